Context: an optimization exercise on an open-source flow, tuned for small area, a short achievable clock period and few clock cycles per item. The choices shown serve that exercise and are no tape-out recipe. RTL that was checked went through simulation tests only; none was proved equivalent to the original. Order is by start time. A run may have started before the one above it ended, and the first run may already hold edits. The series may have gaps, and a smaller design here may also do less where the tests do not look. Function not checked in runs 2, 3, 10, 21, 22, 32, 33, 36, 40 and 41: the RTL went through the layout flow alone. In runs 16 to 41 the design's own scripts or RTL, not TritonCTS, make the clock network. The clock port is modelled as an ideal driver, which makes a skipped or thinned clock tree look cheaper than it is; a real chip needs a root buffer or a tree. Power is estimated from default activity; no workload was simulated.

--- flow/design.v ---
`timescale 1ns / 1ps
module Encoder(clk, reset, start, p_text, m_key, done, c_text);
    input clk, reset, start;
    input wire [block_length-1 : 0] p_text;
    input wire [key_length-1: 0] m_key;
    output reg done;
    output reg [block_length-1 : 0]  c_text;
    reg[4:0] counter ;
    reg [key_length-1:0] key;
    reg [63:0] s_in; 
    wire [key_length-1:0] key_reg;
    wire [63:0] s_out;
    parameter block_length = 64;
    parameter key_length = 80;
    Round_Enc u2(key,s_in,s_out);
    Key_Generator u1(key,counter,key_reg);
    parameter IDLE = 2'b00;
    parameter LOAD = 2'b01;
    parameter ROUND = 2'b10;
    parameter ROUND25 = 2'b11;
    reg [1:0] state;
      always @(posedge clk) begin
        if(reset) begin
            state <= IDLE;
            counter <= 5'd0; 
            done <= 1'b0;
        end 
        else begin
            case (state) 
              IDLE: begin 
                  done <= 0;
                  if (start == 1) begin
                      counter <= 5'd0;
                      state <= LOAD;
                  end
              end 
              LOAD: begin
                  if (counter == 0) begin
                      key <= m_key; 
                      s_in <= p_text;
                      counter <= counter +1;
                  end
                  else begin
                  counter <= counter -1;
                  state <= ROUND;
                  end
              end
              ROUND: begin      
                  if (counter < 5'd24) begin
                      counter <= counter +1;
                      key <= key_reg; 
                      s_in <= s_out;
                  end 
                  else if (counter == 5'd24) begin
                      state <= ROUND25;
                  end
               end
               ROUND25: begin
                  done <= 1;
                  c_text <= s_out[63:0] ^ key_reg[63:0] ;
                  state <= IDLE;
               end   
            endcase
         end
      end
endmodule
module Key_Generator(Key, RC, Key_Register);
    input [79:0] Key;
    input [4:0] RC; 
    output [79:0] Key_Register;
    wire [79:0] keywire; 
    wire [3:0] key1; 
    wire [4:0] key2;
    assign keywire = {Key[66:0],Key[79:67]};
    S_Box lsb(keywire[3:0],key1);        
    assign key2 = (RC ^ keywire[63:59]);
    assign Key_Register = {keywire[79:64],key2,keywire[58:4],key1};
endmodule
module Round_Enc(round_key, state_in, state_out);
    input [79:0] round_key;
    input [63:0] state_in;
    output [63:0] state_out;
    wire [63:0] S1,S2;
    Add_round_key     f1(state_in, round_key[63:0], S1);  
    S_Box_Layer       f2(S1,S2);
    Permutation_Layer f3(S2,state_out);
endmodule    
module Add_round_key(S_in, R_key, S_out);
    input [63:0] S_in;
    input [63:0] R_key;
    output [63:0] S_out;
    assign S_out = R_key ^ S_in;
endmodule
module S_Box_Layer(a, S_a);
    input [63:0] a;
    output [63:0] S_a;
    genvar i;
    generate for(i=0; i<16; i=i+1) begin  
        S_Box f(a[(4*i+3) : (4*i)], S_a[(4*i+3) : (4*i)]); 
        end 
    endgenerate
endmodule
module S_Box(k, S_k);
    input [3:0] k;
    output reg [3:0] S_k; 
    always @* begin
        case(k)
            4'h0: S_k= 4'hE; 
            4'h1: S_k= 4'h4;    
            4'h2: S_k= 4'hB; 
            4'h3: S_k= 4'h1;
            4'h4: S_k= 4'h7; 
            4'h5: S_k= 4'h9;
            4'h6: S_k= 4'hC; 
            4'h7: S_k= 4'hA;    
            4'h8: S_k= 4'hD; 
            4'h9: S_k= 4'h2;
            4'hA: S_k= 4'h0; 
            4'hB: S_k= 4'hF;
            4'hC: S_k= 4'h8; 
            4'hD: S_k= 4'h5;
            4'hE: S_k= 4'h3; 
            4'hF: S_k= 4'h6;
        endcase
    end
endmodule
module Permutation_Layer(s_in, s_out);
    input [63:0] s_in;
    output [63:0] s_out;
    wire [63:0] S1, S2;
    Block_Shuffle     bs(s_in,S1);
    Round_Permutation rp(S1,S2);
    XOR_Operation     xr(S2,s_out);
endmodule
module Block_Shuffle(j, B_j);
    input [63:0] j;
    output [63:0] B_j;
    genvar i;
    generate for(i=0; i<4; i=i+1)  
    Block_S f(j[(16*i+15) : (16*i)], B_j[(16*i+15) : (16*i)]);  
    endgenerate
endmodule
module Block_S(j, B_j);
    input [15:0] j;
    output reg [15:0] B_j;
    always @* begin
        B_j[3:0]  = j[11:8];
        B_j[7:4]  = j[15:12];
        B_j[11:8] = j[3:0];
        B_j[15:12]= j[7:4];
    end
endmodule
module XOR_Operation(X, W_x);
    input [63:0] X;
    output reg [63:0] W_x;
    always @* begin
        W_x[63:48] = (X[63:48]^X[47:32]^X[15:0]);
        W_x[47:32] = (X[47:32]^X[15:0]);
        W_x[31:16] = (X[63:48]^X[31:16]);
        W_x[15:0]  = (X[63:48]^X[31:16]^X[15:0]);
    end
endmodule
module Round_Permutation(j, r_j);
    input [63:0] j;
    output reg [63:0] r_j ;
    always @* begin
        r_j[15:0]  = {j[14:0],j[15]};
        r_j[31:16] = {j[27:16],j[31:28]};
        r_j[47:32] = {j[40:32],j[47:41]};
        r_j[63:48] = {j[54:48],j[63:55]};
    end
endmodule
--- flow/run.sh ---
#!/bin/bash
# synth_recipe.tcl (not shown) runs the flow's synth.tcl, then flattens the netlist and writes it again
# the make line also repeats each setting of config.mk as NAME=value (left out here)
make -C /OpenROAD-flow-scripts/flow DESIGN_CONFIG=/design/flow/config.mk WORK_HOME=/design/flow/orfs CLKGATE_MAP_FILE= SYNTH_SCRIPT=/design/flow/synth_recipe.tcl finish
--- flow/config.mk ---
export PLATFORM = sky130hd
export DESIGN_NAME = Encoder
export DESIGN_NICKNAME = Encoder
export VERILOG_FILES = /design/flow/design.v
export SDC_FILE = /design/flow/constraint.sdc
export NUM_CORES = 4
export LEC_CHECK = 0
export CAP_MARGIN = 20
export CORE_MARGIN = 2
export CORE_UTILIZATION = 40
export SLEW_MARGIN = 20
--- flow/constraint.sdc ---
create_clock -name core_clock -period 3.5 [get_ports {clk}]
set_input_delay 0.7000 -clock core_clock [delete_from_list [all_inputs] [get_ports {clk}]]
set_output_delay 0.7000 -clock core_clock [all_outputs]
set_load 0.01 [all_outputs]
==> summary.txt, run 1 <==
outcome=complete, no violations; Final setup viols=0; Yosys reg bits=220; row count=66; area leader, netlist=edfxtp_1; Core Area=0.0324 mm²; Max H-tree Level=1; Max FO, Critical Path=4; first-pass GRT wire length=50500 µm; final antenna-violating net count=0; Startpoint Class=flip-flop; total wire length=34300 µm; Sw Share=43.2%; 1st-iter DRT viols=502; Post-DP Area=0.0159 mm²; Layout area overhead=27.7%; Root Driver=clkbuf_16; drt first pass iters=5; Post-CTS Resized=0; area share of and/or/nand/nor cells after synthesis=3.76%; synth warn=5; # diodes=0; number of flops mapped to enable cells by yosys=208; CP max stage delay=510 ps; Mapped Nets=1165; Tcrit/Tclk final=90.2%; Boundary Pins=212; Final WS setup=345 ps; Sink Count=220; largest family of logic cells by synthesized area=multiplexers; top_reg_cell synth=edfxtp_1; P per Cell Area=1110 mW/mm²; Hold Path Class=reg -> reg; Seq/Total Area, Yosys=49.5%; Post-Synth XOR/XNOR Area=17.8%; Reg2Reg Setup Slack=340 ps; clock network fraction of total power=13.8%; Fillers=2894; critical path startpoint=key[48]; Synth Area in Compound Gates=3.61%; layout net count=1398; CP bufs+invs=0; largest net degree at the start of global routing=78; Max-slew headroom=50.5%; WS Path Type=reg -> reg; GRT Overall Usage=19.8%; Worst path top cell family by delay=XOR/XNOR gates; RSZ-0062 raised after global routing=no; Max-Cap Viols=0; DR vias/cell=5.01; max reg flops=80; Final Max Slew Viols=0; Post-Syn Area=0.0131 mm²; largest cells by area after synthesis=edfxtp_1, mux2_2, xnor2_1, mux2i_1, xor2_1; Die Y=185 µm; cell internal pwr=10.5 mW; DRC=0; total power=18.5 mW; clock buffer depth=3; Worst R2R Start=key[48]; antenna violations before repair=0; minimum clock period=3160 ps; Crit path arrival time=3430 ps; count leader, synth=edfxtp_1; min-delay src=done; Post-Layout Inst Area=0.0167 mm²; TritonCTS clock tree=built; P_sw=8.01 mW; Post-Synth Adder-Cell Area=3.82%; share of cells above drive strength 1=19.1%; combinational share of power=60.3%; Final Skew=22.2 ps; vias in the first global route=8194; drt wl/cell=20.5 µm; fraction of registers with async set/reset=0%; I/O Buffers=211; maximum clock rate=317 MHz; CTS Buf Count=26; hpwl dp=25700 µm; Routability Congestion=0.795; Pleak=6.07 nW; fraction of synthesized area in multiplexers=19.4%; Worst-Margin Slew=737 ps; CP dominant cell by count=xnor2_1; Flop pwr share=25.9%; worst slack, placed=365 ps; setup TNS=0 ps; clock transition at the registers of the reported paths=60 ps; Worst-Skew Late Latency=530 ps; Cell Chain, Critical Path=xnor2_1 > ha_1 > mux2i_1 > xnor2_1 > xor2_1 > xnor2_1 > mux2_2; CP endpoint kind=flip-flop; Max VDD drop=0.546 mV; Mapped Cells=978; Die W=185 µm; CP required=3770 ps; library cells used by synthesis=51; Setup Fix Bufs, Post-CTS=0; routed vias=8360; Yosys top cell area share=47.7%; Starting Density=40.4%; cts hold-fix bufs=0; die area=0.0342 mm²; global route overflow=0; critical path's slowest cell=xor2_1; Avg Cell Area, Syn=13.4 µm²; Post-synth top cells=edfxtp_1, xnor2_1, mux2_2, mux2i_1, xor2_1; final hold vios=0
-- layout make-up --
type	count	area (µm²)	share of cell area, %
clock buffer	33	698	4.18
clock inverter	12	86.3	0.516
inverter	48	185	1.11
multi-input combinational	684	6390	38.2
sequential	220	6490	38.8
tap	442	553	3.31
timing repair buffer	231	2310	13.8
-- cells in the final DEF, fill, tap and decap left out, types with 5 or more instances in the layout --
master,n
clkdlybuf4s50_1,211
edfxtp_1,208
xnor2_1,121
mux2_2,112
mux2i_1,81
xor2_1,80
nor2_1,68
a21oi_1,48
inv_1,45
ha_1,38
xnor2_2,29
clkbuf_16,27
buf_4,16
nand2_1,14
o21ai_0,13
mux4_2,12
dfxtp_1,10
clkinv_2,8
nand3_1,7
clkbuf_1,6
nor2b_1,5
-- routing by layer --
| layer | vias up | share of wire, % | track usage [%] |
|---|---|---|---|
| li1 | 3980 | - | - |
| met1 | 4114 | 47 | 28.9 |
| met2 | 235 | 46 | 31.6 |
| met3 | 31 | 5.7 | 2.97 |
| met4 | 0 | 1.4 | 3.87 |
| met5 | - | 0 | 0 |
-- tightest hold or removal path, cell delays in order (launching register included) --
cell and delay [ps]:
dfxtp_1 330, mux2i_1 70, nor2_1 70
-- cells by family (layout without fill, tap and decap cells) --
family                   Yosys count  count (layout)
flip-flops                       220             220
buffers and inverters             74             324
multiplexers                     215             215
AO/OA/AOI/OAI                     82              82
adder cells (fa/ha/maj)           40              40
AND/OR/NAND/NOR                  112             112
XOR/XNOR                         235             235
-- path summary, 6_finish.rpt --
check / end / cells after the start
min reg2reg: done / 2
max reg2reg: s_in[1] / 7
max: s_in[1] / 7
min: done / 2
-- per-stage QoR --
step	utilization (%)	hold slack [ps]	cells
after CTS	51.7	515	1670
after global routing	51.7	568	1670
after floorplan	-	500	978
final	51.7	500	1670
after detailed placement	49.2	502	1625
after global placement	49.2	495	1625
-- power by group through the flow --
stage	registers [mW]	clock network, mW	logic [mW]
2_1_floorplan	4.80	0	7.81
3_3_place_gp	4.84	0	11.2
3_5_place_dp	4.85	0	11.3
4_1_cts	4.80	2.61	11.4
5_1_grt	4.85	2.70	12.2
6_report	4.80	2.56	11.2
Testbench counts, summed over its fixed seeds: cycles 14,848, items 512.
==> run 2, diff against run 1 <==
==> flow/design.v (replaced) <==
`timescale 1ns / 1ps
module Encoder(clk, reset, start, p_text, m_key, done, c_text);
    input clk, reset, start;
    input wire [63:0] p_text;
    input wire [79:0] m_key;
    output reg done;
    output wire [63:0] c_text;
    reg [63:0] t;
    reg [79:0] k;
    reg [4:0]  cnt;
    reg        busy;
    function [3:0] sbox(input [3:0] x);
        begin
            sbox[0] = x[1] ^ x[2] ^ x[3] ^ (x[0] & x[3]);
            sbox[1] = ~(x[0] ^ x[3] ^ (x[1] & x[2]) ^ (x[0] & x[2] & x[3]));
            sbox[2] = ~(x[1] ^ (x[0] & x[2]) ^ (x[1] & x[2]) ^ (x[0] & x[3]) ^ (x[2] & x[3])
                        ^ (x[0] & x[2] & x[3]));
            sbox[3] = ~(x[0] ^ x[2] ^ (x[1] & x[2]) ^ (x[0] & x[1] & x[2]) ^ (x[1] & x[3])
                        ^ (x[2] & x[3]) ^ (x[1] & x[2] & x[3]));
        end
    endfunction
    wire [79:0] w = {k[66:0], k[79:67]};
    wire [79:0] g = {w[79:64], cnt ^ w[63:59], w[58:4], sbox(w[3:0])};
    wire [79:0] kd = busy ? g : m_key;
    wire [63:0] b;
    genvar i;
    generate for (i = 0; i < 16; i = i + 1) begin : sb
        assign b[4*i+3:4*i] = sbox(t[4*i+3:4*i]) & {4{busy}};
    end endgenerate
    wire [63:0] c, d, s;
    generate for (i = 0; i < 4; i = i + 1) begin : sh
        assign c[16*i+15:16*i] = {b[16*i+7:16*i+4], b[16*i+3:16*i],
                                  b[16*i+15:16*i+12], b[16*i+11:16*i+8]};
    end endgenerate
    assign d[15:0]  = {c[14:0],  c[15]};
    assign d[31:16] = {c[27:16], c[31:28]};
    assign d[47:32] = {c[40:32], c[47:41]};
    assign d[63:48] = {c[54:48], c[63:55]};
    assign s[63:48] = d[63:48] ^ d[47:32] ^ d[15:0];
    assign s[47:32] = d[47:32] ^ d[15:0];
    assign s[31:16] = d[63:48] ^ d[31:16];
    assign s[15:0]  = d[63:48] ^ d[31:16] ^ d[15:0];
    wire [63:0] y = busy ? g[63:0] : (p_text ^ m_key[63:0]);
    assign c_text = t;
    always @(posedge clk) begin
        t <= s ^ y;
        k <= kd;
        cnt <= busy ? cnt + 5'd1 : 5'd0;
        if (reset) begin
            busy <= 1'b0;
            done <= 1'b0;
        end else if (!busy) begin
            done <= 1'b0;
            busy <= start;
        end else if (cnt == 5'd24) begin
            busy <= 1'b0;
            done <= 1'b1;
        end
    end
endmodule
--- a/flow/config.mk
+++ b/flow/config.mk
@@ -5,6 +5,7 @@
 export SDC_FILE = /design/flow/constraint.sdc
 export NUM_CORES = 4
 export LEC_CHECK = 0
+export ABC_AREA = 1
 export CAP_MARGIN = 20
 export CORE_MARGIN = 2
 export CORE_UTILIZATION = 40
==> summary.txt, run 2 <==
outcome=complete, no violations; Mapped Nets=1936 (+66%); Final Skew=14.2 ps (-7.92 ps); Final setup viols=0 (unchanged); row count=61 (-7.6%); Fillers=2814 (-2.8%); library cells used by synthesis=37 (-27%); Max-slew headroom=56.1% (+5.6 points); cts hold-fix bufs=0 (unchanged); hpwl dp=27100 µm (+5.4%); total wire length=33700 µm (-1.5%); Yosys top cell area share=27.1% (-21 points); Max-Cap Viols=0 (unchanged); placed cells=2286 (+41%); CP bufs+invs=1 (+1); Layout area overhead=26.0%; routed vias=11.0k (+32%); Final Max Slew Viols=0 (unchanged); biggest regs=k (80), t (64), cnt (5); synth warn=1 (-4); count leader, synth=nand2_1; Worst-Margin Slew=653 ps (-83.9 ps); I/O Buffers=211 (unchanged); Crit path arrival time=1700 ps (-1730 ps); Sw Share=50.1% (+6.9 points); combinational share of power=66.5% (+6.2 points); area leader, netlist=dfxtp_1; TritonCTS clock tree=built; cell internal pwr=7.30 mW (-31%); GRT Overall Usage=23.2% (+3.4 points); Root Driver=clkbuf_16; Seq/Total Area, Yosys=27.1% (-22 points); commonest non-fill, non-tap cell in the layout=nand2_1; RSZ-0062 raised after global routing=no; antenna violations before repair=0 (unchanged); final hold vios=0 (unchanged); maximum clock rate=417 MHz (+32%); number of flops mapped to enable cells by yosys=0 (-100%); fraction of registers with async set/reset=0% (unchanged); largest net degree at the start of global routing=128 (+64%); layout net count=2127 (+52%); first-pass GRT wire length=52100 µm (+3.2%); clock transition at the registers of the reported paths=70 ps (about the same); # diodes=0 (unchanged); Max VDD drop=0.326 mV (-40%); Mapped Cells=1736 (+78%); Non-Filler Instances=2318 (+39%); setup TNS=0 ps (unchanged); Starting Density=40.4% (-0.041 points); minimum clock period=2400 ps (-760 ps); drt wl/cell=14.6 µm (-29%); Worst path top cell family by delay=flip-flops; CP max stage delay=630 ps (+120 ps); Die Y=171 µm (-7.5%); Post-CTS Resized=0 (unchanged); max reg flops=80 (unchanged); CP required=2800 ps (-970 ps); Post-Syn Area=0.0112 mm² (-15%); top_reg_cell synth=dfxtp_1; Boundary Pins=212 (unchanged); Cell Chain, Critical Path=clkdlybuf4s50_1; share of cells above drive strength 1=4.18% (-15 points); CTS Buf Count=17 (-35%); die area=0.0293 mm² (-14%); Yosys reg bits=151 (-31%); Tcrit/Tclk final=68.4% (-22 points); DR vias/cell=4.76 (-5.0%); Setup Fix Bufs, Post-CTS=0 (unchanged); P_sw=7.32 mW (-8.6%); Avg Cell Area, Syn=6.43 µm² (-52%); most frequent cells in the layout=nand2_1, clkdlybuf4s50_1, inv_1; global route overflow=0 (unchanged); 1st-iter DRT viols=652 (+30%); Hold Path Class=reg -> reg; Core Area=0.0276 mm² (-15%); Sink Count=151 (-31%); clock buffer depth=2 (-1); DRC=0 (unchanged); Routability Congestion=0.888 (+12%); clock network fraction of total power=12.1% (-1.7 points); CP endpoint kind=output port; Max FO, Critical Path=9 (+5); P per Cell Area=1040 mW/mm² (-6.3%); Worst-Skew Late Latency=430 ps (-100 ps); Flop pwr share=21.4% (-4.5 points); Post-synth top cells=nand2_1, inv_1, dfxtp_1, nand3_1, xor2_1; critical path's slowest cell=dfxtp_1; Reg with most FFs=k; Pleak=7.25 nW (+19%); Max H-tree Level=4 (+3); drt first pass iters=6 (+1); Startpoint Class=flip-flop; vias in the first global route=10.0k (+22%); final antenna-violating net count=0 (unchanged); WS Path Type=reg -> out; largest cells by area after synthesis=dfxtp_1, nand2_1, xor2_1, inv_1, ha_1; Die W=171 µm (-7.5%)
[run 2: cell types whose count changed in the layout (fill, tap and decap cells not counted), moves of 21 or more]
cell / delta
inv_1: +149
mux2_2: -112
o21ai_0: +27
mux2i_1: -81
xnor2_1: -58
nand4_1: +23
nand2_1: +738
nand3_1: +102
edfxtp_1: -208
dfxtp_1: +140
xor2_1: +21
xnor2_2: -29
[run 2: through the flow]
| stage | hold slack [ps] | util, % | worst slack [ps] | cell area (µm²) | total power [mW] |
|---|---|---|---|---|---|
| detailed placement | 413 | 48.9 | 1120 | 13500 | 12.9 |
| global placement | 411 | 48.9 | 1160 | 13500 | 12.6 |
| CTS | 429 | 50.9 | 1100 | 14100 | 14.7 |
| finish | 429 | 50.9 | 1100 | 14100 | 14.6 |
| floorplan | 403 | - | 1800 | 11200 | 10.0 |
| global route | 450 | 50.9 | 954 | 14100 | 16.1 |
[run 2: power groups by stage]
stage          registers [mW]  clock network [mW]  logic, mW
2_1_floorplan            2.99                   0       7.05
3_3_place_gp             3.17                   0       9.45
3_5_place_dp             3.16                   0       9.69
4_1_cts                  3.13                1.79       9.75
5_1_grt                  3.22                1.87       11.0
6_report                 3.13                1.76       9.72
[run 2: kinds of logic (layout without fill, tap and decap cells)]
| family | count (synthesis) | after routing | synth area share (%) |
|---|---|---|---|
| compound gates | 124 | 124 | 6.12 |
| xor+xnor | 170 | 170 | 14.0 |
| fa+ha+maj | 53 | 53 | 5.94 |
| buf+inv | 242 | 446 | 9.39 |
| flops | 151 | 151 | 27.1 |
| simple gates | 996 | 996 | 37.5 |
[run 2: area by class of cell]
cell class	instances	area (µm²)	area share, %
multi-input cells	1343	7090	50.4
flip-flops and latches	151	3030	21.5
repair buffers	216	2170	15.5
inverters	198	748	5.32
clock buffers	23	488	3.47
well taps	378	473	3.36
clock inverters	9	66.3	0.471
[run 2: routing by layer]
| metal | global-route usage, % | wire length (µm) | part of all wire (%) |
|---|---|---|---|
| met1 | 31.1 | 15700 | 46 |
| met4 | 5.86 | 531 | 1.6 |
| met5 | 0 | 0 | 0 |
| met2 | 38.7 | 15600 | 46 |
| met3 | 4.02 | 1910 | 5.7 |
[run 2: path summary, 6_finish.rpt]
check,from,endpoint,slack (ps),cells after the start
worst max-delay path,t[59],c_text[59],1100,1
worst min-delay path,k[60],k[73],430,2
worst max register to register,busy,t[14],1130,6
worst min register to register,k[60],k[73],430,2
==> run 3, diff against run 2 <==
--- a/flow/config.mk
+++ b/flow/config.mk
@@ -9,4 +9,5 @@
 export CAP_MARGIN = 20
 export CORE_MARGIN = 2
 export CORE_UTILIZATION = 40
+export SETUP_SLACK_MARGIN = 2.0
 export SLEW_MARGIN = 20
==> summary.txt, run 3 <==
first-pass GRT wire length=63200 µm (+21%); max reg flops=80 (unchanged); Post-Syn Area=0.0112 mm² (unchanged); vias in the first global route=11.3k (+13%); Final setup viols=0 (unchanged); DRC=0 (unchanged); Root Driver=clkbuf_16; critical path depth in cells=9 (+8); Max-slew headroom=64.3% (+8.1 points); Die Y=171 µm (unchanged); clock transition at the registers of the reported paths=80 ps (about the same); outcome=complete, no violations; Hold Path Class=reg -> reg; drt first pass iters=7 (+1); Die W=171 µm (unchanged); Max FO, Critical Path=3 (-6); RSZ-0062 raised after global routing=yes; Final Skew=13.7 ps (-0.515 ps); GRT met1 Usage=35.7% (+4.6 points); Post-synth top cells=nand2_1, inv_1, dfxtp_1, nand3_1, xor2_1; # diodes=0 (unchanged); drt wl/cell=18.5 µm (+27%); P per Cell Area=1150 mW/mm² (+11%); setup TNS=0 ps (unchanged); CP bufs+invs=2 (+1); Boundary Pins=212 (unchanged); TritonCTS clock tree=built; Routability Congestion=0.849 (-4.4%); hold-critical path depth=2 (unchanged); Avg Cell Area, Syn=6.43 µm² (unchanged); Yosys top cell area share=27.1% (unchanged); layout net count=2289 (+7.6%); Core Area=0.0276 mm² (unchanged); most used routing layer=met2; I/O Buffers=211 (unchanged); commonest non-fill, non-tap cell in the layout=nand2_1; Max-Cap Viols=0 (unchanged); area share of and/or/nand/nor cells after synthesis=37.5% (unchanged); count leader, synth=nand2_1; largest cells by area after synthesis=dfxtp_1, nand2_1, xor2_1, inv_1, ha_1; Max H-tree Level=4 (unchanged); Startpoint Class=flip-flop; final hold vios=0 (unchanged); CP required=3840 ps (+1040 ps); Seq/Total Area, Yosys=27.1% (unchanged); Non-Filler Instances=2480 (+7.0%); Pleak=8.98 nW (+24%); share of cells above drive strength 1=35.5% (+31 points); 1st-iter DRT viols=824 (+26%); Final Max Slew Viols=0 (unchanged); synth warn=1 (unchanged); routed vias=12.5k (+14%); worst r2r path cells=9 (+3); Mapped Cells=1736 (unchanged); Layout area overhead=66.7%; most frequent cells in the layout=nand2_1, inv_1, clkdlybuf4s50_1; Worst path top cell family by delay=simple AND/OR/NAND/NOR gates; maximum clock rate=537 MHz (+29%); CP max stage delay=380 ps (-250 ps); CTS Buf Count=17 (unchanged); critical path's slowest cell=dfxtp_4; antenna violations before repair=1 (+1); Worst-Skew Late Latency=450 ps (+20 ps); WS Path Type=reg -> reg; final antenna-violating net count=0 (unchanged); global route overflow=0 (unchanged); Reg2Reg Setup Slack=1640 ps (+510 ps); hpwl dp=28900 µm (+6.8%); area leader, netlist=dfxtp_1; M3 GR Usage=5.51% (+1.5 points); clock buffer depth=2 (unchanged); largest net degree at the start of global routing=57 (-55%); fraction of registers with async set/reset=0% (unchanged); Max VDD drop=0.583 mV (+79%); fraction of synthesized area in multiplexers=0% (unchanged); Post-Synth XOR/XNOR Area=14.0% (unchanged); Worst-Margin Slew=530 ps (-123 ps); CP endpoint kind=flip-flop; row count=61 (unchanged); minimum clock period=1860 ps (-532 ps); Post-Synth Adder-Cell Area=5.94% (unchanged); DR vias/cell=5.06 (+6.3%); Starting Density=40.4% (unchanged); Cell Chain, Critical Path=buf_4 > ha_4 > xnor2_4 > xor2_2 > inv_2 > nand2_4 > nand4_1 > nand3_2 > nand2_1; top_reg_cell synth=dfxtp_1; Yosys reg bits=151 (unchanged); number of flops mapped to enable cells by yosys=0 (unchanged); biggest regs=k (80), t (64), cnt (5); library cells used by synthesis=37 (unchanged); Synth Area in Compound Gates=6.12% (unchanged); total power=21.5 mW (+47%); largest family of logic cells by synthesized area=simple AND/OR/NAND/NOR gates; Tcrit/Tclk final=53.3% (-15 points); Mapped Nets=1936 (unchanged); placed cells=2286 (unchanged); Crit path arrival time=2200 ps (+500 ps); die area=0.0293 mm² (unchanged); GR Layer Usage met2=49.7% (+11 points); Reg with most FFs=k; total wire length=45800 µm (+36%); GRT Overall Usage=28.8% (+5.5 points); Sink Count=151 (unchanged)
==> run 3: cell counts after synthesis <==
No cell type changed its count.
==> run 3: what timing repair did <==
| action | CTS | global route |
|---|---|---|
| gates cloned | 10 | 2 |
| buffers inserted | 90 | 60 |
| pin swaps | 79 | 169 |
| gates resized for setup | 583 | 358 |
| setup endpoints to repair | 156 | 147 |
| hold buffers | 0 | 0 |
==> run 3: layer usage <==
| layer | wire length (µm) | vias to the layer above |
|---|---|---|
| met5 | 0 | - |
| met4 | 1830 | 0 |
| met3 | 3020 | 106 |
| met2 | 22300 | 436 |
| met1 | 18600 | 5882 |
| li1 | - | 6117 |
==> run 3: area by class of cell <==
| class | instances | area (µm²) |
|---|---|---|
| Tap cell | 378 | 473 |
| Clock buffer | 17 | 425 |
| Fill cell | 2271 | 9020 |
| Inverter | 198 | 764 |
| Timing Repair inverter | 3 | 55.1 |
| Clock inverter | 15 | 179 |
| Multi-Input combinational cell | 1343 | 9460 |
| Timing Repair Buffer | 375 | 3990 |
| Sequential cell | 151 | 3270 |
==> run 3: stage by stage <==
| stage | utilization [%] | hold WS [ps] | area (µm²) | setup slack (ps) |
|---|---|---|---|---|
| 2_1_floorplan | - | 403 | 11600 | 1960 |
| 3_3_place_gp | 50.3 | 409 | 13900 | 1160 |
| 3_5_place_dp | 50.3 | 410 | 13900 | 1150 |
| 4_1_cts | 59.9 | 426 | 16500 | 1720 |
| 5_1_grt | 67.3 | 436 | 18600 | 1520 |
| 6_report | 67.3 | 429 | 18600 | 1640 |
==> run 3: worst min-delay path: cells and delay by family, from the launching register on <==
kind	cells	cell delay (ps)
AND/OR/NAND/NOR	2	90
flip-flops	1	310
==> run 3: logic make-up after synthesis <==
kind of cell | Yosys count
flip-flops | 151
AO/OA/AOI/OAI | 124
XOR/XNOR | 170
adder cells (fa/ha/maj) | 53
AND/OR/NAND/NOR | 996
buffers and inverters | 242
==> run 3: path summary, 6_finish.rpt <==
check,from,endpoint
setup reg to reg,t[12],t[54]
setup / recovery,t[12],t[54]
hold / removal,k[65],k[78]
hold reg to reg,k[65],k[78]
==> run 3: power breakdown <==
group / total, mW / switching (mW) / leakage (nW) / internal, mW
logic: 16.2 / 8.63 / 7.38 / 7.55
registers: 3.38 / 0.848 / 1.30 / 2.53
clock network: 1.90 / 0.935 / 0.295 / 0.967
total: 21.5 / 10.4 / 8.98 / 11.0
==> run 4, diff against run 3 <==
==> flow/design.v (replaced) <==
`timescale 1ns / 1ps
module Encoder(clk, reset, start, p_text, m_key, done, c_text);
    input clk, reset, start;
    input wire [63:0] p_text;
    input wire [79:0] m_key;
    output reg done;
    output wire [63:0] c_text;
    reg [63:0] t;
    reg [79:0] k;
    reg [4:0]  cnt;
    reg        busy;
    wire idle;
    C_inv ui (.A(busy), .Y(idle));
    genvar i;
    wire [79:0] w = {k[66:0], k[79:67]};
    wire [3:0] ks;
    SBox uk (.x(w[3:0]), .y(ks));
    wire [4:0] rcx;
    generate for (i = 0; i < 5; i = i + 1) begin : rc
        C_xor2 u (.A(cnt[i]), .B(w[59+i]), .X(rcx[i]));
    end endgenerate
    wire [79:0] g = {w[79:64], rcx, w[58:4], ks};
    wire [79:0] kd;
    generate for (i = 0; i < 80; i = i + 1) begin : km
        wire n0, n1;
        C_nand2 u0 (.A(g[i]), .B(busy), .Y(n0));
        C_nand2 u1 (.A(m_key[i]), .B(idle), .Y(n1));
        C_nand2 u2 (.A(n0), .B(n1), .Y(kd[i]));
    end endgenerate
    wire [63:0] pn, y;
    generate for (i = 0; i < 64; i = i + 1) begin : yk
        C_nand2 u0 (.A(p_text[i]), .B(idle), .Y(pn[i]));
        C_xnor2 u1 (.A(kd[i]), .B(pn[i]), .Y(y[i]));
    end endgenerate
    wire [63:0] b;
    generate for (i = 0; i < 16; i = i + 1) begin : sb
        SBoxG u (.x(t[4*i+3:4*i]), .en(busy), .enn(idle), .y(b[4*i+3:4*i]));
    end endgenerate
    wire [63:0] c, d;
    generate for (i = 0; i < 4; i = i + 1) begin : sh
        assign c[16*i+15:16*i] = {b[16*i+7:16*i+4], b[16*i+3:16*i],
                                  b[16*i+15:16*i+12], b[16*i+11:16*i+8]};
    end endgenerate
    assign d[15:0]  = {c[14:0],  c[15]};
    assign d[31:16] = {c[27:16], c[31:28]};
    assign d[47:32] = {c[40:32], c[47:41]};
    assign d[63:48] = {c[54:48], c[63:55]};
    wire [63:0] tn;
    wire [15:0] e2, e1, a3, a0;
    generate for (i = 0; i < 16; i = i + 1) begin : mx
        C_xor2 x0 (.A(d[32+i]), .B(d[i]),    .X(e2[i]));
        C_xor2 x1 (.A(d[48+i]), .B(d[16+i]), .X(e1[i]));
        C_xor2 x2 (.A(d[48+i]), .B(y[48+i]), .X(a3[i]));
        C_xor2 x3 (.A(d[i]),    .B(y[i]),    .X(a0[i]));
        C_xor2 x4 (.A(a3[i]),   .B(e2[i]),   .X(tn[48+i]));
        C_xor2 x5 (.A(e2[i]),   .B(y[32+i]), .X(tn[32+i]));
        C_xor2 x6 (.A(e1[i]),   .B(y[16+i]), .X(tn[16+i]));
        C_xor2 x7 (.A(a0[i]),   .B(e1[i]),   .X(tn[i]));
    end endgenerate
    assign c_text = t;
    always @(posedge clk) begin
        t <= tn;
        k <= kd;
        cnt <= busy ? cnt + 5'd1 : 5'd0;
        if (reset) begin
            busy <= 1'b0;
            done <= 1'b0;
        end else if (!busy) begin
            done <= 1'b0;
            busy <= start;
        end else if (cnt == 5'd24) begin
            busy <= 1'b0;
            done <= 1'b1;
        end
    end
endmodule
module SBoxG(x, en, enn, y);
    input [3:0] x;
    input en, enn;
    output [3:0] y;
    wire _00_;
    wire _01_;
    wire _02_;
    wire _03_;
    wire _04_;
    wire _05_;
    wire _06_;
    wire _07_;
    wire _08_;
    wire _09_;
    wire _10_;
    wire _11_;
    wire _12_;
    wire _13_;
    wire _14_;
    wire _15_;
    wire _16_;
    wire _17_;
    wire _18_;
    C_inv g0 (.A(x[0]), .Y(_00_));
    C_inv g1 (.A(x[2]), .Y(_01_));
    C_inv g2 (.A(x[3]), .Y(_02_));
    C_nand2 g3 (.A(_00_), .B(_02_), .Y(_03_));
    C_nor2 g4 (.A(_01_), .B(_03_), .Y(_04_));
    C_nor2 g5 (.A(_00_), .B(_02_), .Y(_05_));
    C_nor2 g6 (.A(x[1]), .B(x[2]), .Y(_06_));
    C_nand2 g7 (.A(_05_), .B(_06_), .Y(_07_));
    C_o311a g8 (.A1(_05_), .A2(_06_), .A3(_04_), .B1(en), .C1(_07_), .X(y[2]));
    C_nand2 g9 (.A(_01_), .B(_05_), .Y(_08_));
    C_nand2 g10 (.A(x[1]), .B(x[2]), .Y(_09_));
    C_inv g11 (.A(_09_), .Y(_10_));
    C_o21ai g12 (.A1(_03_), .A2(_09_), .B1(en), .Y(_11_));
    C_a31oi g13 (.A1(_08_), .A2(_09_), .A3(_03_), .B1(_11_), .Y(y[1]));
    C_nor2 g14 (.A(_06_), .B(_10_), .Y(_12_));
    C_nor2 g15 (.A(x[0]), .B(_02_), .Y(_13_));
    C_o21ai g16 (.A1(_12_), .A2(_13_), .B1(en), .Y(_14_));
    C_a31oi g17 (.A1(_00_), .A2(x[3]), .A3(_12_), .B1(_14_), .Y(y[0]));
    C_o22ai g18 (.A1(x[2]), .A2(x[3]), .B1(x[1]), .B2(_02_), .Y(_15_));
    C_nand2 g19 (.A(_00_), .B(_15_), .Y(_16_));
    C_or2 g20 (.A(_00_), .B(_15_), .X(_17_));
    C_o21ai g21 (.A1(_02_), .A2(_09_), .B1(en), .Y(_18_));
    C_a31oi g22 (.A1(_09_), .A2(_17_), .A3(_16_), .B1(_18_), .Y(y[3]));
endmodule
module SBox(x, y);
    input [3:0] x;
    output [3:0] y;
    wire _00_;
    wire _01_;
    wire _02_;
    wire _03_;
    wire _04_;
    wire _05_;
    wire _06_;
    wire _07_;
    wire _08_;
    wire _09_;
    wire _10_;
    wire _11_;
    wire _12_;
    wire _13_;
    wire _14_;
    wire _15_;
    C_inv g0 (.A(x[0]), .Y(_15_));
    C_inv g1 (.A(x[2]), .Y(_00_));
    C_inv g2 (.A(x[1]), .Y(_01_));
    C_inv g3 (.A(x[3]), .Y(_02_));
    C_o22ai g4 (.A1(_01_), .A2(_02_), .B1(_00_), .B2(x[3]), .Y(_03_));
    C_nor2 g5 (.A(_00_), .B(_01_), .Y(_04_));
    C_inv g6 (.A(_04_), .Y(_05_));
    C_o22ai g7 (.A1(_02_), .A2(_05_), .B1(_15_), .B2(_03_), .Y(_06_));
    C_a31oi g8 (.A1(_15_), .A2(_05_), .A3(_03_), .B1(_06_), .Y(y[3]));
    C_nor2 g9 (.A(_15_), .B(_02_), .Y(_07_));
    C_nor2 g10 (.A(x[2]), .B(x[1]), .Y(_08_));
    C_nor2 g11 (.A(x[0]), .B(x[3]), .Y(_09_));
    C_nand2 g12 (.A(x[2]), .B(_09_), .Y(_10_));
    C_nor2 g13 (.A(_07_), .B(_08_), .Y(_11_));
    C_a32oi g14 (.A1(x[0]), .A2(x[3]), .A3(_08_), .B1(_10_), .B2(_11_), .Y(y[2]));
    C_a311oi g15 (.A1(x[0]), .A2(x[3]), .A3(_00_), .B1(_04_), .C1(_09_), .Y(_12_));
    C_a31oi g16 (.A1(_15_), .A2(_02_), .A3(_04_), .B1(_12_), .Y(y[1]));
    C_nor2 g17 (.A(_04_), .B(_08_), .Y(_13_));
    C_nor2 g18 (.A(x[0]), .B(_02_), .Y(_14_));
    C_xor2 g19 (.A(_13_), .B(_14_), .X(y[0]));
endmodule
module C_a311oi(A1, A2, A3, B1, C1, Y);
    input A1, A2, A3, B1, C1;
    output Y;
    assign Y = (~A1&~B1&~C1) | (~A2&~B1&~C1) | (~A3&~B1&~C1);
endmodule
module C_a31oi(A1, A2, A3, B1, Y);
    input A1, A2, A3, B1;
    output Y;
    assign Y = (~A1&~B1) | (~A2&~B1) | (~A3&~B1);
endmodule
module C_a32oi(A1, A2, A3, B1, B2, Y);
    input A1, A2, A3, B1, B2;
    output Y;
    assign Y = (~A1&~B1) | (~A1&~B2) | (~A2&~B1) | (~A3&~B1) | (~A2&~B2) | (~A3&~B2);
endmodule
module C_inv(A, Y);
    input A;
    output Y;
    assign Y = (~A);
endmodule
module C_nand2(A, B, Y);
    input A, B;
    output Y;
    assign Y = (~A) | (~B);
endmodule
module C_nor2(A, B, Y);
    input A, B;
    output Y;
    assign Y = (~A&~B);
endmodule
module C_o21ai(A1, A2, B1, Y);
    input A1, A2, B1;
    output Y;
    assign Y = (~A1&~A2) | (~B1);
endmodule
module C_o22ai(A1, A2, B1, B2, Y);
    input A1, A2, B1, B2;
    output Y;
    assign Y = (~B1&~B2) | (~A1&~A2);
endmodule
module C_o311a(A1, A2, A3, B1, C1, X);
    input A1, A2, A3, B1, C1;
    output X;
    assign X = (A1&B1&C1) | (A2&B1&C1) | (A3&B1&C1);
endmodule
module C_or2(A, B, X);
    input A, B;
    output X;
    assign X = (A) | (B);
endmodule
module C_xnor2(A, B, Y);
    input A, B;
    output Y;
    assign Y = (~A&~B) | (A&B);
endmodule
module C_xor2(A, B, X);
    input A, B;
    output X;
    assign X = (A&~B) | (~A&B);
endmodule
--- a/flow/config.mk
+++ b/flow/config.mk
@@ -5,9 +5,8 @@
 export SDC_FILE = /design/flow/constraint.sdc
 export NUM_CORES = 4
 export LEC_CHECK = 0
-export ABC_AREA = 1
 export CAP_MARGIN = 20
 export CORE_MARGIN = 2
 export CORE_UTILIZATION = 40
-export SETUP_SLACK_MARGIN = 2.0
 export SLEW_MARGIN = 20
+export SYNTH_HIERARCHICAL = 1
==> summary.txt, run 4 <==
antenna violations before repair=0 (-1); fraction of registers with async set/reset=0% (unchanged); Post-CTS Resized=0 (-100%); CP required=3850 ps (about the same); commonest non-fill, non-tap cell in the layout=nand2_1; Mapped Cells=1063 (-39%); share of cells above drive strength 1=2.98% (-33 points); Sink Count=151 (unchanged); hpwl dp=18600 µm (-36%); biggest regs=k (80), t (64), cnt (5); setup TNS=0 ps (unchanged); layout net count=1446 (-37%); synth warn=7 (+6); max reg flops=80 (unchanged); Yosys top cell area share=38.3% (+11 points); Final Max Slew Viols=0 (unchanged); Root Driver=clkbuf_16; Routability Congestion=0.848 (-0.12%); critical path depth in cells=5 (-4); Sw Share=41.2% (-7.3 points); WS Path Type=reg -> reg; row count=51 (-16%); Hold Path Class=reg -> reg; Yosys reg bits=151 (unchanged); final antenna-violating net count=0 (unchanged); Max VDD drop=0.419 mV (-28%); Max-Cap Viols=0 (unchanged); Setup Fix Bufs, Post-CTS=0 (-100%); critical path startpoint=busy; combinational share of power=48.1% (-27 points); largest net degree at the start of global routing=89 (+56%); Avg Cell Area, Syn=7.42 µm² (+15%); clock buffer depth=2 (unchanged); Seq/Total Area, Yosys=38.3% (+11 points); CP endpoint kind=flip-flop; Final WS setup=1110 ps (-522 ps); CP bufs+invs=1 (-1); Reg with most FFs=k; Boundary Pins=212 (unchanged); Max-slew headroom=44.0% (-20 points); number of flops mapped to enable cells by yosys=0 (unchanged); 1st-iter DRT viols=598 (-27%); Worst R2R Start=busy; TritonCTS clock tree=built; Die Y=144 µm (-16%); reg2reg end=t[12]; Layout area overhead=39.5%; Final Skew=10.1 ps (-3.62 ps); worst slack, placed=1140 ps (-14.2 ps); Max H-tree Level=4 (unchanged); Starting Density=40.7% (+0.26 points); Worst-Skew Late Latency=430 ps (-20 ps); clock network fraction of total power=21.6% (+13 points); Final setup viols=0 (unchanged); global route overflow=0 (unchanged); cell internal pwr=5.41 mW (-51%); P_sw=3.79 mW (-64%); Tcrit/Tclk final=68.2% (+15 points); Reg2Reg Setup Slack=1110 ps (-520 ps); DR vias/cell=4.74 (-6.3%); end of the critical path=t[12]; I/O Buffers=211 (unchanged); most frequent cells in the layout=nand2_1, clkdlybuf4s50_1, dfxtp_1; area leader, netlist=dfxtp_1; Post-synth top cells=nand2_1, dfxtp_1, xor2_1, nor2_1, inv_1; outcome=complete, no violations; largest cells by area after synthesis=dfxtp_1, nand2_1, xor2_1, xnor2_1, nor2_1; count leader, synth=nand2_1; drt first pass iters=7 (unchanged); drt wl/cell=15.0 µm (-19%); Mapped Nets=1212 (-37%); maximum clock rate=419 MHz (-22%); Die W=144 µm (-16%); total power=9.20 mW (-57%); CTS Buf Count=17 (unchanged); Fillers=1891 (-17%); cts hold-fix bufs=0 (unchanged); min-delay src=k[53]; fin util=56.8% (-11 points); Flop pwr share=30.3% (+15 points); GRT Overall Usage=22.4% (-6.4 points); Post-Syn Area=0.00789 mm² (-29%); Max FO, Critical Path=60 (+57); Worst-Margin Slew=840 ps (+310 ps); Worst path top cell family by delay=compound AO/OA/AOI/OAI gates; Cell Chain, Critical Path=buf_4 > o21ai_1 > a31oi_1 > xor2_1 > xor2_1; P per Cell Area=835 mW/mm² (-28%); die area=0.0209 mm² (-29%); worst r2r path cells=5 (-4); vias in the first global route=6644 (-41%); Startpoint Class=flip-flop; # diodes=0 (unchanged); first-pass GRT wire length=34900 µm (-45%); Core Area=0.0194 mm² (-30%); total wire length=23600 µm (-48%); CP max stage delay=560 ps (+180 ps); RSZ-0062 raised after global routing=no; CP dominant cell by count=xor2_1; Crit path arrival time=2730 ps (+530 ps); library cells used by synthesis=23 (-38%); clock transition at the registers of the reported paths=60 ps (-20 ps); DRC=0 (unchanged); Pleak=5.26 nW (-41%); critical path's slowest cell=buf_4; final hold vios=0 (unchanged); top_reg_cell synth=dfxtp_1; routed vias=7464 (-40%); Hold Slack=424 ps (-4.62 ps); minimum clock period=2390 ps (+522 ps)
run 4: how the worst min path moves through the flow:
| stage | to | slack, ps | depth (start not counted) |
|---|---|---|---|
| after global routing | k[64] | 460 | 2 |
| after CTS | k[66] | 430 | 2 |
| final | k[66] | 420 | 2 |
| after floorplan | k[64] | 400 | 2 |
| after detailed placement | k[65] | 410 | 2 |
| after global placement | k[66] | 410 | 2 |
run 4: cells by family (layout without fill, tap and decap cells):
family          count (synthesis)  after routing  share of synthesized area, %
xor+xnor                      199            199                          22.1
buf+inv                        74            321                          3.54
fa+ha+maj                       2              2                         0.317
compound gates                136            136                          11.0
mux                             2              2                         0.254
simple gates                  499            499                          24.5
flops                         151            151                          38.3
run 4: Yosys stat by module (local to each module, per instance), a selection:
module | cells | flip-flops and latches | times used
C_o22ai | 1 | 0 | 18
C_or2 | 1 | 0 | 16
C_xnor2 | 1 | 0 | 64
C_xor2 | 1 | 0 | 134
C_a311oi | 1 | 0 | 1
C_o311a | 1 | 0 | 16
C_a31oi | 1 | 0 | 50
C_o21ai | 1 | 0 | 48
run 4: power by group through the flow:
stage          combinational, mW  sequential [mW]  clock, mW
3_5_place_dp                4.40             2.81          0
4_1_cts                     4.43             2.78       2.02
6_report                    4.43             2.78       1.99
2_1_floorplan               2.54             2.87          0
3_3_place_gp                4.33             2.83          0
5_1_grt                     4.86             2.85       2.08
run 4: layout make-up:
class	instances	area, µm²	area share, %
sequential	151	3030	27.5
multi-input combinational	838	4590	41.7
inverter	73	278	2.52
clock buffer	19	443	4.02
timing repair buffer	216	2150	19.5
clock inverter	13	193	1.75
tap	265	332	3.01
run 4: layer usage:
metal | track usage [%] | part of all wire, % | vias to the layer above
li1 | - | - | 3886
met1 | 29.7 | 46 | 3332
met2 | 36.8 | 46 | 228
met3 | 5.46 | 6.5 | 18
met4 | 5.37 | 1.4 | 0
met5 | 0 | 0 | -
run 4: through the flow:
stage,cells,area (µm²)
after floorplan,1063,7900
after global placement,1543,10400
after detailed placement,1543,10400
after CTS,1575,11000
after global routing,1575,11000
final,1575,11000
run 4: worst min-delay path: cells and delay by family, from the launching register on:
family | cells | cell delay (ps)
simple gates | 2 | 90
flops | 1 | 310
Testbench counts for the RTL of run 4, summed over its fixed seeds: cycles 13,312, items 512.
==> run 5, diff against run 4 <==
--- a/flow/config.mk
+++ b/flow/config.mk
@@ -8,5 +8,6 @@
 export CAP_MARGIN = 20
 export CORE_MARGIN = 2
 export CORE_UTILIZATION = 40
+export SETUP_SLACK_MARGIN = 2.2
 export SLEW_MARGIN = 20
 export SYNTH_HIERARCHICAL = 1
==> summary.txt, run 5 <==
Max-slew headroom=73.0% (+29 points); library cells used by synthesis=23 (unchanged); Hold Path Class=reg -> reg; Crit path arrival time=2160 ps (-570 ps); number of flops mapped to enable cells by yosys=0 (unchanged); Worst-Skew Late Latency=430 ps (about the same); total power=12.5 mW (+36%); Max FO, Critical Path=5 (-92%); first-pass GRT wire length=42900 µm (+23%); fin util=75.1% (+18 points); fraction of registers with async set/reset=0% (unchanged); min-delay src=k[53]; GRT Overall Usage=27.7% (+5.3 points); P_sw=5.52 mW (+46%); Final Max Slew Viols=0 (unchanged); max reg flops=80 (unchanged); commonest non-fill, non-tap cell in the layout=nand2_1; Root Driver=clkbuf_16; die area=0.0209 mm² (unchanged); Hold Slack=425 ps (+0.976 ps); clock transition at the registers of the reported paths=60 ps (about the same); WS Path Type=reg -> reg; Worst path top cell family by delay=simple AND/OR/NAND/NOR gates; share of cells above drive strength 1=38.8% (+36 points); combinational share of power=59.9% (+12 points); Layout area overhead=84.7%; Worst-Margin Slew=403 ps (-437 ps); routed vias=8685 (+16%); clock buffer depth=2 (unchanged); Seq/Total Area, Yosys=38.3% (unchanged); Core Area=0.0194 mm² (unchanged); CP max stage delay=410 ps (-150 ps); largest net degree at the start of global routing=35 (-61%); area leader, netlist=dfxtp_1; minimum clock period=1810 ps (-579 ps); Sink Count=151 (unchanged); critical path depth in cells=6 (+1); hold endpoint=k[66]; vias in the first global route=7873 (+18%); Worst R2R Start=t[12]; top_reg_cell synth=dfxtp_1; DRC=0 (unchanged); CP bufs+invs=1 (unchanged); count leader, synth=nand2_1; P per Cell Area=859 mW/mm² (+2.8%); largest cells by area after synthesis=dfxtp_1, nand2_1, xor2_1, xnor2_1, nor2_1; clock network fraction of total power=15.0% (-6.6 points); CP required=3850 ps (about the same); outcome=complete, no violations; Sw Share=44.1% (+2.9 points); most frequent cells in the layout=nand2_1, clkdlybuf4s50_1, xor2_1; cell internal pwr=7.00 mW (+30%); final hold vios=0 (unchanged); Max VDD drop=0.514 mV (+23%); Tcrit/Tclk final=51.6% (-17 points); Reg with most FFs=k; Boundary Pins=212 (unchanged); Startpoint Class=flip-flop; hpwl dp=19100 µm (+2.5%); Mapped Nets=1212 (unchanged); maximum clock rate=553 MHz (+32%); Yosys reg bits=151 (unchanged); DR vias/cell=5.12 (+8.0%); reg2reg end=t[38]; Pleak=6.58 nW (+25%); synth warn=7 (unchanged); row count=51 (unchanged); CP endpoint kind=flip-flop; Die Y=144 µm (unchanged); RSZ-0062 raised after global routing=yes; total wire length=32100 µm (+36%); Mapped Cells=1063 (unchanged); 1st-iter DRT viols=584 (-2.3%); Routability Congestion=0.844 (-0.48%); antenna violations before repair=2 (+2); final antenna-violating net count=0 (unchanged); global route overflow=0 (unchanged); Avg Cell Area, Syn=7.42 µm² (unchanged); Final Skew=14.5 ps (+4.41 ps); setup TNS=0 ps (unchanged); Cell Chain, Critical Path=clkinvlp_4 > nor2_1 > nand2_1 > a31oi_4 > xor2_4 > xor2_1; Max-Cap Viols=0 (unchanged); Post-synth top cells=nand2_1, dfxtp_1, xor2_1, nor2_1, inv_1; Reg2Reg Setup Slack=1690 ps (+580 ps); Die W=144 µm (unchanged); CTS Buf Count=17 (unchanged); Post-Syn Area=0.00789 mm² (unchanged); Yosys top cell area share=38.3% (unchanged); critical path's slowest cell=dfxtp_4; Max H-tree Level=4 (unchanged); I/O Buffers=211 (unchanged); placed cells=1548 (+0.32%); biggest regs=k (80), t (64), cnt (5); TritonCTS clock tree=built; Flop pwr share=25.1% (-5.2 points); Non-Filler Instances=1697 (+7.7%); Final setup viols=0 (unchanged); worst r2r path cells=6 (+1); hold-critical path depth=2 (unchanged); Starting Density=40.7% (unchanged); layout net count=1566 (+8.3%); drt first pass iters=7 (unchanged); drt wl/cell=18.9 µm (+26%)
run 5: cell counts after synthesis:
Identical to the previous run, type by type.
run 5: modules after synthesis (local to each module, per instance), a selection:
module | copies in the design | cell area [µm²] | flip-flops and latches | cells
Encoder | 1 | 3180 | 151 | 173
C_o311a | 16 | 10.0 | 0 | 1
C_xor2 | 134 | 8.76 | 0 | 1
C_o22ai | 18 | 6.26 | 0 | 1
C_a31oi | 50 | 6.26 | 0 | 1
C_or2 | 16 | 6.26 | 0 | 1
C_o21ai | 48 | 5.00 | 0 | 1
C_inv | 70 | 3.75 | 0 | 1
C_nand2 | 385 | 3.75 | 0 | 1
run 5: worst max-delay path by stage:
stage / startpoint / to / slack (ps)
2_1_floorplan: busy / t[13] / 20
3_3_place_gp: busy / t[12] / 1070
3_5_place_dp: busy / t[12] / 1030
4_1_cts: t[15] / c_text[15] / 1830
5_1_grt: t[12] / t[38] / 1710
6_report: t[12] / t[38] / 1690
run 5: repair_timing:
action                     4_1_cts  5_1_grt
buffers inserted                85       17
setup endpoints to repair      214      133
cloned                          10        3
gates resized for setup        693      171
pin swaps                       88       78
hold buffers                     0        0
run 5: metrics by stage:
stage	setup WS, ps	cell area [µm²]
after floorplan	18.9	7900
after global placement	1070	10400
final	1690	14600
after CTS	1830	13500
after detailed placement	1030	10400
after global routing	1710	14600
run 5: area by class of cell:
class / count / area, µm²
Multi-Input combinational cell: 838 / 6480
Fill cell: 1406 / 4830
Timing Repair Buffer: 335 / 3620
Sequential cell: 151 / 3220
Clock buffer: 20 / 437
Tap cell: 265 / 332
Inverter: 73 / 327
Clock inverter: 12 / 153
Timing Repair inverter: 1 / 7.51
Antenna cell: 2 / 5.00
run 5: cell families after synthesis:
family          share of synthesized area, %
fa+ha+maj                              0.317
flops                                   38.3
mux                                    0.254
compound gates                          11.0
simple gates                            24.5
xor+xnor                                22.1
buf+inv                                 3.54
run 5: power by group through the flow:
stage | combinational (mW) | clock (mW) | sequential [mW]
CTS | 6.33 | 1.88 | 2.99
floorplan | 2.55 | 0 | 2.87
global placement | 4.38 | 0 | 2.82
finish | 7.49 | 1.88 | 3.14
detailed placement | 4.44 | 0 | 2.82
global route | 7.90 | 1.97 | 3.19
run 5: worst register-to-register path, stage by stage (launching register included):
cell,delay [ps]
dfxtp_4,410
clkinvlp_4,190
nor2_1,290
nand2_1,160
a31oi_4,270
xor2_4,250
xor2_1,170
run 5: routing by layer:
| metal | track usage, % | vias up | wire [µm] |
|---|---|---|---|
| li1 | - | 4101 | - |
| met1 | 35.2 | 4148 | 12900 |
| met2 | 46.6 | 368 | 15900 |
| met3 | 6.46 | 68 | 2260 |
| met4 | 8.84 | 0 | 1020 |
| met5 | 0 | - | 0 |
==> run 6, diff against run 5 <==
==> flow/flow/run.sh (new file) <==
#!/bin/bash
# The standard layout, with plain buf_1 cells as the port buffers.
set -uo pipefail
export BUFFER_PORTS_ARGS="-buffer_cell sky130_fd_sc_hd__buf_1"
bash standard.sh > standard_flow.log 2>&1
==> flow/standard.sh (new file) <==
#!/bin/bash
# synth_recipe.tcl (not shown) runs the flow's synth.tcl, then flattens the netlist and writes it again
# the make line also repeats each setting of config.mk as NAME=value (left out here)
make -C /OpenROAD-flow-scripts/flow DESIGN_CONFIG=/design/flow/config.mk WORK_HOME=/design/flow/orfs CLKGATE_MAP_FILE= SYNTH_SCRIPT=/design/flow/synth_recipe.tcl "${@:-finish}"
--- a/flow/config.mk
+++ b/flow/config.mk
@@ -8,6 +8,5 @@
 export CAP_MARGIN = 20
 export CORE_MARGIN = 2
 export CORE_UTILIZATION = 40
-export SETUP_SLACK_MARGIN = 2.2
 export SLEW_MARGIN = 20
 export SYNTH_HIERARCHICAL = 1
removed: flow/run.sh
==> summary.txt, run 6 <==
outcome=complete, no violations; Tcrit/Tclk final=65.3% (+14 points); synth warn=7 (unchanged); Mapped Cells=1063 (unchanged); Yosys reg bits=151 (unchanged); cell internal pwr=4.72 mW (-33%); commonest non-fill, non-tap cell in the layout=nand2_1; Reg with most FFs=k; Max-Cap Viols=0 (unchanged); Final Skew=7.52 ps (-7.01 ps); antenna violations before repair=0 (-2); layout net count=1444 (-7.8%); Avg Cell Area, Syn=7.42 µm² (unchanged); Hold Slack=426 ps (+0.904 ps); Sink Count=151 (unchanged); top_reg_cell synth=dfxtp_1; Final setup viols=0 (unchanged); Post-Synth XOR/XNOR Area=22.1% (unchanged); Max-slew headroom=49.8% (-23 points); # diodes=0 (-2); clock transition at the registers of the reported paths=60 ps (about the same); count leader, synth=nand2_1; P per Cell Area=879 mW/mm² (+2.3%); Post-Synth Adder-Cell Area=0.317% (unchanged); final antenna-violating net count=0 (unchanged); CP required=3860 ps (about the same); row count=51 (unchanged); largest net degree at the start of global routing=155 (+340%); Startpoint Class=flip-flop; Seq/Total Area, Yosys=38.3% (unchanged); Setup Fix Bufs, Post-CTS=0 (-100%); Yosys top cell area share=38.3% (unchanged); DR vias/cell=4.83 (-5.7%); Max VDD drop=0.328 mV (-36%); Worst-Margin Slew=753 ps (+350 ps); minimum clock period=2290 ps (+478 ps); maximum clock rate=438 MHz (-21%); Crit path arrival time=2640 ps (+480 ps); Root Driver=clkbuf_16; GR Layer Usage met2=36.3% (-10 points); Mapped Nets=1212 (unchanged); setup TNS=0 ps (unchanged); share of cells above drive strength 1=2.52% (-36 points); TritonCTS clock tree=built; most frequent cells in the layout=nand2_1, buf_1, dfxtp_1; Post-Syn Area=0.00789 mm² (unchanged); drt first pass iters=5 (-2); clock network fraction of total power=21.4% (+6.4 points); fraction of synthesized area in multiplexers=0.254% (unchanged); die area=0.0209 mm² (unchanged); largest cells by area after synthesis=dfxtp_1, nand2_1, xor2_1, xnor2_1, nor2_1; drt wl/cell=15.0 µm (-21%); WS Path Type=reg -> reg; Post-synth top cells=nand2_1, dfxtp_1, xor2_1, nor2_1, inv_1; Max H-tree Level=4 (unchanged); vias in the first global route=6727 (-15%); Sw Share=44.4% (+0.38 points); fraction of registers with async set/reset=0% (unchanged); max reg flops=80 (unchanged); library cells used by synthesis=23 (unchanged); GRT met1 Usage=30.2% (-4.9 points); Starting Density=40.7% (unchanged); biggest regs=k (80), t (64), cnt (5); most used routing layer=met2; largest family of logic cells by synthesized area=simple AND/OR/NAND/NOR gates; placed cells=1541 (-0.45%); Die W=144 µm (unchanged); Max FO, Critical Path=154 (+149); Non-Filler Instances=1572 (-7.4%); Pleak=4.66 nW (-29%); final hold vios=0 (unchanged); I/O Buffers=211 (unchanged); Hold Path Class=reg -> reg; DRC=0 (unchanged); Boundary Pins=212 (unchanged); Synth Area in Compound Gates=11.0% (unchanged); number of flops mapped to enable cells by yosys=0 (unchanged); Routability Congestion=0.856 (+1.4%); hpwl dp=18300 µm (-3.9%); P_sw=3.77 mW (-32%); Layout area overhead=22.3%; clock buffer depth=2 (unchanged); area leader, netlist=dfxtp_1; Die Y=144 µm (unchanged); global route overflow=0 (unchanged); routed vias=7585 (-13%); RSZ-0062 raised after global routing=no; cts hold-fix bufs=0 (unchanged); combinational share of power=45.4% (-15 points); Core Area=0.0194 mm² (unchanged); 1st-iter DRT viols=434 (-26%); Flop pwr share=33.2% (+8.1 points); CTS Buf Count=17 (unchanged); Final Max Slew Viols=0 (unchanged); total wire length=23600 µm (-26%); GRT Overall Usage=22.6% (-5.1 points); CP endpoint kind=flip-flop; Post-CTS Resized=0 (-100%); M3 GR Usage=4.57% (-1.9 points); Worst-Skew Late Latency=430 ps (about the same); first-pass GRT wire length=35400 µm (-17%); area share of and/or/nand/nor cells after synthesis=24.5% (unchanged)
-- run 6: power by group through the flow --
stage                     Clock (mW)  Combinational (mW)  Sequential, mW
after floorplan                    0                2.54            2.87
after global placement             0                3.78            2.84
after detailed placement           0                3.84            2.83
after CTS                       1.85                3.86            2.80
after global routing            1.92                4.33            2.87
final                           1.82                3.86            2.81
-- run 6: cells by family (layout without fill, tap and decap cells) --
family | Yosys count | after routing
and+or+nand+nor | 499 | 499
xor gates and xnor gates | 199 | 199
DFF | 151 | 151
AOI/OAI and AO/OA | 136 | 136
buffers and inverters | 74 | 318
adders and majority gates | 2 | 2
muxes | 2 | 2
-- run 6: area by class of cell --
| cell class | count | area [µm²] |
|---|---|---|
| tap | 265 | 332 |
| sequential | 151 | 3030 |
| timing repair buffer | 214 | 852 |
| multi-input combinational | 838 | 4590 |
| clock inverter | 7 | 93.8 |
| inverter | 73 | 278 |
| fill | 2032 | 9750 |
| clock buffer | 24 | 482 |
-- run 6: per-layer routing --
layer  wire, µm  vias to the layer above
li1           -                     3880
met3       1530                       40
met2      10700                      262
met4        649                        0
met5          0                        -
met1      10700                     3403
-- run 6: final timing paths --
path	startpoint	end	slack, ps	cells past startpoint
setup / recovery	busy	t[33]	1210	5
hold reg to reg	k[57]	k[70]	430	2
setup reg to reg	busy	t[33]	1210	5
hold / removal	k[57]	k[70]	430	2
-- run 6: per-module statistics from Yosys, one instance, submodules excluded, a selection --
module    flops+latches  cells  area [µm²]  copies in the design
C_o21ai               0      1        5.00                    48
C_nor2                0      1        3.75                    87
C_a31oi               0      1        6.26                    50
C_o311a               0      1        10.0                    16
C_a311oi              0      1        8.76                     1
C_nand2               0      1        3.75                   385
C_a32oi               0      1        8.76                     1
C_or2                 0      1        6.26                    16
Encoder             151    173        3180                     1
C_inv                 0      1        3.75                    70
C_xor2                0      1        8.76                   134
-- run 6: worst max-delay path, cell delays in order, from the launching register on --
cell and delay, ps:
dfxtp_4 370, buf_12 420, o21ai_1 150, a31oi_1 540, xor2_1 360, xor2_1 170
-- run 6: stage by stage --
| stage | total power, mW | util (%) | area (µm²) | setup slack (ps) |
|---|---|---|---|---|
| floorplan | 5.41 | - | 7900 | 12.2 |
| global placement | 6.61 | 46.8 | 9080 | 1350 |
| detailed placement | 6.67 | 46.8 | 9080 | 1310 |
| CTS | 8.51 | 49.8 | 9650 | 1290 |
| global route | 9.12 | 49.8 | 9650 | 1110 |
| finish | 8.49 | 49.8 | 9650 | 1210 |
==> run 7, diff against run 6 <==
==> flow/run.sh (new file) <==
#!/bin/bash
# synth_recipe.tcl (not shown) runs the flow's synth.tcl, then flattens the netlist and writes it again
# the make line also repeats each setting of config.mk as NAME=value (left out here)
make -C /OpenROAD-flow-scripts/flow DESIGN_CONFIG=/design/flow/config.mk WORK_HOME=/design/flow/orfs CLKGATE_MAP_FILE= SYNTH_SCRIPT=/design/flow/synth_recipe.tcl finish
--- a/flow/config.mk
+++ b/flow/config.mk
@@ -8,5 +8,6 @@
 export CAP_MARGIN = 20
 export CORE_MARGIN = 2
 export CORE_UTILIZATION = 40
+export SETUP_SLACK_MARGIN = 1.5
 export SLEW_MARGIN = 20
 export SYNTH_HIERARCHICAL = 1
removed: flow/flow/run.sh
removed: flow/standard.sh
==> summary.txt, run 7 <==
reg2reg end=t[33]; P per Cell Area=802 mW/mm² (-8.8%); Die W=144 µm (unchanged); row count=51 (unchanged); Yosys reg bits=151 (unchanged); DR vias/cell=4.77 (-1.2%); global route overflow=0 (unchanged); CP required=2800 ps (-1060 ps); Sw Share=43.0% (-1.4 points); area leader, netlist=dfxtp_1; critical path's slowest cell=dfxtp_1; Max VDD drop=0.391 mV (+19%); clock transition at the registers of the reported paths=60 ps (about the same); drt wl/cell=15.4 µm (+2.3%); Final Max Slew Viols=0 (unchanged); hpwl dp=18700 µm (+1.9%); Startpoint Class=flip-flop; Mapped Nets=1212 (unchanged); Max-Cap Viols=0 (unchanged); Yosys top cell area share=38.3% (unchanged); Cell Chain, Critical Path=dlygate4sd2_1; Boundary Pins=212 (unchanged); fraction of registers with async set/reset=0% (unchanged); maximum clock rate=526 MHz (+20%); WS Path Type=reg -> out; Reg with most FFs=k; CP endpoint kind=output port; clock network fraction of total power=21.0% (-0.4 points); Sink Count=151 (unchanged); hold-critical path depth=2 (unchanged); total wire length=24300 µm (+3.0%); Reg2Reg Setup Slack=1610 ps (+400 ps); CP max stage delay=420 ps (-120 ps); critical path startpoint=t[7]; die area=0.0209 mm² (unchanged); largest cells by area after synthesis=dfxtp_1, nand2_1, xor2_1, xnor2_1, nor2_1; Mapped Cells=1063 (unchanged); max reg flops=80 (unchanged); outcome=complete, no violations; Post-Syn Area=0.00789 mm² (unchanged); Seq/Total Area, Yosys=38.3% (unchanged); min-delay src=k[53]; share of cells above drive strength 1=4.93% (+2.4 points); Post-synth top cells=nand2_1, dfxtp_1, xor2_1, nor2_1, inv_1; # diodes=0 (unchanged); combinational share of power=47.1% (+1.7 points); I/O Buffers=211 (unchanged); Final Skew=11.7 ps (+4.14 ps); largest net degree at the start of global routing=57 (-63%); Max H-tree Level=4 (unchanged); P_sw=3.81 mW (+0.97%); clock buffer depth=2 (unchanged); top_reg_cell synth=dfxtp_1; Routability Congestion=0.875 (+2.2%); Crit path arrival time=1200 ps (-1440 ps); Core Area=0.0194 mm² (unchanged); layout net count=1454 (+0.69%); Die Y=144 µm (unchanged); TritonCTS clock tree=built; DRC=0 (unchanged); hold endpoint=k[66]; CP bufs+invs=1 (unchanged); Flop pwr share=31.8% (-1.4 points); Worst-Margin Slew=502 ps (-252 ps); synth warn=7 (unchanged); setup TNS=0 ps (unchanged); Fillers=1940 (-4.5%); Worst-Skew Late Latency=430 ps (about the same); count leader, synth=nand2_1; Max FO, Critical Path=4 (-97%); drt first pass iters=5 (unchanged); Starting Density=40.7% (unchanged); routed vias=7543 (-0.55%); final hold vios=0 (unchanged); Root Driver=clkbuf_16; minimum clock period=1900 ps (-383 ps); antenna violations before repair=0 (unchanged); biggest regs=k (80), t (64), cnt (5); worst r2r path cells=6 (+1); vias in the first global route=6841 (+1.7%); RSZ-0062 raised after global routing=no; cell internal pwr=5.04 mW (+6.9%); number of flops mapped to enable cells by yosys=0 (unchanged); GRT Overall Usage=23.1% (+0.49 points); Final setup viols=0 (unchanged); Worst path top cell family by delay=flip-flops; final antenna-violating net count=0 (unchanged); Hold Path Class=reg -> reg; first-pass GRT wire length=36000 µm (+1.7%); commonest non-fill, non-tap cell in the layout=nand2_1; 1st-iter DRT viols=420 (-3.2%); CTS Buf Count=17 (unchanged); Worst R2R Start=busy; Pleak=5.40 nW (+16%); Layout area overhead=39.8%; Avg Cell Area, Syn=7.42 µm² (unchanged); library cells used by synthesis=23 (unchanged); most frequent cells in the layout=nand2_1, clkdlybuf4s50_1, dfxtp_1; fin util=56.9% (+7.1 points); Max-slew headroom=66.4% (+17 points); Tcrit/Tclk final=54.4% (-11 points)
run 7: changes by cell type in the layout (fill, tap and decap cells not counted), moves of 3 or more:
cell	previous run	this run
clkinvlp_4	3	6
inv_6	1	4
buf_4	0	9
buf_1	211	0
clkbuf_1	4	1
dlygate4sd2_1	0	65
xnor2_1	64	61
dfxtp_1	150	139
clkdlybuf4s50_1	0	146
dfxtp_2	0	11
xnor2_2	0	3
run 7: power by group through the flow:
stage | Sequential, mW | Clock, mW | Combinational (mW)
after floorplan | 2.87 | 0 | 2.55
after global placement | 2.86 | 0 | 4.31
after detailed placement | 2.84 | 0 | 4.37
after CTS | 2.81 | 1.89 | 4.14
after global routing | 2.88 | 1.97 | 4.60
final | 2.82 | 1.86 | 4.17
run 7: layout make-up:
type	instances	area, µm²	share of cell area (%)
Timing Repair Buffer	224	2160	19.5
Multi-Input combinational cell	838	4640	42.0
Inverter	73	278	2.52
Clock inverter	13	146	1.33
Clock buffer	19	443	4.01
Sequential cell	151	3040	27.6
Tap cell	265	332	3.01
run 7: cell families (layout without fill, tap and decap cells):
logic type | count (synthesis) | after routing | share of synthesized area (%)
AND/OR/NAND/NOR | 499 | 499 | 24.5
AO/OA/AOI/OAI | 136 | 136 | 11.0
multiplexers | 2 | 2 | 0.254
adder cells (fa/ha/maj) | 2 | 2 | 0.317
flip-flops | 151 | 151 | 38.3
buffers and inverters | 74 | 329 | 3.54
XOR/XNOR | 199 | 199 | 22.1
run 7: worst max path at each step:
stage	endpoint	slack [ps]	cells after the start
final	c_text[7]	1600	1
after global routing	t[12]	1490	7
after detailed placement	t[12]	1230	7
after global placement	t[12]	1260	7
after floorplan	t[13]	20	6
after CTS	t[12]	1480	7
run 7: Yosys stat by module, one instance, submodules excluded, excerpt:
| module | cells inside | flops+latches |
|---|---|---|
| C_xnor2 | 1 | 0 |
| C_a32oi | 1 | 0 |
| C_a311oi | 1 | 0 |
| C_o22ai | 1 | 0 |
| C_a31oi | 1 | 0 |
| C_o21ai | 1 | 0 |
| C_nand2 | 1 | 0 |
run 7: metal layers:
metal / global-route usage [%] / vias up / part of all wire [%]
met5: 0 / - / 0
met4: 7.10 / 0 / 2.1
met3: 6.19 / 26 / 5.8
met2: 37.6 / 200 / 46
met1: 29.9 / 3418 / 46
li1: - / 3899 / -
run 7: timing repair:
action	4_1_cts	5_1_grt
hold endpoints to repair	0	0
buffers inserted	2	4
setup endpoints to repair	107	12
pin swaps	0	1
hold buffers	0	0
gates resized for setup	80	5
run 7: metrics by stage:
step                      power [mW]  setup slack (ps)  std cells  instance area [µm²]  hold WS, ps
after CTS                       8.85              1480       1579                11000          428
after detailed placement        7.21              1230       1545                10400          413
final                           8.85              1600       1583                11000          426
after floorplan                 5.42              18.9       1063                 7900          403
after global placement          7.16              1260       1545                10400          407
after global routing            9.45              1490       1583                11000          444
==> run 8, diff against run 7 <==
==> flow/flow/run.sh (new file) <==
#!/bin/bash
# The standard layout, with plain buf_1 cells as the port buffers.
set -uo pipefail
export BUFFER_PORTS_ARGS="-buffer_cell sky130_fd_sc_hd__buf_1"
bash standard.sh > standard_flow.log 2>&1
==> flow/standard.sh (new file) <==
#!/bin/bash
# synth_recipe.tcl (not shown) runs the flow's synth.tcl, then flattens the netlist and writes it again
# the make line also repeats each setting of config.mk as NAME=value (left out here)
make -C /OpenROAD-flow-scripts/flow DESIGN_CONFIG=/design/flow/config.mk WORK_HOME=/design/flow/orfs CLKGATE_MAP_FILE= SYNTH_SCRIPT=/design/flow/synth_recipe.tcl "${@:-finish}"
--- a/flow/config.mk
+++ b/flow/config.mk
@@ -8,6 +8,6 @@
 export CAP_MARGIN = 20
 export CORE_MARGIN = 2
 export CORE_UTILIZATION = 40
-export SETUP_SLACK_MARGIN = 1.5
+export SETUP_SLACK_MARGIN = 1.8
 export SLEW_MARGIN = 20
 export SYNTH_HIERARCHICAL = 1
removed: flow/run.sh
==> summary.txt, run 8 <==
outcome=complete, no violations; routed vias=7861 (+4.2%); largest net degree at the start of global routing=78 (+37%); Post-Synth Adder-Cell Area=0.317% (unchanged); Non-Filler Instances=1594 (+0.69%); final hold vios=0 (unchanged); fraction of synthesized area in multiplexers=0.254% (unchanged); synth warn=7 (unchanged); Seq/Total Area, Yosys=38.3% (unchanged); Max H-tree Level=4 (unchanged); Hold Slack=424 ps (-1.72 ps); layout net count=1465 (+0.76%); CP max stage delay=350 ps (-70 ps); Sink Count=151 (unchanged); die area=0.0209 mm² (unchanged); drt first pass iters=6 (+1); Max VDD drop=0.427 mV (+9.2%); Post-Layout Inst Area=0.0108 mm² (-1.9%); hpwl dp=17700 µm (-5.5%); Max-slew headroom=70.3% (+4.0 points); Starting Density=40.7% (unchanged); Max FO, Critical Path=5 (+1); setup TNS=0 ps (unchanged); Cell Chain, Critical Path=inv_1 > o22ai_1 > or2_1 > a31oi_2 > xor2_1 > buf_4 > xor2_1; Post-Syn Area=0.00789 mm² (unchanged); area share of and/or/nand/nor cells after synthesis=24.5% (unchanged); Reg with most FFs=k; Tcrit/Tclk final=48.4% (-5.9 points); commonest non-fill, non-tap cell in the layout=nand2_1; first-pass GRT wire length=36600 µm (+1.5%); placed cells=1540 (-0.32%); fraction of registers with async set/reset=0% (unchanged); Yosys top cell area share=38.3% (unchanged); area leader, netlist=dfxtp_1; cts hold-fix bufs=0 (unchanged); Post-synth top cells=nand2_1, dfxtp_1, xor2_1, nor2_1, inv_1; Worst path top cell family by delay=compound AO/OA/AOI/OAI gates; Worst-Skew Late Latency=440 ps (about the same); Pleak=5.20 nW (-3.7%); Core Area=0.0194 mm² (unchanged); Yosys reg bits=151 (unchanged); Worst-Margin Slew=443 ps (-59.1 ps); critical path's slowest cell=dfxtp_2; Max-Cap Viols=0 (unchanged); Routability Congestion=0.852 (-2.6%); # diodes=0 (unchanged); CP bufs+invs=2 (+1); Die Y=144 µm (unchanged); CP dominant cell by count=xor2_1; library cells used by synthesis=23 (unchanged); CTS Buf Count=17 (unchanged); clock buffer depth=2 (unchanged); biggest regs=k (80), t (64), cnt (5); 1st-iter DRT viols=581 (+38%); most frequent cells in the layout=nand2_1, buf_1, xor2_1; minimum clock period=1700 ps (-207 ps); row count=51 (unchanged); Avg Cell Area, Syn=7.42 µm² (unchanged); Worst R2R Start=t[15]; top_reg_cell synth=dfxtp_1; drt wl/cell=17.0 µm (+11%); antenna violations before repair=0 (unchanged); CP endpoint kind=flip-flop; global route overflow=0 (unchanged); max reg flops=80 (unchanged); vias in the first global route=6872 (+0.45%); CP required=3810 ps (+1010 ps); TritonCTS clock tree=built; RSZ-0062 raised after global routing=yes; count leader, synth=nand2_1; maximum clock rate=590 MHz (+12%); Mapped Nets=1212 (unchanged); Post-DP Area=0.00906 mm² (-13%); GRT Overall Usage=23.9% (+0.78 points); largest cells by area after synthesis=dfxtp_1, nand2_1, xor2_1, xnor2_1, nor2_1; Die W=144 µm (unchanged); number of flops mapped to enable cells by yosys=0 (unchanged); total wire length=27200 µm (+12%); Final Max Slew Viols=0 (unchanged); Synth Area in Compound Gates=11.0% (unchanged); DR vias/cell=4.93 (+3.5%); P per Cell Area=872 mW/mm² (+8.7%); critical path startpoint=t[15]; min-delay src=k[53]; Layout area overhead=37.2%; total power=9.44 mW (+6.7%); Boundary Pins=212 (unchanged); final antenna-violating net count=0 (unchanged); Final Skew=14.2 ps (+2.55 ps); share of cells above drive strength 1=20.3% (+15 points); Crit path arrival time=2010 ps (+810 ps); Final setup viols=0 (unchanged); largest family of logic cells by synthesized area=simple AND/OR/NAND/NOR gates; Startpoint Class=flip-flop; Hold Path Class=reg -> reg; Root Driver=clkbuf_16; Post-Synth XOR/XNOR Area=22.1% (unchanged); clock transition at the registers of the reported paths=60 ps (about the same); Mapped Cells=1063 (unchanged); DRC=0 (unchanged); I/O Buffers=211 (unchanged); WS Path Type=reg -> reg
run 8: kinds of logic (layout without fill, tap and decap cells):
| group | count (synthesis) | after routing |
|---|---|---|
| xor+xnor | 199 | 199 |
| mux | 2 | 2 |
| flops | 151 | 151 |
| compound gates | 136 | 136 |
| buf+inv | 74 | 340 |
| fa+ha+maj | 2 | 2 |
| simple gates | 499 | 499 |
run 8: worst min-delay path: stages (launching register included):
cell	delay (ps)
dfxtp_1	300
nand2_1	40
nand2_1	50
run 8: path summary, 6_finish.rpt:
path / to / slack [ps] / cells past startpoint
setup / recovery: t[40] / 1800 / 7
hold / removal: k[66] / 420 / 2
setup reg to reg: t[40] / 1800 / 7
hold reg to reg: k[66] / 420 / 2
run 8: final cells by class:
cell class / count / area [µm²]
clock buffer: 19 / 443
clock inverter: 13 / 156
fill: 1907 / 8570
inverter: 73 / 278
multi-input combinational: 838 / 5250
sequential: 151 / 3100
tap: 265 / 332
timing repair buffer: 235 / 1260
run 8: per-module statistics from Yosys (local to each module, per instance), excerpt:
| module | flip-flops and latches | cell area [µm²] | times used |
|---|---|---|---|
| C_nor2 | 0 | 3.75 | 87 |
| C_xnor2 | 0 | 8.76 | 64 |
| C_a31oi | 0 | 6.26 | 50 |
| C_o311a | 0 | 10.0 | 16 |
| C_a32oi | 0 | 8.76 | 1 |
| C_o22ai | 0 | 6.26 | 18 |
| C_xor2 | 0 | 8.76 | 134 |
| C_inv | 0 | 3.75 | 70 |
| Encoder | 151 | 3180 | 1 |
| C_nand2 | 0 | 3.75 | 385 |
| C_a311oi | 0 | 8.76 | 1 |
| C_or2 | 0 | 6.26 | 16 |
run 8: per-layer routing:
layer  vias up  routed length, µm  part of all wire [%]  global-route usage, %
met5         -                  0                     0                      0
met4         0                730                   2.7                   8.07
met3        37               2030                   7.5                   5.20
met2       305              12700                    47                   39.5
met1      3619              11700                    43                   30.9
li1       3900                  -                     -                      -
run 8: where the power goes:
| part | switching (mW) | internal [mW] |
|---|---|---|
| Combinational | 2.87 | 1.78 |
| Clock | 0.739 | 1.14 |
| Sequential | 0.552 | 2.36 |
| Total | 4.16 | 5.28 |
run 8: timing repair:
item,4_1_cts,5_1_grt
pin swaps,6,19
setup buffers,9,5
cloned,4,4
hold endpoints to repair,0,0
resized for setup,119,114
endpoints found under the setup margin,115,99
run 8: metrics by stage:
stage | worst slack (ps) | util, %
final | 1800 | 55.8
after global routing | 1710 | 55.8
after CTS | 1770 | 53.0
after detailed placement | 1300 | 46.7
after global placement | 1310 | 46.7
after floorplan | 18.9 | -
==> run 9, diff against run 8 <==
--- a/flow/config.mk
+++ b/flow/config.mk
@@ -7,7 +7,9 @@
 export LEC_CHECK = 0
 export CAP_MARGIN = 20
 export CORE_MARGIN = 2
-export CORE_UTILIZATION = 40
+export CORE_UTILIZATION = 60
+export CTS_BUF_LIST = sky130_fd_sc_hd__clkbuf_4 sky130_fd_sc_hd__clkbuf_8
+export PLACE_DENSITY = 0.7
 export SETUP_SLACK_MARGIN = 1.8
 export SLEW_MARGIN = 20
 export SYNTH_HIERARCHICAL = 1
==> summary.txt, run 9 <==
outcome=complete, no violations; # diodes=0 (unchanged); register area=0.00318 mm² (+2.6%); largest cells by area after synthesis=dfxtp_1, nand2_1, xor2_1, xnor2_1, nor2_1; row count=41 (-20%); Mapped Nets=1212 (unchanged); Post-Syn Area=0.00789 mm² (unchanged); Worst-Margin Slew=407 ps (-36.0 ps); vias in the first global route=7342 (+6.8%); Root Driver=clkbuf_8; CP required=3870 ps (+60 ps); RSZ-0062 raised after global routing=yes; commonest non-fill, non-tap cell in the layout=nand2_1; Max FO, Critical Path=18 (+13); top_reg_cell synth=dfxtp_1; CP endpoint kind=flip-flop; Final setup viols=0 (unchanged); clock buffer depth=2 (unchanged); hpwl dp=15900 µm (-9.8%); TritonCTS clock tree=built; Die W=119 µm (-18%); Hold Slack=418 ps (-5.80 ps); Seq/Total Area, Yosys=38.3% (unchanged); Pleak=5.33 nW (+2.5%); drt wl/cell=20.3 µm (+19%); layout net count=1473 (+0.55%); Sw Share=46.0% (+2.0 points); I/O Buffers=211 (unchanged); count leader, synth=nand2_1; routed vias=8760 (+11%); Max-Cap Viols=0 (unchanged); combinational share of power=53.5% (+4.2 points); Starting Density=62.0% (+21 points); P per Cell Area=892 mW/mm² (+2.3%); Max H-tree Level=4 (unchanged); clock network fraction of total power=15.6% (-4.2 points); Yosys top cell area share=38.3% (unchanged); Max VDD drop=0.520 mV (+22%); Post-Layout Inst Area=0.0111 mm² (+2.7%); Core Area=0.0127 mm² (-34%); max reg flops=80 (unchanged); global route overflow=0 (unchanged); Final WS setup=1590 ps (-210 ps); total wire length=30700 µm (+13%); maximum clock rate=525 MHz (-11%); minimum clock period=1910 ps (+210 ps); die area=0.0141 mm² (-32%); Max-slew headroom=72.9% (+2.5 points); Startpoint Class=flip-flop; library cells used by synthesis=23 (unchanged); Multi-input gate area=0.00548 mm² (+4.4%); final antenna-violating net count=0 (unchanged); Die Y=119 µm (-18%); P_sw=4.56 mW (+9.7%); Yosys reg bits=151 (unchanged); CTS Buf Count=17 (unchanged); biggest regs=k (80), t (64), cnt (5); Crit path arrival time=2280 ps (+270 ps); Mapped Cells=1063 (unchanged); Final Skew=21.8 ps (+7.60 ps); number of flops mapped to enable cells by yosys=0 (unchanged); Routability Congestion=0.881 (+3.4%); largest net degree at the start of global routing=78 (unchanged); area leader, netlist=dfxtp_1; Tcrit/Tclk final=54.4% (+6.0 points); Sink Count=151 (unchanged); DR vias/cell=5.81 (+18%); drt first pass iters=9 (+3); Post-DP Area=0.00894 mm² (-1.3%); Worst-Skew Late Latency=470 ps (+30 ps); Post-synth top cells=nand2_1, dfxtp_1, xor2_1, nor2_1, inv_1; Final Max Slew Viols=0 (unchanged); Reg with most FFs=k; cell internal pwr=5.35 mW (+1.3%); synth warn=7 (unchanged); Boundary Pins=212 (unchanged); fraction of registers with async set/reset=0% (unchanged); Layout area overhead=40.9%; worst slack, placed=1390 ps (+95.7 ps); GRT Overall Usage=34.4% (+10 points); Hold Path Class=in -> reg; 1st-iter DRT viols=1004 (+73%); WS Path Type=reg -> reg; share of cells above drive strength 1=25.4% (+5.1 points); first-pass GRT wire length=37400 µm (+2.1%); DRC=0 (unchanged); Flop pwr share=30.9% (about the same); setup TNS=0 ps (unchanged); most frequent cells in the layout=nand2_1, buf_1, xor2_1; antenna violations before repair=1 (+1); Fillers=682 (-64%); Avg Cell Area, Syn=7.42 µm² (unchanged); clock transition at the registers of the reported paths=100 ps (+40 ps); final hold vios=0 (unchanged)
[run 9: cell counts after synthesis]
Identical to the previous run, type by type.
[run 9: worst paths after layout]
path	to	depth (start not counted)	slack, ps	startpoint
max	t[3]	8	1590	busy
min	k[65]	3	420	m_key[65]
max reg2reg	t[3]	8	1590	busy
min reg2reg	k[79]	2	430	k[66]
[run 9: routing by layer]
metal	track usage, %	vias to the layer above	wire, µm
li1	-	3911	-
met3	9.12	185	3780
met5	0	-	0
met1	44.0	3973	11000
met2	54.8	691	13900
met4	14.2	0	2030
[run 9: worst max-delay path, stage by stage (launching register included)]
cell	delay (ps)
dfxtp_4	410
clkinvlp_4	110
buf_12	150
buf_16	170
nand2_1	100
nand2_2	100
xnor2_4	270
xor2_2	230
xor2_1	270
[run 9: final cells by class]
| cell class | instances | share of cell area (%) |
|---|---|---|
| Multi-Input combinational cell | 838 | 49.3 |
| Inverter | 73 | 2.50 |
| Tap cell | 172 | 1.94 |
| Clock buffer | 21 | 2.49 |
| Sequential cell | 151 | 28.6 |
| Timing Repair Buffer | 243 | 13.5 |
| Clock inverter | 10 | 1.58 |
[run 9: per-module statistics from Yosys, one instance, submodules excluded, a selection]
module / cell area [µm²] / copies in the design / cells
Encoder: 3180 / 1 / 173
C_o311a: 10.0 / 16 / 1
C_a311oi: 8.76 / 1 / 1
C_a32oi: 8.76 / 1 / 1
C_xnor2: 8.76 / 64 / 1
C_xor2: 8.76 / 134 / 1
C_a31oi: 6.26 / 50 / 1
C_o22ai: 6.26 / 18 / 1
C_or2: 6.26 / 16 / 1
C_o21ai: 5.00 / 48 / 1
C_inv: 3.75 / 70 / 1
C_nand2: 3.75 / 385 / 1
C_nor2: 3.75 / 87 / 1
[run 9: timing repair]
| item | 4_1_cts | 5_1_grt |
|---|---|---|
| setup buffers | 9 | 11 |
| gates cloned | 4 | 6 |
| hold buffers | 0 | 0 |
| setup endpoints to repair | 125 | 109 |
| pin swaps | 7 | 40 |
| gates resized for setup | 165 | 198 |
[run 9: stage by stage]
step / cells / utilization [%] / total power [mW]
after detailed placement: 1447 / 70.3 / 6.54
after global routing: 1508 / 87.4 / 10.3
after floorplan: 1063 / - / 5.42
after global placement: 1447 / 70.3 / 6.45
after CTS: 1491 / 79.3 / 8.62
final: 1508 / 87.4 / 9.91
[run 9: cell families (layout without fill, tap and decap cells)]
family / Yosys count / after routing / synth area share [%]
simple gates: 499 / 499 / 24.5
flops: 151 / 151 / 38.3
mux: 2 / 2 / 0.254
compound gates: 136 / 136 / 11.0
xor+xnor: 199 / 199 / 22.1
fa+ha+maj: 2 / 2 / 0.317
buf+inv: 74 / 347 / 3.54
[run 9: power by group through the flow]
stage | combinational [mW] | clock [mW] | sequential, mW
4_1_cts | 4.23 | 1.54 | 2.85
6_report | 5.31 | 1.55 | 3.06
5_1_grt | 5.58 | 1.63 | 3.09
2_1_floorplan | 2.55 | 0 | 2.87
3_3_place_gp | 3.66 | 0 | 2.80
3_5_place_dp | 3.75 | 0 | 2.80
==> run 10, diff against run 9 <==
==> flow/design.v (replaced) <==
`timescale 1ns / 1ps
module Encoder(clk, reset, start, p_text, m_key, done, c_text);
    input clk, reset, start;
    input wire [63:0] p_text;
    input wire [79:0] m_key;
    output reg done;
    output wire [63:0] c_text;
    reg [63:0] t;
    reg [79:0] k;
    reg [4:0]  cnt;
    reg        busy;
    wire idle;
    C_inv ui (.A(busy), .Y(idle));
    genvar i;
    wire [79:0] w = {k[66:0], k[79:67]};
    wire [3:0] ks;
    SBox uk (.x(w[3:0]), .y(ks));
    wire [4:0] rcx;
    generate for (i = 0; i < 5; i = i + 1) begin : rc
        C_xor2 u (.A(cnt[i]), .B(w[59+i]), .X(rcx[i]));
    end endgenerate
    wire [79:0] g = {w[79:64], rcx, w[58:4], ks};
    wire [79:0] kd;
    generate for (i = 0; i < 80; i = i + 1) begin : km
        wire n0, n1;
        C_nand2 u0 (.A(g[i]), .B(busy), .Y(n0));
        C_nand2 u1 (.A(m_key[i]), .B(idle), .Y(n1));
        C_nand2 u2 (.A(n0), .B(n1), .Y(kd[i]));
    end endgenerate
    wire [63:0] pn, y;
    generate for (i = 0; i < 64; i = i + 1) begin : yk
        C_nand2 u0 (.A(p_text[i]), .B(idle), .Y(pn[i]));
        C_xnor2 u1 (.A(kd[i]), .B(pn[i]), .Y(y[i]));
    end endgenerate
    wire [63:0] b;
    generate for (i = 0; i < 16; i = i + 1) begin : sb
        SBoxG u (.x(t[4*i+3:4*i]), .enn(idle), .y(b[4*i+3:4*i]));
    end endgenerate
    wire [63:0] c, d;
    generate for (i = 0; i < 4; i = i + 1) begin : sh
        assign c[16*i+15:16*i] = {b[16*i+7:16*i+4], b[16*i+3:16*i],
                                  b[16*i+15:16*i+12], b[16*i+11:16*i+8]};
    end endgenerate
    assign d[15:0]  = {c[14:0],  c[15]};
    assign d[31:16] = {c[27:16], c[31:28]};
    assign d[47:32] = {c[40:32], c[47:41]};
    assign d[63:48] = {c[54:48], c[63:55]};
    wire [63:0] tn;
    wire [15:0] e2, e1, a3, a0;
    generate for (i = 0; i < 16; i = i + 1) begin : mx
        C_xor2 x0 (.A(d[32+i]), .B(d[i]),    .X(e2[i]));
        C_xor2 x1 (.A(d[48+i]), .B(d[16+i]), .X(e1[i]));
        C_xor2 x2 (.A(d[48+i]), .B(y[48+i]), .X(a3[i]));
        C_xor2 x3 (.A(d[i]),    .B(y[i]),    .X(a0[i]));
        C_xor2 x4 (.A(a3[i]),   .B(e2[i]),   .X(tn[48+i]));
        C_xor2 x5 (.A(e2[i]),   .B(y[32+i]), .X(tn[32+i]));
        C_xor2 x6 (.A(e1[i]),   .B(y[16+i]), .X(tn[16+i]));
        C_xor2 x7 (.A(a0[i]),   .B(e1[i]),   .X(tn[i]));
    end endgenerate
    assign c_text = t;
    always @(posedge clk) begin
        t <= tn;
        k <= kd;
        cnt <= busy ? cnt + 5'd1 : 5'd0;
        if (reset) begin
            busy <= 1'b0;
            done <= 1'b0;
        end else if (!busy) begin
            done <= 1'b0;
            busy <= start;
        end else if (cnt == 5'd24) begin
            busy <= 1'b0;
            done <= 1'b1;
        end
    end
endmodule
module SBoxN(x, yn);
    input [3:0] x;
    output [3:0] yn;
    wire n03, a03, n01, a13, e03, x12, qn, f11, f20, f31, f30;
    C_nor2   g0 (.A(x[0]), .B(x[3]), .Y(n03));
    C_nand2  g1 (.A(x[0]), .B(x[3]), .Y(a03));
    C_nor2   g2 (.A(x[0]), .B(x[1]), .Y(n01));
    C_nand2  g3 (.A(x[1]), .B(x[3]), .Y(a13));
    C_xnor2  g4 (.A(x[0]), .B(x[3]), .Y(e03));
    C_xor2   g5 (.A(x[1]), .B(x[2]), .X(x12));
    C_nand2b g6 (.A_N(x[0]), .B(x[3]), .Y(qn));
    C_xor2   g7 (.A(x[1]), .B(n03), .X(f11));
    C_xor2   g8 (.A(x[1]), .B(a03), .X(f20));
    C_xnor2  g9 (.A(x[3]), .B(n01), .Y(f31));
    C_xor2   g10 (.A(x[0]), .B(a13), .X(f30));
    C_xor2   g11 (.A(x12), .B(qn), .X(yn[0]));
    C_mux2i  g12 (.A0(e03), .A1(f11), .S(x[2]), .Y(yn[1]));
    C_mux2i  g13 (.A0(f20), .A1(e03), .S(x[2]), .Y(yn[2]));
    C_mux2i  g14 (.A0(f30), .A1(f31), .S(x[2]), .Y(yn[3]));
endmodule
module SBoxG(x, enn, y);
    input [3:0] x;
    input enn;
    output [3:0] y;
    wire [3:0] yn;
    SBoxN s (.x(x), .yn(yn));
    C_nor2 g0 (.A(yn[0]), .B(enn), .Y(y[0]));
    C_nor2 g1 (.A(yn[1]), .B(enn), .Y(y[1]));
    C_nor2 g2 (.A(yn[2]), .B(enn), .Y(y[2]));
    C_nor2 g3 (.A(yn[3]), .B(enn), .Y(y[3]));
endmodule
module SBox(x, y);
    input [3:0] x;
    output [3:0] y;
    wire [3:0] yn;
    SBoxN s (.x(x), .yn(yn));
    C_inv g0 (.A(yn[0]), .Y(y[0]));
    C_inv g1 (.A(yn[1]), .Y(y[1]));
    C_inv g2 (.A(yn[2]), .Y(y[2]));
    C_inv g3 (.A(yn[3]), .Y(y[3]));
endmodule
module C_inv(A, Y);
    input A;
    output Y;
    assign Y = (~A);
endmodule
module C_mux2i(A0, A1, S, Y);
    input A0, A1, S;
    output Y;
    assign Y = (~A0&~S) | (~A1&S);
endmodule
module C_nand2(A, B, Y);
    input A, B;
    output Y;
    assign Y = (~A) | (~B);
endmodule
module C_nand2b(A_N, B, Y);
    input A_N, B;
    output Y;
    assign Y = (A_N) | (~B);
endmodule
module C_nor2(A, B, Y);
    input A, B;
    output Y;
    assign Y = (~A&~B);
endmodule
module C_xnor2(A, B, Y);
    input A, B;
    output Y;
    assign Y = (~A&~B) | (A&B);
endmodule
module C_xor2(A, B, X);
    input A, B;
    output X;
    assign X = (A&~B) | (~A&B);
endmodule
--- a/flow/config.mk
+++ b/flow/config.mk
@@ -7,9 +7,7 @@
 export LEC_CHECK = 0
 export CAP_MARGIN = 20
 export CORE_MARGIN = 2
-export CORE_UTILIZATION = 60
-export CTS_BUF_LIST = sky130_fd_sc_hd__clkbuf_4 sky130_fd_sc_hd__clkbuf_8
-export PLACE_DENSITY = 0.7
+export CORE_UTILIZATION = 40
 export SETUP_SLACK_MARGIN = 1.8
 export SLEW_MARGIN = 20
 export SYNTH_HIERARCHICAL = 1
==> summary.txt, run 10 <==
outcome=complete, no violations; DRC=0 (unchanged); TritonCTS clock tree=built; Cell Chain, Critical Path=clkinvlp_4 > buf_12 > buf_16 > nand2_2 > nand2_2 > xnor2_2 > xor2_1 > xor2_1; Final Max Slew Viols=0 (unchanged); minimum clock period=1710 ps (-190 ps); count leader, synth=nand2_1; commonest non-fill, non-tap cell in the layout=nand2_1; Max FO, Critical Path=20 (+2); Post-synth top cells=nand2_1, xor2_1, dfxtp_1, nor2_1, xnor2_1; number of flops mapped to enable cells by yosys=0 (unchanged); total wire length=26200 µm (-15%); library cells used by synthesis=16 (-30%); WS Path Type=reg -> reg; I/O Buffers=211 (unchanged); Worst-Skew Late Latency=420 ps (-50 ps); Routability Congestion=0.806 (-8.5%); Yosys reg bits=151 (unchanged); final antenna-violating net count=0 (unchanged); share of cells above drive strength 1=26.2% (+0.80 points); reg2reg end=t[54]; # diodes=0 (unchanged); Boundary Pins=212 (unchanged); Layout area overhead=43.3%; DR vias/cell=4.61 (-21%); CP endpoint kind=flip-flop; Hold Path Class=reg -> reg; Final setup viols=0 (unchanged); vias in the first global route=6723 (-8.4%); Crit path arrival time=2060 ps (-220 ps); Starting Density=40.7% (-21 points); Sink Count=151 (unchanged); Mapped Nets=1147 (-5.4%); hold endpoint=k[77]; clock buffer depth=2 (unchanged); Final Skew=10.4 ps (-11.5 ps); biggest regs=k (80), t (64), cnt (5); maximum clock rate=583 MHz (+11%); first-pass GRT wire length=37200 µm (-0.46%); Multi-input gate area=0.00592 mm² (+8.0%); 1st-iter DRT viols=313 (-69%); Max VDD drop=0.476 mV (-8.6%); Reg with most FFs=k; most frequent cells in the layout=nand2_1, xor2_1, buf_1; global route overflow=0 (unchanged); RSZ-0062 raised after global routing=yes; Fillers=1841 (+170%); Root Driver=clkbuf_16; Max H-tree Level=4 (unchanged); Die W=147 µm (+24%); area leader, netlist=dfxtp_1; CTS Buf Count=17 (unchanged); largest net degree at the start of global routing=91 (+17%); max reg flops=80 (unchanged); Worst R2R Start=busy; synth warn=7 (unchanged); total power=11.0 mW (+11%); Startpoint Class=flip-flop; Pleak=5.54 nW (+3.9%); hold-critical path depth=2 (-1); top_reg_cell synth=dfxtp_1; worst r2r path cells=8 (unchanged); CP required=3840 ps (-30 ps); Reg2Reg Setup Slack=1790 ps (+190 ps); Worst path top cell family by delay=XOR/XNOR gates; min-delay src=k[64]; Hold Slack=421 ps (+2.98 ps); drt first pass iters=5 (-4); Yosys top cell area share=36.8% (-1.5 points); P per Cell Area=938 mW/mm² (+5.2%); clock transition at the registers of the reported paths=70 ps (-30 ps); CP bufs+invs=3 (unchanged); hpwl dp=17600 µm (+10%); Avg Cell Area, Syn=8.23 µm² (+11%); drt wl/cell=16.7 µm (-18%); die area=0.0217 mm² (+54%); fraction of registers with async set/reset=0% (unchanged); final hold vios=0 (unchanged); GRT Overall Usage=22.7% (-12 points); largest cells by area after synthesis=dfxtp_1, xor2_1, nand2_1, xnor2_1, mux2i_1; Die Y=147 µm (+24%); Post-DP Area=0.00942 mm² (+5.4%); CP max stage delay=380 ps (-30 ps); routed vias=7213 (-18%); layout net count=1431 (-2.9%); Mapped Cells=998 (-6.1%); Seq/Total Area, Yosys=36.8% (-1.5 points); register area=0.00327 mm² (+2.8%); Core Area=0.0202 mm² (+59%); Worst-Margin Slew=404 ps (-3.09 ps); cts hold-fix bufs=0 (unchanged); Post-Layout Inst Area=0.0118 mm² (+6.0%); Max-slew headroom=73.0% (+0.16 points); critical path's slowest cell=dfxtp_4; row count=52 (+27%); Max-Cap Viols=0 (unchanged); Post-Syn Area=0.00822 mm² (+4.2%); Tcrit/Tclk final=49.0% (-5.4 points); antenna violations before repair=1 (unchanged)
-- run 10: through the flow --
stage | utilization (%) | setup WS [ps] | TNS, ps | instances
after detailed placement | 46.7 | 1280 | 0 | 1484
after CTS | 53.8 | 1760 | 0 | 1535
after global placement | 46.7 | 1290 | 0 | 1484
after floorplan | - | -240 | -15170 | 998
after global routing | 58.4 | 1670 | 0 | 1565
final | 58.4 | 1790 | 0 | 1565
-- run 10: worst max-delay path by stage --
stage | depth (start not counted) | endpoint | slack, ps | startpoint
final | 8 | t[54] | 1790 | busy
after global routing | 8 | t[54] | 1670 | busy
after CTS | 9 | t[3] | 1760 | k[70]
after detailed placement | 7 | t[3] | 1280 | busy
after global placement | 7 | t[7] | 1290 | busy
after floorplan | 4 | t[32] | -240 | busy
-- run 10: final cells by class --
type	instances	area share, %
Multi-Input combinational cell	838	50.3
Inverter	8	0.287
Timing Repair inverter	1	0.0637
Timing Repair Buffer	265	13.7
Clock inverter	11	1.04
Clock buffer	21	4.01
Sequential cell	151	27.8
Tap cell	270	2.87
-- run 10: cell families after synthesis --
logic type,synth area share (%)
buf+inv,0.426
simple gates,22.0
fa+ha+maj,0.304
xor+xnor,33.8
mux,6.46
flops,36.8
compound gates,0.274
-- run 10: repair_timing --
item / 4_1_cts / 5_1_grt
gates cloned: 6 / 4
buffers inserted: 13 / 26
pin swaps: 13 / 49
gates resized for setup: 220 / 150
setup endpoints to repair: 129 / 112
-- run 10: per-module statistics from Yosys (local to each module, per instance), excerpt --
module / flip-flops and latches / copies in the design
C_xnor2: 0 / 98
C_mux2i: 0 / 51
Encoder: 151 / 1
C_nand2b: 0 / 17
C_inv: 0 / 5
C_xor2: 0 / 218
C_nor2: 0 / 98
C_nand2: 0 / 338
-- run 10: report_power, final --
part	leakage, nW	internal [mW]	switching (mW)	total [mW]
clock	0.280	1.11	0.746	1.86
combinational	3.96	2.67	3.10	5.76
sequential	1.29	2.55	0.880	3.43
-- run 10: worst min-delay path: cells and delay by family, from the launching register on --
kind / cells / cell delay, ps
and+or+nand+nor: 2 / 90
DFF: 1 / 300
-- run 10: layer usage --
| layer | track usage, % | part of all wire [%] | vias up | wire length [µm] |
|---|---|---|---|---|
| met5 | 0 | 0 | - | 0 |
| met4 | 6.78 | 1.7 | 0 | 444 |
| met3 | 5.06 | 6.5 | 22 | 1700 |
| met2 | 37.5 | 47 | 201 | 12400 |
| met1 | 29.7 | 44 | 3344 | 11600 |
| li1 | - | - | 3646 | - |
==> run 11, diff against run 10 <==
--- a/flow/design.v
+++ b/flow/design.v
@@ -9,8 +9,8 @@
     reg [79:0] k;
     reg [4:0]  cnt;
     reg        busy;
-    wire idle;
-    C_inv ui (.A(busy), .Y(idle));
+    reg [1:0]  busy_k;
+    reg [5:0]  idle_r;
     genvar i;
     wire [79:0] w = {k[66:0], k[79:67]};
     wire [3:0] ks;
@@ -23,18 +23,18 @@
     wire [79:0] kd;
     generate for (i = 0; i < 80; i = i + 1) begin : km
         wire n0, n1;
-        C_nand2 u0 (.A(g[i]), .B(busy), .Y(n0));
-        C_nand2 u1 (.A(m_key[i]), .B(idle), .Y(n1));
+        C_nand2 u0 (.A(g[i]), .B(busy_k[i%2]), .Y(n0));
+        C_nand2 u1 (.A(m_key[i]), .B(idle_r[i%2]), .Y(n1));
         C_nand2 u2 (.A(n0), .B(n1), .Y(kd[i]));
     end endgenerate
     wire [63:0] pn, y;
     generate for (i = 0; i < 64; i = i + 1) begin : yk
-        C_nand2 u0 (.A(p_text[i]), .B(idle), .Y(pn[i]));
+        C_nand2 u0 (.A(p_text[i]), .B(idle_r[2+i%2]), .Y(pn[i]));
         C_xnor2 u1 (.A(kd[i]), .B(pn[i]), .Y(y[i]));
     end endgenerate
     wire [63:0] b;
     generate for (i = 0; i < 16; i = i + 1) begin : sb
-        SBoxG u (.x(t[4*i+3:4*i]), .enn(idle), .y(b[4*i+3:4*i]));
+        SBoxG u (.x(t[4*i+3:4*i]), .enn(idle_r[4+i%2]), .y(b[4*i+3:4*i]));
     end endgenerate
     wire [63:0] c, d;
     generate for (i = 0; i < 4; i = i + 1) begin : sh
@@ -58,10 +58,15 @@
         C_xor2 x7 (.A(a0[i]),   .B(e1[i]),   .X(tn[i]));
     end endgenerate
     assign c_text = t;
+    integer j;
     always @(posedge clk) begin
         t <= tn;
         k <= kd;
         cnt <= busy ? cnt + 5'd1 : 5'd0;
+        for (j = 0; j < 2; j = j + 1)
+            busy_k[j] <= !reset && (busy_k[j] ? cnt != 5'd24 : start);
+        for (j = 0; j < 6; j = j + 1)
+            idle_r[j] <= reset || (idle_r[j] ? !start : cnt == 5'd24);
         if (reset) begin
             busy <= 1'b0;
             done <= 1'b0;
==> summary.txt, run 11 <==
hpwl dp=19700 µm (+12%); minimum clock period=1700 ps (-19.6 ps); routed vias=7261 (+0.67%); total power=10.7 mW (-3.5%); Die Y=150 µm (+1.6%); count leader, synth=nand2_1; CP endpoint kind=output port; library cells used by synthesis=18 (+2); die area=0.0224 mm² (+3.2%); synth warn=7 (unchanged); cell internal pwr=6.21 mW (-1.9%); layout net count=1412 (-1.3%); row count=53 (+1.9%); vias in the first global route=7109 (+5.7%); Mapped Cells=1022 (+2.4%); Root Driver=clkbuf_16; Max H-tree Level=4 (unchanged); combinational share of power=47.9% (-4.2 points); final hold vios=0 (unchanged); Seq/Total Area, Yosys=37.5% (+0.71 points); critical path depth in cells=1 (-7); Layout area overhead=28.1%; 1st-iter DRT viols=365 (+17%); commonest non-fill, non-tap cell in the layout=nand2_1; number of flops mapped to enable cells by yosys=0 (unchanged); final antenna-violating net count=0 (unchanged); Die W=150 µm (+1.6%); Max-Cap Viols=0 (unchanged); CP max stage delay=400 ps (+20 ps); largest cells by area after synthesis=dfxtp_1, xor2_1, nand2_1, xnor2_1, mux2i_1; area leader, netlist=dfxtp_1; maximum clock rate=590 MHz (+1.2%); worst r2r path cells=9 (+1); clock transition at the registers of the reported paths=60 ps (about the same); fin util=51.9% (-6.5 points); Hold Path Class=reg -> reg; biggest regs=k (80), t (64), idle_r (6); most frequent cells in the layout=nand2_1, xor2_1, buf_1; Starting Density=40.5% (-0.23 points); Max VDD drop=0.361 mV (-24%); CP bufs+invs=1 (-2); hold-critical path depth=2 (unchanged); GRT Overall Usage=23.0% (+0.33 points); WS Path Type=reg -> out; Flop pwr share=33.5% (+2.5 points); Sink Count=159 (+5.3%); Mapped Nets=1171 (+2.1%); Core Area=0.0210 mm² (+3.9%); Final Skew=12.5 ps (+2.13 ps); Worst-Margin Slew=437 ps (+33.2 ps); P_sw=4.46 mW (-5.6%); P per Cell Area=981 mW/mm² (+4.6%); Worst-Skew Late Latency=430 ps (about the same); Post-synth top cells=nand2_1, xor2_1, dfxtp_1, nor2_1, xnor2_1; Boundary Pins=212 (unchanged); Final Max Slew Viols=0 (unchanged); clock buffer depth=2 (unchanged); Yosys reg bits=159 (+5.3%); RSZ-0062 raised after global routing=yes; critical path's slowest cell=dfxtp_2; DRC=0 (unchanged); Routability Congestion=0.825 (+2.4%); Avg Cell Area, Syn=8.31 µm² (+0.88%); I/O Buffers=211 (unchanged); outcome=complete, no violations; Tcrit/Tclk final=48.4% (-0.56 points); Worst path top cell family by delay=flip-flops; Cell Chain, Critical Path=buf_2; Crit path arrival time=1000 ps (-1060 ps); setup TNS=0 ps (unchanged); first-pass GRT wire length=38600 µm (+3.9%); Max FO, Critical Path=7 (-65%); Final setup viols=0 (unchanged); Max-slew headroom=70.8% (-2.3 points); Post-Syn Area=0.00849 mm² (+3.3%); share of cells above drive strength 1=15.8% (-10 points); Yosys top cell area share=37.5% (+0.71 points); DR vias/cell=4.68 (+1.6%); antenna violations before repair=0 (-1); Startpoint Class=flip-flop; CP required=2800 ps (-1040 ps); # diodes=0 (unchanged); fraction of registers with async set/reset=0% (unchanged); clock network fraction of total power=18.7% (+1.9 points); TritonCTS clock tree=built; Reg with most FFs=k; total wire length=25900 µm (-1.1%); largest net degree at the start of global routing=43 (-53%); drt first pass iters=6 (+1); Pleak=5.08 nW (-8.3%); CTS Buf Count=17 (unchanged); drt wl/cell=16.7 µm (-0.24%); max reg flops=80 (unchanged); Sw Share=41.8% (-0.93 points); global route overflow=0 (unchanged); top_reg_cell synth=dfxtp_1
run 11: path summary, 6_finish.rpt:
path / startpoint / endpoint / slack [ps]
worst max-delay path: t[48] / c_text[48] / 1800
worst min-delay path: k[64] / k[77] / 420
worst max register to register: k[68] / t[3] / 1800
worst min register to register: k[64] / k[77] / 420
run 11: cell type report:
class                   count  area (µm²)
clock inverters             9         156
clock buffers              23         478
multi-input cells         855        5420
inverters                   7        26.3
fillers                  2044       10100
flip-flops and latches    159        3440
repair buffers            223        1010
well taps                 275         344
run 11: Yosys stat by module (local to each module, per instance), a selection:
module,area [µm²],flip-flops and latches,cells
C_nand2b,6.26,0,1
C_nor2,3.75,0,1
C_mux2i,10.0,0,1
Encoder,3450,159,198
C_inv,3.75,0,1
C_xnor2,8.76,0,1
C_xor2,8.76,0,1
C_nand2,3.75,0,1
run 11: per-stage QoR:
step	worst slack, ps	hold WS, ps	std cells	area [µm²]
floorplan	1860	403	1022	8490
global placement	1430	413	1518	9710
detailed placement	1380	410	1518	9710
CTS	1800	422	1550	10700
global route	1690	438	1551	10900
finish	1800	424	1551	10900
run 11: logic make-up (layout without fill, tap and decap cells):
kind of cell             Yosys count  after routing  share of synthesized area, %
AO/OA/AOI/OAI                     10             10                         0.914
adder cells (fa/ha/maj)            2              2                         0.295
AND/OR/NAND/NOR                  473            473                          21.9
flip-flops                       159            159                          37.5
XOR/XNOR                         317            317                          32.7
multiplexers                      53             53                          6.25
buffers and inverters              8            262                         0.398
run 11: power by group through the flow:
stage | Combinational (mW) | Clock, mW | Sequential (mW)
2_1_floorplan | 3.34 | 0 | 3.36
3_3_place_gp | 4.67 | 0 | 3.35
3_5_place_dp | 4.76 | 0 | 3.35
4_1_cts | 4.96 | 2.01 | 3.50
5_1_grt | 5.60 | 2.09 | 3.67
6_report | 5.10 | 1.99 | 3.57
run 11: timing repair:
| item | CTS | global route |
|---|---|---|
| gates resized for setup | 175 | 63 |
| buffers inserted | 0 | 1 |
| hold buffers | 0 | 0 |
| setup endpoints to repair | 122 | 71 |
| pin swaps | 0 | 1 |
run 11: tightest hold or removal path: stages (launching register included):
cell     delay (ps)
dfxtp_1         310
nand2_1          40
nand2_1          50
run 11: layer usage:
| layer | wire [µm] | part of all wire, % | global-route usage, % | vias to the layer above |
|---|---|---|---|---|
| li1 | - | - | - | 3648 |
| met1 | 11400 | 44 | 29.9 | 3385 |
| met2 | 12400 | 48 | 38.6 | 198 |
| met3 | 1490 | 5.7 | 4.33 | 30 |
| met4 | 548 | 2.1 | 7.36 | 0 |
| met5 | 0 | 0 | 0 | - |
Testbench counts for the RTL of run 11, summed over its fixed seeds: cycles 13,312, items 512.
==> run 12, diff against run 11 <==
--- a/flow/design.v
+++ b/flow/design.v
@@ -9,7 +9,7 @@
     reg [79:0] k;
     reg [4:0]  cnt;
     reg        busy;
-    reg [1:0]  busy_k;
+    reg [3:0]  busy_k;
     reg [5:0]  idle_r;
     genvar i;
     wire [79:0] w = {k[66:0], k[79:67]};
@@ -34,7 +34,7 @@
     end endgenerate
     wire [63:0] b;
     generate for (i = 0; i < 16; i = i + 1) begin : sb
-        SBoxG u (.x(t[4*i+3:4*i]), .enn(idle_r[4+i%2]), .y(b[4*i+3:4*i]));
+        SBoxG u (.x(t[4*i+3:4*i]), .en(busy_k[2+i%2]), .enn(idle_r[4+i%2]), .y(b[4*i+3:4*i]));
     end endgenerate
     wire [63:0] c, d;
     generate for (i = 0; i < 4; i = i + 1) begin : sh
@@ -63,7 +63,7 @@
         t <= tn;
         k <= kd;
         cnt <= busy ? cnt + 5'd1 : 5'd0;
-        for (j = 0; j < 2; j = j + 1)
+        for (j = 0; j < 4; j = j + 1)
             busy_k[j] <= !reset && (busy_k[j] ? cnt != 5'd24 : start);
         for (j = 0; j < 6; j = j + 1)
             idle_r[j] <= reset || (idle_r[j] ? !start : cnt == 5'd24);
@@ -79,71 +79,142 @@
         end
     end
 endmodule
-module SBoxN(x, yn);
+module SBoxG(x, en, enn, y);
     input [3:0] x;
-    output [3:0] yn;
-    wire n03, a03, n01, a13, e03, x12, qn, f11, f20, f31, f30;
-    C_nor2   g0 (.A(x[0]), .B(x[3]), .Y(n03));
-    C_nand2  g1 (.A(x[0]), .B(x[3]), .Y(a03));
-    C_nor2   g2 (.A(x[0]), .B(x[1]), .Y(n01));
-    C_nand2  g3 (.A(x[1]), .B(x[3]), .Y(a13));
-    C_xnor2  g4 (.A(x[0]), .B(x[3]), .Y(e03));
-    C_xor2   g5 (.A(x[1]), .B(x[2]), .X(x12));
-    C_nand2b g6 (.A_N(x[0]), .B(x[3]), .Y(qn));
-    C_xor2   g7 (.A(x[1]), .B(n03), .X(f11));
-    C_xor2   g8 (.A(x[1]), .B(a03), .X(f20));
-    C_xnor2  g9 (.A(x[3]), .B(n01), .Y(f31));
-    C_xor2   g10 (.A(x[0]), .B(a13), .X(f30));
-    C_xor2   g11 (.A(x12), .B(qn), .X(yn[0]));
-    C_mux2i  g12 (.A0(e03), .A1(f11), .S(x[2]), .Y(yn[1]));
-    C_mux2i  g13 (.A0(f20), .A1(e03), .S(x[2]), .Y(yn[2]));
-    C_mux2i  g14 (.A0(f30), .A1(f31), .S(x[2]), .Y(yn[3]));
-endmodule
-module SBoxG(x, enn, y);
-    input [3:0] x;
-    input enn;
+    input en, enn;
     output [3:0] y;
-    wire [3:0] yn;
-    SBoxN s (.x(x), .yn(yn));
-    C_nor2 g0 (.A(yn[0]), .B(enn), .Y(y[0]));
-    C_nor2 g1 (.A(yn[1]), .B(enn), .Y(y[1]));
-    C_nor2 g2 (.A(yn[2]), .B(enn), .Y(y[2]));
-    C_nor2 g3 (.A(yn[3]), .B(enn), .Y(y[3]));
+    wire _00_;
+    wire _01_;
+    wire _02_;
+    wire _03_;
+    wire _04_;
+    wire _05_;
+    wire _06_;
+    wire _07_;
+    wire _08_;
+    wire _09_;
+    wire _10_;
+    wire _11_;
+    wire _12_;
+    wire _13_;
+    wire _14_;
+    wire _15_;
+    wire _16_;
+    wire _17_;
+    wire _18_;
+    C_inv g0 (.A(x[0]), .Y(_00_));
+    C_inv g1 (.A(x[2]), .Y(_01_));
+    C_inv g2 (.A(x[3]), .Y(_02_));
+    C_nand2 g3 (.A(_00_), .B(_02_), .Y(_03_));
+    C_nor2 g4 (.A(_01_), .B(_03_), .Y(_04_));
+    C_nor2 g5 (.A(_00_), .B(_02_), .Y(_05_));
+    C_nor2 g6 (.A(x[1]), .B(x[2]), .Y(_06_));
+    C_nand2 g7 (.A(_05_), .B(_06_), .Y(_07_));
+    C_o311a g8 (.A1(_05_), .A2(_06_), .A3(_04_), .B1(en), .C1(_07_), .X(y[2]));
+    C_nand2 g9 (.A(_01_), .B(_05_), .Y(_08_));
+    C_nand2 g10 (.A(x[1]), .B(x[2]), .Y(_09_));
+    C_inv g11 (.A(_09_), .Y(_10_));
+    C_o21ai g12 (.A1(_03_), .A2(_09_), .B1(en), .Y(_11_));
+    C_a31oi g13 (.A1(_08_), .A2(_09_), .A3(_03_), .B1(_11_), .Y(y[1]));
+    C_nor2 g14 (.A(_06_), .B(_10_), .Y(_12_));
+    C_nor2 g15 (.A(x[0]), .B(_02_), .Y(_13_));
+    C_o21ai g16 (.A1(_12_), .A2(_13_), .B1(en), .Y(_14_));
+    C_a31oi g17 (.A1(_00_), .A2(x[3]), .A3(_12_), .B1(_14_), .Y(y[0]));
+    C_o22ai g18 (.A1(x[2]), .A2(x[3]), .B1(x[1]), .B2(_02_), .Y(_15_));
+    C_nand2 g19 (.A(_00_), .B(_15_), .Y(_16_));
+    C_or2 g20 (.A(_00_), .B(_15_), .X(_17_));
+    C_o21ai g21 (.A1(_02_), .A2(_09_), .B1(en), .Y(_18_));
+    C_a31oi g22 (.A1(_09_), .A2(_17_), .A3(_16_), .B1(_18_), .Y(y[3]));
 endmodule
 module SBox(x, y);
     input [3:0] x;
     output [3:0] y;
-    wire [3:0] yn;
-    SBoxN s (.x(x), .yn(yn));
-    C_inv g0 (.A(yn[0]), .Y(y[0]));
-    C_inv g1 (.A(yn[1]), .Y(y[1]));
-    C_inv g2 (.A(yn[2]), .Y(y[2]));
-    C_inv g3 (.A(yn[3]), .Y(y[3]));
+    wire _00_;
+    wire _01_;
+    wire _02_;
+    wire _03_;
+    wire _04_;
+    wire _05_;
+    wire _06_;
+    wire _07_;
+    wire _08_;
+    wire _09_;
+    wire _10_;
+    wire _11_;
+    wire _12_;
+    wire _13_;
+    wire _14_;
+    wire _15_;
+    C_inv g0 (.A(x[0]), .Y(_15_));
+    C_inv g1 (.A(x[2]), .Y(_00_));
+    C_inv g2 (.A(x[1]), .Y(_01_));
+    C_inv g3 (.A(x[3]), .Y(_02_));
+    C_o22ai g4 (.A1(_01_), .A2(_02_), .B1(_00_), .B2(x[3]), .Y(_03_));
+    C_nor2 g5 (.A(_00_), .B(_01_), .Y(_04_));
+    C_inv g6 (.A(_04_), .Y(_05_));
+    C_o22ai g7 (.A1(_02_), .A2(_05_), .B1(_15_), .B2(_03_), .Y(_06_));
+    C_a31oi g8 (.A1(_15_), .A2(_05_), .A3(_03_), .B1(_06_), .Y(y[3]));
+    C_nor2 g9 (.A(_15_), .B(_02_), .Y(_07_));
+    C_nor2 g10 (.A(x[2]), .B(x[1]), .Y(_08_));
+    C_nor2 g11 (.A(x[0]), .B(x[3]), .Y(_09_));
+    C_nand2 g12 (.A(x[2]), .B(_09_), .Y(_10_));
+    C_nor2 g13 (.A(_07_), .B(_08_), .Y(_11_));
+    C_a32oi g14 (.A1(x[0]), .A2(x[3]), .A3(_08_), .B1(_10_), .B2(_11_), .Y(y[2]));
+    C_a311oi g15 (.A1(x[0]), .A2(x[3]), .A3(_00_), .B1(_04_), .C1(_09_), .Y(_12_));
+    C_a31oi g16 (.A1(_15_), .A2(_02_), .A3(_04_), .B1(_12_), .Y(y[1]));
+    C_nor2 g17 (.A(_04_), .B(_08_), .Y(_13_));
+    C_nor2 g18 (.A(x[0]), .B(_02_), .Y(_14_));
+    C_xor2 g19 (.A(_13_), .B(_14_), .X(y[0]));
+endmodule
+module C_a311oi(A1, A2, A3, B1, C1, Y);
+    input A1, A2, A3, B1, C1;
+    output Y;
+    assign Y = (~A1&~B1&~C1) | (~A2&~B1&~C1) | (~A3&~B1&~C1);
+endmodule
+module C_a31oi(A1, A2, A3, B1, Y);
+    input A1, A2, A3, B1;
+    output Y;
+    assign Y = (~A1&~B1) | (~A2&~B1) | (~A3&~B1);
+endmodule
+module C_a32oi(A1, A2, A3, B1, B2, Y);
+    input A1, A2, A3, B1, B2;
+    output Y;
+    assign Y = (~A1&~B1) | (~A1&~B2) | (~A2&~B1) | (~A3&~B1) | (~A2&~B2) | (~A3&~B2);
 endmodule
 module C_inv(A, Y);
     input A;
     output Y;
     assign Y = (~A);
 endmodule
-module C_mux2i(A0, A1, S, Y);
-    input A0, A1, S;
-    output Y;
-    assign Y = (~A0&~S) | (~A1&S);
-endmodule
 module C_nand2(A, B, Y);
     input A, B;
     output Y;
     assign Y = (~A) | (~B);
 endmodule
-module C_nand2b(A_N, B, Y);
-    input A_N, B;
-    output Y;
-    assign Y = (A_N) | (~B);
-endmodule
 module C_nor2(A, B, Y);
     input A, B;
     output Y;
     assign Y = (~A&~B);
+endmodule
+module C_o21ai(A1, A2, B1, Y);
+    input A1, A2, B1;
+    output Y;
+    assign Y = (~A1&~A2) | (~B1);
+endmodule
+module C_o22ai(A1, A2, B1, B2, Y);
+    input A1, A2, B1, B2;
+    output Y;
+    assign Y = (~B1&~B2) | (~A1&~A2);
+endmodule
+module C_o311a(A1, A2, A3, B1, C1, X);
+    input A1, A2, A3, B1, C1;
+    output X;
+    assign X = (A1&B1&C1) | (A2&B1&C1) | (A3&B1&C1);
+endmodule
+module C_or2(A, B, X);
+    input A, B;
+    output X;
+    assign X = (A) | (B);
 endmodule
 module C_xnor2(A, B, Y);
     input A, B;
==> summary.txt, run 12 <==
CP bufs+invs=1 (unchanged); CP endpoint kind=output port; max reg flops=80 (unchanged); Cell Chain, Critical Path=buf_2; total wire length=27000 µm (+4.2%); Root Driver=clkbuf_16; Tcrit/Tclk final=48.6% (+0.12 points); Starting Density=40.6% (+0.11 points); register area=0.00327 mm² (-4.8%); drt wl/cell=16.7 µm (about the same); Max H-tree Level=4 (unchanged); WS Path Type=reg -> out; Mapped Cells=1089 (+6.6%); Worst path top cell family by delay=flip-flops; outcome=complete, no violations; Startpoint Class=flip-flop; DR vias/cell=4.95 (+5.8%); Routability Congestion=0.899 (+8.9%); Mapped Nets=1238 (+5.7%); maximum clock rate=588 MHz (-0.25%); Die Y=147 µm (-1.7%); TritonCTS clock tree=built; share of cells above drive strength 1=17.4% (+1.7 points); worst r2r path cells=7 (-2); Max-Cap Viols=0 (unchanged); antenna violations before repair=0 (unchanged); Final Skew=8.95 ps (-3.54 ps); hold-critical path depth=2 (unchanged); Pleak=5.05 nW (-0.59%); hpwl dp=20700 µm (+5.1%); Boundary Pins=212 (unchanged); Max VDD drop=0.434 mV (+20%); die area=0.0216 mm² (-3.4%); Worst-Margin Slew=486 ps (+49.3 ps); RSZ-0062 raised after global routing=yes; drt first pass iters=6 (unchanged); min-delay src=k[62]; placed cells=1579 (+4.0%); vias in the first global route=7198 (+1.3%); Sink Count=159 (unchanged); Post-Layout Inst Area=0.0107 mm² (-1.6%); cts hold-fix bufs=0 (unchanged); Reg2Reg Setup Slack=1860 ps (+60 ps); synth warn=7 (unchanged); fin util=53.0% (+1.1 points); Final Max Slew Viols=0 (unchanged); total power=9.31 mW (-13%); GRT Overall Usage=24.2% (+1.2 points); Hold Path Class=reg -> reg; reg2reg end=t[49]; Max FO, Critical Path=4 (-3); Max-slew headroom=67.4% (-3.4 points); final antenna-violating net count=0 (unchanged); routed vias=8007 (+10%); global route overflow=0 (unchanged); Post-DP Area=0.00939 mm² (-3.3%); minimum clock period=1700 ps (+4.30 ps); commonest non-fill, non-tap cell in the layout=nand2_1; clock transition at the registers of the reported paths=60 ps (about the same); Fillers=2023 (-1.0%); first-pass GRT wire length=39900 µm (+3.2%); P per Cell Area=871 mW/mm² (-11%); CP max stage delay=410 ps (about the same); most frequent cells in the layout=nand2_1, buf_1, xor2_1; Reg with most FFs=k; Avg Cell Area, Syn=7.52 µm² (-9.4%); Post-Syn Area=0.00819 mm² (-3.5%); Core Area=0.0202 mm² (-3.7%); Layout area overhead=30.5%; setup TNS=0 ps (unchanged); final hold vios=0 (unchanged); clock buffer depth=2 (unchanged); layout net count=1484 (+5.1%); Final setup viols=0 (unchanged); # diodes=0 (unchanged); critical path's slowest cell=dfxtp_2; row count=52 (-1.9%); Non-Filler Instances=1617 (+4.3%); critical path depth in cells=1 (unchanged); CP required=2800 ps (about the same); biggest regs=k (80), t (64), cnt (5); hold endpoint=k[75]; I/O Buffers=211 (unchanged); Die W=147 µm (-1.7%); 1st-iter DRT viols=460 (+26%); DRC=0 (unchanged); Worst R2R Start=t[10]; largest net degree at the start of global routing=43 (unchanged); Multi-input gate area=0.00520 mm² (-3.9%); Worst-Skew Late Latency=430 ps (about the same); Crit path arrival time=1000 ps (about the same); CTS Buf Count=17 (unchanged)
==> run 12: cell types whose count changed in the layout (fill, tap and decap cells not counted), moves of 16 or more <==
cell / change
o21ai_1: +48
inv_1: +61
o311a_1: +16
nand2b_1: -19
mux2i_1: -51
dfxtp_4: -60
o22ai_1: +17
xor2_1: -91
or2_1: +16
a31oi_1: +27
dfxtp_2: +49
nand2_1: +40
xnor2_1: -37
==> run 12: power breakdown <==
part	total (mW)	internal, mW	leakage (nW)	switching [mW]
Sequential	3.08	2.46	1.34	0.613
Clock	1.84	1.08	0.277	0.761
Combinational	4.39	1.64	3.43	2.75
Total	9.31	5.18	5.05	4.13
==> run 12: cell type report <==
| class | instances | share of cell area, % |
|---|---|---|
| Multi-Input combinational cell | 855 | 48.7 |
| Sequential cell | 159 | 30.6 |
| Timing Repair Buffer | 230 | 9.63 |
| Clock buffer | 20 | 4.27 |
| Tap cell | 270 | 3.16 |
| Inverter | 72 | 2.57 |
| Clock inverter | 11 | 1.09 |
==> run 12: worst max-delay path by stage <==
| stage | from | to | slack, ps |
|---|---|---|---|
| CTS | k[70] | t[3] | 1800 |
| floorplan | busy_k[0] | t[0] | 1850 |
| detailed placement | busy_k[2] | t[26] | 1480 |
| finish | t[27] | c_text[27] | 1800 |
| global route | k[69] | t[3] | 1730 |
| global placement | busy_k[2] | t[44] | 1540 |
==> run 12: timing repair <==
action | 4_1_cts | 5_1_grt
cloned | 0 | 0
pin swaps | 2 | 16
setup buffers | 1 | 6
setup endpoints to repair | 123 | 66
gates resized for setup | 127 | 84
==> run 12: per-stage QoR <==
stage               hold WS [ps]  worst slack, ps
floorplan                    403             1850
global placement             408             1540
detailed placement           411             1480
CTS                          422             1800
global route                 447             1730
finish                       426             1800
==> run 12: per-layer routing <==
metal	vias up	wire, µm	track usage, %
met5	-	0	0
met4	0	469	6.59
met3	31	1840	4.19
met2	325	12500	40.1
met1	3670	12100	32.7
li1	3981	-	-
Testbench counts for the RTL of run 12, summed over its fixed seeds: cycles 13,312, items 512.
==> run 13, diff against run 12 <==
--- a/flow/config.mk
+++ b/flow/config.mk
@@ -8,6 +8,6 @@
 export CAP_MARGIN = 20
 export CORE_MARGIN = 2
 export CORE_UTILIZATION = 40
-export SETUP_SLACK_MARGIN = 1.8
+export SETUP_SLACK_MARGIN = 1.95
 export SLEW_MARGIN = 20
 export SYNTH_HIERARCHICAL = 1
==> summary.txt, run 13 <==
outcome=complete, no violations; Max H-tree Level=4 (unchanged); routed vias=9120 (+14%); minimum clock period=1730 ps (+29.9 ps); Hold Path Class=reg -> reg; Max-Cap Viols=0 (unchanged); biggest regs=k (80), t (64), cnt (5); Routability Congestion=0.870 (-3.2%); CP dominant cell by count=buf_6; Worst-Margin Slew=452 ps (-33.6 ps); largest net degree at the start of global routing=23 (-47%); clock network fraction of total power=14.4% (-5.4 points); CTS Buf Count=17 (unchanged); Flop pwr share=27.6% (-5.4 points); Max FO, Critical Path=4 (unchanged); DRC=0 (unchanged); Mapped Cells=1089 (unchanged); Post-Syn Area=0.00819 mm² (unchanged); Max VDD drop=0.518 mV (+19%); setup TNS=0 ps (unchanged); share of cells above drive strength 1=37.3% (+20 points); 1st-iter DRT viols=716 (+56%); Startpoint Class=flip-flop; final hold vios=0 (unchanged); clock transition at the registers of the reported paths=60 ps (about the same); CP bufs+invs=2 (+1); I/O Buffers=211 (unchanged); Die Y=147 µm (unchanged); final antenna-violating net count=0 (unchanged); Max-slew headroom=69.8% (+2.5 points); Final Skew=10.4 ps (+1.42 ps); cell internal pwr=7.01 mW (+35%); Core Area=0.0202 mm² (unchanged); Tcrit/Tclk final=49.4% (+0.85 points); antenna violations before repair=0 (unchanged); Avg Cell Area, Syn=7.52 µm² (unchanged); critical path's slowest cell=dfxtp_4; max reg flops=80 (unchanged); Crit path arrival time=1030 ps (+30 ps); drt first pass iters=7 (+1); Starting Density=40.6% (unchanged); global route overflow=0 (unchanged); GRT Overall Usage=27.4% (+3.2 points); CP endpoint kind=output port; fin util=66.5% (+13 points); # diodes=0 (unchanged); maximum clock rate=578 MHz (-1.7%); layout net count=1604 (+8.1%); commonest non-fill, non-tap cell in the layout=nand2_1; P per Cell Area=932 mW/mm² (+7.0%); most frequent cells in the layout=nand2_1, buf_1, xor2_1; CP max stage delay=370 ps (-40 ps); Sw Share=43.9% (-0.42 points); hpwl dp=20200 µm (-2.6%); Reg with most FFs=k; DR vias/cell=5.25 (+6.0%); Pleak=6.08 nW (+20%); first-pass GRT wire length=45300 µm (+14%); vias in the first global route=8267 (+15%); RSZ-0062 raised after global routing=yes; Die W=147 µm (unchanged); WS Path Type=reg -> out; clock buffer depth=2 (unchanged); die area=0.0216 mm² (unchanged); row count=52 (unchanged); Worst-Skew Late Latency=430 ps (about the same); P_sw=5.49 mW (+33%); total wire length=34700 µm (+28%); Cell Chain, Critical Path=buf_6 > buf_6; Root Driver=clkbuf_16; cts hold-fix bufs=0 (unchanged); Final setup viols=0 (unchanged); Final Max Slew Viols=0 (unchanged); drt wl/cell=20.0 µm (+20%); Layout area overhead=63.7%; synth warn=7 (unchanged); CP required=2800 ps (about the same); Sink Count=159 (unchanged); TritonCTS clock tree=built; combinational share of power=58.0% (+11 points); Mapped Nets=1238 (unchanged); Worst path top cell family by delay=flip-flops; Boundary Pins=212 (unchanged)
[run 13: power by group through the flow]
stage / logic, mW / clock network, mW / registers, mW
after CTS: 5.15 / 1.80 / 3.18
after detailed placement: 3.71 / 0 / 3.02
after global placement: 3.67 / 0 / 3.03
after floorplan: 2.52 / 0 / 2.99
final: 7.25 / 1.80 / 3.45
after global routing: 7.66 / 1.89 / 3.48
[run 13: what timing repair did]
| action | 4_1_cts | 5_1_grt |
|---|---|---|
| setup endpoints to repair | 129 | 129 |
| gates cloned | 0 | 0 |
| gates resized for setup | 332 | 302 |
| buffers inserted | 56 | 78 |
| pin swaps | 29 | 117 |
[run 13: final cells by class]
cell class              instances  area [µm²]
clock buffers                  22         474
inverters                      72         329
flip-flops and latches        159        3440
repair buffers                350        2650
fillers                      1614        6750
clock inverters                 9        85.1
well taps                     270         338
multi-input cells             855        6100
[run 13: path summary, 6_finish.rpt]
| check | cells past startpoint | to | slack (ps) | start |
|---|---|---|---|---|
| setup / recovery | 2 | c_text[62] | 1770 | t[62] |
| hold / removal | 2 | k[70] | 420 | k[57] |
| setup reg to reg | 7 | t[0] | 1810 | t[62] |
| hold reg to reg | 2 | k[70] | 420 | k[57] |
[run 13: worst register-to-register path, delay by kind of cell, from the launching register on]
| kind | cells | cell delay [ps] |
|---|---|---|
| buffers and inverters | 2 | 200 |
| AND/OR/NAND/NOR | 1 | 240 |
| AO/OA/AOI/OAI | 2 | 350 |
| flip-flops | 1 | 380 |
| XOR/XNOR | 2 | 440 |
[run 13: through the flow]
step           cells  power, mW  hold slack (ps)  instance area, µm²  setup slack, ps
6_report        1737       12.5              425               13400             1770
5_1_grt         1737       13.0              438               13400             1700
4_1_cts         1659       10.1              423               11500             1850
3_5_place_dp    1572       6.73              408                9350             1410
3_3_place_gp    1572       6.69              408                9350             1420
2_1_floorplan   1089       5.52              403                8200             1970
[run 13: routing by layer]
| metal | track usage (%) | share of wire, % |
|---|---|---|
| met1 | 35.9 | 40 |
| met2 | 46.0 | 48 |
| met4 | 8.46 | 3.8 |
| met5 | 0 | 0 |
| met3 | 5.12 | 7.8 |
==> run 14, diff against run 13 <==
--- a/flow/config.mk
+++ b/flow/config.mk
@@ -7,7 +7,7 @@
 export LEC_CHECK = 0
 export CAP_MARGIN = 20
 export CORE_MARGIN = 2
-export CORE_UTILIZATION = 40
-export SETUP_SLACK_MARGIN = 1.95
+export CORE_UTILIZATION = 55
+export SETUP_SLACK_MARGIN = 1.8
 export SLEW_MARGIN = 20
 export SYNTH_HIERARCHICAL = 1
==> summary.txt, run 14 <==
Startpoint Class=flip-flop; Mapped Cells=1089 (unchanged); most frequent cells in the layout=nand2_1, buf_1, xor2_1, dfxtp_1, nor2_1; maximum clock rate=579 MHz (+0.17%); clock buffer depth=2 (unchanged); vias in the first global route=7524 (-9.0%); CP required=3840 ps (+1040 ps); biggest regs=k (80), t (64), cnt (5); Starting Density=56.4% (+16 points); Tcrit/Tclk final=49.3% (-0.081 points); Worst-Skew Late Latency=420 ps (about the same); Reg with most FFs=k; Boundary Pins=212 (unchanged); DRC=0 (unchanged); 1st-iter DRT viols=716 (unchanged); Mapped Nets=1238 (unchanged); Die Y=126 µm (-14%); Max-Cap Viols=0 (unchanged); Die W=126 µm (-14%); Avg Cell Area, Syn=7.52 µm² (unchanged); setup TNS=0 ps (unchanged); Layout area overhead=30.7%; DR vias/cell=5.28 (+0.51%); GRT met1 Usage=41.0% (+5.1 points); Final setup viols=0 (unchanged); Worst-Margin Slew=468 ps (+15.4 ps); TritonCTS clock tree=built; CTS Buf Count=17 (unchanged); Sink Count=159 (unchanged); Crit path arrival time=2070 ps (+1040 ps); Post-Syn Area=0.00819 mm² (unchanged); Max H-tree Level=4 (unchanged); outcome=complete, no violations; Root Driver=clkbuf_16; placed cells=1491 (-5.2%); Hold Path Class=reg -> reg; Max VDD drop=0.482 mV (-7.0%); Max-slew headroom=68.8% (-1.0 points); final antenna-violating net count=0 (unchanged); WS Path Type=reg -> reg; max reg flops=80 (unchanged); commonest non-fill, non-tap cell in the layout=nand2_1; total wire length=25500 µm (-26%); GR Layer Usage met2=50.9% (+5.0 points); # diodes=0 (unchanged); drt wl/cell=16.7 µm (-16%); M3 GR Usage=7.22% (+2.1 points); minimum clock period=1730 ps (-2.85 ps); Final Skew=8.19 ps (-2.18 ps); row count=44 (-15%); share of cells above drive strength 1=17.4% (-20 points); synth warn=7 (unchanged); antenna violations before repair=0 (unchanged); global route overflow=0 (unchanged); Core Area=0.0145 mm² (-28%); RSZ-0062 raised after global routing=yes; clock transition at the registers of the reported paths=60 ps (about the same); Routability Congestion=0.868 (-0.21%); first-pass GRT wire length=38400 µm (-15%); final hold vios=0 (unchanged); Pleak=5.04 nW (-17%); I/O Buffers=211 (unchanged); P per Cell Area=886 mW/mm² (-4.9%); GRT Overall Usage=30.9% (+3.5 points); Max FO, Critical Path=5 (+1); die area=0.0159 mm² (-27%); drt first pass iters=6 (-1); hpwl dp=18300 µm (-9.1%); routed vias=8085 (-11%); largest net degree at the start of global routing=43 (+87%); Non-Filler Instances=1532 (-12%); CP endpoint kind=flip-flop; layout net count=1484 (-7.5%); Final Max Slew Viols=0 (unchanged); Hold Slack=426 ps (+0.757 ps); most used routing layer=met2
==> run 14: path summary, 6_finish.rpt <==
check           to  slack, ps  start  cells past startpoint
max           t[5]       1770  t[13]                      7
min          k[78]        430  k[65]                      2
max reg2reg   t[5]       1770  t[13]                      7
min reg2reg  k[78]        430  k[65]                      2
==> run 14: metrics by stage <==
stage	setup WS (ps)	utilization [%]	total power, mW	cell area [µm²]
2_1_floorplan	1850	-	5.52	8190
3_3_place_gp	1590	63.8	6.61	9270
3_5_place_dp	1580	63.8	6.68	9270
4_1_cts	1760	69.8	8.85	10100
5_1_grt	1690	73.7	10.1	10700
6_report	1770	73.7	9.49	10700
==> run 14: layout make-up <==
type,instances,area [µm²]
Inverter,72,275
Fill cell,1184,3820
Clock inverter,12,160
Multi-Input combinational cell,855,5300
Sequential cell,159,3260
Timing Repair Buffer,230,1030
Tap cell,184,230
Clock buffer,20,457
==> run 14: power by group <==
group	internal (mW)	total, mW	switching, mW
clock	1.17	1.93	0.763
combinational	1.69	4.56	2.86
sequential	2.45	3.01	0.559
total	5.30	9.49	4.19
==> run 14: critical path, cell delays in order (launching register included) <==
cell and delay, ps:
dfxtp_2 350, nand2_1 180, inv_1 70, nor2_1 200, o21ai_1 120, a31oi_2 330
xor2_1 230, xor2_1 160
==> run 14: repair_timing <==
action	4_1_cts	5_1_grt
pin swaps	5	28
gates resized for setup	79	135
setup buffers	3	6
endpoints found under the setup margin	70	99
hold buffers	0	0
==> run 14: metal layers <==
layer  wire (µm)  vias to the layer above
met5           0                        -
met4         399                        0
met3        2070                       39
met2       12000                      342
met1       11100                     3736
li1            -                     3968
==> run 15, diff against run 14 <==
--- a/flow/config.mk
+++ b/flow/config.mk
@@ -7,7 +7,9 @@
 export LEC_CHECK = 0
 export CAP_MARGIN = 20
 export CORE_MARGIN = 2
-export CORE_UTILIZATION = 55
+export CORE_UTILIZATION = 40
+export CTS_CLUSTER_DIAMETER = 80
+export CTS_CLUSTER_SIZE = 25
 export SETUP_SLACK_MARGIN = 1.8
 export SLEW_MARGIN = 20
 export SYNTH_HIERARCHICAL = 1
==> summary.txt, run 15 <==
WS Path Type=reg -> out; Max H-tree Level=4 (unchanged); drt first pass iters=6 (unchanged); CP max stage delay=410 ps (+60 ps); routed vias=8007 (-0.96%); final hold vios=0 (unchanged); global route overflow=0 (unchanged); max reg flops=80 (unchanged); maximum clock rate=588 MHz (+1.6%); Crit path arrival time=1000 ps (-1070 ps); Hold Slack=426 ps (+0.115 ps); share of cells above drive strength 1=17.4% (+0.087 points); minimum clock period=1700 ps (-27.0 ps); Final Max Slew Viols=0 (unchanged); critical path's slowest cell=dfxtp_2; Worst path top cell family by delay=flip-flops; Routability Congestion=0.899 (+3.5%); Die Y=147 µm (+17%); total wire length=27000 µm (+5.7%); Worst R2R Start=t[10]; Boundary Pins=212 (unchanged); critical path startpoint=t[27]; cell internal pwr=5.18 mW (-2.3%); CTS Buf Count=17 (unchanged); CP required=2800 ps (-1040 ps); Post-Layout Inst Area=0.0107 mm² (-0.15%); DR vias/cell=4.95 (-6.2%); Startpoint Class=flip-flop; TritonCTS clock tree=built; Core Area=0.0202 mm² (+39%); most frequent cells in the layout=nand2_1, buf_1, xor2_1; CP bufs+invs=1 (unchanged); final antenna-violating net count=0 (unchanged); Layout area overhead=30.5%; RSZ-0062 raised after global routing=yes; hpwl dp=20700 µm (+13%); Avg Cell Area, Syn=7.52 µm² (unchanged); Pleak=5.05 nW (+0.17%); Post-DP Area=0.00939 mm² (+1.3%); 1st-iter DRT viols=460 (-36%); Reg with most FFs=k; die area=0.0216 mm² (+36%); Die W=147 µm (+17%); Mapped Nets=1238 (unchanged); P_sw=4.13 mW (-1.4%); clock transition at the registers of the reported paths=60 ps (about the same); biggest regs=k (80), t (64), cnt (5); Starting Density=40.6% (-16 points); row count=52 (+18%); Root Driver=clkbuf_16; Flop pwr share=33.0% (+1.3 points); Worst-Margin Slew=486 ps (+18.2 ps); Worst-Skew Late Latency=430 ps (about the same); I/O Buffers=211 (unchanged); largest net degree at the start of global routing=43 (unchanged); Sink Count=159 (unchanged); outcome=complete, no violations; Final Skew=8.95 ps (+0.758 ps); Hold Path Class=reg -> reg; combinational share of power=47.2% (-0.8 points); synth warn=7 (unchanged); Max VDD drop=0.434 mV (-9.9%); Sw Share=44.3% (+0.22 points); Max-Cap Viols=0 (unchanged); min-delay src=k[62]; setup TNS=0 ps (unchanged); Post-Syn Area=0.00819 mm² (unchanged); DRC=0 (unchanged); layout net count=1484 (unchanged); Final setup viols=0 (unchanged); clock network fraction of total power=19.8% (-0.5 points); Mapped Cells=1089 (unchanged); first-pass GRT wire length=39900 µm (+3.9%); Cell Chain, Critical Path=buf_2; Max-slew headroom=67.4% (-1.4 points); Max FO, Critical Path=4 (-1); # diodes=0 (unchanged); CP endpoint kind=output port; GRT Overall Usage=24.2% (-6.7 points); clock buffer depth=2 (unchanged); cts hold-fix bufs=0 (unchanged); vias in the first global route=7198 (-4.3%); antenna violations before repair=0 (unchanged); commonest non-fill, non-tap cell in the layout=nand2_1; P per Cell Area=871 mW/mm² (-1.7%); drt wl/cell=16.7 µm (+0.12%); Tcrit/Tclk final=48.6% (-0.77 points)
==> run 15: changes by cell type in the layout (fill, tap and decap cells not counted), moves of 5 or more <==
cell / previous run / this run
buf_1: 167 / 158
dfxtp_1: 110 / 98
inv_1: 62 / 68
clkbuf_2: 15 / 4
buf_2: 27 / 48
a31oi_1: 22 / 27
xor2_1: 110 / 117
inv_2: 8 / 2
xor2_2: 23 / 16
dfxtp_2: 44 / 55
==> run 15: routing by layer <==
layer / up-vias / routed length [µm] / GRT usage, %
met5: - / 0 / 0
met4: 0 / 469 / 6.59
met3: 31 / 1840 / 4.19
met2: 325 / 12500 / 40.1
met1: 3670 / 12100 / 32.7
li1: 3981 / - / -
==> run 15: power groups by stage <==
stage | Combinational (mW) | Clock, mW | Sequential [mW]
6_report | 4.39 | 1.84 | 3.08
5_1_grt | 4.80 | 1.95 | 3.12
4_1_cts | 4.00 | 1.87 | 3.01
3_5_place_dp | 3.79 | 0 | 2.97
3_3_place_gp | 3.73 | 0 | 2.98
2_1_floorplan | 2.52 | 0 | 2.99
==> run 15: repair_timing <==
action                                 in CTS  in global routing
endpoints found under the hold margin       0                  0
setup endpoints to repair                 123                 66
setup buffers                               1                  6
pin swaps                                   2                 16
resized for setup                         127                 84
==> run 15: path summary, 6_finish.rpt <==
| check | slack [ps] | cells past startpoint | to |
|---|---|---|---|
| worst max-delay path | 1800 | 1 | c_text[27] |
| worst min-delay path | 430 | 2 | k[75] |
| worst max register to register | 1860 | 7 | t[49] |
| worst min register to register | 430 | 2 | k[75] |
==> run 15: layout make-up <==
cell class                      count  area, µm²
Clock inverter                     11        116
Timing Repair Buffer              230       1030
Tap cell                          270        338
Fill cell                        2023       9480
Sequential cell                   159       3270
Inverter                           72        275
Clock buffer                       20        457
Multi-Input combinational cell    855       5200
==> run 15: per-stage QoR <==
stage / setup slack [ps] / total power, mW / cells / util (%)
finish: 1800 / 9.31 / 1617 / 53.0
global route: 1730 / 9.88 / 1617 / 53.0
CTS: 1800 / 8.88 / 1611 / 50.9
detailed placement: 1480 / 6.76 / 1579 / 46.6
global placement: 1540 / 6.71 / 1579 / 46.6
floorplan: 1850 / 5.52 / 1089 / -
==> run 16, diff against run 15 <==
==> flow/flow/run.sh (replaced) <==
#!/bin/bash
# The standard layout, with plain buf_1 cells as the port buffers and a
# hand-built two-level clock tree (flow/clock_tree.tcl) in place of TritonCTS.
set -uo pipefail
export BUFFER_PORTS_ARGS="-buffer_cell sky130_fd_sc_hd__buf_1"
export PRE_CTS_TCL="$PWD/flow/clock_tree.tcl"
bash standard.sh > standard_flow.log 2>&1
==> flow/flow/clock_tree.tcl (new file) <==
# Sourced by ORFS's cts.tcl (PRE_CTS_TCL) after the placed design is loaded:
# builds a two-level clock tree (clock port -> 2 clkbuf_16 -> 8 clkbuf_16 ->
# flip-flops, each last-level buffer serving the flip-flops of one region),
# and replaces TritonCTS for this run.
source [file join [file dirname [info script]] clock_tree_lib.tcl]
manual_clock_tree2 1 2 2 4 sky130_fd_sc_hd__clkbuf_16 sky130_fd_sc_hd__clkbuf_16
set_propagated_clock [all_clocks]
rename clock_tree_synthesis tritoncts_not_used
proc clock_tree_synthesis { args } {
  puts "clock_tree_synthesis skipped: the clock tree was built by flow/clock_tree.tcl"
}
==> flow/flow/clock_tree_lib.tcl (new file) <==
# Two-level clock tree: the clock port drives n1 buffers; each drives
# buffers that each drive the flip-flops of one region.
proc mt_split { items nx ny } {
  # items: list of {obj x y}; returns nx*ny groups split by x then by y
  set sx [lsort -integer -index 1 $items]
  set n [llength $sx]
  set groups {}
  for {set i 0} {$i < $nx} {incr i} {
    set col [lrange $sx [expr {$i * $n / $nx}] [expr {($i + 1) * $n / $nx - 1}]]
    set col [lsort -integer -index 2 $col]
    set m [llength $col]
    for {set j 0} {$j < $ny} {incr j} {
      lappend groups [lrange $col [expr {$j * $m / $ny}] [expr {($j + 1) * $m / $ny - 1}]]
    }
  }
  return $groups
}
proc mt_centroid { g } {
  set sx 0; set sy 0
  foreach s $g { set sx [expr {$sx + [lindex $s 1]}]; set sy [expr {$sy + [lindex $s 2]}] }
  return [list [expr {$sx / [llength $g]}] [expr {$sy / [llength $g]}]]
}
proc mt_buffer { name master x y innet outname } {
  set block [ord::get_db_block]
  set inst [odb::dbInst_create $block $master $name]
  $inst setLocation $x $y
  $inst setPlacementStatus PLACED
  set net [odb::dbNet_create $block $outname]
  $net setSigType CLOCK
  [$inst findITerm A] connect $innet
  [$inst findITerm X] connect $net
  return [list $inst $net]
}
proc manual_clock_tree2 { n1x n1y n2x n2y cell1 cell2 } {
  set block [ord::get_db_block]
  set db [ord::get_db]
  set clkNet [$block findNet clk]
  set m1 [$db findMaster $cell1]
  set m2 [$db findMaster $cell2]
  set sinks {}
  foreach it [$clkNet getITerms] {
    set loc [[$it getInst] getLocation]
    lappend sinks [list $it [lindex $loc 0] [lindex $loc 1]]
  }
  # level 2 groups
  set l2 {}
  set k 0
  foreach g [mt_split $sinks $n2x $n2y] {
    lassign [mt_centroid $g] cx cy
    lappend l2 [list $g $cx $cy $k]
    incr k
  }
  # level 1 groups of level 2 buffers
  set k1 0
  foreach g1 [mt_split $l2 $n1x $n1y] {
    lassign [mt_centroid $g1] cx cy
    lassign [mt_buffer "clkbuf_l1_$k1" $m1 $cx $cy $clkNet "clknet_l1_$k1"] i1 n1
    foreach e $g1 {
      lassign $e g x y k2
      lassign [mt_buffer "clkbuf_l2_$k2" $m2 $x $y $n1 "clknet_l2_$k2"] i2 n2
      foreach s $g {
        set it [lindex $s 0]
        $it disconnect
        $it connect $n2
      }
    }
    incr k1
  }
}
--- a/flow/config.mk
+++ b/flow/config.mk
@@ -8,8 +8,6 @@
 export CAP_MARGIN = 20
 export CORE_MARGIN = 2
 export CORE_UTILIZATION = 40
-export CTS_CLUSTER_DIAMETER = 80
-export CTS_CLUSTER_SIZE = 25
 export SETUP_SLACK_MARGIN = 1.8
 export SLEW_MARGIN = 20
 export SYNTH_HIERARCHICAL = 1
==> summary.txt, run 16 <==
share of cells above drive strength 1=9.88% (-7.6 points); hpwl dp=20700 µm (unchanged); Worst path top cell family by delay=flip-flops; Core Area=0.0202 mm² (unchanged); # diodes=0 (unchanged); Mapped Cells=1089 (unchanged); synth warn=7 (unchanged); CP required=2800 ps (about the same); drt wl/cell=16.9 µm (+1.0%); Die Y=147 µm (unchanged); critical path's slowest cell=dfxtp_1; Crit path arrival time=980 ps (-20 ps); global route overflow=0 (unchanged); DRC=0 (unchanged); antenna violations before repair=0 (unchanged); largest net degree at the start of global routing=43 (unchanged); Tcrit/Tclk final=48.0% (-0.52 points); Max-Cap Viols=0 (unchanged); most frequent cells in the layout=nand2_1, buf_1, dfxtp_1; die area=0.0216 mm² (unchanged); Max VDD drop=0.284 mV (-35%); Final WS setup=1820 ps (+18.1 ps); CP endpoint kind=output port; Boundary Pins=212 (unchanged); row count=52 (unchanged); Routability Congestion=0.899 (unchanged); layout net count=1477 (-0.47%); vias in the first global route=7135 (-0.88%); Worst-Margin Slew=459 ps (-27.5 ps); Hold Path Class=reg -> reg; Final Skew=14.0 ps (+5.06 ps); total power=8.49 mW (-8.8%); Max-slew headroom=69.2% (+1.8 points); outcome=complete, no violations; P per Cell Area=825 mW/mm² (-5.2%); maximum clock rate=595 MHz (+1.1%); minimum clock period=1680 ps (-18.1 ps); 1st-iter DRT viols=549 (+19%); Final setup viols=0 (unchanged); RSZ-0062 raised after global routing=yes; setup TNS=0 ps (unchanged); Layout area overhead=25.6%; I/O Buffers=211 (unchanged); Starting Density=40.6% (unchanged); final antenna-violating net count=0 (unchanged); Avg Cell Area, Syn=7.52 µm² (unchanged); CP max stage delay=440 ps (+30 ps); final hold vios=0 (unchanged); biggest regs=k (80), t (64), cnt (5); Die W=147 µm (unchanged); DR vias/cell=4.97 (+0.42%); GRT Overall Usage=23.2% (-1.1 points); Cell Chain, Critical Path=buf_1; total wire length=26900 µm (-0.29%); Reg with most FFs=k; first-pass GRT wire length=39500 µm (-1.0%); max reg flops=80 (unchanged); Worst-Skew Late Latency=320 ps (-110 ps); Max FO, Critical Path=4 (unchanged); worst slack, placed=1480 ps (unchanged); cts hold-fix bufs=0 (unchanged); CP bufs+invs=1 (unchanged); drt first pass iters=6 (unchanged); Post-Syn Area=0.00819 mm² (unchanged); Startpoint Class=flip-flop; clock transition at the registers of the reported paths=90 ps (+30 ps); commonest non-fill, non-tap cell in the layout=nand2_1; WS Path Type=reg -> out; fin util=51.0% (-2.0 points); Mapped Nets=1238 (unchanged); routed vias=7936 (-0.89%); Pleak=4.75 nW (-5.9%); Final Max Slew Viols=0 (unchanged)
run 16: cell count changes in the layout (fill, tap and decap cells not counted), moves of 4 or more:
cell	delta
dfxtp_1	+42
xor2_2	+4
clkinv_2	-5
dfxtp_2	-39
buf_1	+50
buf_2	-47
clkbuf_16	-7
xor2_1	-4
run 16: through the flow:
| stage | hold WS, ps | cell area [µm²] | instances |
|---|---|---|---|
| after detailed placement | 411 | 9390 | 1579 |
| after CTS | 425 | 9860 | 1590 |
| after global routing | 451 | 10300 | 1596 |
| after global placement | 408 | 9390 | 1579 |
| final | 427 | 10300 | 1596 |
| after floorplan | 403 | 8190 | 1089 |
run 16: per-layer routing:
layer	GRT usage, %	share of wire (%)	vias up
met2	39.7	46	302
li1	-	-	3950
met4	3.27	1.9	0
met1	32.3	45	3648
met5	0	0	-
met3	2.45	7.0	36
run 16: power breakdown:
group	internal [mW]	total, mW	switching (mW)	leakage [nW]
clock network	0.514	1.10	0.589	0.123
registers	2.39	3.02	0.625	1.34
logic	1.59	4.37	2.79	3.29
total	4.49	8.49	4.00	4.75
run 16: worst reg2reg max path, stage by stage, from the launching register on:
cell and delay [ps]:
dfxtp_4 390, inv_2 70, o22ai_2 160, o22ai_1 110, a31oi_1 160, nand2_1 90
nand2_2 110, xnor2_2 140, xor2_1 200, xor2_1 170
run 16: path summary, 6_finish.rpt:
kind	endpoint	startpoint	cells after the start	slack [ps]
max reg2reg	t[3]	k[70]	9	1820
max	c_text[13]	t[13]	1	1820
min reg2reg	k[75]	k[62]	2	430
min	k[75]	k[62]	2	430
run 16: final cells by class:
| type | instances | area, µm² |
|---|---|---|
| flip-flops and latches | 159 | 3210 |
| fillers | 2065 | 9880 |
| repair buffers | 230 | 960 |
| plain buffers | 10 | 250 |
| multi-input cells | 855 | 5260 |
| well taps | 270 | 338 |
| inverters | 72 | 270 |
run 16: what timing repair did:
item | 4_1_cts | 5_1_grt
pin swaps | 2 | 21
setup buffers | 1 | 6
setup endpoints to repair | 65 | 64
gates resized for setup | 37 | 86
==> run 17, diff against run 16 <==
==> flow/design.v: back to that of run 11 <==
--- a/flow/config.mk
+++ b/flow/config.mk
@@ -8,6 +8,6 @@
 export CAP_MARGIN = 20
 export CORE_MARGIN = 2
 export CORE_UTILIZATION = 40
-export SETUP_SLACK_MARGIN = 1.8
+export SETUP_SLACK_MARGIN = 1.95
 export SLEW_MARGIN = 20
 export SYNTH_HIERARCHICAL = 1
==> summary.txt, run 17 <==
drt first pass iters=5 (-1); minimum clock period=1600 ps (-79.3 ps); number of flops mapped to enable cells by yosys=0; vias in the first global route=7278 (+2.0%); Die W=150 µm (+1.7%); Worst-Skew Late Latency=310 ps (about the same); Fillers=1926 (-6.7%); Max VDD drop=0.312 mV (+9.9%); Post-synth top cells=nand2_1, xor2_1, dfxtp_1, nor2_1, xnor2_1; top routing layer used=met4; I/O Buffers=211 (unchanged); final antenna-violating net count=0 (unchanged); P per Cell Area=952 mW/mm² (+15%); Startpoint Class=flip-flop; synth warn=7 (unchanged); die area=0.0224 mm² (+3.5%); Max FO, Critical Path=4 (unchanged); worst slack, placed=1510 ps (+30.5 ps); library cells used by synthesis=18; Post-Syn Area=0.00849 mm² (+3.6%); fraction of registers with async set/reset=0%; Crit path arrival time=1840 ps (+860 ps); Yosys reg bits=159; Starting Density=40.5% (-0.11 points); layout net count=1483 (+0.41%); Yosys top cell area share=37.5%; Hold Slack=424 ps (-2.61 ps); first-pass GRT wire length=40500 µm (+2.7%); count leader, synth=nand2_1; share of cells above drive strength 1=26.0% (+16 points); Mapped Nets=1171 (-5.4%); M1 WL=12200 µm (+0.46%); most frequent cells in the layout=nand2_1, xor2_1, buf_1; Seq/Total Area, Yosys=37.5%; antenna violations before repair=0 (unchanged); hpwl dp=19500 µm (-5.8%); CP endpoint kind=flip-flop; setup TNS=0 ps (unchanged); Mapped Cells=1022 (-6.2%); DR vias/cell=4.71 (-5.2%); Hold Path Class=reg -> reg; drt wl/cell=17.7 µm (+4.7%); Final Skew=12.1 ps (-1.91 ps); final hold vios=0 (unchanged); Max-Cap Viols=0 (unchanged); Cell Chain, Critical Path=nor2_2 > xnor2_1 > mux2i_1 > inv_1 > nand2_1 > nand2_2 > xnor2_4 > xor2_1 > xor2_1; worst r2r path cells=9 (unchanged); largest net degree at the start of global routing=35 (-19%); CP bufs+invs=1 (unchanged); RSZ-0062 raised after global routing=yes; global route overflow=0 (unchanged); Tcrit/Tclk final=45.8% (-2.3 points); Avg Cell Area, Syn=8.31 µm² (+10%); max reg flops=80 (unchanged); Layout area overhead=40.5%; Reg with most FFs=k; Core Area=0.0210 mm² (+3.9%); cts hold-fix bufs=0 (unchanged); reg2reg end=t[3]; met2 wire length=13800 µm (+12%); Worst R2R Start=k[68]; fin util=56.9% (+5.9 points); Final WS setup=1900 ps (+79.3 ps); Routability Congestion=0.837 (-6.9%); critical path startpoint=k[68]; Worst path top cell family by delay=XOR/XNOR gates; end of the critical path=t[3]; Worst-Margin Slew=390 ps (-68.8 ps); critical path depth in cells=9 (+8); biggest regs=k (80), t (64), idle_r (6); CP max stage delay=370 ps (-70 ps); 1st-iter DRT viols=339 (-38%); Boundary Pins=212 (unchanged); clock transition at the registers of the reported paths=80 ps (about the same); Pleak=5.49 nW (+15%); DRC=0 (unchanged); Max-slew headroom=74.0% (+4.8 points); top_reg_cell synth=dfxtp_1; Final Max Slew Viols=0 (unchanged); Reg2Reg Setup Slack=1900 ps (+80 ps); maximum clock rate=624 MHz (+5.0%); routed wl met3=1610 µm (-14%); commonest non-fill, non-tap cell in the layout=nand2_1; largest cells by area after synthesis=dfxtp_1, xor2_1, nand2_1, xnor2_1, mux2i_1; Die Y=150 µm (+1.7%); total wire length=28400 µm (+5.4%); row count=53 (+1.9%); GRT Overall Usage=23.7% (+0.54 points); routed vias=7573 (-4.6%); critical path's slowest cell=dfxtp_4; WS Path Type=reg -> reg; # diodes=0 (unchanged); Final setup viols=0 (unchanged); area leader, netlist=dfxtp_1; outcome=complete, no violations; CP required=3730 ps (+930 ps); CP dominant cell by count=xor2_1
-- run 17: logic make-up after synthesis --
logic type,Yosys count,share of synthesized area [%]
and+or+nand+nor,473,21.9
xor gates and xnor gates,317,32.7
DFF,159,37.5
muxes,53,6.25
AOI/OAI and AO/OA,10,0.914
buffers and inverters,8,0.398
adders and majority gates,2,0.295
-- run 17: metrics by stage --
step	cells	instance area, µm²	total power, mW
after CTS	1574	11100	10.3
after floorplan	1022	8490	6.70
after detailed placement	1516	9690	8.07
final	1607	11900	11.4
after global placement	1516	9690	7.99
after global routing	1607	11900	12.1
-- run 17: modules after synthesis (local to each module, per instance), excerpt --
module | times used | area, µm² | flip-flops and latches | cells
C_mux2i | 51 | 10.0 | 0 | 1
C_nand2b | 17 | 6.26 | 0 | 1
C_xnor2 | 98 | 8.76 | 0 | 1
C_nor2 | 98 | 3.75 | 0 | 1
Encoder | 1 | 3450 | 159 | 198
C_inv | 4 | 3.75 | 0 | 1
C_nand2 | 338 | 3.75 | 0 | 1
C_xor2 | 218 | 8.76 | 0 | 1
-- run 17: worst reg2reg max path: cells and delay by family, from the launching register on --
kind | cells | cell delay (ps)
xor gates and xnor gates | 4 | 620
buffers and inverters | 1 | 60
and+or+nand+nor | 3 | 310
DFF | 1 | 370
muxes | 1 | 170
-- run 17: layer usage --
metal / global-route usage (%) / vias to the layer above
li1: - / 3772
met3: 2.90 / 47
met2: 42.2 / 219
met5: 0 / -
met4: 5.85 / 0
met1: 30.5 / 3535
-- run 17: cell type report --
class	count	area, µm²	area share (%)
Buffer	10	250	2.10
Inverter	7	26.3	0.220
Multi-Input combinational cell	855	5860	49.1
Sequential cell	159	3450	29.0
Tap cell	275	344	2.88
Timing Repair Buffer	301	2000	16.7
-- run 17: timing repair --
item / 4_1_cts / 5_1_grt
pin swaps: 22 / 81
endpoints found under the setup margin: 128 / 113
setup buffers: 48 / 33
gates resized for setup: 288 / 130
-- run 17: worst min-delay path by stage --
stage / from / endpoint / slack, ps / cells after the start
after global placement: k[51] / k[64] / 410 / 2
after global routing: k[61] / k[74] / 450 / 2
final: k[63] / k[76] / 420 / 2
after CTS: k[63] / k[76] / 430 / 2
after detailed placement: k[63] / k[76] / 410 / 2
after floorplan: k[51] / k[64] / 400 / 2
-- run 17: power by group --
group	total, mW	switching, mW	internal [mW]
Sequential	3.54	0.894	2.65
Combinational	6.73	3.34	3.39
Clock	1.09	0.575	0.514
Total	11.4	4.81	6.55
Testbench counts for the RTL of run 17, summed over its fixed seeds: cycles 13,312, items 512.
==> run 18, diff against run 17 <==
--- a/flow/config.mk
+++ b/flow/config.mk
@@ -8,6 +8,6 @@
 export CAP_MARGIN = 20
 export CORE_MARGIN = 2
 export CORE_UTILIZATION = 40
-export SETUP_SLACK_MARGIN = 1.95
+export SETUP_SLACK_MARGIN = 2.05
 export SLEW_MARGIN = 20
 export SYNTH_HIERARCHICAL = 1
==> summary.txt, run 18 <==
commonest non-fill, non-tap cell in the layout=nand2_1; maximum clock rate=606 MHz (-2.9%); Worst-Margin Slew=553 ps (+163 ps); number of flops mapped to enable cells by yosys=0 (unchanged); die area=0.0224 mm² (unchanged); biggest regs=k (80), t (64), idle_r (6); Post-Syn Area=0.00849 mm² (unchanged); I/O Buffers=211 (unchanged); Mapped Nets=1171 (unchanged); Worst-Skew Late Latency=320 ps (about the same); Crit path arrival time=1900 ps (+60 ps); clock transition at the registers of the reported paths=90 ps (about the same); Post-synth top cells=nand2_1, xor2_1, dfxtp_1, nor2_1, xnor2_1; Max-Cap Viols=0 (unchanged); P per Cell Area=982 mW/mm² (+3.1%); layout net count=1525 (+2.8%); top_reg_cell synth=dfxtp_1; Die W=150 µm (unchanged); register area=0.00347 mm² (+0.40%); Worst path top cell family by delay=XOR/XNOR gates; antenna violations before repair=0 (unchanged); Max-slew headroom=63.1% (-11 points); Startpoint Class=flip-flop; critical path startpoint=t[11]; Non-Filler Instances=1649 (+2.6%); outcome=complete, no violations; CP bufs+invs=2 (+1); Avg Cell Area, Syn=8.31 µm² (unchanged); Pleak=5.96 nW (+8.7%); critical path's slowest cell=dfxtp_4; most frequent cells in the layout=nand2_1, xor2_1, buf_1; Tcrit/Tclk final=47.1% (+1.4 points); Starting Density=40.5% (unchanged); placed cells=1510 (-0.40%); Reg with most FFs=k; Final Skew=8.92 ps (-3.18 ps); Max FO, Critical Path=4 (unchanged); total wire length=32000 µm (+13%); first-pass GRT wire length=45500 µm (+12%); Seq/Total Area, Yosys=37.5% (unchanged); setup TNS=0 ps (unchanged); routed vias=8053 (+6.3%); max reg flops=80 (unchanged); vias in the first global route=7963 (+9.4%); hpwl dp=19600 µm (+0.18%); synth warn=7 (unchanged); minimum clock period=1650 ps (+47.9 ps); Final setup viols=0 (unchanged); largest net degree at the start of global routing=35 (unchanged); CP required=3750 ps (+20 ps); WS Path Type=reg -> reg; CP max stage delay=370 ps (about the same); fin util=62.3% (+5.4 points); GRT Overall Usage=26.8% (+3.1 points); Yosys top cell area share=37.5% (unchanged); Hold Path Class=reg -> reg; row count=53 (unchanged); area leader, netlist=dfxtp_1; Yosys reg bits=159 (unchanged); Cell Chain, Critical Path=buf_6 > nand2_4 > xor2_1 > mux2i_1 > nor2_2 > buf_4 > xor2_2 > xor2_1; Boundary Pins=212 (unchanged); Multi-input gate area=0.00626 mm² (+6.9%); largest cells by area after synthesis=dfxtp_1, xor2_1, nand2_1, xnor2_1, mux2i_1; Mapped Cells=1022 (unchanged); Fillers=1722 (-11%); Core Area=0.0210 mm² (unchanged); library cells used by synthesis=18 (unchanged); # diodes=0 (unchanged); cts hold-fix bufs=0 (unchanged); CP dominant cell by count=xor2_1; CP endpoint kind=flip-flop; 1st-iter DRT viols=529 (+56%); Die Y=150 µm (unchanged); drt first pass iters=5 (unchanged); RSZ-0062 raised after global routing=yes; final antenna-violating net count=0 (unchanged); final hold vios=0 (unchanged); Routability Congestion=0.821 (-1.9%); Max VDD drop=0.379 mV (+21%); fraction of registers with async set/reset=0% (unchanged); Worst R2R Start=t[11]; min-delay src=k[53]; drt wl/cell=19.4 µm (+10%); DRC=0 (unchanged); Final Max Slew Viols=0 (unchanged); count leader, synth=nand2_1; global route overflow=0 (unchanged); DR vias/cell=4.88 (+3.6%); share of cells above drive strength 1=33.3% (+7.4 points); Layout area overhead=53.8%
[run 18: where the power goes]
part           total [mW]  switching [mW]  internal (mW)
clock                1.11           0.598          0.514
sequential           3.59           0.940           2.65
combinational        8.12            3.96           4.16
[run 18: worst reg2reg max path, cell delays in order (launching register included)]
cell and delay [ps]:
dfxtp_4 370, buf_6 140, nand2_4 60, xor2_1 170, mux2i_1 110, nor2_2 230
buf_4 170, xor2_2 160, xor2_1 160
[run 18: Yosys stat by module, one instance, submodules excluded, excerpt]
module / cells / flip-flops and latches
C_xor2: 1 / 0
C_inv: 1 / 0
C_mux2i: 1 / 0
C_nand2b: 1 / 0
C_nor2: 1 / 0
C_nand2: 1 / 0
Encoder: 198 / 159
C_xnor2: 1 / 0
[run 18: area by class of cell]
class,count,area share (%)
Inverter,7,0.201
Multi-Input combinational cell,855,48.0
Buffer,10,1.92
Sequential cell,159,26.6
Tap cell,275,2.64
Timing Repair Buffer,343,20.7
[run 18: stage by stage]
stage | setup WS [ps] | area, µm² | hold WS (ps) | power, mW
CTS | 1910 | 12400 | 429 | 11.7
finish | 1850 | 13100 | 430 | 12.8
detailed placement | 1570 | 9650 | 409 | 8.10
global route | 1820 | 13100 | 454 | 13.5
global placement | 1470 | 9650 | 408 | 8.03
floorplan | 2050 | 8500 | 403 | 6.70
[run 18: metal layers]
layer	global-route usage (%)	wire, µm	up-vias
li1	-	-	3831
met1	34.2	12900	3841
met2	47.4	15900	317
met3	4.24	2290	64
met4	6.37	979	0
met5	0	0	-
[run 18: repair_timing]
item,CTS,global route
gates cloned,1,0
gates resized for setup,436,115
buffers inserted,109,19
setup endpoints to repair,137,130
pin swaps,94,126
[run 18: logic make-up after synthesis]
logic type	count (synthesis)	synth area share [%]
fa+ha+maj	2	0.295
flops	159	37.5
simple gates	473	21.9
xor+xnor	317	32.7
compound gates	10	0.914
mux	53	6.25
buf+inv	8	0.398
[run 18: path summary, 6_finish.rpt]
check	to	slack (ps)	cells past startpoint
min reg2reg	k[66]	430	2
min	k[66]	430	2
max reg2reg	t[3]	1850	8
max	t[3]	1850	8
==> run 19, diff against run 18 <==
--- a/flow/config.mk
+++ b/flow/config.mk
@@ -8,6 +8,6 @@
 export CAP_MARGIN = 20
 export CORE_MARGIN = 2
 export CORE_UTILIZATION = 40
-export SETUP_SLACK_MARGIN = 2.05
+export SETUP_SLACK_MARGIN = 1.8
 export SLEW_MARGIN = 20
 export SYNTH_HIERARCHICAL = 1
==> summary.txt, run 19 <==
global route overflow=0 (unchanged); Routability Congestion=0.825 (+0.46%); Final Skew=9.88 ps (+0.961 ps); biggest regs=k (80), t (64), idle_r (6); layout net count=1408 (-7.7%); maximum clock rate=600 MHz (-0.95%); clock transition at the registers of the reported paths=80 ps (about the same); die area=0.0224 mm² (unchanged); Yosys top cell area share=37.5% (unchanged); I/O Buffers=211 (unchanged); share of cells above drive strength 1=10.7% (-23 points); # diodes=0 (unchanged); CP max stage delay=460 ps (+90 ps); Pleak=4.73 nW (-21%); fraction of registers with async set/reset=0% (unchanged); Boundary Pins=212 (unchanged); Reg with most FFs=k; Flop pwr share=36.0% (+8.0 points); CP required=3740 ps (about the same); Final Max Slew Viols=0 (unchanged); max reg flops=80 (unchanged); cell internal pwr=5.21 mW (-29%); register area=0.00329 mm² (-5.3%); area leader, netlist=dfxtp_1; critical path's slowest cell=dfxtp_1; Multi-input gate area=0.00548 mm² (-12%); DRC=0 (unchanged); routed vias=7152 (-11%); setup TNS=0 ps (unchanged); Starting Density=40.5% (unchanged); Sw Share=45.2% (+2.3 points); Max FO, Critical Path=7 (+3); Cell Chain, Critical Path=nand2_1 > xor2_1 > mux2i_1 > nor2_2 > xor2_2 > xor2_1; final antenna-violating net count=0 (unchanged); Hold Slack=431 ps (+0.519 ps); total power=9.51 mW (-26%); synth warn=7 (unchanged); P_sw=4.30 mW (-22%); Core Area=0.0210 mm² (unchanged); final hold vios=0 (unchanged); fin util=49.3% (-13 points); Startpoint Class=flip-flop; Mapped Nets=1171 (unchanged); drt first pass iters=5 (unchanged); combinational share of power=52.7% (-11 points); most frequent cells in the layout=nand2_1, buf_1, xor2_1; outcome=complete, no violations; RSZ-0062 raised after global routing=yes; CP dominant cell by count=xor2_1; CP bufs+invs=0 (-2); Fillers=2129 (+24%); clock network fraction of total power=11.4% (+2.7 points); Avg Cell Area, Syn=8.31 µm² (unchanged); Crit path arrival time=1900 ps (about the same); WS Path Type=reg -> reg; drt wl/cell=16.6 µm (-15%); top_reg_cell synth=dfxtp_1; Layout area overhead=21.7%; Post-synth top cells=nand2_1, xor2_1, dfxtp_1, nor2_1, xnor2_1; first-pass GRT wire length=37800 µm (-17%); Worst path top cell family by delay=XOR/XNOR gates; vias in the first global route=6866 (-14%); minimum clock period=1670 ps (+15.7 ps); total wire length=25400 µm (-21%); P per Cell Area=920 mW/mm² (-6.2%); Worst-Margin Slew=452 ps (-101 ps); CP endpoint kind=flip-flop; 1st-iter DRT viols=358 (-32%); Seq/Total Area, Yosys=37.5% (unchanged); Worst-Skew Late Latency=310 ps (about the same); Die Y=150 µm (unchanged); library cells used by synthesis=18 (unchanged); count leader, synth=nand2_1; Max-slew headroom=69.9% (+6.7 points); commonest non-fill, non-tap cell in the layout=nand2_1; number of flops mapped to enable cells by yosys=0 (unchanged); Max-Cap Viols=0 (unchanged); Post-Syn Area=0.00849 mm² (unchanged); antenna violations before repair=0 (unchanged); hpwl dp=19700 µm (+0.74%); Max VDD drop=0.289 mV (-24%); Yosys reg bits=159 (unchanged); GRT Overall Usage=21.8% (-4.9 points); largest cells by area after synthesis=dfxtp_1, xor2_1, nand2_1, xnor2_1, mux2i_1; DR vias/cell=4.67 (-4.4%); Hold Path Class=reg -> reg; Final setup viols=0 (unchanged); Mapped Cells=1022 (unchanged); Die W=150 µm (unchanged); row count=53 (unchanged); cts hold-fix bufs=0 (unchanged); largest net degree at the start of global routing=43 (+23%); Tcrit/Tclk final=47.6% (+0.45 points)
run 19: cell types whose count changed in the layout (fill, tap and decap cells not counted), moves of 15 or more:
cell     delta
buf_6     -113
xnor2_2    -15
nand2_2    -19
nor2_4     -16
nor2_1     +60
xor2_1     +34
nor2_2     -44
buf_4      -54
nand2_1    +21
dfxtp_2    +61
xor2_2     -27
dfxtp_4    -69
buf_1      +63
xnor2_1    +15
run 19: cell type report:
type	instances	share of cell area, %
tap	275	3.33
multi-input combinational	855	53.0
timing repair buffer	226	9.13
sequential	159	31.8
inverter	7	0.254
buffer	10	2.42
run 19: modules after synthesis, one instance, submodules excluded, excerpt:
module	flops+latches	cells inside
C_mux2i	0	1
C_nor2	0	1
C_nand2	0	1
C_inv	0	1
Encoder	159	198
C_nand2b	0	1
C_xor2	0	1
C_xnor2	0	1
run 19: worst paths after layout:
| kind | startpoint | end | slack, ps | cells past startpoint |
|---|---|---|---|---|
| setup / recovery | t[59] | t[12] | 1830 | 6 |
| hold / removal | k[53] | k[66] | 430 | 2 |
| setup reg to reg | t[59] | t[12] | 1830 | 6 |
| hold reg to reg | k[53] | k[66] | 430 | 2 |
run 19: repair_timing:
action                     CTS  global route
setup endpoints to repair   95            68
gates resized for setup     58            61
pin swaps                    3             6
buffers inserted             1             3
run 19: power by group through the flow:
stage / combinational, mW / clock (mW) / sequential [mW]
floorplan: 3.34 / 0 / 3.36
global placement: 4.67 / 0 / 3.35
detailed placement: 4.76 / 0 / 3.35
CTS: 4.88 / 1.11 / 3.37
global route: 5.53 / 1.18 / 3.52
finish: 5.01 / 1.08 / 3.42
run 19: kinds of logic (layout without fill, tap and decap cells):
kind of cell	after synthesis	after routing	synth area share [%]
buffers and inverters	8	243	0.398
DFF	159	159	37.5
adders and majority gates	2	2	0.295
xor gates and xnor gates	317	317	32.7
AOI/OAI and AO/OA	10	10	0.914
muxes	53	53	6.25
and+or+nand+nor	473	473	21.9
run 19: worst min-delay path, delay by kind of cell, from the launching register on:
family | cells | cell delay, ps
DFF | 1 | 310
and+or+nand+nor | 2 | 100
run 19: through the flow:
step,instances,area (µm²),worst slack (ps)
finish,1532,10300,1830
global route,1532,10300,1740
global placement,1518,9710,1430
detailed placement,1518,9710,1380
CTS,1529,10100,1800
floorplan,1022,8490,1860
run 19: routing by layer:
metal  GRT usage, %  share of wire (%)
met3           2.68                6.3
met2           37.1                 47
met5              0                  0
met4           4.29                2.3
met1           30.0                 44
==> run 20, diff against run 19 <==
--- a/flow/config.mk
+++ b/flow/config.mk
@@ -8,6 +8,6 @@
 export CAP_MARGIN = 20
 export CORE_MARGIN = 2
 export CORE_UTILIZATION = 40
-export SETUP_SLACK_MARGIN = 1.8
+export SETUP_SLACK_MARGIN = 1.75
 export SLEW_MARGIN = 20
 export SYNTH_HIERARCHICAL = 1
==> summary.txt, run 20 <==
Reg with most FFs=k; Boundary Pins=212 (unchanged); GRT Overall Usage=21.8% (-0.056 points); Max VDD drop=0.295 mV (+1.9%); Final WS setup=1750 ps (-82.4 ps); CP bufs+invs=1 (+1); Starting Density=40.5% (unchanged); top_reg_cell synth=dfxtp_1; Routability Congestion=0.825 (unchanged); minimum clock period=1750 ps (+82.4 ps); vias in the first global route=6849 (-0.25%); CP max stage delay=500 ps (+40 ps); P per Cell Area=922 mW/mm² (+0.22%); Worst path top cell family by delay=flip-flops; commonest non-fill, non-tap cell in the layout=nand2_1; maximum clock rate=572 MHz (-4.7%); number of flops mapped to enable cells by yosys=0 (unchanged); worst slack, placed=1380 ps (unchanged); area leader, netlist=dfxtp_1; DR vias/cell=4.67 (about the same); first-pass GRT wire length=37700 µm (-0.22%); Final Skew=9.30 ps (-0.578 ps); Cell Chain, Critical Path=buf_1; Hold Slack=429 ps (-1.45 ps); final antenna-violating net count=0 (unchanged); Layout area overhead=20.6%; biggest regs=k (80), t (64), idle_r (6); register area=0.00325 mm² (-1.1%); Post-synth top cells=nand2_1, xor2_1, dfxtp_1, nor2_1, xnor2_1; Crit path arrival time=1050 ps (-850 ps); fin util=48.9% (-0.41 points); Yosys top cell area share=37.5% (unchanged); Final Max Slew Viols=0 (unchanged); Tcrit/Tclk final=49.9% (+2.4 points); fraction of registers with async set/reset=0% (unchanged); hpwl dp=19700 µm (unchanged); Final setup viols=0 (unchanged); antenna violations before repair=0 (unchanged); CP required=2800 ps (-940 ps); die area=0.0224 mm² (unchanged); Mapped Cells=1022 (unchanged); outcome=complete, no violations; total wire length=25300 µm (-0.39%); drt wl/cell=16.5 µm (-0.19%); DRC=0 (unchanged); Max FO, Critical Path=5 (-2); Worst-Skew Late Latency=310 ps (about the same); Pleak=4.69 nW (-0.87%); Yosys reg bits=159 (unchanged); count leader, synth=nand2_1; largest cells by area after synthesis=dfxtp_1, xor2_1, nand2_1, xnor2_1, mux2i_1; synth warn=7 (unchanged); Die Y=150 µm (unchanged); Core Area=0.0210 mm² (unchanged); Fillers=2127 (-0.094%); CP endpoint kind=output port; 1st-iter DRT viols=401 (+12%); Avg Cell Area, Syn=8.31 µm² (unchanged); final hold vios=0 (unchanged); Mapped Nets=1171 (unchanged); share of cells above drive strength 1=7.89% (-2.8 points); drt first pass iters=5 (unchanged); Multi-input gate area=0.00548 mm² (about the same); layout net count=1405 (-0.21%); Die W=150 µm (unchanged); Post-Syn Area=0.00849 mm² (unchanged); # diodes=0 (unchanged); critical path's slowest cell=dfxtp_1; RSZ-0062 raised after global routing=yes; cts hold-fix bufs=0 (unchanged); Max-slew headroom=66.6% (-3.2 points); Hold Path Class=reg -> reg; largest net degree at the start of global routing=43 (unchanged); most frequent cells in the layout=nand2_1, buf_1, xor2_1; Startpoint Class=flip-flop; I/O Buffers=211 (unchanged); WS Path Type=reg -> out; Max-Cap Viols=0 (unchanged); Worst-Margin Slew=501 ps (+48.4 ps); row count=53 (unchanged); library cells used by synthesis=18 (unchanged); setup TNS=0 ps (unchanged); Seq/Total Area, Yosys=37.5% (unchanged); clock transition at the registers of the reported paths=90 ps (about the same); total power=9.45 mW (-0.62%); max reg flops=80 (unchanged); routed vias=7141 (-0.15%); global route overflow=0 (unchanged)
## run 20: final timing paths
| kind | startpoint | to | slack, ps | depth (start not counted) |
|---|---|---|---|---|
| min | k[53] | k[66] | 430 | 2 |
| min reg2reg | k[53] | k[66] | 430 | 2 |
| max reg2reg | idle_r[3] | t[3] | 1800 | 5 |
| max | t[6] | c_text[6] | 1750 | 1 |
## run 20: area by class of cell
cell class | count | area share [%]
timing repair buffer | 223 | 8.77
tap | 275 | 3.36
inverter | 7 | 0.257
buffer | 10 | 2.44
multi-input combinational | 855 | 53.5
sequential | 159 | 31.7
## run 20: where the power goes
part           internal, mW  total, mW  switching (mW)
registers              2.44       3.37           0.933
logic                  2.19       4.99            2.79
clock network         0.514       1.09           0.575
## run 20: cell families (layout without fill, tap and decap cells)
kind of cell / count (synthesis) / after routing / synth area share [%]
flops: 159 / 159 / 37.5
simple gates: 473 / 473 / 21.9
mux: 53 / 53 / 6.25
xor+xnor: 317 / 317 / 32.7
compound gates: 10 / 10 / 0.914
fa+ha+maj: 2 / 2 / 0.295
buf+inv: 8 / 240 / 0.398
## run 20: what timing repair did
| action | 4_1_cts | 5_1_grt |
|---|---|---|
| resized for setup | 14 | 71 |
| gates cloned | 0 | 0 |
| pin swaps | 1 | 5 |
| endpoints found under the setup margin | 57 | 81 |
| buffers inserted | 0 | 1 |
## run 20: per-stage QoR
step | cell area [µm²] | cells
2_1_floorplan | 8490 | 1022
3_3_place_gp | 9710 | 1518
3_5_place_dp | 9710 | 1518
4_1_cts | 10000 | 1528
5_1_grt | 10200 | 1529
6_report | 10200 | 1529
## run 20: metal layers
metal / vias to the layer above / track usage (%) / routed length, µm
li1: 3614 / - / -
met1: 3286 / 30.0 / 11400
met2: 204 / 37.0 / 11800
met3: 37 / 2.44 / 1510
met4: 0 / 4.25 / 602
met5: - / 0 / 0
## run 20: Yosys stat by module (local to each module, per instance), a selection
module / cells / area, µm² / times used
C_inv: 1 / 3.75 / 4
C_nand2b: 1 / 6.26 / 17
C_nor2: 1 / 3.75 / 98
C_xnor2: 1 / 8.76 / 98
C_xor2: 1 / 8.76 / 218
Encoder: 198 / 3450 / 1
==> run 21, diff against run 20 <==
--- a/flow/design.v
+++ b/flow/design.v
@@ -9,7 +9,7 @@
     reg [79:0] k;
     reg [4:0]  cnt;
     reg        busy;
-    reg [1:0]  busy_k;
+    reg [3:0]  busy_k;
     reg [5:0]  idle_r;
     genvar i;
     wire [79:0] w = {k[66:0], k[79:67]};
@@ -34,7 +34,7 @@
     end endgenerate
     wire [63:0] b;
     generate for (i = 0; i < 16; i = i + 1) begin : sb
-        SBoxG u (.x(t[4*i+3:4*i]), .enn(idle_r[4+i%2]), .y(b[4*i+3:4*i]));
+        SBoxG u (.x(t[4*i+3:4*i]), .en(busy_k[2+i%2]), .enn(idle_r[4+i%2]), .y(b[4*i+3:4*i]));
     end endgenerate
     wire [63:0] c, d;
     generate for (i = 0; i < 4; i = i + 1) begin : sh
@@ -63,7 +63,7 @@
         t <= tn;
         k <= kd;
         cnt <= busy ? cnt + 5'd1 : 5'd0;
-        for (j = 0; j < 2; j = j + 1)
+        for (j = 0; j < 4; j = j + 1)
             busy_k[j] <= !reset && (busy_k[j] ? cnt != 5'd24 : start);
         for (j = 0; j < 6; j = j + 1)
             idle_r[j] <= reset || (idle_r[j] ? !start : cnt == 5'd24);
@@ -99,16 +99,35 @@
     C_mux2i  g13 (.A0(f20), .A1(e03), .S(x[2]), .Y(yn[2]));
     C_mux2i  g14 (.A0(f30), .A1(f31), .S(x[2]), .Y(yn[3]));
 endmodule
-module SBoxG(x, enn, y);
+module SBoxG(x, en, enn, y);
     input [3:0] x;
-    input enn;
+    input en, enn;
     output [3:0] y;
-    wire [3:0] yn;
-    SBoxN s (.x(x), .yn(yn));
-    C_nor2 g0 (.A(yn[0]), .B(enn), .Y(y[0]));
-    C_nor2 g1 (.A(yn[1]), .B(enn), .Y(y[1]));
-    C_nor2 g2 (.A(yn[2]), .B(enn), .Y(y[2]));
-    C_nor2 g3 (.A(yn[3]), .B(enn), .Y(y[3]));
+    wire n03, a03, n01, a13, e03, x12, qn, f11, f20, f31, f30, s0n, sel0;
+    wire h1, l1, h2, l2, h3, l3;
+    C_nor2   g0 (.A(x[0]), .B(x[3]), .Y(n03));
+    C_nand2  g1 (.A(x[0]), .B(x[3]), .Y(a03));
+    C_nor2   g2 (.A(x[0]), .B(x[1]), .Y(n01));
+    C_nand2  g3 (.A(x[1]), .B(x[3]), .Y(a13));
+    C_xnor2  g4 (.A(x[0]), .B(x[3]), .Y(e03));
+    C_xor2   g5 (.A(x[1]), .B(x[2]), .X(x12));
+    C_nand2b g6 (.A_N(x[0]), .B(x[3]), .Y(qn));
+    C_nor2   g7 (.A(x[2]), .B(enn), .Y(sel0));
+    C_xor2   g8 (.A(x[1]), .B(n03), .X(f11));
+    C_xor2   g9 (.A(x[1]), .B(a03), .X(f20));
+    C_xnor2  g10 (.A(x[3]), .B(n01), .Y(f31));
+    C_xor2   g11 (.A(x[0]), .B(a13), .X(f30));
+    C_xor2   g12 (.A(x12), .B(qn), .X(s0n));
+    C_nor2   g13 (.A(s0n), .B(enn), .Y(y[0]));
+    C_nand3  g14 (.A(x[2]), .B(en), .C(f11), .Y(h1));
+    C_nand2  g15 (.A(sel0), .B(e03), .Y(l1));
+    C_nand2  g16 (.A(h1), .B(l1), .Y(y[1]));
+    C_nand3  g17 (.A(x[2]), .B(en), .C(e03), .Y(h2));
+    C_nand2  g18 (.A(sel0), .B(f20), .Y(l2));
+    C_nand2  g19 (.A(h2), .B(l2), .Y(y[2]));
+    C_nand3  g20 (.A(x[2]), .B(en), .C(f31), .Y(h3));
+    C_nand2  g21 (.A(sel0), .B(f30), .Y(l3));
+    C_nand2  g22 (.A(h3), .B(l3), .Y(y[3]));
 endmodule
 module SBox(x, y);
     input [3:0] x;
@@ -140,6 +159,11 @@
     output Y;
     assign Y = (A_N) | (~B);
 endmodule
+module C_nand3(A, B, C, Y);
+    input A, B, C;
+    output Y;
+    assign Y = (~A) | (~B) | (~C);
+endmodule
 module C_nor2(A, B, Y);
     input A, B;
     output Y;
--- a/flow/config.mk
+++ b/flow/config.mk
@@ -8,6 +8,6 @@
 export CAP_MARGIN = 20
 export CORE_MARGIN = 2
 export CORE_UTILIZATION = 40
-export SETUP_SLACK_MARGIN = 1.75
+export SETUP_SLACK_MARGIN = 1.8
 export SLEW_MARGIN = 20
 export SYNTH_HIERARCHICAL = 1
==> summary.txt, run 21 <==
outcome=complete, no violations; Reg with most FFs=k; final antenna-violating net count=0 (unchanged); Core Area=0.0210 mm² (+0.32%); Layout area overhead=20.5%; routed vias=7598 (+6.4%); row count=53 (unchanged); number of flops mapped to enable cells by yosys=0 (unchanged); largest family of logic cells by synthesized area=XOR/XNOR gates; WS Path Type=reg -> out; P per Cell Area=882 mW/mm² (-4.4%); final hold vios=0 (unchanged); drt wl/cell=16.9 µm (+2.1%); Fillers=2174 (+2.2%); Reg2Reg Setup Slack=1850 ps (+50 ps); vias in the first global route=7258 (+6.0%); Seq/Total Area, Yosys=37.5% (about the same); maximum clock rate=584 MHz (+2.1%); worst slack, placed=1340 ps (-41.8 ps); Die Y=151 µm (+0.57%); library cells used by synthesis=20 (+2); I/O Buffers=211 (unchanged); biggest regs=k (80), t (64), idle_r (6); Hold Slack=429 ps (+0.0530 ps); Pleak=4.85 nW (+3.5%); Worst-Skew Late Latency=320 ps (about the same); 1st-iter DRT viols=502 (+25%); largest cells by area after synthesis=dfxtp_1, xor2_1, nand2_1, xnor2_1, nor2_1; Post-Synth Adder-Cell Area=0.291% (-0.0034 points); Starting Density=40.9% (+0.35 points); DRC=0 (unchanged); Avg Cell Area, Syn=7.85 µm² (-5.5%); total wire length=27100 µm (+7.2%); Crit path arrival time=1010 ps (-40 ps); Max-Cap Viols=0 (unchanged); global route overflow=0 (unchanged); Post-Syn Area=0.00859 mm² (+1.2%); hpwl dp=20900 µm (+6.0%); CP endpoint kind=output port; layout net count=1481 (+5.4%); most frequent cells in the layout=nand2_1, xor2_1, buf_1; clock transition at the registers of the reported paths=90 ps (about the same); largest net degree at the start of global routing=28 (-35%); CP bufs+invs=1 (unchanged); setup TNS=0 ps (unchanged); Post-Synth XOR/XNOR Area=32.3% (-0.38 points); hold endpoint=k[75]; reg2reg end=t[3]; Mapped Nets=1243 (+6.1%); area share of and/or/nand/nor cells after synthesis=27.3% (+5.4 points); share of cells above drive strength 1=8.95% (+1.1 points); Die W=151 µm (+0.57%); Final setup viols=0 (unchanged); Tcrit/Tclk final=48.9% (-1.0 points); Startpoint Class=flip-flop; die area=0.0227 mm² (+1.2%); antenna violations before repair=0 (unchanged); first-pass GRT wire length=40500 µm (+7.6%); Final Skew=11.7 ps (+2.37 ps); top_reg_cell synth=dfxtp_1; critical path's slowest cell=dfxtp_2; hold-critical path depth=2 (unchanged); GRT Overall Usage=23.3% (+1.6 points); Mapped Cells=1094 (+7.0%); synth warn=7 (unchanged); # diodes=0 (unchanged); Worst-Margin Slew=459 ps (-41.6 ps); cts hold-fix bufs=0 (unchanged); CP required=2800 ps (about the same); RSZ-0062 raised after global routing=yes; Max FO, Critical Path=7 (+2); worst r2r path cells=9 (+4); Final Max Slew Viols=0 (unchanged); Hold Path Class=reg -> reg; Synth Area in Compound Gates=1.37% (+0.46 points); Yosys reg bits=161 (+1.3%); Worst path top cell family by delay=flip-flops; DR vias/cell=4.73 (+1.4%); minimum clock period=1710 ps (-36.1 ps); min-delay src=k[62]; Max-slew headroom=69.2% (+2.6 points); fraction of registers with async set/reset=0% (unchanged); Worst R2R Start=k[70]; CP max stage delay=480 ps (-20 ps); Max VDD drop=0.326 mV (+11%); max reg flops=80 (unchanged); fraction of synthesized area in multiplexers=0.583% (-5.7 points); Boundary Pins=212 (unchanged); Yosys top cell area share=37.5% (about the same); area leader, netlist=dfxtp_1; count leader, synth=nand2_1; Cell Chain, Critical Path=buf_1; Routability Congestion=0.852 (+3.2%); Final WS setup=1790 ps (+36.1 ps); commonest non-fill, non-tap cell in the layout=nand2_1; Post-synth top cells=nand2_1, xor2_1, dfxtp_1, xnor2_1, nor2_1; drt first pass iters=5 (unchanged)
-- run 21: cell types whose count changed in the layout (fill, tap and decap cells not counted), moves of 12 or more --
cell and change:
dfxtp_1 -27, nor2_2 -12, mux2i_1 -48, xor2_1 +15, nand2_1 +94, nand3_1 +48
dfxtp_2 +23, nor2_1 -17, xor2_2 -14
-- run 21: worst max-delay path by stage --
| stage | start | to | slack (ps) | depth (start not counted) |
|---|---|---|---|---|
| final | t[19] | c_text[19] | 1790 | 1 |
| after global routing | k[70] | t[3] | 1720 | 9 |
| after CTS | busy_k[1] | t[7] | 1800 | 6 |
| after detailed placement | idle_r[1] | t[51] | 1340 | 6 |
| after global placement | idle_r[1] | t[49] | 1350 | 6 |
| after floorplan | busy_k[1] | t[13] | 1850 | 5 |
-- run 21: per-stage QoR --
stage	utilization [%]	total power, mW	instances	area, µm²
after floorplan	-	6.47	1094	8590
after global placement	46.8	7.81	1589	9830
after detailed placement	46.8	7.84	1589	9830
after CTS	48.7	9.08	1600	10200
after global routing	49.2	9.82	1605	10400
final	49.2	9.13	1605	10400
-- run 21: Yosys stat by module (local to each module, per instance), excerpt --
module	area, µm²	cells inside
C_xnor2	8.76	1
C_nand3	5.00	1
C_xor2	8.76	1
Encoder	3550	206
C_nand2b	6.26	1
C_nand2	3.75	1
C_mux2i	10.0	1
C_inv	3.75	1
C_nor2	3.75	1
-- run 21: timing repair --
item / 4_1_cts / 5_1_grt
setup endpoints to repair: 109 / 46
setup buffers: 1 / 5
pin swaps: 4 / 12
resized for setup: 76 / 28
-- run 21: metal layers --
metal / routed length [µm] / vias to the layer above / GRT usage, % / share of wire [%]
met5: 0 / - / 0 / 0
met4: 552 / 0 / 4.15 / 2.0
met3: 1940 / 33 / 1.97 / 7.2
met2: 12300 / 246 / 38.4 / 45
met1: 12300 / 3462 / 33.7 / 45
li1: - / 3857 / - / -
-- run 21: kinds of logic after synthesis --
group / count (synthesis)
buffers and inverters: 10
adder cells (fa/ha/maj): 2
AO/OA/AOI/OAI: 12
XOR/XNOR: 317
flip-flops: 161
multiplexers: 5
AND/OR/NAND/NOR: 587
-- run 21: layout make-up --
type,count,area (µm²),area share [%]
Buffer,10,250,2.42
Tap cell,275,344,3.32
Inverter,7,26.3,0.254
Timing Repair Buffer,229,985,9.51
Multi-Input combinational cell,923,5410,52.2
Sequential cell,161,3340,32.3
-- run 21: power by group --
| group | internal [mW] | switching [mW] | total [mW] |
|---|---|---|---|
| Clock | 0.515 | 0.597 | 1.11 |
| Sequential | 2.51 | 1.01 | 3.52 |
| Combinational | 1.93 | 2.57 | 4.50 |
| Total | 4.96 | 4.17 | 9.13 |
==> run 22, diff against run 21 <==
--- a/flow/config.mk
+++ b/flow/config.mk
@@ -8,6 +8,6 @@
 export CAP_MARGIN = 20
 export CORE_MARGIN = 2
 export CORE_UTILIZATION = 40
-export SETUP_SLACK_MARGIN = 1.8
+export SETUP_SLACK_MARGIN = 1.9
 export SLEW_MARGIN = 20
 export SYNTH_HIERARCHICAL = 1
==> summary.txt, run 22 <==
outcome=complete, no violations; largest net degree at the start of global routing=29 (+3.6%); Cell Chain, Critical Path=nand2_2 > xor2_1 > mux2i_1 > inv_1 > nand2_2 > nand2_2 > xnor2_4 > xor2_2 > xor2_1; Max FO, Critical Path=6 (-1); biggest regs=k (80), t (64), idle_r (6); Layout area overhead=28.9%; P per Cell Area=882 mW/mm² (about the same); area leader, netlist=dfxtp_1; total wire length=29800 µm (+10%); Die W=151 µm (unchanged); number of flops mapped to enable cells by yosys=0 (unchanged); CP max stage delay=400 ps (-80 ps); layout net count=1511 (+2.0%); Flop pwr share=36.5% (-2.1 points); synth warn=7 (unchanged); cell internal pwr=5.46 mW (+10%); vias in the first global route=7417 (+2.2%); DR vias/cell=4.85 (+2.5%); library cells used by synthesis=20 (unchanged); CP bufs+invs=1 (unchanged); Hold Slack=430 ps (+1.21 ps); clock transition at the registers of the reported paths=90 ps (about the same); Worst R2R Start=k[70]; setup TNS=0 ps (unchanged); end of the critical path=t[3]; routed vias=7930 (+4.4%); Final setup viols=0 (unchanged); max reg flops=80 (unchanged); global route overflow=0 (unchanged); drt wl/cell=18.3 µm (+8.2%); Max-slew headroom=67.7% (-1.5 points); Routability Congestion=0.868 (+1.9%); critical path depth in cells=9 (+8); Starting Density=40.9% (unchanged); Pleak=5.27 nW (+8.6%); Reg with most FFs=k; Yosys reg bits=161 (unchanged); Boundary Pins=212 (unchanged); CP endpoint kind=flip-flop; DRC=0 (unchanged); Crit path arrival time=1920 ps (+910 ps); Max-Cap Viols=0 (unchanged); WS Path Type=reg -> reg; critical path's slowest cell=dfxtp_4; Yosys top cell area share=37.5% (unchanged); Final Skew=15.4 ps (+3.77 ps); Post-Syn Area=0.00859 mm² (unchanged); 1st-iter DRT viols=593 (+18%); register area=0.00350 mm² (+4.8%); Reg2Reg Setup Slack=1830 ps (-20 ps); fraction of registers with async set/reset=0% (unchanged); final hold vios=0 (unchanged); share of cells above drive strength 1=17.4% (+8.5 points); clock network fraction of total power=11.4% (-0.8 points); first-pass GRT wire length=42300 µm (+4.3%); RSZ-0062 raised after global routing=yes; Seq/Total Area, Yosys=37.5% (unchanged); row count=53 (unchanged); Mapped Cells=1094 (unchanged); top_reg_cell synth=dfxtp_1; Worst-Skew Late Latency=330 ps (about the same); I/O Buffers=211 (unchanged); Startpoint Class=flip-flop; largest cells by area after synthesis=dfxtp_1, xor2_1, nand2_1, xnor2_1, nor2_1; Mapped Nets=1243 (unchanged); maximum clock rate=600 MHz (+2.8%); Hold Path Class=reg -> reg; Worst-Margin Slew=484 ps (+25.5 ps); combinational share of power=52.1% (+2.8 points); final antenna-violating net count=0 (unchanged); die area=0.0227 mm² (unchanged); P_sw=4.31 mW (+3.2%); antenna violations before repair=0 (unchanged); Worst path top cell family by delay=XOR/XNOR gates; # diodes=0 (unchanged); Die Y=151 µm (unchanged); Max VDD drop=0.313 mV (-4.1%); CP dominant cell by count=nand2_2; most frequent cells in the layout=nand2_1, xor2_1, buf_1; Core Area=0.0210 mm² (unchanged); hpwl dp=20600 µm (-1.3%); drt first pass iters=5 (unchanged); reg2reg end=t[3]; count leader, synth=nand2_1; critical path startpoint=k[70]; commonest non-fill, non-tap cell in the layout=nand2_1; CP required=3760 ps (+960 ps); Post-synth top cells=nand2_1, xor2_1, dfxtp_1, xnor2_1, nor2_1; worst r2r path cells=9 (unchanged); minimum clock period=1670 ps (-45.9 ps); Fillers=2020 (-7.1%); Tcrit/Tclk final=47.6% (-1.3 points); GRT Overall Usage=24.6% (+1.3 points); Multi-input gate area=0.00554 mm² (+2.4%); Avg Cell Area, Syn=7.85 µm² (unchanged); Final Max Slew Viols=0 (unchanged); Sw Share=44.1% (-1.6 points)
-- run 22: cell types whose count changed in the layout (fill, tap and decap cells not counted), moves of 11 or more --
cell	before	now
xor2_1	217	206
buf_1	207	148
buf_4	11	38
buf_2	2	46
dfxtp_4	11	72
xor2_2	2	13
dfxtp_2	60	6
-- run 22: what timing repair did --
item | in CTS | in global routing
hold buffers | 0 | 0
buffers inserted | 9 | 31
pin swaps | 7 | 14
gates cloned | 0 | 1
setup endpoints to repair | 128 | 105
gates resized for setup | 190 | 69
-- run 22: kinds of logic (layout without fill, tap and decap cells) --
group,after synthesis,count (layout),synth area share (%)
simple gates,587,587,27.3
xor+xnor,317,317,32.3
flops,161,161,37.5
compound gates,12,12,1.37
buf+inv,10,276,0.583
mux,5,5,0.583
fa+ha+maj,2,2,0.291
-- run 22: cell type report --
type	instances	area share, %
Inverter	7	0.237
Buffer	10	2.26
Sequential cell	161	31.6
Tap cell	275	3.11
Timing Repair Buffer	259	12.8
Multi-Input combinational cell	923	50.0
-- run 22: power by group through the flow --
stage               clock, mW  combinational, mW  sequential, mW
finish                   1.11               5.09            3.56
global route             1.21               5.61            3.65
CTS                      1.13               4.67            3.53
detailed placement          0               4.42            3.42
global placement            0               4.38            3.42
floorplan                   0               3.11            3.36
-- run 22: worst reg2reg max path, cell delays in order (launching register included) --
cell and delay [ps]:
dfxtp_4 400, nand2_2 60, xor2_1 160, mux2i_1 180, inv_1 80, nand2_2 70, nand2_2 90, xnor2_4 230
xor2_2 190, xor2_1 150
-- run 22: Yosys stat by module, one instance, submodules excluded, excerpt --
module,cell area (µm²),times used,flops+latches,cells inside
Encoder,3550,1,161,206
C_nor2,3.75,66,0,1
C_mux2i,10.0,3,0,1
C_nand3,5.00,48,0,1
C_inv,3.75,4,0,1
C_nand2b,6.26,17,0,1
C_xor2,8.76,218,0,1
C_xnor2,8.76,98,0,1
C_nand2,3.75,434,0,1
-- run 22: how the worst min path moves through the flow --
| stage | start | end | slack [ps] | depth (start not counted) |
|---|---|---|---|---|
| 4_1_cts | k[62] | k[75] | 420 | 2 |
| 3_5_place_dp | k[62] | k[75] | 410 | 2 |
| 5_1_grt | k[57] | k[70] | 450 | 2 |
| 6_report | k[62] | k[75] | 430 | 2 |
| 2_1_floorplan | k[51] | k[64] | 400 | 2 |
| 3_3_place_gp | k[57] | k[70] | 410 | 2 |
-- run 22: routing by layer --
metal / share of wire [%] / track usage [%] / vias up
met1: 45 / 35.0 / 3718
met4: 2.1 / 4.81 / 0
met2: 46 / 40.4 / 278
met5: 0 / 0 / -
met3: 7.2 / 2.88 / 35
li1: - / - / 3899
-- run 22: metrics by stage --
step / cell area (µm²) / worst slack (ps) / cells / util, % / power (mW)
2_1_floorplan: 8590 / 1980 / 1094 / - / 6.47
3_3_place_gp: 9760 / 1460 / 1584 / 46.4 / 7.80
3_5_place_dp: 9760 / 1440 / 1584 / 46.4 / 7.84
4_1_cts: 10500 / 1840 / 1603 / 50.0 / 9.33
5_1_grt: 11100 / 1770 / 1635 / 52.7 / 10.5
6_report: 11100 / 1830 / 1635 / 52.7 / 9.76
==> run 23, diff against run 22 <==
==> flow/design.v: back to that of run 11 <==
==> flow/flow/clock_tree.tcl (replaced) <==
# Sourced by ORFS's cts.tcl (PRE_CTS_TCL) after the placed design is loaded:
# builds a two-level clock tree (clock port -> 4 clkbuf_16 -> 8 clkbuf_16 ->
# flip-flops, each last-level buffer serving the flip-flops of one region),
# and replaces TritonCTS for this run.
source [file join [file dirname [info script]] clock_tree_lib.tcl]
manual_clock_tree2 2 2 2 4 sky130_fd_sc_hd__clkbuf_16 sky130_fd_sc_hd__clkbuf_16
set_propagated_clock [all_clocks]
rename clock_tree_synthesis tritoncts_not_used
proc clock_tree_synthesis { args } {
  puts "clock_tree_synthesis skipped: the clock tree was built by flow/clock_tree.tcl"
}
--- a/flow/config.mk
+++ b/flow/config.mk
@@ -8,6 +8,6 @@
 export CAP_MARGIN = 20
 export CORE_MARGIN = 2
 export CORE_UTILIZATION = 40
-export SETUP_SLACK_MARGIN = 1.9
+export SETUP_SLACK_MARGIN = 1.8
 export SLEW_MARGIN = 20
 export SYNTH_HIERARCHICAL = 1
==> summary.txt, run 23 <==
outcome=complete, no violations; Mapped Nets=1171 (-5.8%); Yosys top cell area share=37.5% (about the same); layout net count=1411 (-6.6%); Final WS setup=1840 ps (+4.15 ps); share of cells above drive strength 1=10.3% (-7.1 points); drt wl/cell=16.6 µm (-9.3%); count leader, synth=nand2_1; P per Cell Area=927 mW/mm² (+5.1%); Non-Filler Instances=1535 (-6.1%); GRT met1 Usage=29.9% (-5.1 points); Avg Cell Area, Syn=8.31 µm² (+5.8%); clock network fraction of total power=12.2% (+0.8 points); global route overflow=0 (unchanged); Startpoint Class=flip-flop; Worst-Skew Late Latency=280 ps (-50 ps); max reg flops=80 (unchanged); Tcrit/Tclk final=47.5% (-0.12 points); first-pass GRT wire length=37700 µm (-11%); Max-slew headroom=69.2% (+1.5 points); vias in the first global route=6864 (-7.5%); library cells used by synthesis=18 (-10%); most frequent cells in the layout=nand2_1, buf_1, xor2_1; Flop pwr share=35.3% (-1.2 points); Final Skew=15.2 ps (-0.240 ps); critical path depth in cells=1 (-8); Reg with most FFs=k; CP endpoint kind=output port; Post-DP Area=0.00971 mm² (-0.47%); critical path's slowest cell=dfxtp_1; fraction of registers with async set/reset=0% (unchanged); number of flops mapped to enable cells by yosys=0 (unchanged); Seq/Total Area, Yosys=37.5% (about the same); total wire length=25400 µm (-15%); largest net degree at the start of global routing=43 (+48%); final hold vios=0 (unchanged); most used routing layer=met2; minimum clock period=1660 ps (-4.15 ps); combinational share of power=52.6% (+0.5 points); RSZ-0062 raised after global routing=yes; CP required=2800 ps (-960 ps); antenna violations before repair=0 (unchanged); Sw Share=44.9% (+0.83 points); I/O Buffers=211 (unchanged); area leader, netlist=dfxtp_1; 1st-iter DRT viols=368 (-38%); Core Area=0.0210 mm² (-0.32%); Pleak=4.75 nW (-9.9%); Layout area overhead=22.7%; Max-Cap Viols=0 (unchanged); Post-Syn Area=0.00849 mm² (-1.2%); GR Layer Usage met2=37.3% (-3.1 points); M3 GR Usage=2.38% (-0.50 points); Mapped Cells=1022 (-6.6%); biggest regs=k (80), t (64), idle_r (6); Crit path arrival time=960 ps (-960 ps); GRT Overall Usage=21.8% (-2.8 points); hold-critical path depth=2 (unchanged); top_reg_cell synth=dfxtp_1; Boundary Pins=212 (unchanged); hpwl dp=19700 µm (-4.4%); Starting Density=40.5% (-0.35 points); Final setup viols=0 (unchanged); Worst-Margin Slew=462 ps (-22.8 ps); P_sw=4.34 mW (+0.71%); min-delay src=k[53]; total power=9.65 mW (-1.1%); cell internal pwr=5.32 mW (-2.6%); cts hold-fix bufs=0 (unchanged); worst slack, placed=1380 ps (-61.4 ps); routed vias=7158 (-9.7%); CP max stage delay=470 ps (+70 ps); fin util=49.7% (-3.0 points); CP bufs+invs=1 (unchanged); Worst path top cell family by delay=flip-flops; Max VDD drop=0.293 mV (-6.4%); Cell Chain, Critical Path=buf_1; die area=0.0224 mm² (-1.1%); Die Y=150 µm (-0.57%); drt first pass iters=5 (unchanged); Final Max Slew Viols=0 (unchanged); Routability Congestion=0.825 (-4.9%); commonest non-fill, non-tap cell in the layout=nand2_1; final antenna-violating net count=0 (unchanged); setup TNS=0 ps (unchanged); Hold Slack=429 ps (-1.47 ps); DR vias/cell=4.66 (-3.9%); synth warn=7 (unchanged); # diodes=0 (unchanged); Max FO, Critical Path=6 (unchanged); Reg2Reg Setup Slack=1850 ps (+20 ps); critical path startpoint=t[33]; clock transition at the registers of the reported paths=80 ps (about the same); Post-synth top cells=nand2_1, xor2_1, dfxtp_1, nor2_1, xnor2_1; placed cells=1518 (-4.2%); DRC=0 (unchanged); WS Path Type=reg -> out; worst r2r path cells=9 (unchanged); Worst R2R Start=k[70]; row count=53 (unchanged); Post-Layout Inst Area=0.0104 mm² (-5.9%); maximum clock rate=602 MHz (+0.25%); Yosys reg bits=159 (-1.2%); Hold Path Class=reg -> reg; largest cells by area after synthesis=dfxtp_1, xor2_1, nand2_1, xnor2_1, mux2i_1; Die W=150 µm (-0.57%)
## run 23: changes by cell type after synthesis, sizes merged, moves of 30 or more
cell and delta:
nand2 -96, nor2 +30, nand3 -48, mux2i +48
## run 23: layout make-up
class	count	area, µm²
fill	2119	10500
timing repair buffer	227	936
inverter	7	26.3
multi-input combinational	855	5540
sequential	159	3270
buffer	12	300
tap	275	344
## run 23: metal layers
metal,part of all wire (%),vias up
met5,0,-
met4,2.2,0
met3,5.3,35
met1,45,3298
li1,-,3625
met2,47,200
## run 23: cells by family after synthesis
kind of cell	Yosys count	share of synthesized area, %
and+or+nand+nor	473	21.9
AOI/OAI and AO/OA	10	0.914
xor gates and xnor gates	317	32.7
adders and majority gates	2	0.295
DFF	159	37.5
muxes	53	6.25
buffers and inverters	8	0.398
## run 23: per-module statistics from Yosys (local to each module, per instance), a selection
module	copies in the design	cell area, µm²
C_nor2	98	3.75
C_xnor2	98	8.76
C_nand2b	17	6.26
Encoder	1	3450
C_nand2	338	3.75
C_inv	4	3.75
C_mux2i	51	10.0
C_xor2	218	8.76
## run 23: final timing paths
check	endpoint
max	c_text[33]
min	k[66]
max reg2reg	t[3]
min reg2reg	k[66]
## run 23: what timing repair did
action | 4_1_cts | 5_1_grt
setup endpoints to repair | 70 | 81
setup buffers | 1 | 4
resized for setup | 33 | 81
pin swaps | 3 | 6
cloned | 0 | 0
## run 23: power by group through the flow
| stage | clock, mW | sequential [mW] | combinational [mW] |
|---|---|---|---|
| 6_report | 1.17 | 3.40 | 5.08 |
| 5_1_grt | 1.26 | 3.50 | 5.59 |
| 4_1_cts | 1.19 | 3.33 | 4.88 |
| 3_5_place_dp | 0 | 3.35 | 4.76 |
| 3_3_place_gp | 0 | 3.35 | 4.67 |
| 2_1_floorplan | 0 | 3.36 | 3.34 |
Testbench counts for the RTL of run 23, summed over its fixed seeds: cycles 13,312, items 512.
==> run 24, diff against run 23 <==
==> flow/design.v: back to that of run 12 <==
==> summary.txt, run 24 <==
Reg2Reg Setup Slack=1830 ps (-20 ps); commonest non-fill, non-tap cell in the layout=nand2_1; Mapped Nets=1238 (+5.7%); minimum clock period=1670 ps (+7.16 ps); hpwl dp=20700 µm (+5.1%); Post-DP Area=0.00939 mm² (-3.3%); # diodes=0 (unchanged); Routability Congestion=0.899 (+8.9%); drt wl/cell=16.9 µm (+1.8%); Die W=147 µm (-1.7%); vias in the first global route=7185 (+4.7%); routed vias=7935 (+11%); Worst-Margin Slew=514 ps (+52.0 ps); reg2reg end=t[51]; DRC=0 (unchanged); worst slack, placed=1480 ps (+98.6 ps); row count=52 (-1.9%); DR vias/cell=4.97 (+6.5%); fin util=51.3% (+1.6 points); GRT Overall Usage=23.2% (+1.4 points); P per Cell Area=828 mW/mm² (-11%); Fillers=2064 (-2.6%); Max VDD drop=0.292 mV (-0.30%); register area=0.00321 mm² (-1.6%); drt first pass iters=5 (unchanged); Hold Slack=422 ps (-7.49 ps); share of cells above drive strength 1=10.3% (about the same); layout net count=1479 (+4.8%); Starting Density=40.6% (+0.11 points); 1st-iter DRT viols=498 (+35%); worst r2r path cells=6 (-3); Core Area=0.0202 mm² (-3.7%); Startpoint Class=flip-flop; max reg flops=80 (unchanged); total wire length=27000 µm (+6.0%); Avg Cell Area, Syn=7.52 µm² (-9.4%); Max-slew headroom=65.5% (-3.7 points); Layout area overhead=26.4%; Boundary Pins=212 (unchanged); antenna violations before repair=0 (unchanged); die area=0.0216 mm² (-3.4%); Multi-input gate area=0.00527 mm² (-4.9%); clock transition at the registers of the reported paths=90 ps (about the same); final antenna-violating net count=0 (unchanged); maximum clock rate=599 MHz (-0.43%); Post-Syn Area=0.00819 mm² (-3.5%); RSZ-0062 raised after global routing=yes; CP endpoint kind=flip-flop; Non-Filler Instances=1598 (+4.1%); Max FO, Critical Path=5 (-1); placed cells=1579 (+4.0%); final hold vios=0 (unchanged); Post-Layout Inst Area=0.0104 mm² (-0.56%); WS Path Type=reg -> reg; Crit path arrival time=1840 ps (+880 ps); Final setup viols=0 (unchanged); Final Skew=16.9 ps (+1.73 ps); total power=8.57 mW (-11%); Max-Cap Viols=0 (unchanged); first-pass GRT wire length=39600 µm (+5.2%); Hold Path Class=reg -> reg; Tcrit/Tclk final=47.7% (+0.20 points); Final WS setup=1830 ps (-7.16 ps); most frequent cells in the layout=nand2_1, buf_1, dfxtp_1; Mapped Cells=1089 (+6.6%); hold endpoint=k[75]; global route overflow=0 (unchanged); hold-critical path depth=2 (unchanged); Pleak=4.77 nW (+0.48%); CP max stage delay=400 ps (-70 ps); min-delay src=k[62]; outcome=complete, no violations; critical path's slowest cell=dfxtp_1; Final Max Slew Viols=0 (unchanged); setup TNS=0 ps (unchanged); I/O Buffers=211 (unchanged); Worst R2R Start=t[8]; Die Y=147 µm (-1.7%); biggest regs=k (80), t (64), cnt (5); Cell Chain, Critical Path=inv_1 > nand2_1 > nor2_1 > o311a_1 > xor2_2 > xor2_1; synth warn=7 (unchanged); Worst-Skew Late Latency=280 ps (about the same); CP required=3670 ps (+870 ps); largest net degree at the start of global routing=43 (unchanged); Reg with most FFs=k
[run 24: final cells by class]
cell class                 count  area share (%)
multi-input combinational    855            50.9
sequential                   159            31.0
timing repair buffer         230            9.28
tap                          270            3.26
buffer                        12            2.90
inverter                      72            2.66
[run 24: layer usage]
layer	GRT usage, %	share of wire [%]	vias up
met3	2.55	6.4	35
met2	39.4	46	281
met1	32.2	46	3673
li1	-	-	3946
met4	4.52	2.4	0
met5	0	0	-
[run 24: power breakdown]
group | total [mW] | switching [mW] | internal [mW] | leakage [nW]
registers | 3.03 | 0.639 | 2.39 | 1.34
clock network | 1.19 | 0.572 | 0.613 | 0.148
logic | 4.35 | 2.78 | 1.57 | 3.28
[run 24: worst max-delay path: cells and delay by family, from the launching register on]
family | cells | cell delay [ps]
XOR/XNOR | 2 | 420
flip-flops | 1 | 400
AO/OA/AOI/OAI | 1 | 380
AND/OR/NAND/NOR | 2 | 210
buffers and inverters | 1 | 140
[run 24: worst max-delay path by stage]
stage / cells after the start / from / to / slack (ps)
5_1_grt: 10 / k[69] / t[3] / 1740
6_report: 6 / t[8] / t[51] / 1830
3_3_place_gp: 5 / busy_k[2] / t[44] / 1540
3_5_place_dp: 5 / busy_k[2] / t[26] / 1480
2_1_floorplan: 5 / busy_k[0] / t[0] / 1850
4_1_cts: 6 / t[63] / t[16] / 1730
[run 24: what timing repair did]
action | in CTS | in global routing
hold buffers | 0 | 0
setup endpoints to repair | 63 | 64
resized for setup | 34 | 95
buffers inserted | 1 | 6
cloned | 0 | 0
pin swaps | 3 | 26
Testbench counts for the RTL of run 24, summed over its fixed seeds: cycles 13,312, items 512.
==> run 25, diff against run 24 <==
==> flow/design.v: back to that of run 11 <==
--- a/flow/config.mk
+++ b/flow/config.mk
@@ -8,6 +8,7 @@
 export CAP_MARGIN = 20
 export CORE_MARGIN = 2
 export CORE_UTILIZATION = 40
+export PLACE_DENSITY = 0.75
 export SETUP_SLACK_MARGIN = 1.8
 export SLEW_MARGIN = 20
 export SYNTH_HIERARCHICAL = 1
==> summary.txt, run 25 <==
vias in the first global route=7530 (+4.8%); Worst path top cell family by delay=XOR/XNOR gates; Post-Synth Adder-Cell Area=0.295%; critical path's slowest cell=dfxtp_4; setup TNS=0 ps (unchanged); # diodes=0 (unchanged); Routability Congestion=0.875 (-2.6%); Core Area=0.0210 mm² (+3.9%); CP bufs+invs=1 (unchanged); final antenna-violating net count=0 (unchanged); Boundary Pins=212 (unchanged); Post-synth top cells=nand2_1, xor2_1, dfxtp_1, nor2_1, xnor2_1; I/O Buffers=211 (unchanged); drt wl/cell=17.3 µm (+2.7%); layout net count=1417 (-4.2%); final hold vios=0 (unchanged); Avg Cell Area, Syn=8.31 µm² (+10%); Die Y=150 µm (+1.7%); global route overflow=0 (unchanged); Post-Layout Inst Area=0.0104 mm² (+0.82%); CP dominant cell by count=xor2_1; Cell Chain, Critical Path=buf_4 > nand2_1 > xnor2_1 > xor2_1 > xor2_1; CP required=3710 ps (+40 ps); number of flops mapped to enable cells by yosys=0; RSZ-0062 raised after global routing=yes; Flop pwr share=35.2% (-0.2 points); Final Skew=12.0 ps (-4.96 ps); worst slack, placed=1420 ps (-56.7 ps); Final setup viols=0 (unchanged); row count=53 (+1.9%); combinational share of power=52.6% (+1.8 points); synth warn=7 (unchanged); Sw Share=45.4% (-1.1 points); Post-DP Area=0.00973 mm² (+3.6%); Startpoint Class=flip-flop; WS Path Type=reg -> reg; Max-slew headroom=73.4% (+7.9 points); clock transition at the registers of the reported paths=90 ps (about the same); Max VDD drop=0.352 mV (+21%); fraction of synthesized area in multiplexers=6.25%; hpwl dp=20700 µm (about the same); Pleak=4.78 nW (about the same); most frequent cells in the layout=nand2_1, buf_1, xor2_1; Seq/Total Area, Yosys=37.5%; Starting Density=40.5% (-0.11 points); Yosys reg bits=159; Max FO, Critical Path=19 (+14); area leader, netlist=dfxtp_1; Max-Cap Viols=0 (unchanged); routed vias=7453 (-6.1%); Post-Syn Area=0.00849 mm² (+3.6%); total power=9.75 mW (+14%); cell internal pwr=5.32 mW (+16%); GRT Overall Usage=23.1% (-0.11 points); share of cells above drive strength 1=11.6% (+1.3 points); Layout area overhead=23.0%; top_reg_cell synth=dfxtp_1; max reg flops=80 (unchanged); outcome=complete, no violations; CP max stage delay=490 ps (+90 ps); drt first pass iters=5 (unchanged); Non-Filler Instances=1541 (-3.6%); Mapped Nets=1171 (-5.4%); DR vias/cell=4.84 (-2.6%); Final WS setup=1800 ps (-29.3 ps); Crit path arrival time=1910 ps (+70 ps); DRC=0 (unchanged); largest family of logic cells by synthesized area=XOR/XNOR gates; fin util=49.8% (-1.5 points); commonest non-fill, non-tap cell in the layout=nand2_1; largest net degree at the start of global routing=28 (-35%); Mapped Cells=1022 (-6.2%); clock network fraction of total power=12.3% (-1.5 points); biggest regs=k (80), t (64), idle_r (6); count leader, synth=nand2_1; library cells used by synthesis=18; 1st-iter DRT viols=558 (+12%); Post-Synth XOR/XNOR Area=32.7%; Hold Slack=428 ps (+6.73 ps); Synth Area in Compound Gates=0.914%; antenna violations before repair=1 (+1); total wire length=26700 µm (-0.93%); Die W=150 µm (+1.7%); Yosys top cell area share=37.5%; Tcrit/Tclk final=48.5% (+0.84 points); CP endpoint kind=flip-flop; die area=0.0224 mm² (+3.5%); maximum clock rate=589 MHz (-1.7%); minimum clock period=1700 ps (+29.3 ps); fraction of registers with async set/reset=0%; placed cells=1522 (-3.6%); largest cells by area after synthesis=dfxtp_1, xor2_1, nand2_1, xnor2_1, mux2i_1; Reg with most FFs=k; area share of and/or/nand/nor cells after synthesis=21.9%; Worst-Skew Late Latency=290 ps (about the same); Final Max Slew Viols=0 (unchanged); P per Cell Area=934 mW/mm² (+13%); Hold Path Class=reg -> reg; Worst-Margin Slew=397 ps (-117 ps); first-pass GRT wire length=40400 µm (+1.8%); P_sw=4.43 mW (+11%)
## run 25: cell types whose count changed in the layout (fill, tap and decap cells not counted), sizes merged, moves of 5 or more
cell    before  now
xnor2       64   98
mux2i        2   53
or2         16    0
nand2      387  340
inv         72    7
buf        228  233
a31oi       50    0
o21ai       48    0
xor2       135  219
nor2        92  101
nand2b       6   25
o22ai       18    0
o311a       16    0
## run 25: final timing paths
| kind | startpoint | end | slack, ps | cells after the start |
|---|---|---|---|---|
| max | idle_r[3] | t[15] | 1800 | 5 |
| min | k[63] | k[76] | 430 | 2 |
| max reg2reg | idle_r[3] | t[15] | 1800 | 5 |
| min reg2reg | k[63] | k[76] | 430 | 2 |
## run 25: power by group through the flow
stage | clock network, mW | logic (mW) | registers (mW)
after global routing | 1.27 | 5.61 | 3.52
final | 1.20 | 5.13 | 3.43
after CTS | 1.20 | 4.90 | 3.34
after detailed placement | 0 | 4.75 | 3.36
after global placement | 0 | 4.62 | 3.32
after floorplan | 0 | 3.34 | 3.36
## run 25: per-layer routing
| metal | share of wire [%] | vias up | GRT usage [%] |
|---|---|---|---|
| li1 | - | 3641 | - |
| met1 | 42 | 3527 | 29.8 |
| met2 | 48 | 242 | 40.6 |
| met3 | 6.9 | 41 | 3.23 |
| met4 | 2.6 | 2 | 6.13 |
| met5 | 0.049 | - | 0 |
## run 25: cell type report
| cell class | instances | area, µm² |
|---|---|---|
| Buffer | 12 | 300 |
| Fill cell | 2003 | 10500 |
| Tap cell | 275 | 344 |
| Timing Repair Buffer | 233 | 966 |
| Sequential cell | 159 | 3290 |
| Inverter | 7 | 26.3 |
| Multi-Input combinational cell | 855 | 5510 |
## run 25: logic make-up after synthesis
group / Yosys count
compound gates: 10
xor+xnor: 317
fa+ha+maj: 2
buf+inv: 8
flops: 159
mux: 53
simple gates: 473
## run 25: modules after synthesis (local to each module, per instance), a selection
module    area, µm²  flops+latches  copies in the design  cells
Encoder        3450            159                     1    198
C_xor2         8.76              0                   218      1
C_nand2b       6.26              0                    17      1
C_xnor2        8.76              0                    98      1
C_inv          3.75              0                     4      1
C_nor2         3.75              0                    98      1
C_nand2        3.75              0                   338      1
C_mux2i        10.0              0                    51      1
## run 25: timing repair
item,in CTS,in global routing
pin swaps,3,10
hold buffers,0,0
setup endpoints to repair,74,103
buffers inserted,2,5
gates resized for setup,45,80
## run 25: worst reg2reg max path, delay by kind of cell, from the launching register on
family	cells	cell delay (ps)
DFF	1	490
and+or+nand+nor	1	110
buffers and inverters	1	310
xor gates and xnor gates	3	710
Testbench counts for the RTL of run 25, summed over its fixed seeds: cycles 13,312, items 512.
==> run 26, diff against run 25 <==
--- a/flow/config.mk
+++ b/flow/config.mk
@@ -7,8 +7,7 @@
 export LEC_CHECK = 0
 export CAP_MARGIN = 20
 export CORE_MARGIN = 2
-export CORE_UTILIZATION = 40
-export PLACE_DENSITY = 0.75
+export CORE_UTILIZATION = 50
 export SETUP_SLACK_MARGIN = 1.8
 export SLEW_MARGIN = 20
 export SYNTH_HIERARCHICAL = 1
==> summary.txt, run 26 <==
count leader, synth=nand2_1; Reg2Reg Setup Slack=1730 ps (-80 ps); vias in the first global route=6891 (-8.5%); reg2reg end=t[3]; minimum clock period=1770 ps (+76.3 ps); synth warn=7 (unchanged); drt wl/cell=16.7 µm (-3.9%); most frequent cells in the layout=nand2_1, buf_1, xor2_1; max reg flops=80 (unchanged); Startpoint Class=flip-flop; die area=0.0180 mm² (-19%); top_reg_cell synth=dfxtp_1; Hold Path Class=reg -> reg; fraction of synthesized area in multiplexers=6.25% (unchanged); layout net count=1411 (-0.42%); hpwl dp=18800 µm (-9.1%); Final Skew=11.6 ps (-0.374 ps); Core Area=0.0166 mm² (-21%); share of cells above drive strength 1=9.68% (-1.9 points); Max VDD drop=0.389 mV (+10%); Mapped Cells=1022 (unchanged); Pleak=4.76 nW (-0.23%); DRC=0 (unchanged); hold endpoint=k[65]; Worst-Skew Late Latency=280 ps (about the same); Final Max Slew Viols=0 (unchanged); CP max stage delay=400 ps (-90 ps); Post-synth top cells=nand2_1, xor2_1, dfxtp_1, nor2_1, xnor2_1; Synth Area in Compound Gates=0.914% (unchanged); WS Path Type=reg -> reg; Layout area overhead=21.3%; Max-Cap Viols=0 (unchanged); Die Y=134 µm (-10%); Yosys reg bits=159 (unchanged); worst r2r path cells=9 (+4); drt first pass iters=5 (unchanged); P per Cell Area=922 mW/mm² (-1.3%); routed vias=7120 (-4.5%); Max-slew headroom=62.0% (-11 points); placed cells=1465 (-3.7%); CP required=3700 ps (about the same); Final setup viols=0 (unchanged); largest family of logic cells by synthesized area=XOR/XNOR gates; Post-Synth Adder-Cell Area=0.295% (unchanged); global route overflow=0 (unchanged); area leader, netlist=dfxtp_1; cts hold-fix bufs=0 (unchanged); setup TNS=0 ps (unchanged); commonest non-fill, non-tap cell in the layout=nand2_1; outcome=complete, no violations; min-delay src=k[52]; Post-Synth XOR/XNOR Area=32.7% (unchanged); Avg Cell Area, Syn=8.31 µm² (unchanged); Post-Syn Area=0.00849 mm² (unchanged); Non-Filler Instances=1480 (-4.0%); Max FO, Critical Path=4 (-15); Cell Chain, Critical Path=nand2_2 > xor2_1 > mux2i_1 > inv_1 > nand2_2 > nand2_2 > xnor2_2 > xor2_1 > xor2_1; biggest regs=k (80), t (64), idle_r (6); first-pass GRT wire length=36900 µm (-8.4%); DR vias/cell=4.81 (-0.53%); Crit path arrival time=1970 ps (+60 ps); Reg with most FFs=k; Fillers=1567 (-22%); row count=47 (-11%); Boundary Pins=212 (unchanged); critical path's slowest cell=dfxtp_4; final hold vios=0 (unchanged); GRT Overall Usage=26.1% (+3.0 points); clock transition at the registers of the reported paths=80 ps (about the same); 1st-iter DRT viols=423 (-24%); total wire length=24700 µm (-7.7%); CP endpoint kind=flip-flop; I/O Buffers=211 (unchanged); CP bufs+invs=1 (unchanged); # diodes=0 (unchanged); largest cells by area after synthesis=dfxtp_1, xor2_1, nand2_1, xnor2_1, mux2i_1; antenna violations before repair=0 (-1); Worst R2R Start=k[68]; final antenna-violating net count=0 (unchanged); number of flops mapped to enable cells by yosys=0 (unchanged); RSZ-0062 raised after global routing=yes; fraction of registers with async set/reset=0% (unchanged); Tcrit/Tclk final=50.7% (+2.2 points); Die W=134 µm (-10%); Routability Congestion=0.842 (-3.7%); area share of and/or/nand/nor cells after synthesis=21.9% (unchanged); Worst-Margin Slew=570 ps (+173 ps); Starting Density=51.2% (+11 points); maximum clock rate=564 MHz (-4.3%); largest net degree at the start of global routing=40 (+43%); hold-critical path depth=2 (unchanged); Yosys top cell area share=37.5% (unchanged); Seq/Total Area, Yosys=37.5% (unchanged); Mapped Nets=1171 (unchanged); library cells used by synthesis=18 (unchanged); Worst path top cell family by delay=XOR/XNOR gates
## run 26: cell counts after synthesis
No cell type changed its count.
## run 26: what timing repair did
item | CTS | global route
resized for setup | 25 | 81
gates cloned | 0 | 1
endpoints found under the setup margin | 68 | 86
endpoints found under the hold margin | 0 | 0
setup buffers | 0 | 2
pin swaps | 2 | 13
## run 26: Yosys stat by module, one instance, submodules excluded, a selection
module / flip-flops and latches / cells
Encoder: 159 / 198
C_xor2: 0 / 1
C_mux2i: 0 / 1
C_xnor2: 0 / 1
C_nand2: 0 / 1
C_nor2: 0 / 1
C_inv: 0 / 1
C_nand2b: 0 / 1
## run 26: cell type report
| cell class | instances | area (µm²) | area share (%) |
|---|---|---|---|
| Inverter | 7 | 26.3 | 0.255 |
| Buffer | 12 | 300 | 2.92 |
| Tap cell | 220 | 275 | 2.67 |
| Multi-Input combinational cell | 855 | 5460 | 53.1 |
| Sequential cell | 159 | 3270 | 31.7 |
| Timing Repair Buffer | 227 | 962 | 9.35 |
## run 26: logic make-up after synthesis
logic type                 count (synthesis)
muxes                                     53
DFF                                      159
adders and majority gates                  2
buffers and inverters                      8
xor gates and xnor gates                 317
AOI/OAI and AO/OA                         10
and+or+nand+nor                          473
## run 26: worst reg2reg max path: stages, from the launching register on
cell and delay, ps:
dfxtp_4 400, nand2_2 60, xor2_1 150, mux2i_1 260, inv_1 100, nand2_2 80
nand2_2 70, xnor2_2 210, xor2_1 180, xor2_1 180
## run 26: worst max-delay path by stage
stage,start,end,slack (ps),cells after the start
global placement,idle_r[3],t[1],1390,5
floorplan,busy_k[0],t[0],1860,5
finish,k[68],t[3],1730,9
detailed placement,idle_r[3],t[1],1370,5
CTS,t[1],c_text[1],1790,1
global route,k[68],t[3],1670,9
## run 26: metal layers
metal / share of wire, % / track usage (%) / vias up
met5: 0 / 0 / -
met4: 1.5 / 3.86 / 0
met3: 4.8 / 1.70 / 22
met2: 46 / 43.7 / 214
met1: 47 / 37.9 / 3259
li1: - / - / 3625
## run 26: metrics by stage
step | hold WS (ps) | cell area, µm² | utilization, % | setup slack [ps] | power [mW]
2_1_floorplan | 403 | 8490 | - | 1860 | 6.70
3_3_place_gp | 408 | 9660 | 58.2 | 1390 | 8.04
3_5_place_dp | 414 | 9660 | 58.2 | 1370 | 8.08
4_1_cts | 433 | 10000 | 60.5 | 1790 | 9.29
5_1_grt | 458 | 10300 | 62.1 | 1670 | 10.2
6_report | 430 | 10300 | 62.1 | 1730 | 9.49
## run 26: report_power, final
group	leakage (nW)	internal [mW]	switching, mW
registers	1.34	2.46	0.974
logic	3.28	2.18	2.70
clock network	0.148	0.612	0.554
==> run 27, diff against run 26 <==
--- a/flow/design.v
+++ b/flow/design.v
@@ -13,14 +13,15 @@
     reg [5:0]  idle_r;
     genvar i;
     wire [79:0] w = {k[66:0], k[79:67]};
-    wire [3:0] ks;
-    SBox uk (.x(w[3:0]), .y(ks));
+    reg  [3:0] ks;
+    wire [3:0] ksd;
     wire [4:0] rcx;
     generate for (i = 0; i < 5; i = i + 1) begin : rc
         C_xor2 u (.A(cnt[i]), .B(w[59+i]), .X(rcx[i]));
     end endgenerate
     wire [79:0] g = {w[79:64], rcx, w[58:4], ks};
     wire [79:0] kd;
+    SBox uk (.x(kd[70:67]), .y(ksd));
     generate for (i = 0; i < 80; i = i + 1) begin : km
         wire n0, n1;
         C_nand2 u0 (.A(g[i]), .B(busy_k[i%2]), .Y(n0));
@@ -62,6 +63,7 @@
     always @(posedge clk) begin
         t <= tn;
         k <= kd;
+        ks <= ksd;
         cnt <= busy ? cnt + 5'd1 : 5'd0;
         for (j = 0; j < 2; j = j + 1)
             busy_k[j] <= !reset && (busy_k[j] ? cnt != 5'd24 : start);
--- a/flow/config.mk
+++ b/flow/config.mk
@@ -7,7 +7,7 @@
 export LEC_CHECK = 0
 export CAP_MARGIN = 20
 export CORE_MARGIN = 2
-export CORE_UTILIZATION = 50
+export CORE_UTILIZATION = 40
 export SETUP_SLACK_MARGIN = 1.8
 export SLEW_MARGIN = 20
 export SYNTH_HIERARCHICAL = 1
==> summary.txt, run 27 <==
most frequent cells in the layout=nand2_1, buf_1, xor2_1; Routability Congestion=0.892 (+5.9%); Pleak=4.74 nW (-0.59%); Worst-Margin Slew=422 ps (-148 ps); Post-synth top cells=nand2_1, xor2_1, dfxtp_1, nor2_1, xnor2_1; antenna violations before repair=0 (unchanged); Non-Filler Instances=1534 (+3.6%); Tcrit/Tclk final=48.1% (-2.6 points); Yosys reg bits=159 (unchanged); row count=53 (+13%); fraction of registers with async set/reset=0% (unchanged); die area=0.0224 mm² (+24%); worst r2r path cells=6 (-3); DRC=0 (unchanged); vias in the first global route=6894 (+0.044%); first-pass GRT wire length=37900 µm (+2.6%); Final Skew=9.35 ps (-2.25 ps); Fillers=2104 (+34%); setup TNS=0 ps (unchanged); hpwl dp=19900 µm (+5.7%); GRT Overall Usage=22.1% (-4.1 points); CP max stage delay=480 ps (+80 ps); placed cells=1515 (+3.4%); routed vias=7149 (+0.41%); largest net degree at the start of global routing=43 (+7.5%); largest cells by area after synthesis=dfxtp_1, xor2_1, nand2_1, xnor2_1, mux2i_1; Yosys top cell area share=37.5% (unchanged); synth warn=7 (unchanged); Startpoint Class=flip-flop; share of cells above drive strength 1=9.21% (-0.47 points); Starting Density=40.5% (-11 points); CP bufs+invs=1 (unchanged); max reg flops=76 (-5.0%); maximum clock rate=594 MHz (+5.4%); Die Y=150 µm (+11%); Final setup viols=0 (unchanged); Boundary Pins=212 (unchanged); CP required=2800 ps (-900 ps); Avg Cell Area, Syn=8.31 µm² (unchanged); biggest regs=k (76), t (64), idle_r (6); Layout area overhead=21.8%; 1st-iter DRT viols=371 (-12%); # diodes=0 (unchanged); I/O Buffers=211 (unchanged); clock transition at the registers of the reported paths=80 ps (about the same); Worst R2R Start=t[4]; Max VDD drop=0.298 mV (-23%); global route overflow=0 (unchanged); Max-slew headroom=71.1% (+9.1 points); critical path's slowest cell=dfxtp_1; library cells used by synthesis=18 (unchanged); Post-Syn Area=0.00849 mm² (unchanged); hold-critical path depth=2 (unchanged); final hold vios=0 (unchanged); Mapped Cells=1022 (unchanged); Die W=150 µm (+11%); drt wl/cell=17.2 µm (+3.3%); number of flops mapped to enable cells by yosys=0 (unchanged); Max FO, Critical Path=5 (+1); minimum clock period=1680 ps (-91.7 ps); P per Cell Area=927 mW/mm² (+0.55%); drt first pass iters=5 (unchanged); DR vias/cell=4.66 (-3.1%); hold endpoint=k[75]; reg2reg end=t[62]; Worst path top cell family by delay=flip-flops; RSZ-0062 raised after global routing=yes; top_reg_cell synth=dfxtp_1; Reg with most FFs=k; final antenna-violating net count=0 (unchanged); Max-Cap Viols=0 (unchanged); Hold Path Class=reg -> reg; total wire length=26400 µm (+7.0%); outcome=complete, no violations; count leader, synth=nand2_1; Crit path arrival time=980 ps (-990 ps); area leader, netlist=dfxtp_1; commonest non-fill, non-tap cell in the layout=nand2_1; min-delay src=k[62]; Cell Chain, Critical Path=buf_1; Core Area=0.0210 mm² (+26%); Worst-Skew Late Latency=280 ps (about the same); WS Path Type=reg -> out; Reg2Reg Setup Slack=1850 ps (+120 ps); Final Max Slew Viols=0 (unchanged); Mapped Nets=1171 (unchanged); Seq/Total Area, Yosys=37.5% (unchanged); layout net count=1410 (-0.071%); CP endpoint kind=output port
run 27: cell counts after synthesis:
Identical to the previous run, type by type.
run 27: report_power, final:
part           leakage, nW  internal (mW)  total (mW)  switching [mW]
sequential            1.34           2.47        3.40           0.936
combinational         3.25           2.21        5.01            2.80
clock                0.148          0.613        1.18           0.562
run 27: stage by stage:
step	utilization (%)	hold slack [ps]	area (µm²)	total power, mW	setup slack, ps
after global routing	49.4	457	10300	10.3	1770
after CTS	48.1	430	10100	9.36	1800
after detailed placement	46.2	409	9680	8.09	1600
after floorplan	-	403	8490	6.71	1980
final	49.4	424	10300	9.59	1820
after global placement	46.2	408	9680	7.99	1640
run 27: cells by family after synthesis:
family | synth area share, %
flip-flops | 37.5
AND/OR/NAND/NOR | 21.9
adder cells (fa/ha/maj) | 0.295
multiplexers | 6.25
XOR/XNOR | 32.7
AO/OA/AOI/OAI | 0.914
buffers and inverters | 0.398
run 27: final cells by class:
cell class / instances / area (µm²) / share of cell area, %
plain buffers: 12 / 300 / 2.90
inverters: 7 / 26.3 / 0.254
multi-input cells: 855 / 5440 / 52.6
flip-flops and latches: 159 / 3260 / 31.5
well taps: 275 / 344 / 3.33
repair buffers: 226 / 971 / 9.39
run 27: worst max-delay path by stage:
stage	startpoint	to	slack, ps	cells past startpoint
2_1_floorplan	idle_r[2]	t[0]	1980	4
3_3_place_gp	busy_k[0]	t[62]	1640	5
3_5_place_dp	busy_k[0]	ks[2]	1600	6
4_1_cts	t[60]	t[31]	1800	6
5_1_grt	t[4]	t[62]	1770	6
6_report	t[62]	c_text[62]	1820	1
run 27: timing repair:
item,in CTS,in global routing
setup endpoints to repair,66,89
hold buffers,0,0
resized for setup,31,61
buffers inserted,0,7
pin swaps,1,6
run 27: modules after synthesis (local to each module, per instance), a selection:
module / area (µm²) / cells
C_xnor2: 8.76 / 1
C_nand2b: 6.26 / 1
C_mux2i: 10.0 / 1
C_inv: 3.75 / 1
C_nand2: 3.75 / 1
C_xor2: 8.76 / 1
Encoder: 3450 / 198
C_nor2: 3.75 / 1
run 27: metal layers:
| metal | track usage (%) | vias to the layer above | share of wire (%) |
|---|---|---|---|
| met5 | 0 | - | 0 |
| li1 | - | 3623 | - |
| met3 | 2.96 | 40 | 6.4 |
| met2 | 35.6 | 226 | 45 |
| met1 | 30.9 | 3260 | 46 |
| met4 | 6.13 | 0 | 3.0 |
run 27: tightest hold or removal path: stages, from the launching register on:
cell and delay, ps:
dfxtp_1 310, nand2_1 40, nand2_1 50
Testbench counts for the RTL of run 27, summed over its fixed seeds: cycles 13,312, items 512.
==> run 28, diff against run 27 <==
--- a/flow/config.mk
+++ b/flow/config.mk
@@ -8,6 +8,6 @@
 export CAP_MARGIN = 20
 export CORE_MARGIN = 2
 export CORE_UTILIZATION = 40
-export SETUP_SLACK_MARGIN = 1.8
+export SETUP_SLACK_MARGIN = 1.85
 export SLEW_MARGIN = 20
 export SYNTH_HIERARCHICAL = 1
==> summary.txt, run 28 <==
outcome=complete, no violations; synth warn=7 (unchanged); final antenna-violating net count=0 (unchanged); cell internal pwr=5.36 mW (+1.3%); Avg Cell Area, Syn=8.31 µm² (unchanged); Die W=150 µm (unchanged); Max VDD drop=0.293 mV (-1.7%); Boundary Pins=212 (unchanged); fraction of registers with async set/reset=0% (unchanged); commonest non-fill, non-tap cell in the layout=nand2_1; 1st-iter DRT viols=352 (-5.1%); routed vias=7155 (+0.084%); Final WS setup=1870 ps (+51.3 ps); total wire length=26500 µm (+0.33%); WS Path Type=reg -> out; Yosys top cell area share=37.5% (unchanged); Cell Chain, Critical Path=buf_1; Multi-input gate area=0.00550 mm² (+1.1%); antenna violations before repair=0 (unchanged); maximum clock rate=613 MHz (+3.1%); register area=0.00328 mm² (+0.69%); minimum clock period=1630 ps (-51.3 ps); max reg flops=76 (unchanged); fraction of synthesized area in multiplexers=6.25% (unchanged); Worst path top cell family by delay=flip-flops; Worst-Skew Late Latency=280 ps (about the same); I/O Buffers=211 (unchanged); largest cells by area after synthesis=dfxtp_1, xor2_1, nand2_1, xnor2_1, mux2i_1; Final setup viols=0 (unchanged); Post-Syn Area=0.00849 mm² (unchanged); # diodes=0 (unchanged); area leader, netlist=dfxtp_1; hpwl dp=19900 µm (unchanged); Startpoint Class=flip-flop; Yosys reg bits=159 (unchanged); clock network fraction of total power=12.2% (about the same); P per Cell Area=929 mW/mm² (+0.24%); biggest regs=k (76), t (64), idle_r (6); Max FO, Critical Path=5 (unchanged); Worst-Margin Slew=468 ps (+46.0 ps); CP endpoint kind=output port; Post-Synth Adder-Cell Area=0.295% (unchanged); most used routing layer=met2; Layout area overhead=22.9%; Final Skew=11.1 ps (+1.79 ps); GRT met1 Usage=30.8% (-0.064 points); fin util=49.8% (+0.44 points); Crit path arrival time=930 ps (-50 ps); Reg with most FFs=k; Mapped Nets=1171 (unchanged); drt wl/cell=17.3 µm (+0.33%); Sw Share=44.7% (-0.085 points); CP max stage delay=450 ps (-30 ps); cts hold-fix bufs=0 (unchanged); P_sw=4.34 mW (+0.95%); most frequent cells in the layout=nand2_1, buf_1, xor2_1; critical path's slowest cell=dfxtp_2; final hold vios=0 (unchanged); RSZ-0062 raised after global routing=yes; Tcrit/Tclk final=46.6% (-1.5 points); Starting Density=40.5% (unchanged); Synth Area in Compound Gates=0.914% (unchanged); Seq/Total Area, Yosys=37.5% (unchanged); Die Y=150 µm (unchanged); M3 GR Usage=3.29% (+0.34 points); die area=0.0224 mm² (unchanged); Max-Cap Viols=0 (unchanged); GR Layer Usage met2=36.0% (+0.34 points); top_reg_cell synth=dfxtp_1; Core Area=0.0210 mm² (unchanged); largest net degree at the start of global routing=43 (unchanged); setup TNS=0 ps (unchanged); global route overflow=0 (unchanged); largest family of logic cells by synthesized area=XOR/XNOR gates; CP required=2800 ps (about the same); share of cells above drive strength 1=11.8% (+2.6 points); GRT Overall Usage=22.1% (+0.093 points); Hold Path Class=reg -> reg; combinational share of power=52.4% (+0.2 points); area share of and/or/nand/nor cells after synthesis=21.9% (unchanged); drt first pass iters=5 (unchanged); Max-slew headroom=68.8% (-2.3 points); number of flops mapped to enable cells by yosys=0 (unchanged); DR vias/cell=4.66 (about the same); Flop pwr share=35.4% (about the same); layout net count=1410 (unchanged); Mapped Cells=1022 (unchanged); clock transition at the registers of the reported paths=90 ps (about the same); Pleak=4.76 nW (+0.40%); Routability Congestion=0.892 (unchanged); CP bufs+invs=1 (unchanged); Fillers=2088 (-0.76%); library cells used by synthesis=18 (unchanged); DRC=0 (unchanged); Post-synth top cells=nand2_1, xor2_1, dfxtp_1, nor2_1, xnor2_1; worst slack, placed=1600 ps (unchanged); vias in the first global route=6901 (+0.10%); Final Max Slew Viols=0 (unchanged); Post-Synth XOR/XNOR Area=32.7% (unchanged); first-pass GRT wire length=38100 µm (+0.46%); row count=53 (unchanged); count leader, synth=nand2_1
[run 28: tightest hold or removal path, stage by stage (launching register included)]
cell and delay (ps):
dfxtp_1 320, nand2_1 40, nand2_1 50
[run 28: Yosys stat by module, one instance, submodules excluded, a selection]
module	copies in the design	area [µm²]
C_nand2	338	3.75
C_mux2i	51	10.0
Encoder	1	3450
C_inv	4	3.75
C_xor2	218	8.76
C_nor2	98	3.75
C_nand2b	17	6.26
C_xnor2	98	8.76
[run 28: worst paths after layout]
path,end,cells past startpoint,slack (ps),startpoint
setup reg to reg,t[21],4,1920,idle_r[5]
hold reg to reg,k[75],2,420,k[62]
setup / recovery,c_text[2],1,1870,t[2]
hold / removal,k[75],2,420,k[62]
[run 28: kinds of logic after synthesis]
kind of cell               count (synthesis)
DFF                                      159
buffers and inverters                      8
and+or+nand+nor                          473
xor gates and xnor gates                 317
adders and majority gates                  2
muxes                                     53
AOI/OAI and AO/OA                         10
[run 28: metrics by stage]
step	cell area [µm²]	power (mW)	hold WS (ps)	std cells
finish	10400	9.69	425	1534
global placement	9680	7.99	408	1515
floorplan	8490	6.71	403	1022
global route	10400	10.4	457	1534
detailed placement	9680	8.09	409	1515
CTS	10200	9.47	430	1529
[run 28: power groups by stage]
stage	clock network [mW]	registers (mW)	logic [mW]
4_1_cts	1.20	3.41	4.87
3_3_place_gp	0	3.36	4.63
5_1_grt	1.27	3.54	5.61
2_1_floorplan	0	3.36	3.35
6_report	1.18	3.43	5.08
3_5_place_dp	0	3.38	4.72
[run 28: cell type report]
| class | count | area share [%] |
|---|---|---|
| Buffer | 12 | 2.88 |
| Inverter | 7 | 0.252 |
| Multi-Input combinational cell | 855 | 52.7 |
| Sequential cell | 159 | 31.5 |
| Tap cell | 275 | 3.30 |
| Timing Repair Buffer | 226 | 9.41 |
[run 28: per-layer routing]
metal / routed length [µm] / share of wire, %
met5: 0 / 0
met4: 745 / 2.8
met3: 1950 / 7.4
met2: 11800 / 44
met1: 12000 / 45
[run 28: timing repair]
item,in CTS,in global routing
setup endpoints to repair,115,72
setup buffers,2,5
pin swaps,3,4
gates resized for setup,75,52
==> run 29, diff against run 28 <==
--- a/flow/config.mk
+++ b/flow/config.mk
@@ -8,6 +8,6 @@
 export CAP_MARGIN = 20
 export CORE_MARGIN = 2
 export CORE_UTILIZATION = 40
-export SETUP_SLACK_MARGIN = 1.85
+export SETUP_SLACK_MARGIN = 2.0
 export SLEW_MARGIN = 20
 export SYNTH_HIERARCHICAL = 1
==> summary.txt, run 29 <==
library cells used by synthesis=18 (unchanged); Pleak=5.64 nW (+19%); Die W=150 µm (unchanged); total wire length=30200 µm (+14%); Fillers=1911 (-8.5%); Yosys reg bits=159 (unchanged); cts hold-fix bufs=0 (unchanged); Mapped Nets=1171 (unchanged); maximum clock rate=626 MHz (+2.1%); setup TNS=0 ps (unchanged); GRT Overall Usage=25.1% (+2.9 points); critical path depth in cells=8 (+7); Worst-Margin Slew=431 ps (-36.5 ps); Mapped Cells=1022 (unchanged); DR vias/cell=4.78 (+2.4%); vias in the first global route=7672 (+11%); Boundary Pins=212 (unchanged); critical path's slowest cell=dfxtp_4; # diodes=0 (unchanged); Routability Congestion=0.869 (-2.6%); Hold Slack=431 ps (+5.87 ps); count leader, synth=nand2_1; Max VDD drop=0.343 mV (+17%); Yosys top cell area share=37.5% (unchanged); worst r2r path cells=8 (+4); 1st-iter DRT viols=308 (-13%); Core Area=0.0210 mm² (unchanged); Final Skew=9.97 ps (-1.17 ps); DRC=0 (unchanged); biggest regs=k (76), t (64), idle_r (6); Reg with most FFs=k; Final setup viols=0 (unchanged); first-pass GRT wire length=42700 µm (+12%); CP max stage delay=440 ps (about the same); routed vias=7722 (+7.9%); Seq/Total Area, Yosys=37.5% (unchanged); minimum clock period=1600 ps (-34.1 ps); outcome=complete, no violations; Max-slew headroom=71.0% (+2.2 points); final hold vios=0 (unchanged); reg2reg end=t[6]; I/O Buffers=211 (unchanged); drt first pass iters=5 (unchanged); Starting Density=40.5% (unchanged); largest cells by area after synthesis=dfxtp_1, xor2_1, nand2_1, xnor2_1, mux2i_1; commonest non-fill, non-tap cell in the layout=nand2_1; Final Max Slew Viols=0 (unchanged); critical path startpoint=t[27]; die area=0.0224 mm² (unchanged); CP required=3680 ps (+880 ps); area leader, netlist=dfxtp_1; Layout area overhead=45.2%; number of flops mapped to enable cells by yosys=0 (unchanged); synth warn=7 (unchanged); WS Path Type=reg -> reg; Crit path arrival time=1770 ps (+840 ps); Post-Syn Area=0.00849 mm² (unchanged); Post-synth top cells=nand2_1, xor2_1, dfxtp_1, nor2_1, xnor2_1; Max FO, Critical Path=7 (+2); global route overflow=0 (unchanged); clock transition at the registers of the reported paths=90 ps (about the same); Non-Filler Instances=1616 (+5.3%); Worst-Skew Late Latency=280 ps (about the same); max reg flops=76 (unchanged); CP bufs+invs=2 (+1); Die Y=150 µm (unchanged); fraction of registers with async set/reset=0% (unchanged); Tcrit/Tclk final=45.6% (-0.97 points); layout net count=1492 (+5.8%); Startpoint Class=flip-flop; RSZ-0062 raised after global routing=yes; Max-Cap Viols=0 (unchanged); Worst path top cell family by delay=XOR/XNOR gates; Worst R2R Start=t[27]; placed cells=1517 (+0.13%); share of cells above drive strength 1=28.7% (+17 points); drt wl/cell=18.7 µm (+8.3%); Cell Chain, Critical Path=nand2_2 > xor2_1 > mux2i_1 > nor2_2 > xor2_2 > buf_6 > buf_6 > xor2_1; Reg2Reg Setup Slack=1900 ps (-20 ps); fin util=58.8% (+9.0 points); total power=12.1 mW (+24%); hold-critical path depth=2 (unchanged); most frequent cells in the layout=nand2_1, xor2_1, buf_1; Hold Path Class=reg -> reg; hpwl dp=20800 µm (+4.7%); row count=53 (unchanged); antenna violations before repair=0 (unchanged); final antenna-violating net count=0 (unchanged); CP endpoint kind=flip-flop; Avg Cell Area, Syn=8.31 µm² (unchanged); P per Cell Area=978 mW/mm² (+5.3%); top_reg_cell synth=dfxtp_1; largest net degree at the start of global routing=33 (-23%); end of the critical path=t[6]
[run 29: cell types whose count changed in the layout (fill, tap and decap cells not counted), moves of 9 or more]
cell     before  now
nor2_2       20   52
xnor2_1      98   89
buf_1       204  146
nand2_2       0   16
xor2_1      197  178
buf_4        10   58
nand2_1     340  321
xor2_2       22   40
dfxtp_4       5   71
nor2_4        1   14
dfxtp_2      65    2
nor2_1       80   35
buf_6         1   86
[run 29: final cells by class]
type / count / area [µm²] / share of cell area (%)
buffer: 12 / 300 / 2.44
multi-input combinational: 855 / 5980 / 48.5
tap: 275 / 344 / 2.79
inverter: 7 / 26.3 / 0.213
sequential: 159 / 3450 / 28.0
timing repair buffer: 308 / 2220 / 18.0
[run 29: power breakdown]
group,switching [mW],total (mW),internal [mW]
registers,1.02,3.68,2.66
logic,3.52,7.19,3.67
clock network,0.579,1.19,0.614
[run 29: worst min-delay path by stage]
stage / slack, ps / start / end
after floorplan: 400 / k[51] / k[64]
final: 430 / k[66] / k[79]
after CTS: 430 / k[53] / k[66]
after global routing: 450 / k[59] / k[72]
after global placement: 410 / k[65] / k[78]
after detailed placement: 410 / k[53] / k[66]
[run 29: Yosys stat by module, one instance, submodules excluded, excerpt]
module / times used / flip-flops and latches
C_nor2: 98 / 0
C_nand2b: 17 / 0
Encoder: 1 / 159
C_mux2i: 51 / 0
C_nand2: 338 / 0
C_xor2: 218 / 0
[run 29: cells by family after synthesis]
| group | Yosys count | synth area share [%] |
|---|---|---|
| AND/OR/NAND/NOR | 473 | 21.9 |
| multiplexers | 53 | 6.25 |
| buffers and inverters | 8 | 0.398 |
| XOR/XNOR | 317 | 32.7 |
| flip-flops | 159 | 37.5 |
| AO/OA/AOI/OAI | 10 | 0.914 |
| adder cells (fa/ha/maj) | 2 | 0.295 |
[run 29: per-stage QoR]
stage | worst slack [ps] | area, µm²
detailed placement | 1590 | 9700
global placement | 1570 | 9700
finish | 1900 | 12300
floorplan | 2000 | 8500
global route | 1850 | 12300
CTS | 1930 | 11500
[run 29: repair_timing]
action / CTS / global route
setup endpoints to repair: 132 / 121
pin swaps: 31 / 98
cloned: 0 / 1
setup buffers: 66 / 20
hold endpoints to repair: 0 / 0
resized for setup: 317 / 150
[run 29: worst register-to-register path: cells and delay by family, from the launching register on]
kind                   cells  cell delay [ps]
XOR/XNOR                   3              480
buffers and inverters      2              250
flip-flops                 1              440
multiplexers               1              160
AND/OR/NAND/NOR            2              160
[run 29: metal layers]
metal / track usage (%) / vias up / wire [µm]
li1: - / 3782 / -
met2: 43.4 / 267 / 14500
met4: 7.59 / 0 / 1070
met5: 0 / - / 0
met3: 3.29 / 60 / 1830
met1: 32.6 / 3613 / 12800
==> run 30, diff against run 29 <==
--- a/flow/config.mk
+++ b/flow/config.mk
@@ -8,6 +8,6 @@
 export CAP_MARGIN = 20
 export CORE_MARGIN = 2
 export CORE_UTILIZATION = 40
-export SETUP_SLACK_MARGIN = 2.0
+export SETUP_SLACK_MARGIN = 1.95
 export SLEW_MARGIN = 20
 export SYNTH_HIERARCHICAL = 1
==> summary.txt, run 30 <==
CP endpoint kind=output port; Worst-Skew Late Latency=290 ps (about the same); final antenna-violating net count=0 (unchanged); Tcrit/Tclk final=44.4% (-1.2 points); # diodes=0 (unchanged); Die Y=150 µm (unchanged); Worst path top cell family by delay=flip-flops; Multi-input gate area=0.00569 mm² (-4.9%); Reg2Reg Setup Slack=1960 ps (+60 ps); most used routing layer=met2; die area=0.0224 mm² (unchanged); Final Skew=9.27 ps (-0.693 ps); largest net degree at the start of global routing=35 (+6.1%); max reg flops=76 (unchanged); M3 GR Usage=2.77% (-0.52 points); GR Layer Usage met2=38.8% (-4.6 points); critical path's slowest cell=dfxtp_4; Max-Cap Viols=0 (unchanged); Max FO, Critical Path=7 (unchanged); fraction of registers with async set/reset=0% (unchanged); count leader, synth=nand2_1; Reg with most FFs=k; total wire length=27900 µm (-7.5%); Starting Density=40.5% (unchanged); Hold Path Class=reg -> reg; layout net count=1443 (-3.3%); Hold Slack=428 ps (-2.79 ps); maximum clock rate=643 MHz (+2.8%); minimum clock period=1550 ps (-43.4 ps); CP bufs+invs=1 (-1); global route overflow=0 (unchanged); most frequent cells in the layout=nand2_1, xor2_1, buf_1; area leader, netlist=dfxtp_1; Cell Chain, Critical Path=buf_2; number of flops mapped to enable cells by yosys=0 (unchanged); Routability Congestion=0.892 (+2.6%); fin util=53.9% (-4.9 points); Crit path arrival time=850 ps (-920 ps); CP max stage delay=410 ps (-30 ps); Boundary Pins=212 (unchanged); Final setup viols=0 (unchanged); largest cells by area after synthesis=dfxtp_1, xor2_1, nand2_1, xnor2_1, mux2i_1; Die W=150 µm (unchanged); Max-slew headroom=74.2% (+3.2 points); Final Max Slew Viols=0 (unchanged); DR vias/cell=4.71 (-1.4%); drt first pass iters=4 (-1); outcome=complete, no violations; routed vias=7384 (-4.4%); I/O Buffers=211 (unchanged); commonest non-fill, non-tap cell in the layout=nand2_1; vias in the first global route=7034 (-8.3%); library cells used by synthesis=18 (unchanged); Fillers=1985 (+3.9%); GRT met1 Usage=32.3% (-0.36 points); WS Path Type=reg -> out; P per Cell Area=939 mW/mm² (-4.0%); antenna violations before repair=0 (unchanged); Worst-Margin Slew=379 ps (-52.0 ps); share of cells above drive strength 1=21.1% (-7.7 points); setup TNS=0 ps (unchanged); DRC=0 (unchanged); first-pass GRT wire length=39600 µm (-7.1%); Post-Syn Area=0.00849 mm² (unchanged); RSZ-0062 raised after global routing=yes; GRT Overall Usage=23.3% (-1.8 points); Pleak=5.19 nW (-7.9%); biggest regs=k (76), t (64), idle_r (6); hpwl dp=19900 µm (-4.5%); 1st-iter DRT viols=411 (+33%); Mapped Cells=1022 (unchanged); Post-synth top cells=nand2_1, xor2_1, dfxtp_1, nor2_1, xnor2_1; Startpoint Class=flip-flop; Mapped Nets=1171 (unchanged); Max VDD drop=0.328 mV (-4.3%); row count=53 (unchanged); Yosys reg bits=159 (unchanged); Yosys top cell area share=37.5% (unchanged); CP required=2800 ps (-880 ps); top_reg_cell synth=dfxtp_1; final hold vios=0 (unchanged); synth warn=7 (unchanged); Avg Cell Area, Syn=8.31 µm² (unchanged); Core Area=0.0210 mm² (unchanged); Layout area overhead=33.1%; drt wl/cell=17.8 µm (-4.6%); clock transition at the registers of the reported paths=90 ps (about the same); register area=0.00344 mm² (-0.25%); Seq/Total Area, Yosys=37.5% (unchanged)
-- run 30: worst min-delay path: cells and delay by family (launching register included) --
family / cells / cell delay, ps
AND/OR/NAND/NOR: 2 / 100
flip-flops: 1 / 310
-- run 30: area by class of cell --
class	instances	share of cell area [%]
Tap cell	275	3.05
Buffer	12	2.66
Multi-Input combinational cell	855	50.4
Timing Repair Buffer	259	13.2
Sequential cell	159	30.5
Inverter	7	0.233
-- run 30: cell families (layout without fill, tap and decap cells) --
logic type / count (synthesis) / in the layout / share of synthesized area (%)
AO/OA/AOI/OAI: 10 / 10 / 0.914
XOR/XNOR: 317 / 317 / 32.7
adder cells (fa/ha/maj): 2 / 2 / 0.295
buffers and inverters: 8 / 278 / 0.398
flip-flops: 159 / 159 / 37.5
multiplexers: 53 / 53 / 6.25
AND/OR/NAND/NOR: 473 / 473 / 21.9
-- run 30: timing repair --
item                                   CTS  global route
setup endpoints to repair              132           111
setup buffers                           10            30
hold buffers                             0             0
gates resized for setup                204           129
pin swaps                               12            35
endpoints found under the hold margin    0             0
-- run 30: per-layer routing --
layer	wire, µm	up-vias
li1	-	3678
met1	12400	3418
met2	12900	251
met3	1860	37
met4	777	0
met5	0	-
-- run 30: worst paths after layout --
| check | to | startpoint | cells after the start |
|---|---|---|---|
| setup reg to reg | t[21] | t[52] | 5 |
| hold reg to reg | k[75] | k[62] | 2 |
| setup / recovery | c_text[27] | t[27] | 1 |
| hold / removal | k[75] | k[62] | 2 |
-- run 30: power breakdown --
part / internal (mW) / switching, mW / leakage [nW] / total (mW)
combinational: 2.75 / 3.04 / 3.68 / 5.79
sequential: 2.65 / 0.975 / 1.36 / 3.63
clock: 0.614 / 0.575 / 0.148 / 1.19
total: 6.02 / 4.59 / 5.19 / 10.6
-- run 30: through the flow --
stage	cell area, µm²	cells	power, mW	setup WS [ps]
detailed placement	9680	1515	8.09	1600
global placement	9680	1515	7.99	1640
CTS	10600	1537	9.81	1950
global route	11300	1567	11.3	1870
floorplan	8490	1022	6.71	1980
finish	11300	1567	10.6	1950
-- run 30: per-module statistics from Yosys (local to each module, per instance), excerpt --
module | flip-flops and latches | cells
C_nor2 | 0 | 1
C_mux2i | 0 | 1
C_xnor2 | 0 | 1
C_nand2b | 0 | 1
C_xor2 | 0 | 1
C_nand2 | 0 | 1
C_inv | 0 | 1
Encoder | 159 | 198
==> run 31, diff against run 30 <==
--- a/flow/config.mk
+++ b/flow/config.mk
@@ -8,6 +8,6 @@
 export CAP_MARGIN = 20
 export CORE_MARGIN = 2
 export CORE_UTILIZATION = 40
-export SETUP_SLACK_MARGIN = 1.95
+export SETUP_SLACK_MARGIN = 1.9
 export SLEW_MARGIN = 20
 export SYNTH_HIERARCHICAL = 1
==> summary.txt, run 31 <==
fraction of synthesized area in multiplexers=6.25% (unchanged); Mapped Nets=1171 (unchanged); largest net degree at the start of global routing=43 (+23%); vias in the first global route=6916 (-1.7%); hold-critical path depth=2 (unchanged); Final setup viols=0 (unchanged); Max FO, Critical Path=5 (-2); antenna violations before repair=0 (unchanged); RSZ-0062 raised after global routing=yes; Worst R2R Start=t[7]; total power=9.98 mW (-5.9%); Cell Chain, Critical Path=buf_2; WS Path Type=reg -> out; fraction of registers with async set/reset=0% (unchanged); CP required=2800 ps (about the same); # diodes=0 (unchanged); global route overflow=0 (unchanged); DR vias/cell=4.67 (-0.95%); largest family of logic cells by synthesized area=XOR/XNOR gates; Core Area=0.0210 mm² (unchanged); placed cells=1515 (unchanged); Die Y=150 µm (unchanged); area share of and/or/nand/nor cells after synthesis=21.9% (unchanged); most frequent cells in the layout=nand2_1, xor2_1, buf_1; Max VDD drop=0.297 mV (-9.4%); commonest non-fill, non-tap cell in the layout=nand2_1; synth warn=7 (unchanged); max reg flops=76 (unchanged); library cells used by synthesis=18 (unchanged); Final Skew=10.2 ps (+0.903 ps); 1st-iter DRT viols=346 (-16%); Tcrit/Tclk final=45.2% (+0.81 points); CP bufs+invs=1 (unchanged); Worst-Skew Late Latency=280 ps (about the same); Max-slew headroom=73.7% (-0.47 points); Starting Density=40.5% (unchanged); Boundary Pins=212 (unchanged); first-pass GRT wire length=38500 µm (-2.8%); Post-Synth Adder-Cell Area=0.295% (unchanged); min-delay src=k[62]; Worst-Margin Slew=394 ps (+14.5 ps); I/O Buffers=211 (unchanged); Post-Syn Area=0.00849 mm² (unchanged); largest cells by area after synthesis=dfxtp_1, xor2_1, nand2_1, xnor2_1, mux2i_1; Non-Filler Instances=1536 (-2.0%); critical path's slowest cell=dfxtp_2; reg2reg end=t[62]; number of flops mapped to enable cells by yosys=0 (unchanged); GRT Overall Usage=22.5% (-0.80 points); outcome=complete, no violations; Seq/Total Area, Yosys=37.5% (unchanged); CP endpoint kind=output port; Final Max Slew Viols=0 (unchanged); Final WS setup=1920 ps (-28.3 ps); Crit path arrival time=880 ps (+30 ps); clock transition at the registers of the reported paths=80 ps (about the same); minimum clock period=1580 ps (+28.3 ps); Avg Cell Area, Syn=8.31 µm² (unchanged); Worst path top cell family by delay=flip-flops; Mapped Cells=1022 (unchanged); Reg with most FFs=k; hold endpoint=k[75]; CP max stage delay=420 ps (about the same); hpwl dp=19900 µm (unchanged); critical path startpoint=t[14]; drt first pass iters=5 (+1); drt wl/cell=17.4 µm (-2.3%); fin util=50.9% (-3.0 points); Layout area overhead=25.6%; Max-Cap Viols=0 (unchanged); Yosys top cell area share=37.5% (unchanged); total wire length=26800 µm (-4.2%); Pleak=4.85 nW (-6.5%); worst r2r path cells=6 (+1); share of cells above drive strength 1=15.6% (-5.4 points); final antenna-violating net count=0 (unchanged); Reg2Reg Setup Slack=1950 ps (about the same); routed vias=7169 (-2.9%); Routability Congestion=0.892 (unchanged); cts hold-fix bufs=0 (unchanged); layout net count=1412 (-2.1%); Synth Area in Compound Gates=0.914% (unchanged); final hold vios=0 (unchanged); Post-Synth XOR/XNOR Area=32.7% (unchanged); Startpoint Class=flip-flop; setup TNS=0 ps (unchanged); worst slack, placed=1600 ps (unchanged); Post-synth top cells=nand2_1, xor2_1, dfxtp_1, nor2_1, xnor2_1; maximum clock rate=632 MHz (-1.8%); DRC=0 (unchanged); count leader, synth=nand2_1; Die W=150 µm (unchanged); top_reg_cell synth=dfxtp_1; die area=0.0224 mm² (unchanged); biggest regs=k (76), t (64), idle_r (6); Hold Path Class=reg -> reg; Fillers=2075 (+4.5%); P per Cell Area=935 mW/mm² (-0.33%); area leader, netlist=dfxtp_1; Yosys reg bits=159 (unchanged); row count=53 (unchanged)
[run 31: cell counts after synthesis]
Identical to the previous run, type by type.
[run 31: worst max path at each step]
stage,to,slack [ps],cells past startpoint
3_5_place_dp,ks[2],1600,6
2_1_floorplan,t[0],1980,4
3_3_place_gp,t[62],1640,5
4_1_cts,t[62],1900,6
5_1_grt,t[46],1850,6
6_report,c_text[14],1920,1
[run 31: worst reg2reg max path, cell delays in order, from the launching register on]
cell and delay, ps:
dfxtp_4 380, nor2_1 170, xor2_1 210, mux2i_2 160, nor2_4 200, xor2_2 210, xor2_1 160
[run 31: stage by stage]
stage	cell area (µm²)	hold slack, ps
finish	10700	424
global route	10700	457
CTS	10300	430
detailed placement	9680	409
global placement	9680	408
floorplan	8490	403
[run 31: cell type report]
class	instances	area, µm²	share of cell area [%]
Inverter	7	26.3	0.246
Multi-Input combinational cell	855	5600	52.5
Tap cell	275	344	3.23
Timing Repair Buffer	228	1030	9.66
Sequential cell	159	3360	31.5
Buffer	12	300	2.82
[run 31: timing repair]
action	in CTS	in global routing
gates resized for setup	121	88
setup endpoints to repair	132	86
pin swaps	4	27
setup buffers	3	6
[run 31: Yosys stat by module (local to each module, per instance), excerpt]
module	flops+latches	cells	cell area, µm²
C_inv	0	1	3.75
C_nand2b	0	1	6.26
Encoder	159	198	3450
C_xnor2	0	1	8.76
C_nor2	0	1	3.75
C_xor2	0	1	8.76
C_mux2i	0	1	10.0
C_nand2	0	1	3.75
[run 31: where the power goes]
group	internal (mW)	switching (mW)	leakage (nW)
sequential	2.57	0.950	1.35
combinational	2.35	2.92	3.35
clock	0.613	0.567	0.148
[run 31: kinds of logic (layout without fill, tap and decap cells)]
family / after synthesis / count (layout)
adder cells (fa/ha/maj): 2 / 2
XOR/XNOR: 317 / 317
multiplexers: 53 / 53
flip-flops: 159 / 159
buffers and inverters: 8 / 247
AND/OR/NAND/NOR: 473 / 473
AO/OA/AOI/OAI: 10 / 10
[run 31: per-layer routing]
| layer | wire [µm] | GRT usage [%] |
|---|---|---|
| met1 | 12200 | 30.9 |
| met5 | 0 | 0 |
| met2 | 12300 | 37.2 |
| met3 | 1660 | 3.60 |
| met4 | 640 | 5.57 |
==> run 32, diff against run 31 <==
--- a/flow/design.v
+++ b/flow/design.v
@@ -9,7 +9,7 @@
     reg [79:0] k;
     reg [4:0]  cnt;
     reg        busy;
-    reg [1:0]  busy_k;
+    reg [3:0]  busy_k;
     reg [5:0]  idle_r;
     genvar i;
     wire [79:0] w = {k[66:0], k[79:67]};
@@ -35,7 +35,7 @@
     end endgenerate
     wire [63:0] b;
     generate for (i = 0; i < 16; i = i + 1) begin : sb
-        SBoxG u (.x(t[4*i+3:4*i]), .enn(idle_r[4+i%2]), .y(b[4*i+3:4*i]));
+        SBoxG u (.x(t[4*i+3:4*i]), .en(busy_k[2+i%2]), .enn(idle_r[4+i%2]), .y(b[4*i+3:4*i]));
     end endgenerate
     wire [63:0] c, d;
     generate for (i = 0; i < 4; i = i + 1) begin : sh
@@ -65,7 +65,7 @@
         k <= kd;
         ks <= ksd;
         cnt <= busy ? cnt + 5'd1 : 5'd0;
-        for (j = 0; j < 2; j = j + 1)
+        for (j = 0; j < 4; j = j + 1)
             busy_k[j] <= !reset && (busy_k[j] ? cnt != 5'd24 : start);
         for (j = 0; j < 6; j = j + 1)
             idle_r[j] <= reset || (idle_r[j] ? !start : cnt == 5'd24);
@@ -81,71 +81,142 @@
         end
     end
 endmodule
-module SBoxN(x, yn);
+module SBoxG(x, en, enn, y);
     input [3:0] x;
-    output [3:0] yn;
-    wire n03, a03, n01, a13, e03, x12, qn, f11, f20, f31, f30;
-    C_nor2   g0 (.A(x[0]), .B(x[3]), .Y(n03));
-    C_nand2  g1 (.A(x[0]), .B(x[3]), .Y(a03));
-    C_nor2   g2 (.A(x[0]), .B(x[1]), .Y(n01));
-    C_nand2  g3 (.A(x[1]), .B(x[3]), .Y(a13));
-    C_xnor2  g4 (.A(x[0]), .B(x[3]), .Y(e03));
-    C_xor2   g5 (.A(x[1]), .B(x[2]), .X(x12));
-    C_nand2b g6 (.A_N(x[0]), .B(x[3]), .Y(qn));
-    C_xor2   g7 (.A(x[1]), .B(n03), .X(f11));
-    C_xor2   g8 (.A(x[1]), .B(a03), .X(f20));
-    C_xnor2  g9 (.A(x[3]), .B(n01), .Y(f31));
-    C_xor2   g10 (.A(x[0]), .B(a13), .X(f30));
-    C_xor2   g11 (.A(x12), .B(qn), .X(yn[0]));
-    C_mux2i  g12 (.A0(e03), .A1(f11), .S(x[2]), .Y(yn[1]));
-    C_mux2i  g13 (.A0(f20), .A1(e03), .S(x[2]), .Y(yn[2]));
-    C_mux2i  g14 (.A0(f30), .A1(f31), .S(x[2]), .Y(yn[3]));
-endmodule
-module SBoxG(x, enn, y);
-    input [3:0] x;
-    input enn;
+    input en, enn;
     output [3:0] y;
-    wire [3:0] yn;
-    SBoxN s (.x(x), .yn(yn));
-    C_nor2 g0 (.A(yn[0]), .B(enn), .Y(y[0]));
-    C_nor2 g1 (.A(yn[1]), .B(enn), .Y(y[1]));
-    C_nor2 g2 (.A(yn[2]), .B(enn), .Y(y[2]));
-    C_nor2 g3 (.A(yn[3]), .B(enn), .Y(y[3]));
+    wire _00_;
+    wire _01_;
+    wire _02_;
+    wire _03_;
+    wire _04_;
+    wire _05_;
+    wire _06_;
+    wire _07_;
+    wire _08_;
+    wire _09_;
+    wire _10_;
+    wire _11_;
+    wire _12_;
+    wire _13_;
+    wire _14_;
+    wire _15_;
+    wire _16_;
+    wire _17_;
+    wire _18_;
+    C_inv g0 (.A(x[0]), .Y(_00_));
+    C_inv g1 (.A(x[2]), .Y(_01_));
+    C_inv g2 (.A(x[3]), .Y(_02_));
+    C_nand2 g3 (.A(_00_), .B(_02_), .Y(_03_));
+    C_nor2 g4 (.A(_01_), .B(_03_), .Y(_04_));
+    C_nor2 g5 (.A(_00_), .B(_02_), .Y(_05_));
+    C_nor2 g6 (.A(x[1]), .B(x[2]), .Y(_06_));
+    C_nand2 g7 (.A(_05_), .B(_06_), .Y(_07_));
+    C_o311a g8 (.A1(_05_), .A2(_06_), .A3(_04_), .B1(en), .C1(_07_), .X(y[2]));
+    C_nand2 g9 (.A(_01_), .B(_05_), .Y(_08_));
+    C_nand2 g10 (.A(x[1]), .B(x[2]), .Y(_09_));
+    C_inv g11 (.A(_09_), .Y(_10_));
+    C_o21ai g12 (.A1(_03_), .A2(_09_), .B1(en), .Y(_11_));
+    C_a31oi g13 (.A1(_08_), .A2(_09_), .A3(_03_), .B1(_11_), .Y(y[1]));
+    C_nor2 g14 (.A(_06_), .B(_10_), .Y(_12_));
+    C_nor2 g15 (.A(x[0]), .B(_02_), .Y(_13_));
+    C_o21ai g16 (.A1(_12_), .A2(_13_), .B1(en), .Y(_14_));
+    C_a31oi g17 (.A1(_00_), .A2(x[3]), .A3(_12_), .B1(_14_), .Y(y[0]));
+    C_o22ai g18 (.A1(x[2]), .A2(x[3]), .B1(x[1]), .B2(_02_), .Y(_15_));
+    C_nand2 g19 (.A(_00_), .B(_15_), .Y(_16_));
+    C_or2 g20 (.A(_00_), .B(_15_), .X(_17_));
+    C_o21ai g21 (.A1(_02_), .A2(_09_), .B1(en), .Y(_18_));
+    C_a31oi g22 (.A1(_09_), .A2(_17_), .A3(_16_), .B1(_18_), .Y(y[3]));
 endmodule
 module SBox(x, y);
     input [3:0] x;
     output [3:0] y;
-    wire [3:0] yn;
-    SBoxN s (.x(x), .yn(yn));
-    C_inv g0 (.A(yn[0]), .Y(y[0]));
-    C_inv g1 (.A(yn[1]), .Y(y[1]));
-    C_inv g2 (.A(yn[2]), .Y(y[2]));
-    C_inv g3 (.A(yn[3]), .Y(y[3]));
+    wire _00_;
+    wire _01_;
+    wire _02_;
+    wire _03_;
+    wire _04_;
+    wire _05_;
+    wire _06_;
+    wire _07_;
+    wire _08_;
+    wire _09_;
+    wire _10_;
+    wire _11_;
+    wire _12_;
+    wire _13_;
+    wire _14_;
+    wire _15_;
+    C_inv g0 (.A(x[0]), .Y(_15_));
+    C_inv g1 (.A(x[2]), .Y(_00_));
+    C_inv g2 (.A(x[1]), .Y(_01_));
+    C_inv g3 (.A(x[3]), .Y(_02_));
+    C_o22ai g4 (.A1(_01_), .A2(_02_), .B1(_00_), .B2(x[3]), .Y(_03_));
+    C_nor2 g5 (.A(_00_), .B(_01_), .Y(_04_));
+    C_inv g6 (.A(_04_), .Y(_05_));
+    C_o22ai g7 (.A1(_02_), .A2(_05_), .B1(_15_), .B2(_03_), .Y(_06_));
+    C_a31oi g8 (.A1(_15_), .A2(_05_), .A3(_03_), .B1(_06_), .Y(y[3]));
+    C_nor2 g9 (.A(_15_), .B(_02_), .Y(_07_));
+    C_nor2 g10 (.A(x[2]), .B(x[1]), .Y(_08_));
+    C_nor2 g11 (.A(x[0]), .B(x[3]), .Y(_09_));
+    C_nand2 g12 (.A(x[2]), .B(_09_), .Y(_10_));
+    C_nor2 g13 (.A(_07_), .B(_08_), .Y(_11_));
+    C_a32oi g14 (.A1(x[0]), .A2(x[3]), .A3(_08_), .B1(_10_), .B2(_11_), .Y(y[2]));
+    C_a311oi g15 (.A1(x[0]), .A2(x[3]), .A3(_00_), .B1(_04_), .C1(_09_), .Y(_12_));
+    C_a31oi g16 (.A1(_15_), .A2(_02_), .A3(_04_), .B1(_12_), .Y(y[1]));
+    C_nor2 g17 (.A(_04_), .B(_08_), .Y(_13_));
+    C_nor2 g18 (.A(x[0]), .B(_02_), .Y(_14_));
+    C_xor2 g19 (.A(_13_), .B(_14_), .X(y[0]));
+endmodule
+module C_a311oi(A1, A2, A3, B1, C1, Y);
+    input A1, A2, A3, B1, C1;
+    output Y;
+    assign Y = (~A1&~B1&~C1) | (~A2&~B1&~C1) | (~A3&~B1&~C1);
+endmodule
+module C_a31oi(A1, A2, A3, B1, Y);
+    input A1, A2, A3, B1;
+    output Y;
+    assign Y = (~A1&~B1) | (~A2&~B1) | (~A3&~B1);
+endmodule
+module C_a32oi(A1, A2, A3, B1, B2, Y);
+    input A1, A2, A3, B1, B2;
+    output Y;
+    assign Y = (~A1&~B1) | (~A1&~B2) | (~A2&~B1) | (~A3&~B1) | (~A2&~B2) | (~A3&~B2);
 endmodule
 module C_inv(A, Y);
     input A;
     output Y;
     assign Y = (~A);
 endmodule
-module C_mux2i(A0, A1, S, Y);
-    input A0, A1, S;
-    output Y;
-    assign Y = (~A0&~S) | (~A1&S);
-endmodule
 module C_nand2(A, B, Y);
     input A, B;
     output Y;
     assign Y = (~A) | (~B);
 endmodule
-module C_nand2b(A_N, B, Y);
-    input A_N, B;
-    output Y;
-    assign Y = (A_N) | (~B);
-endmodule
 module C_nor2(A, B, Y);
     input A, B;
     output Y;
     assign Y = (~A&~B);
+endmodule
+module C_o21ai(A1, A2, B1, Y);
+    input A1, A2, B1;
+    output Y;
+    assign Y = (~A1&~A2) | (~B1);
+endmodule
+module C_o22ai(A1, A2, B1, B2, Y);
+    input A1, A2, B1, B2;
+    output Y;
+    assign Y = (~B1&~B2) | (~A1&~A2);
+endmodule
+module C_o311a(A1, A2, A3, B1, C1, X);
+    input A1, A2, A3, B1, C1;
+    output X;
+    assign X = (A1&B1&C1) | (A2&B1&C1) | (A3&B1&C1);
+endmodule
+module C_or2(A, B, X);
+    input A, B;
+    output X;
+    assign X = (A) | (B);
 endmodule
 module C_xnor2(A, B, Y);
     input A, B;
==> summary.txt, run 32 <==
CP bufs+invs=1 (unchanged); Final WS setup=1910 ps (-5.03 ps); clock transition at the registers of the reported paths=90 ps (about the same); Starting Density=40.6% (+0.11 points); worst r2r path cells=6 (unchanged); Max-slew headroom=66.0% (-7.8 points); Tcrit/Tclk final=45.4% (+0.14 points); Boundary Pins=212 (unchanged); commonest non-fill, non-tap cell in the layout=nand2_1; I/O Buffers=211 (unchanged); Die W=147 µm (-1.7%); Max-Cap Viols=0 (unchanged); Max VDD drop=0.299 mV (+0.75%); Multi-input gate area=0.00560 mm² (about the same); outcome=complete, no violations; Fillers=1929 (-7.0%); die area=0.0216 mm² (-3.4%); synth warn=7 (unchanged); total wire length=30400 µm (+14%); Final Skew=14.5 ps (+4.34 ps); routed vias=8264 (+15%); RSZ-0062 raised after global routing=yes; most frequent cells in the layout=nand2_1, buf_1, xor2_1; Cell Chain, Critical Path=clkbuf_2; WS Path Type=reg -> out; worst slack, placed=1230 ps (-365 ps); P per Cell Area=833 mW/mm² (-11%); Worst-Skew Late Latency=280 ps (about the same); maximum clock rate=630 MHz (-0.32%); minimum clock period=1590 ps (+5.03 ps); Hold Slack=431 ps (+7.37 ps); row count=52 (-1.9%); layout net count=1518 (+7.5%); Reg2Reg Setup Slack=1920 ps (-30 ps); vias in the first global route=7635 (+10%); critical path startpoint=t[17]; 1st-iter DRT viols=519 (+50%); Layout area overhead=37.5%; Avg Cell Area, Syn=7.52 µm² (-9.4%); final antenna-violating net count=0 (unchanged); critical path's slowest cell=dfxtp_2; antenna violations before repair=0 (unchanged); Core Area=0.0202 mm² (-3.7%); Mapped Nets=1238 (+5.7%); Hold Path Class=reg -> reg; fin util=55.9% (+5.0 points); largest net degree at the start of global routing=35 (-19%); Routability Congestion=0.847 (-5.1%); total power=9.39 mW (-5.9%); max reg flops=76 (unchanged); Worst R2R Start=idle_r[0]; Mapped Cells=1089 (+6.6%); Final Max Slew Viols=0 (unchanged); share of cells above drive strength 1=22.2% (+6.5 points); Final setup viols=0 (unchanged); Worst path top cell family by delay=flip-flops; reg2reg end=t[0]; Crit path arrival time=890 ps (about the same); drt wl/cell=18.6 µm (+6.7%); Startpoint Class=flip-flop; biggest regs=k (76), t (64), cnt (5); drt first pass iters=5 (unchanged); CP max stage delay=420 ps (about the same); CP required=2800 ps (about the same); Pleak=5.12 nW (+5.4%); DR vias/cell=5.05 (+8.2%); # diodes=0 (unchanged); setup TNS=0 ps (unchanged); Worst-Margin Slew=510 ps (+116 ps); Reg with most FFs=k; DRC=0 (unchanged); critical path depth in cells=1 (unchanged); CP endpoint kind=output port; register area=0.00331 mm² (-1.7%); end of the critical path=c_text[17]; Post-Syn Area=0.00819 mm² (-3.5%); cts hold-fix bufs=0 (unchanged); final hold vios=0 (unchanged); Die Y=147 µm (-1.7%); Max FO, Critical Path=4 (-1); GRT Overall Usage=25.1% (+2.6 points); global route overflow=0 (unchanged); hpwl dp=19900 µm (about the same); first-pass GRT wire length=42000 µm (+9.1%)
==> run 32: cell types whose count changed in the layout (fill, tap and decap cells not counted), moves of 18 or more <==
cell / delta
mux2i_1: -50
xor2_1: -89
a31oi_2: +24
nand2b_1: -19
dfxtp_4: -18
o21ai_1: +45
buf_4: +29
inv_1: +45
xnor2_1: -41
nand2_1: +26
==> run 32: final cells by class <==
cell class	count	area share, %
inverters	72	2.51
multi-input cells	855	49.7
well taps	270	3.00
plain buffers	12	2.67
flip-flops and latches	159	29.4
repair buffers	269	12.7
==> run 32: routing by layer <==
layer	wire, µm	up-vias	global-route usage, %
met5	0	-	0
met4	928	0	5.96
met3	2030	62	2.89
met2	14200	329	42.9
met1	13200	3838	34.1
li1	-	4035	-
==> run 32: worst min-delay path by stage <==
stage                     start  endpoint  slack, ps  depth (start not counted)
after floorplan           k[51]     k[64]        400                          2
after global placement    k[65]     k[78]        410                          2
after detailed placement  k[51]     k[64]        410                          2
after CTS                 k[65]     k[78]        430                          2
after global routing      k[53]     k[66]        460                          2
final                     k[65]     k[78]        430                          2
==> run 32: power by group <==
part / internal [mW] / switching (mW) / leakage, nW
combinational: 1.95 / 3.07 / 3.62
sequential: 2.48 / 0.697 / 1.35
clock: 0.614 / 0.584 / 0.148
total: 5.04 / 4.35 / 5.12
==> run 32: through the flow <==
step | cells | cell area (µm²)
after floorplan | 1089 | 8200
after global placement | 1571 | 9340
after detailed placement | 1571 | 9340
after CTS | 1604 | 10400
after global routing | 1637 | 11300
final | 1637 | 11300
==> run 32: timing repair <==
action | CTS | global route
setup endpoints to repair | 83 | 97
pin swaps | 22 | 51
gates resized for setup | 110 | 170
buffers inserted | 21 | 33
==> run 33, diff against run 32 <==
==> flow/design.v (replaced) <==
`timescale 1ns / 1ps
module Encoder(clk, reset, start, p_text, m_key, done, c_text);
    input clk, reset, start;
    input wire [63:0] p_text;
    input wire [79:0] m_key;
    output reg done;
    output wire [63:0] c_text;
    reg [63:0] t;
    reg [79:0] k;
    reg [4:0]  cnt;
    reg        busy;
    reg [1:0]  busy_k;
    reg [5:0]  idle_r;
    genvar i;
    wire [79:0] w = {k[66:0], k[79:67]};
    reg  [3:0] ks;
    wire [3:0] ksd;
    wire [4:0] rcx;
    generate for (i = 0; i < 5; i = i + 1) begin : rc
        C_xor2 u (.A(cnt[i]), .B(w[59+i]), .X(rcx[i]));
    end endgenerate
    wire [79:0] g = {w[79:64], rcx, w[58:4], ks};
    wire [79:0] kd;
    SBox uk (.x(kd[70:67]), .y(ksd));
    generate for (i = 0; i < 80; i = i + 1) begin : km
        wire n0, n1;
        C_nand2 u0 (.A(g[i]), .B(busy_k[i%2]), .Y(n0));
        C_nand2 u1 (.A(m_key[i]), .B(idle_r[i%2]), .Y(n1));
        C_nand2 u2 (.A(n0), .B(n1), .Y(kd[i]));
    end endgenerate
    wire [63:0] pn, y;
    generate for (i = 0; i < 64; i = i + 1) begin : yk
        C_nand2 u0 (.A(p_text[i]), .B(idle_r[2+i%2]), .Y(pn[i]));
        C_xnor2 u1 (.A(kd[i]), .B(pn[i]), .Y(y[i]));
    end endgenerate
    wire [63:0] b;
    generate for (i = 0; i < 16; i = i + 1) begin : sb
        SBoxG u (.x(t[4*i+3:4*i]), .enn(idle_r[4+i%2]), .y(b[4*i+3:4*i]));
    end endgenerate
    wire [63:0] c, d;
    generate for (i = 0; i < 4; i = i + 1) begin : sh
        assign c[16*i+15:16*i] = {b[16*i+7:16*i+4], b[16*i+3:16*i],
                                  b[16*i+15:16*i+12], b[16*i+11:16*i+8]};
    end endgenerate
    assign d[15:0]  = {c[14:0],  c[15]};
    assign d[31:16] = {c[27:16], c[31:28]};
    assign d[47:32] = {c[40:32], c[47:41]};
    assign d[63:48] = {c[54:48], c[63:55]};
    wire [63:0] tn;
    wire [15:0] e2, e1, a3, a0;
    generate for (i = 0; i < 16; i = i + 1) begin : mx
        C_xor2 x0 (.A(d[32+i]), .B(d[i]),    .X(e2[i]));
        C_xor2 x1 (.A(d[48+i]), .B(d[16+i]), .X(e1[i]));
        C_xor2 x2 (.A(d[48+i]), .B(y[48+i]), .X(a3[i]));
        C_xor2 x3 (.A(d[i]),    .B(y[i]),    .X(a0[i]));
        C_xor2 x4 (.A(a3[i]),   .B(e2[i]),   .X(tn[48+i]));
        C_xor2 x5 (.A(e2[i]),   .B(y[32+i]), .X(tn[32+i]));
        C_xor2 x6 (.A(e1[i]),   .B(y[16+i]), .X(tn[16+i]));
        C_xor2 x7 (.A(a0[i]),   .B(e1[i]),   .X(tn[i]));
    end endgenerate
    assign c_text = t;
    integer j;
    always @(posedge clk) begin
        t <= tn;
        k <= kd;
        ks <= ksd;
        cnt <= busy ? cnt + 5'd1 : 5'd0;
        for (j = 0; j < 2; j = j + 1)
            busy_k[j] <= !reset && (busy_k[j] ? cnt != 5'd24 : start);
        for (j = 0; j < 6; j = j + 1)
            idle_r[j] <= reset || (idle_r[j] ? !start : cnt == 5'd24);
        if (reset) begin
            busy <= 1'b0;
            done <= 1'b0;
        end else if (!busy) begin
            done <= 1'b0;
            busy <= start;
        end else if (cnt == 5'd24) begin
            busy <= 1'b0;
            done <= 1'b1;
        end
    end
endmodule
module SBoxN(x, yn);
    input [3:0] x;
    output [3:0] yn;
    wire n03, a03, n01, a13, e03, x12, qn, f11, f20, f31, f30;
    C_nor2   g0 (.A(x[0]), .B(x[3]), .Y(n03));
    C_nand2  g1 (.A(x[0]), .B(x[3]), .Y(a03));
    C_nor2   g2 (.A(x[0]), .B(x[1]), .Y(n01));
    C_nand2  g3 (.A(x[1]), .B(x[3]), .Y(a13));
    C_nand2b g4 (.A_N(n03), .B(a03), .Y(e03));    
    C_xor2   g5 (.A(x[1]), .B(x[2]), .X(x12));
    C_nand2b g6 (.A_N(x[0]), .B(x[3]), .Y(qn));
    C_xor2   g7 (.A(x[1]), .B(n03), .X(f11));
    C_xor2   g8 (.A(x[1]), .B(a03), .X(f20));
    C_xnor2  g9 (.A(x[3]), .B(n01), .Y(f31));
    C_xor2   g10 (.A(x[0]), .B(a13), .X(f30));
    C_xor2   g11 (.A(x12), .B(qn), .X(yn[0]));
    C_mux2i  g12 (.A0(e03), .A1(f11), .S(x[2]), .Y(yn[1]));
    C_mux2i  g13 (.A0(f20), .A1(e03), .S(x[2]), .Y(yn[2]));
    C_mux2i  g14 (.A0(f30), .A1(f31), .S(x[2]), .Y(yn[3]));
endmodule
module SBoxG(x, enn, y);
    input [3:0] x;
    input enn;
    output [3:0] y;
    wire [3:0] yn;
    SBoxN s (.x(x), .yn(yn));
    C_nor2 g0 (.A(yn[0]), .B(enn), .Y(y[0]));
    C_nor2 g1 (.A(yn[1]), .B(enn), .Y(y[1]));
    C_nor2 g2 (.A(yn[2]), .B(enn), .Y(y[2]));
    C_nor2 g3 (.A(yn[3]), .B(enn), .Y(y[3]));
endmodule
module SBox(x, y);
    input [3:0] x;
    output [3:0] y;
    wire [3:0] yn;
    SBoxN s (.x(x), .yn(yn));
    C_inv g0 (.A(yn[0]), .Y(y[0]));
    C_inv g1 (.A(yn[1]), .Y(y[1]));
    C_inv g2 (.A(yn[2]), .Y(y[2]));
    C_inv g3 (.A(yn[3]), .Y(y[3]));
endmodule
module C_inv(A, Y);
    input A;
    output Y;
    assign Y = (~A);
endmodule
module C_mux2i(A0, A1, S, Y);
    input A0, A1, S;
    output Y;
    assign Y = (~A0&~S) | (~A1&S);
endmodule
module C_nand2(A, B, Y);
    input A, B;
    output Y;
    assign Y = (~A) | (~B);
endmodule
module C_nand2b(A_N, B, Y);
    input A_N, B;
    output Y;
    assign Y = (A_N) | (~B);
endmodule
module C_nor2(A, B, Y);
    input A, B;
    output Y;
    assign Y = (~A&~B);
endmodule
module C_xnor2(A, B, Y);
    input A, B;
    output Y;
    assign Y = (~A&~B) | (A&B);
endmodule
module C_xor2(A, B, X);
    input A, B;
    output X;
    assign X = (A&~B) | (~A&B);
endmodule
==> summary.txt, run 33 <==
worst slack, placed=1560 ps (+330 ps); Synth Area in Compound Gates=0.918%; reg2reg end=t[8]; final hold vios=0 (unchanged); vias in the first global route=7118 (-6.8%); number of flops mapped to enable cells by yosys=0; CP bufs+invs=1 (unchanged); DR vias/cell=4.74 (-6.1%); Routability Congestion=0.893 (+5.4%); critical path depth in cells=1 (unchanged); Boundary Pins=212 (unchanged); Die W=149 µm (+1.5%); Avg Cell Area, Syn=8.27 µm² (+9.8%); Worst-Skew Late Latency=280 ps (about the same); Max VDD drop=0.287 mV (-4.0%); Max-Cap Viols=0 (unchanged); CP required=2800 ps (about the same); Post-DP Area=0.00963 mm² (+3.2%); outcome=complete, no violations; largest family of logic cells by synthesized area=XOR/XNOR gates; antenna violations before repair=0 (unchanged); Worst path top cell family by delay=flip-flops; largest net degree at the start of global routing=43 (+23%); Final Max Slew Viols=0 (unchanged); global route overflow=0 (unchanged); row count=53 (+1.9%); clock transition at the registers of the reported paths=80 ps (about the same); total wire length=27200 µm (-11%); Starting Density=40.4% (-0.19 points); Max-slew headroom=74.1% (+8.1 points); fraction of synthesized area in multiplexers=6.28%; die area=0.0223 mm² (+3.0%); Die Y=149 µm (+1.5%); I/O Buffers=211 (unchanged); routed vias=7332 (-11%); maximum clock rate=629 MHz (-0.13%); Max FO, Critical Path=5 (+1); synth warn=7 (unchanged); Cell Chain, Critical Path=buf_2; Post-synth top cells=nand2_1, xor2_1, dfxtp_1, nor2_1, xnor2_1; max reg flops=76 (unchanged); layout net count=1421 (-6.4%); minimum clock period=1590 ps (+2.11 ps); area leader, netlist=dfxtp_1; cts hold-fix bufs=0 (unchanged); first-pass GRT wire length=40200 µm (-4.4%); largest cells by area after synthesis=dfxtp_1, xor2_1, nand2_1, xnor2_1, mux2i_1; top_reg_cell synth=dfxtp_1; hpwl dp=20100 µm (+0.98%); Crit path arrival time=890 ps (about the same); Worst-Margin Slew=389 ps (-121 ps); Startpoint Class=flip-flop; worst r2r path cells=6 (unchanged); Post-Syn Area=0.00845 mm² (+3.1%); Final setup viols=0 (unchanged); fraction of registers with async set/reset=0%; Tcrit/Tclk final=45.4% (+0.060 points); Final Skew=13.4 ps (-1.12 ps); Mapped Nets=1171 (-5.4%); library cells used by synthesis=18; count leader, synth=nand2_1; Worst R2R Start=t[30]; DRC=0 (unchanged); end of the critical path=c_text[10]; Layout area overhead=26.9%; GRT Overall Usage=23.6% (-1.5 points); Reg with most FFs=k; CP max stage delay=430 ps (about the same); Yosys top cell area share=37.7%; Hold Path Class=reg -> reg; critical path's slowest cell=dfxtp_2; share of cells above drive strength 1=16.2% (-5.9 points); CP endpoint kind=output port; critical path startpoint=t[10]; Fillers=2092 (+8.4%); P per Cell Area=918 mW/mm² (+10%); drt wl/cell=17.6 µm (-5.5%); Hold Slack=434 ps (+2.32 ps); Post-Synth XOR/XNOR Area=31.1%; final antenna-violating net count=0 (unchanged); area share of and/or/nand/nor cells after synthesis=23.3%; Mapped Cells=1022 (-6.2%); Post-Layout Inst Area=0.0107 mm² (-4.9%); setup TNS=0 ps (unchanged); WS Path Type=reg -> out; RSZ-0062 raised after global routing=yes; drt first pass iters=5 (unchanged); Pleak=4.97 nW (-2.9%); Seq/Total Area, Yosys=37.7%; Core Area=0.0209 mm² (+3.6%); Yosys reg bits=159; Post-Synth Adder-Cell Area=0.296%; most frequent cells in the layout=nand2_1, xor2_1, buf_1; Final WS setup=1910 ps (-2.11 ps); 1st-iter DRT viols=479 (-7.7%); Reg2Reg Setup Slack=1950 ps (+30 ps); commonest non-fill, non-tap cell in the layout=nand2_1; biggest regs=k (76), t (64), idle_r (6)
==> run 33: through the flow <==
step / instances / total power, mW / util (%)
2_1_floorplan: 1022 / 6.50 / -
3_3_place_gp: 1514 / 7.80 / 46.1
3_5_place_dp: 1514 / 7.90 / 46.1
4_1_cts: 1532 / 9.49 / 49.6
5_1_grt: 1545 / 10.5 / 51.3
6_report: 1546 / 9.84 / 51.3
==> run 33: worst min path at each step <==
stage	from	end	depth (start not counted)
6_report	k[65]	k[78]	2
5_1_grt	k[66]	k[79]	2
4_1_cts	k[66]	k[79]	2
3_5_place_dp	k[66]	k[79]	2
3_3_place_gp	k[60]	k[73]	2
2_1_floorplan	k[51]	k[64]	2
==> run 33: repair_timing <==
| action | CTS | global route |
|---|---|---|
| setup endpoints to repair | 131 | 84 |
| buffers inserted | 6 | 13 |
| resized for setup | 135 | 79 |
| pin swaps | 6 | 20 |
==> run 33: cell families after synthesis <==
family                   count (synthesis)
AND/OR/NAND/NOR                        490
flip-flops                             159
XOR/XNOR                               300
buffers and inverters                    8
multiplexers                            53
adder cells (fa/ha/maj)                  2
AO/OA/AOI/OAI                           10
==> run 33: power by group <==
group	internal (mW)	switching (mW)	total [mW]
sequential	2.56	0.908	3.47
clock	0.614	0.577	1.19
combinational	2.32	2.86	5.18
==> run 33: routing by layer <==
metal / part of all wire (%) / GRT usage, % / vias to the layer above
met1: 45 / 33.0 / 3413
li1: - / - / 3647
met4: 2.1 / 4.86 / 0
met2: 47 / 39.1 / 238
met3: 6.1 / 3.09 / 34
met5: 0 / 0 / -
==> run 33: final cells by class <==
class                           count  area [µm²]  area share (%)
Multi-Input combinational cell    855        5570            51.9
Sequential cell                   159        3350            31.3
Timing Repair Buffer              237        1130            10.5
Tap cell                          275         344            3.21
Buffer                             12         300            2.80
Inverter                            7        26.3           0.245
Antenna cell                        1        2.50          0.0233
==> run 33: Yosys stat by module (local to each module, per instance), a selection <==
module	cell area, µm²	cells	times used	flops+latches
C_xor2	8.76	1	218	0
Encoder	3450	198	1	159
C_nand2	3.75	1	338	0
C_nor2	3.75	1	98	0
C_mux2i	10.0	1	51	0
C_xnor2	8.76	1	81	0
C_inv	3.75	1	4	0
C_nand2b	6.26	1	34	0
==> run 34, diff against run 33 <==
--- a/flow/design.v
+++ b/flow/design.v
@@ -89,7 +89,7 @@
     C_nand2  g1 (.A(x[0]), .B(x[3]), .Y(a03));
     C_nor2   g2 (.A(x[0]), .B(x[1]), .Y(n01));
     C_nand2  g3 (.A(x[1]), .B(x[3]), .Y(a13));
-    C_nand2b g4 (.A_N(n03), .B(a03), .Y(e03));    
+    C_xnor2  g4 (.A(x[0]), .B(x[3]), .Y(e03));
     C_xor2   g5 (.A(x[1]), .B(x[2]), .X(x12));
     C_nand2b g6 (.A_N(x[0]), .B(x[3]), .Y(qn));
     C_xor2   g7 (.A(x[1]), .B(n03), .X(f11));
--- a/flow/config.mk
+++ b/flow/config.mk
@@ -7,7 +7,7 @@
 export LEC_CHECK = 0
 export CAP_MARGIN = 20
 export CORE_MARGIN = 2
-export CORE_UTILIZATION = 40
+export CORE_UTILIZATION = 33
 export SETUP_SLACK_MARGIN = 1.9
 export SLEW_MARGIN = 20
 export SYNTH_HIERARCHICAL = 1
==> summary.txt, run 34 <==
drt first pass iters=5 (unchanged); Multi-input gate area=0.00565 mm² (+1.5%); Worst-Skew Late Latency=280 ps (about the same); share of cells above drive strength 1=17.4% (+1.2 points); Final Skew=8.49 ps (-4.91 ps); Boundary Pins=212 (unchanged); CP required=2800 ps (about the same); Final setup viols=0 (unchanged); 1st-iter DRT viols=475 (-0.84%); fin util=43.6% (-7.7 points); Startpoint Class=flip-flop; I/O Buffers=211 (unchanged); GRT Overall Usage=20.2% (-3.4 points); first-pass GRT wire length=41100 µm (+2.3%); Max FO, Critical Path=5 (unchanged); drt wl/cell=18.0 µm (+2.5%); worst r2r path cells=6 (unchanged); setup TNS=0 ps (unchanged); fraction of registers with async set/reset=0% (unchanged); antenna violations before repair=0 (unchanged); Max-slew headroom=74.5% (+0.48 points); max reg flops=76 (unchanged); # diodes=0 (-1); Pleak=4.99 nW (+0.40%); Yosys reg bits=159 (unchanged); biggest regs=k (76), t (64), idle_r (6); Cell Chain, Critical Path=buf_1; Core Area=0.0253 mm² (+21%); routed vias=7318 (-0.19%); global route overflow=0 (unchanged); top_reg_cell synth=dfxtp_1; Avg Cell Area, Syn=8.31 µm² (+0.50%); commonest non-fill, non-tap cell in the layout=nand2_1; Layout area overhead=29.7%; Mapped Nets=1171 (unchanged); count leader, synth=nand2_1; Max VDD drop=0.473 mV (+65%); CP bufs+invs=1 (unchanged); layout net count=1432 (+0.77%); Post-Syn Area=0.00849 mm² (+0.50%); Tcrit/Tclk final=45.9% (+0.53 points); row count=58 (+9.4%); hold-critical path depth=2 (unchanged); clock transition at the registers of the reported paths=90 ps (about the same); library cells used by synthesis=18 (unchanged); maximum clock rate=622 MHz (-1.2%); Post-synth top cells=nand2_1, xor2_1, dfxtp_1, nor2_1, xnor2_1; DRC=0 (unchanged); vias in the first global route=7109 (-0.13%); Mapped Cells=1022 (unchanged); Die Y=164 µm (+10%); register area=0.00339 mm² (+1.0%); WS Path Type=reg -> out; outcome=complete, no violations; P per Cell Area=937 mW/mm² (+2.1%); critical path's slowest cell=dfxtp_2; Crit path arrival time=910 ps (+20 ps); most frequent cells in the layout=nand2_1, xor2_1, buf_1; Die W=164 µm (+10%); number of flops mapped to enable cells by yosys=0 (unchanged); Seq/Total Area, Yosys=37.5% (-0.19 points); largest cells by area after synthesis=dfxtp_1, xor2_1, nand2_1, xnor2_1, mux2i_1; CP max stage delay=450 ps (+20 ps); hold endpoint=k[65]; Yosys top cell area share=37.5% (-0.19 points); area leader, netlist=dfxtp_1; Final WS setup=1890 ps (-18.7 ps); total wire length=29000 µm (+6.8%); reg2reg end=t[4]; Reg2Reg Setup Slack=1950 ps (about the same); critical path depth in cells=1 (unchanged); hpwl dp=21400 µm (+6.3%); Hold Slack=434 ps (+0.706 ps); largest net degree at the start of global routing=35 (-19%); worst slack, placed=1340 ps (-230 ps); Hold Path Class=reg -> reg; min-delay src=k[52]; Final Max Slew Viols=0 (unchanged); Reg with most FFs=k; DR vias/cell=4.54 (-4.2%); final hold vios=0 (unchanged); Starting Density=33.6% (-6.8 points); minimum clock period=1610 ps (+18.7 ps); cts hold-fix bufs=0 (unchanged); RSZ-0062 raised after global routing=yes; Worst path top cell family by delay=flip-flops; synth warn=7 (unchanged); Routability Congestion=0.850 (-4.8%); final antenna-violating net count=0 (unchanged); CP endpoint kind=output port; Fillers=2594 (+24%); Worst-Margin Slew=381 ps (-8.54 ps); die area=0.0270 mm² (+21%); Worst R2R Start=t[26]; Max-Cap Viols=0 (unchanged)
## run 34: cell type report
type	count	share of cell area (%)
inverters	7	0.239
repair buffers	248	11.2
plain buffers	12	2.73
well taps	330	3.75
multi-input cells	855	51.3
flip-flops and latches	159	30.8
## run 34: kinds of logic (layout without fill, tap and decap cells)
group / after synthesis / count (layout) / synth area share (%)
adder cells (fa/ha/maj): 2 / 2 / 0.295
multiplexers: 53 / 53 / 6.25
AO/OA/AOI/OAI: 10 / 10 / 0.914
AND/OR/NAND/NOR: 473 / 473 / 21.9
XOR/XNOR: 317 / 317 / 32.7
flip-flops: 159 / 159 / 37.5
buffers and inverters: 8 / 267 / 0.398
## run 34: worst max-delay path by stage
stage	startpoint	end	slack [ps]
finish	t[14]	c_text[14]	1890
CTS	t[60]	c_text[60]	1900
global placement	idle_r[4]	t[4]	1290
floorplan	idle_r[2]	t[0]	1980
global route	t[14]	c_text[14]	1860
detailed placement	idle_r[4]	t[4]	1340
## run 34: Yosys stat by module, one instance, submodules excluded, excerpt
module    times used  cell area [µm²]  cells inside  flops+latches
C_inv              4             3.75             1              0
C_mux2i           51             10.0             1              0
C_nand2          338             3.75             1              0
C_nand2b          17             6.26             1              0
C_nor2            98             3.75             1              0
C_xnor2           98             8.76             1              0
C_xor2           218             8.76             1              0
Encoder            1             3450           198            159
## run 34: repair_timing
action                     4_1_cts  5_1_grt
pin swaps                       13       21
gates resized for setup        153       79
buffers inserted                12       14
setup endpoints to repair      132       91
## run 34: through the flow
step	power, mW	cells	area (µm²)
2_1_floorplan	6.71	1022	8490
3_3_place_gp	8.08	1573	9790
3_5_place_dp	8.19	1573	9790
4_1_cts	9.93	1597	10600
5_1_grt	11.0	1611	11000
6_report	10.3	1611	11000
## run 34: power by group
| part | total [mW] | leakage, nW | internal [mW] | switching, mW |
|---|---|---|---|---|
| logic | 5.52 | 3.48 | 2.49 | 3.03 |
| registers | 3.59 | 1.36 | 2.60 | 0.983 |
| clock network | 1.21 | 0.148 | 0.614 | 0.593 |
## run 34: routing by layer
metal	part of all wire, %	routed length [µm]	GRT usage (%)
met5	0	0	0
met3	5.7	1660	2.01
met1	45	13200	27.9
met2	47	13500	34.4
met4	2.3	680	4.15
Testbench counts for the RTL of run 34, summed over its fixed seeds: cycles 13,312, items 512.
==> run 35, diff against run 34 <==
--- a/flow/config.mk
+++ b/flow/config.mk
@@ -7,7 +7,7 @@
 export LEC_CHECK = 0
 export CAP_MARGIN = 20
 export CORE_MARGIN = 2
-export CORE_UTILIZATION = 33
+export CORE_UTILIZATION = 50
 export SETUP_SLACK_MARGIN = 1.9
 export SLEW_MARGIN = 20
 export SYNTH_HIERARCHICAL = 1
==> summary.txt, run 35 <==
final antenna-violating net count=0 (unchanged); largest net degree at the start of global routing=43 (+23%); Mapped Nets=1171 (unchanged); fraction of registers with async set/reset=0% (unchanged); DRC=0 (unchanged); Worst path top cell family by delay=flip-flops; Cell Chain, Critical Path=buf_2; Yosys top cell area share=37.5% (unchanged); met2 wire length=12100 µm (-10%); total wire length=25600 µm (-12%); Die Y=134 µm (-18%); max reg flops=76 (unchanged); 1st-iter DRT viols=363 (-24%); Post-synth top cells=nand2_1, xor2_1, dfxtp_1, nor2_1, xnor2_1; area leader, netlist=dfxtp_1; I/O Buffers=211 (unchanged); clock transition at the registers of the reported paths=90 ps (about the same); top routing layer used=met4; Reg with most FFs=k; CP endpoint kind=output port; Hold Path Class=reg -> reg; cts hold-fix bufs=0 (unchanged); Final setup viols=0 (unchanged); Layout area overhead=24.1%; Mapped Cells=1022 (unchanged); Boundary Pins=212 (unchanged); commonest non-fill, non-tap cell in the layout=nand2_1; minimum clock period=1610 ps (-2.88 ps); Max-Cap Viols=0 (unchanged); vias in the first global route=6847 (-3.7%); library cells used by synthesis=18 (unchanged); M1 WL=11800 µm (-10%); number of flops mapped to enable cells by yosys=0 (unchanged); P per Cell Area=937 mW/mm² (about the same); biggest regs=k (76), t (64), idle_r (6); row count=47 (-19%); CP bufs+invs=1 (unchanged); Hold Slack=432 ps (-2.64 ps); antenna violations before repair=0 (unchanged); Pleak=4.88 nW (-2.2%); final hold vios=0 (unchanged); Avg Cell Area, Syn=8.31 µm² (unchanged); hpwl dp=18500 µm (-13%); drt wl/cell=17.3 µm (-4.0%); Max-slew headroom=72.8% (-1.7 points); DR vias/cell=4.85 (+6.7%); CP required=2800 ps (about the same); Worst-Skew Late Latency=290 ps (about the same); GRT Overall Usage=26.5% (+6.3 points); routed vias=7185 (-1.8%); Crit path arrival time=910 ps (about the same); global route overflow=0 (unchanged); Starting Density=51.2% (+18 points); most frequent cells in the layout=nand2_1, xor2_1, buf_1; Routability Congestion=0.854 (+0.47%); synth warn=7 (unchanged); Worst-Margin Slew=405 ps (+24.7 ps); count leader, synth=nand2_1; top_reg_cell synth=dfxtp_1; Final Skew=16.2 ps (+7.71 ps); Post-Syn Area=0.00849 mm² (unchanged); Tcrit/Tclk final=45.9% (-0.082 points); outcome=complete, no violations; layout net count=1413 (-1.3%); CP max stage delay=440 ps (about the same); RSZ-0062 raised after global routing=yes; critical path's slowest cell=dfxtp_2; first-pass GRT wire length=37100 µm (-9.7%); routed wl met3=1180 µm (-29%); # diodes=0 (unchanged); Die W=134 µm (-18%); Core Area=0.0166 mm² (-34%); die area=0.0180 mm² (-33%); maximum clock rate=623 MHz (+0.18%); largest cells by area after synthesis=dfxtp_1, xor2_1, nand2_1, xnor2_1, mux2i_1; Yosys reg bits=159 (unchanged); share of cells above drive strength 1=15.1% (-2.3 points); WS Path Type=reg -> out; setup TNS=0 ps (unchanged); Max FO, Critical Path=7 (+2); Seq/Total Area, Yosys=37.5% (unchanged); Startpoint Class=flip-flop; drt first pass iters=5 (unchanged); Max VDD drop=0.362 mV (-24%); Final Max Slew Viols=0 (unchanged)
-- run 35: cell counts after synthesis --
No cell type changed its count.
-- run 35: kinds of logic (layout without fill, tap and decap cells) --
group,Yosys count,count (layout),synth area share (%)
flops,159,159,37.5
mux,53,53,6.25
buf+inv,8,248,0.398
xor+xnor,317,317,32.7
simple gates,473,473,21.9
compound gates,10,10,0.914
fa+ha+maj,2,2,0.295
-- run 35: metrics by stage --
stage / utilization [%] / cells / power [mW] / cell area (µm²) / worst slack [ps]
6_report: 63.5 / 1482 / 9.87 / 10500 / 1890
5_1_grt: 63.5 / 1482 / 10.5 / 10500 / 1870
4_1_cts: 61.5 / 1476 / 9.54 / 10200 / 1900
3_5_place_dp: 58.1 / 1462 / 8.05 / 9630 / 1540
3_3_place_gp: 58.1 / 1462 / 8.00 / 9630 / 1560
2_1_floorplan: - / 1022 / 6.71 / 8490 / 1980
-- run 35: worst register-to-register path: cells and delay by family, from the launching register on --
kind	cells	cell delay, ps
and+or+nand+nor	2	420
muxes	1	120
DFF	1	380
xor gates and xnor gates	3	570
-- run 35: what timing repair did --
action,CTS,global route
endpoints found under the hold margin,0,0
buffers inserted,2,6
setup endpoints to repair,131,97
resized for setup,111,88
pin swaps,5,15
-- run 35: worst paths after layout --
check	depth (start not counted)	end	slack (ps)	from
hold / removal	2	k[79]	430	k[66]
setup / recovery	1	c_text[24]	1890	t[24]
hold reg to reg	2	k[79]	430	k[66]
setup reg to reg	6	t[0]	1950	t[61]
-- run 35: report_power, final --
part	switching [mW]	internal (mW)
registers	0.954	2.57
logic	2.82	2.34
clock network	0.577	0.613
-- run 35: cell type report --
cell class	instances	area [µm²]
buffer	12	300
multi-input combinational	855	5540
sequential	159	3350
inverter	7	26.3
fill	1563	6050
tap	220	275
timing repair buffer	229	1040
-- run 35: layer usage --
layer / GRT usage [%] / up-vias
met4: 4.74 / 0
met5: 0 / -
li1: - / 3628
met3: 1.85 / 32
met2: 45.8 / 201
met1: 36.9 / 3324
-- run 35: modules after synthesis (local to each module, per instance), excerpt --
module	area, µm²	copies in the design	flops+latches	cells inside
C_xnor2	8.76	98	0	1
C_inv	3.75	4	0	1
C_nand2	3.75	338	0	1
C_xor2	8.76	218	0	1
C_nor2	3.75	98	0	1
Encoder	3450	1	159	198
C_nand2b	6.26	17	0	1
C_mux2i	10.0	51	0	1
==> run 36, diff against run 35 <==
--- a/flow/design.v
+++ b/flow/design.v
@@ -9,7 +9,7 @@
     reg [79:0] k;
     reg [4:0]  cnt;
     reg        busy;
-    reg [1:0]  busy_k;
+    reg [3:0]  busy_k;
     reg [5:0]  idle_r;
     genvar i;
     wire [79:0] w = {k[66:0], k[79:67]};
@@ -35,7 +35,7 @@
     end endgenerate
     wire [63:0] b;
     generate for (i = 0; i < 16; i = i + 1) begin : sb
-        SBoxG u (.x(t[4*i+3:4*i]), .enn(idle_r[4+i%2]), .y(b[4*i+3:4*i]));
+        SBoxG u (.x(t[4*i+3:4*i]), .en(busy_k[2+i%2]), .enn(idle_r[4+i%2]), .y(b[4*i+3:4*i]));
     end endgenerate
     wire [63:0] c, d;
     generate for (i = 0; i < 4; i = i + 1) begin : sh
@@ -65,7 +65,7 @@
         k <= kd;
         ks <= ksd;
         cnt <= busy ? cnt + 5'd1 : 5'd0;
-        for (j = 0; j < 2; j = j + 1)
+        for (j = 0; j < 4; j = j + 1)
             busy_k[j] <= !reset && (busy_k[j] ? cnt != 5'd24 : start);
         for (j = 0; j < 6; j = j + 1)
             idle_r[j] <= reset || (idle_r[j] ? !start : cnt == 5'd24);
@@ -101,16 +101,35 @@
     C_mux2i  g13 (.A0(f20), .A1(e03), .S(x[2]), .Y(yn[2]));
     C_mux2i  g14 (.A0(f30), .A1(f31), .S(x[2]), .Y(yn[3]));
 endmodule
-module SBoxG(x, enn, y);
+module SBoxG(x, en, enn, y);
     input [3:0] x;
-    input enn;
+    input en, enn;
     output [3:0] y;
-    wire [3:0] yn;
-    SBoxN s (.x(x), .yn(yn));
-    C_nor2 g0 (.A(yn[0]), .B(enn), .Y(y[0]));
-    C_nor2 g1 (.A(yn[1]), .B(enn), .Y(y[1]));
-    C_nor2 g2 (.A(yn[2]), .B(enn), .Y(y[2]));
-    C_nor2 g3 (.A(yn[3]), .B(enn), .Y(y[3]));
+    wire n03, a03, n01, a13, e03, x12, qn, f11, f20, f31, f30, s0n, sel0;
+    wire h1, l1, h2, l2, h3, l3;
+    C_nor2   g0 (.A(x[0]), .B(x[3]), .Y(n03));
+    C_nand2  g1 (.A(x[0]), .B(x[3]), .Y(a03));
+    C_nor2   g2 (.A(x[0]), .B(x[1]), .Y(n01));
+    C_nand2  g3 (.A(x[1]), .B(x[3]), .Y(a13));
+    C_xnor2  g4 (.A(x[0]), .B(x[3]), .Y(e03));
+    C_xor2   g5 (.A(x[1]), .B(x[2]), .X(x12));
+    C_nand2b g6 (.A_N(x[0]), .B(x[3]), .Y(qn));
+    C_nor2   g7 (.A(x[2]), .B(enn), .Y(sel0));
+    C_xor2   g8 (.A(x[1]), .B(n03), .X(f11));
+    C_xor2   g9 (.A(x[1]), .B(a03), .X(f20));
+    C_xnor2  g10 (.A(x[3]), .B(n01), .Y(f31));
+    C_xor2   g11 (.A(x[0]), .B(a13), .X(f30));
+    C_xor2   g12 (.A(x12), .B(qn), .X(s0n));
+    C_nor2   g13 (.A(s0n), .B(enn), .Y(y[0]));
+    C_nand3  g14 (.A(x[2]), .B(en), .C(f11), .Y(h1));
+    C_nand2  g15 (.A(sel0), .B(e03), .Y(l1));
+    C_nand2  g16 (.A(h1), .B(l1), .Y(y[1]));
+    C_nand3  g17 (.A(x[2]), .B(en), .C(e03), .Y(h2));
+    C_nand2  g18 (.A(sel0), .B(f20), .Y(l2));
+    C_nand2  g19 (.A(h2), .B(l2), .Y(y[2]));
+    C_nand3  g20 (.A(x[2]), .B(en), .C(f31), .Y(h3));
+    C_nand2  g21 (.A(sel0), .B(f30), .Y(l3));
+    C_nand2  g22 (.A(h3), .B(l3), .Y(y[3]));
 endmodule
 module SBox(x, y);
     input [3:0] x;
@@ -142,6 +161,11 @@
     output Y;
     assign Y = (A_N) | (~B);
 endmodule
+module C_nand3(A, B, C, Y);
+    input A, B, C;
+    output Y;
+    assign Y = (~A) | (~B) | (~C);
+endmodule
 module C_nor2(A, B, Y);
     input A, B;
     output Y;
--- a/flow/config.mk
+++ b/flow/config.mk
@@ -7,7 +7,7 @@
 export LEC_CHECK = 0
 export CAP_MARGIN = 20
 export CORE_MARGIN = 2
-export CORE_UTILIZATION = 50
+export CORE_UTILIZATION = 40
 export SETUP_SLACK_MARGIN = 1.9
 export SLEW_MARGIN = 20
 export SYNTH_HIERARCHICAL = 1
==> summary.txt, run 36 <==
CP required=2800 ps (about the same); max reg flops=76 (unchanged); Startpoint Class=flip-flop; total wire length=28400 µm (+11%); Non-Filler Instances=1615 (+9.0%); final hold vios=0 (unchanged); Post-Syn Area=0.00859 mm² (+1.2%); most frequent cells in the layout=nand2_1, xor2_1, buf_1; Pleak=5.08 nW (+4.1%); antenna violations before repair=0 (unchanged); CP bufs+invs=1 (unchanged); Layout area overhead=25.4%; fraction of registers with async set/reset=0% (unchanged); final antenna-violating net count=0 (unchanged); setup TNS=0 ps (unchanged); routed vias=7632 (+6.2%); # diodes=0 (unchanged); drt wl/cell=17.6 µm (+1.7%); Final Skew=8.67 ps (-7.52 ps); GRT Overall Usage=24.1% (-2.3 points); drt first pass iters=5 (unchanged); top_reg_cell synth=dfxtp_1; I/O Buffers=211 (unchanged); Final WS setup=1910 ps (+14.4 ps); DR vias/cell=4.73 (-2.5%); row count=53 (+13%); library cells used by synthesis=20 (+2); Hold Path Class=reg -> reg; RSZ-0062 raised after global routing=yes; Cell Chain, Critical Path=buf_2; Max-Cap Viols=0 (unchanged); Max FO, Critical Path=6 (-1); Die Y=151 µm (+12%); 1st-iter DRT viols=510 (+40%); cts hold-fix bufs=0 (unchanged); hold-critical path depth=2 (unchanged); largest net degree at the start of global routing=28 (-35%); worst r2r path cells=6 (unchanged); critical path depth in cells=1 (unchanged); Avg Cell Area, Syn=7.85 µm² (-5.5%); Starting Density=40.9% (-10 points); outcome=complete, no violations; minimum clock period=1590 ps (-14.4 ps); synth warn=7 (unchanged); clock transition at the registers of the reported paths=90 ps (about the same); Post-synth top cells=nand2_1, xor2_1, dfxtp_1, xnor2_1, nor2_1; count leader, synth=nand2_1; Worst-Skew Late Latency=280 ps (about the same); commonest non-fill, non-tap cell in the layout=nand2_1; hpwl dp=21100 µm (+14%); first-pass GRT wire length=41200 µm (+11%); Boundary Pins=212 (unchanged); largest cells by area after synthesis=dfxtp_1, xor2_1, nand2_1, xnor2_1, nor2_1; CP max stage delay=410 ps (-30 ps); share of cells above drive strength 1=13.1% (-2.1 points); global route overflow=0 (unchanged); Max-slew headroom=69.5% (-3.2 points); placed cells=1588 (+8.6%); Yosys reg bits=161 (+1.3%); layout net count=1491 (+5.5%); Final Max Slew Viols=0 (unchanged); WS Path Type=reg -> out; maximum clock rate=629 MHz (+0.90%); Yosys top cell area share=37.5% (about the same); Crit path arrival time=890 ps (-20 ps); Seq/Total Area, Yosys=37.5% (about the same); Mapped Nets=1243 (+6.1%); worst slack, placed=1360 ps (-177 ps); Reg with most FFs=k; Die W=151 µm (+12%); Mapped Cells=1094 (+7.0%); Core Area=0.0210 mm² (+27%); P per Cell Area=884 mW/mm² (-5.6%); area leader, netlist=dfxtp_1; vias in the first global route=7106 (+3.8%); Routability Congestion=0.912 (+6.8%); Worst path top cell family by delay=flip-flops; DRC=0 (unchanged); Tcrit/Tclk final=45.5% (-0.41 points); CP endpoint kind=output port; Max VDD drop=0.386 mV (+6.6%); critical path's slowest cell=dfxtp_2; biggest regs=k (76), t (64), idle_r (6); Final setup viols=0 (unchanged); die area=0.0227 mm² (+26%); Worst-Margin Slew=454 ps (+48.4 ps); number of flops mapped to enable cells by yosys=0 (unchanged)
## run 36: cell count changes after synthesis, sizes merged
cell	change
nand3	+48
nand2	+96
mux2i	-48
buf	+2
dfxtp	+2
a211oi	+2
nor2	-30
## run 36: final timing paths
kind	start	end	slack [ps]
hold / removal	k[63]	k[76]	430
hold reg to reg	k[63]	k[76]	430
setup / recovery	t[22]	c_text[22]	1910
setup reg to reg	idle_r[1]	t[11]	1940
## run 36: area by class of cell
| class | count | area [µm²] |
|---|---|---|
| buffer | 12 | 300 |
| inverter | 7 | 26.3 |
| sequential | 161 | 3430 |
| timing repair buffer | 237 | 1200 |
| tap | 275 | 344 |
| multi-input combinational | 923 | 5470 |
| fill | 2093 | 10300 |
## run 36: stage by stage
step | total power, mW | instance area [µm²] | utilization (%) | hold slack (ps)
5_1_grt | 10.2 | 10800 | 51.2 | 457
6_report | 9.52 | 10800 | 51.2 | 430
3_5_place_dp | 7.87 | 9800 | 46.6 | 411
4_1_cts | 9.34 | 10500 | 49.9 | 431
2_1_floorplan | 6.48 | 8590 | - | 403
3_3_place_gp | 7.83 | 9800 | 46.6 | 408
## run 36: power by group
part	internal (mW)	switching [mW]	total, mW
Sequential	2.62	0.998	3.61
Combinational	2.05	2.66	4.71
Clock	0.613	0.576	1.19
## run 36: cells by family (layout without fill, tap and decap cells)
family	count (synthesis)	count (layout)	share of synthesized area, %
flip-flops	161	161	37.5
adder cells (fa/ha/maj)	2	2	0.291
XOR/XNOR	317	317	32.3
AO/OA/AOI/OAI	12	12	1.37
multiplexers	5	5	0.583
buffers and inverters	10	256	0.583
AND/OR/NAND/NOR	587	587	27.3
## run 36: worst min-delay path, stage by stage, from the launching register on
cell     delay, ps
dfxtp_1        310
nand2_1         50
nand2_1         50
## run 36: modules after synthesis (local to each module, per instance), excerpt
module	cell area (µm²)	flops+latches
C_inv	3.75	0
C_mux2i	10.0	0
C_nand2	3.75	0
C_nand2b	6.26	0
C_nand3	5.00	0
C_nor2	3.75	0
C_xnor2	8.76	0
C_xor2	8.76	0
Encoder	3550	161
## run 36: metal layers
metal  part of all wire (%)  vias to the layer above  wire [µm]  global-route usage, %
li1                       -                     3881          -                      -
met1                     45                     3473      12800                   33.6
met2                     47                      247      13300                   40.4
met3                    5.9                       31       1690                   2.64
met4                    2.0                        0        557                   5.19
met5                      0                        -          0                      0
## run 36: timing repair
item	in CTS	in global routing
gates resized for setup	119	60
buffers inserted	8	7
pin swaps	1	2
hold endpoints to repair	0	0
setup endpoints to repair	132	76
==> run 37, diff against run 36 <==
==> flow/design.v: back to that of run 27 <==
==> flow/flow/clock_tree.tcl (replaced) <==
# Sourced by ORFS's cts.tcl (PRE_CTS_TCL) after the placed design is loaded:
# builds a two-level clock tree (clock port -> 4 clkbuf_8 -> 8 clkbuf_16 ->
# flip-flops, each last-level buffer serving the flip-flops of one region),
# and replaces TritonCTS for this run.
source [file join [file dirname [info script]] clock_tree_lib.tcl]
manual_clock_tree2 2 2 2 4 sky130_fd_sc_hd__clkbuf_8 sky130_fd_sc_hd__clkbuf_16
set_propagated_clock [all_clocks]
rename clock_tree_synthesis tritoncts_not_used
proc clock_tree_synthesis { args } {
  puts "clock_tree_synthesis skipped: the clock tree was built by flow/clock_tree.tcl"
}
==> summary.txt, run 37 <==
P per Cell Area=929 mW/mm² (+5.1%); critical path depth in cells=1 (unchanged); outcome=complete, no violations; most frequent cells in the layout=nand2_1, xor2_1, buf_1; WS Path Type=reg -> out; Non-Filler Instances=1537 (-4.8%); final antenna-violating net count=0 (unchanged); Final Max Slew Viols=0 (unchanged); synth warn=7 (unchanged); Yosys top cell area share=37.5% (about the same); number of flops mapped to enable cells by yosys=0 (unchanged); worst r2r path cells=6 (unchanged); first-pass GRT wire length=38500 µm (-6.6%); Post-Layout Inst Area=0.0106 mm² (-1.2%); placed cells=1515 (-4.6%); Die Y=150 µm (-0.57%); clock transition at the registers of the reported paths=80 ps (about the same); Seq/Total Area, Yosys=37.5% (about the same); row count=53 (unchanged); Max VDD drop=0.320 mV (-17%); Startpoint Class=flip-flop; DR vias/cell=4.69 (-0.82%); Worst-Skew Late Latency=290 ps (about the same); die area=0.0224 mm² (-1.1%); P_sw=4.42 mW (+4.4%); area leader, netlist=dfxtp_1; # diodes=0 (unchanged); top_reg_cell synth=dfxtp_1; Routability Congestion=0.892 (-2.2%); routed vias=7204 (-5.6%); Tcrit/Tclk final=45.2% (-0.24 points); fraction of registers with async set/reset=0% (unchanged); Reg with most FFs=k; combinational share of power=53.3% (+3.8 points); maximum clock rate=632 MHz (+0.54%); 1st-iter DRT viols=422 (-17%); cell internal pwr=5.46 mW (+3.4%); I/O Buffers=211 (unchanged); layout net count=1413 (-5.2%); max reg flops=76 (unchanged); biggest regs=k (76), t (64), idle_r (6); total wire length=26700 µm (-6.0%); CP endpoint kind=output port; Max FO, Critical Path=6 (unchanged); antenna violations before repair=0 (unchanged); largest net degree at the start of global routing=43 (+54%); clock network fraction of total power=10.9% (-1.6 points); Worst-Margin Slew=415 ps (-39.0 ps); Fillers=2068 (-1.2%); GRT Overall Usage=22.5% (-1.7 points); CP max stage delay=420 ps (about the same); Yosys reg bits=159 (-1.2%); Layout area overhead=25.3% (about the same); Sw Share=44.7% (+0.22 points); Final Skew=7.47 ps (-1.21 ps); Max-Cap Viols=0 (unchanged); Avg Cell Area, Syn=8.31 µm² (+5.8%); Post-Syn Area=0.00849 mm² (-1.2%); commonest non-fill, non-tap cell in the layout=nand2_1; Cell Chain, Critical Path=buf_2; library cells used by synthesis=18 (-10%); minimum clock period=1580 ps (-8.52 ps); vias in the first global route=6911 (-2.7%); Boundary Pins=212 (unchanged); Post-synth top cells=nand2_1, xor2_1, dfxtp_1, nor2_1, xnor2_1; Crit path arrival time=880 ps (about the same); drt wl/cell=17.4 µm (-1.3%); final hold vios=0 (unchanged); Mapped Cells=1022 (-6.6%); Worst path top cell family by delay=flip-flops; hpwl dp=19900 µm (-5.8%); total power=9.88 mW (+3.8%); critical path's slowest cell=dfxtp_2; Core Area=0.0210 mm² (-0.32%); largest cells by area after synthesis=dfxtp_1, xor2_1, nand2_1, xnor2_1, mux2i_1; Pleak=4.85 nW (-4.4%); hold-critical path depth=2 (unchanged); Starting Density=40.5% (-0.35 points); Die W=150 µm (-0.57%); count leader, synth=nand2_1; Mapped Nets=1171 (-5.8%); DRC=0 (unchanged); fin util=50.8% (-0.46 points); Post-DP Area=0.00968 mm² (-1.2%); Flop pwr share=35.8% (-2.2 points); Max-slew headroom=72.4% (+2.8 points); drt first pass iters=5 (unchanged); Final setup viols=0 (unchanged); CP required=2800 ps (about the same); RSZ-0062 raised after global routing=yes; CP bufs+invs=1 (unchanged); share of cells above drive strength 1=15.8% (+2.8 points); global route overflow=0 (unchanged); Hold Path Class=reg -> reg; setup TNS=0 ps (unchanged)
-- run 37: cell count changes in the layout (fill, tap and decap cells not counted), moves of 10 or more --
cell,before,now
mux2i_1,5,52
clkbuf_2,17,7
nor2_2,5,32
nand3_1,50,2
xor2_2,10,26
xor2_1,209,193
nand2_1,436,340
-- run 37: modules after synthesis, one instance, submodules excluded, excerpt --
module    times used  cell area (µm²)  flip-flops and latches
Encoder            1             3450                     159
C_mux2i           51             10.0                       0
C_xnor2           98             8.76                       0
C_xor2           218             8.76                       0
C_nand2b          17             6.26                       0
C_inv              4             3.75                       0
C_nand2          338             3.75                       0
C_nor2            98             3.75                       0
-- run 37: layout make-up --
| cell class | instances | area (µm²) | share of cell area [%] |
|---|---|---|---|
| buffer | 12 | 255 | 2.40 |
| inverter | 7 | 26.3 | 0.247 |
| multi-input combinational | 855 | 5590 | 52.5 |
| sequential | 159 | 3380 | 31.8 |
| tap | 275 | 344 | 3.23 |
| timing repair buffer | 229 | 1040 | 9.81 |
-- run 37: logic make-up (layout without fill, tap and decap cells) --
family	count (synthesis)	after routing	share of synthesized area [%]
and+or+nand+nor	473	473	21.9
xor gates and xnor gates	317	317	32.7
DFF	159	159	37.5
muxes	53	53	6.25
AOI/OAI and AO/OA	10	10	0.914
buffers and inverters	8	248	0.398
adders and majority gates	2	2	0.295
-- run 37: final timing paths --
path | from | end | slack [ps]
min | k[62] | k[75] | 420
max | t[1] | c_text[1] | 1920
max reg2reg | t[52] | t[22] | 1950
min reg2reg | k[62] | k[75] | 420
-- run 37: metal layers --
metal / share of wire [%] / global-route usage, % / vias up
met4: 3.2 / 6.56 / 0
li1: - / - / 3635
met3: 7.2 / 3.23 / 43
met1: 45 / 30.9 / 3284
met2: 45 / 36.8 / 242
met5: 0 / 0 / -
-- run 37: per-stage QoR --
stage | hold slack (ps) | setup WS, ps
3_3_place_gp | 408 | 1640
2_1_floorplan | 403 | 1980
5_1_grt | 457 | 1860
4_1_cts | 432 | 1900
3_5_place_dp | 409 | 1600
6_report | 422 | 1920
-- run 37: power by group through the flow --
stage | Combinational, mW | Clock, mW | Sequential [mW]
floorplan | 3.35 | 0 | 3.36
global placement | 4.63 | 0 | 3.36
detailed placement | 4.72 | 0 | 3.38
CTS | 4.98 | 1.09 | 3.42
global route | 5.79 | 1.16 | 3.65
finish | 5.27 | 1.07 | 3.54
-- run 37: what timing repair did --
item / in CTS / in global routing
gates resized for setup: 132 / 86
endpoints found under the setup margin: 132 / 91
hold buffers: 0 / 0
hold endpoints to repair: 0 / 0
setup buffers: 3 / 7
pin swaps: 4 / 21
Testbench counts for the RTL of run 37, summed over its fixed seeds: cycles 13,312, items 512.
==> run 38, diff against run 37 <==
--- a/flow/config.mk
+++ b/flow/config.mk
@@ -8,6 +8,6 @@
 export CAP_MARGIN = 20
 export CORE_MARGIN = 2
 export CORE_UTILIZATION = 40
-export SETUP_SLACK_MARGIN = 1.9
+export SETUP_SLACK_MARGIN = 1.87
 export SLEW_MARGIN = 20
 export SYNTH_HIERARCHICAL = 1
==> summary.txt, run 38 <==
row count=53 (unchanged); Seq/Total Area, Yosys=37.5% (unchanged); Die W=150 µm (unchanged); commonest non-fill, non-tap cell in the layout=nand2_1; GRT Overall Usage=22.1% (-0.35 points); Hold Path Class=reg -> reg; hold endpoint=k[75]; drt first pass iters=4 (-1); Routability Congestion=0.892 (unchanged); setup TNS=0 ps (unchanged); Mapped Nets=1171 (unchanged); Cell Chain, Critical Path=buf_1; Avg Cell Area, Syn=8.31 µm² (unchanged); Final Max Slew Viols=0 (unchanged); Max FO, Critical Path=5 (-1); top_reg_cell synth=dfxtp_1; RSZ-0062 raised after global routing=yes; layout net count=1411 (-0.14%); Reg2Reg Setup Slack=1940 ps (about the same); Starting Density=40.5% (unchanged); reg2reg end=t[17]; Post-DP Area=0.00968 mm² (unchanged); Post-Synth Adder-Cell Area=0.295% (unchanged); Tcrit/Tclk final=45.9% (+0.72 points); share of cells above drive strength 1=13.7% (-2.2 points); die area=0.0224 mm² (unchanged); Multi-input gate area=0.00553 mm² (-1.1%); hpwl dp=19900 µm (unchanged); I/O Buffers=211 (unchanged); global route overflow=0 (unchanged); Worst path top cell family by delay=flip-flops; Max-Cap Viols=0 (unchanged); worst r2r path cells=4 (-2); antenna violations before repair=0 (unchanged); most frequent cells in the layout=nand2_1, xor2_1, buf_1; largest family of logic cells by synthesized area=XOR/XNOR gates; DRC=0 (unchanged); Max-slew headroom=67.2% (-5.2 points); # diodes=0 (unchanged); count leader, synth=nand2_1; vias in the first global route=6860 (-0.74%); Startpoint Class=flip-flop; M3 GR Usage=2.90% (-0.34 points); Max VDD drop=0.318 mV (-0.62%); biggest regs=k (76), t (64), idle_r (6); min-delay src=k[62]; CP endpoint kind=output port; CP max stage delay=430 ps (about the same); Post-Layout Inst Area=0.0105 mm² (-1.7%); Final setup viols=0 (unchanged); synth warn=7 (unchanged); GRT met1 Usage=31.1% (+0.25 points); Yosys top cell area share=37.5% (unchanged); WS Path Type=reg -> out; area leader, netlist=dfxtp_1; total wire length=26400 µm (-1.0%); placed cells=1515 (unchanged); most used routing layer=met2; Worst-Margin Slew=492 ps (+77.4 ps); Synth Area in Compound Gates=0.914% (unchanged); Mapped Cells=1022 (unchanged); Post-synth top cells=nand2_1, xor2_1, dfxtp_1, nor2_1, xnor2_1; GR Layer Usage met2=35.8% (-1.0 points); total power=9.69 mW (-2.0%); largest cells by area after synthesis=dfxtp_1, xor2_1, nand2_1, xnor2_1, mux2i_1; number of flops mapped to enable cells by yosys=0 (unchanged); Crit path arrival time=910 ps (+30 ps); Worst-Skew Late Latency=290 ps (about the same); 1st-iter DRT viols=372 (-12%); final hold vios=0 (unchanged); maximum clock rate=622 MHz (-1.6%); Hold Slack=424 ps (+1.29 ps); critical path's slowest cell=dfxtp_2; Layout area overhead=23.2%; Post-Synth XOR/XNOR Area=32.7% (unchanged); fraction of synthesized area in multiplexers=6.25% (unchanged); hold-critical path depth=2 (unchanged); Pleak=4.78 nW (-1.5%); register area=0.00330 mm² (-2.4%); final antenna-violating net count=0 (unchanged); minimum clock period=1610 ps (+25.3 ps); Worst R2R Start=idle_r[4]; DR vias/cell=4.65 (-0.76%); Die Y=150 µm (unchanged); Boundary Pins=212 (unchanged); Core Area=0.0210 mm² (unchanged); outcome=complete, no violations; fraction of registers with async set/reset=0% (unchanged); critical path depth in cells=1 (unchanged); drt wl/cell=17.2 µm (-0.87%); Non-Filler Instances=1535 (-0.13%); CP required=2800 ps (about the same); area share of and/or/nand/nor cells after synthesis=21.9% (unchanged); Yosys reg bits=159 (unchanged); library cells used by synthesis=18 (unchanged); Post-Syn Area=0.00849 mm² (unchanged); CP bufs+invs=1 (unchanged); cts hold-fix bufs=0 (unchanged); largest net degree at the start of global routing=43 (unchanged); max reg flops=76 (unchanged); Reg with most FFs=k; Final Skew=7.32 ps (-0.144 ps); clock transition at the registers of the reported paths=90 ps (about the same); routed vias=7140 (-0.89%); P per Cell Area=926 mW/mm² (-0.33%); Fillers=2100 (+1.5%); first-pass GRT wire length=38000 µm (-1.3%)
run 38: cell counts after synthesis:
No cell type changed its count.
run 38: how the worst max path moves through the flow:
stage / end / slack, ps / start
2_1_floorplan: t[0] / 1980 / idle_r[2]
3_3_place_gp: t[62] / 1640 / busy_k[0]
3_5_place_dp: ks[2] / 1600 / busy_k[0]
4_1_cts: t[55] / 1870 / idle_r[3]
5_1_grt: t[17] / 1850 / t[23]
6_report: c_text[18] / 1890 / t[18]
run 38: area by class of cell:
cell class | instances | area share [%]
timing repair buffer | 227 | 9.61
tap | 275 | 3.29
buffer | 12 | 2.44
sequential | 159 | 31.6
inverter | 7 | 0.251
multi-input combinational | 855 | 52.9
run 38: per-module statistics from Yosys, one instance, submodules excluded, excerpt:
module / cells / copies in the design / cell area, µm² / flip-flops and latches
C_mux2i: 1 / 51 / 10.0 / 0
C_nand2b: 1 / 17 / 6.26 / 0
C_nor2: 1 / 98 / 3.75 / 0
C_xnor2: 1 / 98 / 8.76 / 0
C_xor2: 1 / 218 / 8.76 / 0
C_inv: 1 / 4 / 3.75 / 0
Encoder: 198 / 1 / 3450 / 159
C_nand2: 1 / 338 / 3.75 / 0
run 38: logic make-up after synthesis:
| family | count (synthesis) |
|---|---|
| simple gates | 473 |
| fa+ha+maj | 2 |
| flops | 159 |
| mux | 53 |
| compound gates | 10 |
| buf+inv | 8 |
| xor+xnor | 317 |
run 38: through the flow:
stage	setup slack, ps	util [%]
detailed placement	1600	46.2
global route	1850	49.9
floorplan	1980	-
finish	1890	49.9
CTS	1870	48.6
global placement	1640	46.2
run 38: power breakdown:
part           internal (mW)  switching (mW)
clock network          0.515           0.557
logic                   2.30            2.86
registers               2.51           0.947
total                   5.32            4.37
run 38: layer usage:
layer	share of wire, %	wire length (µm)	up-vias
li1	-	-	3629
met1	46	12300	3264
met2	45	11800	210
met3	5.9	1560	37
met4	2.9	772	0
met5	0	0	-
run 38: tightest hold or removal path: stages (launching register included):
cell     delay, ps
dfxtp_1        310
nand2_1         40
nand2_1         50
run 38: what timing repair did:
item / 4_1_cts / 5_1_grt
gates resized for setup: 101 / 56
setup buffers: 3 / 5
pin swaps: 4 / 12
setup endpoints to repair: 131 / 70
==> run 39, diff against run 38 <==
--- a/flow/config.mk
+++ b/flow/config.mk
@@ -8,6 +8,6 @@
 export CAP_MARGIN = 20
 export CORE_MARGIN = 2
 export CORE_UTILIZATION = 40
-export SETUP_SLACK_MARGIN = 1.87
+export SETUP_SLACK_MARGIN = 1.93
 export SLEW_MARGIN = 20
 export SYNTH_HIERARCHICAL = 1
==> summary.txt, run 39 <==
Sw Share=44.0% (-1.1 points); Routability Congestion=0.892 (unchanged); worst r2r path cells=7 (+3); Boundary Pins=212 (unchanged); P per Cell Area=927 mW/mm² (+0.10%); max reg flops=76 (unchanged); Post-synth top cells=nand2_1, xor2_1, dfxtp_1, nor2_1, xnor2_1; Layout area overhead=29.7%; global route overflow=0 (unchanged); 1st-iter DRT viols=445 (+20%); layout net count=1432 (+1.5%); GRT Overall Usage=22.9% (+0.74 points); Startpoint Class=flip-flop; WS Path Type=reg -> reg; final hold vios=0 (unchanged); total power=10.2 mW (+5.4%); # diodes=0 (unchanged); Final Skew=7.76 ps (+0.433 ps); reg2reg end=t[2]; Max VDD drop=0.338 mV (+6.3%); drt first pass iters=4 (unchanged); largest cells by area after synthesis=dfxtp_1, xor2_1, nand2_1, xnor2_1, mux2i_1; combinational share of power=54.0% (+0.7 points); Seq/Total Area, Yosys=37.5% (unchanged); commonest non-fill, non-tap cell in the layout=nand2_1; Max-slew headroom=67.4% (+0.20 points); Final setup viols=0 (unchanged); Reg2Reg Setup Slack=1920 ps (-20 ps); Worst-Skew Late Latency=290 ps (about the same); Starting Density=40.5% (unchanged); library cells used by synthesis=18 (unchanged); vias in the first global route=6966 (+1.5%); Flop pwr share=35.4% (-0.3 points); top_reg_cell synth=dfxtp_1; CP required=3720 ps (+920 ps); Yosys top cell area share=37.5% (unchanged); count leader, synth=nand2_1; Worst R2R Start=t[11]; Die W=150 µm (unchanged); Tcrit/Tclk final=45.0% (-0.90 points); Crit path arrival time=1790 ps (+880 ps); Max-Cap Viols=0 (unchanged); RSZ-0062 raised after global routing=yes; hpwl dp=19900 µm (unchanged); CP endpoint kind=flip-flop; DRC=0 (unchanged); Avg Cell Area, Syn=8.31 µm² (unchanged); Yosys reg bits=159 (unchanged); Post-Syn Area=0.00849 mm² (unchanged); synth warn=7 (unchanged); hold endpoint=k[75]; maximum clock rate=634 MHz (+2.0%); DR vias/cell=4.72 (+1.4%); I/O Buffers=211 (unchanged); clock network fraction of total power=10.5% (-0.6 points); share of cells above drive strength 1=19.8% (+6.2 points); hold-critical path depth=2 (unchanged); Final Max Slew Viols=0 (unchanged); number of flops mapped to enable cells by yosys=0 (unchanged); Post-Layout Inst Area=0.0110 mm² (+5.3%); largest net degree at the start of global routing=41 (-4.7%); Mapped Nets=1171 (unchanged); outcome=complete, no violations; biggest regs=k (76), t (64), idle_r (6); setup TNS=0 ps (unchanged); die area=0.0224 mm² (unchanged); min-delay src=k[62]; Post-DP Area=0.00968 mm² (unchanged); first-pass GRT wire length=39000 µm (+2.6%); Hold Path Class=reg -> reg; area leader, netlist=dfxtp_1; Max FO, Critical Path=7 (+2); most frequent cells in the layout=nand2_1, xor2_1, buf_1; Reg with most FFs=k; Core Area=0.0210 mm² (unchanged); final antenna-violating net count=0 (unchanged); Die Y=150 µm (unchanged); drt wl/cell=17.7 µm (+2.5%); P_sw=4.49 mW (+2.8%); total wire length=27500 µm (+3.9%); Pleak=5.06 nW (+5.9%); cell internal pwr=5.72 mW (+7.5%); antenna violations before repair=0 (unchanged); fraction of registers with async set/reset=0% (unchanged); clock transition at the registers of the reported paths=90 ps (about the same); Mapped Cells=1022 (unchanged); minimum clock period=1580 ps (-31.5 ps); Worst-Margin Slew=489 ps (-3.00 ps); row count=53 (unchanged); routed vias=7337 (+2.8%)
run 39: cell counts after synthesis:
Identical to the previous run, type by type.
run 39: power groups by stage:
| stage | registers [mW] | clock network (mW) | logic (mW) |
|---|---|---|---|
| after global routing | 3.72 | 1.16 | 6.04 |
| after detailed placement | 3.38 | 0 | 4.72 |
| after floorplan | 3.36 | 0 | 3.35 |
| final | 3.62 | 1.08 | 5.52 |
| after global placement | 3.36 | 0 | 4.63 |
| after CTS | 3.49 | 1.09 | 4.99 |
run 39: final cells by class:
class,instances,area [µm²]
buffer,12,255
fill,2026,9940
inverter,7,26.3
multi-input combinational,855,5650
sequential,159,3440
tap,275,344
timing repair buffer,248,1300
run 39: per-module statistics from Yosys, one instance, submodules excluded, a selection:
module | cell area (µm²) | flip-flops and latches | times used | cells inside
C_xnor2 | 8.76 | 0 | 98 | 1
C_nor2 | 3.75 | 0 | 98 | 1
C_nand2 | 3.75 | 0 | 338 | 1
Encoder | 3450 | 159 | 1 | 198
C_xor2 | 8.76 | 0 | 218 | 1
C_inv | 3.75 | 0 | 4 | 1
C_mux2i | 10.0 | 0 | 51 | 1
C_nand2b | 6.26 | 0 | 17 | 1
run 39: cell families (layout without fill, tap and decap cells):
group / count (synthesis) / after routing / synth area share [%]
AO/OA/AOI/OAI: 10 / 10 / 0.914
XOR/XNOR: 317 / 317 / 32.7
adder cells (fa/ha/maj): 2 / 2 / 0.295
buffers and inverters: 8 / 267 / 0.398
flip-flops: 159 / 159 / 37.5
multiplexers: 53 / 53 / 6.25
AND/OR/NAND/NOR: 473 / 473 / 21.9
run 39: worst max-delay path: stages (launching register included):
cell     delay [ps]
dfxtp_4         380
nor2_1          130
xor2_1          160
mux2i_1         100
nor2_2          230
buf_4           180
xor2_1          160
xor2_1          150
run 39: stage by stage:
step | std cells | setup slack [ps] | util, % | hold slack, ps
global route | 1556 | 1860 | 52.6 | 457
finish | 1556 | 1920 | 52.6 | 426
global placement | 1515 | 1640 | 46.2 | 408
floorplan | 1022 | 1980 | - | 403
detailed placement | 1515 | 1600 | 46.2 | 409
CTS | 1535 | 1930 | 49.5 | 432
run 39: metal layers:
layer / routed length (µm) / part of all wire, % / vias up / track usage, %
met3: 1810 / 6.6 / 38 / 2.62
li1: - / - / 3666 / -
met1: 12300 / 45 / 3394 / 31.9
met5: 0 / 0 / - / 0
met4: 775 / 2.8 / 0 / 6.32
met2: 12600 / 46 / 239 / 37.5
run 39: what timing repair did:
item,4_1_cts,5_1_grt
resized for setup,162,134
gates cloned,0,0
pin swaps,10,32
setup endpoints to repair,132,112
buffers inserted,8,21
hold buffers,0,0
run 39: worst max-delay path by stage:
stage	startpoint	to	slack (ps)	depth (start not counted)
global route	t[52]	t[22]	1860	6
finish	t[11]	t[2]	1920	7
floorplan	idle_r[2]	t[0]	1980	4
global placement	busy_k[0]	t[62]	1640	5
CTS	busy_k[1]	ks[2]	1930	6
detailed placement	busy_k[0]	ks[2]	1600	6
==> run 40, diff against run 39 <==
--- a/flow/design.v
+++ b/flow/design.v
@@ -89,9 +89,9 @@
     C_nand2  g1 (.A(x[0]), .B(x[3]), .Y(a03));
     C_nor2   g2 (.A(x[0]), .B(x[1]), .Y(n01));
     C_nand2  g3 (.A(x[1]), .B(x[3]), .Y(a13));
-    C_xnor2  g4 (.A(x[0]), .B(x[3]), .Y(e03));
+    C_nand2b g4 (.A_N(n03), .B(a03), .Y(e03));    
     C_xor2   g5 (.A(x[1]), .B(x[2]), .X(x12));
-    C_nand2b g6 (.A_N(x[0]), .B(x[3]), .Y(qn));
+    C_nand2  g6 (.A(x[3]), .B(a03), .Y(qn));      
     C_xor2   g7 (.A(x[1]), .B(n03), .X(f11));
     C_xor2   g8 (.A(x[1]), .B(a03), .X(f20));
     C_xnor2  g9 (.A(x[3]), .B(n01), .Y(f31));
--- a/flow/config.mk
+++ b/flow/config.mk
@@ -8,6 +8,6 @@
 export CAP_MARGIN = 20
 export CORE_MARGIN = 2
 export CORE_UTILIZATION = 40
-export SETUP_SLACK_MARGIN = 1.93
+export SETUP_SLACK_MARGIN = 1.9
 export SLEW_MARGIN = 20
 export SYNTH_HIERARCHICAL = 1
==> summary.txt, run 40 <==
outcome=complete, no violations; biggest regs=k (76), t (64), idle_r (6); Max VDD drop=0.333 mV (-1.4%); GRT Overall Usage=22.3% (-0.51 points); Mapped Nets=1171 (unchanged); Tcrit/Tclk final=45.6% (+0.54 points); antenna violations before repair=0 (unchanged); row count=53 (unchanged); routed vias=7281 (-0.76%); Worst path top cell family by delay=flip-flops; drt wl/cell=17.5 µm (-1.1%); Worst R2R Start=t[52]; WS Path Type=reg -> out; CP endpoint kind=output port; global route overflow=0 (unchanged); largest net degree at the start of global routing=40 (-2.4%); Die Y=149 µm (-0.49%); min-delay src=k[63]; share of cells above drive strength 1=16.5% (-3.3 points); max reg flops=76 (unchanged); # diodes=0 (unchanged); fraction of registers with async set/reset=0% (unchanged); Fillers=2089 (+3.1%); DR vias/cell=4.71 (-0.12%); final hold vios=0 (unchanged); Crit path arrival time=900 ps (-890 ps); setup TNS=0 ps (unchanged); Yosys top cell area share=37.9% (+0.38 points); commonest non-fill, non-tap cell in the layout=nand2_1; total wire length=27000 µm (-1.8%); worst slack, placed=1560 ps (-40.4 ps); DRC=0 (unchanged); Cell Chain, Critical Path=buf_2; Final WS setup=1900 ps (-19.0 ps); Final Max Slew Viols=0 (unchanged); library cells used by synthesis=18 (unchanged); P per Cell Area=921 mW/mm² (-0.66%); die area=0.0222 mm² (-0.97%); Routability Congestion=0.844 (-5.5%); Core Area=0.0208 mm² (-0.63%); Post-Syn Area=0.00840 mm² (-1.0%); Final Skew=15.6 ps (+7.87 ps); Starting Density=40.4% (-0.15 points); Worst-Skew Late Latency=300 ps (about the same); Boundary Pins=212 (unchanged); 1st-iter DRT viols=353 (-21%); hpwl dp=19700 µm (-0.94%); Worst-Margin Slew=373 ps (-116 ps); area leader, netlist=dfxtp_1; minimum clock period=1600 ps (+19.0 ps); most frequent cells in the layout=nand2_1, xor2_1, buf_1; Max FO, Critical Path=6 (-1); top_reg_cell synth=dfxtp_1; clock transition at the registers of the reported paths=80 ps (about the same); I/O Buffers=211 (unchanged); Max-slew headroom=75.1% (+7.7 points); CP bufs+invs=1 (unchanged); vias in the first global route=7041 (+1.1%); critical path's slowest cell=dfxtp_2; final antenna-violating net count=0 (unchanged); Seq/Total Area, Yosys=37.9% (+0.38 points); layout net count=1422 (-0.70%); Post-synth top cells=nand2_1, xor2_1, dfxtp_1, nor2_1, xnor2_1; total power=9.79 mW (-4.1%); CP required=2800 ps (-920 ps); count leader, synth=nand2_1; maximum clock rate=627 MHz (-1.2%); number of flops mapped to enable cells by yosys=0 (unchanged); Final setup viols=0 (unchanged); Die W=149 µm (-0.49%); Max-Cap Viols=0 (unchanged); synth warn=7 (unchanged); RSZ-0062 raised after global routing=yes; register area=0.00335 mm² (-2.4%); drt first pass iters=5 (+1); Reg with most FFs=k; largest cells by area after synthesis=dfxtp_1, xor2_1, nand2_1, xnor2_1, mux2i_1; Startpoint Class=flip-flop; Pleak=4.98 nW (-1.7%); Yosys reg bits=159 (unchanged); Avg Cell Area, Syn=8.22 µm² (-1.0%); Mapped Cells=1022 (unchanged); CP max stage delay=420 ps (+40 ps); Multi-input gate area=0.00552 mm² (-2.3%); first-pass GRT wire length=38300 µm (-1.6%); Reg2Reg Setup Slack=1970 ps (+50 ps); Hold Path Class=reg -> reg; Layout area overhead=26.5%; critical path startpoint=t[17]
## run 40: report_power, final
group          total (mW)  switching [mW]  internal, mW  leakage, nW
clock                1.10           0.580         0.515        0.127
sequential           3.44           0.882          2.56         1.35
combinational        5.25            2.91          2.34         3.50
## run 40: cell type report
cell class,instances,share of cell area [%]
Buffer,12,2.40
Multi-Input combinational cell,855,51.9
Sequential cell,159,31.5
Tap cell,275,3.24
Inverter,7,0.247
Timing Repair Buffer,238,10.6
## run 40: metrics by stage
stage	cells	util, %	cell area [µm²]	hold slack, ps
CTS	1533	49.2	10200	430
floorplan	1022	-	8410	403
detailed placement	1517	46.2	9610	410
global route	1546	51.1	10600	455
global placement	1517	46.2	9610	409
finish	1546	51.1	10600	432
## run 40: repair_timing
action,CTS,global route
buffers inserted,4,13
pin swaps,10,24
endpoints found under the setup margin,131,95
resized for setup,134,75
hold buffers,0,0
## run 40: path summary, 6_finish.rpt
check	end	depth (start not counted)
worst min register to register	k[76]	2
worst min-delay path	k[76]	2
worst max-delay path	c_text[17]	1
worst max register to register	t[5]	7
## run 40: logic make-up after synthesis
kind of cell | Yosys count | share of synthesized area (%)
buf+inv | 8 | 0.402
flops | 159 | 37.9
mux | 53 | 6.31
simple gates | 490 | 22.9
fa+ha+maj | 2 | 0.298
compound gates | 10 | 0.923
xor+xnor | 300 | 31.3
## run 40: Yosys stat by module, one instance, submodules excluded, a selection
module	times used	cells	flip-flops and latches	area, µm²
C_inv	4	1	0	3.75
C_nand2	355	1	0	3.75
C_xnor2	81	1	0	8.76
C_nand2b	17	1	0	6.26
C_nor2	98	1	0	3.75
Encoder	1	198	159	3450
C_mux2i	51	1	0	10.0
C_xor2	218	1	0	8.76
## run 40: per-layer routing
metal  track usage [%]  share of wire (%)  vias to the layer above
met2              37.8                 47                      213
met4              3.86                1.9                        0
met3              2.23                5.5                       25
met5                 0                  0                        -
li1                  -                  -                     3650
met1              31.4                 46                     3393
==> run 41, diff against run 40 <==
--- a/flow/design.v
+++ b/flow/design.v
@@ -10,7 +10,7 @@
     reg [4:0]  cnt;
     reg        busy;
     reg [1:0]  busy_k;
-    reg [5:0]  idle_r;
+    reg [3:0]  idle_r;
     genvar i;
     wire [79:0] w = {k[66:0], k[79:67]};
     reg  [3:0] ks;
@@ -35,7 +35,7 @@
     end endgenerate
     wire [63:0] b;
     generate for (i = 0; i < 16; i = i + 1) begin : sb
-        SBoxG u (.x(t[4*i+3:4*i]), .enn(idle_r[4+i%2]), .y(b[4*i+3:4*i]));
+        SBoxG u (.x(t[4*i+3:4*i]), .enn(idle_r[2+i%2]), .y(b[4*i+3:4*i]));
     end endgenerate
     wire [63:0] c, d;
     generate for (i = 0; i < 4; i = i + 1) begin : sh
@@ -67,7 +67,7 @@
         cnt <= busy ? cnt + 5'd1 : 5'd0;
         for (j = 0; j < 2; j = j + 1)
             busy_k[j] <= !reset && (busy_k[j] ? cnt != 5'd24 : start);
-        for (j = 0; j < 6; j = j + 1)
+        for (j = 0; j < 4; j = j + 1)
             idle_r[j] <= reset || (idle_r[j] ? !start : cnt == 5'd24);
         if (reset) begin
             busy <= 1'b0;
@@ -89,9 +89,9 @@
     C_nand2  g1 (.A(x[0]), .B(x[3]), .Y(a03));
     C_nor2   g2 (.A(x[0]), .B(x[1]), .Y(n01));
     C_nand2  g3 (.A(x[1]), .B(x[3]), .Y(a13));
-    C_nand2b g4 (.A_N(n03), .B(a03), .Y(e03));    
+    C_xnor2  g4 (.A(x[0]), .B(x[3]), .Y(e03));
     C_xor2   g5 (.A(x[1]), .B(x[2]), .X(x12));
-    C_nand2  g6 (.A(x[3]), .B(a03), .Y(qn));      
+    C_nand2b g6 (.A_N(x[0]), .B(x[3]), .Y(qn));
     C_xor2   g7 (.A(x[1]), .B(n03), .X(f11));
     C_xor2   g8 (.A(x[1]), .B(a03), .X(f20));
     C_xnor2  g9 (.A(x[3]), .B(n01), .Y(f31));
==> summary.txt, run 41 <==
outcome=complete, no violations; drt first pass iters=5 (unchanged); Post-Syn Area=0.00842 mm² (+0.21%); count leader, synth=nand2_1; DRC=0 (unchanged); Yosys reg bits=157 (-1.3%); Worst path top cell family by delay=flip-flops; Tcrit/Tclk final=45.5% (-0.073 points); minimum clock period=1590 ps (-2.57 ps); Flop pwr share=35.4% (+0.2 points); Crit path arrival time=890 ps (about the same); fraction of registers with async set/reset=0% (unchanged); WS Path Type=reg -> out; Seq/Total Area, Yosys=37.3% (-0.55 points); Max-slew headroom=74.1% (-0.98 points); Reg with most FFs=k; first-pass GRT wire length=39200 µm (+2.3%); DR vias/cell=4.63 (-1.6%); Sw Share=44.4% (-0.28 points); maximum clock rate=628 MHz (+0.16%); Multi-input gate area=0.00555 mm² (+0.45%); Final setup viols=0 (unchanged); Hold Path Class=reg -> reg; CP max stage delay=410 ps (about the same); row count=53 (unchanged); library cells used by synthesis=18 (unchanged); number of flops mapped to enable cells by yosys=0 (unchanged); Cell Chain, Critical Path=buf_2; Worst-Skew Late Latency=300 ps (about the same); Worst-Margin Slew=388 ps (+14.7 ps); clock network fraction of total power=11.0% (-0.2 points); final hold vios=0 (unchanged); I/O Buffers=211 (unchanged); routed vias=7111 (-2.3%); Pleak=4.90 nW (-1.6%); P per Cell Area=921 mW/mm² (about the same); critical path's slowest cell=dfxtp_2; Startpoint Class=flip-flop; max reg flops=76 (unchanged); clock transition at the registers of the reported paths=90 ps (about the same); total wire length=27100 µm (+0.37%); setup TNS=0 ps (unchanged); top_reg_cell synth=dfxtp_1; combinational share of power=53.5% (about the same); largest cells by area after synthesis=dfxtp_1, xor2_1, nand2_1, xnor2_1, mux2i_1; worst slack, placed=1440 ps (-124 ps); Max-Cap Viols=0 (unchanged); Starting Density=40.4% (+0.084 points); Reg2Reg Setup Slack=1960 ps (about the same); Die Y=149 µm (+0.10%); Boundary Pins=212 (unchanged); Die W=149 µm (+0.10%); RSZ-0062 raised after global routing=yes; Routability Congestion=0.848 (+0.51%); Core Area=0.0208 mm² (unchanged); biggest regs=k (76), t (64), cnt (5); layout net count=1410 (-0.84%); Max FO, Critical Path=7 (+1); share of cells above drive strength 1=15.8% (-0.72 points); most frequent cells in the layout=nand2_1, xor2_1, buf_1; register area=0.00332 mm² (-1.2%); antenna violations before repair=1 (+1); P_sw=4.35 mW (-0.50%); vias in the first global route=6915 (-1.8%); Final WS setup=1910 ps (+2.57 ps); GRT Overall Usage=23.0% (+0.70 points); global route overflow=0 (unchanged); hpwl dp=18800 µm (-4.7%); CP endpoint kind=output port; fin util=51.1% (about the same); Avg Cell Area, Syn=8.29 µm² (+0.80%); total power=9.81 mW (+0.13%); Max VDD drop=0.315 mV (-5.6%); Fillers=2087 (-0.096%); Mapped Cells=1016 (-0.59%); Post-synth top cells=nand2_1, xor2_1, dfxtp_1, nor2_1, xnor2_1; Hold Slack=420 ps (-12.4 ps); commonest non-fill, non-tap cell in the layout=nand2_1; final antenna-violating net count=0 (unchanged); cell internal pwr=5.45 mW (+0.64%); Final Skew=16.7 ps (+1.11 ps); CP bufs+invs=1 (unchanged); largest net degree at the start of global routing=43 (+7.5%); area leader, netlist=dfxtp_1; 1st-iter DRT viols=391 (+11%); synth warn=7 (unchanged); Final Max Slew Viols=0 (unchanged); Yosys top cell area share=37.3% (-0.55 points); drt wl/cell=17.6 µm (+1.1%); Layout area overhead=26.4%; Mapped Nets=1165 (-0.51%); CP required=2800 ps (about the same); die area=0.0222 mm² (+0.20%)
run 41: changes by cell type after synthesis:
cell and change:
xnor2_1 +17, nand2_1 -17, nand2b_1 -2, o211ai_1 -2
dfxtp_1 -2
run 41: cells by family after synthesis:
kind of cell / count (synthesis) / synth area share [%]
xor gates and xnor gates: 317 / 33.0
muxes: 53 / 6.30
adders and majority gates: 2 / 0.297
DFF: 157 / 37.3
AOI/OAI and AO/OA: 8 / 0.743
and+or+nand+nor: 471 / 22.0
buffers and inverters: 8 / 0.401
run 41: layer usage:
metal,track usage (%),part of all wire (%),wire length (µm)
met1,31.0,44,11900
met2,40.2,48,13100
met3,2.84,5.9,1590
met4,4.05,1.9,511
met5,0,0,0
run 41: worst paths after layout:
path / start / to / cells past startpoint
hold reg to reg: k[63] / k[76] / 2
setup reg to reg: t[53] / t[56] / 7
hold / removal: k[63] / k[76] / 2
setup / recovery: t[3] / c_text[3] / 1
run 41: timing repair:
action	in CTS	in global routing
pin swaps	11	10
cloned	1	1
gates resized for setup	139	58
hold buffers	0	0
setup buffers	8	7
endpoints found under the setup margin	132	89
run 41: modules after synthesis (local to each module, per instance), excerpt:
module    times used  cells  flip-flops and latches
C_inv              4      1                       0
C_mux2i           51      1                       0
C_nand2          338      1                       0
C_nand2b          17      1                       0
C_nor2            98      1                       0
C_xnor2           98      1                       0
C_xor2           218      1                       0
Encoder            1    192                     157
run 41: final cells by class:
| class | count | area share [%] |
|---|---|---|
| antenna | 1 | 0.0235 |
| buffer | 12 | 2.40 |
| inverter | 7 | 0.247 |
| multi-input combinational | 851 | 52.1 |
| sequential | 157 | 31.2 |
| tap | 275 | 3.23 |
| timing repair buffer | 232 | 10.8 |
run 41: stage by stage:
| step | instance area [µm²] | instances |
|---|---|---|
| 6_report | 10600 | 1535 |
| 5_1_grt | 10600 | 1534 |
| 4_1_cts | 10300 | 1526 |
| 3_5_place_dp | 9600 | 1505 |
| 3_3_place_gp | 9600 | 1505 |
| 2_1_floorplan | 8430 | 1016 |
run 41: power by group through the flow:
stage          Sequential (mW)  Clock, mW  Combinational, mW
2_1_floorplan             3.33          0               3.34
3_3_place_gp              3.35          0               4.59
3_5_place_dp              3.36          0               4.67
4_1_cts                   3.40       1.09               5.08
5_1_grt                   3.58       1.16               5.78
6_report                  3.48       1.08               5.25

-- afterwards: timing with drivers on the ports --
In the flow no input, the clock included, has a driving cell. The finished layouts below were timed again as built, in two steps. Step 1: set_driving_cell puts a clkbuf_16 on clk and a buf_2 on each other input, an assumption about the parent block. Step 2 also shifts input and output timing later by t, the mid clock arrival at the registers, as if the neighbouring blocks saw the same clock. Slacks: ideal / step 1 / step 2; pairs: ideal / step 1.
| run | t (ns) | setup slack, ns | worst setup path at the end |
|---|---|---|---|
| run 1 | 0.569 | 0.345 / 0.345 / 0.345 | register to register |
| run 2 | 0.474 | 1.104 / 1.056 / 1.128 | register to register |
| run 3 | 0.490 | 1.636 / 1.606 / 1.257 | input to register |
| run 4 | 0.468 | 1.114 / 1.114 / 1.114 | register to register |
| run 5 | 0.470 | 1.693 / 1.693 / 1.488 | input to register |
| run 6 | 0.466 | 1.215 / 1.215 / 1.215 | register to register |
| run 7 | 0.475 | 1.598 / 1.550 / 1.404 | input to register |
| run 8 | 0.475 | 1.804 / 1.763 / 1.804 | register to register |
| run 9 | 0.505 | 1.595 / 1.595 / 1.595 | register to register |
| run 10 | 0.457 | 1.785 / 1.776 / 1.785 | register to register |
| run 11 | 0.470 | 1.805 / 1.759 / 1.801 | input to register |
| run 12 | 0.470 | 1.801 / 1.756 / 1.732 | input to register |
| run 13 | 0.476 | 1.771 / 1.723 / 1.769 | input to register |
| run 14 | 0.465 | 1.774 / 1.756 / 1.755 | input to register |
| run 15 | 0.470 | 1.801 / 1.756 / 1.732 | input to register |
| run 16 | 0.369 | 1.819 / 1.761 / 1.761 | input to register |
| run 17 | 0.369 | 1.898 / 1.862 / 1.814 | input to register |
| run 18 | 0.377 | 1.850 / 1.822 / 1.789 | input to register |
| run 19 | 0.369 | 1.834 / 1.774 / 1.834 | register to register |
| run 20 | 0.370 | 1.752 / 1.691 / 1.805 | register to register |
| run 21 | 0.377 | 1.788 / 1.724 / 1.758 | input to register |
| run 22 | 0.382 | 1.834 / 1.834 / 1.760 | input to register |
| run 23 | 0.368 | 1.838 / 1.745 / 1.840 | input to register |
| run 24 | 0.373 | 1.831 / 1.748 / 1.713 | input to register |
| run 25 | 0.376 | 1.802 / 1.745 / 1.802 | register to register |
| run 26 | 0.365 | 1.725 / 1.726 / 1.726 | register to register |
| run 27 | 0.372 | 1.817 / 1.723 / 1.819 | input to register |
| run 28 | 0.371 | 1.868 / 1.774 / 1.835 | input to register |
| run 29 | 0.379 | 1.903 / 1.811 / 1.700 | input to register |
| run 30 | 0.376 | 1.946 / 1.851 / 1.850 | input to register |
| run 31 | 0.372 | 1.918 / 1.824 / 1.810 | input to register |
| run 32 | 0.373 | 1.913 / 1.817 / 1.742 | input to register |
| run 33 | 0.372 | 1.910 / 1.816 / 1.818 | input to register |
| run 34 | 0.374 | 1.892 / 1.798 / 1.813 | input to register |
| run 35 | 0.369 | 1.895 / 1.803 / 1.778 | input to register |
| run 36 | 0.372 | 1.909 / 1.813 / 1.736 | input to register |
| run 37 | 0.365 | 1.918 / 1.838 / 1.801 | input to register |
| run 38 | 0.366 | 1.892 / 1.812 / 1.830 | input to register |
| run 39 | 0.368 | 1.924 / 1.846 / 1.833 | input to register |
| run 40 | 0.369 | 1.905 / 1.825 / 1.848 | input to register |
| run 41 | 0.368 | 1.907 / 1.828 / 1.814 | input to register |
After both steps every run listed still meets setup and hold. For run 3, which loses most, drivers alone change the setup slack by -0.030 ns; drivers and shift together by -0.379 ns.
